Source: an optimization exercise on an open RTL-to-GDS flow (aim: small area). Production flows keep margins and buffers that such runs may drop. At most, simulation tests tie the RTL to the original design; equivalence was not proved. The runs stand in the order in which they began. Some may have run side by side, so a run need not build on the results above it, and the first need not be the original design. The series may have gaps, and a smaller design here may also do less where the tests do not look. The RTL of runs 3 to 8, 10, 11, 13, 16, 18, 20 and 22 to 24 was laid out without a check of its function. No activity file was given, so power comes from the tool's default toggle rates.

`flow/run.sh`:
```
#!/bin/bash
# synth_recipe.tcl (not shown) runs the flow's synth.tcl, then flattens the netlist and writes it again
# the make line also repeats each setting of config.mk as NAME=value (left out here)
make -C /OpenROAD-flow-scripts/flow DESIGN_CONFIG=/design/flow/config.mk WORK_HOME=/design/flow/orfs CLKGATE_MAP_FILE= SYNTH_SCRIPT=/design/flow/synth_recipe.tcl finish
```
`flow/config.mk`:
```
export PLATFORM = sky130hd
export DESIGN_NAME = fp_mult
export DESIGN_NICKNAME = fp_mult
export VERILOG_FILES = /design/flow/design.v
export SDC_FILE = /design/flow/constraint.sdc
export NUM_CORES = 4
export LEC_CHECK = 0
export CAP_MARGIN = 20
export CORE_MARGIN = 2
export CORE_UTILIZATION = 40
export SLEW_MARGIN = 20
```
`flow/constraint.sdc`:
```
create_clock -name core_clock -period 8.0 [get_ports {clk}]
set_input_delay 1.6000 -clock core_clock [delete_from_list [all_inputs] [get_ports {clk}]]
set_output_delay 1.6000 -clock core_clock [all_outputs]
set_load 0.01 [all_outputs]
```
`flow/design.v`:
```
`timescale 1ns / 1ps
module preprocess #(parameter E_WIDTH=8, M_WIDTH=23) (clk, reset, a, b, res_sign, a_with_hid, b_with_hid, a_exp, b_exp);
    input [E_WIDTH+M_WIDTH:0] a;
    input [E_WIDTH+M_WIDTH:0] b;
    input clk;
    input reset;
    output reg res_sign;
    output reg [M_WIDTH:0] a_with_hid;
    output reg [M_WIDTH:0] b_with_hid;
    output reg [E_WIDTH-1:0] a_exp;
    output reg [E_WIDTH-1:0] b_exp;
    wire [M_WIDTH-1 : 0]a_m = a[M_WIDTH-1 : 0];
    wire [M_WIDTH-1 : 0]b_m = b[M_WIDTH-1 : 0];
    wire [E_WIDTH-1 : 0]a_e = a[E_WIDTH+M_WIDTH-1 : M_WIDTH];
    wire [E_WIDTH-1 : 0]b_e = b[E_WIDTH+M_WIDTH-1 : M_WIDTH];
    wire a_s = a[E_WIDTH+M_WIDTH];
    wire b_s = b[E_WIDTH+M_WIDTH];
    wire a_expo_is_00 = ~|a_e;
    wire b_expo_is_00 = ~|b_e;
    wire a_expo_is_ff = &a_e;
    wire b_expo_is_ff = &b_e;
    wire a_frac_is_00 = ~|a_e;
    wire b_frac_is_00 = ~|b_e;
    wire a_is_inf = a_expo_is_ff & a_frac_is_00;
    wire b_is_inf = b_expo_is_ff & b_frac_is_00;
    wire a_is_nan = a_expo_is_ff & ~a_frac_is_00;
    wire b_is_nan = b_expo_is_ff & ~b_frac_is_00;
    wire a_is_0 = a_expo_is_00 & a_frac_is_00;
    wire b_is_0 = b_expo_is_00 & b_frac_is_00;
    wire out_is_0 = a_is_0 | b_is_0;
  	wire [2:0] spc_case;
  assign spc_case[0] = a_is_nan | b_is_nan | (a_is_0 & b_is_inf) | (b_is_0 & a_is_inf);
  assign spc_case[1] = a_is_inf | b_is_inf;
  assign spc_case[2] = ~spc_case[1] & ~spc_case[0];
    always @(posedge clk) begin
      if(reset == 0) begin
        res_sign <= 0;
        a_with_hid <= 0;
        b_with_hid <= 0;
        res_sign <= 0;
        a_exp <= 0;
        b_exp <= 0;
      end
      else begin
    	a_with_hid <= {~a_expo_is_00,a_m};  
    	b_with_hid <= {~b_expo_is_00,b_m};
        res_sign <= a_s ^ b_s;
        a_exp <= a_e;
        b_exp <= b_e;
      end
    end
endmodule
`timescale 1ns / 1ps
module mult1 #(parameter E_WIDTH=8, M_WIDTH=23) (clk, reset, a_with_hid, b_with_hid, a_exp, b_exp, a_with_hid_prev, b_with_hid_prev, temp_48resman, norm_e);
    input clk;
    input reset;
    input [M_WIDTH:0] a_with_hid;
    input [M_WIDTH:0] b_with_hid;
  	input [E_WIDTH-1:0] a_exp;
    input [E_WIDTH-1:0] b_exp;
  	output reg [M_WIDTH:0] a_with_hid_prev;
    output reg [M_WIDTH:0] b_with_hid_prev;
  	output reg [E_WIDTH:0] norm_e;
    output reg [2*M_WIDTH+1:0] temp_48resman;
    always @(posedge clk) begin
      if(reset == 0) begin
        temp_48resman <= 0;
        norm_e <= 0;
        a_with_hid_prev <= 0;
        b_with_hid_prev <= 0;
      end
      else begin
    	temp_48resman <= ({6'b000000, a_with_hid[23:0]}*{11'b00000000000, b_with_hid[23:17]});
        norm_e <= a_exp+b_exp;
        a_with_hid_prev <= a_with_hid;
        b_with_hid_prev <= b_with_hid;
      end
    end
endmodule
`timescale 1ns / 1ps
module mult2 #(parameter E_WIDTH=8, M_WIDTH=23) (clk, reset, a_with_hid, b_with_hid, norm_e_prev, temp_48resman, norm_m, norm_e, grs);
    input clk;
    input reset;
    input [M_WIDTH:0] a_with_hid;
    input [M_WIDTH:0] b_with_hid;
    input [E_WIDTH:0] norm_e_prev;
    input [2*(M_WIDTH+1)-1:0] temp_48resman;
    output reg [M_WIDTH-1:0] norm_m;
    output reg [E_WIDTH:0] norm_e;
    output reg grs;
    wire [2*(E_WIDTH+M_WIDTH+1)-1:0]temp_m;
    assign temp_m = (temp_48resman<<17) + ({6'b000000, a_with_hid}*{1'b0, b_with_hid[16:0]});
    always @(posedge clk) begin
      if(reset == 0) begin
        grs <= 0;
        norm_m <= 0;
        norm_e <= 0;
      end
      else begin
  		grs <= (temp_m[M_WIDTH] & temp_m[M_WIDTH+1]) | (|temp_m[M_WIDTH-1:0]);
    	norm_m <= (temp_m[2*(M_WIDTH+1)-1]? temp_m[2*M_WIDTH:M_WIDTH+1] : temp_m[2*(M_WIDTH+1)-1:M_WIDTH]);
    	norm_e <= norm_e_prev + temp_m[2*(M_WIDTH+1)-1];
      end
    end
endmodule
`timescale 1ns / 1ps
module norm_round #(parameter E_WIDTH=8, M_WIDTH=23) (clk, reset, res_sign, norm_e, norm_m, grs, res);
    input clk;
    input reset;
    input res_sign;
    input [E_WIDTH:0] norm_e;
    input [M_WIDTH-1:0] norm_m;
    input grs;
    output reg [E_WIDTH+M_WIDTH:0] res;
    wire [E_WIDTH:0] e;
    wire [M_WIDTH:0] m;
    wire [M_WIDTH:0] mm;
    wire [M_WIDTH:0] round_man;
    assign mm = norm_m + 1;
    assign round_man = grs ? mm : norm_m;
    assign m = round_man[M_WIDTH] ? {1'b0, round_man[M_WIDTH:1]} : round_man[M_WIDTH:0];
    assign e = round_man[M_WIDTH] ? norm_e - 126 : norm_e - 127;
  	always @(posedge clk) begin
      if(reset == 0) begin
      	res <= 0;
      end
      else begin
  		res <= {res_sign, e[E_WIDTH-1:0], m[M_WIDTH-1:0]};
      end
    end
endmodule
`timescale 1ns / 1ps
module fp_mult #(parameter E_WIDTH=8, M_WIDTH=23) (clk, reset, a, b, res);
    input clk;
    input reset;
    input [E_WIDTH+M_WIDTH:0] a;
    input [E_WIDTH+M_WIDTH:0] b;
    output [E_WIDTH+M_WIDTH:0] res;
  	wire res_sign;
    wire [M_WIDTH:0] a_with_hid;
    wire [M_WIDTH:0] b_with_hid;
    wire [M_WIDTH:0] a_with_hid_prev;
    wire [M_WIDTH:0] b_with_hid_prev;
    wire [E_WIDTH-1:0] a_exp;
    wire [E_WIDTH-1:0] b_exp;
    wire [2*(M_WIDTH+1)-1:0] temp_48resman;
    wire [M_WIDTH-1:0] norm_m;
    wire [E_WIDTH:0] norm_e;
  	wire [E_WIDTH:0] norm_e_prev;
    wire grs;
  	wire [E_WIDTH+M_WIDTH:0] ress;    
  reg [2:1] res_sign_prev;
  preprocess #(E_WIDTH, M_WIDTH) prep(
    				clk, 
    				reset, 
    				a,
    				b,
    				res_sign, 
    				a_with_hid[M_WIDTH:0], 		
    				b_with_hid[M_WIDTH:0], 
    				a_exp[E_WIDTH-1:0], 
    				b_exp[E_WIDTH-1:0]
  				);
  mult1 #(E_WIDTH, M_WIDTH) m1 (
    				clk, 
    				reset,
    				a_with_hid,
    				b_with_hid,
    				a_exp[E_WIDTH-1:0], 
    				b_exp[E_WIDTH-1:0], 
    				a_with_hid_prev,
    				b_with_hid_prev,
    				temp_48resman[2*(M_WIDTH+1)-1:0],
    				norm_e_prev
  		   );
  mult2 #(E_WIDTH, M_WIDTH) m2 (
    				clk, 
    				reset, 
    				a_with_hid_prev, 
    				b_with_hid_prev, 
    				norm_e_prev,
    				temp_48resman, 
    				norm_m[M_WIDTH-1:0], 
    				norm_e[E_WIDTH:0], 
    				grs
  		   );
  norm_round #(E_WIDTH, M_WIDTH) nr(
    				clk, 
    				reset, 
    				res_sign_prev[2], 
    				norm_e, 
    				norm_m, 
    				grs, 
    				ress[E_WIDTH+M_WIDTH:0]
  			   );
    assign res = ress;
  always @ (posedge clk) begin
      res_sign_prev[2] <= res_sign_prev[1];
      res_sign_prev[1] <= res_sign;
    end
endmodule
```
==> results.txt, run 1 <==
- Type of the tightest min-delay check: reg -> reg
- Core area: ~65,000 sq um
- Post-synth EDFFs: 0
- Post-Place Cell Area: about 28,000 sq um
- Multi-input gate area: around 19,000 sq um
- Most Frequent Cell on Critical Path: fa_1
- Asr flop ratio synth: 0%
- Sequential area share after synthesis: between 10% and 20%
- Rows: between 90 and 100
- Worst vdd ir: between 0.00015 and 0.0002 V
- Final WS setup: roughly 0.5 ns
- # fillers: 6,302
- Crit path capture type: flop
- Final Skew: 0.0216 ns
- Kind of critical path: reg -> reg
- Delay-heaviest family, CP: adder cells
- Maximum fanout along the worst path: 23
- CTS H-tree depth: 1
- # hold bufs at CTS: 0
- Slowest cell on the critical path: dfxtp_1
- Initial antenna violation count: 0
- Final HPWL from detailed placement: 51,800 um
- First-pass DRT Iterations: 7
- Synthesized instance count: 2,921
- IO Pins: 98
- Setup Buffers After CTS: 0
- DR iter-0 viols: a little under 900
- Post-route cell area: around 29,000 sq um
- Synth cell types: 74
- DRC Markers: 0
- Final GP Congestion: between 0.9 and 1
- Place WS: 0.350 ns
- Post-Syn Area: around 26,000 sq um
- Clk sinks: around 210
- Synth warnings: 5
- Final hold slack: between 0.3 and 0.4 ns
- Worst slew margin: between 20% and 30%
- Grt ovf: 0
- Synth Register Bits: between 200 and 250
- Die Wd: around 260 um
- DIE HEIGHT: around 260 um
- Period Utilization, post-route: ~94%
- Largest net degree at the start of global routing: 99
- Clock-pin slew of the registers on the worst-case setup and hold paths: 0.06 ns
- Hold depth: 0
- Final hold viol count: 0
- Max Cap Violations: 0
- Synth top area cells: fa_1 (35%), dfxtp_1 (16%), ha_1 (9.3%)
- Final worst path period need: approximately 7.5 ns
- R2R setup slack: 0.51 ns
- Peak Freq: roughly 130 MHz
- Critical Path RT: between 8 and 9 ns
- Vias in the first global route: approximately 22,000
- Antenna-violating nets left: 0
- Min-delay src: prep.res_sign
- GRT Util Overall: roughly a fifth
- Arr. time, crit path: between 7 and 8 ns
- WP buf/inv: 3
- Maximum clock path buffer count: 3
- CTS tree: yes
- Synth top area share: 35.5%
- CTS Buf Count: 23
- Root buf cell: clkbuf_16
- Leak pwr: between 10 and 15 nW
- CP Depth: 23
- Initial Util: 40.5%
- Total number of vias: 19,200
- Critical Path, Cell by Cell: nand2_1, fa_1, inv_1, fa_1, fa_1, fa_1, fa_1, inv_1, fa_1, inv_1, ha_1, a21oi_1, o21ai_0, a311oi_2, nand2_1, a211oi_2, mux2_4, nand3_4, ha_1, and3_1, nand3_1, xor2_1, nor2_1
- Total Wirelength: roughly 63,000 um
- Area added between synthesis and finish: 10.1%
- Total power: about 3.5 mW
- Setup TNS: 0 ns
- Status: complete, no violations
- Fraction of layout instances using a drive strength above 1: roughly 3.2%
- Skew-Pair Late Insertion Delay: 0.54 ns
- Vias per inst: 5.01
- Average cell area after synthesis: a little under 9 sq um
- Critical R2R Launch: m1.b_with_hid_prev[11]
- Crit path launch type: flop
- Fin nets: 3,681
- Slew Viols, Final: 0
- Slowest cell delay on critical path: 1.03 ns
- Final setup vio count: 0
- Worst setup startpoint: m1.b_with_hid_prev[11]
- Register area: 4230 sq um
- Global-route wire length before repair: about 110,000 um
- Reg2Reg Depth: 23
- Post-CTS Resized: 0
- Dominant cell type by area after synthesis: fa_1
- Ant. Diodes: 0
- Wire per inst: ~16 um
- RSZ-0062 raised after global routing: no
- Port bufs: 97
- Main synth FF type: dfxtp_1
- Worst-Margin Slew: 1.08 ns
- Full die area: ~67,000 sq um
- PwrDens: 120 nW/um^2
Yosys cell counts, types with 3 or more instances:
| cell | instances |
|---|---|
| o21a_1 | 7 |
| nor4_1 | 11 |
| a31oi_1 | 7 |
| mux2i_1 | 16 |
| nand3b_1 | 3 |
| a21boi_0 | 3 |
| o211a_1 | 3 |
| o21ai_0 | 37 |
| or2_2 | 3 |
| o211ai_1 | 8 |
| ha_1 | 194 |
| or3_1 | 5 |
| o2111ai_1 | 3 |
| and2_1 | 325 |
| nand4_1 | 18 |
| o21ai_1 | 6 |
| o41ai_1 | 3 |
| o21bai_1 | 13 |
| xor2_1 | 44 |
| clkbuf_1 | 104 |
| nor3_1 | 19 |
| o22ai_1 | 7 |
| o31ai_1 | 4 |
| xnor2_1 | 54 |
| and3_1 | 12 |
| nor2_1 | 100 |
| a21o_1 | 33 |
| nor2b_1 | 13 |
| fa_1 | 463 |
| nand2b_1 | 9 |
| a21oi_1 | 93 |
| dfxtp_1 | 211 |
| a221o_1 | 3 |
| nand3_1 | 25 |
| and4_1 | 3 |
| or4_1 | 3 |
| a211oi_1 | 11 |
| nand2_1 | 426 |
| buf_2 | 5 |
| inv_1 | 570 |
layout make-up:
class	instances	area share [%]
Multi-Input combinational cell	2022	67.1
Sequential cell	211	14.7
Inverter	571	7.45
Timing Repair Buffer	129	4.20
Tap cell	855	3.72
Clock buffer	30	2.20
Clock inverter	12	0.678
kinds of logic after synthesis:
family                     count (synthesis)  synth area share, %
muxes                                     19                0.756
AOI/OAI and AO/OA                        262                 6.42
buffers and inverters                    688                 10.0
xor gates and xnor gates                  98                 3.28
DFF                                      211                 16.2
adders and majority gates                657                 44.8
and+or+nand+nor                          986                 18.6
metal layers:
layer | vias to the layer above | GRT usage [%] | wire length, um
li1 | 8914 | - | -
met1 | 9690 | 24.2 | 26400
met2 | 466 | 36.2 | 32000
met3 | 124 | 2.29 | 3040
met4 | 0 | 6.32 | 1800
met5 | - | 0 | 0
report_power, final:
group	leakage, nW	switching, mW	internal [mW]
Sequential	1.74	0.129	1.14
Combinational	11.9	0.587	0.438
Clock	0.398	0.456	0.698
cells in the final DEF (no fill, tap or decap), types with 36 or more instances in the layout:
cell type        count
a21oi_1             93
and2_1             325
clkdlybuf4s50_1     96
dfxtp_1            208
fa_1               463
ha_1               194
inv_1              570
nand2_1            426
nor2_1             100
o21ai_0             36
xnor2_1             54
xor2_1              44
flip-flops by register name, summed over array words and instances, names as in the netlist, 17 cells and up:
name	cells
nr.res	32
m1.temp_48resman	31
m1.a_with_hid_prev	24
prep.a_with_hid	24
prep.b_with_hid	24
m2.norm_m	23
m1.b_with_hid_prev	17
worst paths after layout:
kind	endpoint
worst max-delay path	m2.norm_e[7]
worst min-delay path	res_sign_prev[1]
worst max register to register	m2.norm_e[7]
worst min register to register	res_sign_prev[1]
metrics by stage:
step                instances  utilization (%)
finish                   3830             44.5
global route             3830             44.5
CTS                      3830             44.5
detailed placement       3788             43.3
global placement         3788             43.3
floorplan                2921                -
==> run 2, diff against run 1 <==
==> flow/design.v (replaced) <==
module fpm_pre (a, b, xe, ma, mb);
  input [31:0] a;
  input [31:0] b;
  output [7:0] xe;
  output [23:0] ma;
  output [23:0] mb;
  assign xe = a[30:23] + b[30:23] + 8'd129;
  assign ma = {|a[30:23], a[22:0]};
  assign mb = {|b[30:23], b[22:0]};
endmodule
module fpm_mul (ma, mb, ph, g);
  input [23:0] ma;
  input [23:0] mb;
  output [24:0] ph;   
  output g;           
  wire one0 = mb[0] ^ 1'b0;
  wire two0 = (mb[1] & ~mb[0] & ~1'b0) | (~mb[1] & mb[0] & 1'b0);
  wire neg0 = mb[1] & ~(mb[0] & 1'b0);
  wire [24:0] pp0;
  assign pp0[0] = (one0 & (ma[0] ^ neg0)) | (two0 & (1'b0 ^ neg0));
  assign pp0[1] = (one0 & (ma[1] ^ neg0)) | (two0 & (ma[0] ^ neg0));
  assign pp0[2] = (one0 & (ma[2] ^ neg0)) | (two0 & (ma[1] ^ neg0));
  assign pp0[3] = (one0 & (ma[3] ^ neg0)) | (two0 & (ma[2] ^ neg0));
  assign pp0[4] = (one0 & (ma[4] ^ neg0)) | (two0 & (ma[3] ^ neg0));
  assign pp0[5] = (one0 & (ma[5] ^ neg0)) | (two0 & (ma[4] ^ neg0));
  assign pp0[6] = (one0 & (ma[6] ^ neg0)) | (two0 & (ma[5] ^ neg0));
  assign pp0[7] = (one0 & (ma[7] ^ neg0)) | (two0 & (ma[6] ^ neg0));
  assign pp0[8] = (one0 & (ma[8] ^ neg0)) | (two0 & (ma[7] ^ neg0));
  assign pp0[9] = (one0 & (ma[9] ^ neg0)) | (two0 & (ma[8] ^ neg0));
  assign pp0[10] = (one0 & (ma[10] ^ neg0)) | (two0 & (ma[9] ^ neg0));
  assign pp0[11] = (one0 & (ma[11] ^ neg0)) | (two0 & (ma[10] ^ neg0));
  assign pp0[12] = (one0 & (ma[12] ^ neg0)) | (two0 & (ma[11] ^ neg0));
  assign pp0[13] = (one0 & (ma[13] ^ neg0)) | (two0 & (ma[12] ^ neg0));
  assign pp0[14] = (one0 & (ma[14] ^ neg0)) | (two0 & (ma[13] ^ neg0));
  assign pp0[15] = (one0 & (ma[15] ^ neg0)) | (two0 & (ma[14] ^ neg0));
  assign pp0[16] = (one0 & (ma[16] ^ neg0)) | (two0 & (ma[15] ^ neg0));
  assign pp0[17] = (one0 & (ma[17] ^ neg0)) | (two0 & (ma[16] ^ neg0));
  assign pp0[18] = (one0 & (ma[18] ^ neg0)) | (two0 & (ma[17] ^ neg0));
  assign pp0[19] = (one0 & (ma[19] ^ neg0)) | (two0 & (ma[18] ^ neg0));
  assign pp0[20] = (one0 & (ma[20] ^ neg0)) | (two0 & (ma[19] ^ neg0));
  assign pp0[21] = (one0 & (ma[21] ^ neg0)) | (two0 & (ma[20] ^ neg0));
  assign pp0[22] = (one0 & (ma[22] ^ neg0)) | (two0 & (ma[21] ^ neg0));
  assign pp0[23] = (one0 & (ma[23] ^ neg0)) | (two0 & (ma[22] ^ neg0));
  assign pp0[24] = (one0 & (1'b0 ^ neg0)) | (two0 & (ma[23] ^ neg0));
  wire n0 = ~neg0;
  wire one1 = mb[2] ^ mb[1];
  wire two1 = (mb[3] & ~mb[2] & ~mb[1]) | (~mb[3] & mb[2] & mb[1]);
  wire neg1 = mb[3] & ~(mb[2] & mb[1]);
  wire [24:0] pp1;
  assign pp1[0] = (one1 & (ma[0] ^ neg1)) | (two1 & (1'b0 ^ neg1));
  assign pp1[1] = (one1 & (ma[1] ^ neg1)) | (two1 & (ma[0] ^ neg1));
  assign pp1[2] = (one1 & (ma[2] ^ neg1)) | (two1 & (ma[1] ^ neg1));
  assign pp1[3] = (one1 & (ma[3] ^ neg1)) | (two1 & (ma[2] ^ neg1));
  assign pp1[4] = (one1 & (ma[4] ^ neg1)) | (two1 & (ma[3] ^ neg1));
  assign pp1[5] = (one1 & (ma[5] ^ neg1)) | (two1 & (ma[4] ^ neg1));
  assign pp1[6] = (one1 & (ma[6] ^ neg1)) | (two1 & (ma[5] ^ neg1));
  assign pp1[7] = (one1 & (ma[7] ^ neg1)) | (two1 & (ma[6] ^ neg1));
  assign pp1[8] = (one1 & (ma[8] ^ neg1)) | (two1 & (ma[7] ^ neg1));
  assign pp1[9] = (one1 & (ma[9] ^ neg1)) | (two1 & (ma[8] ^ neg1));
  assign pp1[10] = (one1 & (ma[10] ^ neg1)) | (two1 & (ma[9] ^ neg1));
  assign pp1[11] = (one1 & (ma[11] ^ neg1)) | (two1 & (ma[10] ^ neg1));
  assign pp1[12] = (one1 & (ma[12] ^ neg1)) | (two1 & (ma[11] ^ neg1));
  assign pp1[13] = (one1 & (ma[13] ^ neg1)) | (two1 & (ma[12] ^ neg1));
  assign pp1[14] = (one1 & (ma[14] ^ neg1)) | (two1 & (ma[13] ^ neg1));
  assign pp1[15] = (one1 & (ma[15] ^ neg1)) | (two1 & (ma[14] ^ neg1));
  assign pp1[16] = (one1 & (ma[16] ^ neg1)) | (two1 & (ma[15] ^ neg1));
  assign pp1[17] = (one1 & (ma[17] ^ neg1)) | (two1 & (ma[16] ^ neg1));
  assign pp1[18] = (one1 & (ma[18] ^ neg1)) | (two1 & (ma[17] ^ neg1));
  assign pp1[19] = (one1 & (ma[19] ^ neg1)) | (two1 & (ma[18] ^ neg1));
  assign pp1[20] = (one1 & (ma[20] ^ neg1)) | (two1 & (ma[19] ^ neg1));
  assign pp1[21] = (one1 & (ma[21] ^ neg1)) | (two1 & (ma[20] ^ neg1));
  assign pp1[22] = (one1 & (ma[22] ^ neg1)) | (two1 & (ma[21] ^ neg1));
  assign pp1[23] = (one1 & (ma[23] ^ neg1)) | (two1 & (ma[22] ^ neg1));
  assign pp1[24] = (one1 & (1'b0 ^ neg1)) | (two1 & (ma[23] ^ neg1));
  wire n1 = ~neg1;
  wire one2 = mb[4] ^ mb[3];
  wire two2 = (mb[5] & ~mb[4] & ~mb[3]) | (~mb[5] & mb[4] & mb[3]);
  wire neg2 = mb[5] & ~(mb[4] & mb[3]);
  wire [24:0] pp2;
  assign pp2[0] = (one2 & (ma[0] ^ neg2)) | (two2 & (1'b0 ^ neg2));
  assign pp2[1] = (one2 & (ma[1] ^ neg2)) | (two2 & (ma[0] ^ neg2));
  assign pp2[2] = (one2 & (ma[2] ^ neg2)) | (two2 & (ma[1] ^ neg2));
  assign pp2[3] = (one2 & (ma[3] ^ neg2)) | (two2 & (ma[2] ^ neg2));
  assign pp2[4] = (one2 & (ma[4] ^ neg2)) | (two2 & (ma[3] ^ neg2));
  assign pp2[5] = (one2 & (ma[5] ^ neg2)) | (two2 & (ma[4] ^ neg2));
  assign pp2[6] = (one2 & (ma[6] ^ neg2)) | (two2 & (ma[5] ^ neg2));
  assign pp2[7] = (one2 & (ma[7] ^ neg2)) | (two2 & (ma[6] ^ neg2));
  assign pp2[8] = (one2 & (ma[8] ^ neg2)) | (two2 & (ma[7] ^ neg2));
  assign pp2[9] = (one2 & (ma[9] ^ neg2)) | (two2 & (ma[8] ^ neg2));
  assign pp2[10] = (one2 & (ma[10] ^ neg2)) | (two2 & (ma[9] ^ neg2));
  assign pp2[11] = (one2 & (ma[11] ^ neg2)) | (two2 & (ma[10] ^ neg2));
  assign pp2[12] = (one2 & (ma[12] ^ neg2)) | (two2 & (ma[11] ^ neg2));
  assign pp2[13] = (one2 & (ma[13] ^ neg2)) | (two2 & (ma[12] ^ neg2));
  assign pp2[14] = (one2 & (ma[14] ^ neg2)) | (two2 & (ma[13] ^ neg2));
  assign pp2[15] = (one2 & (ma[15] ^ neg2)) | (two2 & (ma[14] ^ neg2));
  assign pp2[16] = (one2 & (ma[16] ^ neg2)) | (two2 & (ma[15] ^ neg2));
  assign pp2[17] = (one2 & (ma[17] ^ neg2)) | (two2 & (ma[16] ^ neg2));
  assign pp2[18] = (one2 & (ma[18] ^ neg2)) | (two2 & (ma[17] ^ neg2));
  assign pp2[19] = (one2 & (ma[19] ^ neg2)) | (two2 & (ma[18] ^ neg2));
  assign pp2[20] = (one2 & (ma[20] ^ neg2)) | (two2 & (ma[19] ^ neg2));
  assign pp2[21] = (one2 & (ma[21] ^ neg2)) | (two2 & (ma[20] ^ neg2));
  assign pp2[22] = (one2 & (ma[22] ^ neg2)) | (two2 & (ma[21] ^ neg2));
  assign pp2[23] = (one2 & (ma[23] ^ neg2)) | (two2 & (ma[22] ^ neg2));
  assign pp2[24] = (one2 & (1'b0 ^ neg2)) | (two2 & (ma[23] ^ neg2));
  wire n2 = ~neg2;
  wire one3 = mb[6] ^ mb[5];
  wire two3 = (mb[7] & ~mb[6] & ~mb[5]) | (~mb[7] & mb[6] & mb[5]);
  wire neg3 = mb[7] & ~(mb[6] & mb[5]);
  wire [24:0] pp3;
  assign pp3[0] = (one3 & (ma[0] ^ neg3)) | (two3 & (1'b0 ^ neg3));
  assign pp3[1] = (one3 & (ma[1] ^ neg3)) | (two3 & (ma[0] ^ neg3));
  assign pp3[2] = (one3 & (ma[2] ^ neg3)) | (two3 & (ma[1] ^ neg3));
  assign pp3[3] = (one3 & (ma[3] ^ neg3)) | (two3 & (ma[2] ^ neg3));
  assign pp3[4] = (one3 & (ma[4] ^ neg3)) | (two3 & (ma[3] ^ neg3));
  assign pp3[5] = (one3 & (ma[5] ^ neg3)) | (two3 & (ma[4] ^ neg3));
  assign pp3[6] = (one3 & (ma[6] ^ neg3)) | (two3 & (ma[5] ^ neg3));
  assign pp3[7] = (one3 & (ma[7] ^ neg3)) | (two3 & (ma[6] ^ neg3));
  assign pp3[8] = (one3 & (ma[8] ^ neg3)) | (two3 & (ma[7] ^ neg3));
  assign pp3[9] = (one3 & (ma[9] ^ neg3)) | (two3 & (ma[8] ^ neg3));
  assign pp3[10] = (one3 & (ma[10] ^ neg3)) | (two3 & (ma[9] ^ neg3));
  assign pp3[11] = (one3 & (ma[11] ^ neg3)) | (two3 & (ma[10] ^ neg3));
  assign pp3[12] = (one3 & (ma[12] ^ neg3)) | (two3 & (ma[11] ^ neg3));
  assign pp3[13] = (one3 & (ma[13] ^ neg3)) | (two3 & (ma[12] ^ neg3));
  assign pp3[14] = (one3 & (ma[14] ^ neg3)) | (two3 & (ma[13] ^ neg3));
  assign pp3[15] = (one3 & (ma[15] ^ neg3)) | (two3 & (ma[14] ^ neg3));
  assign pp3[16] = (one3 & (ma[16] ^ neg3)) | (two3 & (ma[15] ^ neg3));
  assign pp3[17] = (one3 & (ma[17] ^ neg3)) | (two3 & (ma[16] ^ neg3));
  assign pp3[18] = (one3 & (ma[18] ^ neg3)) | (two3 & (ma[17] ^ neg3));
  assign pp3[19] = (one3 & (ma[19] ^ neg3)) | (two3 & (ma[18] ^ neg3));
  assign pp3[20] = (one3 & (ma[20] ^ neg3)) | (two3 & (ma[19] ^ neg3));
  assign pp3[21] = (one3 & (ma[21] ^ neg3)) | (two3 & (ma[20] ^ neg3));
  assign pp3[22] = (one3 & (ma[22] ^ neg3)) | (two3 & (ma[21] ^ neg3));
  assign pp3[23] = (one3 & (ma[23] ^ neg3)) | (two3 & (ma[22] ^ neg3));
  assign pp3[24] = (one3 & (1'b0 ^ neg3)) | (two3 & (ma[23] ^ neg3));
  wire n3 = ~neg3;
  wire one4 = mb[8] ^ mb[7];
  wire two4 = (mb[9] & ~mb[8] & ~mb[7]) | (~mb[9] & mb[8] & mb[7]);
  wire neg4 = mb[9] & ~(mb[8] & mb[7]);
  wire [24:0] pp4;
  assign pp4[0] = (one4 & (ma[0] ^ neg4)) | (two4 & (1'b0 ^ neg4));
  assign pp4[1] = (one4 & (ma[1] ^ neg4)) | (two4 & (ma[0] ^ neg4));
  assign pp4[2] = (one4 & (ma[2] ^ neg4)) | (two4 & (ma[1] ^ neg4));
  assign pp4[3] = (one4 & (ma[3] ^ neg4)) | (two4 & (ma[2] ^ neg4));
  assign pp4[4] = (one4 & (ma[4] ^ neg4)) | (two4 & (ma[3] ^ neg4));
  assign pp4[5] = (one4 & (ma[5] ^ neg4)) | (two4 & (ma[4] ^ neg4));
  assign pp4[6] = (one4 & (ma[6] ^ neg4)) | (two4 & (ma[5] ^ neg4));
  assign pp4[7] = (one4 & (ma[7] ^ neg4)) | (two4 & (ma[6] ^ neg4));
  assign pp4[8] = (one4 & (ma[8] ^ neg4)) | (two4 & (ma[7] ^ neg4));
  assign pp4[9] = (one4 & (ma[9] ^ neg4)) | (two4 & (ma[8] ^ neg4));
  assign pp4[10] = (one4 & (ma[10] ^ neg4)) | (two4 & (ma[9] ^ neg4));
  assign pp4[11] = (one4 & (ma[11] ^ neg4)) | (two4 & (ma[10] ^ neg4));
  assign pp4[12] = (one4 & (ma[12] ^ neg4)) | (two4 & (ma[11] ^ neg4));
  assign pp4[13] = (one4 & (ma[13] ^ neg4)) | (two4 & (ma[12] ^ neg4));
  assign pp4[14] = (one4 & (ma[14] ^ neg4)) | (two4 & (ma[13] ^ neg4));
  assign pp4[15] = (one4 & (ma[15] ^ neg4)) | (two4 & (ma[14] ^ neg4));
  assign pp4[16] = (one4 & (ma[16] ^ neg4)) | (two4 & (ma[15] ^ neg4));
  assign pp4[17] = (one4 & (ma[17] ^ neg4)) | (two4 & (ma[16] ^ neg4));
  assign pp4[18] = (one4 & (ma[18] ^ neg4)) | (two4 & (ma[17] ^ neg4));
  assign pp4[19] = (one4 & (ma[19] ^ neg4)) | (two4 & (ma[18] ^ neg4));
  assign pp4[20] = (one4 & (ma[20] ^ neg4)) | (two4 & (ma[19] ^ neg4));
  assign pp4[21] = (one4 & (ma[21] ^ neg4)) | (two4 & (ma[20] ^ neg4));
  assign pp4[22] = (one4 & (ma[22] ^ neg4)) | (two4 & (ma[21] ^ neg4));
  assign pp4[23] = (one4 & (ma[23] ^ neg4)) | (two4 & (ma[22] ^ neg4));
  assign pp4[24] = (one4 & (1'b0 ^ neg4)) | (two4 & (ma[23] ^ neg4));
  wire n4 = ~neg4;
  wire one5 = mb[10] ^ mb[9];
  wire two5 = (mb[11] & ~mb[10] & ~mb[9]) | (~mb[11] & mb[10] & mb[9]);
  wire neg5 = mb[11] & ~(mb[10] & mb[9]);
  wire [24:0] pp5;
  assign pp5[0] = (one5 & (ma[0] ^ neg5)) | (two5 & (1'b0 ^ neg5));
  assign pp5[1] = (one5 & (ma[1] ^ neg5)) | (two5 & (ma[0] ^ neg5));
  assign pp5[2] = (one5 & (ma[2] ^ neg5)) | (two5 & (ma[1] ^ neg5));
  assign pp5[3] = (one5 & (ma[3] ^ neg5)) | (two5 & (ma[2] ^ neg5));
  assign pp5[4] = (one5 & (ma[4] ^ neg5)) | (two5 & (ma[3] ^ neg5));
  assign pp5[5] = (one5 & (ma[5] ^ neg5)) | (two5 & (ma[4] ^ neg5));
  assign pp5[6] = (one5 & (ma[6] ^ neg5)) | (two5 & (ma[5] ^ neg5));
  assign pp5[7] = (one5 & (ma[7] ^ neg5)) | (two5 & (ma[6] ^ neg5));
  assign pp5[8] = (one5 & (ma[8] ^ neg5)) | (two5 & (ma[7] ^ neg5));
  assign pp5[9] = (one5 & (ma[9] ^ neg5)) | (two5 & (ma[8] ^ neg5));
  assign pp5[10] = (one5 & (ma[10] ^ neg5)) | (two5 & (ma[9] ^ neg5));
  assign pp5[11] = (one5 & (ma[11] ^ neg5)) | (two5 & (ma[10] ^ neg5));
  assign pp5[12] = (one5 & (ma[12] ^ neg5)) | (two5 & (ma[11] ^ neg5));
  assign pp5[13] = (one5 & (ma[13] ^ neg5)) | (two5 & (ma[12] ^ neg5));
  assign pp5[14] = (one5 & (ma[14] ^ neg5)) | (two5 & (ma[13] ^ neg5));
  assign pp5[15] = (one5 & (ma[15] ^ neg5)) | (two5 & (ma[14] ^ neg5));
  assign pp5[16] = (one5 & (ma[16] ^ neg5)) | (two5 & (ma[15] ^ neg5));
  assign pp5[17] = (one5 & (ma[17] ^ neg5)) | (two5 & (ma[16] ^ neg5));
  assign pp5[18] = (one5 & (ma[18] ^ neg5)) | (two5 & (ma[17] ^ neg5));
  assign pp5[19] = (one5 & (ma[19] ^ neg5)) | (two5 & (ma[18] ^ neg5));
  assign pp5[20] = (one5 & (ma[20] ^ neg5)) | (two5 & (ma[19] ^ neg5));
  assign pp5[21] = (one5 & (ma[21] ^ neg5)) | (two5 & (ma[20] ^ neg5));
  assign pp5[22] = (one5 & (ma[22] ^ neg5)) | (two5 & (ma[21] ^ neg5));
  assign pp5[23] = (one5 & (ma[23] ^ neg5)) | (two5 & (ma[22] ^ neg5));
  assign pp5[24] = (one5 & (1'b0 ^ neg5)) | (two5 & (ma[23] ^ neg5));
  wire n5 = ~neg5;
  wire one6 = mb[12] ^ mb[11];
  wire two6 = (mb[13] & ~mb[12] & ~mb[11]) | (~mb[13] & mb[12] & mb[11]);
  wire neg6 = mb[13] & ~(mb[12] & mb[11]);
  wire [24:0] pp6;
  assign pp6[0] = (one6 & (ma[0] ^ neg6)) | (two6 & (1'b0 ^ neg6));
  assign pp6[1] = (one6 & (ma[1] ^ neg6)) | (two6 & (ma[0] ^ neg6));
  assign pp6[2] = (one6 & (ma[2] ^ neg6)) | (two6 & (ma[1] ^ neg6));
  assign pp6[3] = (one6 & (ma[3] ^ neg6)) | (two6 & (ma[2] ^ neg6));
  assign pp6[4] = (one6 & (ma[4] ^ neg6)) | (two6 & (ma[3] ^ neg6));
  assign pp6[5] = (one6 & (ma[5] ^ neg6)) | (two6 & (ma[4] ^ neg6));
  assign pp6[6] = (one6 & (ma[6] ^ neg6)) | (two6 & (ma[5] ^ neg6));
  assign pp6[7] = (one6 & (ma[7] ^ neg6)) | (two6 & (ma[6] ^ neg6));
  assign pp6[8] = (one6 & (ma[8] ^ neg6)) | (two6 & (ma[7] ^ neg6));
  assign pp6[9] = (one6 & (ma[9] ^ neg6)) | (two6 & (ma[8] ^ neg6));
  assign pp6[10] = (one6 & (ma[10] ^ neg6)) | (two6 & (ma[9] ^ neg6));
  assign pp6[11] = (one6 & (ma[11] ^ neg6)) | (two6 & (ma[10] ^ neg6));
  assign pp6[12] = (one6 & (ma[12] ^ neg6)) | (two6 & (ma[11] ^ neg6));
  assign pp6[13] = (one6 & (ma[13] ^ neg6)) | (two6 & (ma[12] ^ neg6));
  assign pp6[14] = (one6 & (ma[14] ^ neg6)) | (two6 & (ma[13] ^ neg6));
  assign pp6[15] = (one6 & (ma[15] ^ neg6)) | (two6 & (ma[14] ^ neg6));
  assign pp6[16] = (one6 & (ma[16] ^ neg6)) | (two6 & (ma[15] ^ neg6));
  assign pp6[17] = (one6 & (ma[17] ^ neg6)) | (two6 & (ma[16] ^ neg6));
  assign pp6[18] = (one6 & (ma[18] ^ neg6)) | (two6 & (ma[17] ^ neg6));
  assign pp6[19] = (one6 & (ma[19] ^ neg6)) | (two6 & (ma[18] ^ neg6));
  assign pp6[20] = (one6 & (ma[20] ^ neg6)) | (two6 & (ma[19] ^ neg6));
  assign pp6[21] = (one6 & (ma[21] ^ neg6)) | (two6 & (ma[20] ^ neg6));
  assign pp6[22] = (one6 & (ma[22] ^ neg6)) | (two6 & (ma[21] ^ neg6));
  assign pp6[23] = (one6 & (ma[23] ^ neg6)) | (two6 & (ma[22] ^ neg6));
  assign pp6[24] = (one6 & (1'b0 ^ neg6)) | (two6 & (ma[23] ^ neg6));
  wire n6 = ~neg6;
  wire one7 = mb[14] ^ mb[13];
  wire two7 = (mb[15] & ~mb[14] & ~mb[13]) | (~mb[15] & mb[14] & mb[13]);
  wire neg7 = mb[15] & ~(mb[14] & mb[13]);
  wire [24:0] pp7;
  assign pp7[0] = (one7 & (ma[0] ^ neg7)) | (two7 & (1'b0 ^ neg7));
  assign pp7[1] = (one7 & (ma[1] ^ neg7)) | (two7 & (ma[0] ^ neg7));
  assign pp7[2] = (one7 & (ma[2] ^ neg7)) | (two7 & (ma[1] ^ neg7));
  assign pp7[3] = (one7 & (ma[3] ^ neg7)) | (two7 & (ma[2] ^ neg7));
  assign pp7[4] = (one7 & (ma[4] ^ neg7)) | (two7 & (ma[3] ^ neg7));
  assign pp7[5] = (one7 & (ma[5] ^ neg7)) | (two7 & (ma[4] ^ neg7));
  assign pp7[6] = (one7 & (ma[6] ^ neg7)) | (two7 & (ma[5] ^ neg7));
  assign pp7[7] = (one7 & (ma[7] ^ neg7)) | (two7 & (ma[6] ^ neg7));
  assign pp7[8] = (one7 & (ma[8] ^ neg7)) | (two7 & (ma[7] ^ neg7));
  assign pp7[9] = (one7 & (ma[9] ^ neg7)) | (two7 & (ma[8] ^ neg7));
  assign pp7[10] = (one7 & (ma[10] ^ neg7)) | (two7 & (ma[9] ^ neg7));
  assign pp7[11] = (one7 & (ma[11] ^ neg7)) | (two7 & (ma[10] ^ neg7));
  assign pp7[12] = (one7 & (ma[12] ^ neg7)) | (two7 & (ma[11] ^ neg7));
  assign pp7[13] = (one7 & (ma[13] ^ neg7)) | (two7 & (ma[12] ^ neg7));
  assign pp7[14] = (one7 & (ma[14] ^ neg7)) | (two7 & (ma[13] ^ neg7));
  assign pp7[15] = (one7 & (ma[15] ^ neg7)) | (two7 & (ma[14] ^ neg7));
  assign pp7[16] = (one7 & (ma[16] ^ neg7)) | (two7 & (ma[15] ^ neg7));
  assign pp7[17] = (one7 & (ma[17] ^ neg7)) | (two7 & (ma[16] ^ neg7));
  assign pp7[18] = (one7 & (ma[18] ^ neg7)) | (two7 & (ma[17] ^ neg7));
  assign pp7[19] = (one7 & (ma[19] ^ neg7)) | (two7 & (ma[18] ^ neg7));
  assign pp7[20] = (one7 & (ma[20] ^ neg7)) | (two7 & (ma[19] ^ neg7));
  assign pp7[21] = (one7 & (ma[21] ^ neg7)) | (two7 & (ma[20] ^ neg7));
  assign pp7[22] = (one7 & (ma[22] ^ neg7)) | (two7 & (ma[21] ^ neg7));
  assign pp7[23] = (one7 & (ma[23] ^ neg7)) | (two7 & (ma[22] ^ neg7));
  assign pp7[24] = (one7 & (1'b0 ^ neg7)) | (two7 & (ma[23] ^ neg7));
  wire n7 = ~neg7;
  wire one8 = mb[16] ^ mb[15];
  wire two8 = (mb[17] & ~mb[16] & ~mb[15]) | (~mb[17] & mb[16] & mb[15]);
  wire neg8 = mb[17] & ~(mb[16] & mb[15]);
  wire [24:0] pp8;
  assign pp8[0] = (one8 & (ma[0] ^ neg8)) | (two8 & (1'b0 ^ neg8));
  assign pp8[1] = (one8 & (ma[1] ^ neg8)) | (two8 & (ma[0] ^ neg8));
  assign pp8[2] = (one8 & (ma[2] ^ neg8)) | (two8 & (ma[1] ^ neg8));
  assign pp8[3] = (one8 & (ma[3] ^ neg8)) | (two8 & (ma[2] ^ neg8));
  assign pp8[4] = (one8 & (ma[4] ^ neg8)) | (two8 & (ma[3] ^ neg8));
  assign pp8[5] = (one8 & (ma[5] ^ neg8)) | (two8 & (ma[4] ^ neg8));
  assign pp8[6] = (one8 & (ma[6] ^ neg8)) | (two8 & (ma[5] ^ neg8));
  assign pp8[7] = (one8 & (ma[7] ^ neg8)) | (two8 & (ma[6] ^ neg8));
  assign pp8[8] = (one8 & (ma[8] ^ neg8)) | (two8 & (ma[7] ^ neg8));
  assign pp8[9] = (one8 & (ma[9] ^ neg8)) | (two8 & (ma[8] ^ neg8));
  assign pp8[10] = (one8 & (ma[10] ^ neg8)) | (two8 & (ma[9] ^ neg8));
  assign pp8[11] = (one8 & (ma[11] ^ neg8)) | (two8 & (ma[10] ^ neg8));
  assign pp8[12] = (one8 & (ma[12] ^ neg8)) | (two8 & (ma[11] ^ neg8));
  assign pp8[13] = (one8 & (ma[13] ^ neg8)) | (two8 & (ma[12] ^ neg8));
  assign pp8[14] = (one8 & (ma[14] ^ neg8)) | (two8 & (ma[13] ^ neg8));
  assign pp8[15] = (one8 & (ma[15] ^ neg8)) | (two8 & (ma[14] ^ neg8));
  assign pp8[16] = (one8 & (ma[16] ^ neg8)) | (two8 & (ma[15] ^ neg8));
  assign pp8[17] = (one8 & (ma[17] ^ neg8)) | (two8 & (ma[16] ^ neg8));
  assign pp8[18] = (one8 & (ma[18] ^ neg8)) | (two8 & (ma[17] ^ neg8));
  assign pp8[19] = (one8 & (ma[19] ^ neg8)) | (two8 & (ma[18] ^ neg8));
  assign pp8[20] = (one8 & (ma[20] ^ neg8)) | (two8 & (ma[19] ^ neg8));
  assign pp8[21] = (one8 & (ma[21] ^ neg8)) | (two8 & (ma[20] ^ neg8));
  assign pp8[22] = (one8 & (ma[22] ^ neg8)) | (two8 & (ma[21] ^ neg8));
  assign pp8[23] = (one8 & (ma[23] ^ neg8)) | (two8 & (ma[22] ^ neg8));
  assign pp8[24] = (one8 & (1'b0 ^ neg8)) | (two8 & (ma[23] ^ neg8));
  wire n8 = ~neg8;
  wire one9 = mb[18] ^ mb[17];
  wire two9 = (mb[19] & ~mb[18] & ~mb[17]) | (~mb[19] & mb[18] & mb[17]);
  wire neg9 = mb[19] & ~(mb[18] & mb[17]);
  wire [24:0] pp9;
  assign pp9[0] = (one9 & (ma[0] ^ neg9)) | (two9 & (1'b0 ^ neg9));
  assign pp9[1] = (one9 & (ma[1] ^ neg9)) | (two9 & (ma[0] ^ neg9));
  assign pp9[2] = (one9 & (ma[2] ^ neg9)) | (two9 & (ma[1] ^ neg9));
  assign pp9[3] = (one9 & (ma[3] ^ neg9)) | (two9 & (ma[2] ^ neg9));
  assign pp9[4] = (one9 & (ma[4] ^ neg9)) | (two9 & (ma[3] ^ neg9));
  assign pp9[5] = (one9 & (ma[5] ^ neg9)) | (two9 & (ma[4] ^ neg9));
  assign pp9[6] = (one9 & (ma[6] ^ neg9)) | (two9 & (ma[5] ^ neg9));
  assign pp9[7] = (one9 & (ma[7] ^ neg9)) | (two9 & (ma[6] ^ neg9));
  assign pp9[8] = (one9 & (ma[8] ^ neg9)) | (two9 & (ma[7] ^ neg9));
  assign pp9[9] = (one9 & (ma[9] ^ neg9)) | (two9 & (ma[8] ^ neg9));
  assign pp9[10] = (one9 & (ma[10] ^ neg9)) | (two9 & (ma[9] ^ neg9));
  assign pp9[11] = (one9 & (ma[11] ^ neg9)) | (two9 & (ma[10] ^ neg9));
  assign pp9[12] = (one9 & (ma[12] ^ neg9)) | (two9 & (ma[11] ^ neg9));
  assign pp9[13] = (one9 & (ma[13] ^ neg9)) | (two9 & (ma[12] ^ neg9));
  assign pp9[14] = (one9 & (ma[14] ^ neg9)) | (two9 & (ma[13] ^ neg9));
  assign pp9[15] = (one9 & (ma[15] ^ neg9)) | (two9 & (ma[14] ^ neg9));
  assign pp9[16] = (one9 & (ma[16] ^ neg9)) | (two9 & (ma[15] ^ neg9));
  assign pp9[17] = (one9 & (ma[17] ^ neg9)) | (two9 & (ma[16] ^ neg9));
  assign pp9[18] = (one9 & (ma[18] ^ neg9)) | (two9 & (ma[17] ^ neg9));
  assign pp9[19] = (one9 & (ma[19] ^ neg9)) | (two9 & (ma[18] ^ neg9));
  assign pp9[20] = (one9 & (ma[20] ^ neg9)) | (two9 & (ma[19] ^ neg9));
  assign pp9[21] = (one9 & (ma[21] ^ neg9)) | (two9 & (ma[20] ^ neg9));
  assign pp9[22] = (one9 & (ma[22] ^ neg9)) | (two9 & (ma[21] ^ neg9));
  assign pp9[23] = (one9 & (ma[23] ^ neg9)) | (two9 & (ma[22] ^ neg9));
  assign pp9[24] = (one9 & (1'b0 ^ neg9)) | (two9 & (ma[23] ^ neg9));
  wire n9 = ~neg9;
  wire one10 = mb[20] ^ mb[19];
  wire two10 = (mb[21] & ~mb[20] & ~mb[19]) | (~mb[21] & mb[20] & mb[19]);
  wire neg10 = mb[21] & ~(mb[20] & mb[19]);
  wire [24:0] pp10;
  assign pp10[0] = (one10 & (ma[0] ^ neg10)) | (two10 & (1'b0 ^ neg10));
  assign pp10[1] = (one10 & (ma[1] ^ neg10)) | (two10 & (ma[0] ^ neg10));
  assign pp10[2] = (one10 & (ma[2] ^ neg10)) | (two10 & (ma[1] ^ neg10));
  assign pp10[3] = (one10 & (ma[3] ^ neg10)) | (two10 & (ma[2] ^ neg10));
  assign pp10[4] = (one10 & (ma[4] ^ neg10)) | (two10 & (ma[3] ^ neg10));
  assign pp10[5] = (one10 & (ma[5] ^ neg10)) | (two10 & (ma[4] ^ neg10));
  assign pp10[6] = (one10 & (ma[6] ^ neg10)) | (two10 & (ma[5] ^ neg10));
  assign pp10[7] = (one10 & (ma[7] ^ neg10)) | (two10 & (ma[6] ^ neg10));
  assign pp10[8] = (one10 & (ma[8] ^ neg10)) | (two10 & (ma[7] ^ neg10));
  assign pp10[9] = (one10 & (ma[9] ^ neg10)) | (two10 & (ma[8] ^ neg10));
  assign pp10[10] = (one10 & (ma[10] ^ neg10)) | (two10 & (ma[9] ^ neg10));
  assign pp10[11] = (one10 & (ma[11] ^ neg10)) | (two10 & (ma[10] ^ neg10));
  assign pp10[12] = (one10 & (ma[12] ^ neg10)) | (two10 & (ma[11] ^ neg10));
  assign pp10[13] = (one10 & (ma[13] ^ neg10)) | (two10 & (ma[12] ^ neg10));
  assign pp10[14] = (one10 & (ma[14] ^ neg10)) | (two10 & (ma[13] ^ neg10));
  assign pp10[15] = (one10 & (ma[15] ^ neg10)) | (two10 & (ma[14] ^ neg10));
  assign pp10[16] = (one10 & (ma[16] ^ neg10)) | (two10 & (ma[15] ^ neg10));
  assign pp10[17] = (one10 & (ma[17] ^ neg10)) | (two10 & (ma[16] ^ neg10));
  assign pp10[18] = (one10 & (ma[18] ^ neg10)) | (two10 & (ma[17] ^ neg10));
  assign pp10[19] = (one10 & (ma[19] ^ neg10)) | (two10 & (ma[18] ^ neg10));
  assign pp10[20] = (one10 & (ma[20] ^ neg10)) | (two10 & (ma[19] ^ neg10));
  assign pp10[21] = (one10 & (ma[21] ^ neg10)) | (two10 & (ma[20] ^ neg10));
  assign pp10[22] = (one10 & (ma[22] ^ neg10)) | (two10 & (ma[21] ^ neg10));
  assign pp10[23] = (one10 & (ma[23] ^ neg10)) | (two10 & (ma[22] ^ neg10));
  assign pp10[24] = (one10 & (1'b0 ^ neg10)) | (two10 & (ma[23] ^ neg10));
  wire n10 = ~neg10;
  wire one11 = mb[22] ^ mb[21];
  wire two11 = (mb[23] & ~mb[22] & ~mb[21]) | (~mb[23] & mb[22] & mb[21]);
  wire neg11 = mb[23] & ~(mb[22] & mb[21]);
  wire [24:0] pp11;
  assign pp11[0] = (one11 & (ma[0] ^ neg11)) | (two11 & (1'b0 ^ neg11));
  assign pp11[1] = (one11 & (ma[1] ^ neg11)) | (two11 & (ma[0] ^ neg11));
  assign pp11[2] = (one11 & (ma[2] ^ neg11)) | (two11 & (ma[1] ^ neg11));
  assign pp11[3] = (one11 & (ma[3] ^ neg11)) | (two11 & (ma[2] ^ neg11));
  assign pp11[4] = (one11 & (ma[4] ^ neg11)) | (two11 & (ma[3] ^ neg11));
  assign pp11[5] = (one11 & (ma[5] ^ neg11)) | (two11 & (ma[4] ^ neg11));
  assign pp11[6] = (one11 & (ma[6] ^ neg11)) | (two11 & (ma[5] ^ neg11));
  assign pp11[7] = (one11 & (ma[7] ^ neg11)) | (two11 & (ma[6] ^ neg11));
  assign pp11[8] = (one11 & (ma[8] ^ neg11)) | (two11 & (ma[7] ^ neg11));
  assign pp11[9] = (one11 & (ma[9] ^ neg11)) | (two11 & (ma[8] ^ neg11));
  assign pp11[10] = (one11 & (ma[10] ^ neg11)) | (two11 & (ma[9] ^ neg11));
  assign pp11[11] = (one11 & (ma[11] ^ neg11)) | (two11 & (ma[10] ^ neg11));
  assign pp11[12] = (one11 & (ma[12] ^ neg11)) | (two11 & (ma[11] ^ neg11));
  assign pp11[13] = (one11 & (ma[13] ^ neg11)) | (two11 & (ma[12] ^ neg11));
  assign pp11[14] = (one11 & (ma[14] ^ neg11)) | (two11 & (ma[13] ^ neg11));
  assign pp11[15] = (one11 & (ma[15] ^ neg11)) | (two11 & (ma[14] ^ neg11));
  assign pp11[16] = (one11 & (ma[16] ^ neg11)) | (two11 & (ma[15] ^ neg11));
  assign pp11[17] = (one11 & (ma[17] ^ neg11)) | (two11 & (ma[16] ^ neg11));
  assign pp11[18] = (one11 & (ma[18] ^ neg11)) | (two11 & (ma[17] ^ neg11));
  assign pp11[19] = (one11 & (ma[19] ^ neg11)) | (two11 & (ma[18] ^ neg11));
  assign pp11[20] = (one11 & (ma[20] ^ neg11)) | (two11 & (ma[19] ^ neg11));
  assign pp11[21] = (one11 & (ma[21] ^ neg11)) | (two11 & (ma[20] ^ neg11));
  assign pp11[22] = (one11 & (ma[22] ^ neg11)) | (two11 & (ma[21] ^ neg11));
  assign pp11[23] = (one11 & (ma[23] ^ neg11)) | (two11 & (ma[22] ^ neg11));
  assign pp11[24] = (one11 & (1'b0 ^ neg11)) | (two11 & (ma[23] ^ neg11));
  wire n11 = ~neg11;
  wire n12 = ma[0] & mb[23];
  wire n13 = ma[1] & mb[23];
  wire n14 = ma[2] & mb[23];
  wire n15 = ma[3] & mb[23];
  wire n16 = ma[4] & mb[23];
  wire n17 = ma[5] & mb[23];
  wire n18 = ma[6] & mb[23];
  wire n19 = ma[7] & mb[23];
  wire n20 = ma[8] & mb[23];
  wire n21 = ma[9] & mb[23];
  wire n22 = ma[10] & mb[23];
  wire n23 = ma[11] & mb[23];
  wire n24 = ma[12] & mb[23];
  wire n25 = ma[13] & mb[23];
  wire n26 = ma[14] & mb[23];
  wire n27 = ma[15] & mb[23];
  wire n28 = ma[16] & mb[23];
  wire n29 = ma[17] & mb[23];
  wire n30 = ma[18] & mb[23];
  wire n31 = ma[19] & mb[23];
  wire n32 = ma[20] & mb[23];
  wire n33 = ma[21] & mb[23];
  wire n34 = ma[22] & mb[23];
  wire n35 = ma[23] & mb[23];
  wire hs1, hc1;
  fpm_ha ha1 (.a(neg0), .b(pp0[0]), .s(hs1), .co(hc1));
  wire hs2, hc2;
  fpm_ha ha2 (.a(pp0[1]), .b(hc1), .s(hs2), .co(hc2));
  wire fs1, fc1;
  fpm_fa fa1 (.a(neg1), .b(pp0[2]), .c(pp1[0]), .s(fs1), .co(fc1));
  wire hs3, hc3;
  fpm_ha ha3 (.a(fs1), .b(hc2), .s(hs3), .co(hc3));
  wire fs2, fc2;
  fpm_fa fa2 (.a(pp0[3]), .b(pp1[1]), .c(fc1), .s(fs2), .co(fc2));
  wire hs4, hc4;
  fpm_ha ha4 (.a(hc3), .b(fs2), .s(hs4), .co(hc4));
  wire fs3, fc3;
  fpm_fa fa3 (.a(neg2), .b(pp0[4]), .c(pp1[2]), .s(fs3), .co(fc3));
  wire fs4, fc4;
  fpm_fa fa4 (.a(pp2[0]), .b(fs3), .c(fc2), .s(fs4), .co(fc4));
  wire hs5, hc5;
  fpm_ha ha5 (.a(hc4), .b(fs4), .s(hs5), .co(hc5));
  wire fs5, fc5;
  fpm_fa fa5 (.a(pp0[5]), .b(pp1[3]), .c(pp2[1]), .s(fs5), .co(fc5));
  wire fs6, fc6;
  fpm_fa fa6 (.a(fc3), .b(fs5), .c(fc4), .s(fs6), .co(fc6));
  wire hs6, hc6;
  fpm_ha ha6 (.a(hc5), .b(fs6), .s(hs6), .co(hc6));
  wire fs7, fc7;
  fpm_fa fa7 (.a(neg3), .b(pp0[6]), .c(pp1[4]), .s(fs7), .co(fc7));
  wire fs8, fc8;
  fpm_fa fa8 (.a(pp2[2]), .b(pp3[0]), .c(fc5), .s(fs8), .co(fc8));
  wire fs9, fc9;
  fpm_fa fa9 (.a(fs7), .b(fs8), .c(fc6), .s(fs9), .co(fc9));
  wire hs7, hc7;
  fpm_ha ha7 (.a(hc6), .b(fs9), .s(hs7), .co(hc7));
  wire fs10, fc10;
  fpm_fa fa10 (.a(pp0[7]), .b(pp1[5]), .c(pp2[3]), .s(fs10), .co(fc10));
  wire fs11, fc11;
  fpm_fa fa11 (.a(pp3[1]), .b(fc7), .c(fs10), .s(fs11), .co(fc11));
  wire fs12, fc12;
  fpm_fa fa12 (.a(fc8), .b(fs11), .c(fc9), .s(fs12), .co(fc12));
  wire hs8, hc8;
  fpm_ha ha8 (.a(hc7), .b(fs12), .s(hs8), .co(hc8));
  wire fs13, fc13;
  fpm_fa fa13 (.a(neg4), .b(pp0[8]), .c(pp1[6]), .s(fs13), .co(fc13));
  wire fs14, fc14;
  fpm_fa fa14 (.a(pp2[4]), .b(pp3[2]), .c(pp4[0]), .s(fs14), .co(fc14));
  wire fs15, fc15;
  fpm_fa fa15 (.a(fc10), .b(fs13), .c(fs14), .s(fs15), .co(fc15));
  wire fs16, fc16;
  fpm_fa fa16 (.a(fc11), .b(fs15), .c(fc12), .s(fs16), .co(fc16));
  wire fs17, fc17;
  fpm_fa fa17 (.a(pp0[9]), .b(pp1[7]), .c(pp2[5]), .s(fs17), .co(fc17));
  wire fs18, fc18;
  fpm_fa fa18 (.a(pp3[3]), .b(pp4[1]), .c(fc13), .s(fs18), .co(fc18));
  wire fs19, fc19;
  fpm_fa fa19 (.a(fc14), .b(fs17), .c(fc15), .s(fs19), .co(fc19));
  wire hs9, hc9;
  fpm_ha ha9 (.a(fs18), .b(fs19), .s(hs9), .co(hc9));
  wire fs20, fc20;
  fpm_fa fa20 (.a(neg5), .b(pp0[10]), .c(pp1[8]), .s(fs20), .co(fc20));
  wire fs21, fc21;
  fpm_fa fa21 (.a(pp2[6]), .b(pp3[4]), .c(pp4[2]), .s(fs21), .co(fc21));
  wire fs22, fc22;
  fpm_fa fa22 (.a(pp5[0]), .b(fc17), .c(fs20), .s(fs22), .co(fc22));
  wire fs23, fc23;
  fpm_fa fa23 (.a(fs21), .b(fc18), .c(fs22), .s(fs23), .co(fc23));
  wire hs10, hc10;
  fpm_ha ha10 (.a(fc19), .b(fs23), .s(hs10), .co(hc10));
  wire fs24, fc24;
  fpm_fa fa24 (.a(pp0[11]), .b(pp1[9]), .c(pp2[7]), .s(fs24), .co(fc24));
  wire fs25, fc25;
  fpm_fa fa25 (.a(pp3[5]), .b(pp4[3]), .c(pp5[1]), .s(fs25), .co(fc25));
  wire fs26, fc26;
  fpm_fa fa26 (.a(fc20), .b(fc21), .c(fs24), .s(fs26), .co(fc26));
  wire fs27, fc27;
  fpm_fa fa27 (.a(fs25), .b(fc22), .c(fs26), .s(fs27), .co(fc27));
  wire hs11, hc11;
  fpm_ha ha11 (.a(fc23), .b(fs27), .s(hs11), .co(hc11));
  wire fs28, fc28;
  fpm_fa fa28 (.a(neg6), .b(pp0[12]), .c(pp1[10]), .s(fs28), .co(fc28));
  wire fs29, fc29;
  fpm_fa fa29 (.a(pp2[8]), .b(pp3[6]), .c(pp4[4]), .s(fs29), .co(fc29));
  wire fs30, fc30;
  fpm_fa fa30 (.a(pp5[2]), .b(pp6[0]), .c(fc24), .s(fs30), .co(fc30));
  wire fs31, fc31;
  fpm_fa fa31 (.a(fc25), .b(fs28), .c(fs29), .s(fs31), .co(fc31));
  wire fs32, fc32;
  fpm_fa fa32 (.a(fc26), .b(fs30), .c(fs31), .s(fs32), .co(fc32));
  wire hs12, hc12;
  fpm_ha ha12 (.a(fc27), .b(fs32), .s(hs12), .co(hc12));
  wire fs33, fc33;
  fpm_fa fa33 (.a(pp0[13]), .b(pp1[11]), .c(pp2[9]), .s(fs33), .co(fc33));
  wire fs34, fc34;
  fpm_fa fa34 (.a(pp3[7]), .b(pp4[5]), .c(pp5[3]), .s(fs34), .co(fc34));
  wire fs35, fc35;
  fpm_fa fa35 (.a(pp6[1]), .b(fc28), .c(fc29), .s(fs35), .co(fc35));
  wire fs36, fc36;
  fpm_fa fa36 (.a(fs33), .b(fs34), .c(fc30), .s(fs36), .co(fc36));
  wire fs37, fc37;
  fpm_fa fa37 (.a(fc31), .b(fs35), .c(fs36), .s(fs37), .co(fc37));
  wire hs13, hc13;
  fpm_ha ha13 (.a(fc32), .b(fs37), .s(hs13), .co(hc13));
  wire fs38, fc38;
  fpm_fa fa38 (.a(neg7), .b(pp0[14]), .c(pp1[12]), .s(fs38), .co(fc38));
  wire fs39, fc39;
  fpm_fa fa39 (.a(pp2[10]), .b(pp3[8]), .c(pp4[6]), .s(fs39), .co(fc39));
  wire fs40, fc40;
  fpm_fa fa40 (.a(pp5[4]), .b(pp6[2]), .c(pp7[0]), .s(fs40), .co(fc40));
  wire fs41, fc41;
  fpm_fa fa41 (.a(fc33), .b(fc34), .c(fs38), .s(fs41), .co(fc41));
  wire fs42, fc42;
  fpm_fa fa42 (.a(fs39), .b(fs40), .c(fc35), .s(fs42), .co(fc42));
  wire fs43, fc43;
  fpm_fa fa43 (.a(fs41), .b(fc36), .c(fs42), .s(fs43), .co(fc43));
  wire hs14, hc14;
  fpm_ha ha14 (.a(fc37), .b(fs43), .s(hs14), .co(hc14));
  wire fs44, fc44;
  fpm_fa fa44 (.a(pp0[15]), .b(pp1[13]), .c(pp2[11]), .s(fs44), .co(fc44));
  wire fs45, fc45;
  fpm_fa fa45 (.a(pp3[9]), .b(pp4[7]), .c(pp5[5]), .s(fs45), .co(fc45));
  wire fs46, fc46;
  fpm_fa fa46 (.a(pp6[3]), .b(pp7[1]), .c(fc38), .s(fs46), .co(fc46));
  wire fs47, fc47;
  fpm_fa fa47 (.a(fc39), .b(fc40), .c(fs44), .s(fs47), .co(fc47));
  wire fs48, fc48;
  fpm_fa fa48 (.a(fs45), .b(fc41), .c(fs46), .s(fs48), .co(fc48));
  wire fs49, fc49;
  fpm_fa fa49 (.a(fs47), .b(fc42), .c(fs48), .s(fs49), .co(fc49));
  wire hs15, hc15;
  fpm_ha ha15 (.a(fc43), .b(fs49), .s(hs15), .co(hc15));
  wire fs50, fc50;
  fpm_fa fa50 (.a(neg8), .b(pp0[16]), .c(pp1[14]), .s(fs50), .co(fc50));
  wire fs51, fc51;
  fpm_fa fa51 (.a(pp2[12]), .b(pp3[10]), .c(pp4[8]), .s(fs51), .co(fc51));
  wire fs52, fc52;
  fpm_fa fa52 (.a(pp5[6]), .b(pp6[4]), .c(pp7[2]), .s(fs52), .co(fc52));
  wire fs53, fc53;
  fpm_fa fa53 (.a(pp8[0]), .b(fc44), .c(fc45), .s(fs53), .co(fc53));
  wire fs54, fc54;
  fpm_fa fa54 (.a(fs50), .b(fs51), .c(fs52), .s(fs54), .co(fc54));
  wire fs55, fc55;
  fpm_fa fa55 (.a(fc46), .b(fc47), .c(fs53), .s(fs55), .co(fc55));
  wire fs56, fc56;
  fpm_fa fa56 (.a(fs54), .b(fc48), .c(fs55), .s(fs56), .co(fc56));
  wire hs16, hc16;
  fpm_ha ha16 (.a(fc49), .b(fs56), .s(hs16), .co(hc16));
  wire fs57, fc57;
  fpm_fa fa57 (.a(pp0[17]), .b(pp1[15]), .c(pp2[13]), .s(fs57), .co(fc57));
  wire fs58, fc58;
  fpm_fa fa58 (.a(pp3[11]), .b(pp4[9]), .c(pp5[7]), .s(fs58), .co(fc58));
  wire fs59, fc59;
  fpm_fa fa59 (.a(pp6[5]), .b(pp7[3]), .c(pp8[1]), .s(fs59), .co(fc59));
  wire fs60, fc60;
  fpm_fa fa60 (.a(fc50), .b(fc51), .c(fc52), .s(fs60), .co(fc60));
  wire fs61, fc61;
  fpm_fa fa61 (.a(fs57), .b(fs58), .c(fs59), .s(fs61), .co(fc61));
  wire fs62, fc62;
  fpm_fa fa62 (.a(fc53), .b(fc54), .c(fs60), .s(fs62), .co(fc62));
  wire fs63, fc63;
  fpm_fa fa63 (.a(fs61), .b(fc55), .c(fs62), .s(fs63), .co(fc63));
  wire hs17, hc17;
  fpm_ha ha17 (.a(fc56), .b(fs63), .s(hs17), .co(hc17));
  wire fs64, fc64;
  fpm_fa fa64 (.a(neg9), .b(pp0[18]), .c(pp1[16]), .s(fs64), .co(fc64));
  wire fs65, fc65;
  fpm_fa fa65 (.a(pp2[14]), .b(pp3[12]), .c(pp4[10]), .s(fs65), .co(fc65));
  wire fs66, fc66;
  fpm_fa fa66 (.a(pp5[8]), .b(pp6[6]), .c(pp7[4]), .s(fs66), .co(fc66));
  wire fs67, fc67;
  fpm_fa fa67 (.a(pp8[2]), .b(pp9[0]), .c(fc57), .s(fs67), .co(fc67));
  wire fs68, fc68;
  fpm_fa fa68 (.a(fc58), .b(fc59), .c(fs64), .s(fs68), .co(fc68));
  wire fs69, fc69;
  fpm_fa fa69 (.a(fs65), .b(fs66), .c(fc60), .s(fs69), .co(fc69));
  wire fs70, fc70;
  fpm_fa fa70 (.a(fc61), .b(fs67), .c(fs68), .s(fs70), .co(fc70));
  wire fs71, fc71;
  fpm_fa fa71 (.a(fc62), .b(fs69), .c(fs70), .s(fs71), .co(fc71));
  wire hs18, hc18;
  fpm_ha ha18 (.a(fc63), .b(fs71), .s(hs18), .co(hc18));
  wire fs72, fc72;
  fpm_fa fa72 (.a(pp0[19]), .b(pp1[17]), .c(pp2[15]), .s(fs72), .co(fc72));
  wire fs73, fc73;
  fpm_fa fa73 (.a(pp3[13]), .b(pp4[11]), .c(pp5[9]), .s(fs73), .co(fc73));
  wire fs74, fc74;
  fpm_fa fa74 (.a(pp6[7]), .b(pp7[5]), .c(pp8[3]), .s(fs74), .co(fc74));
  wire fs75, fc75;
  fpm_fa fa75 (.a(pp9[1]), .b(fc64), .c(fc65), .s(fs75), .co(fc75));
  wire fs76, fc76;
  fpm_fa fa76 (.a(fc66), .b(fs72), .c(fs73), .s(fs76), .co(fc76));
  wire fs77, fc77;
  fpm_fa fa77 (.a(fs74), .b(fc67), .c(fc68), .s(fs77), .co(fc77));
  wire fs78, fc78;
  fpm_fa fa78 (.a(fs75), .b(fs76), .c(fc69), .s(fs78), .co(fc78));
  wire fs79, fc79;
  fpm_fa fa79 (.a(fc70), .b(fs77), .c(fs78), .s(fs79), .co(fc79));
  wire hs19, hc19;
  fpm_ha ha19 (.a(fc71), .b(fs79), .s(hs19), .co(hc19));
  wire fs80, fc80;
  fpm_fa fa80 (.a(neg10), .b(pp0[20]), .c(pp10[0]), .s(fs80), .co(fc80));
  wire fs81, fc81;
  fpm_fa fa81 (.a(pp1[18]), .b(pp2[16]), .c(pp3[14]), .s(fs81), .co(fc81));
  wire fs82, fc82;
  fpm_fa fa82 (.a(pp4[12]), .b(pp5[10]), .c(pp6[8]), .s(fs82), .co(fc82));
  wire fs83, fc83;
  fpm_fa fa83 (.a(pp7[6]), .b(pp8[4]), .c(pp9[2]), .s(fs83), .co(fc83));
  wire fs84, fc84;
  fpm_fa fa84 (.a(fc72), .b(fc73), .c(fc74), .s(fs84), .co(fc84));
  wire fs85, fc85;
  fpm_fa fa85 (.a(fs80), .b(fs81), .c(fs82), .s(fs85), .co(fc85));
  wire fs86, fc86;
  fpm_fa fa86 (.a(fs83), .b(fc75), .c(fc76), .s(fs86), .co(fc86));
  wire fs87, fc87;
  fpm_fa fa87 (.a(fs84), .b(fs85), .c(fc77), .s(fs87), .co(fc87));
  wire fs88, fc88;
  fpm_fa fa88 (.a(fs86), .b(fc78), .c(fs87), .s(fs88), .co(fc88));
  wire hs20, hc20;
  fpm_ha ha20 (.a(fc79), .b(fs88), .s(hs20), .co(hc20));
  wire fs89, fc89;
  fpm_fa fa89 (.a(pp0[21]), .b(pp10[1]), .c(pp1[19]), .s(fs89), .co(fc89));
  wire fs90, fc90;
  fpm_fa fa90 (.a(pp2[17]), .b(pp3[15]), .c(pp4[13]), .s(fs90), .co(fc90));
  wire fs91, fc91;
  fpm_fa fa91 (.a(pp5[11]), .b(pp6[9]), .c(pp7[7]), .s(fs91), .co(fc91));
  wire fs92, fc92;
  fpm_fa fa92 (.a(pp8[5]), .b(pp9[3]), .c(fc80), .s(fs92), .co(fc92));
  wire fs93, fc93;
  fpm_fa fa93 (.a(fc81), .b(fc82), .c(fc83), .s(fs93), .co(fc93));
  wire fs94, fc94;
  fpm_fa fa94 (.a(fs89), .b(fs90), .c(fs91), .s(fs94), .co(fc94));
  wire fs95, fc95;
  fpm_fa fa95 (.a(fc84), .b(fc85), .c(fs92), .s(fs95), .co(fc95));
  wire fs96, fc96;
  fpm_fa fa96 (.a(fs93), .b(fs94), .c(fc86), .s(fs96), .co(fc96));
  wire fs97, fc97;
  fpm_fa fa97 (.a(fs95), .b(fc87), .c(fs96), .s(fs97), .co(fc97));
  wire hs21, hc21;
  fpm_ha ha21 (.a(fc88), .b(fs97), .s(hs21), .co(hc21));
  wire fs98, fc98;
  fpm_fa fa98 (.a(neg11), .b(pp0[22]), .c(pp10[2]), .s(fs98), .co(fc98));
  wire fs99, fc99;
  fpm_fa fa99 (.a(pp11[0]), .b(pp1[20]), .c(pp2[18]), .s(fs99), .co(fc99));
  wire fs100, fc100;
  fpm_fa fa100 (.a(pp3[16]), .b(pp4[14]), .c(pp5[12]), .s(fs100), .co(fc100));
  wire fs101, fc101;
  fpm_fa fa101 (.a(pp6[10]), .b(pp7[8]), .c(pp8[6]), .s(fs101), .co(fc101));
  wire fs102, fc102;
  fpm_fa fa102 (.a(pp9[4]), .b(fc89), .c(fc90), .s(fs102), .co(fc102));
  wire fs103, fc103;
  fpm_fa fa103 (.a(fc91), .b(fs100), .c(fs101), .s(fs103), .co(fc103));
  wire fs104, fc104;
  fpm_fa fa104 (.a(fs98), .b(fs99), .c(fc92), .s(fs104), .co(fc104));
  wire fs105, fc105;
  fpm_fa fa105 (.a(fc93), .b(fc94), .c(fs102), .s(fs105), .co(fc105));
  wire fs106, fc106;
  fpm_fa fa106 (.a(fs103), .b(fc95), .c(fs104), .s(fs106), .co(fc106));
  wire fs107, fc107;
  fpm_fa fa107 (.a(fs105), .b(fc96), .c(fs106), .s(fs107), .co(fc107));
  wire hs22, hc22;
  fpm_ha ha22 (.a(fc97), .b(fs107), .s(hs22), .co(hc22));
  wire fs108, fc108;
  fpm_fa fa108 (.a(pp0[23]), .b(pp10[3]), .c(pp11[1]), .s(fs108), .co(fc108));
  wire fs109, fc109;
  fpm_fa fa109 (.a(pp1[21]), .b(pp2[19]), .c(pp3[17]), .s(fs109), .co(fc109));
  wire fs110, fc110;
  fpm_fa fa110 (.a(pp4[15]), .b(pp5[13]), .c(pp6[11]), .s(fs110), .co(fc110));
  wire fs111, fc111;
  fpm_fa fa111 (.a(pp7[9]), .b(pp8[7]), .c(pp9[5]), .s(fs111), .co(fc111));
  wire fs112, fc112;
  fpm_fa fa112 (.a(fc100), .b(fc101), .c(fc98), .s(fs112), .co(fc112));
  wire fs113, fc113;
  fpm_fa fa113 (.a(fc99), .b(fs108), .c(fs109), .s(fs113), .co(fc113));
  wire fs114, fc114;
  fpm_fa fa114 (.a(fs110), .b(fs111), .c(fc102), .s(fs114), .co(fc114));
  wire fs115, fc115;
  fpm_fa fa115 (.a(fc103), .b(fs112), .c(fs113), .s(fs115), .co(fc115));
  wire fs116, fc116;
  fpm_fa fa116 (.a(fc104), .b(fc105), .c(fs114), .s(fs116), .co(fc116));
  wire fs117, fc117;
  fpm_fa fa117 (.a(fs115), .b(fc106), .c(fs116), .s(fs117), .co(fc117));
  wire hs23, hc23;
  fpm_ha ha23 (.a(fc107), .b(fs117), .s(hs23), .co(hc23));
  wire fs118, fc118;
  fpm_fa fa118 (.a(n12), .b(pp0[24]), .c(pp10[4]), .s(fs118), .co(fc118));
  wire fs119, fc119;
  fpm_fa fa119 (.a(pp11[2]), .b(pp1[22]), .c(pp2[20]), .s(fs119), .co(fc119));
  wire fs120, fc120;
  fpm_fa fa120 (.a(pp3[18]), .b(pp4[16]), .c(pp5[14]), .s(fs120), .co(fc120));
  wire fs121, fc121;
  fpm_fa fa121 (.a(pp6[12]), .b(pp7[10]), .c(pp8[8]), .s(fs121), .co(fc121));
  wire fs122, fc122;
  fpm_fa fa122 (.a(pp9[6]), .b(fc108), .c(fc109), .s(fs122), .co(fc122));
  wire fs123, fc123;
  fpm_fa fa123 (.a(fc110), .b(fc111), .c(fs118), .s(fs123), .co(fc123));
  wire fs124, fc124;
  fpm_fa fa124 (.a(fs119), .b(fs120), .c(fs121), .s(fs124), .co(fc124));
  wire fs125, fc125;
  fpm_fa fa125 (.a(fc112), .b(fc113), .c(fs122), .s(fs125), .co(fc125));
  wire fs126, fc126;
  fpm_fa fa126 (.a(fs123), .b(fs124), .c(fc114), .s(fs126), .co(fc126));
  wire fs127, fc127;
  fpm_fa fa127 (.a(fc115), .b(fs125), .c(fc116), .s(fs127), .co(fc127));
  wire fs128, fc128;
  fpm_fa fa128 (.a(fs126), .b(fc117), .c(fs127), .s(fs128), .co(fc128));
  wire fs129, fc129;
  fpm_fa fa129 (.a(1'b1), .b(n13), .c(n0), .s(fs129), .co(fc129));
  wire fs130, fc130;
  fpm_fa fa130 (.a(pp10[5]), .b(pp11[3]), .c(pp1[23]), .s(fs130), .co(fc130));
  wire fs131, fc131;
  fpm_fa fa131 (.a(pp2[21]), .b(pp3[19]), .c(pp4[17]), .s(fs131), .co(fc131));
  wire fs132, fc132;
  fpm_fa fa132 (.a(pp5[15]), .b(pp6[13]), .c(pp7[11]), .s(fs132), .co(fc132));
  wire fs133, fc133;
  fpm_fa fa133 (.a(pp8[9]), .b(pp9[7]), .c(fs129), .s(fs133), .co(fc133));
  wire fs134, fc134;
  fpm_fa fa134 (.a(fc118), .b(fc119), .c(fc120), .s(fs134), .co(fc134));
  wire fs135, fc135;
  fpm_fa fa135 (.a(fc121), .b(fs130), .c(fs131), .s(fs135), .co(fc135));
  wire fs136, fc136;
  fpm_fa fa136 (.a(fs132), .b(fc122), .c(fs133), .s(fs136), .co(fc136));
  wire fs137, fc137;
  fpm_fa fa137 (.a(fc123), .b(fc124), .c(fs134), .s(fs137), .co(fc137));
  wire fs138, fc138;
  fpm_fa fa138 (.a(fs135), .b(fc125), .c(fs136), .s(fs138), .co(fc138));
  wire fs139, fc139;
  fpm_fa fa139 (.a(fs137), .b(fc126), .c(fs138), .s(fs139), .co(fc139));
  wire hs24, hc24;
  fpm_ha ha24 (.a(fc127), .b(fs139), .s(hs24), .co(hc24));
  wire fs140, fc140;
  fpm_fa fa140 (.a(1'b1), .b(n14), .c(pp10[6]), .s(fs140), .co(fc140));
  wire fs141, fc141;
  fpm_fa fa141 (.a(pp11[4]), .b(pp1[24]), .c(pp2[22]), .s(fs141), .co(fc141));
  wire fs142, fc142;
  fpm_fa fa142 (.a(pp3[20]), .b(pp4[18]), .c(pp5[16]), .s(fs142), .co(fc142));
  wire fs143, fc143;
  fpm_fa fa143 (.a(pp6[14]), .b(pp7[12]), .c(pp8[10]), .s(fs143), .co(fc143));
  wire fs144, fc144;
  fpm_fa fa144 (.a(pp9[8]), .b(fc129), .c(fc130), .s(fs144), .co(fc144));
  wire fs145, fc145;
  fpm_fa fa145 (.a(fc131), .b(fc132), .c(fs140), .s(fs145), .co(fc145));
  wire fs146, fc146;
  fpm_fa fa146 (.a(fs141), .b(fs142), .c(fs143), .s(fs146), .co(fc146));
  wire fs147, fc147;
  fpm_fa fa147 (.a(fc133), .b(fc134), .c(fc135), .s(fs147), .co(fc147));
  wire fs148, fc148;
  fpm_fa fa148 (.a(fs144), .b(fs145), .c(fs146), .s(fs148), .co(fc148));
  wire fs149, fc149;
  fpm_fa fa149 (.a(fc136), .b(fc137), .c(fs147), .s(fs149), .co(fc149));
  wire fs150, fc150;
  fpm_fa fa150 (.a(fs148), .b(fc138), .c(fs149), .s(fs150), .co(fc150));
  wire hs25, hc25;
  fpm_ha ha25 (.a(fc139), .b(fs150), .s(hs25), .co(hc25));
  wire fs151, fc151;
  fpm_fa fa151 (.a(n15), .b(n1), .c(pp10[7]), .s(fs151), .co(fc151));
  wire fs152, fc152;
  fpm_fa fa152 (.a(pp11[5]), .b(pp2[23]), .c(pp3[21]), .s(fs152), .co(fc152));
  wire fs153, fc153;
  fpm_fa fa153 (.a(pp4[19]), .b(pp5[17]), .c(pp6[15]), .s(fs153), .co(fc153));
  wire fs154, fc154;
  fpm_fa fa154 (.a(pp7[13]), .b(pp8[11]), .c(pp9[9]), .s(fs154), .co(fc154));
  wire fs155, fc155;
  fpm_fa fa155 (.a(fc140), .b(fc141), .c(fc142), .s(fs155), .co(fc155));
  wire fs156, fc156;
  fpm_fa fa156 (.a(fc143), .b(fs151), .c(fs152), .s(fs156), .co(fc156));
  wire fs157, fc157;
  fpm_fa fa157 (.a(fs153), .b(fs154), .c(fc144), .s(fs157), .co(fc157));
  wire fs158, fc158;
  fpm_fa fa158 (.a(fc145), .b(fc146), .c(fs155), .s(fs158), .co(fc158));
  wire fs159, fc159;
  fpm_fa fa159 (.a(fs156), .b(fc147), .c(fs157), .s(fs159), .co(fc159));
  wire fs160, fc160;
  fpm_fa fa160 (.a(fc148), .b(fs158), .c(fc149), .s(fs160), .co(fc160));
  wire fs161, fc161;
  fpm_fa fa161 (.a(fs159), .b(fc150), .c(fs160), .s(fs161), .co(fc161));
  wire fs162, fc162;
  fpm_fa fa162 (.a(1'b1), .b(n16), .c(pp10[8]), .s(fs162), .co(fc162));
  wire fs163, fc163;
  fpm_fa fa163 (.a(pp11[6]), .b(pp2[24]), .c(pp3[22]), .s(fs163), .co(fc163));
  wire fs164, fc164;
  fpm_fa fa164 (.a(pp4[20]), .b(pp5[18]), .c(pp6[16]), .s(fs164), .co(fc164));
  wire fs165, fc165;
  fpm_fa fa165 (.a(pp7[14]), .b(pp8[12]), .c(pp9[10]), .s(fs165), .co(fc165));
  wire fs166, fc166;
  fpm_fa fa166 (.a(fc151), .b(fc152), .c(fc153), .s(fs166), .co(fc166));
  wire fs167, fc167;
  fpm_fa fa167 (.a(fc154), .b(fs162), .c(fs163), .s(fs167), .co(fc167));
  wire fs168, fc168;
  fpm_fa fa168 (.a(fs164), .b(fs165), .c(fc155), .s(fs168), .co(fc168));
  wire fs169, fc169;
  fpm_fa fa169 (.a(fc156), .b(fs166), .c(fs167), .s(fs169), .co(fc169));
  wire fs170, fc170;
  fpm_fa fa170 (.a(fc157), .b(fc158), .c(fs168), .s(fs170), .co(fc170));
  wire fs171, fc171;
  fpm_fa fa171 (.a(fs169), .b(fc159), .c(fs170), .s(fs171), .co(fc171));
  wire hs26, hc26;
  fpm_ha ha26 (.a(fc160), .b(fs171), .s(hs26), .co(hc26));
  wire fs172, fc172;
  fpm_fa fa172 (.a(n17), .b(n2), .c(pp10[9]), .s(fs172), .co(fc172));
  wire fs173, fc173;
  fpm_fa fa173 (.a(pp11[7]), .b(pp3[23]), .c(pp4[21]), .s(fs173), .co(fc173));
  wire fs174, fc174;
  fpm_fa fa174 (.a(pp5[19]), .b(pp6[17]), .c(pp7[15]), .s(fs174), .co(fc174));
  wire fs175, fc175;
  fpm_fa fa175 (.a(pp8[13]), .b(pp9[11]), .c(fc162), .s(fs175), .co(fc175));
  wire fs176, fc176;
  fpm_fa fa176 (.a(fc163), .b(fc164), .c(fc165), .s(fs176), .co(fc176));
  wire fs177, fc177;
  fpm_fa fa177 (.a(fs172), .b(fs173), .c(fs174), .s(fs177), .co(fc177));
  wire fs178, fc178;
  fpm_fa fa178 (.a(fc166), .b(fc167), .c(fs175), .s(fs178), .co(fc178));
  wire fs179, fc179;
  fpm_fa fa179 (.a(fs176), .b(fs177), .c(fc168), .s(fs179), .co(fc179));
  wire fs180, fc180;
  fpm_fa fa180 (.a(fc169), .b(fs178), .c(fc170), .s(fs180), .co(fc180));
  wire fs181, fc181;
  fpm_fa fa181 (.a(fs179), .b(fc171), .c(fs180), .s(fs181), .co(fc181));
  wire fs182, fc182;
  fpm_fa fa182 (.a(1'b1), .b(n18), .c(pp10[10]), .s(fs182), .co(fc182));
  wire fs183, fc183;
  fpm_fa fa183 (.a(pp11[8]), .b(pp3[24]), .c(pp4[22]), .s(fs183), .co(fc183));
  wire fs184, fc184;
  fpm_fa fa184 (.a(pp5[20]), .b(pp6[18]), .c(pp7[16]), .s(fs184), .co(fc184));
  wire fs185, fc185;
  fpm_fa fa185 (.a(pp8[14]), .b(pp9[12]), .c(fc172), .s(fs185), .co(fc185));
  wire fs186, fc186;
  fpm_fa fa186 (.a(fc173), .b(fc174), .c(fs182), .s(fs186), .co(fc186));
  wire fs187, fc187;
  fpm_fa fa187 (.a(fs183), .b(fs184), .c(fc175), .s(fs187), .co(fc187));
  wire fs188, fc188;
  fpm_fa fa188 (.a(fc176), .b(fc177), .c(fs185), .s(fs188), .co(fc188));
  wire fs189, fc189;
  fpm_fa fa189 (.a(fs186), .b(fc178), .c(fs187), .s(fs189), .co(fc189));
  wire fs190, fc190;
  fpm_fa fa190 (.a(fs188), .b(fc179), .c(fs189), .s(fs190), .co(fc190));
  wire hs27, hc27;
  fpm_ha ha27 (.a(fc180), .b(fs190), .s(hs27), .co(hc27));
  wire fs191, fc191;
  fpm_fa fa191 (.a(n19), .b(n3), .c(pp10[11]), .s(fs191), .co(fc191));
  wire fs192, fc192;
  fpm_fa fa192 (.a(pp11[9]), .b(pp4[23]), .c(pp5[21]), .s(fs192), .co(fc192));
  wire fs193, fc193;
  fpm_fa fa193 (.a(pp6[19]), .b(pp7[17]), .c(pp8[15]), .s(fs193), .co(fc193));
  wire fs194, fc194;
  fpm_fa fa194 (.a(pp9[13]), .b(fc182), .c(fc183), .s(fs194), .co(fc194));
  wire fs195, fc195;
  fpm_fa fa195 (.a(fc184), .b(fs191), .c(fs192), .s(fs195), .co(fc195));
  wire fs196, fc196;
  fpm_fa fa196 (.a(fs193), .b(fc185), .c(fc186), .s(fs196), .co(fc196));
  wire fs197, fc197;
  fpm_fa fa197 (.a(fs194), .b(fs195), .c(fc187), .s(fs197), .co(fc197));
  wire fs198, fc198;
  fpm_fa fa198 (.a(fc188), .b(fs196), .c(fc189), .s(fs198), .co(fc198));
  wire fs199, fc199;
  fpm_fa fa199 (.a(fs197), .b(fc190), .c(fs198), .s(fs199), .co(fc199));
  wire fs200, fc200;
  fpm_fa fa200 (.a(1'b1), .b(n20), .c(pp10[12]), .s(fs200), .co(fc200));
  wire fs201, fc201;
  fpm_fa fa201 (.a(pp11[10]), .b(pp4[24]), .c(pp5[22]), .s(fs201), .co(fc201));
  wire fs202, fc202;
  fpm_fa fa202 (.a(pp6[20]), .b(pp7[18]), .c(pp8[16]), .s(fs202), .co(fc202));
  wire fs203, fc203;
  fpm_fa fa203 (.a(pp9[14]), .b(fc191), .c(fc192), .s(fs203), .co(fc203));
  wire fs204, fc204;
  fpm_fa fa204 (.a(fc193), .b(fs200), .c(fs201), .s(fs204), .co(fc204));
  wire fs205, fc205;
  fpm_fa fa205 (.a(fs202), .b(fc194), .c(fc195), .s(fs205), .co(fc205));
  wire fs206, fc206;
  fpm_fa fa206 (.a(fs203), .b(fs204), .c(fc196), .s(fs206), .co(fc206));
  wire fs207, fc207;
  fpm_fa fa207 (.a(fs205), .b(fc197), .c(fs206), .s(fs207), .co(fc207));
  wire hs28, hc28;
  fpm_ha ha28 (.a(fc198), .b(fs207), .s(hs28), .co(hc28));
  wire fs208, fc208;
  fpm_fa fa208 (.a(n21), .b(n4), .c(pp10[13]), .s(fs208), .co(fc208));
  wire fs209, fc209;
  fpm_fa fa209 (.a(pp11[11]), .b(pp5[23]), .c(pp6[21]), .s(fs209), .co(fc209));
  wire fs210, fc210;
  fpm_fa fa210 (.a(pp7[19]), .b(pp8[17]), .c(pp9[15]), .s(fs210), .co(fc210));
  wire fs211, fc211;
  fpm_fa fa211 (.a(fc200), .b(fc201), .c(fc202), .s(fs211), .co(fc211));
  wire fs212, fc212;
  fpm_fa fa212 (.a(fs208), .b(fs209), .c(fs210), .s(fs212), .co(fc212));
  wire fs213, fc213;
  fpm_fa fa213 (.a(fc203), .b(fc204), .c(fs211), .s(fs213), .co(fc213));
  wire fs214, fc214;
  fpm_fa fa214 (.a(fs212), .b(fc205), .c(fs213), .s(fs214), .co(fc214));
  wire fs215, fc215;
  fpm_fa fa215 (.a(fc206), .b(fs214), .c(fc207), .s(fs215), .co(fc215));
  wire fs216, fc216;
  fpm_fa fa216 (.a(1'b1), .b(n22), .c(pp10[14]), .s(fs216), .co(fc216));
  wire fs217, fc217;
  fpm_fa fa217 (.a(pp11[12]), .b(pp5[24]), .c(pp6[22]), .s(fs217), .co(fc217));
  wire fs218, fc218;
  fpm_fa fa218 (.a(pp7[20]), .b(pp8[18]), .c(pp9[16]), .s(fs218), .co(fc218));
  wire fs219, fc219;
  fpm_fa fa219 (.a(fc208), .b(fc209), .c(fc210), .s(fs219), .co(fc219));
  wire fs220, fc220;
  fpm_fa fa220 (.a(fs216), .b(fs217), .c(fs218), .s(fs220), .co(fc220));
  wire fs221, fc221;
  fpm_fa fa221 (.a(fc211), .b(fc212), .c(fs219), .s(fs221), .co(fc221));
  wire fs222, fc222;
  fpm_fa fa222 (.a(fs220), .b(fc213), .c(fs221), .s(fs222), .co(fc222));
  wire hs29, hc29;
  fpm_ha ha29 (.a(fc214), .b(fs222), .s(hs29), .co(hc29));
  wire fs223, fc223;
  fpm_fa fa223 (.a(n23), .b(n5), .c(pp10[15]), .s(fs223), .co(fc223));
  wire fs224, fc224;
  fpm_fa fa224 (.a(pp11[13]), .b(pp6[23]), .c(pp7[21]), .s(fs224), .co(fc224));
  wire fs225, fc225;
  fpm_fa fa225 (.a(pp8[19]), .b(pp9[17]), .c(fc216), .s(fs225), .co(fc225));
  wire fs226, fc226;
  fpm_fa fa226 (.a(fc217), .b(fc218), .c(fs223), .s(fs226), .co(fc226));
  wire fs227, fc227;
  fpm_fa fa227 (.a(fs224), .b(fc219), .c(fc220), .s(fs227), .co(fc227));
  wire fs228, fc228;
  fpm_fa fa228 (.a(fs225), .b(fs226), .c(fc221), .s(fs228), .co(fc228));
  wire fs229, fc229;
  fpm_fa fa229 (.a(fs227), .b(fc222), .c(fs228), .s(fs229), .co(fc229));
  wire fs230, fc230;
  fpm_fa fa230 (.a(1'b1), .b(n24), .c(pp10[16]), .s(fs230), .co(fc230));
  wire fs231, fc231;
  fpm_fa fa231 (.a(pp11[14]), .b(pp6[24]), .c(pp7[22]), .s(fs231), .co(fc231));
  wire fs232, fc232;
  fpm_fa fa232 (.a(pp8[20]), .b(pp9[18]), .c(fc223), .s(fs232), .co(fc232));
  wire fs233, fc233;
  fpm_fa fa233 (.a(fc224), .b(fs230), .c(fs231), .s(fs233), .co(fc233));
  wire fs234, fc234;
  fpm_fa fa234 (.a(fc225), .b(fc226), .c(fs232), .s(fs234), .co(fc234));
  wire fs235, fc235;
  fpm_fa fa235 (.a(fs233), .b(fc227), .c(fs234), .s(fs235), .co(fc235));
  wire hs30, hc30;
  fpm_ha ha30 (.a(fc228), .b(fs235), .s(hs30), .co(hc30));
  wire fs236, fc236;
  fpm_fa fa236 (.a(n25), .b(n6), .c(pp10[17]), .s(fs236), .co(fc236));
  wire fs237, fc237;
  fpm_fa fa237 (.a(pp11[15]), .b(pp7[23]), .c(pp8[21]), .s(fs237), .co(fc237));
  wire fs238, fc238;
  fpm_fa fa238 (.a(pp9[19]), .b(fc230), .c(fc231), .s(fs238), .co(fc238));
  wire fs239, fc239;
  fpm_fa fa239 (.a(fs236), .b(fs237), .c(fc232), .s(fs239), .co(fc239));
  wire fs240, fc240;
  fpm_fa fa240 (.a(fc233), .b(fs238), .c(fc234), .s(fs240), .co(fc240));
  wire fs241, fc241;
  fpm_fa fa241 (.a(fs239), .b(fc235), .c(fs240), .s(fs241), .co(fc241));
  wire fs242, fc242;
  fpm_fa fa242 (.a(1'b1), .b(n26), .c(pp10[18]), .s(fs242), .co(fc242));
  wire fs243, fc243;
  fpm_fa fa243 (.a(pp11[16]), .b(pp7[24]), .c(pp8[22]), .s(fs243), .co(fc243));
  wire fs244, fc244;
  fpm_fa fa244 (.a(pp9[20]), .b(fc236), .c(fc237), .s(fs244), .co(fc244));
  wire fs245, fc245;
  fpm_fa fa245 (.a(fs242), .b(fs243), .c(fc238), .s(fs245), .co(fc245));
  wire fs246, fc246;
  fpm_fa fa246 (.a(fs244), .b(fc239), .c(fs245), .s(fs246), .co(fc246));
  wire hs31, hc31;
  fpm_ha ha31 (.a(fc240), .b(fs246), .s(hs31), .co(hc31));
  wire fs247, fc247;
  fpm_fa fa247 (.a(n27), .b(n7), .c(pp10[19]), .s(fs247), .co(fc247));
  wire fs248, fc248;
  fpm_fa fa248 (.a(pp11[17]), .b(pp8[23]), .c(pp9[21]), .s(fs248), .co(fc248));
  wire fs249, fc249;
  fpm_fa fa249 (.a(fc242), .b(fc243), .c(fs247), .s(fs249), .co(fc249));
  wire fs250, fc250;
  fpm_fa fa250 (.a(fs248), .b(fc244), .c(fs249), .s(fs250), .co(fc250));
  wire fs251, fc251;
  fpm_fa fa251 (.a(fc245), .b(fs250), .c(fc246), .s(fs251), .co(fc251));
  wire fs252, fc252;
  fpm_fa fa252 (.a(1'b1), .b(n28), .c(pp10[20]), .s(fs252), .co(fc252));
  wire fs253, fc253;
  fpm_fa fa253 (.a(pp11[18]), .b(pp8[24]), .c(pp9[22]), .s(fs253), .co(fc253));
  wire fs254, fc254;
  fpm_fa fa254 (.a(fc247), .b(fc248), .c(fs252), .s(fs254), .co(fc254));
  wire fs255, fc255;
  fpm_fa fa255 (.a(fs253), .b(fc249), .c(fs254), .s(fs255), .co(fc255));
  wire hs32, hc32;
  fpm_ha ha32 (.a(fc250), .b(fs255), .s(hs32), .co(hc32));
  wire fs256, fc256;
  fpm_fa fa256 (.a(n29), .b(n8), .c(pp10[21]), .s(fs256), .co(fc256));
  wire fs257, fc257;
  fpm_fa fa257 (.a(pp11[19]), .b(pp9[23]), .c(fc252), .s(fs257), .co(fc257));
  wire fs258, fc258;
  fpm_fa fa258 (.a(fc253), .b(fs256), .c(fc254), .s(fs258), .co(fc258));
  wire fs259, fc259;
  fpm_fa fa259 (.a(fs257), .b(fc255), .c(fs258), .s(fs259), .co(fc259));
  wire fs260, fc260;
  fpm_fa fa260 (.a(1'b1), .b(n30), .c(pp10[22]), .s(fs260), .co(fc260));
  wire fs261, fc261;
  fpm_fa fa261 (.a(pp11[20]), .b(pp9[24]), .c(fc256), .s(fs261), .co(fc261));
  wire fs262, fc262;
  fpm_fa fa262 (.a(fs260), .b(fc257), .c(fs261), .s(fs262), .co(fc262));
  wire hs33, hc33;
  fpm_ha ha33 (.a(fc258), .b(fs262), .s(hs33), .co(hc33));
  wire fs263, fc263;
  fpm_fa fa263 (.a(n31), .b(n9), .c(pp10[23]), .s(fs263), .co(fc263));
  wire fs264, fc264;
  fpm_fa fa264 (.a(pp11[21]), .b(fc260), .c(fs263), .s(fs264), .co(fc264));
  wire fs265, fc265;
  fpm_fa fa265 (.a(fc261), .b(fs264), .c(fc262), .s(fs265), .co(fc265));
  wire fs266, fc266;
  fpm_fa fa266 (.a(1'b1), .b(n32), .c(pp10[24]), .s(fs266), .co(fc266));
  wire fs267, fc267;
  fpm_fa fa267 (.a(pp11[22]), .b(fc263), .c(fs266), .s(fs267), .co(fc267));
  wire hs34, hc34;
  fpm_ha ha34 (.a(fc264), .b(fs267), .s(hs34), .co(hc34));
  wire fs268, fc268;
  fpm_fa fa268 (.a(n33), .b(n10), .c(pp11[23]), .s(fs268), .co(fc268));
  wire fs269, fc269;
  fpm_fa fa269 (.a(fc266), .b(fs268), .c(fc267), .s(fs269), .co(fc269));
  wire fs270, fc270;
  fpm_fa fa270 (.a(1'b1), .b(n34), .c(pp11[24]), .s(fs270), .co(fc270));
  wire hs35, hc35;
  fpm_ha ha35 (.a(fc268), .b(fs270), .s(hs35), .co(hc35));
  wire fs271, fc271;
  fpm_fa fa271 (.a(n35), .b(n11), .c(fc270), .s(fs271), .co(fc271));
  wire [47:0] p;
  assign p[0] = hs1;
  assign p[1] = hs2;
  assign p[2] = hs3;
  assign p[3] = hs4;
  assign p[4] = hs5;
  assign p[5] = hs6;
  assign p[6] = hs7;
  assign p[7] = hs8;
  wire [39:0] fx = {hc35, fc269, hc34, fc265, hc33, fc259, hc32, fc251, hc31, fc241, hc30, fc229, hc29, fc215, hc28, fc199, hc27, fc181, hc26, fc161, hc25, hc24, fc128, hc23, hc22, hc21, hc20, hc19, hc18, hc17, hc16, hc15, hc14, hc13, hc12, hc11, hc10, hc9, fc16, hc8};
  wire [39:0] fy = {fs271, hs35, fs269, hs34, fs265, hs33, fs259, hs32, fs251, hs31, fs241, hs30, fs229, hs29, fs215, hs28, fs199, hs27, fs181, hs26, fs161, hs25, hs24, fs128, hs23, hs22, hs21, hs20, hs19, hs18, hs17, hs16, hs15, hs14, hs13, hs12, hs11, hs10, hs9, fs16};
  wire [39:0] fg = fx & fy;
  wire [39:0] fh = fx ^ fy;
  wire bg1 = fg[1] | (fh[1] & fg[0]);
  wire bp1 = fh[1] & fh[0];
  wire bg2 = fg[3] | (fh[3] & fg[2]);
  wire bp2 = fh[3] & fh[2];
  wire bg3 = fg[5] | (fh[5] & fg[4]);
  wire bp3 = fh[5] & fh[4];
  wire bg4 = fg[7] | (fh[7] & fg[6]);
  wire bp4 = fh[7] & fh[6];
  wire bg5 = fg[9] | (fh[9] & fg[8]);
  wire bp5 = fh[9] & fh[8];
  wire bg6 = fg[11] | (fh[11] & fg[10]);
  wire bp6 = fh[11] & fh[10];
  wire bg7 = fg[13] | (fh[13] & fg[12]);
  wire bp7 = fh[13] & fh[12];
  wire bg8 = fg[15] | (fh[15] & fg[14]);
  wire bp8 = fh[15] & fh[14];
  wire bg9 = fg[17] | (fh[17] & fg[16]);
  wire bp9 = fh[17] & fh[16];
  wire bg10 = fg[19] | (fh[19] & fg[18]);
  wire bp10 = fh[19] & fh[18];
  wire bg11 = fg[21] | (fh[21] & fg[20]);
  wire bp11 = fh[21] & fh[20];
  wire bg12 = fg[23] | (fh[23] & fg[22]);
  wire bp12 = fh[23] & fh[22];
  wire bg13 = fg[25] | (fh[25] & fg[24]);
  wire bp13 = fh[25] & fh[24];
  wire bg14 = fg[27] | (fh[27] & fg[26]);
  wire bp14 = fh[27] & fh[26];
  wire bg15 = fg[29] | (fh[29] & fg[28]);
  wire bp15 = fh[29] & fh[28];
  wire bg16 = fg[31] | (fh[31] & fg[30]);
  wire bp16 = fh[31] & fh[30];
  wire bg17 = fg[33] | (fh[33] & fg[32]);
  wire bp17 = fh[33] & fh[32];
  wire bg18 = fg[35] | (fh[35] & fg[34]);
  wire bp18 = fh[35] & fh[34];
  wire bg19 = fg[37] | (fh[37] & fg[36]);
  wire bp19 = fh[37] & fh[36];
  wire bg20 = fg[39] | (fh[39] & fg[38]);
  wire bp20 = fh[39] & fh[38];
  wire bg21 = bg2 | (bp2 & bg1);
  wire bp21 = bp2 & bp1;
  wire bg22 = bg4 | (bp4 & bg3);
  wire bp22 = bp4 & bp3;
  wire bg23 = bg6 | (bp6 & bg5);
  wire bp23 = bp6 & bp5;
  wire bg24 = bg8 | (bp8 & bg7);
  wire bp24 = bp8 & bp7;
  wire bg25 = bg10 | (bp10 & bg9);
  wire bp25 = bp10 & bp9;
  wire bg26 = bg12 | (bp12 & bg11);
  wire bp26 = bp12 & bp11;
  wire bg27 = bg14 | (bp14 & bg13);
  wire bp27 = bp14 & bp13;
  wire bg28 = bg16 | (bp16 & bg15);
  wire bp28 = bp16 & bp15;
  wire bg29 = bg18 | (bp18 & bg17);
  wire bp29 = bp18 & bp17;
  wire bg30 = bg20 | (bp20 & bg19);
  wire bp30 = bp20 & bp19;
  wire bg31 = bg22 | (bp22 & bg21);
  wire bp31 = bp22 & bp21;
  wire bg32 = bg24 | (bp24 & bg23);
  wire bp32 = bp24 & bp23;
  wire bg33 = bg26 | (bp26 & bg25);
  wire bp33 = bp26 & bp25;
  wire bg34 = bg28 | (bp28 & bg27);
  wire bp34 = bp28 & bp27;
  wire bg35 = bg30 | (bp30 & bg29);
  wire bp35 = bp30 & bp29;
  wire bg36 = bg32 | (bp32 & bg31);
  wire bp36 = bp32 & bp31;
  wire bg37 = bg34 | (bp34 & bg33);
  wire bp37 = bp34 & bp33;
  wire bg38 = bg37 | (bp37 & bg36);
  wire bp38 = bp37 & bp36;
  wire bg39 = bg33 | (bp33 & bg36);
  wire bp39 = bp33 & bp36;
  wire bg40 = bg35 | (bp35 & bg38);
  wire bp40 = bp35 & bp38;
  wire bg41 = bg23 | (bp23 & bg31);
  wire bp41 = bp23 & bp31;
  wire bg42 = bg25 | (bp25 & bg36);
  wire bp42 = bp25 & bp36;
  wire bg43 = bg27 | (bp27 & bg39);
  wire bp43 = bp27 & bp39;
  wire bg44 = bg29 | (bp29 & bg38);
  wire bp44 = bp29 & bp38;
  wire bg45 = bg3 | (bp3 & bg21);
  wire bp45 = bp3 & bp21;
  wire bg46 = bg5 | (bp5 & bg31);
  wire bp46 = bp5 & bp31;
  wire bg47 = bg7 | (bp7 & bg41);
  wire bp47 = bp7 & bp41;
  wire bg48 = bg9 | (bp9 & bg36);
  wire bp48 = bp9 & bp36;
  wire bg49 = bg11 | (bp11 & bg42);
  wire bp49 = bp11 & bp42;
  wire bg50 = bg13 | (bp13 & bg39);
  wire bp50 = bp13 & bp39;
  wire bg51 = bg15 | (bp15 & bg43);
  wire bp51 = bp15 & bp43;
  wire bg52 = bg17 | (bp17 & bg38);
  wire bp52 = bp17 & bp38;
  wire bg53 = bg19 | (bp19 & bg44);
  wire bp53 = bp19 & bp44;
  wire bg54 = fg[2] | (fh[2] & bg1);
  wire bp54 = fh[2] & bp1;
  wire bg55 = fg[4] | (fh[4] & bg21);
  wire bp55 = fh[4] & bp21;
  wire bg56 = fg[6] | (fh[6] & bg45);
  wire bp56 = fh[6] & bp45;
  wire bg57 = fg[8] | (fh[8] & bg31);
  wire bp57 = fh[8] & bp31;
  wire bg58 = fg[10] | (fh[10] & bg46);
  wire bp58 = fh[10] & bp46;
  wire bg59 = fg[12] | (fh[12] & bg41);
  wire bp59 = fh[12] & bp41;
  wire bg60 = fg[14] | (fh[14] & bg47);
  wire bp60 = fh[14] & bp47;
  wire bg61 = fg[16] | (fh[16] & bg36);
  wire bp61 = fh[16] & bp36;
  wire bg62 = fg[18] | (fh[18] & bg48);
  wire bp62 = fh[18] & bp48;
  wire bg63 = fg[20] | (fh[20] & bg42);
  wire bp63 = fh[20] & bp42;
  wire bg64 = fg[22] | (fh[22] & bg49);
  wire bp64 = fh[22] & bp49;
  wire bg65 = fg[24] | (fh[24] & bg39);
  wire bp65 = fh[24] & bp39;
  wire bg66 = fg[26] | (fh[26] & bg50);
  wire bp66 = fh[26] & bp50;
  wire bg67 = fg[28] | (fh[28] & bg43);
  wire bp67 = fh[28] & bp43;
  wire bg68 = fg[30] | (fh[30] & bg51);
  wire bp68 = fh[30] & bp51;
  wire bg69 = fg[32] | (fh[32] & bg38);
  wire bp69 = fh[32] & bp38;
  wire bg70 = fg[34] | (fh[34] & bg52);
  wire bp70 = fh[34] & bp52;
  wire bg71 = fg[36] | (fh[36] & bg44);
  wire bp71 = fh[36] & bp44;
  wire bg72 = fg[38] | (fh[38] & bg53);
  wire bp72 = fh[38] & bp53;
  assign p[8] = fh[0] ^ 1'b0;
  assign p[9] = fh[1] ^ fg[0];
  assign p[10] = fh[2] ^ bg1;
  assign p[11] = fh[3] ^ bg54;
  assign p[12] = fh[4] ^ bg21;
  assign p[13] = fh[5] ^ bg55;
  assign p[14] = fh[6] ^ bg45;
  assign p[15] = fh[7] ^ bg56;
  assign p[16] = fh[8] ^ bg31;
  assign p[17] = fh[9] ^ bg57;
  assign p[18] = fh[10] ^ bg46;
  assign p[19] = fh[11] ^ bg58;
  assign p[20] = fh[12] ^ bg41;
  assign p[21] = fh[13] ^ bg59;
  assign p[22] = fh[14] ^ bg47;
  assign p[23] = fh[15] ^ bg60;
  assign p[24] = fh[16] ^ bg36;
  assign p[25] = fh[17] ^ bg61;
  assign p[26] = fh[18] ^ bg48;
  assign p[27] = fh[19] ^ bg62;
  assign p[28] = fh[20] ^ bg42;
  assign p[29] = fh[21] ^ bg63;
  assign p[30] = fh[22] ^ bg49;
  assign p[31] = fh[23] ^ bg64;
  assign p[32] = fh[24] ^ bg39;
  assign p[33] = fh[25] ^ bg65;
  assign p[34] = fh[26] ^ bg50;
  assign p[35] = fh[27] ^ bg66;
  assign p[36] = fh[28] ^ bg43;
  assign p[37] = fh[29] ^ bg67;
  assign p[38] = fh[30] ^ bg51;
  assign p[39] = fh[31] ^ bg68;
  assign p[40] = fh[32] ^ bg38;
  assign p[41] = fh[33] ^ bg69;
  assign p[42] = fh[34] ^ bg52;
  assign p[43] = fh[35] ^ bg70;
  assign p[44] = fh[36] ^ bg44;
  assign p[45] = fh[37] ^ bg71;
  assign p[46] = fh[38] ^ bg53;
  assign p[47] = fh[39] ^ bg72;
  assign ph = p[47:23];
  assign g = (p[23] & p[24]) | (|p[22:0]);
endmodule
module fpm_fa (a, b, c, s, co);
  input a, b, c;
  output s, co;
  assign s = a ^ b ^ c;
  assign co = (a & b) | (a & c) | (b & c);
endmodule
module fpm_ha (a, b, s, co);
  input a, b;
  output s, co;
  assign s = a ^ b;
  assign co = a & b;
endmodule
module fpm_round (xe, ph, g, r);
  input [7:0] xe;
  input [24:0] ph;
  input g;
  output [30:0] r;
  wire t = ph[24];
  wire [22:0] n = t ? ph[23:1] : ph[22:0];
  wire [23:0] rr = {1'b0, n} + g;
  wire [7:0] e = xe + t + rr[23];
  assign r = {e, rr[23] ? rr[23:1] : rr[22:0]};
endmodule
module fp_mult (clk, reset, a, b, res);
  input clk;
  input reset;
  input [31:0] a;
  input [31:0] b;
  output reg [31:0] res;
  wire [7:0] xe0;
  wire [23:0] ma0, mb0;
  fpm_pre pre (.a(a), .b(b), .xe(xe0), .ma(ma0), .mb(mb0));
  reg s1;
  reg [7:0] xe1;
  reg [23:0] ma1, mb1;
  always @(posedge clk) begin
    s1 <= a[31] ^ b[31];
    xe1 <= xe0;
    ma1 <= ma0;
    mb1 <= mb0;
  end
  wire [24:0] ph1;
  wire g1;
  fpm_mul mul (.ma(ma1), .mb(mb1), .ph(ph1), .g(g1));
  reg s2;
  reg [7:0] xe2;
  reg [24:0] ph2;
  reg g2;
  always @(posedge clk) begin
    s2 <= s1;
    xe2 <= xe1;
    ph2 <= ph1;
    g2 <= g1;
  end
  wire [30:0] r2;
  fpm_round rnd (.xe(xe2), .ph(ph2), .g(g2), .r(r2));
  reg [31:0] r3;
  always @(posedge clk) r3 <= {s2, r2};
  always @(posedge clk) res <= reset ? r3 : 32'd0;
endmodule
--- a/flow/config.mk
+++ b/flow/config.mk
@@ -9,3 +9,5 @@
 export CORE_MARGIN = 2
 export CORE_UTILIZATION = 40
 export SLEW_MARGIN = 20
+export SYNTH_HIERARCHICAL = 1
+export SYNTH_MINIMUM_KEEP_SIZE = 0
==> results.txt, run 2 <==
- Synth cell count leaders: fa_1 (292), xnor2_1 (286), o22ai_1 (264)
- Final setup vio count: 0
- Post-Syn Area: 18,700 sq um
- Synth cell types: 67
- Slowest cell delay on critical path: about 0.6 ns
- Clk sinks: roughly 160
- Slowest cell on the critical path: inv_2
- Total Wirelength: 53,100 um
- Antenna-violating nets left: 0
- CP Depth: 21
- Delay-heaviest family, CP: adder cells
- Commonest non-fill, non-tap cell in the layout: fa_1
- Final Skew: roughly 0.019 ns
- Largest net degree at the start of global routing: 43
- DRC Markers: 0
- Worst-Margin Slew: 1.07 ns
- Period Utilization, post-route: between 90% and 100%
- Post-synth EDFFs: 0
- CTS Buf Count: 17
- Rows: just under 80
- Crit path launch type: flop
- Synth top area cells: fa_1 (31%), dfxtp_1 (17%), xnor2_1 (13%)
- Max Cap Violations: 0
- Sequential area share after synthesis: around 17%
- Crit path capture type: flop
- Critical R2R Launch: mb1[15]
- Initial antenna violation count: 0
- Root buf cell: clkbuf_16
- Synth Register Bits: between 150 and 200
- CTS H-tree depth: 4
- DR iter-0 viols: around 1,300
- Maximum clock path buffer count: 2
- Largest regs: r3 (32), res (32), ph2 (25)
- Peak Freq: ~130 MHz
- Ant. Diodes: 0
- Setup TNS: 0 ns
- Cell with the most instances after synthesis: fa_1
- # fillers: between 4,000 and 5,000
- Total number of vias: roughly 14,000
- Slew Viols, Final: 0
- Die Wd: between 200 and 250 um
- Average cell area after synthesis: 10.2 sq um
- Global-route wire length before repair: 81,900 um
- Core area: 46,400 sq um
- Synth top area share: 31.2%
- Maximum fanout along the worst path: 26
- Fin nets: approximately 2,300
- Hold depth: 0
- Final HPWL from detailed placement: 44,000 um
- Initial Util: slightly above 40%
- Post-CTS Resized: 0
- Status: complete, no violations
- Synth warnings: 7
- Main synth FF type: dfxtp_1
- CTS tree: yes
- Port bufs: 97
- Synthesized instance count: about 1,800
- Vias in the first global route: approximately 14,000
- RSZ-0062 raised after global routing: no
- Final hold slack: approximately 0.33 ns
- Full die area: between 40,000 and 50,000 sq um
- Vias per inst: roughly 5.7
- Wire per inst: 21.6 um
- First-pass DRT Iterations: 7
- Critical Path RT: 8.34 ns
- Worst slew margin: 28.6%
- Worst setup startpoint: mb1[15]
- Most frequent cells in the layout: fa_1 (292), xnor2_1 (286), o22ai_1 (264)
- Dominant cell type by area after synthesis: fa_1
- Arr. time, crit path: between 7 and 8 ns
- Reg2Reg Depth: 21
- Skew-Pair Late Insertion Delay: 0.47 ns
- Kind of critical path: reg -> reg
- Critical Path, Cell by Cell: ha_1, nand2b_1, inv_2, xnor2_1, o22ai_1, fa_1, fa_1, fa_1, fa_1, fa_1, fa_1, ha_1, a21oi_2, o21ai_1, a221o_1, a31o_1, a31o_2, a221o_1, a211o_1, fa_1, xor2_1
- Clock-pin slew of the registers on the worst-case setup and hold paths: approximately 0.070 ns
- Fraction of layout instances using a drive strength above 1: under 10%
- DIE HEIGHT: between 200 and 250 um
- Area added between synthesis and finish: 10.6%
- IO Pins: between 90 and 100
- Min-delay src: xe1[2]
- Type of the tightest min-delay check: reg -> reg
- Grt ovf: 0
- # hold bufs at CTS: 0
- WP buf/inv: 1
- Final GP Congestion: 0.969
- Final hold viol count: 0
- GRT Util Overall: between 20% and 30%
- Most Frequent Cell on Critical Path: fa_1
- Final worst path period need: between 7 and 8 ns
- Asr flop ratio synth: 0%
- Setup Buffers After CTS: 0
run 2: cell families after synthesis:
kind of cell | after synthesis | share of synthesized area [%]
muxes | 39 | 2.15
buffers and inverters | 247 | 6.14
and+or+nand+nor | 256 | 7.81
AOI/OAI and AO/OA | 423 | 14.6
adders and majority gates | 392 | 37.9
DFF | 156 | 16.7
xor gates and xnor gates | 315 | 14.7
other | 1 | 0.0200
run 2: area by class of cell:
type,instances,area [sq um],area share [%]
Clock buffer,17,425,2.05
Clock inverter,15,188,0.906
Inverter,57,214,1.03
Multi-Input combinational cell,1437,14500,70.1
Sequential cell,156,3120,15.1
Tap cell,607,759,3.67
Timing Repair Buffer,165,1480,7.15
run 2: per-stage QoR:
stage	std cells	utilization (%)	worst slack [ns]	area, sq um
finish	2454	44.7	0.529	20700
floorplan	1840	-	0.716	18800
global route	2454	44.7	0.206	20700
detailed placement	2422	43.4	0.522	20100
global placement	2422	43.4	0.625	20100
CTS	2454	44.7	0.499	20700
run 2: Yosys stat by module, one instance, submodules excluded:
module     area, sq um  copies in the design
fpm_fa            20.0                   271
fpm_round         1340                     1
fpm_ha            12.5                    35
fpm_pre            744                     1
fpm_mul           7390                     1
fp_mult           3390                     1
run 2: final timing paths:
| check | endpoint | slack (ns) |
|---|---|---|
| setup / recovery | ph2[22] | 0.53 |
| hold / removal | xe2[2] | 0.33 |
| setup reg to reg | ph2[22] | 0.53 |
| hold reg to reg | xe2[2] | 0.33 |
run 2: worst reg2reg max path: stages, from the launching register on:
cell	delay, ns
dfxtp_1	0.37
ha_1	0.21
nand2b_1	0.31
inv_2	0.60
xnor2_1	0.23
o22ai_1	0.14
fa_1	0.42
fa_1	0.46
fa_1	0.53
fa_1	0.43
fa_1	0.41
fa_1	0.48
ha_1	0.37
a21oi_2	0.20
o21ai_1	0.09
a221o_1	0.34
a31o_1	0.24
a31o_2	0.28
a221o_1	0.39
a211o_1	0.30
fa_1	0.38
xor2_1	0.17
run 2: per-layer routing:
metal  global-route usage (%)  wire length (um)
met2                     34.2             23200
met4                     8.37              1880
met3                     4.65              4430
met1                     31.5             23600
met5                        0                 0
Power of run 2 is not shown: default switching activity piles up to over one toggle a cycle in this logic, so the estimate is an artifact.
==> run 3, diff against run 2 <==
--- a/flow/design.v
+++ b/flow/design.v
@@ -4,9 +4,21 @@
   output [7:0] xe;
   output [23:0] ma;
   output [23:0] mb;
-  assign xe = a[30:23] + b[30:23] + 8'd129;
-  assign ma = {|a[30:23], a[22:0]};
-  assign mb = {|b[30:23], b[22:0]};
+  wire [7:0] ea = a[30:23];
+  wire [7:0] eb = b[30:23];
+  wire [7:0] c;
+  wire [7:0] s;
+  fpm_fa e0 (.a(ea[0]), .b(eb[0]), .c(1'b1), .s(s[0]), .co(c[1]));
+  genvar i;
+  generate
+    for (i = 1; i < 7; i = i + 1) begin : g_e
+      fpm_fa ei (.a(ea[i]), .b(eb[i]), .c(c[i]), .s(s[i]), .co(c[i + 1]));
+    end
+  endgenerate
+  assign s[7] = ~(ea[7] ^ eb[7] ^ c[7]);
+  assign xe = s;
+  assign ma = {|ea, a[22:0]};
+  assign mb = {|eb, b[22:0]};
 endmodule
 module fpm_mul (ma, mb, ph, g);
   input [23:0] ma;
@@ -1228,9 +1240,26 @@
   output [30:0] r;
   wire t = ph[24];
   wire [22:0] n = t ? ph[23:1] : ph[22:0];
-  wire [23:0] rr = {1'b0, n} + g;
-  wire [7:0] e = xe + t + rr[23];
-  assign r = {e, rr[23] ? rr[23:1] : rr[22:0]};
+  wire [23:0] c;
+  wire [22:0] rr;
+  assign c[0] = g;
+  genvar i;
+  generate
+    for (i = 0; i < 23; i = i + 1) begin : g_r
+      fpm_ha ri (.a(n[i]), .b(c[i]), .s(rr[i]), .co(c[i + 1]));
+    end
+  endgenerate
+  wire ovf = c[23];
+  wire [7:0] e;
+  wire [8:0] ec;
+  fpm_fa e0 (.a(xe[0]), .b(t), .c(ovf), .s(e[0]), .co(ec[1]));
+  generate
+    for (i = 1; i < 7; i = i + 1) begin : g_e
+      fpm_ha ei (.a(xe[i]), .b(ec[i]), .s(e[i]), .co(ec[i + 1]));
+    end
+  endgenerate
+  assign e[7] = xe[7] ^ ec[7];
+  assign r = {e, rr[22] | ovf, rr[21:0]};
 endmodule
 module fp_mult (clk, reset, a, b, res);
   input clk;
@@ -1265,7 +1294,7 @@
   end
   wire [30:0] r2;
   fpm_round rnd (.xe(xe2), .ph(ph2), .g(g2), .r(r2));
-  reg [31:0] r3;
-  always @(posedge clk) r3 <= {s2, r2};
-  always @(posedge clk) res <= reset ? r3 : 32'd0;
+  reg [31:0] r3n;
+  always @(posedge clk) r3n <= ~{s2, r2};
+  always @(posedge clk) res <= ~(r3n | {32{~reset}});
 endmodule
--- a/flow/config.mk
+++ b/flow/config.mk
@@ -8,6 +8,7 @@
 export CAP_MARGIN = 20
 export CORE_MARGIN = 2
 export CORE_UTILIZATION = 40
+export CTS_BUF_LIST = sky130_fd_sc_hd__clkbuf_4 sky130_fd_sc_hd__clkbuf_8
 export SLEW_MARGIN = 20
 export SYNTH_HIERARCHICAL = 1
 export SYNTH_MINIMUM_KEEP_SIZE = 0
==> results.txt, run 3 <==
- Kind of critical path: reg -> reg
- Worst-Margin Slew: 0.840 ns
- Global-route wire length before repair: between 70,000 and 80,000 um
- Status: complete, no violations
- Final WS setup: 0.484 ns
- Most frequent cells in the layout: fa_1 (299), xnor2_1 (272), o22ai_1 (264)
- Critical Path RT: around 8.4 ns
- Hold Path End: xe2[0]
- Antenna-violating nets left: 0
- Area added between synthesis and finish: 10.1%
- Clock-pin slew of the registers on the worst-case setup and hold paths: 0.10 ns
- CTS H-tree depth: 4
- Synth cell types: 50
- Cell with the most instances after synthesis: fa_1
- Clk sinks: approximately 160
- Synth cell count leaders: fa_1 (299), xnor2_1 (272), o22ai_1 (264)
- Total Wirelength: approximately 51,000 um
- Ant. Diodes: 0
- Synth top area share: between 30 and 40%
- Critical R2R Launch: mb1[7]
- Period Utilization, post-route: 93.9%
- Final HPWL from detailed placement: between 40,000 and 50,000 um
- Commonest non-fill, non-tap cell in the layout: fa_1
- Arr. time, crit path: a little under 8 ns
- Main synth FF type: dfxtp_1
- Synth top area cells: fa_1 (33%), dfxtp_1 (17%), xnor2_1 (13%)
- Synth Register Bits: 156
- Rows: 78
- Wire per inst: ~22 um
- Largest net degree at the start of global routing: 33
- DIE HEIGHT: around 220 um
- Initial Util: around two fifths
- Post-CTS Resized: 0
- # fillers: 4,332
- Sequential area share after synthesis: between 10% and 20%
- First-pass DRT Iterations: 7
- Vias in the first global route: approximately 14,000
- Skew-Pair Late Insertion Delay: 0.54 ns
- Total number of vias: approximately 13,000
- Largest regs: r3n (32), res (32), ph2 (25)
- Root buf cell: clkbuf_8
- Inst Count DP: around 2,300
- DRC Markers: 0
- Reg2Reg Depth: 22
- Final setup vio count: 0
- Post-Syn Area: roughly 18,000 sq um
- Post-synth EDFFs: 0
- Crit path capture type: flop
- Min-delay src: xe1[0]
- Fin nets: between 2,000 and 2,500
- Worst slew margin: roughly 44%
- Final worst path period need: 7.52 ns
- R2R Path End: ph2[22]
- Maximum fanout along the worst path: 26
- Final Skew: roughly 0.026 ns
- Average cell area after synthesis: roughly 11 sq um
- Maximum clock path buffer count: 2
- Place WS: ~0.49 ns
- # hold bufs at CTS: 0
- Dominant cell type by area after synthesis: fa_1
- Full die area: 47,100 sq um
- Util after Layout: between 40 and 50%
- Core area: roughly 45,000 sq um
- Die Wd: between 200 and 250 um
- Asr flop ratio synth: 0%
- Fin cells: 2,336
- Fraction of layout instances using a drive strength above 1: 9.56%
- Slew Viols, Final: 0
- IO Pins: 98
- CTS tree: yes
- Crit path launch type: flop
- Final GP Congestion: about 0.98
- Synth warnings: 7
- Grt ovf: 0
- Peak Freq: roughly 130 MHz
- Initial antenna violation count: 1
- Setup TNS: 0 ns
- DR iter-0 viols: 1,042
- Final hold viol count: 0
- R2R setup slack: roughly 0.48 ns
- Type of the tightest min-delay check: reg -> reg
- Hold depth: 0
- Max Cap Violations: 0
- CTS Buf Count: 17
- Vias per inst: 5.52
- Port bufs: just under 100
- RSZ-0062 raised after global routing: no
- Setup Buffers After CTS: 0
- GRT Util Overall: 22.6%
- Synthesized instance count: between 1,500 and 2,000
-- run 3: changes by cell type after synthesis, sizes merged, moves of 12 or more --
cell / change
and2: -34
nand2: -31
and2b: +30
inv: +20
mux2: +16
buf: +15
a21oi: -14
nand4: -14
nor2: -14
xnor2: -14
ha: +12
nand3: -12
xor2: -12
-- run 3: cell families (layout without fill, tap and decap cells) --
family	after synthesis	count (layout)	share of synthesized area [%]
adder cells (fa/ha/maj)	411	411	40.7
XOR/XNOR	289	289	14.0
multiplexers	46	46	2.70
AND/OR/NAND/NOR	158	158	5.15
other	2	13	0.0414
buffers and inverters	275	291	7.20
AO/OA/AOI/OAI	372	372	13.0
flip-flops	156	156	17.2
-- run 3: worst max-delay path by stage --
stage / to / cells after the start / start / slack [ns]
2_1_floorplan: ph2[22] / 24 / mb1[1] / 0.72
3_3_place_gp: ph2[22] / 22 / mb1[7] / 0.51
3_5_place_dp: ph2[22] / 22 / mb1[7] / 0.49
4_1_cts: ph2[24] / 24 / mb1[1] / 0.47
5_1_grt: ph2[24] / 24 / mb1[1] / 0.12
6_report: ph2[22] / 22 / mb1[7] / 0.48
-- run 3: worst max-delay path, stage by stage (launching register included) --
cell and delay, ns:
dfxtp_1 0.50, ha_1 0.19, nand2b_1 0.43, inv_2 0.09
buf_12 0.20, xnor2_1 0.26, o22ai_1 0.15, fa_1 0.54
fa_1 0.45, fa_1 0.50, fa_1 0.50, fa_1 0.41
fa_1 0.48, ha_1 0.36, a21oi_1 0.17, o21ai_0 0.14
a221o_1 0.28, a31o_1 0.25, a31o_2 0.30, a221o_1 0.39
a211o_1 0.28, fa_1 0.37, xor2_1 0.16
-- run 3: final cells by class --
class | count | area (sq um) | share of cell area [%]
clock buffers | 18 | 248 | 1.24
clock inverters | 14 | 150 | 0.752
inverters | 76 | 285 | 1.43
multi-input cells | 1289 | 13800 | 69.0
flip-flops and latches | 156 | 3120 | 15.6
well taps | 600 | 751 | 3.76
repair buffers | 183 | 1620 | 8.14
-- run 3: metal layers --
layer	vias to the layer above	part of all wire [%]	track usage, %	wire, um
met5	-	0	0	0
met4	0	2.3	7.15	1200
met3	71	9.5	5.94	4880
met2	553	46	35.4	23400
met1	6456	43	30.7	21900
li1	5826	-	-	-
-- run 3: per-module statistics from Yosys, one instance, submodules excluded --
module     cells  times used
fpm_pre       55           1
fpm_fa         1         279
fp_mult      224           1
fpm_ha         1          64
fpm_mul     1038           1
fpm_round     49           1
-- run 3: metrics by stage --
step	cell area, sq um	hold slack (ns)
6_report	20000	0.334
5_1_grt	20000	0.340
4_1_cts	20000	0.335
3_5_place_dp	19600	0.312
3_3_place_gp	19600	0.312
2_1_floorplan	18200	0.310
Power of run 3 is not shown: the default activity estimate is doubtful for this run.
==> run 4, diff against run 3 <==
--- a/flow/config.mk
+++ b/flow/config.mk
@@ -8,7 +8,6 @@
 export CAP_MARGIN = 20
 export CORE_MARGIN = 2
 export CORE_UTILIZATION = 40
-export CTS_BUF_LIST = sky130_fd_sc_hd__clkbuf_4 sky130_fd_sc_hd__clkbuf_8
 export SLEW_MARGIN = 20
 export SYNTH_HIERARCHICAL = 1
 export SYNTH_MINIMUM_KEEP_SIZE = 0
==> results.txt, run 4 <==
- Status: complete, no violations
- Crit path capture type: flop
- Antenna-violating nets left: 0
- Post-CTS Resized: 0
- RSZ-0062 raised after global routing: no
- Period Utilization, post-route: around 94%
- Grt ovf: 0
- Max Cap Violations: 0
- Largest net degree at the start of global routing: 33
- CTS tree: yes
- Final Skew: between 0.015 and 0.02 ns
- Clk sinks: between 150 and 200
- Full die area: around 47,000 sq um
- Initial Util: around two fifths
- Clock-pin slew of the registers on the worst-case setup and hold paths: 0.07 ns
- R2R Path End: ph2[22]
- First-pass DRT Iterations: 5
- Synthesized instance count: roughly 1,700
- Worst Setup EP: ph2[22]
- Global-route wire length before repair: between 70,000 and 80,000 um
- Setup Buffers After CTS: 0
- WP buf/inv: 2
- Synth cell count leaders: fa_1 (299), xnor2_1 (272), o22ai_1 (264)
- Port bufs: a little under 100
- Crit path launch type: flop
- Vias per inst: between 5 and 6
- Synth top area share: between 30 and 40%
- Cell with the most instances after synthesis: fa_1
- Slew Viols, Final: 0
- Final worst path period need: 7.50 ns
- Worst slew margin: a little over two fifths
- Dominant cell type by area after synthesis: fa_1
- Wire per inst: 22.0 um
- # fillers: 4,313
- Maximum fanout along the worst path: 26
- Root buf cell: clkbuf_16
- Final hold viol count: 0
- Delay-heaviest family, CP: adder cells
- Initial antenna violation count: 1
- # hold bufs at CTS: 0
- Critical R2R Launch: mb1[7]
- GRT Util Overall: 22.7%
- Die Wd: 217 um
- Final GP Congestion: 0.983
- Final HPWL from detailed placement: roughly 43,000 um
- Setup TNS: 0 ns
- Rows: 78
- CTS H-tree depth: 4
- Slowest cell on the critical path: fa_1
- Arr. time, crit path: slightly below 8 ns
- DIE HEIGHT: roughly 220 um
- Final setup vio count: 0
- IO Pins: 98
- Critical Path RT: roughly 8.4 ns
- Ant. Diodes: 0
- DRC Markers: 0
- Skew-Pair Late Insertion Delay: around 0.48 ns
- Critical Path, Cell by Cell: ha_1, nand2b_1, inv_2, buf_12, xnor2_1, o22ai_1, fa_1, fa_1, fa_1, fa_1, fa_1, fa_1, ha_1, a21oi_2, o21ai_1, a221o_1, a31o_1, a31o_2, a221o_1, a211o_1, fa_1, xor2_1
- Reg2Reg Depth: 22
- Largest regs: r3n (32), res (32), ph2 (25)
- Average cell area after synthesis: 10.6 sq um
- Post-synth EDFFs: 0
- Synth Register Bits: approximately 160
- Area added between synthesis and finish: 11.1%
- Fraction of layout instances using a drive strength above 1: about a tenth
- Most Frequent Cell on Critical Path: fa_1
- Slowest cell delay on critical path: 0.53 ns
- R2R setup slack: 0.50 ns
- Fin nets: 2,200
- Kind of critical path: reg -> reg
- Main synth FF type: dfxtp_1
- Hold depth: 0
- Vias in the first global route: around 14,000
- Worst setup startpoint: mb1[7]
- Total number of vias: ~13,000
- DR iter-0 viols: 961
- Most frequent cells in the layout: fa_1 (299), xnor2_1 (272), o22ai_1 (264)
- CP Depth: 22
- Sequential area share after synthesis: between 10% and 20%
- Synth top area cells: fa_1 (33%), dfxtp_1 (17%), xnor2_1 (13%)
- Post-Syn Area: roughly 18,000 sq um
- Total Wirelength: 51,300 um
- Core area: between 40,000 and 50,000 sq um
- Asr flop ratio synth: 0%
- CTS Buf Count: 17
- Min-delay src: xe1[1]
- Maximum clock path buffer count: 2
- Peak Freq: approximately 130 MHz
- Type of the tightest min-delay check: reg -> reg
- Worst-Margin Slew: around 0.86 ns
- Commonest non-fill, non-tap cell in the layout: fa_1
- Synth warnings: 7
- Synth cell types: 50
## run 4: worst min-delay path by stage
stage | end | slack (ns)
floorplan | s2 | 0.31
global placement | xe2[3] | 0.31
detailed placement | s2 | 0.31
CTS | s2 | 0.33
global route | xe2[7] | 0.33
finish | xe2[1] | 0.33
## run 4: cell families after synthesis
| group | share of synthesized area, % |
|---|---|
| other | 0.0414 |
| flip-flops | 17.2 |
| multiplexers | 2.70 |
| AND/OR/NAND/NOR | 5.15 |
| buffers and inverters | 7.20 |
| AO/OA/AOI/OAI | 13.0 |
| XOR/XNOR | 14.0 |
| adder cells (fa/ha/maj) | 40.7 |
## run 4: layout make-up
type / instances / area (sq um) / area share, %
flip-flops and latches: 156 / 3120 / 15.5
multi-input cells: 1289 / 13800 / 68.4
clock inverters: 14 / 150 / 0.745
well taps: 600 / 751 / 3.73
repair buffers: 183 / 1620 / 8.06
inverters: 76 / 285 / 1.42
clock buffers: 18 / 439 / 2.18
## run 4: per-stage QoR
stage | std cells | utilization (%) | cell area, sq um | setup slack (ns) | hold slack (ns)
6_report | 2336 | 44.7 | 20200 | 0.505 | 0.328
5_1_grt | 2336 | 44.7 | 20200 | 0.108 | 0.333
4_1_cts | 2336 | 44.7 | 20200 | 0.466 | 0.328
3_5_place_dp | 2304 | 43.4 | 19600 | 0.494 | 0.312
3_3_place_gp | 2304 | 43.4 | 19600 | 0.512 | 0.312
2_1_floorplan | 1720 | - | 18200 | 0.716 | 0.310
## run 4: metal layers
metal | vias up | routed length, um | part of all wire, % | track usage (%)
met4 | 0 | 1500 | 2.9 | 8.06
met3 | 82 | 5560 | 11 | 8.05
met1 | 6443 | 21100 | 41 | 29.4
met5 | - | 0 | 0 | 0
li1 | 5834 | - | - | -
met2 | 544 | 23100 | 45 | 34.9
## run 4: per-module statistics from Yosys, one instance, submodules excluded
| module | area [sq um] | flops+latches | times used |
|---|---|---|---|
| fpm_mul | 7390 | 0 | 1 |
| fp_mult | 3500 | 156 | 1 |
| fpm_round | 462 | 0 | 1 |
| fpm_pre | 399 | 0 | 1 |
| fpm_fa | 20.0 | 0 | 279 |
| fpm_ha | 12.5 | 0 | 64 |
Power of run 4 is not shown: the default activity estimate is doubtful for this run.
==> run 5, diff against run 4 <==
--- a/flow/design.v
+++ b/flow/design.v
@@ -1294,7 +1294,7 @@
   end
   wire [30:0] r2;
   fpm_round rnd (.xe(xe2), .ph(ph2), .g(g2), .r(r2));
-  reg [31:0] r3n;
-  always @(posedge clk) r3n <= ~{s2, r2};
-  always @(posedge clk) res <= ~(r3n | {32{~reset}});
+  reg [31:0] r3;
+  always @(posedge clk) r3 <= {s2, r2};
+  always @(posedge clk) res <= reset ? r3 : 32'd0;
 endmodule
==> flow/config.mk (replaced) <==
export PLATFORM = sky130hd
export DESIGN_NAME = fp_mult
export DESIGN_NICKNAME = fp_mult
export VERILOG_FILES = /design/flow/design.v
export SDC_FILE = /design/flow/constraint.sdc
export NUM_CORES = 4
export LEC_CHECK = 0
export CAP_MARGIN = 0
export CORE_MARGIN = 2
export CORE_UTILIZATION = 60
export CTS_BUF_LIST = sky130_fd_sc_hd__clkbuf_8
export SLEW_MARGIN = 0
export SYNTH_HIERARCHICAL = 1
export SYNTH_MINIMUM_KEEP_SIZE = 0
==> results.txt, run 5 <==
- Status: complete, no violations
- # fillers: about 2,400
- Kind of critical path: reg -> reg
- Final setup vio count: 0
- Root buf cell: clkbuf_8
- CTS tree: yes
- Initial Util: about three fifths
- Clk sinks: 156
- Total Wirelength: ~49,000 um
- # hold bufs at CTS: 0
- Critical Path, Cell by Cell: ha_1, nand2b_1, inv_2, xnor2_1, o22ai_1, fa_1, fa_1, fa_1, fa_1, fa_1, ha_1, ha_1, a21oi_1, o21ai_0, a221o_1, a31o_1, a31o_2, a221o_1, a211o_1, fa_1, xor2_1
- Type of the tightest min-delay check: reg -> reg
- Crit path capture type: flop
- Vias in the first global route: 13,100
- R2R setup slack: roughly 0.50 ns
- Critical R2R Launch: mb1[13]
- Critical Path RT: 8.37 ns
- Dominant cell type by area after synthesis: fa_1
- Total number of vias: 12,800
- Port bufs: 97
- Clock-pin slew of the registers on the worst-case setup and hold paths: about 0.080 ns
- Antenna-violating nets left: 0
- Maximum clock path buffer count: 2
- Slowest cell delay on critical path: roughly 0.54 ns
- Synthesized instance count: roughly 1,700
- Final GP Congestion: ~1.1
- WP buf/inv: 1
- Setup TNS: 0 ns
- RSZ-0062 raised after global routing: no
- Synth top area cells: fa_1 (33%), dfxtp_1 (17%), xnor2_1 (13%)
- Setup Buffers After CTS: 0
- Skew-Pair Late Insertion Delay: 0.49 ns
- Post-Place Cell Area: between 15,000 and 20,000 sq um
- Largest net degree at the start of global routing: 33
- Wire per inst: 23.5 um
- Final HPWL from detailed placement: between 40,000 and 50,000 um
- Crit path launch type: flop
- Ant. Diodes: 0
- Reg2Reg Depth: 21
- Main synth FF type: dfxtp_1
- Worst slew margin: 44.8%
- R2R Path End: ph2[22]
- Place WS: between 0.5 and 0.6 ns
- Final WS setup: 0.498 ns
- IO Pins: just under 100
- Largest regs: r3 (32), res (32), ph2 (25)
- DIE HEIGHT: 177 um
- Final Skew: between 0.015 and 0.02 ns
- Slew Viols, Final: 0
- Grt ovf: 0
- Period Utilization, post-route: between 90% and 100%
- Post-synth EDFFs: 0
- Synth cell count leaders: fa_1 (299), xnor2_1 (274), o22ai_1 (264)
- Commonest non-fill, non-tap cell in the layout: fa_1
- Post-route cell area: around 20,000 sq um
- Final worst path period need: between 7 and 8 ns
- Slowest cell on the critical path: fa_1
- CTS H-tree depth: 4
- Post-Syn Area: about 18,000 sq um
- Fin nets: roughly 2,200
- DRC Markers: 0
- Global-route wire length before repair: 75,300 um
- Rows: 63
- Die Wd: approximately 180 um
- Worst-Margin Slew: 0.827 ns
- Post-CTS Resized: 0
- Arr. time, crit path: 7.88 ns
- Area added between synthesis and finish: 8.71%
- Full die area: 31,400 sq um
- Average cell area after synthesis: around 11 sq um
- Worst Setup EP: ph2[22]
- Initial antenna violation count: 1
- Synth warnings: 7
- Worst setup startpoint: mb1[13]
- Most Frequent Cell on Critical Path: fa_1
- GRT Util Overall: roughly a third
- Cell with the most instances after synthesis: fa_1
- Asr flop ratio synth: 0%
- Most frequent cells in the layout: fa_1 (299), xnor2_1 (274), o22ai_1 (264)
- CTS Buf Count: 17
- Peak Freq: around 130 MHz
- Sequential area share after synthesis: between 10% and 20%
- Core area: between 20,000 and 30,000 sq um
- Max Cap Violations: 0
- Fraction of layout instances using a drive strength above 1: between 10% and 20%
- Synth cell types: 50
- DR iter-0 viols: 1,185
- CP Depth: 21
- Final hold viol count: 0
- Maximum fanout along the worst path: 19
- Delay-heaviest family, CP: adder cells
- Vias per inst: around 6
- Synth Register Bits: 156
- First-pass DRT Iterations: 5
- Synth top area share: approximately a third
==> run 5: cell types whose count changed after synthesis, sizes merged <==
cell | before | now
buf | 121 | 117
and2b | 30 | 0
clkbuf | 78 | 82
inv | 76 | 44
and2 | 25 | 57
nor2b | 13 | 11
xor2 | 17 | 15
xnor2 | 272 | 274
==> run 5: through the flow <==
step	hold WS [ns]	util [%]	cells
after floorplan	0.310	-	1688
after global placement	0.310	64.5	2055
after detailed placement	0.313	64.5	2055
after CTS	0.327	66.1	2087
after global routing	0.328	66.1	2087
final	0.326	66.1	2087
==> run 5: modules after synthesis (local to each module, per instance) <==
module | cells inside | times used
fp_mult | 192 | 1
fpm_fa | 1 | 279
fpm_mul | 1038 | 1
fpm_pre | 55 | 1
fpm_ha | 1 | 64
fpm_round | 49 | 1
==> run 5: worst register-to-register path: stages, from the launching register on <==
cell and delay (ns):
dfxtp_1 0.44, ha_1 0.17, nand2b_1 0.37, inv_2 0.35, xnor2_1 0.38, o22ai_1 0.17, fa_1 0.49, fa_1 0.42
fa_1 0.49, fa_1 0.54, fa_1 0.42, ha_1 0.31, ha_1 0.33, a21oi_1 0.14, o21ai_0 0.22, a221o_1 0.35
a31o_1 0.25, a31o_2 0.29, a221o_1 0.41, a211o_1 0.30, fa_1 0.38, xor2_1 0.17
==> run 5: worst min-delay path by stage <==
| stage | to | startpoint | cells after the start | slack (ns) |
|---|---|---|---|---|
| after floorplan | r3[31] | s2 | 0 | 0.31 |
| after global placement | r3[31] | s2 | 0 | 0.31 |
| after detailed placement | xe2[4] | xe1[4] | 0 | 0.31 |
| after CTS | s2 | s1 | 0 | 0.33 |
| after global routing | xe2[2] | xe1[2] | 0 | 0.33 |
| final | s2 | s1 | 0 | 0.33 |
==> run 5: kinds of logic (layout without fill, tap and decap cells) <==
logic type	Yosys count	count (layout)	share of synthesized area [%]
mux	46	46	2.71
other cells	2	13	0.0417
flops	156	156	17.3
simple gates	158	158	5.20
fa+ha+maj	411	411	41.0
compound gates	372	372	13.1
buf+inv	243	252	6.58
xor+xnor	289	289	14.0
==> run 5: layout make-up <==
type | count | area, sq um | share of cell area, %
clock buffers | 18 | 248 | 1.26
clock inverters | 14 | 216 | 1.10
inverters | 44 | 165 | 0.843
multi-input cells | 1289 | 13800 | 70.4
flip-flops and latches | 156 | 3120 | 15.9
well taps | 390 | 488 | 2.49
repair buffers | 176 | 1560 | 7.98
==> run 5: layer usage <==
metal / global-route usage [%] / part of all wire (%) / vias to the layer above
met1: 46.6 / 43 / 6288
met3: 7.54 / 9.6 / 95
met5: 0 / 0 / -
li1: - / - / 5756
met4: 9.46 / 2.5 / 0
met2: 49.0 / 44 / 637
Power of run 5 is not shown: default switching activity piles up to over one toggle a cycle in this logic, so the estimate is an artifact.
==> run 6, diff against run 5 <==
==> flow/flow/run.sh (new file) <==
#!/bin/bash
# Layout flow: the standard ORFS flow (standard synthesis unchanged),
# with the port buffers that global placement inserts made plain buf_1
# cells instead of the tool's default choice. Every input and output port
# still gets its own buffer.
set -euo pipefail
export BUFFER_PORTS_ARGS="-buffer_cell sky130_fd_sc_hd__buf_1"
bash standard.sh > standard_flow.log 2>&1
==> flow/standard.sh (new file) <==
#!/bin/bash
# synth_recipe.tcl (not shown) runs the flow's synth.tcl, then flattens the netlist and writes it again
# the make line also repeats each setting of config.mk as NAME=value (left out here)
make -C /OpenROAD-flow-scripts/flow DESIGN_CONFIG=/design/flow/config.mk WORK_HOME=/design/flow/orfs CLKGATE_MAP_FILE= SYNTH_SCRIPT=/design/flow/synth_recipe.tcl "${@:-finish}"
removed: flow/run.sh
==> results.txt, run 6 <==
- Max Cap Violations: 0
- Setup Buffers After CTS: 0
- IO Pins: between 90 and 100
- Crit path launch type: flop
- Total number of vias: roughly 13,000
- First-pass DRT Iterations: 5
- Main synth FF type: dfxtp_1
- # hold bufs at CTS: 0
- CTS tree: yes
- Skew-Pair Late Insertion Delay: roughly 0.48 ns
- Root buf cell: clkbuf_8
- Total Wirelength: 50,800 um
- Reg2Reg Depth: 23
- Slowest cell delay on critical path: ~0.52 ns
- Initial Util: 60.8%
- Grt ovf: 0
- Cell with the most instances after synthesis: fa_1
- Core area: 29,600 sq um
- Area added between synthesis and finish: 5.11%
- Antenna-violating nets left: 0
- DIE HEIGHT: 177 um
- Worst-Margin Slew: around 1.0 ns
- Kind of critical path: reg -> reg
- Critical Path, Cell by Cell: ha_1, nand2b_1, inv_2, xnor2_1, o22ai_1, fa_1, fa_1, fa_1, fa_1, fa_1, fa_1, fa_1, ha_1, fa_1, a211oi_2, o211ai_1, a41o_1, a31o_1, a31o_2, a221o_1, a211o_1, fa_1, xor2_1
- Final Skew: around 0.015 ns
- Initial antenna violation count: 0
- RSZ-0062 raised after global routing: no
- Wire per inst: 24.3 um
- Rows: 63
- Multi-input gate area: approximately 14,000 sq um
- Die Wd: between 150 and 200 um
- Post-synth EDFFs: 0
- DR iter-0 viols: roughly 1,300
- Peak Freq: 130 MHz
- Clk sinks: between 150 and 200
- Worst slew margin: 32.2%
- Synth cell count leaders: fa_1 (299), xnor2_1 (274), o22ai_1 (264)
- Setup TNS: 0 ns
- Inst Count DP: 2,057
- Global-route wire length before repair: 77,700 um
- Slew Viols, Final: 0
- Post-CTS Resized: 0
- Most Frequent Cell on Critical Path: fa_1
- Sequential area share after synthesis: between 15 and 20%
- Hold depth: 0
- Synth warnings: 7
- Largest regs: r3 (32), res (32), ph2 (25)
- Type of the tightest min-delay check: reg -> reg
- Vias in the first global route: around 13,000
- Synth Register Bits: about 160
- Slowest cell on the critical path: fa_1
- Critical Path RT: 8.38 ns
- Most frequent cells in the layout: fa_1 (299), xnor2_1 (274), o22ai_1 (264)
- Final hold slack: approximately 0.33 ns
- Fin nets: approximately 2,200
- Status: complete, no violations
- Final setup vio count: 0
- CTS H-tree depth: 4
- Synthesized instance count: about 1,700
- Period Utilization, post-route: 95.8%
- Arr. time, crit path: about 8.1 ns
- Maximum fanout along the worst path: 13
- Fraction of layout instances using a drive strength above 1: 11.4%
- Commonest non-fill, non-tap cell in the layout: fa_1
- Full die area: 31,400 sq um
- Post-route cell area: ~19,000 sq um
- Final hold viol count: 0
- Synth top area share: between 30 and 40%
- Final worst path period need: 7.67 ns
- Vias per inst: a little over 6
- Dominant cell type by area after synthesis: fa_1
- Post-Place Cell Area: ~19,000 sq um
- # fillers: around 2,500
- DRC Markers: 0
- Fin cells: between 2,000 and 2,500
- Synth top area cells: fa_1 (33%), dfxtp_1 (17%), xnor2_1 (13%)
- Final GP Congestion: between 1 and 1.5
- Register area: around 3100 sq um
- CTS Buf Count: 17
- Post-Syn Area: ~18,000 sq um
- Average cell area after synthesis: about 11 sq um
- Asr flop ratio synth: 0%
- GRT Util Overall: roughly a third
- Maximum clock path buffer count: 2
- Final HPWL from detailed placement: ~42,000 um
- Clock-pin slew of the registers on the worst-case setup and hold paths: roughly 0.09 ns
- Crit path capture type: flop
- Port bufs: a little under 100
- Ant. Diodes: 0
- Largest net degree at the start of global routing: 33
- Synth cell types: 50
-- run 6: worst paths after layout --
check                             from       to  slack [ns]
worst max-delay path            mb1[1]  ph2[22]        0.33
worst min-delay path            xe1[5]   xe2[5]        0.33
worst min register to register  xe1[5]   xe2[5]        0.33
worst max register to register  mb1[1]  ph2[22]        0.33
-- run 6: critical path: cells and delay by family, from the launching register on --
family	cells	cell delay, ns
xor gates and xnor gates	2	0.35
buffers and inverters	1	0.30
AOI/OAI and AO/OA	8	2.22
and+or+nand+nor	1	0.23
adders and majority gates	11	4.13
DFF	1	0.32
-- run 6: through the flow --
step                      setup slack (ns)  utilization, %
after floorplan                      0.716               -
after global placement               0.477            62.6
after detailed placement             0.455            62.6
after CTS                            0.424            63.9
after global routing                0.0254            63.9
final                                0.333            63.9
-- run 6: layer usage --
layer / wire length, um / GRT usage [%] / up-vias
li1: - / - / 5762
met1: 21600 / 47.4 / 6326
met2: 22300 / 50.6 / 680
met3: 5490 / 9.23 / 110
met4: 1460 / 10.2 / 0
met5: 0 / 0 / -
-- run 6: final cells by class --
type / instances / share of cell area (%)
clock buffers: 18 / 1.31
flip-flops and latches: 156 / 16.5
inverters: 44 / 0.872
repair buffers: 178 / 5.20
multi-input cells: 1289 / 72.8
well taps: 390 / 2.58
clock inverters: 14 / 0.733
-- run 6: cell families (layout without fill, tap and decap cells) --
group	after synthesis	after routing	share of synthesized area, %
adder cells (fa/ha/maj)	411	411	41.0
AO/OA/AOI/OAI	372	372	13.1
XOR/XNOR	289	289	14.0
buffers and inverters	243	254	6.58
AND/OR/NAND/NOR	158	158	5.20
flip-flops	156	156	17.3
multiplexers	46	46	2.71
other	2	13	0.0417
-- run 6: modules after synthesis, one instance, submodules excluded --
module / cells / flops+latches / area [sq um] / times used
fp_mult: 192 / 156 / 3390 / 1
fpm_fa: 1 / 0 / 20.0 / 279
fpm_ha: 1 / 0 / 12.5 / 64
fpm_mul: 1038 / 0 / 7390 / 1
fpm_pre: 55 / 0 / 399 / 1
fpm_round: 49 / 0 / 462 / 1
Power of run 6 is left out for the same reason.
## Run 7: large edit since run 6, in outline
flow/design.v: 1300 -> 1300 lines; modules unchanged: 5
  fpm_mul: edited, 1201 -> 1201 lines, shown in part
==> module fpm_mul, changes in run 7, first 35 of 866 lines <==
@@ -451,554 +451,554 @@
   fpm_fa fa22 (.a(pp5[0]), .b(fc17), .c(fs20), .s(fs22), .co(fc22));
   wire fs23, fc23;
   fpm_fa fa23 (.a(fs21), .b(fc18), .c(fs22), .s(fs23), .co(fc23));
-  wire hs10, hc10;
-  fpm_ha ha10 (.a(fc19), .b(fs23), .s(hs10), .co(hc10));
   wire fs24, fc24;
-  fpm_fa fa24 (.a(pp0[11]), .b(pp1[9]), .c(pp2[7]), .s(fs24), .co(fc24));
+  fpm_fa fa24 (.a(fc19), .b(fs23), .c(hc9), .s(fs24), .co(fc24));
   wire fs25, fc25;
-  fpm_fa fa25 (.a(pp3[5]), .b(pp4[3]), .c(pp5[1]), .s(fs25), .co(fc25));
+  fpm_fa fa25 (.a(pp0[11]), .b(pp1[9]), .c(pp2[7]), .s(fs25), .co(fc25));
   wire fs26, fc26;
-  fpm_fa fa26 (.a(fc20), .b(fc21), .c(fs24), .s(fs26), .co(fc26));
+  fpm_fa fa26 (.a(pp3[5]), .b(pp4[3]), .c(pp5[1]), .s(fs26), .co(fc26));
   wire fs27, fc27;
-  fpm_fa fa27 (.a(fs25), .b(fc22), .c(fs26), .s(fs27), .co(fc27));
-  wire hs11, hc11;
-  fpm_ha ha11 (.a(fc23), .b(fs27), .s(hs11), .co(hc11));
+  fpm_fa fa27 (.a(fc20), .b(fc21), .c(fs25), .s(fs27), .co(fc27));
   wire fs28, fc28;
-  fpm_fa fa28 (.a(neg6), .b(pp0[12]), .c(pp1[10]), .s(fs28), .co(fc28));
+  fpm_fa fa28 (.a(fs26), .b(fc22), .c(fs27), .s(fs28), .co(fc28));
   wire fs29, fc29;
-  fpm_fa fa29 (.a(pp2[8]), .b(pp3[6]), .c(pp4[4]), .s(fs29), .co(fc29));
+  fpm_fa fa29 (.a(fc23), .b(fs28), .c(fc24), .s(fs29), .co(fc29));
   wire fs30, fc30;
-  fpm_fa fa30 (.a(pp5[2]), .b(pp6[0]), .c(fc24), .s(fs30), .co(fc30));
+  fpm_fa fa30 (.a(neg6), .b(pp0[12]), .c(pp1[10]), .s(fs30), .co(fc30));
   wire fs31, fc31;
-  fpm_fa fa31 (.a(fc25), .b(fs28), .c(fs29), .s(fs31), .co(fc31));
+  fpm_fa fa31 (.a(pp2[8]), .b(pp3[6]), .c(pp4[4]), .s(fs31), .co(fc31));
   wire fs32, fc32;
-  fpm_fa fa32 (.a(fc26), .b(fs30), .c(fs31), .s(fs32), .co(fc32));
-  wire hs12, hc12;
--- a/flow/config.mk
+++ b/flow/config.mk
@@ -9,6 +9,7 @@
 export CORE_MARGIN = 2
 export CORE_UTILIZATION = 60
 export CTS_BUF_LIST = sky130_fd_sc_hd__clkbuf_8
+export GPL_TIMING_DRIVEN = 0
 export SLEW_MARGIN = 0
 export SYNTH_HIERARCHICAL = 1
 export SYNTH_MINIMUM_KEEP_SIZE = 0
==> results.txt, run 7 <==
- Status: complete, no violations
- Vias per inst: between 6 and 7
- Final worst path period need: slightly below 8 ns
- Peak Freq: about 130 MHz
- Fin cells: between 2,000 and 2,500
- First-pass DRT Iterations: 5
- Rows: 63
- CTS Buf Count: 17
- Full die area: 31,500 sq um
- R2R setup slack: 0.18 ns
- Die Wd: 177 um
- IO Pins: 98
- Initial antenna violation count: 0
- Grt ovf: 0
- DIE HEIGHT: roughly 180 um
- Synth Register Bits: 156
- WL met2: 22,700 um
- Asr flop ratio synth: 0%
- Register area: 3120 sq um
- Dominant cell type by area after synthesis: fa_1
- GRT Util Overall: a little over a third
- Final GP Congestion: about 1.0
- Fraction of layout instances using a drive strength above 1: ~15%
- Worst-Margin Slew: about 1.3 ns
- Largest net degree at the start of global routing: 17
- Final hold viol count: 0
- Critical Path RT: ~8.3 ns
- Type of the tightest min-delay check: reg -> reg
- Main synth FF type: dfxtp_1
- DRC Markers: 0
- Inst Count DP: between 2,000 and 2,500
- Cell with the most instances after synthesis: fa_1
- Fin nets: around 2,200
- Maximum clock path buffer count: 2
- Global-route wire length before repair: 80,000 um
- Post-synth EDFFs: 0
- Wire per inst: between 20 and 25 um
- Arr. time, crit path: between 8 and 9 ns
- Sequential area share after synthesis: between 15 and 20%
- Crit path capture type: flop
- Synth warnings: 7
- Area added between synthesis and finish: 6.06%
- Total Wirelength: ~52,000 um
- Ant. Diodes: 0
- Synthesized instance count: between 1,500 and 2,000
- Slew Viols, Final: 0
- Multi-input gate area: 13,700 sq um
- Port bufs: 51
- Synth top area share: around a third
- # hold bufs at CTS: 0
- Post-Syn Area: about 18,000 sq um
- CTS H-tree depth: 4
- Maximum fanout along the worst path: 10
- Synth top area cells: fa_1 (33%), dfxtp_1 (17%), xnor2_1 (13%)
- Final setup vio count: 0
- Skew-Pair Late Insertion Delay: approximately 0.5 ns
- Core area: roughly 30,000 sq um
- Worst slew margin: 13.8%
- Largest regs: r3 (32), res (32), ph2 (25)
- Most frequent cells in the layout: fa_1 (300), xnor2_1 (272), o22ai_1 (264)
- DR WL met3: between 6000 and 7000 um
- Kind of critical path: reg -> reg
- Clk sinks: 156
- Root buf cell: clkbuf_8
- Max Cap Violations: 0
- Commonest non-fill, non-tap cell in the layout: fa_1
- Final HPWL from detailed placement: ~43,000 um
- Synth cell count leaders: fa_1 (301), xnor2_1 (272), o22ai_1 (264)
- Antenna-violating nets left: 0
- Post-route cell area: roughly 19,000 sq um
- Post-Place Cell Area: ~19,000 sq um
- Crit path launch type: flop
- Initial Util: 60.9%
- Period Utilization, post-route: 97.7%
- Clock-pin slew of the registers on the worst-case setup and hold paths: around 0.09 ns
- Util after Layout: 64.6%
- Average cell area after synthesis: ~11 sq um
- CTS tree: yes
- Highest Signal Layer: met4
- Setup TNS: 0 ns
- Vias in the first global route: approximately 13,000
- # fillers: between 2,000 and 3,000
- M1 WL: approximately 22,000 um
- Total number of vias: 13,200
- Final Skew: between 0.02 and 0.025 ns
- DR iter-0 viols: approximately 1,500
- Synth cell types: 57
run 7: changes by cell type after synthesis, moves of 3 or more:
cell / delta
buf_2: +56
clkbuf_1: -33
buf_4: +20
o21a_1: +3
and3_1: -4
and4_1: +4
ha_1: -13
a31oi_1: +4
o21ai_0: -6
a21oi_1: -6
a21o_1: -7
buf_1: -45
inv_1: -13
nand2_1: -3
run 7: layer usage:
metal	global-route usage (%)	vias to the layer above
met3	9.92	110
met1	49.2	6551
li1	-	5813
met5	0	-
met2	51.7	739
met4	12.6	0
run 7: per-module statistics from Yosys (local to each module, per instance):
module	flops+latches	times used
fpm_fa	0	291
fpm_mul	0	1
fpm_round	0	1
fpm_pre	0	1
fp_mult	156	1
fpm_ha	0	52
run 7: layout make-up:
cell class | instances | area share (%)
multi-input cells | 1271 | 71.5
flip-flops and latches | 156 | 16.3
plain buffers | 195 | 6.11
well taps | 390 | 2.55
clock buffers | 17 | 1.22
repair buffers | 52 | 1.04
inverters | 31 | 0.673
clock inverters | 14 | 0.575
run 7: logic make-up after synthesis:
family,after synthesis,share of synthesized area [%]
AOI/OAI and AO/OA,363,13.0
other,2,0.0416
xor gates and xnor gates,289,14.0
muxes,46,2.71
and+or+nand+nor,160,5.46
adders and majority gates,400,40.2
DFF,156,17.3
buffers and inverters,230,7.19
run 7: through the flow:
stage	hold slack, ns	setup WS [ns]
2_1_floorplan	0.310	1.29
3_3_place_gp	0.310	-0.0847
3_5_place_dp	0.313	-0.155
4_1_cts	0.334	0.00643
5_1_grt	0.331	-0.0562
6_report	0.333	0.181
run 7: path summary, 6_finish.rpt:
path | start | to | cells past startpoint
max | ma1[4] | g2 | 22
min | xe1[4] | xe2[4] | 0
max reg2reg | ma1[4] | g2 | 22
min reg2reg | xe1[4] | xe2[4] | 0
run 7: critical path, cell delays in order (launching register included):
cell	delay, ns
dfxtp_1	0.32
clkbuf_1	0.47
buf_2	0.50
mux2i_1	0.14
a22o_1	0.22
fa_1	0.48
fa_1	0.42
fa_1	0.40
fa_1	0.39
fa_1	0.40
fa_1	0.44
ha_1	0.20
fa_1	0.44
a41o_1	0.29
a41oi_4	0.32
o21bai_1	0.14
a21oi_1	0.24
o21ai_0	0.17
fa_2	0.53
nor4b_2	0.29
nand4_1	0.28
a21oi_1	0.20
nand4_1	0.28
run 7: what timing repair did:
item | CTS | global route
hold endpoints to repair | 0 | 0
pin swaps | 1 | 1
gates resized for setup | 4 | 9
buffers inserted | 1 | 0
endpoints found under the setup margin | 1 | 1
Power of run 7 is left out for the same reason.
==> run 8, diff against run 7 <==
--- a/flow/config.mk
+++ b/flow/config.mk
@@ -8,7 +8,7 @@
 export CAP_MARGIN = 0
 export CORE_MARGIN = 2
 export CORE_UTILIZATION = 60
-export CTS_BUF_LIST = sky130_fd_sc_hd__clkbuf_8
+export CTS_BUF_LIST = sky130_fd_sc_hd__clkbuf_4 sky130_fd_sc_hd__clkbuf_8 sky130_fd_sc_hd__clkbuf_16
 export GPL_TIMING_DRIVEN = 0
 export SLEW_MARGIN = 0
 export SYNTH_HIERARCHICAL = 1
==> results.txt, run 8 <==
- Final HPWL from detailed placement: between 40,000 and 50,000 um
- Skew-Pair Late Insertion Delay: about 0.45 ns
- Final Skew: between 0.02 and 0.025 ns
- Critical Path RT: slightly above 8 ns
- Period Utilization, post-route: slightly below 100%
- Slew Viols, Final: 0
- Initial Util: approximately three fifths
- Die Wd: approximately 180 um
- Max Cap Violations: 0
- Maximum clock path buffer count: 2
- Final GP Congestion: around 1.0
- CTS H-tree depth: 4
- Port bufs: between 50 and 60
- CTS tree: yes
- Kind of critical path: reg -> reg
- Reg2Reg Depth: 23
- Status: complete, no violations
- Clock-pin slew of the registers on the worst-case setup and hold paths: around 0.06 ns
- Multi-input gate area: roughly 14,000 sq um
- Synth Register Bits: roughly 160
- Most Frequent Cell on Critical Path: fa_1
- Commonest non-fill, non-tap cell in the layout: fa_1
- Post-Syn Area: 18,100 sq um
- Worst slew margin: 9.48%
- Synth warnings: 7
- Peak Freq: ~130 MHz
- R2R Path End: g2
- Arr. time, crit path: approximately 8.1 ns
- Final hold viol count: 0
- CP Depth: 23
- DRC Markers: 0
- Worst-Margin Slew: 1.36 ns
- Final worst path period need: between 7 and 8 ns
- IO Pins: 98
- Type of the tightest min-delay check: reg -> reg
- Rows: 63
- Area added between synthesis and finish: 7.07%
- Ant. Diodes: 0
- R2R setup slack: ~0.15 ns
- Fraction of layout instances using a drive strength above 1: approximately 15%
- Maximum fanout along the worst path: 10
- Fin nets: 2,191
- Core area: roughly 30,000 sq um
- Critical R2R Launch: ma1[1]
- Total Wirelength: roughly 53,000 um
- GRT Util Overall: a little over a third
- Root buf cell: clkbuf_16
- Initial antenna violation count: 0
- Delay-heaviest family, CP: adder cells
- WP buf/inv: 2
- Synth cell types: 57
- Crit path launch type: flop
- Vias in the first global route: approximately 13,000
- Vias per inst: 6.26
- # fillers: 2,479
- Slowest cell delay on critical path: around 0.53 ns
- Dominant cell type by area after synthesis: fa_1
- Main synth FF type: dfxtp_1
- Total number of vias: ~13,000
- Post-Place Cell Area: between 15,000 and 20,000 sq um
- Final setup vio count: 0
- DIE HEIGHT: between 150 and 200 um
- Cell with the most instances after synthesis: fa_1
- Largest net degree at the start of global routing: 17
- Full die area: 31,500 sq um
- Largest regs: r3 (32), res (32), ph2 (25)
- Synthesized instance count: between 1,500 and 2,000
- Post-synth EDFFs: 0
- Wire per inst: between 20 and 25 um
- Worst setup startpoint: ma1[1]
- CTS Buf Count: 17
- Sequential area share after synthesis: roughly 17%
- Register area: approximately 3100 sq um
- Global-route wire length before repair: 80,400 um
- Antenna-violating nets left: 0
- Asr flop ratio synth: 0%
- Average cell area after synthesis: between 10 and 15 sq um
- Synth top area cells: fa_1 (33%), dfxtp_1 (17%), xnor2_1 (13%)
- DR iter-0 viols: 1,593
- Util after Layout: 65.2%
- Clk sinks: about 160
- Grt ovf: 0
- Setup TNS: 0 ns
- Synth top area share: between 30% and 40%
- Worst Setup EP: g2
- # hold bufs at CTS: 0
- Synth cell count leaders: fa_1 (301), xnor2_1 (272), o22ai_1 (264)
- Crit path capture type: flop
- Post-route cell area: 19,300 sq um
- Critical Path, Cell by Cell: clkbuf_1, buf_4, mux2i_1, a22o_1, fa_1, fa_1, fa_1, fa_1, fa_1, fa_1, fa_1, ha_1, fa_1, a41o_1, a41oi_4, o21bai_1, a21oi_1, o21ai_0, fa_2, nor4b_2, nand4_1, a21oi_1, nand4_1
- Slowest cell on the critical path: fa_2
- Most frequent cells in the layout: fa_1 (300), xnor2_1 (272), o22ai_1 (264)
- First-pass DRT Iterations: 5
[run 8: metal layers]
metal | global-route usage, % | vias up | wire (um)
li1 | - | 5813 | -
met1 | 48.9 | 6641 | 22000
met2 | 52.4 | 762 | 22900
met3 | 10.9 | 106 | 6280
met4 | 12.4 | 0 | 1730
met5 | 0 | - | 0
[run 8: worst min path at each step]
stage          endpoint  depth (start not counted)  startpoint
2_1_floorplan    r3[31]                          0          s2
5_1_grt          r3[31]                          0          s2
3_3_place_gp         s2                          0          s1
3_5_place_dp     r3[31]                          0          s2
4_1_cts          r3[31]                          0          s2
6_report         r3[31]                          0          s2
[run 8: cell type report]
cell class | instances | area share, %
plain buffers | 196 | 6.06
clock buffers | 17 | 2.20
clock inverters | 14 | 0.570
inverters | 31 | 0.641
multi-input cells | 1271 | 70.8
flip-flops and latches | 156 | 16.2
well taps | 390 | 2.52
repair buffers | 52 | 1.03
[run 8: logic make-up (layout without fill, tap and decap cells)]
family / after synthesis / in the layout / synth area share, %
fa+ha+maj: 400 / 400 / 40.2
mux: 46 / 46 / 2.71
simple gates: 160 / 160 / 5.46
flops: 156 / 156 / 17.3
xor+xnor: 289 / 289 / 14.0
compound gates: 363 / 363 / 13.0
buf+inv: 230 / 310 / 7.19
other cells: 2 / 13 / 0.0416
[run 8: repair_timing]
item                                    4_1_cts  5_1_grt
setup buffers                                 1        0
cloned                                        0        0
endpoints found under the setup margin        1        1
pin swaps                                     1        1
gates resized for setup                       5        4
hold endpoints to repair                      0        0
[run 8: through the flow]
step                      instances  worst slack (ns)  hold slack (ns)
after floorplan                1657              1.29            0.310
after global placement         2098           -0.0847            0.310
after detailed placement       2098            -0.155            0.313
after CTS                      2130            0.0139            0.329
after global routing           2127           -0.0451            0.328
final                          2127             0.149            0.327
[run 8: per-module statistics from Yosys, one instance, submodules excluded]
module,cells,copies in the design,area [sq um]
fp_mult,192,1,3390
fpm_pre,55,1,399
fpm_ha,1,52,12.5
fpm_round,49,1,462
fpm_mul,1007,1,7330
fpm_fa,1,291,20.0
Power of run 8 is left out for the same reason.
==> run 9: too many edits to list; what changed since run 8 <==
flow/design.v: 1300 -> 1341 lines; modules unchanged: 5
  fpm_mul: edited, 1201 -> 1237 lines, shown in part
  fpm_bsel: new, 5 lines
==> module fpm_mul as of run 9, first 27 of 1237 lines <==
module fpm_mul (ma, mb, ph, g);
  input [23:0] ma;
  input [23:0] mb;
  output [24:0] ph;   
  output g;           
  wire one0 = mb[0] ^ 1'b0;
  wire two0 = (mb[1] & ~mb[0] & ~1'b0) | (~mb[1] & mb[0] & 1'b0);
  wire neg0 = mb[1] & ~(mb[0] & 1'b0);
  wire [24:0] pp0;
  wire [25:0] y0 = ~({1'b0, ma, 1'b0} ^ {26{neg0}});
  wire one_n0 = ~one0;
  wire two_n0 = ~two0;
  fpm_bsel bs0_0 (.y0(y0[1]), .y1(y0[0]), .one_n(one_n0), .two_n(two_n0), .pp(pp0[0]));
  fpm_bsel bs0_1 (.y0(y0[2]), .y1(y0[1]), .one_n(one_n0), .two_n(two_n0), .pp(pp0[1]));
  fpm_bsel bs0_2 (.y0(y0[3]), .y1(y0[2]), .one_n(one_n0), .two_n(two_n0), .pp(pp0[2]));
  fpm_bsel bs0_3 (.y0(y0[4]), .y1(y0[3]), .one_n(one_n0), .two_n(two_n0), .pp(pp0[3]));
  fpm_bsel bs0_4 (.y0(y0[5]), .y1(y0[4]), .one_n(one_n0), .two_n(two_n0), .pp(pp0[4]));
  fpm_bsel bs0_5 (.y0(y0[6]), .y1(y0[5]), .one_n(one_n0), .two_n(two_n0), .pp(pp0[5]));
  fpm_bsel bs0_6 (.y0(y0[7]), .y1(y0[6]), .one_n(one_n0), .two_n(two_n0), .pp(pp0[6]));
  fpm_bsel bs0_7 (.y0(y0[8]), .y1(y0[7]), .one_n(one_n0), .two_n(two_n0), .pp(pp0[7]));
  fpm_bsel bs0_8 (.y0(y0[9]), .y1(y0[8]), .one_n(one_n0), .two_n(two_n0), .pp(pp0[8]));
  fpm_bsel bs0_9 (.y0(y0[10]), .y1(y0[9]), .one_n(one_n0), .two_n(two_n0), .pp(pp0[9]));
  fpm_bsel bs0_10 (.y0(y0[11]), .y1(y0[10]), .one_n(one_n0), .two_n(two_n0), .pp(pp0[10]));
  fpm_bsel bs0_11 (.y0(y0[12]), .y1(y0[11]), .one_n(one_n0), .two_n(two_n0), .pp(pp0[11]));
  fpm_bsel bs0_12 (.y0(y0[13]), .y1(y0[12]), .one_n(one_n0), .two_n(two_n0), .pp(pp0[12]));
  fpm_bsel bs0_13 (.y0(y0[14]), .y1(y0[13]), .one_n(one_n0), .two_n(two_n0), .pp(pp0[13]));
  fpm_bsel bs0_14 (.y0(y0[15]), .y1(y0[14]), .one_n(one_n0), .two_n(two_n0), .pp(pp0[14]));
==> module fpm_bsel as of run 9 <==
module fpm_bsel (y0, y1, one_n, two_n, pp);
  input y0, y1, one_n, two_n;
  output pp;
  assign pp = ~((one_n | y0) & (two_n | y1));
endmodule
--- a/flow/config.mk
+++ b/flow/config.mk
@@ -9,7 +9,7 @@
 export CORE_MARGIN = 2
 export CORE_UTILIZATION = 60
 export CTS_BUF_LIST = sky130_fd_sc_hd__clkbuf_4 sky130_fd_sc_hd__clkbuf_8 sky130_fd_sc_hd__clkbuf_16
-export GPL_TIMING_DRIVEN = 0
+export CTS_CLUSTER_SIZE = 30
 export SLEW_MARGIN = 0
 export SYNTH_HIERARCHICAL = 1
 export SYNTH_MINIMUM_KEEP_SIZE = 0
==> results.txt, run 9 <==
- Slowest cell on the critical path: nor2b_2
- Largest net degree at the start of global routing: 33
- Max Cap Violations: 0
- Final HPWL from detailed placement: approximately 38,000 um
- Grt ovf: 0
- CTS H-tree depth: 4
- Critical Path RT: 8.31 ns
- Clock-pin slew of the registers on the worst-case setup and hold paths: about 0.080 ns
- Final GP Congestion: 0.952
- Total number of vias: about 13,000
- CTS Buf Count: 17
- Period Utilization, post-route: roughly 90%
- # hold bufs at CTS: 0
- Asr flop ratio synth: 0%
- Synth cell count leaders: fa_1 (301), o22ai_1 (300), xnor2_1 (293)
- R2R Path End: g2
- Post-CTS Resized: 0
- Maximum clock path buffer count: 2
- Critical R2R Launch: mb1[1]
- Synth top area cells: fa_1 (35%), dfxtp_1 (18%), xnor2_1 (15%)
- Total Wirelength: 49,300 um
- Delay-heaviest family, CP: adder cells
- Status: complete, no violations
- Reg2Reg Depth: 23
- Crit path launch type: flop
- Type of the tightest min-delay check: reg -> reg
- Die Wd: ~170 um
- Worst slew margin: between 15 and 20%
- Largest regs: r3 (32), res (32), ph2 (25)
- CTS tree: yes
- Setup Buffers After CTS: 0
- Synth Register Bits: between 150 and 200
- Slew Viols, Final: 0
- Sequential area share after synthesis: between 15 and 20%
- RSZ-0062 raised after global routing: no
- Synthesized instance count: ~1,500
- Peak Freq: about 140 MHz
- Full die area: a little over 30,000 sq um
- Synth warnings: 7
- Final setup vio count: 0
- Dominant cell type by area after synthesis: fa_1
- Core area: roughly 29,000 sq um
- Worst-Margin Slew: between 1 and 1.5 ns
- First-pass DRT Iterations: 5
- Initial antenna violation count: 0
- Maximum fanout along the worst path: 11
- DIE HEIGHT: between 150 and 200 um
- Most frequent cells in the layout: fa_1 (301), o22ai_1 (300), xnor2_1 (293)
- Rows: 62
- Initial Util: between 60% and 70%
- Global-route wire length before repair: between 70,000 and 80,000 um
- Average cell area after synthesis: approximately 11 sq um
- Vias per inst: about 6.4
- Hold Path End: xe2[2]
- Final Skew: ~0.022 ns
- Kind of critical path: reg -> reg
- Hold depth: 0
- Most Frequent Cell on Critical Path: fa_1
- R2R setup slack: 0.81 ns
- Area added between synthesis and finish: 6.22%
- Wire per inst: 24.9 um
- Synth top area share: between 30% and 40%
- WP buf/inv: 0
- Root buf cell: clkbuf_16
- Post-synth EDFFs: 0
- Vias in the first global route: around 13,000
- Cell with the most instances after synthesis: fa_1
- DR iter-0 viols: roughly 1,300
- Main synth FF type: dfxtp_1
- Crit path capture type: flop
- Fraction of layout instances using a drive strength above 1: 10.1%
- Final worst path period need: between 7 and 8 ns
- Register area: about 3100 sq um
- Critical Path, Cell by Cell: ha_1, nor2b_2, xnor2_1, o22ai_1, fa_1, fa_1, fa_1, fa_1, fa_1, fa_1, fa_1, ha_1, fa_1, a41oi_2, o21bai_1, a31o_2, a31oi_1, o21ai_0, fa_1, nor4b_1, nand4_1, a21oi_1, nand4_1
- DRC Markers: 0
- Skew-Pair Late Insertion Delay: between 0.4 and 0.5 ns
- Final hold slack: about 0.32 ns
- GRT Util Overall: roughly 33%
- Final hold viol count: 0
- Fin nets: between 2,000 and 2,500
- Ant. Diodes: 0
- Setup TNS: 0 ns
- IO Pins: 98
- # fillers: approximately 2,300
- Clk sinks: around 160
- Min-delay src: xe1[2]
- Synth cell types: 46
- Post-Syn Area: around 17,000 sq um
- Antenna-violating nets left: 0
- Slowest cell delay on critical path: 0.53 ns
- Multi-input gate area: between 10,000 and 15,000 sq um
- Arr. time, crit path: about 7.5 ns
- Port bufs: a little under 100
- Commonest non-fill, non-tap cell in the layout: fa_1
## run 9: layout make-up
| type | instances | area share (%) |
|---|---|---|
| clock buffer | 17 | 2.30 |
| clock inverter | 15 | 1.06 |
| inverter | 30 | 0.609 |
| multi-input combinational | 1236 | 72.8 |
| sequential | 156 | 16.9 |
| tap | 384 | 2.60 |
| timing repair buffer | 140 | 3.71 |
## run 9: metrics by stage
| stage | setup slack, ns | cell area [sq um] | utilization [%] | instances |
|---|---|---|---|---|
| finish | 0.806 | 18500 | 64.6 | 1978 |
| global route | 0.333 | 18500 | 64.6 | 1978 |
| CTS | 0.817 | 18500 | 64.6 | 1978 |
| detailed placement | 0.840 | 17900 | 62.4 | 1946 |
| global placement | 1.03 | 17900 | 62.4 | 1946 |
| floorplan | 0.687 | 17500 | - | 1557 |
## run 9: kinds of logic (layout without fill, tap and decap cells)
kind of cell,Yosys count,count (layout),synth area share (%)
mux,23,23,1.49
buf+inv,165,202,5.37
other cells,2,13,0.0431
xor+xnor,312,312,15.7
fa+ha+maj,400,400,41.7
flops,156,156,17.9
compound gates,355,355,12.9
simple gates,133,133,4.85
## run 9: routing by layer
metal | wire length (um) | vias to the layer above | global-route usage, %
li1 | - | 5467 | -
met1 | 21600 | 6276 | 50.0
met2 | 20200 | 795 | 47.0
met3 | 6300 | 80 | 10.4
met4 | 1120 | 0 | 8.72
met5 | 0 | - | 0
## run 9: worst max-delay path by stage
| stage | slack, ns | cells after the start | start | endpoint |
|---|---|---|---|---|
| after detailed placement | 0.84 | 23 | mb1[1] | g2 |
| after floorplan | 0.69 | 23 | mb1[1] | g2 |
| after CTS | 0.82 | 23 | mb1[1] | g2 |
| final | 0.81 | 23 | mb1[1] | g2 |
| after global routing | 0.33 | 23 | mb1[1] | g2 |
| after global placement | 1.03 | 23 | mb1[1] | g2 |
## run 9: per-module statistics from Yosys (local to each module, per instance)
module / flops+latches / cells inside / area (sq um) / times used
fpm_ha: 0 / 1 / 12.5 / 52
fpm_round: 0 / 49 / 462 / 1
fpm_pre: 0 / 55 / 399 / 1
fpm_bsel: 0 / 1 / 6.26 / 300
fpm_mul: 0 / 607 / 4810 / 1
fpm_fa: 0 / 1 / 20.0 / 291
fp_mult: 156 / 192 / 3390 / 1
Power of run 9 is left out for the same reason.
==> run 10, diff against run 9 <==
--- a/flow/design.v
+++ b/flow/design.v
@@ -445,6 +445,16 @@
   wire n33 = ma[21] & mb[23];
   wire n34 = ma[22] & mb[23];
   wire n35 = ma[23] & mb[23];
+  wire n36 = ~n16;
+  wire n37 = ~n18;
+  wire n38 = ~n20;
+  wire n39 = ~n22;
+  wire n40 = ~n24;
+  wire n41 = ~n26;
+  wire n42 = ~n28;
+  wire n43 = ~n30;
+  wire n44 = ~n32;
+  wire n45 = ~n34;
   wire hs1, hc1;
   fpm_ha ha1 (.a(neg0), .b(pp0[0]), .s(hs1), .co(hc1));
   wire hs2, hc2;
@@ -748,31 +758,29 @@
   wire fs134, fc134;
   fpm_fa fa134 (.a(fs132), .b(fc123), .c(fs133), .s(fs134), .co(fc134));
   wire fs135, fc135;
-  fpm_fa fa135 (.a(1'b1), .b(n13), .c(n0), .s(fs135), .co(fc135));
+  fpm_fa fa135 (.a(n13), .b(neg0), .c(pp10[5]), .s(fs135), .co(fc135));
   wire fs136, fc136;
-  fpm_fa fa136 (.a(pp10[5]), .b(pp11[3]), .c(pp1[23]), .s(fs136), .co(fc136));
+  fpm_fa fa136 (.a(pp11[3]), .b(pp1[23]), .c(pp2[21]), .s(fs136), .co(fc136));
   wire fs137, fc137;
-  fpm_fa fa137 (.a(pp2[21]), .b(pp3[19]), .c(pp4[17]), .s(fs137), .co(fc137));
+  fpm_fa fa137 (.a(pp3[19]), .b(pp4[17]), .c(pp5[15]), .s(fs137), .co(fc137));
   wire fs138, fc138;
-  fpm_fa fa138 (.a(pp5[15]), .b(pp6[13]), .c(pp7[11]), .s(fs138), .co(fc138));
+  fpm_fa fa138 (.a(pp6[13]), .b(pp7[11]), .c(pp8[9]), .s(fs138), .co(fc138));
   wire fs139, fc139;
-  fpm_fa fa139 (.a(pp8[9]), .b(pp9[7]), .c(fs135), .s(fs139), .co(fc139));
+  fpm_fa fa139 (.a(pp9[7]), .b(fc124), .c(fc125), .s(fs139), .co(fc139));
   wire fs140, fc140;
-  fpm_fa fa140 (.a(fc124), .b(fc125), .c(fc126), .s(fs140), .co(fc140));
+  fpm_fa fa140 (.a(fc126), .b(fc127), .c(fs135), .s(fs140), .co(fc140));
   wire fs141, fc141;
-  fpm_fa fa141 (.a(fc127), .b(fs136), .c(fs137), .s(fs141), .co(fc141));
+  fpm_fa fa141 (.a(fs136), .b(fs137), .c(fs138), .s(fs141), .co(fc141));
   wire fs142, fc142;
-  fpm_fa fa142 (.a(fs138), .b(fc128), .c(fs139), .s(fs142), .co(fc142));
+  fpm_fa fa142 (.a(fc128), .b(fc129), .c(fc130), .s(fs142), .co(fc142));
   wire fs143, fc143;
-  fpm_fa fa143 (.a(fc129), .b(fc130), .c(fs140), .s(fs143), .co(fc143));
+  fpm_fa fa143 (.a(fs139), .b(fs140), .c(fs141), .s(fs143), .co(fc143));
   wire fs144, fc144;
-  fpm_fa fa144 (.a(fs141), .b(fc131), .c(fs142), .s(fs144), .co(fc144));
+  fpm_fa fa144 (.a(fc131), .b(fs142), .c(fc132), .s(fs144), .co(fc144));
   wire fs145, fc145;
-  fpm_fa fa145 (.a(fs143), .b(fc132), .c(fs144), .s(fs145), .co(fc145));
-  wire hs18, hc18;
-  fpm_ha ha18 (.a(fc133), .b(fs145), .s(hs18), .co(hc18));
+  fpm_fa fa145 (.a(fs143), .b(fc133), .c(fs144), .s(fs145), .co(fc145));
   wire fs146, fc146;
-  fpm_fa fa146 (.a(1'b1), .b(n14), .c(pp10[6]), .s(fs146), .co(fc146));
+  fpm_fa fa146 (.a(n14), .b(neg0), .c(pp10[6]), .s(fs146), .co(fc146));
   wire fs147, fc147;
   fpm_fa fa147 (.a(pp11[4]), .b(pp1[24]), .c(pp2[22]), .s(fs147), .co(fc147));
   wire fs148, fc148;
@@ -793,270 +801,248 @@
   fpm_fa fa155 (.a(fc142), .b(fc143), .c(fs153), .s(fs155), .co(fc155));
   wire fs156, fc156;
   fpm_fa fa156 (.a(fs154), .b(fc144), .c(fs155), .s(fs156), .co(fc156));
-  wire hs19, hc19;
-  fpm_ha ha19 (.a(fc145), .b(fs156), .s(hs19), .co(hc19));
   wire fs157, fc157;
-  fpm_fa fa157 (.a(n15), .b(n1), .c(pp10[7]), .s(fs157), .co(fc157));
+  fpm_fa fa157 (.a(n15), .b(n0), .c(n1), .s(fs157), .co(fc157));
   wire fs158, fc158;
-  fpm_fa fa158 (.a(pp11[5]), .b(pp2[23]), .c(pp3[21]), .s(fs158), .co(fc158));
+  fpm_fa fa158 (.a(pp10[7]), .b(pp11[5]), .c(pp2[23]), .s(fs158), .co(fc158));
   wire fs159, fc159;
-  fpm_fa fa159 (.a(pp4[19]), .b(pp5[17]), .c(pp6[15]), .s(fs159), .co(fc159));
+  fpm_fa fa159 (.a(pp3[21]), .b(pp4[19]), .c(pp5[17]), .s(fs159), .co(fc159));
   wire fs160, fc160;
-  fpm_fa fa160 (.a(pp7[13]), .b(pp8[11]), .c(pp9[9]), .s(fs160), .co(fc160));
+  fpm_fa fa160 (.a(pp6[15]), .b(pp7[13]), .c(pp8[11]), .s(fs160), .co(fc160));
   wire fs161, fc161;
-  fpm_fa fa161 (.a(fc146), .b(fc147), .c(fc148), .s(fs161), .co(fc161));
+  fpm_fa fa161 (.a(pp9[9]), .b(fs157), .c(fc146), .s(fs161), .co(fc161));
   wire fs162, fc162;
-  fpm_fa fa162 (.a(fc149), .b(fs157), .c(fs158), .s(fs162), .co(fc162));
+  fpm_fa fa162 (.a(fc147), .b(fc148), .c(fc149), .s(fs162), .co(fc162));
   wire fs163, fc163;
-  fpm_fa fa163 (.a(fs159), .b(fs160), .c(fc150), .s(fs163), .co(fc163));
+  fpm_fa fa163 (.a(fs158), .b(fs159), .c(fs160), .s(fs163), .co(fc163));
   wire fs164, fc164;
-  fpm_fa fa164 (.a(fc151), .b(fc152), .c(fs161), .s(fs164), .co(fc164));
+  fpm_fa fa164 (.a(fc150), .b(fc151), .c(fc152), .s(fs164), .co(fc164));
   wire fs165, fc165;
-  fpm_fa fa165 (.a(fs162), .b(fc153), .c(fs163), .s(fs165), .co(fc165));
+  fpm_fa fa165 (.a(fs161), .b(fs162), .c(fs163), .s(fs165), .co(fc165));
   wire fs166, fc166;
-  fpm_fa fa166 (.a(fc154), .b(fs164), .c(fc155), .s(fs166), .co(fc166));
+  fpm_fa fa166 (.a(fc153), .b(fc154), .c(fs164), .s(fs166), .co(fc166));
   wire fs167, fc167;
-  fpm_fa fa167 (.a(fs165), .b(fc156), .c(fs166), .s(fs167), .co(fc167));
+  fpm_fa fa167 (.a(fs165), .b(fc155), .c(fs166), .s(fs167), .co(fc167));
   wire fs168, fc168;
-  fpm_fa fa168 (.a(1'b1), .b(n16), .c(pp10[8]), .s(fs168), .co(fc168));
+  fpm_fa fa168 (.a(n36), .b(pp10[8]), .c(pp11[6]), .s(fs168), .co(fc168));
   wire fs169, fc169;
-  fpm_fa fa169 (.a(pp11[6]), .b(pp2[24]), .c(pp3[22]), .s(fs169), .co(fc169));
+  fpm_fa fa169 (.a(pp2[24]), .b(pp3[22]), .c(pp4[20]), .s(fs169), .co(fc169));
   wire fs170, fc170;
-  fpm_fa fa170 (.a(pp4[20]), .b(pp5[18]), .c(pp6[16]), .s(fs170), .co(fc170));
+  fpm_fa fa170 (.a(pp5[18]), .b(pp6[16]), .c(pp7[14]), .s(fs170), .co(fc170));
   wire fs171, fc171;
-  fpm_fa fa171 (.a(pp7[14]), .b(pp8[12]), .c(pp9[10]), .s(fs171), .co(fc171));
+  fpm_fa fa171 (.a(pp8[12]), .b(pp9[10]), .c(fc157), .s(fs171), .co(fc171));
   wire fs172, fc172;
-  fpm_fa fa172 (.a(fc157), .b(fc158), .c(fc159), .s(fs172), .co(fc172));
+  fpm_fa fa172 (.a(fc158), .b(fc159), .c(fc160), .s(fs172), .co(fc172));
   wire fs173, fc173;
-  fpm_fa fa173 (.a(fc160), .b(fs168), .c(fs169), .s(fs173), .co(fc173));
+  fpm_fa fa173 (.a(fs168), .b(fs169), .c(fs170), .s(fs173), .co(fc173));
   wire fs174, fc174;
-  fpm_fa fa174 (.a(fs170), .b(fs171), .c(fc161), .s(fs174), .co(fc174));
+  fpm_fa fa174 (.a(fs171), .b(fc161), .c(fc162), .s(fs174), .co(fc174));
   wire fs175, fc175;
-  fpm_fa fa175 (.a(fc162), .b(fs172), .c(fs173), .s(fs175), .co(fc175));
+  fpm_fa fa175 (.a(fc163), .b(fs172), .c(fs173), .s(fs175), .co(fc175));
   wire fs176, fc176;
-  fpm_fa fa176 (.a(fc163), .b(fc164), .c(fs174), .s(fs176), .co(fc176));
+  fpm_fa fa176 (.a(fc164), .b(fs174), .c(fc165), .s(fs176), .co(fc176));
   wire fs177, fc177;
-  fpm_fa fa177 (.a(fs175), .b(fc165), .c(fs176), .s(fs177), .co(fc177));
-  wire hs20, hc20;
-  fpm_ha ha20 (.a(fc166), .b(fs177), .s(hs20), .co(hc20));
+  fpm_fa fa177 (.a(fs175), .b(fc166), .c(fs176), .s(fs177), .co(fc177));
   wire fs178, fc178;
-  fpm_fa fa178 (.a(n17), .b(n2), .c(pp10[9]), .s(fs178), .co(fc178));
+  fpm_fa fa178 (.a(n16), .b(n17), .c(n2), .s(fs178), .co(fc178));
   wire fs179, fc179;
-  fpm_fa fa179 (.a(pp11[7]), .b(pp3[23]), .c(pp4[21]), .s(fs179), .co(fc179));
+  fpm_fa fa179 (.a(pp10[9]), .b(pp11[7]), .c(pp3[23]), .s(fs179), .co(fc179));
   wire fs180, fc180;
-  fpm_fa fa180 (.a(pp5[19]), .b(pp6[17]), .c(pp7[15]), .s(fs180), .co(fc180));
+  fpm_fa fa180 (.a(pp4[21]), .b(pp5[19]), .c(pp6[17]), .s(fs180), .co(fc180));
   wire fs181, fc181;
-  fpm_fa fa181 (.a(pp8[13]), .b(pp9[11]), .c(fc168), .s(fs181), .co(fc181));
+  fpm_fa fa181 (.a(pp7[15]), .b(pp8[13]), .c(pp9[11]), .s(fs181), .co(fc181));
   wire fs182, fc182;
-  fpm_fa fa182 (.a(fc169), .b(fc170), .c(fc171), .s(fs182), .co(fc182));
+  fpm_fa fa182 (.a(fs178), .b(fc168), .c(fc169), .s(fs182), .co(fc182));
   wire fs183, fc183;
-  fpm_fa fa183 (.a(fs178), .b(fs179), .c(fs180), .s(fs183), .co(fc183));
+  fpm_fa fa183 (.a(fc170), .b(fc171), .c(fs179), .s(fs183), .co(fc183));
   wire fs184, fc184;
-  fpm_fa fa184 (.a(fc172), .b(fc173), .c(fs181), .s(fs184), .co(fc184));
+  fpm_fa fa184 (.a(fs180), .b(fs181), .c(fc172), .s(fs184), .co(fc184));
   wire fs185, fc185;
-  fpm_fa fa185 (.a(fs182), .b(fs183), .c(fc174), .s(fs185), .co(fc185));
+  fpm_fa fa185 (.a(fc173), .b(fs182), .c(fs183), .s(fs185), .co(fc185));
   wire fs186, fc186;
-  fpm_fa fa186 (.a(fc175), .b(fs184), .c(fc176), .s(fs186), .co(fc186));
+  fpm_fa fa186 (.a(fc174), .b(fs184), .c(fc175), .s(fs186), .co(fc186));
   wire fs187, fc187;
-  fpm_fa fa187 (.a(fs185), .b(fc177), .c(fs186), .s(fs187), .co(fc187));
+  fpm_fa fa187 (.a(fs185), .b(fc176), .c(fs186), .s(fs187), .co(fc187));
   wire fs188, fc188;
-  fpm_fa fa188 (.a(1'b1), .b(n18), .c(pp10[10]), .s(fs188), .co(fc188));
+  fpm_fa fa188 (.a(n37), .b(pp10[10]), .c(pp11[8]), .s(fs188), .co(fc188));
   wire fs189, fc189;
-  fpm_fa fa189 (.a(pp11[8]), .b(pp3[24]), .c(pp4[22]), .s(fs189), .co(fc189));
+  fpm_fa fa189 (.a(pp3[24]), .b(pp4[22]), .c(pp5[20]), .s(fs189), .co(fc189));
   wire fs190, fc190;
-  fpm_fa fa190 (.a(pp5[20]), .b(pp6[18]), .c(pp7[16]), .s(fs190), .co(fc190));
+  fpm_fa fa190 (.a(pp6[18]), .b(pp7[16]), .c(pp8[14]), .s(fs190), .co(fc190));
   wire fs191, fc191;
-  fpm_fa fa191 (.a(pp8[14]), .b(pp9[12]), .c(fc178), .s(fs191), .co(fc191));
+  fpm_fa fa191 (.a(pp9[12]), .b(fc178), .c(fc179), .s(fs191), .co(fc191));
   wire fs192, fc192;
-  fpm_fa fa192 (.a(fc179), .b(fc180), .c(fs188), .s(fs192), .co(fc192));
+  fpm_fa fa192 (.a(fc180), .b(fc181), .c(fs188), .s(fs192), .co(fc192));
   wire fs193, fc193;
-  fpm_fa fa193 (.a(fs189), .b(fs190), .c(fc181), .s(fs193), .co(fc193));
+  fpm_fa fa193 (.a(fs189), .b(fs190), .c(fc182), .s(fs193), .co(fc193));
   wire fs194, fc194;
-  fpm_fa fa194 (.a(fc182), .b(fc183), .c(fs191), .s(fs194), .co(fc194));
+  fpm_fa fa194 (.a(fc183), .b(fs191), .c(fs192), .s(fs194), .co(fc194));
   wire fs195, fc195;
-  fpm_fa fa195 (.a(fs192), .b(fc184), .c(fs193), .s(fs195), .co(fc195));
+  fpm_fa fa195 (.a(fc184), .b(fs193), .c(fc185), .s(fs195), .co(fc195));
   wire fs196, fc196;
-  fpm_fa fa196 (.a(fs194), .b(fc185), .c(fs195), .s(fs196), .co(fc196));
-  wire hs21, hc21;
-  fpm_ha ha21 (.a(fc186), .b(fs196), .s(hs21), .co(hc21));
+  fpm_fa fa196 (.a(fs194), .b(fc186), .c(fs195), .s(fs196), .co(fc196));
   wire fs197, fc197;
-  fpm_fa fa197 (.a(n19), .b(n3), .c(pp10[11]), .s(fs197), .co(fc197));
+  fpm_fa fa197 (.a(n18), .b(n19), .c(n3), .s(fs197), .co(fc197));
   wire fs198, fc198;
-  fpm_fa fa198 (.a(pp11[9]), .b(pp4[23]), .c(pp5[21]), .s(fs198), .co(fc198));
+  fpm_fa fa198 (.a(pp10[11]), .b(pp11[9]), .c(pp4[23]), .s(fs198), .co(fc198));
   wire fs199, fc199;
-  fpm_fa fa199 (.a(pp6[19]), .b(pp7[17]), .c(pp8[15]), .s(fs199), .co(fc199));
+  fpm_fa fa199 (.a(pp5[21]), .b(pp6[19]), .c(pp7[17]), .s(fs199), .co(fc199));
   wire fs200, fc200;
-  fpm_fa fa200 (.a(pp9[13]), .b(fc188), .c(fc189), .s(fs200), .co(fc200));
+  fpm_fa fa200 (.a(pp8[15]), .b(pp9[13]), .c(fs197), .s(fs200), .co(fc200));
   wire fs201, fc201;
-  fpm_fa fa201 (.a(fc190), .b(fs197), .c(fs198), .s(fs201), .co(fc201));
+  fpm_fa fa201 (.a(fc188), .b(fc189), .c(fc190), .s(fs201), .co(fc201));
   wire fs202, fc202;
-  fpm_fa fa202 (.a(fs199), .b(fc191), .c(fc192), .s(fs202), .co(fc202));
+  fpm_fa fa202 (.a(fs198), .b(fs199), .c(fc191), .s(fs202), .co(fc202));
   wire fs203, fc203;
-  fpm_fa fa203 (.a(fs200), .b(fs201), .c(fc193), .s(fs203), .co(fc203));
+  fpm_fa fa203 (.a(fs200), .b(fc192), .c(fs201), .s(fs203), .co(fc203));
   wire fs204, fc204;
-  fpm_fa fa204 (.a(fc194), .b(fs202), .c(fc195), .s(fs204), .co(fc204));
+  fpm_fa fa204 (.a(fc193), .b(fs202), .c(fc194), .s(fs204), .co(fc204));
   wire fs205, fc205;
-  fpm_fa fa205 (.a(fs203), .b(fc196), .c(fs204), .s(fs205), .co(fc205));
+  fpm_fa fa205 (.a(fs203), .b(fc195), .c(fs204), .s(fs205), .co(fc205));
   wire fs206, fc206;
-  fpm_fa fa206 (.a(1'b1), .b(n20), .c(pp10[12]), .s(fs206), .co(fc206));
+  fpm_fa fa206 (.a(n38), .b(pp10[12]), .c(pp11[10]), .s(fs206), .co(fc206));
   wire fs207, fc207;
-  fpm_fa fa207 (.a(pp11[10]), .b(pp4[24]), .c(pp5[22]), .s(fs207), .co(fc207));
+  fpm_fa fa207 (.a(pp4[24]), .b(pp5[22]), .c(pp6[20]), .s(fs207), .co(fc207));
   wire fs208, fc208;
-  fpm_fa fa208 (.a(pp6[20]), .b(pp7[18]), .c(pp8[16]), .s(fs208), .co(fc208));
+  fpm_fa fa208 (.a(pp7[18]), .b(pp8[16]), .c(pp9[14]), .s(fs208), .co(fc208));
   wire fs209, fc209;
-  fpm_fa fa209 (.a(pp9[14]), .b(fc197), .c(fc198), .s(fs209), .co(fc209));
+  fpm_fa fa209 (.a(fc197), .b(fc198), .c(fc199), .s(fs209), .co(fc209));
   wire fs210, fc210;
-  fpm_fa fa210 (.a(fc199), .b(fs206), .c(fs207), .s(fs210), .co(fc210));
+  fpm_fa fa210 (.a(fs206), .b(fs207), .c(fs208), .s(fs210), .co(fc210));
   wire fs211, fc211;
-  fpm_fa fa211 (.a(fs208), .b(fc200), .c(fc201), .s(fs211), .co(fc211));
+  fpm_fa fa211 (.a(fc200), .b(fc201), .c(fs209), .s(fs211), .co(fc211));
   wire fs212, fc212;
-  fpm_fa fa212 (.a(fs209), .b(fs210), .c(fc202), .s(fs212), .co(fc212));
+  fpm_fa fa212 (.a(fs210), .b(fc202), .c(fc203), .s(fs212), .co(fc212));
   wire fs213, fc213;
-  fpm_fa fa213 (.a(fs211), .b(fc203), .c(fs212), .s(fs213), .co(fc213));
-  wire hs22, hc22;
-  fpm_ha ha22 (.a(fc204), .b(fs213), .s(hs22), .co(hc22));
+  fpm_fa fa213 (.a(fs211), .b(fc204), .c(fs212), .s(fs213), .co(fc213));
   wire fs214, fc214;
-  fpm_fa fa214 (.a(n21), .b(n4), .c(pp10[13]), .s(fs214), .co(fc214));
+  fpm_fa fa214 (.a(n20), .b(n21), .c(n4), .s(fs214), .co(fc214));
   wire fs215, fc215;
-  fpm_fa fa215 (.a(pp11[11]), .b(pp5[23]), .c(pp6[21]), .s(fs215), .co(fc215));
+  fpm_fa fa215 (.a(pp10[13]), .b(pp11[11]), .c(pp5[23]), .s(fs215), .co(fc215));
   wire fs216, fc216;
-  fpm_fa fa216 (.a(pp7[19]), .b(pp8[17]), .c(pp9[15]), .s(fs216), .co(fc216));
+  fpm_fa fa216 (.a(pp6[21]), .b(pp7[19]), .c(pp8[17]), .s(fs216), .co(fc216));
   wire fs217, fc217;
-  fpm_fa fa217 (.a(fc206), .b(fc207), .c(fc208), .s(fs217), .co(fc217));
+  fpm_fa fa217 (.a(pp9[15]), .b(fs214), .c(fc206), .s(fs217), .co(fc217));
   wire fs218, fc218;
-  fpm_fa fa218 (.a(fs214), .b(fs215), .c(fs216), .s(fs218), .co(fc218));
+  fpm_fa fa218 (.a(fc207), .b(fc208), .c(fs215), .s(fs218), .co(fc218));
   wire fs219, fc219;
-  fpm_fa fa219 (.a(fc209), .b(fc210), .c(fs217), .s(fs219), .co(fc219));
+  fpm_fa fa219 (.a(fs216), .b(fc209), .c(fc210), .s(fs219), .co(fc219));
   wire fs220, fc220;
-  fpm_fa fa220 (.a(fs218), .b(fc211), .c(fs219), .s(fs220), .co(fc220));
+  fpm_fa fa220 (.a(fs217), .b(fs218), .c(fc211), .s(fs220), .co(fc220));
   wire fs221, fc221;
-  fpm_fa fa221 (.a(fc212), .b(fs220), .c(fc213), .s(fs221), .co(fc221));
+  fpm_fa fa221 (.a(fs219), .b(fc212), .c(fs220), .s(fs221), .co(fc221));
   wire fs222, fc222;
-  fpm_fa fa222 (.a(1'b1), .b(n22), .c(pp10[14]), .s(fs222), .co(fc222));
+  fpm_fa fa222 (.a(n39), .b(pp10[14]), .c(pp11[12]), .s(fs222), .co(fc222));
   wire fs223, fc223;
-  fpm_fa fa223 (.a(pp11[12]), .b(pp5[24]), .c(pp6[22]), .s(fs223), .co(fc223));
+  fpm_fa fa223 (.a(pp5[24]), .b(pp6[22]), .c(pp7[20]), .s(fs223), .co(fc223));
   wire fs224, fc224;
-  fpm_fa fa224 (.a(pp7[20]), .b(pp8[18]), .c(pp9[16]), .s(fs224), .co(fc224));
+  fpm_fa fa224 (.a(pp8[18]), .b(pp9[16]), .c(fc214), .s(fs224), .co(fc224));
   wire fs225, fc225;
-  fpm_fa fa225 (.a(fc214), .b(fc215), .c(fc216), .s(fs225), .co(fc225));
+  fpm_fa fa225 (.a(fc215), .b(fc216), .c(fs222), .s(fs225), .co(fc225));
   wire fs226, fc226;
-  fpm_fa fa226 (.a(fs222), .b(fs223), .c(fs224), .s(fs226), .co(fc226));
+  fpm_fa fa226 (.a(fs223), .b(fs224), .c(fc217), .s(fs226), .co(fc226));
   wire fs227, fc227;
-  fpm_fa fa227 (.a(fc217), .b(fc218), .c(fs225), .s(fs227), .co(fc227));
+  fpm_fa fa227 (.a(fc218), .b(fs225), .c(fc219), .s(fs227), .co(fc227));
   wire fs228, fc228;
-  fpm_fa fa228 (.a(fs226), .b(fc219), .c(fs227), .s(fs228), .co(fc228));
-  wire hs23, hc23;
-  fpm_ha ha23 (.a(fc220), .b(fs228), .s(hs23), .co(hc23));
+  fpm_fa fa228 (.a(fs226), .b(fc220), .c(fs227), .s(fs228), .co(fc228));
   wire fs229, fc229;
-  fpm_fa fa229 (.a(n23), .b(n5), .c(pp10[15]), .s(fs229), .co(fc229));
+  fpm_fa fa229 (.a(n22), .b(n23), .c(n5), .s(fs229), .co(fc229));
   wire fs230, fc230;
-  fpm_fa fa230 (.a(pp11[13]), .b(pp6[23]), .c(pp7[21]), .s(fs230), .co(fc230));
+  fpm_fa fa230 (.a(pp10[15]), .b(pp11[13]), .c(pp6[23]), .s(fs230), .co(fc230));
   wire fs231, fc231;
-  fpm_fa fa231 (.a(pp8[19]), .b(pp9[17]), .c(fc222), .s(fs231), .co(fc231));
+  fpm_fa fa231 (.a(pp7[21]), .b(pp8[19]), .c(pp9[17]), .s(fs231), .co(fc231));
   wire fs232, fc232;
-  fpm_fa fa232 (.a(fc223), .b(fc224), .c(fs229), .s(fs232), .co(fc232));
+  fpm_fa fa232 (.a(fs229), .b(fc222), .c(fc223), .s(fs232), .co(fc232));
   wire fs233, fc233;
-  fpm_fa fa233 (.a(fs230), .b(fc225), .c(fc226), .s(fs233), .co(fc233));
+  fpm_fa fa233 (.a(fc224), .b(fs230), .c(fs231), .s(fs233), .co(fc233));
   wire fs234, fc234;
-  fpm_fa fa234 (.a(fs231), .b(fs232), .c(fc227), .s(fs234), .co(fc234));
+  fpm_fa fa234 (.a(fc225), .b(fs232), .c(fs233), .s(fs234), .co(fc234));
   wire fs235, fc235;
-  fpm_fa fa235 (.a(fs233), .b(fc228), .c(fs234), .s(fs235), .co(fc235));
+  fpm_fa fa235 (.a(fc226), .b(fs234), .c(fc227), .s(fs235), .co(fc235));
   wire fs236, fc236;
-  fpm_fa fa236 (.a(1'b1), .b(n24), .c(pp10[16]), .s(fs236), .co(fc236));
+  fpm_fa fa236 (.a(n40), .b(pp10[16]), .c(pp11[14]), .s(fs236), .co(fc236));
   wire fs237, fc237;
-  fpm_fa fa237 (.a(pp11[14]), .b(pp6[24]), .c(pp7[22]), .s(fs237), .co(fc237));
+  fpm_fa fa237 (.a(pp6[24]), .b(pp7[22]), .c(pp8[20]), .s(fs237), .co(fc237));
   wire fs238, fc238;
-  fpm_fa fa238 (.a(pp8[20]), .b(pp9[18]), .c(fc229), .s(fs238), .co(fc238));
+  fpm_fa fa238 (.a(pp9[18]), .b(fc229), .c(fc230), .s(fs238), .co(fc238));
   wire fs239, fc239;
-  fpm_fa fa239 (.a(fc230), .b(fs236), .c(fs237), .s(fs239), .co(fc239));
+  fpm_fa fa239 (.a(fc231), .b(fs236), .c(fs237), .s(fs239), .co(fc239));
   wire fs240, fc240;
-  fpm_fa fa240 (.a(fc231), .b(fc232), .c(fs238), .s(fs240), .co(fc240));
+  fpm_fa fa240 (.a(fc232), .b(fc233), .c(fs238), .s(fs240), .co(fc240));
   wire fs241, fc241;
-  fpm_fa fa241 (.a(fs239), .b(fc233), .c(fs240), .s(fs241), .co(fc241));
+  fpm_fa fa241 (.a(fs239), .b(fc234), .c(fs240), .s(fs241), .co(fc241));
   wire fs242, fc242;
-  fpm_fa fa242 (.a(fc234), .b(fs241), .c(fc235), .s(fs242), .co(fc242));
+  fpm_fa fa242 (.a(n24), .b(n25), .c(n6), .s(fs242), .co(fc242));
   wire fs243, fc243;
-  fpm_fa fa243 (.a(n25), .b(n6), .c(pp10[17]), .s(fs243), .co(fc243));
+  fpm_fa fa243 (.a(pp10[17]), .b(pp11[15]), .c(pp7[23]), .s(fs243), .co(fc243));
   wire fs244, fc244;
-  fpm_fa fa244 (.a(pp11[15]), .b(pp7[23]), .c(pp8[21]), .s(fs244), .co(fc244));
+  fpm_fa fa244 (.a(pp8[21]), .b(pp9[19]), .c(fs242), .s(fs244), .co(fc244));
   wire fs245, fc245;
-  fpm_fa fa245 (.a(pp9[19]), .b(fc236), .c(fc237), .s(fs245), .co(fc245));
+  fpm_fa fa245 (.a(fc236), .b(fc237), .c(fs243), .s(fs245), .co(fc245));
   wire fs246, fc246;
-  fpm_fa fa246 (.a(fs243), .b(fs244), .c(fc238), .s(fs246), .co(fc246));
+  fpm_fa fa246 (.a(fc238), .b(fs244), .c(fc239), .s(fs246), .co(fc246));
   wire fs247, fc247;
-  fpm_fa fa247 (.a(fc239), .b(fs245), .c(fc240), .s(fs247), .co(fc247));
+  fpm_fa fa247 (.a(fs245), .b(fc240), .c(fs246), .s(fs247), .co(fc247));
   wire fs248, fc248;
-  fpm_fa fa248 (.a(fs246), .b(fc241), .c(fs247), .s(fs248), .co(fc248));
+  fpm_fa fa248 (.a(n41), .b(pp10[18]), .c(pp11[16]), .s(fs248), .co(fc248));
   wire fs249, fc249;
-  fpm_fa fa249 (.a(1'b1), .b(n26), .c(pp10[18]), .s(fs249), .co(fc249));
+  fpm_fa fa249 (.a(pp7[24]), .b(pp8[22]), .c(pp9[20]), .s(fs249), .co(fc249));
   wire fs250, fc250;
-  fpm_fa fa250 (.a(pp11[16]), .b(pp7[24]), .c(pp8[22]), .s(fs250), .co(fc250));
+  fpm_fa fa250 (.a(fc242), .b(fc243), .c(fs248), .s(fs250), .co(fc250));
   wire fs251, fc251;
-  fpm_fa fa251 (.a(pp9[20]), .b(fc243), .c(fc244), .s(fs251), .co(fc251));
+  fpm_fa fa251 (.a(fs249), .b(fc244), .c(fc245), .s(fs251), .co(fc251));
   wire fs252, fc252;
-  fpm_fa fa252 (.a(fs249), .b(fs250), .c(fc245), .s(fs252), .co(fc252));
+  fpm_fa fa252 (.a(fs250), .b(fc246), .c(fs251), .s(fs252), .co(fc252));
   wire fs253, fc253;
-  fpm_fa fa253 (.a(fs251), .b(fc246), .c(fs252), .s(fs253), .co(fc253));
+  fpm_fa fa253 (.a(n26), .b(n27), .c(n7), .s(fs253), .co(fc253));
   wire fs254, fc254;
-  fpm_fa fa254 (.a(fc247), .b(fs253), .c(fc248), .s(fs254), .co(fc254));
+  fpm_fa fa254 (.a(pp10[19]), .b(pp11[17]), .c(pp8[23]), .s(fs254), .co(fc254));
   wire fs255, fc255;
-  fpm_fa fa255 (.a(n27), .b(n7), .c(pp10[19]), .s(fs255), .co(fc255));
+  fpm_fa fa255 (.a(pp9[21]), .b(fs253), .c(fc248), .s(fs255), .co(fc255));
   wire fs256, fc256;
-  fpm_fa fa256 (.a(pp11[17]), .b(pp8[23]), .c(pp9[21]), .s(fs256), .co(fc256));
+  fpm_fa fa256 (.a(fc249), .b(fs254), .c(fc250), .s(fs256), .co(fc256));
   wire fs257, fc257;
-  fpm_fa fa257 (.a(fc249), .b(fc250), .c(fs255), .s(fs257), .co(fc257));
+  fpm_fa fa257 (.a(fs255), .b(fc251), .c(fs256), .s(fs257), .co(fc257));
   wire fs258, fc258;
-  fpm_fa fa258 (.a(fs256), .b(fc251), .c(fs257), .s(fs258), .co(fc258));
+  fpm_fa fa258 (.a(n42), .b(pp10[20]), .c(pp11[18]), .s(fs258), .co(fc258));
   wire fs259, fc259;
-  fpm_fa fa259 (.a(fc252), .b(fs258), .c(fc253), .s(fs259), .co(fc259));
+  fpm_fa fa259 (.a(pp8[24]), .b(pp9[22]), .c(fc253), .s(fs259), .co(fc259));
   wire fs260, fc260;
-  fpm_fa fa260 (.a(1'b1), .b(n28), .c(pp10[20]), .s(fs260), .co(fc260));
+  fpm_fa fa260 (.a(fc254), .b(fs258), .c(fs259), .s(fs260), .co(fc260));
   wire fs261, fc261;
-  fpm_fa fa261 (.a(pp11[18]), .b(pp8[24]), .c(pp9[22]), .s(fs261), .co(fc261));
+  fpm_fa fa261 (.a(fc255), .b(fs260), .c(fc256), .s(fs261), .co(fc261));
   wire fs262, fc262;
-  fpm_fa fa262 (.a(fc255), .b(fc256), .c(fs260), .s(fs262), .co(fc262));
+  fpm_fa fa262 (.a(n28), .b(n29), .c(n8), .s(fs262), .co(fc262));
   wire fs263, fc263;
-  fpm_fa fa263 (.a(fs261), .b(fc257), .c(fs262), .s(fs263), .co(fc263));
+  fpm_fa fa263 (.a(pp10[21]), .b(pp11[19]), .c(pp9[23]), .s(fs263), .co(fc263));
   wire fs264, fc264;
-  fpm_fa fa264 (.a(fc258), .b(fs263), .c(fc259), .s(fs264), .co(fc264));
+  fpm_fa fa264 (.a(fs262), .b(fc258), .c(fc259), .s(fs264), .co(fc264));
   wire fs265, fc265;
-  fpm_fa fa265 (.a(n29), .b(n8), .c(pp10[21]), .s(fs265), .co(fc265));
+  fpm_fa fa265 (.a(fs263), .b(fc260), .c(fs264), .s(fs265), .co(fc265));
   wire fs266, fc266;
-  fpm_fa fa266 (.a(pp11[19]), .b(pp9[23]), .c(fc260), .s(fs266), .co(fc266));
+  fpm_fa fa266 (.a(n43), .b(pp10[22]), .c(pp11[20]), .s(fs266), .co(fc266));
   wire fs267, fc267;
-  fpm_fa fa267 (.a(fc261), .b(fs265), .c(fc262), .s(fs267), .co(fc267));
+  fpm_fa fa267 (.a(pp9[24]), .b(fc262), .c(fc263), .s(fs267), .co(fc267));
   wire fs268, fc268;
-  fpm_fa fa268 (.a(fs266), .b(fc263), .c(fs267), .s(fs268), .co(fc268));
+  fpm_fa fa268 (.a(fs266), .b(fc264), .c(fs267), .s(fs268), .co(fc268));
   wire fs269, fc269;
-  fpm_fa fa269 (.a(1'b1), .b(n30), .c(pp10[22]), .s(fs269), .co(fc269));
+  fpm_fa fa269 (.a(n30), .b(n31), .c(n9), .s(fs269), .co(fc269));
   wire fs270, fc270;
-  fpm_fa fa270 (.a(pp11[20]), .b(pp9[24]), .c(fc265), .s(fs270), .co(fc270));
+  fpm_fa fa270 (.a(pp10[23]), .b(pp11[21]), .c(fs269), .s(fs270), .co(fc270));
   wire fs271, fc271;
-  fpm_fa fa271 (.a(fs269), .b(fc266), .c(fs270), .s(fs271), .co(fc271));
+  fpm_fa fa271 (.a(fc266), .b(fc267), .c(fs270), .s(fs271), .co(fc271));
   wire fs272, fc272;
-  fpm_fa fa272 (.a(fc267), .b(fs271), .c(fc268), .s(fs272), .co(fc272));
+  fpm_fa fa272 (.a(n44), .b(pp10[24]), .c(pp11[22]), .s(fs272), .co(fc272));
   wire fs273, fc273;
-  fpm_fa fa273 (.a(n31), .b(n9), .c(pp10[23]), .s(fs273), .co(fc273));
+  fpm_fa fa273 (.a(fc269), .b(fs272), .c(fc270), .s(fs273), .co(fc273));
   wire fs274, fc274;
-  fpm_fa fa274 (.a(pp11[21]), .b(fc269), .c(fs273), .s(fs274), .co(fc274));
+  fpm_fa fa274 (.a(n32), .b(n33), .c(n10), .s(fs274), .co(fc274));
   wire fs275, fc275;
-  fpm_fa fa275 (.a(fc270), .b(fs274), .c(fc271), .s(fs275), .co(fc275));
+  fpm_fa fa275 (.a(pp11[23]), .b(fs274), .c(fc272), .s(fs275), .co(fc275));
   wire fs276, fc276;
-  fpm_fa fa276 (.a(1'b1), .b(n32), .c(pp10[24]), .s(fs276), .co(fc276));
+  fpm_fa fa276 (.a(n45), .b(pp11[24]), .c(fc274), .s(fs276), .co(fc276));
   wire fs277, fc277;
-  fpm_fa fa277 (.a(pp11[22]), .b(fc273), .c(fs276), .s(fs277), .co(fc277));
-  wire fs278, fc278;
-  fpm_fa fa278 (.a(fc274), .b(fs277), .c(fc275), .s(fs278), .co(fc278));
-  wire fs279, fc279;
-  fpm_fa fa279 (.a(n33), .b(n10), .c(pp11[23]), .s(fs279), .co(fc279));
-  wire fs280, fc280;
-  fpm_fa fa280 (.a(fc276), .b(fs279), .c(fc277), .s(fs280), .co(fc280));
-  wire fs281, fc281;
-  fpm_fa fa281 (.a(1'b1), .b(n34), .c(pp11[24]), .s(fs281), .co(fc281));
-  wire fs282, fc282;
-  fpm_fa fa282 (.a(fc279), .b(fs281), .c(fc280), .s(fs282), .co(fc282));
-  wire fs283, fc283;
-  fpm_fa fa283 (.a(n35), .b(n11), .c(fc281), .s(fs283), .co(fc283));
+  fpm_fa fa277 (.a(n34), .b(n35), .c(n11), .s(fs277), .co(fc277));
   wire [47:0] p;
   assign p[0] = hs1;
   assign p[1] = hs2;
@@ -1066,8 +1052,8 @@
   assign p[5] = hs6;
   assign p[6] = hs7;
   assign p[7] = hs8;
-  wire [39:0] fx = {fc282, fs282, fc278, fs278, fc272, fs272, fc264, fs264, fc254, fs254, fc242, fs242, hc23, fc221, hc22, fc205, hc21, fc187, hc20, fc167, hc19, hc18, fc134, hc17, hc16, hc15, hc14, hc13, fc77, fs77, fc61, fs61, fc47, fs47, fs40, fc29, fs29, fs24, fc16, hc8};
-  wire [39:0] fy = {fs283, 1'b0, fs280, 1'b0, fs275, 1'b0, fs268, 1'b0, fs259, 1'b0, fs248, 1'b0, fs235, hs23, fs221, hs22, fs205, hs21, fs187, hs20, fs167, hs19, hs18, fs134, hs17, hs16, hs15, hs14, hs13, 1'b0, hs12, 1'b0, hs11, 1'b0, 1'b0, hs10, 1'b0, 1'b0, hs9, fs16};
+  wire [39:0] fx = {fc276, fc275, fc273, fc271, fc268, fc265, fc261, fc257, fc252, fc247, fc241, fc235, fc228, fc221, fc213, fc205, fc196, fc187, fc177, fc167, fc156, fc145, fc134, hc17, hc16, hc15, hc14, hc13, fc77, fs77, fc61, fs61, fc47, fs47, fs40, fc29, fs29, fs24, fc16, hc8};
+  wire [39:0] fy = {fs277, fs276, fs275, fs273, fs271, fs268, fs265, fs261, fs257, fs252, fs247, fs241, fs235, fs228, fs221, fs213, fs205, fs196, fs187, fs177, fs167, fs156, fs145, fs134, hs17, hs16, hs15, hs14, hs13, 1'b0, hs12, 1'b0, hs11, 1'b0, 1'b0, hs10, 1'b0, 1'b0, hs9, fs16};
   wire [39:0] fg = fx & fy;
   wire [39:0] fh = fx ^ fy;
   wire bg1 = fg[1] | (fh[1] & fg[0]);
==> flow/flow/run.sh (replaced) <==
#!/bin/bash
# Layout flow: the standard ORFS flow (standard synthesis unchanged) with
#  - plain buf_1 cells as the port buffers global placement inserts (every
#    input and output port still gets its own buffer);
#  - clock tree built from clkbuf_8 (clkbuf_16 at the root), without the
#    dummy loads CTS otherwise adds for balancing.
set -euo pipefail
export BUFFER_PORTS_ARGS="-buffer_cell sky130_fd_sc_hd__buf_1"
export CTS_ARGS="-sink_clustering_enable -repair_clock_nets -buf_list sky130_fd_sc_hd__clkbuf_8 -root_buf sky130_fd_sc_hd__clkbuf_16 -dont_use_dummy_load"
bash standard.sh > standard_flow.log 2>&1
--- a/flow/config.mk
+++ b/flow/config.mk
@@ -8,8 +8,7 @@
 export CAP_MARGIN = 0
 export CORE_MARGIN = 2
 export CORE_UTILIZATION = 60
-export CTS_BUF_LIST = sky130_fd_sc_hd__clkbuf_4 sky130_fd_sc_hd__clkbuf_8 sky130_fd_sc_hd__clkbuf_16
-export CTS_CLUSTER_SIZE = 30
+export CTS_BUF_LIST = sky130_fd_sc_hd__clkbuf_8
 export SLEW_MARGIN = 0
 export SYNTH_HIERARCHICAL = 1
 export SYNTH_MINIMUM_KEEP_SIZE = 0
==> results.txt, run 10 <==
- Synth cell count leaders: fa_1 (301), o22ai_1 (300), xnor2_1 (296)
- Slew Viols, Final: 0
- Die Wd: between 150 and 200 um
- Arr. time, crit path: ~8 ns
- Full die area: around 30,000 sq um
- Commonest non-fill, non-tap cell in the layout: fa_1
- Final GP Congestion: approximately 1.1
- Crit path capture type: flop
- Maximum clock path buffer count: 2
- Max Cap Violations: 0
- Grt ovf: 0
- Asr flop ratio synth: 0%
- Initial Util: 60.6%
- Dominant cell type by area after synthesis: fa_1
- Worst slew margin: 29.4%
- Fin nets: 2,064
- Area added between synthesis and finish: 5.63%
- Final Skew: roughly 0.047 ns
- Final setup vio count: 0
- DR iter-0 viols: about 1,600
- DIE HEIGHT: approximately 170 um
- Peak Freq: 131 MHz
- Synth cell types: 45
- CTS H-tree depth: 4
- Wire per inst: between 20 and 25 um
- # fillers: 2,438
- Critical Path RT: between 8 and 9 ns
- Grt met2 use: between 40% and 50%
- RSZ-0062 raised after global routing: no
- Rows: 62
- Maximum fanout along the worst path: 24
- CTS tree: yes
- Worst-Margin Slew: 1.06 ns
- Final HPWL from detailed placement: about 41,000 um
- Reg2Reg Depth: 24
- Hold depth: 0
- Met1 Use GR: between 40% and 50%
- Clock-pin slew of the registers on the worst-case setup and hold paths: about 0.070 ns
- Port bufs: 97
- Vias in the first global route: 13,000
- Skew-Pair Late Insertion Delay: between 0.4 and 0.5 ns
- Synth top area cells: fa_1 (35%), dfxtp_1 (18%), xnor2_1 (15%)
- Post-Syn Area: between 15,000 and 20,000 sq um
- Min-delay src: xe1[5]
- CTS Buf Count: 17
- Setup TNS: 0 ns
- R2R setup slack: ~0.35 ns
- Worst setup startpoint: mb1[1]
- Largest net degree at the start of global routing: 33
- Global-route wire length before repair: between 70,000 and 80,000 um
- Final hold viol count: 0
- Vias per inst: 6.37
- Post-synth EDFFs: 0
- Root buf cell: clkbuf_16
- Setup Buffers After CTS: 0
- First-pass DRT Iterations: 5
- Crit path launch type: flop
- Most frequent cells in the layout: fa_1 (301), o22ai_1 (300), xnor2_1 (296)
- Main synth FF type: dfxtp_1
- Critical R2R Launch: mb1[1]
- IO Pins: 98
- GRT Util Overall: approximately a third
- Total Wirelength: about 50,000 um
- Type of the tightest min-delay check: reg -> reg
- Largest regs: r3 (32), res (32), ph2 (25)
- Fraction of layout instances using a drive strength above 1: 11.4%
- Initial antenna violation count: 0
- GRT busiest layer: met2
- Antenna-violating nets left: 0
- Period Utilization, post-route: between 90% and 100%
- Synth warnings: 7
- Cell with the most instances after synthesis: fa_1
- Kind of critical path: reg -> reg
- Synthesized instance count: about 1,600
- Synth top area share: between 30% and 40%
- DRC Markers: 0
- Clk sinks: 156
- Core area: roughly 29,000 sq um
- Total number of vias: roughly 13,000
- Sequential area share after synthesis: a little under a fifth
- Synth Register Bits: roughly 160
- Final worst path period need: about 7.7 ns
- Average cell area after synthesis: about 11 sq um
- Met3 Usage GRT: between 10% and 20%
- Status: complete, no violations
==> run 10: cell count changes after synthesis, moves of 4 or more <==
cell and change:
a21o_1 +6, clkbuf_1 +29, buf_2 -34, o21bai_1 -4, a21oi_1 -4, buf_1 +15
inv_1 +14, nand2_1 +6, and2_1 -9, ha_1 -7
==> run 10: routing by layer <==
layer | vias to the layer above | share of wire [%] | wire, um
met2 | 766 | 42 | 21000
met4 | 0 | 2.9 | 1450
li1 | 5468 | - | -
met5 | - | 0 | 0
met3 | 107 | 13 | 6490
met1 | 6326 | 42 | 20700
==> run 10: repair_timing <==
item / in CTS / in global routing
hold buffers: 0 / 0
resized for setup: 0 / 1
endpoints found under the setup margin: 0 / 1
==> run 10: stage by stage <==
stage / instances / instance area, sq um / hold slack [ns] / setup WS, ns / util (%)
after floorplan: 1554 / 17300 / 0.310 / 0.222 / -
after global placement: 1970 / 18000 / 0.310 / 0.450 / 63.1
after detailed placement: 1970 / 18000 / 0.312 / 0.348 / 63.1
after CTS: 1987 / 18300 / 0.329 / 0.304 / 64.0
after global routing: 1987 / 18300 / 0.340 / 0.0126 / 64.0
final: 1988 / 18300 / 0.329 / 0.347 / 64.0
==> run 10: logic make-up (layout without fill, tap and decap cells) <==
group / after synthesis / after routing / synth area share [%]
XOR/XNOR: 312 / 312 / 15.8
flip-flops: 156 / 156 / 18.1
buffers and inverters: 189 / 238 / 5.69
adder cells (fa/ha/maj): 393 / 393 / 41.5
other: 1 / 2 / 0.0217
AO/OA/AOI/OAI: 348 / 348 / 12.7
AND/OR/NAND/NOR: 132 / 132 / 4.68
multiplexers: 23 / 23 / 1.50
==> run 10: per-module statistics from Yosys, one instance, submodules excluded <==
module     copies in the design  cells inside  area, sq um
fpm_bsel                    300             1         6.26
fpm_fa                      285             1         20.0
fpm_mul                       1           627         4880
fp_mult                       1           192         3390
fpm_pre                       1            55          399
fpm_round                     1            49          462
fpm_ha                       46             1         12.5
==> run 10: worst paths after layout <==
kind,endpoint
setup / recovery,ph2[24]
hold / removal,xe2[5]
setup reg to reg,ph2[24]
hold reg to reg,xe2[5]
==> run 10: area by class of cell <==
class                   instances  area (sq um)  share of cell area [%]
diodes                          1          2.50                  0.0137
clock buffers                  17           245                    1.34
inverters                      44           165                   0.904
multi-input cells            1209         13300                    72.6
flip-flops and latches        156          3120                    17.1
well taps                     384           480                    2.63
repair buffers                177           993                    5.44
==> run 10: critical path, cell delays in order, from the launching register on <==
cell	delay, ns
dfxtp_2	0.47
ha_1	0.28
nor2b_2	0.18
buf_6	0.32
xnor2_1	0.13
o22ai_1	0.25
fa_1	0.48
fa_1	0.43
fa_1	0.41
fa_1	0.40
fa_1	0.39
fa_1	0.45
ha_1	0.21
fa_1	0.41
a41o_1	0.21
a41o_2	0.30
a211oi_1	0.20
buf_4	0.17
o31a_1	0.25
o21ai_2	0.11
a21oi_2	0.27
o41a_1	0.26
o41ai_2	0.10
fa_1	0.38
xnor2_1	0.43
Power of run 10 is not shown: the default activity estimate is doubtful for this run.
==> run 11, diff against run 10 <==
--- a/flow/config.mk
+++ b/flow/config.mk
@@ -7,7 +7,7 @@
 export LEC_CHECK = 0
 export CAP_MARGIN = 0
 export CORE_MARGIN = 2
-export CORE_UTILIZATION = 60
+export CORE_UTILIZATION = 70
 export CTS_BUF_LIST = sky130_fd_sc_hd__clkbuf_8
 export SLEW_MARGIN = 0
 export SYNTH_HIERARCHICAL = 1
==> results.txt, run 11 <==
- Type of the tightest min-delay check: reg -> reg
- RSZ-0062 raised after global routing: no
- Global-route wire length before repair: between 70,000 and 80,000 um
- Area added between synthesis and finish: 4.89%
- Final hold viol count: 0
- Synth top area share: about a third
- Vias in the first global route: 13,300
- Rows: 57
- Cell with the most instances after synthesis: fa_1
- First-pass DRT Iterations: 6
- Synth warnings: 7
- Asr flop ratio synth: 0%
- Wire per inst: about 25 um
- Max Cap Violations: 0
- Final Skew: 0.0388 ns
- DR iter-0 viols: approximately 1,400
- Die Wd: between 150 and 200 um
- Period Utilization, post-route: between 90 and 100%
- CTS H-tree depth: 4
- Worst slew margin: between 20 and 30%
- DIE HEIGHT: between 150 and 200 um
- R2R Path End: ph2[16]
- Initial Util: between 70% and 80%
- Fin nets: around 2,000
- Grt ovf: 0
- Fraction of layout instances using a drive strength above 1: 11.1%
- Clk sinks: around 160
- Fin cells: ~1,900
- # fillers: between 1,500 and 2,000
- Initial antenna violation count: 0
- Port bufs: slightly below 100
- Synth cell count leaders: fa_1 (301), o22ai_1 (300), xnor2_1 (296)
- Commonest non-fill, non-tap cell in the layout: fa_1
- Ant. Diodes: 0
- # hold bufs at CTS: 0
- Util after Layout: approximately three quarters
- Clock-pin slew of the registers on the worst-case setup and hold paths: around 0.10 ns
- Reg2Reg Depth: 23
- Sequential area share after synthesis: a little under a fifth
- R2R setup slack: about 0.50 ns
- Hold depth: 0
- Largest net degree at the start of global routing: 33
- Hold Path End: xe2[5]
- Full die area: between 20,000 and 30,000 sq um
- DRC Markers: 0
- IO Pins: roughly 100
- Most frequent cells in the layout: fa_1 (301), o22ai_1 (300), xnor2_1 (296)
- Final worst path period need: approximately 7.5 ns
- Main synth FF type: dfxtp_1
- Final hold slack: between 0.3 and 0.4 ns
- Synth top area cells: fa_1 (35%), dfxtp_1 (18%), xnor2_1 (15%)
- Skew-Pair Late Insertion Delay: about 0.39 ns
- Total number of vias: 12,900
- Final GP Congestion: ~1.0
- Total Wirelength: 47,900 um
- Vias per inst: 6.72
- Core area: 24,300 sq um
- GRT Util Overall: a little under two fifths
- Final setup vio count: 0
- Synthesized instance count: approximately 1,600
- Root buf cell: clkbuf_16
- Min-delay src: xe1[5]
- Setup Buffers After CTS: 0
- Inst Count DP: around 1,900
- Kind of critical path: reg -> reg
- Critical R2R Launch: mb1[3]
- Setup TNS: 0 ns
- Final HPWL from detailed placement: roughly 38,000 um
- Post-Syn Area: roughly 17,000 sq um
- Status: complete, no violations
- Post-CTS Resized: 0
- Antenna-violating nets left: 0
- Synth cell types: 45
- Arr. time, crit path: between 7 and 8 ns
- Maximum clock path buffer count: 2
- Critical Path RT: between 8 and 9 ns
- Crit path capture type: flop
- Crit path launch type: flop
- Largest regs: r3 (32), res (32), ph2 (25)
- Slew Viols, Final: 0
- Post-synth EDFFs: 0
- CTS tree: yes
- CTS Buf Count: 17
- Synth Register Bits: between 150 and 200
- Worst-Margin Slew: roughly 1.1 ns
- Dominant cell type by area after synthesis: fa_1
- Average cell area after synthesis: between 10 and 15 sq um
- Peak Freq: between 100 and 150 MHz
- Maximum fanout along the worst path: 9
[run 11: worst max path at each step]
stage,from,to,cells after the start,slack [ns]
2_1_floorplan,mb1[1],g2,25,0.22
3_3_place_gp,mb1[3],ph2[16],23,0.70
3_5_place_dp,mb1[3],ph2[16],23,0.59
4_1_cts,mb1[3],ph2[16],23,0.57
5_1_grt,mb1[3],g2,24,0.11
6_report,mb1[3],ph2[16],23,0.50
[run 11: per-stage QoR]
step / setup WS (ns) / area (sq um)
after floorplan: 0.222 / 17300
after global placement: 0.702 / 17900
after detailed placement: 0.592 / 17900
after CTS: 0.567 / 18100
after global routing: 0.111 / 18100
final: 0.497 / 18100
[run 11: critical path, cell delays in order (launching register included)]
cell	delay (ns)
dfxtp_1	0.54
nor2b_2	0.53
xnor2_1	0.21
o22ai_1	0.15
fa_1	0.41
fa_1	0.39
fa_1	0.40
fa_1	0.40
fa_1	0.40
fa_1	0.39
fa_1	0.45
ha_1	0.20
fa_1	0.41
a41o_1	0.22
a41o_2	0.30
a211oi_1	0.23
buf_4	0.18
o31a_1	0.24
o21ai_2	0.10
a21oi_2	0.28
nor2_1	0.12
or2_2	0.32
fa_1	0.37
xor2_1	0.14
[run 11: logic make-up (layout without fill, tap and decap cells)]
group	count (synthesis)	count (layout)	share of synthesized area, %
adders and majority gates	393	393	41.5
AOI/OAI and AO/OA	348	348	12.7
xor gates and xnor gates	312	312	15.8
buffers and inverters	189	234	5.69
DFF	156	156	18.1
and+or+nand+nor	132	132	4.68
muxes	23	23	1.50
other	1	1	0.0217
[run 11: routing by layer]
layer	GRT usage, %	up-vias	wire [um]
met5	2.46	-	85
met4	13.1	2	1820
met3	14.5	153	7190
met2	55.5	958	20600
met1	52.5	6343	18300
li1	-	5458	-
[run 11: area by class of cell]
type,count,area (sq um),share of cell area (%)
well taps,324,405,2.24
multi-input cells,1209,13200,73.1
clock buffers,17,245,1.35
repair buffers,173,947,5.22
inverters,44,165,0.911
flip-flops and latches,156,3120,17.2
[run 11: modules after synthesis (local to each module, per instance)]
module	flip-flops and latches	copies in the design	cells
fpm_pre	0	1	55
fpm_bsel	0	300	1
fpm_mul	0	1	627
fpm_round	0	1	49
fp_mult	156	1	192
fpm_ha	0	46	1
fpm_fa	0	285	1
Power of run 11 is not shown: default switching activity piles up to over one toggle a cycle in this logic, so the estimate is an artifact.
==> run 12, diff against run 11 <==
==> flow/design.v: back to that of run 9 <==
--- a/flow/config.mk
+++ b/flow/config.mk
@@ -7,7 +7,7 @@
 export LEC_CHECK = 0
 export CAP_MARGIN = 0
 export CORE_MARGIN = 2
-export CORE_UTILIZATION = 70
+export CORE_UTILIZATION = 60
 export CTS_BUF_LIST = sky130_fd_sc_hd__clkbuf_8
 export SLEW_MARGIN = 0
 export SYNTH_HIERARCHICAL = 1
==> results.txt, run 12 <==
- Crit path launch type: flop
- Vias per inst: ~6.4
- CTS Buf Count: 17
- Setup TNS: 0 ns
- Asr flop ratio synth: 0%
- Area added between synthesis and finish: 4.07%
- CTS tree: yes
- Crit path capture type: flop
- Wire per inst: 24.8 um
- Total Wirelength: roughly 49,000 um
- Grt ovf: 0
- Skew-Pair Late Insertion Delay: between 0.4 and 0.5 ns
- IO Pins: 98
- Kind of critical path: reg -> reg
- Slew Viols, Final: 0
- Grt met2 use: a little under half
- Max Cap Violations: 0
- Final setup vio count: 0
- Worst setup startpoint: mb1[1]
- First-pass DRT Iterations: 7
- CTS H-tree depth: 4
- Post-Syn Area: ~17,000 sq um
- Cell with the most instances after synthesis: fa_1
- Synthesized instance count: approximately 1,500
- Met3 Usage GRT: approximately a tenth
- Register area: 3120 sq um
- Synth top area cells: fa_1 (35%), dfxtp_1 (18%), xnor2_1 (15%)
- Maximum fanout along the worst path: 11
- DR iter-0 viols: between 1,000 and 1,500
- Initial antenna violation count: 0
- Type of the tightest min-delay check: reg -> reg
- Post-CTS Resized: 0
- Clk sinks: ~160
- Port bufs: 97
- Final hold viol count: 0
- Synth warnings: 7
- GRT busiest layer: met1
- Average cell area after synthesis: 11.3 sq um
- Arr. time, crit path: roughly 7.5 ns
- Fin nets: around 2,000
- Maximum clock path buffer count: 2
- DRC Markers: 0
- Post-synth EDFFs: 0
- Largest regs: r3 (32), res (32), ph2 (25)
- Critical Path RT: between 8 and 9 ns
- Die Wd: about 170 um
- Root buf cell: clkbuf_16
- Total number of vias: roughly 13,000
- Setup Buffers After CTS: 0
- Commonest non-fill, non-tap cell in the layout: fa_1
- Critical R2R Launch: mb1[1]
- Main synth FF type: dfxtp_1
- Worst-Margin Slew: roughly 1.2 ns
- # fillers: around 2,400
- Synth cell count leaders: fa_1 (301), o22ai_1 (300), xnor2_1 (293)
- Global-route wire length before repair: between 70,000 and 80,000 um
- Largest net degree at the start of global routing: 33
- # hold bufs at CTS: 0
- Clock-pin slew of the registers on the worst-case setup and hold paths: roughly 0.09 ns
- RSZ-0062 raised after global routing: no
- Final worst path period need: 7.23 ns
- Final Skew: 0.0432 ns
- Final HPWL from detailed placement: about 38,000 um
- Status: complete, no violations
- Period Utilization, post-route: 90.3%
- Worst slew margin: between 10% and 20%
- Util after Layout: 63.3%
- Synth Register Bits: 156
- Core area: between 20,000 and 30,000 sq um
- Multi-input gate area: around 13,000 sq um
- Peak Freq: approximately 140 MHz
- Most frequent cells in the layout: fa_1 (301), o22ai_1 (300), xnor2_1 (293)
- Dominant cell type by area after synthesis: fa_1
- Final GP Congestion: 0.952
- Vias in the first global route: roughly 13,000
- Min-delay src: xe1[2]
- Antenna-violating nets left: 0
- Met1 Use GR: around half
- Full die area: slightly above 30,000 sq um
- Inst Count DP: around 2,000
- Fraction of layout instances using a drive strength above 1: under 10%
- Initial Util: between 60% and 70%
- Fin cells: 1,964
- GRT Util Overall: between 30% and 40%
- Rows: between 60 and 70
- Synth top area share: between 30% and 40%
- Synth cell types: between 40 and 50
- DIE HEIGHT: 174 um
- Sequential area share after synthesis: between 10% and 20%
-- run 12: layer usage --
layer	part of all wire, %	up-vias
met5	0	-
met4	2.3	0
met3	13	74
met2	41	764
met1	44	6244
li1	-	5449
-- run 12: final timing paths --
| check | endpoint | slack [ns] | cells after the start |
|---|---|---|---|
| worst max-delay path | g2 | 0.77 | 23 |
| worst min-delay path | xe2[2] | 0.30 | 0 |
| worst max register to register | g2 | 0.77 | 23 |
| worst min register to register | xe2[2] | 0.30 | 0 |
-- run 12: cell type report --
class / instances / area share [%]
multi-input cells: 1236 / 74.3
clock buffers: 17 / 1.35
inverters: 30 / 0.621
diodes: 1 / 0.0138
flip-flops and latches: 156 / 17.2
well taps: 384 / 2.65
repair buffers: 140 / 3.79
-- run 12: per-stage QoR --
step / cell area, sq um / hold slack (ns) / worst slack [ns]
CTS: 18100 / 0.306 / 0.817
global placement: 17900 / 0.312 / 1.03
finish: 18100 / 0.304 / 0.773
global route: 18100 / 0.301 / 0.339
detailed placement: 17900 / 0.313 / 0.840
floorplan: 17500 / 0.310 / 0.687
-- run 12: logic make-up after synthesis --
family / count (synthesis) / synth area share (%)
adder cells (fa/ha/maj): 400 / 41.7
AO/OA/AOI/OAI: 355 / 12.9
XOR/XNOR: 312 / 15.7
buffers and inverters: 165 / 5.37
flip-flops: 156 / 17.9
AND/OR/NAND/NOR: 133 / 4.85
multiplexers: 23 / 1.49
other: 2 / 0.0431
-- run 12: modules after synthesis (local to each module, per instance) --
module,flip-flops and latches,times used,cell area (sq um),cells
fp_mult,156,1,3390,192
fpm_bsel,0,300,6.26,1
fpm_fa,0,291,20.0,1
fpm_ha,0,52,12.5,1
fpm_mul,0,1,4810,607
fpm_pre,0,1,399,55
fpm_round,0,1,462,49
-- run 12: worst max-delay path, stage by stage (launching register included) --
cell	delay, ns
dfxtp_1	0.32
ha_1	0.20
nor2b_2	0.54
xnor2_1	0.22
o22ai_1	0.14
fa_1	0.42
fa_1	0.40
fa_1	0.40
fa_1	0.40
fa_1	0.39
fa_1	0.39
fa_1	0.44
ha_1	0.21
fa_1	0.44
a41oi_2	0.19
o21bai_1	0.14
a31o_2	0.28
a31oi_1	0.26
o21ai_0	0.17
fa_1	0.45
nor4b_1	0.32
nand4_1	0.14
a21oi_1	0.15
nand4_1	0.10
Power of run 12 is left out for the same reason.
==> run 13, diff against run 12 <==
--- a/flow/design.v
+++ b/flow/design.v
@@ -445,6 +445,16 @@
   wire n33 = ma[21] & mb[23];
   wire n34 = ma[22] & mb[23];
   wire n35 = ma[23] & mb[23];
+  wire n36 = ~n16;
+  wire n37 = ~n18;
+  wire n38 = ~n20;
+  wire n39 = ~n22;
+  wire n40 = ~n24;
+  wire n41 = ~n26;
+  wire n42 = ~n28;
+  wire n43 = ~n30;
+  wire n44 = ~n32;
+  wire n45 = ~n34;
   wire hs1, hc1;
   fpm_ha ha1 (.a(neg0), .b(pp0[0]), .s(hs1), .co(hc1));
   wire hs2, hc2;
@@ -452,7 +462,7 @@
   wire fs1, fc1;
   fpm_fa fa1 (.a(neg1), .b(pp0[2]), .c(pp1[0]), .s(fs1), .co(fc1));
   wire hs3, hc3;
-  fpm_ha ha3 (.a(fs1), .b(hc2), .s(hs3), .co(hc3));
+  fpm_ha ha3 (.a(hc2), .b(fs1), .s(hs3), .co(hc3));
   wire fs2, fc2;
   fpm_fa fa2 (.a(pp0[3]), .b(pp1[1]), .c(fc1), .s(fs2), .co(fc2));
   wire hs4, hc4;
@@ -531,20 +541,20 @@
   fpm_fa fa33 (.a(fc26), .b(fs30), .c(fs31), .s(fs33), .co(fc33));
   wire fs34, fc34;
   fpm_fa fa34 (.a(fc27), .b(fs32), .c(fs33), .s(fs34), .co(fc34));
-  wire hs10, hc10;
-  fpm_ha ha10 (.a(fc28), .b(fs34), .s(hs10), .co(hc10));
   wire fs35, fc35;
-  fpm_fa fa35 (.a(pp0[13]), .b(pp1[11]), .c(pp2[9]), .s(fs35), .co(fc35));
+  fpm_fa fa35 (.a(fc28), .b(fs34), .c(fc29), .s(fs35), .co(fc35));
   wire fs36, fc36;
-  fpm_fa fa36 (.a(pp3[7]), .b(pp4[5]), .c(pp5[3]), .s(fs36), .co(fc36));
+  fpm_fa fa36 (.a(pp0[13]), .b(pp1[11]), .c(pp2[9]), .s(fs36), .co(fc36));
   wire fs37, fc37;
-  fpm_fa fa37 (.a(pp6[1]), .b(fc30), .c(fc31), .s(fs37), .co(fc37));
+  fpm_fa fa37 (.a(pp3[7]), .b(pp4[5]), .c(pp5[3]), .s(fs37), .co(fc37));
   wire fs38, fc38;
-  fpm_fa fa38 (.a(fs35), .b(fs36), .c(fc32), .s(fs38), .co(fc38));
+  fpm_fa fa38 (.a(pp6[1]), .b(fc30), .c(fc31), .s(fs38), .co(fc38));
   wire fs39, fc39;
-  fpm_fa fa39 (.a(fc33), .b(fs37), .c(fs38), .s(fs39), .co(fc39));
+  fpm_fa fa39 (.a(fs36), .b(fs37), .c(fc32), .s(fs39), .co(fc39));
   wire fs40, fc40;
-  fpm_fa fa40 (.a(fc34), .b(fs39), .c(hc10), .s(fs40), .co(fc40));
+  fpm_fa fa40 (.a(fc33), .b(fs38), .c(fs39), .s(fs40), .co(fc40));
+  wire hs10, hc10;
+  fpm_ha ha10 (.a(fc34), .b(fs40), .s(hs10), .co(hc10));
   wire fs41, fc41;
   fpm_fa fa41 (.a(neg7), .b(pp0[14]), .c(pp1[12]), .s(fs41), .co(fc41));
   wire fs42, fc42;
@@ -552,13 +562,13 @@
   wire fs43, fc43;
   fpm_fa fa43 (.a(pp5[4]), .b(pp6[2]), .c(pp7[0]), .s(fs43), .co(fc43));
   wire fs44, fc44;
-  fpm_fa fa44 (.a(fc35), .b(fc36), .c(fs41), .s(fs44), .co(fc44));
+  fpm_fa fa44 (.a(fc36), .b(fc37), .c(fs41), .s(fs44), .co(fc44));
   wire fs45, fc45;
-  fpm_fa fa45 (.a(fs42), .b(fs43), .c(fc37), .s(fs45), .co(fc45));
+  fpm_fa fa45 (.a(fs42), .b(fs43), .c(fc38), .s(fs45), .co(fc45));
   wire fs46, fc46;
-  fpm_fa fa46 (.a(fs44), .b(fc38), .c(fs45), .s(fs46), .co(fc46));
+  fpm_fa fa46 (.a(fs44), .b(fc39), .c(fs45), .s(fs46), .co(fc46));
   wire fs47, fc47;
-  fpm_fa fa47 (.a(fc39), .b(fs46), .c(fc40), .s(fs47), .co(fc47));
+  fpm_fa fa47 (.a(fc40), .b(fs46), .c(hc10), .s(fs47), .co(fc47));
   wire fs48, fc48;
   fpm_fa fa48 (.a(pp0[15]), .b(pp1[13]), .c(pp2[11]), .s(fs48), .co(fc48));
   wire fs49, fc49;
@@ -571,24 +581,24 @@
   fpm_fa fa52 (.a(fs49), .b(fc44), .c(fs50), .s(fs52), .co(fc52));
   wire fs53, fc53;
   fpm_fa fa53 (.a(fs51), .b(fc45), .c(fs52), .s(fs53), .co(fc53));
-  wire hs11, hc11;
-  fpm_ha ha11 (.a(fc46), .b(fs53), .s(hs11), .co(hc11));
   wire fs54, fc54;
-  fpm_fa fa54 (.a(neg8), .b(pp0[16]), .c(pp1[14]), .s(fs54), .co(fc54));
+  fpm_fa fa54 (.a(fc46), .b(fs53), .c(fc47), .s(fs54), .co(fc54));
   wire fs55, fc55;
-  fpm_fa fa55 (.a(pp2[12]), .b(pp3[10]), .c(pp4[8]), .s(fs55), .co(fc55));
+  fpm_fa fa55 (.a(neg8), .b(pp0[16]), .c(pp1[14]), .s(fs55), .co(fc55));
   wire fs56, fc56;
-  fpm_fa fa56 (.a(pp5[6]), .b(pp6[4]), .c(pp7[2]), .s(fs56), .co(fc56));
+  fpm_fa fa56 (.a(pp2[12]), .b(pp3[10]), .c(pp4[8]), .s(fs56), .co(fc56));
   wire fs57, fc57;
-  fpm_fa fa57 (.a(pp8[0]), .b(fc48), .c(fc49), .s(fs57), .co(fc57));
+  fpm_fa fa57 (.a(pp5[6]), .b(pp6[4]), .c(pp7[2]), .s(fs57), .co(fc57));
   wire fs58, fc58;
-  fpm_fa fa58 (.a(fs54), .b(fs55), .c(fs56), .s(fs58), .co(fc58));
+  fpm_fa fa58 (.a(pp8[0]), .b(fc48), .c(fc49), .s(fs58), .co(fc58));
   wire fs59, fc59;
-  fpm_fa fa59 (.a(fc50), .b(fc51), .c(fs57), .s(fs59), .co(fc59));
+  fpm_fa fa59 (.a(fs55), .b(fs56), .c(fs57), .s(fs59), .co(fc59));
   wire fs60, fc60;
-  fpm_fa fa60 (.a(fs58), .b(fc52), .c(fs59), .s(fs60), .co(fc60));
+  fpm_fa fa60 (.a(fc50), .b(fc51), .c(fs58), .s(fs60), .co(fc60));
   wire fs61, fc61;
-  fpm_fa fa61 (.a(fc53), .b(fs60), .c(hc11), .s(fs61), .co(fc61));
+  fpm_fa fa61 (.a(fs59), .b(fc52), .c(fs60), .s(fs61), .co(fc61));
+  wire hs11, hc11;
+  fpm_ha ha11 (.a(fc53), .b(fs61), .s(hs11), .co(hc11));
   wire fs62, fc62;
   fpm_fa fa62 (.a(pp0[17]), .b(pp1[15]), .c(pp2[13]), .s(fs62), .co(fc62));
   wire fs63, fc63;
@@ -596,33 +606,33 @@
   wire fs64, fc64;
   fpm_fa fa64 (.a(pp6[5]), .b(pp7[3]), .c(pp8[1]), .s(fs64), .co(fc64));
   wire fs65, fc65;
-  fpm_fa fa65 (.a(fc54), .b(fc55), .c(fc56), .s(fs65), .co(fc65));
+  fpm_fa fa65 (.a(fc55), .b(fc56), .c(fc57), .s(fs65), .co(fc65));
   wire fs66, fc66;
   fpm_fa fa66 (.a(fs62), .b(fs63), .c(fs64), .s(fs66), .co(fc66));
   wire fs67, fc67;
-  fpm_fa fa67 (.a(fc57), .b(fc58), .c(fs65), .s(fs67), .co(fc67));
+  fpm_fa fa67 (.a(fc58), .b(fc59), .c(fs65), .s(fs67), .co(fc67));
   wire fs68, fc68;
-  fpm_fa fa68 (.a(fs66), .b(fc59), .c(fs67), .s(fs68), .co(fc68));
-  wire hs12, hc12;
-  fpm_ha ha12 (.a(fc60), .b(fs68), .s(hs12), .co(hc12));
+  fpm_fa fa68 (.a(fs66), .b(fc60), .c(fs67), .s(fs68), .co(fc68));
   wire fs69, fc69;
-  fpm_fa fa69 (.a(neg9), .b(pp0[18]), .c(pp1[16]), .s(fs69), .co(fc69));
+  fpm_fa fa69 (.a(fc61), .b(fs68), .c(hc11), .s(fs69), .co(fc69));
   wire fs70, fc70;
-  fpm_fa fa70 (.a(pp2[14]), .b(pp3[12]), .c(pp4[10]), .s(fs70), .co(fc70));
+  fpm_fa fa70 (.a(neg9), .b(pp0[18]), .c(pp1[16]), .s(fs70), .co(fc70));
   wire fs71, fc71;
-  fpm_fa fa71 (.a(pp5[8]), .b(pp6[6]), .c(pp7[4]), .s(fs71), .co(fc71));
+  fpm_fa fa71 (.a(pp2[14]), .b(pp3[12]), .c(pp4[10]), .s(fs71), .co(fc71));
   wire fs72, fc72;
-  fpm_fa fa72 (.a(pp8[2]), .b(pp9[0]), .c(fc62), .s(fs72), .co(fc72));
+  fpm_fa fa72 (.a(pp5[8]), .b(pp6[6]), .c(pp7[4]), .s(fs72), .co(fc72));
   wire fs73, fc73;
-  fpm_fa fa73 (.a(fc63), .b(fc64), .c(fs69), .s(fs73), .co(fc73));
+  fpm_fa fa73 (.a(pp8[2]), .b(pp9[0]), .c(fc62), .s(fs73), .co(fc73));
   wire fs74, fc74;
-  fpm_fa fa74 (.a(fs70), .b(fs71), .c(fc65), .s(fs74), .co(fc74));
+  fpm_fa fa74 (.a(fc63), .b(fc64), .c(fs70), .s(fs74), .co(fc74));
   wire fs75, fc75;
-  fpm_fa fa75 (.a(fc66), .b(fs72), .c(fs73), .s(fs75), .co(fc75));
+  fpm_fa fa75 (.a(fs71), .b(fs72), .c(fc65), .s(fs75), .co(fc75));
   wire fs76, fc76;
-  fpm_fa fa76 (.a(fc67), .b(fs74), .c(fs75), .s(fs76), .co(fc76));
+  fpm_fa fa76 (.a(fc66), .b(fs73), .c(fs74), .s(fs76), .co(fc76));
   wire fs77, fc77;
-  fpm_fa fa77 (.a(fc68), .b(fs76), .c(hc12), .s(fs77), .co(fc77));
+  fpm_fa fa77 (.a(fc67), .b(fs75), .c(fs76), .s(fs77), .co(fc77));
+  wire hs12, hc12;
+  fpm_ha ha12 (.a(fc68), .b(fs77), .s(hs12), .co(hc12));
   wire fs78, fc78;
   fpm_fa fa78 (.a(pp0[19]), .b(pp1[17]), .c(pp2[15]), .s(fs78), .co(fc78));
   wire fs79, fc79;
@@ -630,433 +640,409 @@
   wire fs80, fc80;
   fpm_fa fa80 (.a(pp6[7]), .b(pp7[5]), .c(pp8[3]), .s(fs80), .co(fc80));
   wire fs81, fc81;
-  fpm_fa fa81 (.a(pp9[1]), .b(fc69), .c(fc70), .s(fs81), .co(fc81));
+  fpm_fa fa81 (.a(pp9[1]), .b(fc70), .c(fc71), .s(fs81), .co(fc81));
   wire fs82, fc82;
-  fpm_fa fa82 (.a(fc71), .b(fs78), .c(fs79), .s(fs82), .co(fc82));
+  fpm_fa fa82 (.a(fc72), .b(fs78), .c(fs79), .s(fs82), .co(fc82));
   wire fs83, fc83;
-  fpm_fa fa83 (.a(fs80), .b(fc72), .c(fc73), .s(fs83), .co(fc83));
+  fpm_fa fa83 (.a(fs80), .b(fc73), .c(fc74), .s(fs83), .co(fc83));
   wire fs84, fc84;
-  fpm_fa fa84 (.a(fs81), .b(fs82), .c(fc74), .s(fs84), .co(fc84));
+  fpm_fa fa84 (.a(fs81), .b(fs82), .c(fc75), .s(fs84), .co(fc84));
   wire fs85, fc85;
-  fpm_fa fa85 (.a(fc75), .b(fs83), .c(fs84), .s(fs85), .co(fc85));
-  wire hs13, hc13;
-  fpm_ha ha13 (.a(fc76), .b(fs85), .s(hs13), .co(hc13));
+  fpm_fa fa85 (.a(fs83), .b(fc76), .c(fs84), .s(fs85), .co(fc85));
   wire fs86, fc86;
-  fpm_fa fa86 (.a(neg10), .b(pp0[20]), .c(pp10[0]), .s(fs86), .co(fc86));
+  fpm_fa fa86 (.a(fc77), .b(hc12), .c(fs85), .s(fs86), .co(fc86));
   wire fs87, fc87;
-  fpm_fa fa87 (.a(pp1[18]), .b(pp2[16]), .c(pp3[14]), .s(fs87), .co(fc87));
+  fpm_fa fa87 (.a(neg10), .b(pp0[20]), .c(pp10[0]), .s(fs87), .co(fc87));
   wire fs88, fc88;
-  fpm_fa fa88 (.a(pp4[12]), .b(pp5[10]), .c(pp6[8]), .s(fs88), .co(fc88));
+  fpm_fa fa88 (.a(pp1[18]), .b(pp2[16]), .c(pp3[14]), .s(fs88), .co(fc88));
   wire fs89, fc89;
-  fpm_fa fa89 (.a(pp7[6]), .b(pp8[4]), .c(pp9[2]), .s(fs89), .co(fc89));
+  fpm_fa fa89 (.a(pp4[12]), .b(pp5[10]), .c(pp6[8]), .s(fs89), .co(fc89));
   wire fs90, fc90;
-  fpm_fa fa90 (.a(fc78), .b(fc79), .c(fc80), .s(fs90), .co(fc90));
+  fpm_fa fa90 (.a(pp7[6]), .b(pp8[4]), .c(pp9[2]), .s(fs90), .co(fc90));
   wire fs91, fc91;
-  fpm_fa fa91 (.a(fs86), .b(fs87), .c(fs88), .s(fs91), .co(fc91));
+  fpm_fa fa91 (.a(fc78), .b(fc79), .c(fc80), .s(fs91), .co(fc91));
   wire fs92, fc92;
-  fpm_fa fa92 (.a(fs89), .b(fc81), .c(fc82), .s(fs92), .co(fc92));
+  fpm_fa fa92 (.a(fs87), .b(fs88), .c(fs89), .s(fs92), .co(fc92));
   wire fs93, fc93;
-  fpm_fa fa93 (.a(fs90), .b(fs91), .c(fc83), .s(fs93), .co(fc93));
+  fpm_fa fa93 (.a(fs90), .b(fc81), .c(fc82), .s(fs93), .co(fc93));
   wire fs94, fc94;
-  fpm_fa fa94 (.a(fs92), .b(fc84), .c(fs93), .s(fs94), .co(fc94));
-  wire hs14, hc14;
-  fpm_ha ha14 (.a(fc85), .b(fs94), .s(hs14), .co(hc14));
+  fpm_fa fa94 (.a(fs91), .b(fs92), .c(fc83), .s(fs94), .co(fc94));
   wire fs95, fc95;
-  fpm_fa fa95 (.a(pp0[21]), .b(pp10[1]), .c(pp1[19]), .s(fs95), .co(fc95));
+  fpm_fa fa95 (.a(fs93), .b(fc84), .c(fs94), .s(fs95), .co(fc95));
+  wire hs13, hc13;
+  fpm_ha ha13 (.a(fc85), .b(fs95), .s(hs13), .co(hc13));
   wire fs96, fc96;
-  fpm_fa fa96 (.a(pp2[17]), .b(pp3[15]), .c(pp4[13]), .s(fs96), .co(fc96));
+  fpm_fa fa96 (.a(pp0[21]), .b(pp10[1]), .c(pp1[19]), .s(fs96), .co(fc96));
   wire fs97, fc97;
-  fpm_fa fa97 (.a(pp5[11]), .b(pp6[9]), .c(pp7[7]), .s(fs97), .co(fc97));
+  fpm_fa fa97 (.a(pp2[17]), .b(pp3[15]), .c(pp4[13]), .s(fs97), .co(fc97));
   wire fs98, fc98;
-  fpm_fa fa98 (.a(pp8[5]), .b(pp9[3]), .c(fc86), .s(fs98), .co(fc98));
+  fpm_fa fa98 (.a(pp5[11]), .b(pp6[9]), .c(pp7[7]), .s(fs98), .co(fc98));
   wire fs99, fc99;
-  fpm_fa fa99 (.a(fc87), .b(fc88), .c(fc89), .s(fs99), .co(fc99));
+  fpm_fa fa99 (.a(pp8[5]), .b(pp9[3]), .c(fc87), .s(fs99), .co(fc99));
   wire fs100, fc100;
-  fpm_fa fa100 (.a(fs95), .b(fs96), .c(fs97), .s(fs100), .co(fc100));
+  fpm_fa fa100 (.a(fc88), .b(fc89), .c(fc90), .s(fs100), .co(fc100));
   wire fs101, fc101;
-  fpm_fa fa101 (.a(fc90), .b(fc91), .c(fs98), .s(fs101), .co(fc101));
+  fpm_fa fa101 (.a(fs96), .b(fs97), .c(fs98), .s(fs101), .co(fc101));
   wire fs102, fc102;
-  fpm_fa fa102 (.a(fs99), .b(fs100), .c(fc92), .s(fs102), .co(fc102));
+  fpm_fa fa102 (.a(fc91), .b(fc92), .c(fs100), .s(fs102), .co(fc102));
   wire fs103, fc103;
-  fpm_fa fa103 (.a(fs101), .b(fc93), .c(fs102), .s(fs103), .co(fc103));
-  wire hs15, hc15;
-  fpm_ha ha15 (.a(fc94), .b(fs103), .s(hs15), .co(hc15));
+  fpm_fa fa103 (.a(fs99), .b(fs101), .c(fc93), .s(fs103), .co(fc103));
   wire fs104, fc104;
-  fpm_fa fa104 (.a(neg11), .b(pp0[22]), .c(pp10[2]), .s(fs104), .co(fc104));
+  fpm_fa fa104 (.a(fs102), .b(fc94), .c(fs103), .s(fs104), .co(fc104));
+  wire hs14, hc14;
+  fpm_ha ha14 (.a(fc95), .b(fs104), .s(hs14), .co(hc14));
   wire fs105, fc105;
-  fpm_fa fa105 (.a(pp11[0]), .b(pp1[20]), .c(pp2[18]), .s(fs105), .co(fc105));
+  fpm_fa fa105 (.a(neg11), .b(pp0[22]), .c(pp10[2]), .s(fs105), .co(fc105));
   wire fs106, fc106;
-  fpm_fa fa106 (.a(pp3[16]), .b(pp4[14]), .c(pp5[12]), .s(fs106), .co(fc106));
+  fpm_fa fa106 (.a(pp11[0]), .b(pp1[20]), .c(pp2[18]), .s(fs106), .co(fc106));
   wire fs107, fc107;
-  fpm_fa fa107 (.a(pp6[10]), .b(pp7[8]), .c(pp8[6]), .s(fs107), .co(fc107));
+  fpm_fa fa107 (.a(pp3[16]), .b(pp4[14]), .c(pp5[12]), .s(fs107), .co(fc107));
   wire fs108, fc108;
-  fpm_fa fa108 (.a(pp9[4]), .b(fc95), .c(fc96), .s(fs108), .co(fc108));
+  fpm_fa fa108 (.a(pp6[10]), .b(pp7[8]), .c(pp8[6]), .s(fs108), .co(fc108));
   wire fs109, fc109;
-  fpm_fa fa109 (.a(fc97), .b(fs104), .c(fs105), .s(fs109), .co(fc109));
+  fpm_fa fa109 (.a(pp9[4]), .b(fc96), .c(fc97), .s(fs109), .co(fc109));
   wire fs110, fc110;
-  fpm_fa fa110 (.a(fs106), .b(fs107), .c(fc98), .s(fs110), .co(fc110));
+  fpm_fa fa110 (.a(fc98), .b(fs105), .c(fs106), .s(fs110), .co(fc110));
   wire fs111, fc111;
-  fpm_fa fa111 (.a(fc99), .b(fc100), .c(fs108), .s(fs111), .co(fc111));
+  fpm_fa fa111 (.a(fs107), .b(fs108), .c(fc100), .s(fs111), .co(fc111));
   wire fs112, fc112;
-  fpm_fa fa112 (.a(fs109), .b(fc101), .c(fs110), .s(fs112), .co(fc112));
+  fpm_fa fa112 (.a(fc99), .b(fc101), .c(fs109), .s(fs112), .co(fc112));
   wire fs113, fc113;
-  fpm_fa fa113 (.a(fs111), .b(fc102), .c(fs112), .s(fs113), .co(fc113));
-  wire hs16, hc16;
-  fpm_ha ha16 (.a(fc103), .b(fs113), .s(hs16), .co(hc16));
+  fpm_fa fa113 (.a(fs110), .b(fc102), .c(fs111), .s(fs113), .co(fc113));
   wire fs114, fc114;
-  fpm_fa fa114 (.a(pp0[23]), .b(pp10[3]), .c(pp11[1]), .s(fs114), .co(fc114));
+  fpm_fa fa114 (.a(fs112), .b(fc103), .c(fs113), .s(fs114), .co(fc114));
+  wire hs15, hc15;
+  fpm_ha ha15 (.a(fc104), .b(fs114), .s(hs15), .co(hc15));
   wire fs115, fc115;
-  fpm_fa fa115 (.a(pp1[21]), .b(pp2[19]), .c(pp3[17]), .s(fs115), .co(fc115));
+  fpm_fa fa115 (.a(pp0[23]), .b(pp10[3]), .c(pp11[1]), .s(fs115), .co(fc115));
   wire fs116, fc116;
-  fpm_fa fa116 (.a(pp4[15]), .b(pp5[13]), .c(pp6[11]), .s(fs116), .co(fc116));
+  fpm_fa fa116 (.a(pp1[21]), .b(pp2[19]), .c(pp3[17]), .s(fs116), .co(fc116));
   wire fs117, fc117;
-  fpm_fa fa117 (.a(pp7[9]), .b(pp8[7]), .c(pp9[5]), .s(fs117), .co(fc117));
+  fpm_fa fa117 (.a(pp4[15]), .b(pp5[13]), .c(pp6[11]), .s(fs117), .co(fc117));
   wire fs118, fc118;
-  fpm_fa fa118 (.a(fc104), .b(fc105), .c(fc106), .s(fs118), .co(fc118));
+  fpm_fa fa118 (.a(pp7[9]), .b(pp8[7]), .c(pp9[5]), .s(fs118), .co(fc118));
   wire fs119, fc119;
-  fpm_fa fa119 (.a(fc107), .b(fs114), .c(fs115), .s(fs119), .co(fc119));
+  fpm_fa fa119 (.a(fc105), .b(fc106), .c(fc107), .s(fs119), .co(fc119));
   wire fs120, fc120;
-  fpm_fa fa120 (.a(fs116), .b(fs117), .c(fc108), .s(fs120), .co(fc120));
+  fpm_fa fa120 (.a(fc108), .b(fs115), .c(fs116), .s(fs120), .co(fc120));
   wire fs121, fc121;
-  fpm_fa fa121 (.a(fc109), .b(fs118), .c(fs119), .s(fs121), .co(fc121));
+  fpm_fa fa121 (.a(fs117), .b(fs118), .c(fc109), .s(fs121), .co(fc121));
   wire fs122, fc122;
-  fpm_fa fa122 (.a(fc110), .b(fc111), .c(fs120), .s(fs122), .co(fc122));
+  fpm_fa fa122 (.a(fc110), .b(fs119), .c(fs120), .s(fs122), .co(fc122));
   wire fs123, fc123;
-  fpm_fa fa123 (.a(fs121), .b(fc112), .c(fs122), .s(fs123), .co(fc123));
-  wire hs17, hc17;
-  fpm_ha ha17 (.a(fc113), .b(fs123), .s(hs17), .co(hc17));
+  fpm_fa fa123 (.a(fc111), .b(fc112), .c(fs121), .s(fs123), .co(fc123));
   wire fs124, fc124;
-  fpm_fa fa124 (.a(n12), .b(pp0[24]), .c(pp10[4]), .s(fs124), .co(fc124));
+  fpm_fa fa124 (.a(fs122), .b(fc113), .c(fs123), .s(fs124), .co(fc124));
+  wire hs16, hc16;
+  fpm_ha ha16 (.a(fc114), .b(fs124), .s(hs16), .co(hc16));
   wire fs125, fc125;
-  fpm_fa fa125 (.a(pp11[2]), .b(pp1[22]), .c(pp2[20]), .s(fs125), .co(fc125));
+  fpm_fa fa125 (.a(n12), .b(pp0[24]), .c(pp10[4]), .s(fs125), .co(fc125));
   wire fs126, fc126;
-  fpm_fa fa126 (.a(pp3[18]), .b(pp4[16]), .c(pp5[14]), .s(fs126), .co(fc126));
+  fpm_fa fa126 (.a(pp11[2]), .b(pp1[22]), .c(pp2[20]), .s(fs126), .co(fc126));
   wire fs127, fc127;
-  fpm_fa fa127 (.a(pp6[12]), .b(pp7[10]), .c(pp8[8]), .s(fs127), .co(fc127));
+  fpm_fa fa127 (.a(pp3[18]), .b(pp4[16]), .c(pp5[14]), .s(fs127), .co(fc127));
   wire fs128, fc128;
-  fpm_fa fa128 (.a(pp9[6]), .b(fc114), .c(fc115), .s(fs128), .co(fc128));
+  fpm_fa fa128 (.a(pp6[12]), .b(pp7[10]), .c(pp8[8]), .s(fs128), .co(fc128));
   wire fs129, fc129;
-  fpm_fa fa129 (.a(fc116), .b(fc117), .c(fs124), .s(fs129), .co(fc129));
+  fpm_fa fa129 (.a(pp9[6]), .b(fc115), .c(fc116), .s(fs129), .co(fc129));
   wire fs130, fc130;
-  fpm_fa fa130 (.a(fs125), .b(fs126), .c(fs127), .s(fs130), .co(fc130));
+  fpm_fa fa130 (.a(fc117), .b(fc118), .c(fs125), .s(fs130), .co(fc130));
   wire fs131, fc131;
-  fpm_fa fa131 (.a(fc118), .b(fc119), .c(fs128), .s(fs131), .co(fc131));
+  fpm_fa fa131 (.a(fs126), .b(fs127), .c(fs128), .s(fs131), .co(fc131));
   wire fs132, fc132;
-  fpm_fa fa132 (.a(fs129), .b(fs130), .c(fc120), .s(fs132), .co(fc132));
+  fpm_fa fa132 (.a(fc119), .b(fc120), .c(fs129), .s(fs132), .co(fc132));
   wire fs133, fc133;
-  fpm_fa fa133 (.a(fc121), .b(fs131), .c(fc122), .s(fs133), .co(fc133));
+  fpm_fa fa133 (.a(fs130), .b(fs131), .c(fc121), .s(fs133), .co(fc133));
   wire fs134, fc134;
-  fpm_fa fa134 (.a(fs132), .b(fc123), .c(fs133), .s(fs134), .co(fc134));
+  fpm_fa fa134 (.a(fs132), .b(fc122), .c(fc123), .s(fs134), .co(fc134));
   wire fs135, fc135;
-  fpm_fa fa135 (.a(1'b1), .b(n13), .c(n0), .s(fs135), .co(fc135));
+  fpm_fa fa135 (.a(fs133), .b(fc124), .c(fs134), .s(fs135), .co(fc135));
   wire fs136, fc136;
-  fpm_fa fa136 (.a(pp10[5]), .b(pp11[3]), .c(pp1[23]), .s(fs136), .co(fc136));
+  fpm_fa fa136 (.a(n13), .b(neg0), .c(pp10[5]), .s(fs136), .co(fc136));
   wire fs137, fc137;
-  fpm_fa fa137 (.a(pp2[21]), .b(pp3[19]), .c(pp4[17]), .s(fs137), .co(fc137));
+  fpm_fa fa137 (.a(pp11[3]), .b(pp1[23]), .c(pp2[21]), .s(fs137), .co(fc137));
   wire fs138, fc138;
-  fpm_fa fa138 (.a(pp5[15]), .b(pp6[13]), .c(pp7[11]), .s(fs138), .co(fc138));
+  fpm_fa fa138 (.a(pp3[19]), .b(pp4[17]), .c(pp5[15]), .s(fs138), .co(fc138));
   wire fs139, fc139;
-  fpm_fa fa139 (.a(pp8[9]), .b(pp9[7]), .c(fs135), .s(fs139), .co(fc139));
+  fpm_fa fa139 (.a(pp6[13]), .b(pp7[11]), .c(pp8[9]), .s(fs139), .co(fc139));
   wire fs140, fc140;
-  fpm_fa fa140 (.a(fc124), .b(fc125), .c(fc126), .s(fs140), .co(fc140));
+  fpm_fa fa140 (.a(pp9[7]), .b(fc125), .c(fc126), .s(fs140), .co(fc140));
   wire fs141, fc141;
-  fpm_fa fa141 (.a(fc127), .b(fs136), .c(fs137), .s(fs141), .co(fc141));
+  fpm_fa fa141 (.a(fc127), .b(fc128), .c(fs136), .s(fs141), .co(fc141));
   wire fs142, fc142;
-  fpm_fa fa142 (.a(fs138), .b(fc128), .c(fs139), .s(fs142), .co(fc142));
+  fpm_fa fa142 (.a(fs137), .b(fs138), .c(fs139), .s(fs142), .co(fc142));
   wire fs143, fc143;
-  fpm_fa fa143 (.a(fc129), .b(fc130), .c(fs140), .s(fs143), .co(fc143));
+  fpm_fa fa143 (.a(fc129), .b(fc130), .c(fc131), .s(fs143), .co(fc143));
   wire fs144, fc144;
-  fpm_fa fa144 (.a(fs141), .b(fc131), .c(fs142), .s(fs144), .co(fc144));
+  fpm_fa fa144 (.a(fs140), .b(fs141), .c(fs142), .s(fs144), .co(fc144));
   wire fs145, fc145;
-  fpm_fa fa145 (.a(fs143), .b(fc132), .c(fs144), .s(fs145), .co(fc145));
-  wire hs18, hc18;
-  fpm_ha ha18 (.a(fc133), .b(fs145), .s(hs18), .co(hc18));
+  fpm_fa fa145 (.a(fc132), .b(fs143), .c(fs144), .s(fs145), .co(fc145));
   wire fs146, fc146;
-  fpm_fa fa146 (.a(1'b1), .b(n14), .c(pp10[6]), .s(fs146), .co(fc146));
+  fpm_fa fa146 (.a(fc133), .b(fs145), .c(fc134), .s(fs146), .co(fc146));
   wire fs147, fc147;
-  fpm_fa fa147 (.a(pp11[4]), .b(pp1[24]), .c(pp2[22]), .s(fs147), .co(fc147));
+  fpm_fa fa147 (.a(n14), .b(neg0), .c(pp10[6]), .s(fs147), .co(fc147));
   wire fs148, fc148;
-  fpm_fa fa148 (.a(pp3[20]), .b(pp4[18]), .c(pp5[16]), .s(fs148), .co(fc148));
+  fpm_fa fa148 (.a(pp11[4]), .b(pp1[24]), .c(pp2[22]), .s(fs148), .co(fc148));
   wire fs149, fc149;
-  fpm_fa fa149 (.a(pp6[14]), .b(pp7[12]), .c(pp8[10]), .s(fs149), .co(fc149));
+  fpm_fa fa149 (.a(pp3[20]), .b(pp4[18]), .c(pp5[16]), .s(fs149), .co(fc149));
   wire fs150, fc150;
-  fpm_fa fa150 (.a(pp9[8]), .b(fc135), .c(fc136), .s(fs150), .co(fc150));
+  fpm_fa fa150 (.a(pp6[14]), .b(pp7[12]), .c(pp8[10]), .s(fs150), .co(fc150));
   wire fs151, fc151;
-  fpm_fa fa151 (.a(fc137), .b(fc138), .c(fs146), .s(fs151), .co(fc151));
+  fpm_fa fa151 (.a(pp9[8]), .b(fc136), .c(fc137), .s(fs151), .co(fc151));
   wire fs152, fc152;
-  fpm_fa fa152 (.a(fs147), .b(fs148), .c(fs149), .s(fs152), .co(fc152));
+  fpm_fa fa152 (.a(fc138), .b(fc139), .c(fs147), .s(fs152), .co(fc152));
   wire fs153, fc153;
-  fpm_fa fa153 (.a(fc139), .b(fc140), .c(fc141), .s(fs153), .co(fc153));
+  fpm_fa fa153 (.a(fs148), .b(fs149), .c(fs150), .s(fs153), .co(fc153));
   wire fs154, fc154;
-  fpm_fa fa154 (.a(fs150), .b(fs151), .c(fs152), .s(fs154), .co(fc154));
+  fpm_fa fa154 (.a(fc140), .b(fc141), .c(fc142), .s(fs154), .co(fc154));
   wire fs155, fc155;
-  fpm_fa fa155 (.a(fc142), .b(fc143), .c(fs153), .s(fs155), .co(fc155));
+  fpm_fa fa155 (.a(fs151), .b(fs152), .c(fs153), .s(fs155), .co(fc155));
   wire fs156, fc156;
-  fpm_fa fa156 (.a(fs154), .b(fc144), .c(fs155), .s(fs156), .co(fc156));
-  wire hs19, hc19;
-  fpm_ha ha19 (.a(fc145), .b(fs156), .s(hs19), .co(hc19));
+  fpm_fa fa156 (.a(fc143), .b(fs154), .c(fc144), .s(fs156), .co(fc156));
   wire fs157, fc157;
-  fpm_fa fa157 (.a(n15), .b(n1), .c(pp10[7]), .s(fs157), .co(fc157));
+  fpm_fa fa157 (.a(fs155), .b(fc145), .c(fs156), .s(fs157), .co(fc157));
   wire fs158, fc158;
-  fpm_fa fa158 (.a(pp11[5]), .b(pp2[23]), .c(pp3[21]), .s(fs158), .co(fc158));
+  fpm_fa fa158 (.a(n15), .b(n0), .c(n1), .s(fs158), .co(fc158));
   wire fs159, fc159;
-  fpm_fa fa159 (.a(pp4[19]), .b(pp5[17]), .c(pp6[15]), .s(fs159), .co(fc159));
+  fpm_fa fa159 (.a(pp10[7]), .b(pp11[5]), .c(pp2[23]), .s(fs159), .co(fc159));
   wire fs160, fc160;
-  fpm_fa fa160 (.a(pp7[13]), .b(pp8[11]), .c(pp9[9]), .s(fs160), .co(fc160));
+  fpm_fa fa160 (.a(pp3[21]), .b(pp4[19]), .c(pp5[17]), .s(fs160), .co(fc160));
   wire fs161, fc161;
-  fpm_fa fa161 (.a(fc146), .b(fc147), .c(fc148), .s(fs161), .co(fc161));
+  fpm_fa fa161 (.a(pp6[15]), .b(pp7[13]), .c(pp8[11]), .s(fs161), .co(fc161));
   wire fs162, fc162;
-  fpm_fa fa162 (.a(fc149), .b(fs157), .c(fs158), .s(fs162), .co(fc162));
+  fpm_fa fa162 (.a(pp9[9]), .b(fs158), .c(fc147), .s(fs162), .co(fc162));
   wire fs163, fc163;
-  fpm_fa fa163 (.a(fs159), .b(fs160), .c(fc150), .s(fs163), .co(fc163));
+  fpm_fa fa163 (.a(fc148), .b(fc149), .c(fc150), .s(fs163), .co(fc163));
   wire fs164, fc164;
-  fpm_fa fa164 (.a(fc151), .b(fc152), .c(fs161), .s(fs164), .co(fc164));
+  fpm_fa fa164 (.a(fs159), .b(fs160), .c(fs161), .s(fs164), .co(fc164));
   wire fs165, fc165;
-  fpm_fa fa165 (.a(fs162), .b(fc153), .c(fs163), .s(fs165), .co(fc165));
+  fpm_fa fa165 (.a(fc151), .b(fc152), .c(fc153), .s(fs165), .co(fc165));
   wire fs166, fc166;
-  fpm_fa fa166 (.a(fc154), .b(fs164), .c(fc155), .s(fs166), .co(fc166));
+  fpm_fa fa166 (.a(fs162), .b(fs163), .c(fs164), .s(fs166), .co(fc166));
   wire fs167, fc167;
-  fpm_fa fa167 (.a(fs165), .b(fc156), .c(fs166), .s(fs167), .co(fc167));
+  fpm_fa fa167 (.a(fc154), .b(fs165), .c(fc155), .s(fs167), .co(fc167));
   wire fs168, fc168;
-  fpm_fa fa168 (.a(1'b1), .b(n16), .c(pp10[8]), .s(fs168), .co(fc168));
+  fpm_fa fa168 (.a(fs166), .b(fc156), .c(fs167), .s(fs168), .co(fc168));
   wire fs169, fc169;
-  fpm_fa fa169 (.a(pp11[6]), .b(pp2[24]), .c(pp3[22]), .s(fs169), .co(fc169));
+  fpm_fa fa169 (.a(n36), .b(pp10[8]), .c(pp11[6]), .s(fs169), .co(fc169));
   wire fs170, fc170;
-  fpm_fa fa170 (.a(pp4[20]), .b(pp5[18]), .c(pp6[16]), .s(fs170), .co(fc170));
+  fpm_fa fa170 (.a(pp2[24]), .b(pp3[22]), .c(pp4[20]), .s(fs170), .co(fc170));
   wire fs171, fc171;
-  fpm_fa fa171 (.a(pp7[14]), .b(pp8[12]), .c(pp9[10]), .s(fs171), .co(fc171));
+  fpm_fa fa171 (.a(pp5[18]), .b(pp6[16]), .c(pp7[14]), .s(fs171), .co(fc171));
   wire fs172, fc172;
-  fpm_fa fa172 (.a(fc157), .b(fc158), .c(fc159), .s(fs172), .co(fc172));
+  fpm_fa fa172 (.a(pp8[12]), .b(pp9[10]), .c(fc158), .s(fs172), .co(fc172));
   wire fs173, fc173;
-  fpm_fa fa173 (.a(fc160), .b(fs168), .c(fs169), .s(fs173), .co(fc173));
+  fpm_fa fa173 (.a(fc159), .b(fc160), .c(fc161), .s(fs173), .co(fc173));
   wire fs174, fc174;
-  fpm_fa fa174 (.a(fs170), .b(fs171), .c(fc161), .s(fs174), .co(fc174));
+  fpm_fa fa174 (.a(fs169), .b(fs170), .c(fs171), .s(fs174), .co(fc174));
   wire fs175, fc175;
-  fpm_fa fa175 (.a(fc162), .b(fs172), .c(fs173), .s(fs175), .co(fc175));
+  fpm_fa fa175 (.a(fs172), .b(fc162), .c(fc163), .s(fs175), .co(fc175));
   wire fs176, fc176;
-  fpm_fa fa176 (.a(fc163), .b(fc164), .c(fs174), .s(fs176), .co(fc176));
+  fpm_fa fa176 (.a(fc164), .b(fs173), .c(fs174), .s(fs176), .co(fc176));
   wire fs177, fc177;
-  fpm_fa fa177 (.a(fs175), .b(fc165), .c(fs176), .s(fs177), .co(fc177));
-  wire hs20, hc20;
-  fpm_ha ha20 (.a(fc166), .b(fs177), .s(hs20), .co(hc20));
+  fpm_fa fa177 (.a(fc165), .b(fs175), .c(fc166), .s(fs177), .co(fc177));
   wire fs178, fc178;
-  fpm_fa fa178 (.a(n17), .b(n2), .c(pp10[9]), .s(fs178), .co(fc178));
+  fpm_fa fa178 (.a(fs176), .b(fc167), .c(fs177), .s(fs178), .co(fc178));
   wire fs179, fc179;
-  fpm_fa fa179 (.a(pp11[7]), .b(pp3[23]), .c(pp4[21]), .s(fs179), .co(fc179));
+  fpm_fa fa179 (.a(n16), .b(n17), .c(n2), .s(fs179), .co(fc179));
   wire fs180, fc180;
-  fpm_fa fa180 (.a(pp5[19]), .b(pp6[17]), .c(pp7[15]), .s(fs180), .co(fc180));
+  fpm_fa fa180 (.a(pp10[9]), .b(pp11[7]), .c(pp3[23]), .s(fs180), .co(fc180));
   wire fs181, fc181;
-  fpm_fa fa181 (.a(pp8[13]), .b(pp9[11]), .c(fc168), .s(fs181), .co(fc181));
+  fpm_fa fa181 (.a(pp4[21]), .b(pp5[19]), .c(pp6[17]), .s(fs181), .co(fc181));
   wire fs182, fc182;
-  fpm_fa fa182 (.a(fc169), .b(fc170), .c(fc171), .s(fs182), .co(fc182));
+  fpm_fa fa182 (.a(pp7[15]), .b(pp8[13]), .c(pp9[11]), .s(fs182), .co(fc182));
   wire fs183, fc183;
-  fpm_fa fa183 (.a(fs178), .b(fs179), .c(fs180), .s(fs183), .co(fc183));
+  fpm_fa fa183 (.a(fs179), .b(fc169), .c(fc170), .s(fs183), .co(fc183));
   wire fs184, fc184;
-  fpm_fa fa184 (.a(fc172), .b(fc173), .c(fs181), .s(fs184), .co(fc184));
+  fpm_fa fa184 (.a(fc171), .b(fs180), .c(fs181), .s(fs184), .co(fc184));
   wire fs185, fc185;
-  fpm_fa fa185 (.a(fs182), .b(fs183), .c(fc174), .s(fs185), .co(fc185));
+  fpm_fa fa185 (.a(fs182), .b(fc172), .c(fc173), .s(fs185), .co(fc185));
   wire fs186, fc186;
-  fpm_fa fa186 (.a(fc175), .b(fs184), .c(fc176), .s(fs186), .co(fc186));
+  fpm_fa fa186 (.a(fc174), .b(fs183), .c(fs184), .s(fs186), .co(fc186));
   wire fs187, fc187;
-  fpm_fa fa187 (.a(fs185), .b(fc177), .c(fs186), .s(fs187), .co(fc187));
+  fpm_fa fa187 (.a(fc175), .b(fs185), .c(fc176), .s(fs187), .co(fc187));
   wire fs188, fc188;
-  fpm_fa fa188 (.a(1'b1), .b(n18), .c(pp10[10]), .s(fs188), .co(fc188));
+  fpm_fa fa188 (.a(fs186), .b(fc177), .c(fs187), .s(fs188), .co(fc188));
   wire fs189, fc189;
-  fpm_fa fa189 (.a(pp11[8]), .b(pp3[24]), .c(pp4[22]), .s(fs189), .co(fc189));
+  fpm_fa fa189 (.a(n37), .b(pp10[10]), .c(pp11[8]), .s(fs189), .co(fc189));
   wire fs190, fc190;
-  fpm_fa fa190 (.a(pp5[20]), .b(pp6[18]), .c(pp7[16]), .s(fs190), .co(fc190));
+  fpm_fa fa190 (.a(pp3[24]), .b(pp4[22]), .c(pp5[20]), .s(fs190), .co(fc190));
   wire fs191, fc191;
-  fpm_fa fa191 (.a(pp8[14]), .b(pp9[12]), .c(fc178), .s(fs191), .co(fc191));
+  fpm_fa fa191 (.a(pp6[18]), .b(pp7[16]), .c(pp8[14]), .s(fs191), .co(fc191));
   wire fs192, fc192;
-  fpm_fa fa192 (.a(fc179), .b(fc180), .c(fs188), .s(fs192), .co(fc192));
+  fpm_fa fa192 (.a(pp9[12]), .b(fc179), .c(fc180), .s(fs192), .co(fc192));
   wire fs193, fc193;
-  fpm_fa fa193 (.a(fs189), .b(fs190), .c(fc181), .s(fs193), .co(fc193));
+  fpm_fa fa193 (.a(fc181), .b(fc182), .c(fs189), .s(fs193), .co(fc193));
   wire fs194, fc194;
-  fpm_fa fa194 (.a(fc182), .b(fc183), .c(fs191), .s(fs194), .co(fc194));
+  fpm_fa fa194 (.a(fs190), .b(fs191), .c(fc183), .s(fs194), .co(fc194));
   wire fs195, fc195;
-  fpm_fa fa195 (.a(fs192), .b(fc184), .c(fs193), .s(fs195), .co(fc195));
+  fpm_fa fa195 (.a(fc184), .b(fs192), .c(fs193), .s(fs195), .co(fc195));
   wire fs196, fc196;
-  fpm_fa fa196 (.a(fs194), .b(fc185), .c(fs195), .s(fs196), .co(fc196));
-  wire hs21, hc21;
-  fpm_ha ha21 (.a(fc186), .b(fs196), .s(hs21), .co(hc21));
+  fpm_fa fa196 (.a(fc185), .b(fs194), .c(fc186), .s(fs196), .co(fc196));
   wire fs197, fc197;
-  fpm_fa fa197 (.a(n19), .b(n3), .c(pp10[11]), .s(fs197), .co(fc197));
+  fpm_fa fa197 (.a(fs195), .b(fc187), .c(fs196), .s(fs197), .co(fc197));
   wire fs198, fc198;
-  fpm_fa fa198 (.a(pp11[9]), .b(pp4[23]), .c(pp5[21]), .s(fs198), .co(fc198));
+  fpm_fa fa198 (.a(n18), .b(n19), .c(n3), .s(fs198), .co(fc198));
   wire fs199, fc199;
-  fpm_fa fa199 (.a(pp6[19]), .b(pp7[17]), .c(pp8[15]), .s(fs199), .co(fc199));
+  fpm_fa fa199 (.a(pp10[11]), .b(pp11[9]), .c(pp4[23]), .s(fs199), .co(fc199));
   wire fs200, fc200;
-  fpm_fa fa200 (.a(pp9[13]), .b(fc188), .c(fc189), .s(fs200), .co(fc200));
+  fpm_fa fa200 (.a(pp5[21]), .b(pp6[19]), .c(pp7[17]), .s(fs200), .co(fc200));
   wire fs201, fc201;
-  fpm_fa fa201 (.a(fc190), .b(fs197), .c(fs198), .s(fs201), .co(fc201));
+  fpm_fa fa201 (.a(pp8[15]), .b(pp9[13]), .c(fs198), .s(fs201), .co(fc201));
   wire fs202, fc202;
-  fpm_fa fa202 (.a(fs199), .b(fc191), .c(fc192), .s(fs202), .co(fc202));
+  fpm_fa fa202 (.a(fc189), .b(fc190), .c(fc191), .s(fs202), .co(fc202));
   wire fs203, fc203;
-  fpm_fa fa203 (.a(fs200), .b(fs201), .c(fc193), .s(fs203), .co(fc203));
+  fpm_fa fa203 (.a(fs199), .b(fs200), .c(fs201), .s(fs203), .co(fc203));
   wire fs204, fc204;
-  fpm_fa fa204 (.a(fc194), .b(fs202), .c(fc195), .s(fs204), .co(fc204));
+  fpm_fa fa204 (.a(fc192), .b(fc193), .c(fs202), .s(fs204), .co(fc204));
   wire fs205, fc205;
-  fpm_fa fa205 (.a(fs203), .b(fc196), .c(fs204), .s(fs205), .co(fc205));
+  fpm_fa fa205 (.a(fs203), .b(fc194), .c(fs204), .s(fs205), .co(fc205));
   wire fs206, fc206;
-  fpm_fa fa206 (.a(1'b1), .b(n20), .c(pp10[12]), .s(fs206), .co(fc206));
+  fpm_fa fa206 (.a(fc195), .b(fc196), .c(fs205), .s(fs206), .co(fc206));
   wire fs207, fc207;
-  fpm_fa fa207 (.a(pp11[10]), .b(pp4[24]), .c(pp5[22]), .s(fs207), .co(fc207));
+  fpm_fa fa207 (.a(n38), .b(pp10[12]), .c(pp11[10]), .s(fs207), .co(fc207));
   wire fs208, fc208;
-  fpm_fa fa208 (.a(pp6[20]), .b(pp7[18]), .c(pp8[16]), .s(fs208), .co(fc208));
+  fpm_fa fa208 (.a(pp4[24]), .b(pp5[22]), .c(pp6[20]), .s(fs208), .co(fc208));
   wire fs209, fc209;
-  fpm_fa fa209 (.a(pp9[14]), .b(fc197), .c(fc198), .s(fs209), .co(fc209));
+  fpm_fa fa209 (.a(pp7[18]), .b(pp8[16]), .c(pp9[14]), .s(fs209), .co(fc209));
   wire fs210, fc210;
-  fpm_fa fa210 (.a(fc199), .b(fs206), .c(fs207), .s(fs210), .co(fc210));
+  fpm_fa fa210 (.a(fc198), .b(fc199), .c(fc200), .s(fs210), .co(fc210));
   wire fs211, fc211;
-  fpm_fa fa211 (.a(fs208), .b(fc200), .c(fc201), .s(fs211), .co(fc211));
+  fpm_fa fa211 (.a(fs207), .b(fs208), .c(fs209), .s(fs211), .co(fc211));
   wire fs212, fc212;
-  fpm_fa fa212 (.a(fs209), .b(fs210), .c(fc202), .s(fs212), .co(fc212));
+  fpm_fa fa212 (.a(fc201), .b(fc202), .c(fs210), .s(fs212), .co(fc212));
   wire fs213, fc213;
-  fpm_fa fa213 (.a(fs211), .b(fc203), .c(fs212), .s(fs213), .co(fc213));
-  wire hs22, hc22;
-  fpm_ha ha22 (.a(fc204), .b(fs213), .s(hs22), .co(hc22));
+  fpm_fa fa213 (.a(fs211), .b(fc203), .c(fc204), .s(fs213), .co(fc213));
   wire fs214, fc214;
-  fpm_fa fa214 (.a(n21), .b(n4), .c(pp10[13]), .s(fs214), .co(fc214));
+  fpm_fa fa214 (.a(fs212), .b(fc205), .c(fs213), .s(fs214), .co(fc214));
   wire fs215, fc215;
-  fpm_fa fa215 (.a(pp11[11]), .b(pp5[23]), .c(pp6[21]), .s(fs215), .co(fc215));
+  fpm_fa fa215 (.a(n20), .b(n21), .c(n4), .s(fs215), .co(fc215));
   wire fs216, fc216;
-  fpm_fa fa216 (.a(pp7[19]), .b(pp8[17]), .c(pp9[15]), .s(fs216), .co(fc216));
+  fpm_fa fa216 (.a(pp10[13]), .b(pp11[11]), .c(pp5[23]), .s(fs216), .co(fc216));
   wire fs217, fc217;
-  fpm_fa fa217 (.a(fc206), .b(fc207), .c(fc208), .s(fs217), .co(fc217));
+  fpm_fa fa217 (.a(pp6[21]), .b(pp7[19]), .c(pp8[17]), .s(fs217), .co(fc217));
   wire fs218, fc218;
-  fpm_fa fa218 (.a(fs214), .b(fs215), .c(fs216), .s(fs218), .co(fc218));
+  fpm_fa fa218 (.a(pp9[15]), .b(fs215), .c(fc207), .s(fs218), .co(fc218));
   wire fs219, fc219;
-  fpm_fa fa219 (.a(fc209), .b(fc210), .c(fs217), .s(fs219), .co(fc219));
+  fpm_fa fa219 (.a(fc208), .b(fc209), .c(fs216), .s(fs219), .co(fc219));
   wire fs220, fc220;
-  fpm_fa fa220 (.a(fs218), .b(fc211), .c(fs219), .s(fs220), .co(fc220));
+  fpm_fa fa220 (.a(fs217), .b(fc210), .c(fc211), .s(fs220), .co(fc220));
   wire fs221, fc221;
-  fpm_fa fa221 (.a(fc212), .b(fs220), .c(fc213), .s(fs221), .co(fc221));
+  fpm_fa fa221 (.a(fs218), .b(fs219), .c(fc212), .s(fs221), .co(fc221));
   wire fs222, fc222;
-  fpm_fa fa222 (.a(1'b1), .b(n22), .c(pp10[14]), .s(fs222), .co(fc222));
+  fpm_fa fa222 (.a(fs220), .b(fc213), .c(fs221), .s(fs222), .co(fc222));
   wire fs223, fc223;
-  fpm_fa fa223 (.a(pp11[12]), .b(pp5[24]), .c(pp6[22]), .s(fs223), .co(fc223));
+  fpm_fa fa223 (.a(n39), .b(pp10[14]), .c(pp11[12]), .s(fs223), .co(fc223));
   wire fs224, fc224;
-  fpm_fa fa224 (.a(pp7[20]), .b(pp8[18]), .c(pp9[16]), .s(fs224), .co(fc224));
+  fpm_fa fa224 (.a(pp5[24]), .b(pp6[22]), .c(pp7[20]), .s(fs224), .co(fc224));
   wire fs225, fc225;
-  fpm_fa fa225 (.a(fc214), .b(fc215), .c(fc216), .s(fs225), .co(fc225));
+  fpm_fa fa225 (.a(pp8[18]), .b(pp9[16]), .c(fc215), .s(fs225), .co(fc225));
   wire fs226, fc226;
-  fpm_fa fa226 (.a(fs222), .b(fs223), .c(fs224), .s(fs226), .co(fc226));
+  fpm_fa fa226 (.a(fc216), .b(fc217), .c(fs223), .s(fs226), .co(fc226));
   wire fs227, fc227;
-  fpm_fa fa227 (.a(fc217), .b(fc218), .c(fs225), .s(fs227), .co(fc227));
+  fpm_fa fa227 (.a(fs224), .b(fs225), .c(fc218), .s(fs227), .co(fc227));
   wire fs228, fc228;
-  fpm_fa fa228 (.a(fs226), .b(fc219), .c(fs227), .s(fs228), .co(fc228));
-  wire hs23, hc23;
-  fpm_ha ha23 (.a(fc220), .b(fs228), .s(hs23), .co(hc23));
+  fpm_fa fa228 (.a(fc219), .b(fs226), .c(fc220), .s(fs228), .co(fc228));
   wire fs229, fc229;
-  fpm_fa fa229 (.a(n23), .b(n5), .c(pp10[15]), .s(fs229), .co(fc229));
+  fpm_fa fa229 (.a(fs227), .b(fc221), .c(fs228), .s(fs229), .co(fc229));
   wire fs230, fc230;
-  fpm_fa fa230 (.a(pp11[13]), .b(pp6[23]), .c(pp7[21]), .s(fs230), .co(fc230));
+  fpm_fa fa230 (.a(n22), .b(n23), .c(n5), .s(fs230), .co(fc230));
   wire fs231, fc231;
-  fpm_fa fa231 (.a(pp8[19]), .b(pp9[17]), .c(fc222), .s(fs231), .co(fc231));
+  fpm_fa fa231 (.a(pp10[15]), .b(pp11[13]), .c(pp6[23]), .s(fs231), .co(fc231));
   wire fs232, fc232;
-  fpm_fa fa232 (.a(fc223), .b(fc224), .c(fs229), .s(fs232), .co(fc232));
+  fpm_fa fa232 (.a(pp7[21]), .b(pp8[19]), .c(pp9[17]), .s(fs232), .co(fc232));
   wire fs233, fc233;
-  fpm_fa fa233 (.a(fs230), .b(fc225), .c(fc226), .s(fs233), .co(fc233));
+  fpm_fa fa233 (.a(fs230), .b(fc223), .c(fc224), .s(fs233), .co(fc233));
   wire fs234, fc234;
-  fpm_fa fa234 (.a(fs231), .b(fs232), .c(fc227), .s(fs234), .co(fc234));
+  fpm_fa fa234 (.a(fs231), .b(fs232), .c(fc225), .s(fs234), .co(fc234));
   wire fs235, fc235;
-  fpm_fa fa235 (.a(fs233), .b(fc228), .c(fs234), .s(fs235), .co(fc235));
+  fpm_fa fa235 (.a(fc226), .b(fs233), .c(fs234), .s(fs235), .co(fc235));
   wire fs236, fc236;
-  fpm_fa fa236 (.a(1'b1), .b(n24), .c(pp10[16]), .s(fs236), .co(fc236));
+  fpm_fa fa236 (.a(fc227), .b(fs235), .c(fc228), .s(fs236), .co(fc236));
   wire fs237, fc237;
-  fpm_fa fa237 (.a(pp11[14]), .b(pp6[24]), .c(pp7[22]), .s(fs237), .co(fc237));
+  fpm_fa fa237 (.a(n40), .b(pp10[16]), .c(pp11[14]), .s(fs237), .co(fc237));
   wire fs238, fc238;
-  fpm_fa fa238 (.a(pp8[20]), .b(pp9[18]), .c(fc229), .s(fs238), .co(fc238));
+  fpm_fa fa238 (.a(pp6[24]), .b(pp7[22]), .c(pp8[20]), .s(fs238), .co(fc238));
   wire fs239, fc239;
-  fpm_fa fa239 (.a(fc230), .b(fs236), .c(fs237), .s(fs239), .co(fc239));
+  fpm_fa fa239 (.a(pp9[18]), .b(fc230), .c(fc231), .s(fs239), .co(fc239));
   wire fs240, fc240;
-  fpm_fa fa240 (.a(fc231), .b(fc232), .c(fs238), .s(fs240), .co(fc240));
+  fpm_fa fa240 (.a(fc232), .b(fs237), .c(fs238), .s(fs240), .co(fc240));
   wire fs241, fc241;
-  fpm_fa fa241 (.a(fs239), .b(fc233), .c(fs240), .s(fs241), .co(fc241));
+  fpm_fa fa241 (.a(fc233), .b(fs239), .c(fc234), .s(fs241), .co(fc241));
   wire fs242, fc242;
-  fpm_fa fa242 (.a(fc234), .b(fs241), .c(fc235), .s(fs242), .co(fc242));
+  fpm_fa fa242 (.a(fs240), .b(fc235), .c(fs241), .s(fs242), .co(fc242));
   wire fs243, fc243;
-  fpm_fa fa243 (.a(n25), .b(n6), .c(pp10[17]), .s(fs243), .co(fc243));
+  fpm_fa fa243 (.a(n24), .b(n25), .c(n6), .s(fs243), .co(fc243));
   wire fs244, fc244;
-  fpm_fa fa244 (.a(pp11[15]), .b(pp7[23]), .c(pp8[21]), .s(fs244), .co(fc244));
+  fpm_fa fa244 (.a(pp10[17]), .b(pp11[15]), .c(pp7[23]), .s(fs244), .co(fc244));
   wire fs245, fc245;
-  fpm_fa fa245 (.a(pp9[19]), .b(fc236), .c(fc237), .s(fs245), .co(fc245));
+  fpm_fa fa245 (.a(pp8[21]), .b(pp9[19]), .c(fs243), .s(fs245), .co(fc245));
   wire fs246, fc246;
-  fpm_fa fa246 (.a(fs243), .b(fs244), .c(fc238), .s(fs246), .co(fc246));
+  fpm_fa fa246 (.a(fc237), .b(fc238), .c(fs244), .s(fs246), .co(fc246));
   wire fs247, fc247;
-  fpm_fa fa247 (.a(fc239), .b(fs245), .c(fc240), .s(fs247), .co(fc247));
+  fpm_fa fa247 (.a(fs245), .b(fc239), .c(fc240), .s(fs247), .co(fc247));
   wire fs248, fc248;
   fpm_fa fa248 (.a(fs246), .b(fc241), .c(fs247), .s(fs248), .co(fc248));
   wire fs249, fc249;
-  fpm_fa fa249 (.a(1'b1), .b(n26), .c(pp10[18]), .s(fs249), .co(fc249));
+  fpm_fa fa249 (.a(n41), .b(pp10[18]), .c(pp11[16]), .s(fs249), .co(fc249));
   wire fs250, fc250;
-  fpm_fa fa250 (.a(pp11[16]), .b(pp7[24]), .c(pp8[22]), .s(fs250), .co(fc250));
+  fpm_fa fa250 (.a(pp7[24]), .b(pp8[22]), .c(pp9[20]), .s(fs250), .co(fc250));
   wire fs251, fc251;
-  fpm_fa fa251 (.a(pp9[20]), .b(fc243), .c(fc244), .s(fs251), .co(fc251));
+  fpm_fa fa251 (.a(fc243), .b(fc244), .c(fs249), .s(fs251), .co(fc251));
   wire fs252, fc252;
-  fpm_fa fa252 (.a(fs249), .b(fs250), .c(fc245), .s(fs252), .co(fc252));
+  fpm_fa fa252 (.a(fs250), .b(fc245), .c(fc246), .s(fs252), .co(fc252));
   wire fs253, fc253;
-  fpm_fa fa253 (.a(fs251), .b(fc246), .c(fs252), .s(fs253), .co(fc253));
+  fpm_fa fa253 (.a(fs251), .b(fc247), .c(fs252), .s(fs253), .co(fc253));
   wire fs254, fc254;
-  fpm_fa fa254 (.a(fc247), .b(fs253), .c(fc248), .s(fs254), .co(fc254));
+  fpm_fa fa254 (.a(n26), .b(n27), .c(n7), .s(fs254), .co(fc254));
   wire fs255, fc255;
-  fpm_fa fa255 (.a(n27), .b(n7), .c(pp10[19]), .s(fs255), .co(fc255));
+  fpm_fa fa255 (.a(pp10[19]), .b(pp11[17]), .c(pp8[23]), .s(fs255), .co(fc255));
   wire fs256, fc256;
-  fpm_fa fa256 (.a(pp11[17]), .b(pp8[23]), .c(pp9[21]), .s(fs256), .co(fc256));
+  fpm_fa fa256 (.a(pp9[21]), .b(fs254), .c(fc249), .s(fs256), .co(fc256));
   wire fs257, fc257;
-  fpm_fa fa257 (.a(fc249), .b(fc250), .c(fs255), .s(fs257), .co(fc257));
+  fpm_fa fa257 (.a(fc250), .b(fs255), .c(fc251), .s(fs257), .co(fc257));
   wire fs258, fc258;
-  fpm_fa fa258 (.a(fs256), .b(fc251), .c(fs257), .s(fs258), .co(fc258));
+  fpm_fa fa258 (.a(fs256), .b(fc252), .c(fs257), .s(fs258), .co(fc258));
   wire fs259, fc259;
-  fpm_fa fa259 (.a(fc252), .b(fs258), .c(fc253), .s(fs259), .co(fc259));
+  fpm_fa fa259 (.a(n42), .b(pp10[20]), .c(pp11[18]), .s(fs259), .co(fc259));
   wire fs260, fc260;
-  fpm_fa fa260 (.a(1'b1), .b(n28), .c(pp10[20]), .s(fs260), .co(fc260));
+  fpm_fa fa260 (.a(pp8[24]), .b(pp9[22]), .c(fc254), .s(fs260), .co(fc260));
   wire fs261, fc261;
-  fpm_fa fa261 (.a(pp11[18]), .b(pp8[24]), .c(pp9[22]), .s(fs261), .co(fc261));
+  fpm_fa fa261 (.a(fc255), .b(fs259), .c(fs260), .s(fs261), .co(fc261));
   wire fs262, fc262;
-  fpm_fa fa262 (.a(fc255), .b(fc256), .c(fs260), .s(fs262), .co(fc262));
+  fpm_fa fa262 (.a(fc256), .b(fs261), .c(fc257), .s(fs262), .co(fc262));
   wire fs263, fc263;
-  fpm_fa fa263 (.a(fs261), .b(fc257), .c(fs262), .s(fs263), .co(fc263));
+  fpm_fa fa263 (.a(n28), .b(n29), .c(n8), .s(fs263), .co(fc263));
   wire fs264, fc264;
-  fpm_fa fa264 (.a(fc258), .b(fs263), .c(fc259), .s(fs264), .co(fc264));
+  fpm_fa fa264 (.a(pp10[21]), .b(pp11[19]), .c(pp9[23]), .s(fs264), .co(fc264));
   wire fs265, fc265;
-  fpm_fa fa265 (.a(n29), .b(n8), .c(pp10[21]), .s(fs265), .co(fc265));
+  fpm_fa fa265 (.a(fs263), .b(fc259), .c(fs264), .s(fs265), .co(fc265));
   wire fs266, fc266;
-  fpm_fa fa266 (.a(pp11[19]), .b(pp9[23]), .c(fc260), .s(fs266), .co(fc266));
+  fpm_fa fa266 (.a(fc260), .b(fs265), .c(fc261), .s(fs266), .co(fc266));
   wire fs267, fc267;
-  fpm_fa fa267 (.a(fc261), .b(fs265), .c(fc262), .s(fs267), .co(fc267));
+  fpm_fa fa267 (.a(n43), .b(pp10[22]), .c(pp11[20]), .s(fs267), .co(fc267));
   wire fs268, fc268;
-  fpm_fa fa268 (.a(fs266), .b(fc263), .c(fs267), .s(fs268), .co(fc268));
+  fpm_fa fa268 (.a(pp9[24]), .b(fc263), .c(fc264), .s(fs268), .co(fc268));
   wire fs269, fc269;
-  fpm_fa fa269 (.a(1'b1), .b(n30), .c(pp10[22]), .s(fs269), .co(fc269));
+  fpm_fa fa269 (.a(fs267), .b(fc265), .c(fs268), .s(fs269), .co(fc269));
   wire fs270, fc270;
-  fpm_fa fa270 (.a(pp11[20]), .b(pp9[24]), .c(fc265), .s(fs270), .co(fc270));
+  fpm_fa fa270 (.a(n30), .b(n31), .c(n9), .s(fs270), .co(fc270));
   wire fs271, fc271;
-  fpm_fa fa271 (.a(fs269), .b(fc266), .c(fs270), .s(fs271), .co(fc271));
+  fpm_fa fa271 (.a(pp10[23]), .b(pp11[21]), .c(fs270), .s(fs271), .co(fc271));
   wire fs272, fc272;
   fpm_fa fa272 (.a(fc267), .b(fs271), .c(fc268), .s(fs272), .co(fc272));
   wire fs273, fc273;
-  fpm_fa fa273 (.a(n31), .b(n9), .c(pp10[23]), .s(fs273), .co(fc273));
+  fpm_fa fa273 (.a(n44), .b(pp10[24]), .c(pp11[22]), .s(fs273), .co(fc273));
   wire fs274, fc274;
-  fpm_fa fa274 (.a(pp11[21]), .b(fc269), .c(fs273), .s(fs274), .co(fc274));
+  fpm_fa fa274 (.a(fc270), .b(fs273), .c(fc271), .s(fs274), .co(fc274));
   wire fs275, fc275;
-  fpm_fa fa275 (.a(fc270), .b(fs274), .c(fc271), .s(fs275), .co(fc275));
+  fpm_fa fa275 (.a(n32), .b(n33), .c(n10), .s(fs275), .co(fc275));
   wire fs276, fc276;
-  fpm_fa fa276 (.a(1'b1), .b(n32), .c(pp10[24]), .s(fs276), .co(fc276));
+  fpm_fa fa276 (.a(pp11[23]), .b(fs275), .c(fc273), .s(fs276), .co(fc276));
   wire fs277, fc277;
-  fpm_fa fa277 (.a(pp11[22]), .b(fc273), .c(fs276), .s(fs277), .co(fc277));
+  fpm_fa fa277 (.a(n45), .b(pp11[24]), .c(fc275), .s(fs277), .co(fc277));
   wire fs278, fc278;
-  fpm_fa fa278 (.a(fc274), .b(fs277), .c(fc275), .s(fs278), .co(fc278));
-  wire fs279, fc279;
-  fpm_fa fa279 (.a(n33), .b(n10), .c(pp11[23]), .s(fs279), .co(fc279));
-  wire fs280, fc280;
-  fpm_fa fa280 (.a(fc276), .b(fs279), .c(fc277), .s(fs280), .co(fc280));
-  wire fs281, fc281;
-  fpm_fa fa281 (.a(1'b1), .b(n34), .c(pp11[24]), .s(fs281), .co(fc281));
-  wire fs282, fc282;
-  fpm_fa fa282 (.a(fc279), .b(fs281), .c(fc280), .s(fs282), .co(fc282));
-  wire fs283, fc283;
-  fpm_fa fa283 (.a(n35), .b(n11), .c(fc281), .s(fs283), .co(fc283));
+  fpm_fa fa278 (.a(n34), .b(n35), .c(n11), .s(fs278), .co(fc278));
   wire [47:0] p;
   assign p[0] = hs1;
   assign p[1] = hs2;
@@ -1066,8 +1052,8 @@
   assign p[5] = hs6;
   assign p[6] = hs7;
   assign p[7] = hs8;
-  wire [39:0] fx = {fc282, fs282, fc278, fs278, fc272, fs272, fc264, fs264, fc254, fs254, fc242, fs242, hc23, fc221, hc22, fc205, hc21, fc187, hc20, fc167, hc19, hc18, fc134, hc17, hc16, hc15, hc14, hc13, fc77, fs77, fc61, fs61, fc47, fs47, fs40, fc29, fs29, fs24, fc16, hc8};
-  wire [39:0] fy = {fs283, 1'b0, fs280, 1'b0, fs275, 1'b0, fs268, 1'b0, fs259, 1'b0, fs248, 1'b0, fs235, hs23, fs221, hs22, fs205, hs21, fs187, hs20, fs167, hs19, hs18, fs134, hs17, hs16, hs15, hs14, hs13, 1'b0, hs12, 1'b0, hs11, 1'b0, 1'b0, hs10, 1'b0, 1'b0, hs9, fs16};
+  wire [39:0] fx = {fc277, fc276, fc274, fc272, fc269, fc266, fc262, fc258, fc253, fc248, fc242, fc236, fc229, fc222, fc214, fc206, fc197, fc188, fc178, fc168, fc157, fc146, fc135, hc16, hc15, hc14, hc13, fc86, fs86, fc69, fs69, fc54, fs54, fs47, fc35, fs35, fs29, fs24, fc16, hc8};
+  wire [39:0] fy = {fs278, fs277, fs276, fs274, fs272, fs269, fs266, fs262, fs258, fs253, fs248, fs242, fs236, fs229, fs222, fs214, fs206, fs197, fs188, fs178, fs168, fs157, fs146, fs135, hs16, hs15, hs14, hs13, 1'b0, hs12, 1'b0, hs11, 1'b0, 1'b0, hs10, 1'b0, 1'b0, 1'b0, hs9, fs16};
   wire [39:0] fg = fx & fy;
   wire [39:0] fh = fx ^ fy;
   wire bg1 = fg[1] | (fh[1] & fg[0]);
==> results.txt, run 13 <==
- Status: complete, no violations
- Final setup vio count: 0
- Worst slew margin: between 10% and 20%
- Dominant cell type by area after synthesis: fa_1
- Crit path capture type: flop
- Slowest cell on the critical path: nor4_1
- Critical Path RT: 8.25 ns
- Post-route cell area: around 18,000 sq um
- Post-synth EDFFs: 0
- Largest regs: r3 (32), res (32), ph2 (25)
- CTS tree: yes
- Fin nets: roughly 2,100
- Synth top area share: between 30% and 40%
- Synth Register Bits: ~160
- Crit path launch type: flop
- # fillers: 2,359
- Die Wd: 174 um
- Fraction of layout instances using a drive strength above 1: between 10 and 15%
- Rows: 62
- Skew-Pair Late Insertion Delay: around 0.4 ns
- Final hold viol count: 0
- Antenna-violating nets left: 0
- Delay-heaviest family, CP: adder cells
- Post-Place Cell Area: around 18,000 sq um
- Final worst path period need: around 7.7 ns
- Initial Util: about three fifths
- Most frequent cells in the layout: fa_1 (303), o22ai_1 (300), xnor2_1 (296)
- Period Utilization, post-route: 95.7%
- Total number of vias: around 13,000
- Synth top area cells: fa_1 (35%), dfxtp_1 (18%), xnor2_1 (15%)
- Area added between synthesis and finish: 5.02%
- Setup Buffers After CTS: 0
- Asr flop ratio synth: 0%
- Synth cell count leaders: fa_1 (303), o22ai_1 (300), xnor2_1 (296)
- Slew Viols, Final: 0
- Type of the tightest min-delay check: reg -> reg
- Commonest non-fill, non-tap cell in the layout: fa_1
- Root buf cell: clkbuf_16
- Register area: approximately 3100 sq um
- Critical Path, Cell by Cell: buf_4, nand2_1, o22ai_1, fa_1, fa_1, fa_1, fa_1, fa_1, fa_1, fa_1, ha_1, fa_1, and3_4, a31oi_4, nor2_1, o211a_1, o2111ai_1, nand2_1, fa_1, nor2_1, nand4_1, nor4_1, nand3_1
- Worst-Margin Slew: about 1.2 ns
- DRC Markers: 0
- Peak Freq: ~130 MHz
- Final HPWL from detailed placement: around 40,000 um
- Final Skew: between 0.03 and 0.04 ns
- Global-route wire length before repair: approximately 75,000 um
- Synth warnings: 7
- Port bufs: slightly below 100
- Post-Syn Area: ~17,000 sq um
- CTS Buf Count: 17
- IO Pins: just under 100
- Synthesized instance count: ~1,600
- Average cell area after synthesis: approximately 11 sq um
- Most Frequent Cell on Critical Path: fa_1
- DIE HEIGHT: 174 um
- Largest net degree at the start of global routing: 33
- RSZ-0062 raised after global routing: no
- Maximum fanout along the worst path: 31
- Grt ovf: 0
- Full die area: between 30,000 and 40,000 sq um
- Multi-input gate area: between 10,000 and 15,000 sq um
- Slowest cell delay on critical path: between 0.7 and 0.8 ns
- CTS H-tree depth: 4
- Post-CTS Resized: 0
- Setup TNS: 0 ns
- # hold bufs at CTS: 0
- Max Cap Violations: 0
- Clk sinks: approximately 160
- GRT Util Overall: between 30% and 40%
- Cell with the most instances after synthesis: fa_1
- Initial antenna violation count: 0
- Vias per inst: roughly 6.3
- Final GP Congestion: 1.02
- Core area: around 29,000 sq um
- Main synth FF type: dfxtp_1
- Ant. Diodes: 0
- WP buf/inv: 1
- First-pass DRT Iterations: 5
- Sequential area share after synthesis: ~18%
- Wire per inst: around 24 um
- Synth cell types: 53
- Arr. time, crit path: 7.90 ns
- Vias in the first global route: about 13,000
- Total Wirelength: ~48,000 um
- DR iter-0 viols: 1,354
- Kind of critical path: reg -> reg
- Clock-pin slew of the registers on the worst-case setup and hold paths: roughly 0.08 ns
- Maximum clock path buffer count: 2
==> run 13: cell types whose count changed after synthesis, moves of 4 or more <==
| cell | change |
|---|---|
| nor2_1 | +4 |
| ha_1 | -10 |
| a31oi_1 | -4 |
| inv_1 | +19 |
| buf_1 | +16 |
| nand2_1 | +6 |
| and2_1 | -10 |
| buf_2 | -25 |
| clkbuf_1 | +19 |
==> run 13: logic make-up after synthesis <==
| group | after synthesis | share of synthesized area (%) |
|---|---|---|
| flip-flops | 156 | 17.9 |
| XOR/XNOR | 312 | 15.7 |
| multiplexers | 23 | 1.49 |
| other | 1 | 0.0215 |
| AO/OA/AOI/OAI | 352 | 12.8 |
| buffers and inverters | 194 | 5.82 |
| adder cells (fa/ha/maj) | 392 | 41.2 |
| AND/OR/NAND/NOR | 143 | 5.03 |
==> run 13: worst paths after layout <==
kind / from / end / slack, ns / depth (start not counted)
max: mb1[1] / g2 / 0.35 / 23
min: s1 / s2 / 0.31 / 0
max reg2reg: mb1[1] / g2 / 0.35 / 23
min reg2reg: s1 / s2 / 0.31 / 0
==> run 13: through the flow <==
stage | utilization, % | hold WS (ns) | setup WS, ns | std cells
floorplan | - | 0.310 | 0.730 | 1573
global placement | 63.1 | 0.310 | 0.727 | 1981
detailed placement | 63.1 | 0.314 | 0.578 | 1981
CTS | 63.9 | 0.308 | 0.576 | 1998
global route | 63.9 | 0.313 | 0.0621 | 1998
finish | 63.9 | 0.307 | 0.345 | 1998
==> run 13: worst register-to-register path: cells and delay by family (launching register included) <==
kind,cells,cell delay (ns)
AOI/OAI and AO/OA,4,0.84
adders and majority gates,10,3.95
buffers and inverters,1,0.27
and+or+nand+nor,8,2.15
DFF,1,0.32
==> run 13: per-module statistics from Yosys, one instance, submodules excluded <==
module | area [sq um] | cells
fp_mult | 3390 | 192
fpm_ha | 12.5 | 1
fpm_fa | 20.0 | 1
fpm_pre | 399 | 55
fpm_mul | 5010 | 646
fpm_bsel | 6.26 | 1
fpm_round | 462 | 49
==> run 13: layout make-up <==
| cell class | instances | share of cell area, % |
|---|---|---|
| multi-input combinational | 1223 | 73.0 |
| clock buffer | 17 | 1.34 |
| timing repair buffer | 169 | 4.94 |
| sequential | 156 | 17.1 |
| tap | 384 | 2.63 |
| inverter | 49 | 1.01 |
==> run 13: layer usage <==
metal | vias to the layer above | share of wire [%] | GRT usage (%)
met2 | 781 | 43 | 47.8
met3 | 95 | 12 | 10.2
met4 | 0 | 3.1 | 11.7
met5 | - | 0 | 0
met1 | 6248 | 42 | 46.9
li1 | 5504 | - | -
Power of run 13 is left out for the same reason.
==> run 14, diff against run 13 <==
==> flow/design.v: back to that of run 9 <==
--- a/flow/config.mk
+++ b/flow/config.mk
@@ -7,7 +7,7 @@
 export LEC_CHECK = 0
 export CAP_MARGIN = 0
 export CORE_MARGIN = 2
-export CORE_UTILIZATION = 60
+export CORE_UTILIZATION = 70
 export CTS_BUF_LIST = sky130_fd_sc_hd__clkbuf_8
 export SLEW_MARGIN = 0
 export SYNTH_HIERARCHICAL = 1
==> results.txt, run 14 <==
- Worst-Margin Slew: 1.25 ns
- Cell with the most instances after synthesis: fa_1
- Clk sinks: 156
- Grt ovf: 0
- Type of the tightest min-delay check: reg -> reg
- First-pass DRT Iterations: 8
- RSZ-0062 raised after global routing: no
- GRT Util Overall: between 30% and 40%
- Final Skew: around 0.052 ns
- Main synth FF type: dfxtp_1
- Maximum clock path buffer count: 2
- Post-Place Cell Area: about 18,000 sq um
- Setup TNS: 0 ns
- Antenna-violating nets left: 0
- # hold bufs at CTS: 0
- CTS Buf Count: 17
- Synthesized instance count: between 1,500 and 2,000
- Fraction of layout instances using a drive strength above 1: under 10%
- Grt met2 use: roughly 57%
- Root buf cell: clkbuf_16
- Final HPWL from detailed placement: 36,100 um
- Peak Freq: roughly 130 MHz
- Synth top area cells: fa_1 (35%), dfxtp_1 (18%), xnor2_1 (15%)
- Met1 Use GR: 52.5%
- Wire per inst: around 25 um
- Asr flop ratio synth: 0%
- Synth cell types: 46
- Max Cap Violations: 0
- Post-Syn Area: roughly 17,000 sq um
- Critical Path RT: roughly 8.2 ns
- DR iter-0 viols: about 1,600
- Largest net degree at the start of global routing: 33
- Total number of vias: about 13,000
- Initial antenna violation count: 1
- IO Pins: 98
- Met3 Usage GRT: a little over an eighth
- Skew-Pair Late Insertion Delay: roughly 0.4 ns
- Global-route wire length before repair: between 70,000 and 80,000 um
- Most frequent cells in the layout: fa_1 (301), o22ai_1 (300), xnor2_1 (293)
- Clock-pin slew of the registers on the worst-case setup and hold paths: around 0.11 ns
- Crit path launch type: flop
- Post-route cell area: approximately 18,000 sq um
- Period Utilization, post-route: around 93%
- Maximum fanout along the worst path: 29
- Worst slew margin: 16.7%
- Most Frequent Cell on Critical Path: fa_1
- Commonest non-fill, non-tap cell in the layout: fa_1
- Final hold viol count: 0
- CTS H-tree depth: 4
- Status: complete, no violations
- Fin nets: roughly 2,100
- Average cell area after synthesis: 11.3 sq um
- Ant. Diodes: 0
- Kind of critical path: reg -> reg
- Final GP Congestion: 0.962
- GRT busiest layer: met2
- Util after Layout: 74.1%
- Critical Path, Cell by Cell: buf_4, nor3b_1, a21oi_1, o22ai_1, fa_1, fa_1, fa_1, fa_1, fa_1, fa_1, fa_1, ha_1, fa_1, a41oi_2, o21bai_1, a31o_2, a31oi_1, o21ai_0, fa_1, nor4b_1, nand4_1, a21oi_1, nand4_1
- Synth warnings: 7
- CTS tree: yes
- Vias per inst: a little under 7
- Vias in the first global route: roughly 14,000
- Area added between synthesis and finish: 3.74%
- Crit path capture type: flop
- Slowest cell on the critical path: fa_1
- Sequential area share after synthesis: approximately 18%
- Final worst path period need: roughly 7.4 ns
- Synth top area share: ~35%
- Dominant cell type by area after synthesis: fa_1
- DRC Markers: 0
- Post-CTS Resized: 0
- Port bufs: 97
- DIE HEIGHT: between 150 and 200 um
- Largest regs: r3 (32), res (32), ph2 (25)
- Final setup vio count: 0
- Slowest cell delay on critical path: roughly 0.46 ns
- Slew Viols, Final: 0
- Synth Register Bits: approximately 160
- Die Wd: roughly 160 um
- Total Wirelength: 48,000 um
- Synth cell count leaders: fa_1 (301), o22ai_1 (300), xnor2_1 (293)
- Full die area: around 26,000 sq um
- Setup Buffers After CTS: 0
- Post-synth EDFFs: 0
- Core area: between 20,000 and 25,000 sq um
- Initial Util: around 70%
- Arr. time, crit path: about 7.7 ns
- Rows: 57
run 14: per-stage QoR:
stage / std cells / hold slack [ns] / setup WS [ns]
floorplan: 1557 / 0.310 / 0.687
CTS: 1907 / 0.308 / 0.706
global route: 1907 / 0.314 / 0.362
global placement: 1890 / 0.310 / 0.903
finish: 1907 / 0.312 / 0.578
detailed placement: 1890 / 0.312 / 0.752
run 14: final timing paths:
check	endpoint	cells past startpoint	slack [ns]	from
setup / recovery	g2	23	0.58	mb1[1]
hold / removal	s2	0	0.31	s1
setup reg to reg	g2	23	0.58	mb1[1]
hold reg to reg	s2	0	0.31	s1
run 14: layout make-up:
class                   instances  area [sq um]
repair buffers                144           717
inverters                      30           113
multi-input cells            1236         13500
well taps                     324           405
flip-flops and latches        156          3120
clock buffers                  17           245
fillers                      1819          6330
run 14: critical path: cells and delay by family (launching register included):
family          cells  cell delay, ns
buf+inv             1            0.38
flops               1            0.34
simple gates        4            0.69
fa+ha+maj          10            3.93
compound gates      8            1.93
run 14: logic make-up after synthesis:
logic type,Yosys count,share of synthesized area (%)
flops,156,17.9
xor+xnor,312,15.7
compound gates,355,12.9
other cells,2,0.0431
mux,23,1.49
simple gates,133,4.85
fa+ha+maj,400,41.7
buf+inv,165,5.37
run 14: per-module statistics from Yosys, one instance, submodules excluded:
module     cell area [sq um]  copies in the design  flops+latches
fpm_pre                  399                     1              0
fpm_mul                 4810                     1              0
fpm_bsel                6.26                   300              0
fpm_fa                  20.0                   291              0
fp_mult                 3390                     1            156
fpm_round                462                     1              0
fpm_ha                  12.5                    52              0
run 14: metal layers:
| layer | part of all wire [%] | wire length [um] |
|---|---|---|
| met1 | 39 | 18700 |
| met2 | 43 | 20600 |
| met3 | 15 | 6970 |
| met4 | 3.6 | 1740 |
| met5 | 0.029 | 14 |
Power of run 14 is left out for the same reason.
==> run 15, diff against run 14 <==
--- a/flow/config.mk
+++ b/flow/config.mk
@@ -5,9 +5,10 @@
 export SDC_FILE = /design/flow/constraint.sdc
 export NUM_CORES = 4
 export LEC_CHECK = 0
+export ABC_AREA = 1
 export CAP_MARGIN = 0
 export CORE_MARGIN = 2
-export CORE_UTILIZATION = 70
+export CORE_UTILIZATION = 60
 export CTS_BUF_LIST = sky130_fd_sc_hd__clkbuf_8
 export SLEW_MARGIN = 0
 export SYNTH_HIERARCHICAL = 1
==> results.txt, run 15 <==
- Most Frequent Cell on Critical Path: fa_1
- Largest net degree at the start of global routing: 33
- R2R setup slack: 1.13 ns
- WP buf/inv: 1
- Maximum fanout along the worst path: 26
- Status: complete, no violations
- IO Pins: 98
- CTS H-tree depth: 4
- Fin nets: between 4,000 and 5,000
- Initial Util: between 60% and 70%
- CTS Buf Count: 17
- Critical R2R Launch: mb1[2]
- Synth cell types: 34
- Setup TNS: 0 ns
- GRT Util Overall: 33.6%
- Maximum clock path buffer count: 2
- Post-Syn Area: between 20,000 and 25,000 sq um
- Multiplexer share of the synthesized area: 0%
- Multi-input gate area: 14,800 sq um
- Ant. Diodes: 0
- Final HPWL from detailed placement: between 50,000 and 60,000 um
- Core area: 38,900 sq um
- Dominant cell type by area after synthesis: fa_1
- Max Cap Violations: 0
- Synth cell count leaders: inv_1 (1,327), nand2_1 (1,081), fa_1 (301)
- R2R Path End: g2
- Commonest non-fill, non-tap cell in the layout: inv_1
- Grt ovf: 0
- Worst setup startpoint: mb1[2]
- Global-route wire length before repair: around 100,000 um
- Clk sinks: roughly 160
- Die Wd: around 200 um
- Main synth FF type: dfxtp_1
- DIE HEIGHT: 203 um
- Critical Path RT: 8.31 ns
- Type of the tightest min-delay check: reg -> reg
- Rows: between 70 and 80
- Largest regs: r3 (32), res (32), ph2 (25)
- Register area: about 3100 sq um
- Slew Viols, Final: 0
- Final Skew: between 0.04 and 0.05 ns
- Kind of critical path: reg -> reg
- Wire per inst: between 15 and 20 um
- Final setup vio count: 0
- Final hold viol count: 0
- DR iter-0 viols: roughly 1,300
- Hold depth: 0
- CP Depth: 26
- Reg2Reg Depth: 26
- Slowest cell delay on critical path: 0.80 ns
- Xor/xnor share of the synthesized area: between 10% and 20%
- Total Wirelength: about 65,000 um
- Sequential area share after synthesis: between 10% and 20%
- Post-synth EDFFs: 0
- Root buf cell: clkbuf_16
- Period Utilization, post-route: 85.8%
- # hold bufs at CTS: 0
- Full die area: between 40,000 and 50,000 sq um
- Antenna-violating nets left: 0
- Port bufs: 97
- Synthesized instance count: approximately 3,500
- Crit path launch type: flop
- Largest family of logic cells by synthesized area: adder cells
- Delay-heaviest family, CP: adder cells
- First-pass DRT Iterations: 5
- Setup Buffers After CTS: 0
- Synth Area in Adders: 30.5%
- Synth warnings: 7
- Crit path capture type: flop
- Arr. time, crit path: slightly above 7 ns
- Worst slew margin: 17.0%
- Cell with the most instances after synthesis: inv_1
- Synth top area share: about a quarter
- Average cell area after synthesis: roughly 6.7 sq um
- RSZ-0062 raised after global routing: no
- Asr flop ratio synth: 0%
- # fillers: 3,755
- Total number of vias: 18,400
- Area added between synthesis and finish: 3.59%
- Clock-pin slew of the registers on the worst-case setup and hold paths: 0.08 ns
- Post-CTS Resized: 0
- Vias per inst: ~4.5
- Skew-Pair Late Insertion Delay: approximately 0.45 ns
- Final hold slack: 0.327 ns
- Peak Freq: about 150 MHz
- CTS tree: yes
- Worst-Margin Slew: 1.24 ns
- Fraction of layout instances using a drive strength above 1: 3.60%
- Simple-Gate Fraction of Synth Area: between 10% and 20%
- Synth top area cells: fa_1 (25%), inv_1 (21%), nand2_1 (17%)
- Vias in the first global route: 18,300
- Synth Area in Compound Gates: less than 1%
- Final worst path period need: 6.87 ns
- Initial antenna violation count: 0
- Synth Register Bits: approximately 160
- Slowest cell on the critical path: nor2_4
- Most frequent cells in the layout: inv_1 (1,327), nand2_1 (1,081), fa_1 (301)
- DRC Markers: 0
- Worst Setup EP: g2
- Final GP Congestion: around 0.93
run 15: cell types whose count changed in the layout (fill, tap and decap cells not counted), moves of 10 or more:
cell and change:
nor2_1 +24, buf_4 +15, nor2_4 +12, nor2b_1 -11, nand2_2 +11, and2_2 -33
nor3b_1 -10, and2_1 -24, nor2b_2 -11, inv_1 +1297, mux2_2 -23, nand2_1 +1067
o22ai_1 -299
run 15: layout make-up:
type	instances	area share, %
Multi-Input combinational cell	1919	60.1
Inverter	1330	20.2
Sequential cell	156	12.7
Timing Repair Buffer	160	3.44
Tap cell	518	2.63
Clock buffer	17	0.994
run 15: metrics by stage:
step                      cell area (sq um)  setup WS (ns)  util (%)  instances
after global routing                  24700          0.775      63.4       4100
after CTS                             24700           1.13      63.4       4100
final                                 24700           1.13      63.4       4100
after global placement                24400           1.27      62.8       4083
after detailed placement              24400           1.08      62.8       4083
after floorplan                       23900           1.06         -       3556
run 15: worst min-delay path by stage:
stage           start  endpoint  slack [ns]
2_1_floorplan      s2    r3[31]        0.31
3_3_place_gp   xe1[6]    xe2[6]        0.31
3_5_place_dp   xe1[6]    xe2[6]        0.31
4_1_cts        xe1[7]    xe2[7]        0.32
5_1_grt        xe1[7]    xe2[7]        0.33
6_report       xe1[7]    xe2[7]        0.33
run 15: cells by family after synthesis:
group,count (synthesis)
AND/OR/NAND/NOR,1163
XOR/XNOR,304
adder cells (fa/ha/maj),400
other,2
flip-flops,156
AO/OA/AOI/OAI,39
buffers and inverters,1481
run 15: worst register-to-register path: cells and delay by family, from the launching register on:
kind                     cells  cell delay (ns)
AO/OA/AOI/OAI                2             0.37
XOR/XNOR                     1             0.23
adder cells (fa/ha/maj)     11             4.03
buffers and inverters        1             0.06
flip-flops                   1             0.34
AND/OR/NAND/NOR             11             1.69
run 15: layer usage:
layer	up-vias	GRT usage, %	part of all wire, %
met3	91	8.55	8.7
met5	-	0	0
met1	8352	45.8	45
li1	9418	-	-
met4	0	10.8	2.9
met2	538	52.4	43
run 15: modules after synthesis (local to each module, per instance):
module / cells inside / times used / flip-flops and latches / cell area, sq um
fp_mult: 228 / 1 / 156 / 3420
fpm_mul: 706 / 1 / 0 / 5130
fpm_pre: 66 / 1 / 0 / 429
fpm_bsel: 7 / 300 / 0 / 26.3
fpm_ha: 1 / 52 / 0 / 12.5
fpm_round: 102 / 1 / 0 / 490
fpm_fa: 1 / 291 / 0 / 20.0
Power of run 15 is not shown: the default activity estimate is doubtful for this run.
==> run 16: too many edits to list; what changed since run 15 <==
flow/design.v: 1341 -> 1341 lines; modules unchanged: 6
  fpm_mul: edited, 1237 -> 1237 lines, shown in part
==> module fpm_mul, changes in run 16, first 40 of 809 lines <==
@@ -430,7 +430,7 @@
   wire fs1, fc1;
   fpm_fa fa1 (.a(neg1), .b(pp0[2]), .c(pp1[0]), .s(fs1), .co(fc1));
   wire hs3, hc3;
-  fpm_ha ha3 (.a(fs1), .b(hc2), .s(hs3), .co(hc3));
+  fpm_ha ha3 (.a(hc2), .b(fs1), .s(hs3), .co(hc3));
   wire fs2, fc2;
   fpm_fa fa2 (.a(pp0[3]), .b(pp1[1]), .c(fc1), .s(fs2), .co(fc2));
   wire hs4, hc4;
@@ -509,20 +509,20 @@
   fpm_fa fa33 (.a(fc26), .b(fs30), .c(fs31), .s(fs33), .co(fc33));
   wire fs34, fc34;
   fpm_fa fa34 (.a(fc27), .b(fs32), .c(fs33), .s(fs34), .co(fc34));
-  wire hs10, hc10;
-  fpm_ha ha10 (.a(fc28), .b(fs34), .s(hs10), .co(hc10));
   wire fs35, fc35;
-  fpm_fa fa35 (.a(pp0[13]), .b(pp1[11]), .c(pp2[9]), .s(fs35), .co(fc35));
+  fpm_fa fa35 (.a(fc28), .b(fs34), .c(fc29), .s(fs35), .co(fc35));
   wire fs36, fc36;
-  fpm_fa fa36 (.a(pp3[7]), .b(pp4[5]), .c(pp5[3]), .s(fs36), .co(fc36));
+  fpm_fa fa36 (.a(pp0[13]), .b(pp1[11]), .c(pp2[9]), .s(fs36), .co(fc36));
   wire fs37, fc37;
-  fpm_fa fa37 (.a(pp6[1]), .b(fc30), .c(fc31), .s(fs37), .co(fc37));
+  fpm_fa fa37 (.a(pp3[7]), .b(pp4[5]), .c(pp5[3]), .s(fs37), .co(fc37));
   wire fs38, fc38;
-  fpm_fa fa38 (.a(fs35), .b(fs36), .c(fc32), .s(fs38), .co(fc38));
+  fpm_fa fa38 (.a(pp6[1]), .b(fc30), .c(fc31), .s(fs38), .co(fc38));
   wire fs39, fc39;
-  fpm_fa fa39 (.a(fc33), .b(fs37), .c(fs38), .s(fs39), .co(fc39));
+  fpm_fa fa39 (.a(fs36), .b(fs37), .c(fc32), .s(fs39), .co(fc39));
   wire fs40, fc40;
-  fpm_fa fa40 (.a(fc34), .b(fs39), .c(hc10), .s(fs40), .co(fc40));
+  fpm_fa fa40 (.a(fc33), .b(fs38), .c(fs39), .s(fs40), .co(fc40));
+  wire hs10, hc10;
+  fpm_ha ha10 (.a(fc34), .b(fs40), .s(hs10), .co(hc10));
   wire fs41, fc41;
   fpm_fa fa41 (.a(neg7), .b(pp0[14]), .c(pp1[12]), .s(fs41), .co(fc41));
   wire fs42, fc42;
@@ -530,13 +530,13 @@
   wire fs43, fc43;
--- a/flow/config.mk
+++ b/flow/config.mk
@@ -5,7 +5,6 @@
 export SDC_FILE = /design/flow/constraint.sdc
 export NUM_CORES = 4
 export LEC_CHECK = 0
-export ABC_AREA = 1
 export CAP_MARGIN = 0
 export CORE_MARGIN = 2
 export CORE_UTILIZATION = 60
==> results.txt, run 16 <==
- Status: complete, no violations
- DIE HEIGHT: 174 um
- Final HPWL from detailed placement: between 30,000 and 40,000 um
- Clk sinks: 156
- R2R Path End: g2
- WP buf/inv: 2
- Slew Viols, Final: 0
- Synth top area share: a little over a third
- Grt ovf: 0
- Crit path launch type: flop
- Core area: 28,600 sq um
- Final setup vio count: 0
- IO Pins: 98
- Post-Syn Area: ~17,000 sq um
- Initial Util: 60.8%
- Synth warnings: 7
- Reg2Reg Depth: 25
- CTS Buf Count: 17
- Inst Count DP: about 2,000
- DR iter-0 viols: about 1,400
- Asr flop ratio synth: 0%
- Global-route wire length before repair: 77,600 um
- Synth Register Bits: between 150 and 200
- Critical Path RT: 8.28 ns
- Synthesized instance count: 1,545
- Sequential area share after synthesis: approximately 18%
- # hold bufs at CTS: 0
- Rows: between 60 and 70
- Area added between synthesis and finish: 5.30%
- Commonest non-fill, non-tap cell in the layout: fa_1
- Wire per inst: between 20 and 30 um
- Fraction of layout instances using a drive strength above 1: roughly 11%
- Kind of critical path: reg -> reg
- Final WS setup: a little over 0.6 ns
- Synth top area cells: fa_1 (35%), dfxtp_1 (18%), xnor2_1 (15%)
- Average cell area after synthesis: between 10 and 15 sq um
- Vias per inst: ~6.4
- Critical R2R Launch: mb1[1]
- Worst slew margin: approximately 30%
- Fin nets: approximately 2,100
- Final hold slack: approximately 0.3 ns
- RSZ-0062 raised after global routing: no
- Initial antenna violation count: 1
- Setup TNS: 0 ns
- Slowest cell on the critical path: fa_1
- Port bufs: 97
- Max Cap Violations: 0
- Maximum clock path buffer count: 2
- Most Frequent Cell on Critical Path: fa_1
- Die Wd: approximately 170 um
- Full die area: 30,400 sq um
- Worst-Margin Slew: between 1 and 1.5 ns
- Type of the tightest min-delay check: reg -> reg
- Final Skew: around 0.045 ns
- # fillers: ~2,300
- Hold depth: 0
- Delay-heaviest family, CP: adder cells
- Peak Freq: between 100 and 150 MHz
- Root buf cell: clkbuf_16
- R2R setup slack: between 0.6 and 0.7 ns
- Hold Path End: xe2[4]
- Final worst path period need: ~7.4 ns
- Largest net degree at the start of global routing: 33
- Ant. Diodes: 0
- Setup Buffers After CTS: 0
- DRC Markers: 0
- CTS H-tree depth: 4
- Total number of vias: 12,800
- Maximum fanout along the worst path: 29
- Dominant cell type by area after synthesis: fa_1
- Arr. time, crit path: approximately 7.7 ns
- Post-CTS Resized: 0
- Min-delay src: xe1[4]
- Antenna-violating nets left: 0
- Place WS: about 0.7 ns
- First-pass DRT Iterations: 5
- Synth cell types: 48
- Main synth FF type: dfxtp_1
- Post-synth EDFFs: 0
- Vias in the first global route: roughly 13,000
- Skew-Pair Late Insertion Delay: approximately 0.40 ns
- Fin cells: between 1,500 and 2,000
- Synth cell count leaders: fa_1 (303), o22ai_1 (300), xnor2_1 (295)
- Total Wirelength: 50,200 um
- Final hold viol count: 0
- Cell with the most instances after synthesis: fa_1
- Most frequent cells in the layout: fa_1 (303), o22ai_1 (300), xnor2_1 (295)
- GRT Util Overall: ~34%
- CTS tree: yes
- Crit path capture type: flop
- Slowest cell delay on critical path: 0.44 ns
- Final GP Congestion: 1.03
- Clock-pin slew of the registers on the worst-case setup and hold paths: around 0.10 ns
- Largest regs: r3 (32), res (32), ph2 (25)
- Period Utilization, post-route: between 90% and 100%
[run 16: cell types whose count changed after synthesis, sizes merged, moves of 7 or more]
cell | previous run | this run
o21ai | 23 | 5
a31oi | 0 | 7
a21oi | 6 | 20
nor2b | 0 | 24
and2 | 0 | 56
inv | 1330 | 31
o22ai | 1 | 300
nor3b | 0 | 10
nand2 | 1096 | 16
mux2 | 0 | 23
buf | 127 | 116
nor2 | 48 | 5
[run 16: cell type report]
cell class                 count  area, sq um  share of cell area (%)
timing repair buffer         166          895                    4.88
inverter                      31          116                   0.635
clock buffer                  17          245                    1.34
tap                          384          480                    2.62
sequential                   156         3120                    17.0
multi-input combinational   1234        13500                    73.5
[run 16: modules after synthesis (local to each module, per instance)]
module | times used | area (sq um) | flops+latches | cells
fpm_mul | 1 | 4790 | 0 | 606
fp_mult | 1 | 3390 | 156 | 192
fpm_round | 1 | 462 | 0 | 49
fpm_pre | 1 | 399 | 0 | 55
fpm_fa | 292 | 20.0 | 0 | 1
fpm_ha | 51 | 12.5 | 0 | 1
fpm_bsel | 300 | 6.26 | 0 | 1
[run 16: worst max path at each step]
stage / startpoint / depth (start not counted) / end
finish: mb1[1] / 25 / g2
CTS: mb1[1] / 25 / g2
floorplan: mb1[1] / 24 / g2
global route: mb1[1] / 25 / g2
detailed placement: mb1[1] / 25 / g2
global placement: mb1[1] / 25 / g2
[run 16: metal layers]
layer	GRT usage (%)	part of all wire, %	up-vias
met5	0	0.018	-
met4	12.8	4.1	2
met3	8.27	11	144
met2	50.9	44	820
met1	48.5	41	6322
li1	-	-	5481
[run 16: per-stage QoR]
stage	utilization [%]	area, sq um
floorplan	-	17400
global placement	63.1	18100
detailed placement	63.1	18100
CTS	64.0	18300
global route	64.0	18300
finish	64.0	18300
[run 16: kinds of logic (layout without fill, tap and decap cells)]
family | after synthesis | in the layout | synth area share (%)
and+or+nand+nor | 140 | 140 | 5.08
other | 2 | 13 | 0.0432
muxes | 23 | 23 | 1.49
DFF | 156 | 156 | 17.9
buffers and inverters | 166 | 214 | 5.31
xor gates and xnor gates | 312 | 312 | 15.7
AOI/OAI and AO/OA | 347 | 347 | 12.6
adders and majority gates | 399 | 399 | 41.8
Power of run 16 is not shown: default switching activity piles up to over one toggle a cycle in this logic, so the estimate is an artifact.
==> run 17, diff against run 16 <==
==> flow/design.v: back to that of run 9 <==
==> flow/flow/run.sh (replaced) <==
#!/bin/bash
# Layout flow: the standard ORFS flow (standard synthesis unchanged) with
#  - the buffers synthesis inserted removed at floorplan (global placement
#    is not timing-driven here, so it would not remove them);
#  - plain buf_1 cells as the port buffers global placement inserts (every
#    input and output port still gets its own buffer);
#  - clock tree built from clkbuf_8 (clkbuf_16 at the root), without the
#    dummy loads CTS otherwise adds for balancing.
set -euo pipefail
export REMOVE_ABC_BUFFERS=1
export BUFFER_PORTS_ARGS="-buffer_cell sky130_fd_sc_hd__buf_1"
export CTS_ARGS="-sink_clustering_enable -repair_clock_nets -buf_list sky130_fd_sc_hd__clkbuf_8 -root_buf sky130_fd_sc_hd__clkbuf_16 -dont_use_dummy_load"
bash standard.sh > standard_flow.log 2>&1
--- a/flow/config.mk
+++ b/flow/config.mk
@@ -9,6 +9,7 @@
 export CORE_MARGIN = 2
 export CORE_UTILIZATION = 60
 export CTS_BUF_LIST = sky130_fd_sc_hd__clkbuf_8
+export GPL_TIMING_DRIVEN = 0
 export SLEW_MARGIN = 0
 export SYNTH_HIERARCHICAL = 1
 export SYNTH_MINIMUM_KEEP_SIZE = 0
==> results.txt, run 17 <==
- Worst-Margin Slew: 1.24 ns
- Final Skew: 0.0324 ns
- Post-synth EDFFs: 0
- Inst Count DP: 1,923
- Main synth FF type: dfxtp_1
- Cell with the most instances after synthesis: fa_1
- Status: complete, no violations
- Vias in the first global route: 12,900
- Synth cell count leaders: fa_1 (301), o22ai_1 (300), xnor2_1 (293)
- Most frequent cells in the layout: fa_1 (301), o22ai_1 (300), xnor2_1 (293)
- Arr. time, crit path: 7.88 ns
- Final HPWL from detailed placement: around 37,000 um
- Average cell area after synthesis: around 11 sq um
- Worst slew margin: between 15 and 20%
- # fillers: around 2,300
- Synth warnings: 7
- Synth Register Bits: approximately 160
- Final GP Congestion: between 0.9 and 1
- Maximum fanout along the worst path: 30
- CTS tree: yes
- Critical Path, Cell by Cell: nor3b_1, a21oi_2, o22ai_1, fa_1, fa_1, fa_1, fa_1, fa_1, fa_1, fa_1, ha_1, fa_1, a41oi_2, o21bai_1, a31o_2, a31oi_2, o21ai_0, fa_1, nor4b_1, nand4_1, a21oi_1, nand4_1
- Type of the tightest min-delay check: reg -> reg
- Register area: about 3100 sq um
- CP Depth: 22
- Clk sinks: 156
- Fraction of layout instances using a drive strength above 1: 8.88%
- Clock-pin slew of the registers on the worst-case setup and hold paths: about 0.080 ns
- Final setup vio count: 0
- GRT Util Overall: between 30% and 40%
- Synth top area share: 34.6%
- Slowest cell on the critical path: dfxtp_4
- Crit path capture type: flop
- Rows: 62
- Asr flop ratio synth: 0%
- Final hold slack: 0.332 ns
- Largest regs: r3 (32), res (32), ph2 (25)
- DR iter-0 viols: roughly 1,800
- CTS H-tree depth: 4
- Period Utilization, post-route: a little over nine tenths
- Largest net degree at the start of global routing: 33
- Initial antenna violation count: 0
- # hold bufs at CTS: 0
- Slew Viols, Final: 0
- Crit path launch type: flop
- DIE HEIGHT: approximately 170 um
- Delay-heaviest family, CP: adder cells
- Total Wirelength: between 40,000 and 50,000 um
- Root buf cell: clkbuf_16
- Fin nets: about 2,000
- Final worst path period need: between 7 and 8 ns
- First-pass DRT Iterations: 6
- Core area: approximately 29,000 sq um
- Sequential area share after synthesis: between 10% and 20%
- Die Wd: roughly 170 um
- Skew-Pair Late Insertion Delay: around 0.40 ns
- Maximum clock path buffer count: 2
- Grt ovf: 0
- Area added between synthesis and finish: 5.20%
- Slowest cell delay on critical path: between 0.7 and 0.8 ns
- Full die area: 30,400 sq um
- Critical Path RT: a little over 8 ns
- DRC Markers: 0
- Commonest non-fill, non-tap cell in the layout: fa_1
- RSZ-0062 raised after global routing: no
- Peak Freq: between 100 and 150 MHz
- Global-route wire length before repair: between 70,000 and 80,000 um
- Hold depth: 0
- Reg2Reg Depth: 22
- Ant. Diodes: 0
- Kind of critical path: reg -> reg
- Initial Util: approximately three fifths
- Max Cap Violations: 0
- Port bufs: 97
- Synth cell types: 46
- Synth top area cells: fa_1 (35%), dfxtp_1 (18%), xnor2_1 (15%)
- Antenna-violating nets left: 0
- WP buf/inv: 0
- Total number of vias: approximately 13,000
- Fin cells: between 1,500 and 2,000
- Synthesized instance count: between 1,500 and 2,000
- IO Pins: 98
- Post-Syn Area: approximately 17,000 sq um
- Multi-input gate area: 13,500 sq um
- Most Frequent Cell on Critical Path: fa_1
- Wire per inst: 25.4 um
- Dominant cell type by area after synthesis: fa_1
- Vias per inst: around 6.5
- CTS Buf Count: 17
- Final hold viol count: 0
run 17: changes by cell type after synthesis, moves of 3 or more:
cell      before  now
buf_1         24   19
buf_2         22   34
o21ai_0        2    7
o21a_1         0    3
clkbuf_1      16    9
a21oi_1       18   22
ha_1          96   99
run 17: cell type report:
| class | count | area share [%] |
|---|---|---|
| tap | 384 | 2.62 |
| sequential | 156 | 17.1 |
| timing repair buffer | 126 | 4.36 |
| multi-input combinational | 1236 | 73.9 |
| inverter | 30 | 0.656 |
| clock buffer | 17 | 1.34 |
run 17: Yosys stat by module, one instance, submodules excluded:
module / cells / flip-flops and latches
fpm_round: 49 / 0
fpm_pre: 55 / 0
fpm_fa: 1 / 0
fpm_mul: 607 / 0
fpm_bsel: 1 / 0
fpm_ha: 1 / 0
fp_mult: 192 / 156
run 17: final timing paths:
check | startpoint | to | slack (ns)
hold reg to reg | xe1[6] | xe2[6] | 0.33
setup / recovery | mb1[1] | g2 | 0.34
hold / removal | xe1[6] | xe2[6] | 0.33
setup reg to reg | mb1[1] | g2 | 0.34
run 17: cells by family after synthesis:
kind of cell	count (synthesis)	share of synthesized area, %
AOI/OAI and AO/OA	355	12.9
xor gates and xnor gates	312	15.7
adders and majority gates	400	41.7
buffers and inverters	165	5.37
DFF	156	17.9
muxes	23	1.49
other	2	0.0431
and+or+nand+nor	133	4.85
run 17: repair_timing:
| action | in CTS | in global routing |
|---|---|---|
| buffers inserted | 0 | 9 |
| pin swaps | 0 | 0 |
| resized for setup | 2 | 6 |
| endpoints found under the setup margin | 1 | 3 |
run 17: metrics by stage:
| step | worst slack (ns) | cell area (sq um) | utilization, % | TNS (ns) |
|---|---|---|---|---|
| after floorplan | -0.476 | 16600 | - | -0.632 |
| after global placement | -2.23 | 17500 | 61.1 | -41.65 |
| after detailed placement | -0.272 | 18000 | 62.8 | -0.272 |
| after CTS | 0.0124 | 18200 | 63.7 | 0 |
| after global routing | 0.0156 | 18300 | 64.0 | 0 |
| final | 0.335 | 18300 | 64.0 | 0 |
run 17: worst reg2reg max path: stages, from the launching register on:
cell and delay (ns):
dfxtp_4 0.74, nor3b_1 0.15, a21oi_2 0.58, o22ai_1 0.19
fa_1 0.42, fa_1 0.38, fa_1 0.39, fa_1 0.39
fa_1 0.39, fa_1 0.39, fa_1 0.46, ha_1 0.23
fa_1 0.44, a41oi_2 0.18, o21bai_1 0.19, a31o_2 0.31
a31oi_2 0.29, o21ai_0 0.17, fa_1 0.47, nor4b_1 0.29
nand4_1 0.15, a21oi_1 0.18, nand4_1 0.14
run 17: per-layer routing:
metal  track usage (%)  wire, um
met5                 0         0
met4              9.73      1240
met1              49.9     21200
met3              9.56      6350
met2              47.3     20700
Power of run 17 is left out for the same reason.
==> run 18, diff against run 17 <==
--- a/flow/design.v
+++ b/flow/design.v
@@ -1274,6 +1274,12 @@
   output pp;
   assign pp = ~((one_n | y0) & (two_n | y1));
 endmodule
+module fpm_clr (d, keep, q);
+  input [31:0] d;
+  input keep;
+  output [31:0] q;
+  assign q = d & {32{keep}};
+endmodule
 module fpm_round (xe, ph, g, r);
   input [7:0] xe;
   input [24:0] ph;
@@ -1337,5 +1343,7 @@
   fpm_round rnd (.xe(xe2), .ph(ph2), .g(g2), .r(r2));
   reg [31:0] r3;
   always @(posedge clk) r3 <= {s2, r2};
-  always @(posedge clk) res <= reset ? r3 : 32'd0;
+  wire [31:0] r3g;
+  fpm_clr clr (.d(r3), .keep(reset), .q(r3g));
+  always @(posedge clk) res <= r3g;
 endmodule
==> flow/flow/run.sh (replaced) <==
#!/bin/bash
# Layout flow: the standard ORFS flow (standard synthesis unchanged) with
#  - plain buf_1 cells as the port buffers global placement inserts (every
#    input and output port still gets its own buffer);
#  - clock tree built from clkbuf_8 (clkbuf_16 at the root), without the
#    dummy loads CTS otherwise adds for balancing.
set -euo pipefail
export BUFFER_PORTS_ARGS="-buffer_cell sky130_fd_sc_hd__buf_1"
export CTS_ARGS="-sink_clustering_enable -repair_clock_nets -buf_list sky130_fd_sc_hd__clkbuf_8 -root_buf sky130_fd_sc_hd__clkbuf_16 -dont_use_dummy_load"
bash standard.sh > standard_flow.log 2>&1
--- a/flow/config.mk
+++ b/flow/config.mk
@@ -9,7 +9,6 @@
 export CORE_MARGIN = 2
 export CORE_UTILIZATION = 60
 export CTS_BUF_LIST = sky130_fd_sc_hd__clkbuf_8
-export GPL_TIMING_DRIVEN = 0
 export SLEW_MARGIN = 0
 export SYNTH_HIERARCHICAL = 1
 export SYNTH_MINIMUM_KEEP_SIZE = 0
==> results.txt, run 18 <==
- # hold bufs at CTS: 0
- Ant. Diodes: 0
- Wire per inst: roughly 25 um
- Slowest cell on the critical path: fa_1
- DIE HEIGHT: roughly 170 um
- DRC Markers: 0
- Clk sinks: 156
- Post-CTS Resized: 0
- Peak Freq: between 100 and 150 MHz
- Worst-Margin Slew: about 1.2 ns
- Final HPWL from detailed placement: 39,800 um
- Total number of vias: 12,900
- Synth Area in Compound Gates: between 10% and 20%
- Global-route wire length before repair: ~78,000 um
- Final worst path period need: roughly 7.4 ns
- Xor/xnor share of the synthesized area: between 15 and 20%
- Slowest cell delay on critical path: 0.45 ns
- First-pass DRT Iterations: 6
- CTS tree: yes
- Crit path launch type: flop
- # fillers: about 2,400
- Final setup vio count: 0
- Maximum fanout along the worst path: 29
- Area added between synthesis and finish: 5.32%
- WP buf/inv: 1
- Synth cell count leaders: fa_1 (301), o22ai_1 (300), xnor2_1 (295)
- DR iter-0 viols: ~1,500
- Final Skew: between 0.03 and 0.04 ns
- Post-synth EDFFs: 0
- Kind of critical path: reg -> reg
- Main synth FF type: dfxtp_1
- Largest net degree at the start of global routing: 33
- Rows: 62
- Port bufs: between 90 and 100
- Initial antenna violation count: 1
- Final hold viol count: 0
- IO Pins: slightly below 100
- Synth Area in Adders: between 40% and 50%
- Critical Path RT: around 8.3 ns
- Root buf cell: clkbuf_16
- CTS Buf Count: 17
- Setup TNS: 0 ns
- Synth warnings: 7
- Grt ovf: 0
- RSZ-0062 raised after global routing: no
- Clock-pin slew of the registers on the worst-case setup and hold paths: roughly 0.1 ns
- Synth top area share: a little over a third
- Cell with the most instances after synthesis: fa_1
- Skew-Pair Late Insertion Delay: 0.40 ns
- Initial Util: 60.7%
- Commonest non-fill, non-tap cell in the layout: fa_1
- Max Cap Violations: 0
- Final GP Congestion: 1.04
- Synth cell types: 46
- Arr. time, crit path: about 7.7 ns
- Setup Buffers After CTS: 0
- Period Utilization, post-route: about 90%
- CTS H-tree depth: 4
- Util after Layout: ~64%
- Slew Viols, Final: 0
- Delay-heaviest family, CP: adder cells
- Most frequent cells in the layout: fa_1 (301), o22ai_1 (300), xnor2_1 (295)
- Crit path capture type: flop
- Worst slew margin: approximately 18%
- Largest family of logic cells by synthesized area: adder cells
- Vias in the first global route: roughly 13,000
- Fin nets: 2,073
- Maximum clock path buffer count: 2
- Full die area: around 30,000 sq um
- GRT Util Overall: approximately a third
- Vias per inst: roughly 6.5
- Largest regs: r3 (32), res (32), ph2 (25)
- Synth top area cells: fa_1 (35%), dfxtp_1 (18%), xnor2_1 (15%)
- Antenna-violating nets left: 0
- Simple-Gate Fraction of Synth Area: under 10%
- Die Wd: about 170 um
- Critical Path, Cell by Cell: buf_4, nor3b_1, a21oi_2, o22ai_1, fa_1, fa_1, fa_1, fa_1, fa_1, fa_1, fa_1, ha_1, fa_1, a41o_1, a41o_1, a31o_2, a31oi_1, o21ai_0, fa_1, nor4b_1, nand4_1, a21oi_1, nand4_1
- Synthesized instance count: ~1,500
- Core area: around 29,000 sq um
- Sequential area share after synthesis: roughly 18%
- Type of the tightest min-delay check: reg -> reg
- Post-Syn Area: 17,400 sq um
- Dominant cell type by area after synthesis: fa_1
- Asr flop ratio synth: 0%
- Average cell area after synthesis: around 11 sq um
- Fraction of layout instances using a drive strength above 1: 10.7%
- Synth Register Bits: about 160
- Most Frequent Cell on Critical Path: fa_1
- Multiplexer share of the synthesized area: under 10%
- Status: complete, no violations
- Total Wirelength: 50,200 um
run 18: worst register-to-register path, stage by stage, from the launching register on:
cell,delay (ns)
dfxtp_1,0.35
buf_4,0.40
nor3b_1,0.13
a21oi_2,0.42
o22ai_1,0.18
fa_1,0.42
fa_1,0.43
fa_1,0.42
fa_1,0.40
fa_1,0.40
fa_1,0.39
fa_1,0.44
ha_1,0.20
fa_1,0.41
a41o_1,0.21
a41o_1,0.28
a31o_2,0.27
a31oi_1,0.25
o21ai_0,0.18
fa_1,0.46
nor4b_1,0.28
nand4_1,0.13
a21oi_1,0.14
nand4_1,0.10
run 18: per-stage QoR:
step | hold slack (ns) | std cells | cell area, sq um | setup slack (ns)
after floorplan | 0.310 | 1555 | 17400 | 0.538
after global placement | 0.310 | 1972 | 18000 | 0.785
after detailed placement | 0.312 | 1972 | 18000 | 0.685
after CTS | 0.325 | 1989 | 18300 | 0.650
after global routing | 0.329 | 1989 | 18300 | 0.272
final | 0.321 | 1989 | 18300 | 0.588
run 18: path summary, 6_finish.rpt:
kind | from | to | slack [ns] | depth (start not counted)
setup / recovery | mb1[1] | g2 | 0.59 | 23
hold / removal | xe1[7] | xe2[7] | 0.32 | 0
setup reg to reg | mb1[1] | g2 | 0.59 | 23
hold reg to reg | xe1[7] | xe2[7] | 0.32 | 0
run 18: final cells by class:
type | count | area [sq um] | area share (%)
multi-input combinational | 1234 | 13400 | 73.4
sequential | 156 | 3120 | 17.1
timing repair buffer | 168 | 897 | 4.91
tap | 384 | 480 | 2.63
clock buffer | 17 | 245 | 1.34
inverter | 30 | 113 | 0.616
run 18: modules after synthesis (local to each module, per instance), a selection:
module	area [sq um]	flops+latches	cells	times used
fpm_clr	255	0	35	1
fp_mult	3130	156	157	1
fpm_round	462	0	49	1
fpm_pre	399	0	55	1
fpm_mul	4760	0	605	1
fpm_fa	20.0	0	1	291
run 18: logic make-up (layout without fill, tap and decap cells):
| logic type | count (synthesis) | count (layout) |
|---|---|---|
| buf+inv | 165 | 215 |
| simple gates | 135 | 135 |
| xor+xnor | 312 | 312 |
| other cells | 2 | 13 |
| flops | 156 | 156 |
| fa+ha+maj | 400 | 400 |
| compound gates | 351 | 351 |
| mux | 23 | 23 |
run 18: layer usage:
| layer | part of all wire, % | global-route usage (%) | wire length (um) |
|---|---|---|---|
| met1 | 42 | 49.4 | 21100 |
| met2 | 42 | 49.9 | 21300 |
| met3 | 12 | 9.45 | 5940 |
| met4 | 3.5 | 11.6 | 1760 |
| met5 | 0 | 0 | 0 |
Power of run 18 is left out for the same reason.
==> run 19, diff against run 18 <==
--- a/flow/design.v
+++ b/flow/design.v
@@ -1274,12 +1274,6 @@
   output pp;
   assign pp = ~((one_n | y0) & (two_n | y1));
 endmodule
-module fpm_clr (d, keep, q);
-  input [31:0] d;
-  input keep;
-  output [31:0] q;
-  assign q = d & {32{keep}};
-endmodule
 module fpm_round (xe, ph, g, r);
   input [7:0] xe;
   input [24:0] ph;
@@ -1343,7 +1337,5 @@
   fpm_round rnd (.xe(xe2), .ph(ph2), .g(g2), .r(r2));
   reg [31:0] r3;
   always @(posedge clk) r3 <= {s2, r2};
-  wire [31:0] r3g;
-  fpm_clr clr (.d(r3), .keep(reset), .q(r3g));
-  always @(posedge clk) res <= r3g;
+  always @(posedge clk) res <= reset ? r3 : 32'd0;
 endmodule
--- a/flow/config.mk
+++ b/flow/config.mk
@@ -9,6 +9,7 @@
 export CORE_MARGIN = 2
 export CORE_UTILIZATION = 60
 export CTS_BUF_LIST = sky130_fd_sc_hd__clkbuf_8
+export PLACE_DENSITY = 0.8
 export SLEW_MARGIN = 0
 export SYNTH_HIERARCHICAL = 1
 export SYNTH_MINIMUM_KEEP_SIZE = 0
==> results.txt, run 19 <==
- Status: complete, no violations
- Place WS: 0.787 ns
- Post-synth EDFFs: 0
- Main synth FF type: dfxtp_1
- First-pass DRT Iterations: 7
- Antenna-violating nets left: 0
- Post-Syn Area: 17,400 sq um
- Synth cell types: 46
- Worst slew margin: 12.3%
- Synth Area in Compound Gates: approximately 13%
- R2R setup slack: just over 0.7 ns
- Synth top area share: between 30 and 40%
- Type of the tightest min-delay check: reg -> reg
- Largest family of logic cells by synthesized area: adder cells
- Clock-pin slew of the registers on the worst-case setup and hold paths: around 0.090 ns
- Reg2Reg Depth: 24
- Core area: around 29,000 sq um
- Multiplexer share of the synthesized area: approximately 1.5%
- Min-delay src: xe1[1]
- CTS Buf Count: 17
- Simple-Gate Fraction of Synth Area: roughly 4.8%
- Area added between synthesis and finish: 4.04%
- Synth warnings: 7
- Period Utilization, post-route: 90.9%
- Global-route wire length before repair: between 70,000 and 80,000 um
- Worst-Margin Slew: approximately 1.3 ns
- Synth top area cells: fa_1 (35%), dfxtp_1 (18%), xnor2_1 (15%)
- Crit path capture type: flop
- Largest net degree at the start of global routing: 33
- CTS H-tree depth: 4
- Final hold viol count: 0
- Root buf cell: clkbuf_16
- Commonest non-fill, non-tap cell in the layout: fa_1
- Setup TNS: 0 ns
- Asr flop ratio synth: 0%
- Fraction of layout instances using a drive strength above 1: 9.05%
- Final GP Congestion: approximately 0.97
- Worst setup startpoint: mb1[1]
- IO Pins: 98
- Critical R2R Launch: mb1[1]
- DR iter-0 viols: around 1,500
- Dominant cell type by area after synthesis: fa_1
- Most Frequent Cell on Critical Path: fa_1
- Final WS setup: roughly 0.73 ns
- GRT Util Overall: approximately a third
- Vias per inst: 6.48
- Maximum clock path buffer count: 2
- Total Wirelength: ~47,000 um
- Fin nets: 2,048
- Sequential area share after synthesis: 17.9%
- Hold Path End: xe2[1]
- Vias in the first global route: 13,400
- Critical Path RT: a little over 8 ns
- Grt ovf: 0
- R2R Path End: g2
- Final worst path period need: roughly 7.3 ns
- Slowest cell on the critical path: fa_1
- Max Cap Violations: 0
- Synth Register Bits: between 150 and 200
- Synthesized instance count: about 1,500
- Final setup vio count: 0
- # hold bufs at CTS: 0
- Total number of vias: 12,700
- Average cell area after synthesis: roughly 11 sq um
- Full die area: ~30,000 sq um
- CTS tree: yes
- Xor/xnor share of the synthesized area: between 15 and 20%
- Final HPWL from detailed placement: ~36,000 um
- Maximum fanout along the worst path: 29
- Wire per inst: 23.7 um
- Slew Viols, Final: 0
- Port bufs: 97
- Rows: 62
- Post-CTS Resized: 0
- Critical Path, Cell by Cell: buf_4, nor3b_1, a21oi_1, buf_4, o22ai_1, fa_1, fa_1, fa_1, fa_1, fa_1, fa_1, fa_1, ha_1, fa_1, a41oi_2, o21bai_1, a31o_2, a31oi_1, o21ai_0, fa_1, nor4b_1, nand4_1, a21oi_1, nand4_1
- Slowest cell delay on critical path: 0.45 ns
- Ant. Diodes: 0
- Initial antenna violation count: 0
- Cell with the most instances after synthesis: fa_1
- Die Wd: around 170 um
- Crit path launch type: flop
- Hold depth: 0
- RSZ-0062 raised after global routing: no
- Peak Freq: 137 MHz
- Initial Util: around 61%
- Synth cell count leaders: fa_1 (301), o22ai_1 (300), xnor2_1 (293)
- DRC Markers: 0
- Skew-Pair Late Insertion Delay: ~0.40 ns
- Most frequent cells in the layout: fa_1 (301), o22ai_1 (300), xnor2_1 (293)
- Clk sinks: around 160
- Final Skew: 0.0323 ns
- Arr. time, crit path: 7.52 ns
- DIE HEIGHT: around 170 um
- Synth Area in Adders: 41.7%
- Setup Buffers After CTS: 0
- Kind of critical path: reg -> reg
- Largest regs: r3 (32), res (32), ph2 (25)
-- run 19: cell types whose count changed after synthesis, moves of 2 or more --
cell,previous run,this run
nor4_1,9,7
nand3_1,1,3
xor2_1,17,19
a41o_1,4,0
buf_2,23,34
o21a_1,1,3
a21o_1,4,2
xnor2_1,295,293
a21oi_1,18,22
clkbuf_1,20,9
-- run 19: how the worst max path moves through the flow --
stage                     to  slack (ns)
after floorplan           g2        0.69
after detailed placement  g2        0.79
after CTS                 g2        0.75
final                     g2        0.73
after global routing      g2        0.31
after global placement    g2        0.96
-- run 19: layout make-up --
cell class | instances | area [sq um]
Sequential cell | 156 | 3120
Tap cell | 384 | 480
Timing Repair Buffer | 141 | 707
Clock buffer | 17 | 245
Inverter | 30 | 113
Fill cell | 2296 | 10500
Multi-Input combinational cell | 1236 | 13500
-- run 19: kinds of logic after synthesis --
family,Yosys count
simple gates,133
xor+xnor,312
compound gates,355
flops,156
other cells,2
fa+ha+maj,400
buf+inv,165
mux,23
-- run 19: layer usage --
layer | global-route usage (%) | vias to the layer above | routed length (um)
met1 | 41.8 | 6231 | 17800
li1 | - | 5431 | -
met5 | 0 | - | 0
met3 | 10.1 | 162 | 6080
met4 | 14.4 | 0 | 2300
met2 | 48.0 | 894 | 20500
-- run 19: metrics by stage --
| stage | util [%] | hold slack (ns) | std cells | instance area (sq um) |
|---|---|---|---|---|
| after global placement | 62.4 | 0.313 | 1947 | 17900 |
| final | 63.3 | 0.318 | 1964 | 18100 |
| after detailed placement | 62.4 | 0.313 | 1947 | 17900 |
| after CTS | 63.3 | 0.320 | 1964 | 18100 |
| after global routing | 63.3 | 0.317 | 1964 | 18100 |
| after floorplan | - | 0.310 | 1557 | 17500 |
-- run 19: Yosys stat by module, one instance, submodules excluded --
module | cells | flops+latches | copies in the design | cell area (sq um)
fpm_bsel | 1 | 0 | 300 | 6.26
fpm_pre | 55 | 0 | 1 | 399
fpm_round | 49 | 0 | 1 | 462
fpm_ha | 1 | 0 | 52 | 12.5
fpm_fa | 1 | 0 | 291 | 20.0
fp_mult | 192 | 156 | 1 | 3390
fpm_mul | 607 | 0 | 1 | 4810
-- run 19: worst max-delay path, delay by kind of cell, from the launching register on --
kind | cells | cell delay (ns)
adder cells (fa/ha/maj) | 10 | 3.87
flip-flops | 1 | 0.33
AO/OA/AOI/OAI | 8 | 1.57
buffers and inverters | 2 | 0.67
AND/OR/NAND/NOR | 4 | 0.69
Power of run 19 is left out for the same reason.
==> run 20: too many edits to list; what changed since run 19 <==
flow/design.v: 1341 -> 1593 lines; modules unchanged: 6
  fpm_mul: edited, 1237 -> 1484 lines, shown in part
  fpm_sel3: new, 5 lines
==> module fpm_mul as of run 20, first 61 of 1484 lines <==
module fpm_mul (ma, mb, ph, g);
  input [23:0] ma;
  input [23:0] mb;
  output [24:0] ph;   
  output g;           
  wire tg0 = ma[0] & 1'b0;
  wire th0 = ma[0] ^ 1'b0;
  wire tg1 = ma[1] & ma[0];
  wire th1 = ma[1] ^ ma[0];
  wire tg2 = ma[2] & ma[1];
  wire th2 = ma[2] ^ ma[1];
  wire tg3 = ma[3] & ma[2];
  wire th3 = ma[3] ^ ma[2];
  wire tg4 = ma[4] & ma[3];
  wire th4 = ma[4] ^ ma[3];
  wire tg5 = ma[5] & ma[4];
  wire th5 = ma[5] ^ ma[4];
  wire tg6 = ma[6] & ma[5];
  wire th6 = ma[6] ^ ma[5];
  wire tg7 = ma[7] & ma[6];
  wire th7 = ma[7] ^ ma[6];
  wire tg8 = ma[8] & ma[7];
  wire th8 = ma[8] ^ ma[7];
  wire tg9 = ma[9] & ma[8];
  wire th9 = ma[9] ^ ma[8];
  wire tg10 = ma[10] & ma[9];
  wire th10 = ma[10] ^ ma[9];
  wire tg11 = ma[11] & ma[10];
  wire th11 = ma[11] ^ ma[10];
  wire tg12 = ma[12] & ma[11];
  wire th12 = ma[12] ^ ma[11];
  wire tg13 = ma[13] & ma[12];
  wire th13 = ma[13] ^ ma[12];
  wire tg14 = ma[14] & ma[13];
  wire th14 = ma[14] ^ ma[13];
  wire tg15 = ma[15] & ma[14];
  wire th15 = ma[15] ^ ma[14];
  wire tg16 = ma[16] & ma[15];
  wire th16 = ma[16] ^ ma[15];
  wire tg17 = ma[17] & ma[16];
  wire th17 = ma[17] ^ ma[16];
  wire tg18 = ma[18] & ma[17];
  wire th18 = ma[18] ^ ma[17];
  wire tg19 = ma[19] & ma[18];
  wire th19 = ma[19] ^ ma[18];
  wire tg20 = ma[20] & ma[19];
  wire th20 = ma[20] ^ ma[19];
  wire tg21 = ma[21] & ma[20];
  wire th21 = ma[21] ^ ma[20];
  wire tg22 = ma[22] & ma[21];
  wire th22 = ma[22] ^ ma[21];
  wire tg23 = ma[23] & ma[22];
  wire th23 = ma[23] ^ ma[22];
  wire tg24 = 1'b0 & ma[23];
  wire th24 = 1'b0 ^ ma[23];
  wire tbg1 = tg1 | (th1 & tg0);
  wire tbp1 = th1 & th0;
  wire tbg2 = tg3 | (th3 & tg2);
  wire tbp2 = th3 & th2;
  wire tbg3 = tg5 | (th5 & tg4);
  wire tbp3 = th5 & th4;
==> module fpm_sel3 as of run 20 <==
module fpm_sel3 (s1, x1, s2, x2, s3, x3, ppn);
  input s1, x1, s2, x2, s3, x3;
  output ppn;
  assign ppn = ~((s1 & x1) | (s2 & x2) | (s3 & x3));
endmodule
--- a/flow/config.mk
+++ b/flow/config.mk
@@ -6,10 +6,11 @@
 export NUM_CORES = 4
 export LEC_CHECK = 0
 export CAP_MARGIN = 0
+export CELL_PAD_IN_SITES_DETAIL_PLACEMENT = 1
+export CELL_PAD_IN_SITES_GLOBAL_PLACEMENT = 2
 export CORE_MARGIN = 2
-export CORE_UTILIZATION = 60
+export CORE_UTILIZATION = 50
 export CTS_BUF_LIST = sky130_fd_sc_hd__clkbuf_8
-export PLACE_DENSITY = 0.8
 export SLEW_MARGIN = 0
 export SYNTH_HIERARCHICAL = 1
 export SYNTH_MINIMUM_KEEP_SIZE = 0
==> results.txt, run 20 <==
- Status: complete, no violations
- Inst Count DP: 1,823
- Vias in the first global route: between 10,000 and 15,000
- Initial antenna violation count: 0
- CTS tree: yes
- Clock-pin slew of the registers on the worst-case setup and hold paths: around 0.1 ns
- Synth warnings: 7
- Clk sinks: 156
- Worst-Margin Slew: just over 1 ns
- Final worst path period need: slightly below 8 ns
- Rows: between 60 and 70
- Synth top area share: between 30% and 40%
- Fraction of layout instances using a drive strength above 1: roughly 18%
- Average cell area after synthesis: around 12 sq um
- Full die area: 33,100 sq um
- Initial Util: about half
- Die Wd: 182 um
- Port bufs: 97
- Critical Path RT: 8.28 ns
- Synth Register Bits: roughly 160
- First-pass DRT Iterations: 20
- Fin nets: roughly 1,900
- Setup TNS: 0 ns
- DRC Markers: 0
- Final hold viol count: 0
- Crit path launch type: flop
- Hold depth: 0
- Commonest non-fill, non-tap cell in the layout: a222oi_1
- Core area: about 31,000 sq um
- Largest regs: r3 (32), res (32), ph2 (25)
- Total number of vias: 13,700
- Multi-input gate area: approximately 12,000 sq um
- Worst slew margin: about 31%
- CTS H-tree depth: 4
- Final setup vio count: 0
- Maximum fanout along the worst path: 10
- Wire per inst: 31.8 um
- Final Skew: about 0.032 ns
- Final hold slack: about 0.33 ns
- Synth cell types: a little under 60
- GRT Util Overall: 36.0%
- IO Pins: 98
- Util after Layout: between 50% and 60%
- Kind of critical path: reg -> reg
- Period Utilization, post-route: between 90% and 100%
- Grt ovf: 0
- Most frequent cells in the layout: a222oi_1 (276), fa_1 (261), dfxtp_1 (156)
- Peak Freq: 129 MHz
- Max Cap Violations: 0
- R2R setup slack: approximately 0.24 ns
- Sequential area share after synthesis: between 10% and 20%
- DIE HEIGHT: between 150 and 200 um
- Ant. Diodes: 0
- Synth top area cells: fa_1 (35%), dfxtp_1 (20%), a222oi_1 (17%)
- Post-synth EDFFs: 0
- Maximum clock path buffer count: 2
- Arr. time, crit path: 8.05 ns
- Vias per inst: around 7.4
- Largest net degree at the start of global routing: 38
- # hold bufs at CTS: 0
- Skew-Pair Late Insertion Delay: 0.41 ns
- CTS Buf Count: 17
- Area added between synthesis and finish: 10.6%
- Fin cells: between 1,500 and 2,000
- # fillers: roughly 3,300
- Final GP Congestion: around 1.0
- Register area: roughly 3100 sq um
- Slew Viols, Final: 0
- Main synth FF type: dfxtp_1
- Total Wirelength: just under 60,000 um
- Post-Syn Area: between 15,000 and 20,000 sq um
- Final HPWL from detailed placement: 42,700 um
- Dominant cell type by area after synthesis: fa_1
- Asr flop ratio synth: 0%
- Crit path capture type: flop
- Type of the tightest min-delay check: reg -> reg
- Synthesized instance count: ~1,300
- Antenna-violating nets left: 0
- Root buf cell: clkbuf_16
- Global-route wire length before repair: 88,800 um
- Synth cell count leaders: a222oi_1 (276), fa_1 (276), dfxtp_1 (156)
- Reg2Reg Depth: 27
- DR iter-0 viols: 2,927
==> run 20: repair_timing <==
action                                  in CTS  in global routing
endpoints found under the setup margin       8                 19
resized for setup                            2                 48
buffers inserted                             1                  6
pin swaps                                    2                 29
==> run 20: worst max-delay path, cell delays in order, from the launching register on <==
cell and delay, ns:
dfxtp_1 0.34, ha_1 0.31, a21o_1 0.17, a21oi_2 0.15
o21a_2 0.20, o21ai_2 0.11, buf_4 0.16, o21a_1 0.21
o21a_1 0.20, o21a_1 0.19, nor2_1 0.28, buf_4 0.28
a222oi_1 0.14, fa_1 0.53, fa_1 0.53, fa_1 0.45
fa_1 0.41, fa_1 0.46, fa_1 0.39, ha_1 0.36
a31o_2 0.28, a21oi_4 0.20, o21ai_1 0.14, a21oi_1 0.17
o221ai_1 0.18, or3_4 0.37, a31oi_2 0.21, xor2_1 0.23
==> run 20: worst paths after layout <==
check,from,end
worst max-delay path,ma1[3],ph2[8]
worst min-delay path,s1,s2
worst max register to register,ma1[3],ph2[8]
worst min register to register,s1,s2
==> run 20: metal layers <==
layer / up-vias / wire length (um) / global-route usage, %
met5: - / 0 / 0
met4: 0 / 4090 / 22.7
met3: 230 / 6960 / 7.06
met2: 1096 / 27200 / 58.1
met1: 6904 / 20400 / 44.6
li1: 5488 / - / -
==> run 20: cell type report <==
type | count | area share (%)
multi-input combinational | 1015 | 69.7
sequential | 156 | 17.8
timing repair buffer | 215 | 7.25
tap | 402 | 2.87
clock buffer | 17 | 1.40
inverter | 42 | 0.900
==> run 20: cells by family after synthesis <==
logic type               Yosys count  share of synthesized area [%]
AO/OA/AOI/OAI                    360                           21.4
XOR/XNOR                          45                           2.58
adder cells (fa/ha/maj)          364                           41.9
buffers and inverters            123                           4.67
flip-flops                       156                           19.7
multiplexers                      35                           2.49
other                              1                         0.0237
AND/OR/NAND/NOR                  210                           7.24
==> run 20: Yosys stat by module, one instance, submodules excluded <==
module	flops+latches	cells inside
fp_mult	156	192
fpm_fa	0	1
fpm_ha	0	1
fpm_mul	0	415
fpm_pre	0	55
fpm_round	0	49
fpm_sel3	0	1
==> run 20: per-stage QoR <==
stage / cell area [sq um] / worst slack (ns)
2_1_floorplan: 15800 / 0.316
3_3_place_gp: 17000 / 0.125
3_5_place_dp: 17000 / -0.132
4_1_cts: 17200 / 0.00732
5_1_grt: 17500 / -0.0121
6_report: 17500 / 0.239
Power of run 20 is left out for the same reason.
## Run 21: large edit since run 20, in outline
flow/design.v: 1593 -> 1523 lines; modules unchanged: 6
  fpm_x3: new, 163 lines, not shown
  fpm_mul: edited, 1484 -> 1247 lines, shown in part
  fp_mult: edited, 37 -> 41 lines
==> module fpm_mul, changes in run 21, first 60 of 1045 lines <==
@@ -1,191 +1,10 @@
-module fpm_mul (ma, mb, ph, g);
+module fpm_mul (ma, a3h, mb, ph, g);
+  input [25:1] a3h;
   input [23:0] ma;
   input [23:0] mb;
   output [24:0] ph;   
   output g;           
-  wire tg0 = ma[0] & 1'b0;
-  wire th0 = ma[0] ^ 1'b0;
-  wire tg1 = ma[1] & ma[0];
-  wire th1 = ma[1] ^ ma[0];
-  wire tg2 = ma[2] & ma[1];
-  wire th2 = ma[2] ^ ma[1];
-  wire tg3 = ma[3] & ma[2];
-  wire th3 = ma[3] ^ ma[2];
-  wire tg4 = ma[4] & ma[3];
-  wire th4 = ma[4] ^ ma[3];
-  wire tg5 = ma[5] & ma[4];
-  wire th5 = ma[5] ^ ma[4];
-  wire tg6 = ma[6] & ma[5];
-  wire th6 = ma[6] ^ ma[5];
-  wire tg7 = ma[7] & ma[6];
-  wire th7 = ma[7] ^ ma[6];
-  wire tg8 = ma[8] & ma[7];
-  wire th8 = ma[8] ^ ma[7];
-  wire tg9 = ma[9] & ma[8];
-  wire th9 = ma[9] ^ ma[8];
-  wire tg10 = ma[10] & ma[9];
-  wire th10 = ma[10] ^ ma[9];
-  wire tg11 = ma[11] & ma[10];
-  wire th11 = ma[11] ^ ma[10];
-  wire tg12 = ma[12] & ma[11];
-  wire th12 = ma[12] ^ ma[11];
-  wire tg13 = ma[13] & ma[12];
-  wire th13 = ma[13] ^ ma[12];
-  wire tg14 = ma[14] & ma[13];
-  wire th14 = ma[14] ^ ma[13];
-  wire tg15 = ma[15] & ma[14];
-  wire th15 = ma[15] ^ ma[14];
-  wire tg16 = ma[16] & ma[15];
-  wire th16 = ma[16] ^ ma[15];
-  wire tg17 = ma[17] & ma[16];
-  wire th17 = ma[17] ^ ma[16];
-  wire tg18 = ma[18] & ma[17];
-  wire th18 = ma[18] ^ ma[17];
-  wire tg19 = ma[19] & ma[18];
-  wire th19 = ma[19] ^ ma[18];
-  wire tg20 = ma[20] & ma[19];
-  wire th20 = ma[20] ^ ma[19];
-  wire tg21 = ma[21] & ma[20];
-  wire th21 = ma[21] ^ ma[20];
-  wire tg22 = ma[22] & ma[21];
-  wire th22 = ma[22] ^ ma[21];
-  wire tg23 = ma[23] & ma[22];
-  wire th23 = ma[23] ^ ma[22];
-  wire tg24 = 1'b0 & ma[23];
-  wire th24 = 1'b0 ^ ma[23];
-  wire tbg1 = tg1 | (th1 & tg0);
-  wire tbp1 = th1 & th0;
==> module fp_mult, changes in run 21 <==
@@ -7,10 +7,14 @@
   wire [7:0] xe0;
   wire [23:0] ma0, mb0;
   fpm_pre pre (.a(a), .b(b), .xe(xe0), .ma(ma0), .mb(mb0));
+  wire [25:1] a3h0;
+  fpm_x3 x3 (.ma(ma0), .a3h(a3h0));
   reg s1;
   reg [7:0] xe1;
   reg [23:0] ma1, mb1;
+  reg [25:1] a3h1;
   always @(posedge clk) begin
+    a3h1 <= a3h0;
     s1 <= a[31] ^ b[31];
     xe1 <= xe0;
     ma1 <= ma0;
@@ -18,7 +22,7 @@
   end
   wire [24:0] ph1;
   wire g1;
-  fpm_mul mul (.ma(ma1), .mb(mb1), .ph(ph1), .g(g1));
+  fpm_mul mul (.ma(ma1), .a3h(a3h1), .mb(mb1), .ph(ph1), .g(g1));
   reg s2;
   reg [7:0] xe2;
   reg [24:0] ph2;
==> results.txt, run 21 <==
- IO Pins: roughly 100
- Final setup vio count: 0
- # hold bufs at CTS: 0
- Min-delay src: xe1[0]
- Grt ovf: 0
- Synth Area in Adders: between 40% and 50%
- Slew Viols, Final: 0
- Worst slew margin: around 22%
- Antenna-violating nets left: 0
- Root buf cell: clkbuf_16
- Arr. time, crit path: roughly 7.3 ns
- Setup TNS: 0 ns
- Area added between synthesis and finish: 5.69%
- Final hold viol count: 0
- Maximum clock path buffer count: 2
- Hold depth: 0
- Total Wirelength: 56,900 um
- Final HPWL from detailed placement: 41,000 um
- Synthesized instance count: between 1,000 and 1,500
- DR iter-0 viols: ~3,100
- Cell with the most instances after synthesis: fa_1
- Synth top area share: 35.4%
- Final worst path period need: about 7 ns
- Critical Path RT: 8.32 ns
- Met3 Usage GRT: between 10% and 20%
- Synth cell types: 52
- CTS tree: yes
- Wire per inst: about 31 um
- Max Cap Violations: 0
- Slowest cell on the critical path: fa_1
- Synth Register Bits: 181
- Xor/xnor share of the synthesized area: 1.85%
- Sequential area share after synthesis: between 20% and 30%
- Initial Util: 50.8%
- Synth cell count leaders: fa_1 (292), a222oi_1 (276), dfxtp_1 (181)
- Worst-Margin Slew: between 1 and 1.5 ns
- First-pass DRT Iterations: 15
- Largest family of logic cells by synthesized area: adder cells
- Peak Freq: around 140 MHz
- Critical R2R Launch: ph2[24]
- Die Wd: approximately 190 um
- Met1 Use GR: 43.3%
- Multiplexer share of the synthesized area: under 10%
- Rows: 66
- Post-Syn Area: around 17,000 sq um
- Synth Area in Compound Gates: between 10% and 20%
- Fraction of layout instances using a drive strength above 1: 12.0%
- Post-CTS Resized: 0
- Skew-Pair Late Insertion Delay: roughly 0.43 ns
- CTS H-tree depth: 4
- CTS Buf Count: 17
- Core area: ~33,000 sq um
- Total number of vias: between 10,000 and 15,000
- Vias in the first global route: about 14,000
- Vias per inst: ~7.2
- Slowest cell delay on critical path: a little under 0.4 ns
- Worst setup startpoint: ph2[24]
- Reg2Reg Depth: 32
- Setup Buffers After CTS: 0
- Clk sinks: between 150 and 200
- Average cell area after synthesis: about 13 sq um
- Simple-Gate Fraction of Synth Area: 5.61%
- Grt met2 use: 52.6%
- Asr flop ratio synth: 0%
- Final Skew: about 0.038 ns
- Largest regs: r3 (32), res (32)
- Global-route wire length before repair: 86,200 um
- Main synth FF type: dfxtp_1
- GRT Util Overall: between 30% and 40%
- Most frequent cells in the layout: fa_1 (292), a222oi_1 (276), dfxtp_1 (181)
- Post-synth EDFFs: 0
- Kind of critical path: reg -> reg
- DRC Markers: 0
- Final GP Congestion: around 0.97
- Crit path capture type: flop
- Full die area: around 35,000 sq um
- Commonest non-fill, non-tap cell in the layout: fa_1
- Fin nets: 1,853
- RSZ-0062 raised after global routing: no
- Status: complete, no violations
- Period Utilization, post-route: ~90%
- Synth top area cells: fa_1 (35%), dfxtp_1 (22%), a222oi_1 (17%)
- Crit path launch type: flop
- Clock-pin slew of the registers on the worst-case setup and hold paths: about 0.10 ns
- Dominant cell type by area after synthesis: fa_1
- Port bufs: 97
- Synth warnings: 7
- Type of the tightest min-delay check: reg -> reg
- GRT busiest layer: met2
- Most Frequent Cell on Critical Path: ha_1
- Largest net degree at the start of global routing: 33
- Maximum fanout along the worst path: 23
- Initial antenna violation count: 1
- DIE HEIGHT: ~190 um
[run 21: cell types whose count changed in the layout (fill, tap and decap cells not counted), sizes merged, moves of 5 or more]
cell	before	now
dfxtp	156	181
a21boi	12	0
nand2	62	55
a21oi	20	14
nand3	23	3
fa	276	292
xor2	23	13
inv	42	79
buf	215	167
or2	7	2
nor2	13	7
[run 21: worst max-delay path, delay by kind of cell, from the launching register on]
family                   cells  cell delay, ns
XOR/XNOR                     1            0.16
adder cells (fa/ha/maj)     29            5.72
buffers and inverters        1            0.30
flip-flops                   1            0.36
multiplexers                 1            0.38
[run 21: routing by layer]
| metal | wire length, um | share of wire [%] |
|---|---|---|
| met1 | 21200 | 37 |
| met2 | 25400 | 45 |
| met3 | 7620 | 13 |
| met4 | 2610 | 4.6 |
| met5 | 16 | 0.028 |
[run 21: cell type report]
class | count | area (sq um)
tap | 442 | 553
multi-input combinational | 959 | 11900
timing repair buffer | 167 | 890
inverter | 79 | 297
antenna | 1 | 2.50
fill | 3427 | 15100
clock buffer | 17 | 245
sequential | 181 | 3620
[run 21: cell families (layout without fill, tap and decap cells)]
logic type / count (synthesis) / after routing
other: 1 / 2
AOI/OAI and AO/OA: 340 / 340
and+or+nand+nor: 166 / 166
xor gates and xnor gates: 35 / 35
DFF: 181 / 181
buffers and inverters: 181 / 263
muxes: 35 / 35
adders and majority gates: 382 / 382
[run 21: per-stage QoR]
| step | cell area (sq um) | hold WS, ns | instances | utilization [%] | setup WS (ns) |
|---|---|---|---|---|---|
| global placement | 17200 | 0.310 | 1828 | 52.9 | 1.15 |
| global route | 17500 | 0.325 | 1845 | 53.7 | 0.609 |
| floorplan | 16500 | 0.310 | 1321 | - | 1.55 |
| detailed placement | 17200 | 0.313 | 1828 | 52.9 | 0.970 |
| CTS | 17500 | 0.322 | 1845 | 53.7 | 0.911 |
| finish | 17500 | 0.321 | 1846 | 53.7 | 0.979 |
[run 21: worst paths after layout]
path              endpoint  slack, ns
setup reg to reg    r3[30]       0.98
hold reg to reg     xe2[0]       0.32
hold / removal      xe2[0]       0.32
setup / recovery    r3[30]       0.98
[run 21: Yosys stat by module (local to each module, per instance), a selection]
module | cells inside | cell area (sq um)
fpm_fa | 1 | 20.0
fpm_sel3 | 1 | 10.0
fp_mult | 217 | 3890
fpm_round | 49 | 462
fpm_ha | 1 | 12.5
fpm_x3 | 141 | 1190
Power of run 21 is left out for the same reason.
==> run 22, diff against run 21 <==
--- a/flow/design.v
+++ b/flow/design.v
@@ -1427,7 +1427,7 @@
   assign p[45] = qs37;
   assign p[46] = qs38;
   assign p[47] = qs39;
-  assign ph = ~p[47:23];
+  assign ph = p[47:23];
   assign g = (~p[23] & ~p[24]) | ~(&p[22:0]);
 endmodule
 module fpm_fa (a, b, c, s, co);
@@ -1452,13 +1452,13 @@
   output ppn;
   assign ppn = ~((s1 & x1) | (s2 & x2) | (s3 & x3));
 endmodule
-module fpm_round (xe, ph, g, r);
+module fpm_round (xe, phn, g, r);
   input [7:0] xe;
-  input [24:0] ph;
+  input [24:0] phn;
   input g;
   output [30:0] r;
-  wire t = ph[24];
-  wire [22:0] n = t ? ph[23:1] : ph[22:0];
+  wire t = ~phn[24];
+  wire [22:0] n = ~(t ? phn[23:1] : phn[22:0]);
   wire [23:0] c;
   wire [22:0] rr;
   assign c[0] = g;
@@ -1516,7 +1516,7 @@
     g2 <= g1;
   end
   wire [30:0] r2;
-  fpm_round rnd (.xe(xe2), .ph(ph2), .g(g2), .r(r2));
+  fpm_round rnd (.xe(xe2), .phn(ph2), .g(g2), .r(r2));
   reg [31:0] r3;
   always @(posedge clk) r3 <= {s2, r2};
   always @(posedge clk) res <= reset ? r3 : 32'd0;
==> results.txt, run 22 <==
- Setup Buffers After CTS: 0
- Fraction of layout instances using a drive strength above 1: 10.9%
- Synth cell count leaders: fa_1 (292), a222oi_1 (276), dfxtp_1 (181)
- Worst setup startpoint: mb1[0]
- Final hold viol count: 0
- Grt met2 use: between 50% and 60%
- Largest regs: r3 (32), res (32)
- Kind of critical path: reg -> reg
- Max Cap Violations: 0
- Critical Path, Cell by Cell: and2_1, a222oi_1, fa_1, fa_1, fa_1, fa_1, fa_1, fa_1, ha_1, nand2_1, o21ai_0, a21oi_1, nor2b_1, o21ai_0, fa_1, nor4_1, nand4_1, nor4_1, buf_4, o211ai_1
- Asr flop ratio synth: 0%
- IO Pins: between 90 and 100
- Global-route wire length before repair: between 80,000 and 90,000 um
- CTS tree: yes
- CP Depth: 20
- Main synth FF type: dfxtp_1
- Initial Util: approximately half
- CTS H-tree depth: 4
- Simple-Gate Fraction of Synth Area: ~5.6%
- Worst slew margin: between 30 and 40%
- Post-Syn Area: about 17,000 sq um
- Status: complete, no violations
- Core area: about 33,000 sq um
- Post-synth EDFFs: 0
- RSZ-0062 raised after global routing: no
- Synth top area share: a little over a third
- Worst-Margin Slew: 1.05 ns
- CTS Buf Count: 17
- Area added between synthesis and finish: 4.96%
- Min-delay src: s2
- Arr. time, crit path: between 7 and 8 ns
- Most Frequent Cell on Critical Path: fa_1
- Setup TNS: 0 ns
- Final GP Congestion: between 0.9 and 1
- Hold depth: 0
- Vias in the first global route: around 15,000
- Clock-pin slew of the registers on the worst-case setup and hold paths: roughly 0.070 ns
- Total Wirelength: 58,100 um
- Full die area: 34,800 sq um
- Cell with the most instances after synthesis: fa_1
- Vias per inst: 7.26
- Synth warnings: 7
- Average cell area after synthesis: 12.4 sq um
- Sequential area share after synthesis: between 20% and 30%
- Largest family of logic cells by synthesized area: adder cells
- Slowest cell delay on critical path: 0.83 ns
- First-pass DRT Iterations: 14
- GRT Util Overall: about 34%
- Root buf cell: clkbuf_16
- Inst Count DP: roughly 1,800
- Initial antenna violation count: 0
- Final HPWL from detailed placement: approximately 43,000 um
- Rows: 66
- Ant. Diodes: 0
- Slowest cell on the critical path: and2_1
- Xor/xnor share of the synthesized area: roughly 1.8%
- Largest net degree at the start of global routing: 33
- Final setup vio count: 0
- Skew-Pair Late Insertion Delay: 0.41 ns
- Die Wd: 186 um
- Dominant cell type by area after synthesis: fa_1
- Synth Area in Compound Gates: between 10% and 20%
- Crit path launch type: flop
- WP buf/inv: 1
- Delay-heaviest family, CP: adder cells
- Total number of vias: between 10,000 and 15,000
- Critical Path RT: approximately 8 ns
- Grt ovf: 0
- Met1 Use GR: between 40% and 50%
- Reg2Reg Depth: 20
- Synth Area in Adders: roughly two fifths
- Final Skew: 0.0437 ns
- Synth top area cells: fa_1 (35%), dfxtp_1 (22%), a222oi_1 (17%)
- Port bufs: 97
- Period Utilization, post-route: 87.9%
- Met3 Usage GRT: about 12%
- Antenna-violating nets left: 0
- Peak Freq: approximately 140 MHz
- Most frequent cells in the layout: fa_1 (292), a222oi_1 (276), dfxtp_1 (181)
- Clk sinks: 181
- Final worst path period need: around 7.0 ns
- Post-CTS Resized: 0
- Commonest non-fill, non-tap cell in the layout: fa_1
- Crit path capture type: flop
- Critical R2R Launch: mb1[0]
- DRC Markers: 0
- Fin cells: between 1,500 and 2,000
- DIE HEIGHT: ~190 um
- Synth cell types: just over 50
- GRT busiest layer: met2
- Maximum fanout along the worst path: 24
- Multiplexer share of the synthesized area: 2.19%
- Wire per inst: about 31 um
- Util after Layout: between 50% and 60%
- Type of the tightest min-delay check: reg -> reg
- # hold bufs at CTS: 0
- Maximum clock path buffer count: 2
- Synthesized instance count: around 1,300
- Fin nets: 1,862
- Synth Register Bits: roughly 180
- Slew Viols, Final: 0
- DR iter-0 viols: approximately 3,400
-- run 22: cell types whose count changed in the layout (fill, tap and decap cells not counted), moves of 5 or more --
| cell | change |
|---|---|
| inv_1 | -12 |
| buf_4 | +14 |
| mux2i_1 | +23 |
| o21a_1 | -5 |
| mux2_2 | -23 |
| xor2_1 | +8 |
| a21oi_1 | +6 |
| xnor2_1 | -8 |
-- run 22: cell type report --
class	count	area, sq um
clock buffers	17	245
multi-input cells	966	11800
repair buffers	181	995
well taps	442	553
inverters	67	251
flip-flops and latches	181	3620
fillers	3435	15200
-- run 22: cells by family (layout without fill, tap and decap cells) --
| group | after synthesis | count (layout) |
|---|---|---|
| and+or+nand+nor | 169 | 169 |
| buffers and inverters | 195 | 265 |
| DFF | 181 | 181 |
| adders and majority gates | 382 | 382 |
| AOI/OAI and AO/OA | 344 | 344 |
| muxes | 35 | 35 |
| xor gates and xnor gates | 35 | 35 |
| other | 1 | 1 |
-- run 22: per-layer routing --
metal / wire (um) / share of wire, % / vias to the layer above
li1: - / - / 5357
met1: 22100 / 38 / 6780
met2: 25300 / 43 / 1156
met3: 8670 / 15 / 162
met4: 2090 / 3.6 / 0
met5: 0 / 0 / -
-- run 22: worst register-to-register path, delay by kind of cell, from the launching register on --
family,cells,cell delay [ns]
AO/OA/AOI/OAI,5,1.01
flip-flops,1,0.39
buffers and inverters,1,0.21
AND/OR/NAND/NOR,6,1.68
adder cells (fa/ha/maj),8,3.56
-- run 22: modules after synthesis (local to each module, per instance) --
module	cell area, sq um	flops+latches
fp_mult	3890	181
fpm_fa	20.0	0
fpm_ha	12.5	0
fpm_mul	2040	0
fpm_pre	399	0
fpm_round	465	0
fpm_sel3	10.0	0
fpm_x3	1200	0
-- run 22: worst paths after layout --
check,end,slack (ns)
max,g2,0.97
min,r3[31],0.33
max reg2reg,g2,0.97
min reg2reg,r3[31],0.33
-- run 22: per-stage QoR --
stage	setup WS [ns]	area, sq um	hold slack (ns)
6_report	0.970	17500	0.328
5_1_grt	0.622	17500	0.340
4_1_cts	1.05	17500	0.329
3_5_place_dp	1.09	17200	0.313
3_3_place_gp	1.22	17200	0.310
2_1_floorplan	1.67	16600	0.310
Power of run 22 is not shown: the default activity estimate is doubtful for this run.
--- run 23: outline of the changes from run 22 ---
flow/design.v: 1523 -> 1511 lines; modules unchanged: 7
  fpm_mul: edited, 1247 -> 1227 lines, shown in part
  fpm_clr: new, 6 lines
  fp_mult: edited, 41 -> 43 lines
==> module fpm_mul, changes in run 23, first 36 of 1137 lines <==
@@ -434,6 +434,8 @@
   fpm_fa fa18 (.a(fc12), .b(fs16), .c(fs17), .s(fs18), .co(fc18));
   wire fs19, fc19;
   fpm_fa fa19 (.a(fc13), .b(fs18), .c(fc14), .s(fs19), .co(fc19));
+  wire hs5, hc5;
+  fpm_ha ha5 (.a(fs19), .b(fc15), .s(hs5), .co(hc5));
   wire fs20, fc20;
   fpm_fa fa20 (.a(ppn1[8]), .b(ppn2[6]), .c(ppn3[4]), .s(fs20), .co(fc20));
   wire fs21, fc21;
@@ -443,491 +445,497 @@
   wire fs23, fc23;
   fpm_fa fa23 (.a(fs21), .b(fc18), .c(fs22), .s(fs23), .co(fc23));
   wire fs24, fc24;
-  fpm_fa fa24 (.a(ppn0[10]), .b(ppn0[11]), .c(ppn1[9]), .s(fs24), .co(fc24));
+  fpm_fa fa24 (.a(fs23), .b(fc19), .c(hc5), .s(fs24), .co(fc24));
   wire fs25, fc25;
-  fpm_fa fa25 (.a(ppn2[7]), .b(ppn3[5]), .c(ppn4[3]), .s(fs25), .co(fc25));
+  fpm_fa fa25 (.a(ppn0[10]), .b(ppn0[11]), .c(ppn1[9]), .s(fs25), .co(fc25));
   wire fs26, fc26;
-  fpm_fa fa26 (.a(ppn5[1]), .b(fc20), .c(fc21), .s(fs26), .co(fc26));
+  fpm_fa fa26 (.a(ppn2[7]), .b(ppn3[5]), .c(ppn4[3]), .s(fs26), .co(fc26));
   wire fs27, fc27;
-  fpm_fa fa27 (.a(fs24), .b(fs25), .c(fc22), .s(fs27), .co(fc27));
+  fpm_fa fa27 (.a(ppn5[1]), .b(fc20), .c(fc21), .s(fs27), .co(fc27));
   wire fs28, fc28;
-  fpm_fa fa28 (.a(fs26), .b(fs27), .c(fc23), .s(fs28), .co(fc28));
+  fpm_fa fa28 (.a(fs25), .b(fs26), .c(fc22), .s(fs28), .co(fc28));
   wire fs29, fc29;
-  fpm_fa fa29 (.a(ppn1[10]), .b(ppn2[8]), .c(ppn3[6]), .s(fs29), .co(fc29));
+  fpm_fa fa29 (.a(fs27), .b(fs28), .c(fc23), .s(fs29), .co(fc29));
+  wire hs6, hc6;
+  fpm_ha ha6 (.a(fs29), .b(fc24), .s(hs6), .co(hc6));
   wire fs30, fc30;
-  fpm_fa fa30 (.a(ppn4[4]), .b(ppn5[2]), .c(ppn6[0]), .s(fs30), .co(fc30));
+  fpm_fa fa30 (.a(ppn1[10]), .b(ppn2[8]), .c(ppn3[6]), .s(fs30), .co(fc30));
   wire fs31, fc31;
==> module fpm_clr as of run 23 <==
module fpm_clr (d, keep, q);
  input [31:0] d;
  input keep;
  output [31:0] q;
  assign q = d & {32{keep}};
endmodule
==> module fp_mult, changes in run 23 <==
@@ -37,5 +37,7 @@
   fpm_round rnd (.xe(xe2), .phn(ph2), .g(g2), .r(r2));
   reg [31:0] r3;
   always @(posedge clk) r3 <= {s2, r2};
-  always @(posedge clk) res <= reset ? r3 : 32'd0;
+  wire [31:0] r3g;
+  fpm_clr clr (.d(r3), .keep(reset), .q(r3g));
+  always @(posedge clk) res <= r3g;
 endmodule
==> results.txt, run 23 <==
- Crit path launch type: flop
- Core area: approximately 33,000 sq um
- Worst-Margin Slew: between 1 and 1.5 ns
- Largest regs: r3 (32), res (32)
- Most frequent cells in the layout: fa_1 (292), a222oi_1 (276), dfxtp_1 (181)
- Port bufs: 97
- Slowest cell on the critical path: and2_1
- Max Cap Violations: 0
- Clock-pin slew of the registers on the worst-case setup and hold paths: approximately 0.11 ns
- Final worst path period need: roughly 7.4 ns
- Setup TNS: 0 ns
- Clk sinks: around 180
- Period Utilization, post-route: between 90% and 100%
- Final hold viol count: 0
- Full die area: roughly 35,000 sq um
- Total number of vias: around 13,000
- Delay-heaviest family, CP: adder cells
- Fin nets: around 1,900
- Vias per inst: around 7
- Critical Path RT: around 8.3 ns
- Final setup vio count: 0
- Commonest non-fill, non-tap cell in the layout: fa_1
- CTS tree: yes
- Synth top area share: between 30% and 40%
- CTS H-tree depth: 4
- Final Skew: 0.0528 ns
- # hold bufs at CTS: 0
- Worst slew margin: about 25%
- IO Pins: 98
- Multi-input gate area: 11,900 sq um
- # fillers: between 3,000 and 4,000
- Grt ovf: 0
- Setup Buffers After CTS: 0
- Maximum fanout along the worst path: 24
- WP buf/inv: 1
- Synth top area cells: fa_1 (35%), dfxtp_1 (22%), a222oi_1 (17%)
- Synth warnings: 7
- Peak Freq: 136 MHz
- Final HPWL from detailed placement: between 40,000 and 50,000 um
- Cell with the most instances after synthesis: fa_1
- Die Wd: about 190 um
- Final GP Congestion: 0.941
- Vias in the first global route: around 14,000
- Sequential area share after synthesis: 21.7%
- Slowest cell delay on critical path: around 0.73 ns
- RSZ-0062 raised after global routing: no
- Arr. time, crit path: about 7.6 ns
- Antenna-violating nets left: 0
- Place WS: 0.801 ns
- Synthesized instance count: approximately 1,300
- Main synth FF type: dfxtp_1
- Skew-Pair Late Insertion Delay: ~0.4 ns
- Crit path capture type: flop
- Root buf cell: clkbuf_16
- Reg2Reg Depth: 25
- GRT Util Overall: between 30% and 40%
- Average cell area after synthesis: around 13 sq um
- Hold depth: 0
- Rows: 66
- Ant. Diodes: 0
- Maximum clock path buffer count: 2
- Asr flop ratio synth: 0%
- Total Wirelength: 58,600 um
- Synth cell types: 57
- Fraction of layout instances using a drive strength above 1: around 12%
- Post-CTS Resized: 0
- Area added between synthesis and finish: 5.25%
- Slew Viols, Final: 0
- Largest net degree at the start of global routing: 33
- Status: complete, no violations
- Final WS setup: 0.639 ns
- Initial Util: between 50% and 60%
- CP Depth: 25
- Global-route wire length before repair: around 88,000 um
- Dominant cell type by area after synthesis: fa_1
- DRC Markers: 0
- Post-Syn Area: approximately 17,000 sq um
- Kind of critical path: reg -> reg
- First-pass DRT Iterations: 19
- DR iter-0 viols: 3,350
- Post-synth EDFFs: 0
- Type of the tightest min-delay check: reg -> reg
- Synth Register Bits: between 150 and 200
- CTS Buf Count: 17
- Most Frequent Cell on Critical Path: fa_1
- Wire per inst: between 30 and 40 um
- DIE HEIGHT: roughly 190 um
- Initial antenna violation count: 0
- Synth cell count leaders: fa_1 (292), a222oi_1 (276), dfxtp_1 (181)
- Register area: 3620 sq um
[run 23: cell types whose count changed after synthesis, sizes merged, moves of 4 or more]
| cell | previous run | this run |
|---|---|---|
| a211oi | 1 | 6 |
| inv | 67 | 60 |
| nand4 | 10 | 6 |
| o21a | 2 | 7 |
| o21ai | 14 | 8 |
[run 23: cells by family after synthesis]
group,after synthesis,synth area share [%]
adder cells (fa/ha/maj),383,41.9
AO/OA/AOI/OAI,340,19.7
buffers and inverters,188,7.14
flip-flops,181,21.7
AND/OR/NAND/NOR,166,5.64
multiplexers,35,2.19
XOR/XNOR,33,1.73
other,1,0.0225
[run 23: worst paths after layout]
kind	start	end	slack [ns]
worst min-delay path	xe1[2]	xe2[2]	0.32
worst max-delay path	mb1[0]	g2	0.64
worst max register to register	mb1[0]	g2	0.64
worst min register to register	xe1[2]	xe2[2]	0.32
[run 23: layout make-up]
type	instances	area share (%)
flip-flops and latches	181	20.6
repair buffers	187	5.92
clock buffers	17	1.40
well taps	442	3.15
inverters	60	1.28
multi-input cells	958	67.6
[run 23: per-module statistics from Yosys (local to each module, per instance)]
module / cells inside / flops+latches / area [sq um] / times used
fp_mult: 182 / 181 / 3630 / 1
fpm_clr: 35 / 0 / 255 / 1
fpm_fa: 1 / 0 / 20.0 / 273
fpm_ha: 1 / 0 / 12.5 / 38
fpm_mul: 276 / 0 / 2020 / 1
fpm_pre: 55 / 0 / 399 / 1
fpm_round: 51 / 0 / 465 / 1
fpm_sel3: 1 / 0 / 10.0 / 276
fpm_x3: 141 / 0 / 1210 / 1
[run 23: per-layer routing]
| metal | GRT usage, % | up-vias | share of wire [%] |
|---|---|---|---|
| li1 | - | 5322 | - |
| met1 | 46.4 | 6701 | 39 |
| met2 | 49.8 | 1140 | 43 |
| met3 | 9.97 | 144 | 14 |
| met4 | 13.1 | 0 | 3.7 |
| met5 | 0 | - | 0 |
[run 23: through the flow]
step                      hold WS, ns  util (%)  cells  area, sq um
after global routing            0.320      53.7   1845        17600
final                           0.316      53.7   1845        17600
after detailed placement        0.313      53.0   1828        17300
after CTS                       0.314      53.7   1845        17600
after floorplan                 0.310         -   1327        16700
after global placement          0.310      53.0   1828        17300
Power of run 23 is not shown: the default activity estimate is doubtful for this run.
==> run 24, diff against run 23 <==
--- a/flow/design.v
+++ b/flow/design.v
@@ -857,270 +857,270 @@
   fpm_fa fa134 (.a(fs131), .b(fc122), .c(fs132), .s(fs134), .co(fc134));
   wire fs135, fc135;
   fpm_fa fa135 (.a(fs133), .b(fc123), .c(fs134), .s(fs135), .co(fc135));
-  wire hs8, hc8;
-  fpm_ha ha8 (.a(fc124), .b(fs135), .s(hs8), .co(hc8));
   wire fs136, fc136;
-  fpm_fa fa136 (.a(ppn0[25]), .b(ppn10[5]), .c(ppn11[3]), .s(fs136), .co(fc136));
+  fpm_fa fa136 (.a(fc124), .b(fs135), .c(fc125), .s(fs136), .co(fc136));
   wire fs137, fc137;
-  fpm_fa fa137 (.a(ppn1[23]), .b(ppn2[21]), .c(ppn3[19]), .s(fs137), .co(fc137));
+  fpm_fa fa137 (.a(ppn0[25]), .b(ppn10[5]), .c(ppn11[3]), .s(fs137), .co(fc137));
   wire fs138, fc138;
-  fpm_fa fa138 (.a(ppn4[17]), .b(ppn5[15]), .c(ppn6[13]), .s(fs138), .co(fc138));
+  fpm_fa fa138 (.a(ppn1[23]), .b(ppn2[21]), .c(ppn3[19]), .s(fs138), .co(fc138));
   wire fs139, fc139;
-  fpm_fa fa139 (.a(ppn7[11]), .b(ppn8[9]), .c(ppn9[7]), .s(fs139), .co(fc139));
+  fpm_fa fa139 (.a(ppn4[17]), .b(ppn5[15]), .c(ppn6[13]), .s(fs139), .co(fc139));
   wire fs140, fc140;
-  fpm_fa fa140 (.a(fc126), .b(fc127), .c(fc128), .s(fs140), .co(fc140));
+  fpm_fa fa140 (.a(ppn7[11]), .b(ppn8[9]), .c(ppn9[7]), .s(fs140), .co(fc140));
   wire fs141, fc141;
-  fpm_fa fa141 (.a(fc129), .b(fs136), .c(fs137), .s(fs141), .co(fc141));
+  fpm_fa fa141 (.a(fc126), .b(fc127), .c(fc128), .s(fs141), .co(fc141));
   wire fs142, fc142;
-  fpm_fa fa142 (.a(fs138), .b(fs139), .c(fc130), .s(fs142), .co(fc142));
+  fpm_fa fa142 (.a(fc129), .b(fs137), .c(fs138), .s(fs142), .co(fc142));
   wire fs143, fc143;
-  fpm_fa fa143 (.a(fc131), .b(fs140), .c(fs141), .s(fs143), .co(fc143));
+  fpm_fa fa143 (.a(fs139), .b(fs140), .c(fc130), .s(fs143), .co(fc143));
   wire fs144, fc144;
-  fpm_fa fa144 (.a(fc132), .b(fc133), .c(fs142), .s(fs144), .co(fc144));
+  fpm_fa fa144 (.a(fc131), .b(fs141), .c(fs142), .s(fs144), .co(fc144));
   wire fs145, fc145;
-  fpm_fa fa145 (.a(fs143), .b(fc134), .c(fs144), .s(fs145), .co(fc145));
-  wire hs9, hc9;
-  fpm_ha ha9 (.a(fc135), .b(fs145), .s(hs9), .co(hc9));
+  fpm_fa fa145 (.a(fc132), .b(fc133), .c(fs143), .s(fs145), .co(fc145));
   wire fs146, fc146;
-  fpm_fa fa146 (.a(ppn11[4]), .b(ppn1[24]), .c(ppn2[22]), .s(fs146), .co(fc146));
+  fpm_fa fa146 (.a(fs144), .b(fc134), .c(fs145), .s(fs146), .co(fc146));
+  wire hs8, hc8;
+  fpm_ha ha8 (.a(fc135), .b(fs146), .s(hs8), .co(hc8));
   wire fs147, fc147;
-  fpm_fa fa147 (.a(ppn3[20]), .b(ppn4[18]), .c(ppn5[16]), .s(fs147), .co(fc147));
+  fpm_fa fa147 (.a(ppn11[4]), .b(ppn1[24]), .c(ppn2[22]), .s(fs147), .co(fc147));
   wire fs148, fc148;
-  fpm_fa fa148 (.a(ppn6[14]), .b(ppn7[12]), .c(ppn8[10]), .s(fs148), .co(fc148));
+  fpm_fa fa148 (.a(ppn3[20]), .b(ppn4[18]), .c(ppn5[16]), .s(fs148), .co(fc148));
   wire fs149, fc149;
-  fpm_fa fa149 (.a(ppn9[8]), .b(n11), .c(fc136), .s(fs149), .co(fc149));
+  fpm_fa fa149 (.a(ppn6[14]), .b(ppn7[12]), .c(ppn8[10]), .s(fs149), .co(fc149));
   wire fs150, fc150;
-  fpm_fa fa150 (.a(fc137), .b(fc138), .c(fc139), .s(fs150), .co(fc150));
+  fpm_fa fa150 (.a(ppn9[8]), .b(n11), .c(fc137), .s(fs150), .co(fc150));
   wire fs151, fc151;
-  fpm_fa fa151 (.a(fs146), .b(fs147), .c(fs148), .s(fs151), .co(fc151));
+  fpm_fa fa151 (.a(fc138), .b(fc139), .c(fc140), .s(fs151), .co(fc151));
   wire fs152, fc152;
-  fpm_fa fa152 (.a(fc140), .b(fc141), .c(fs149), .s(fs152), .co(fc152));
+  fpm_fa fa152 (.a(fs147), .b(fs148), .c(fs149), .s(fs152), .co(fc152));
   wire fs153, fc153;
-  fpm_fa fa153 (.a(fs150), .b(fs151), .c(fc142), .s(fs153), .co(fc153));
+  fpm_fa fa153 (.a(fc141), .b(fc142), .c(fs150), .s(fs153), .co(fc153));
   wire fs154, fc154;
-  fpm_fa fa154 (.a(fs152), .b(fc143), .c(fc144), .s(fs154), .co(fc154));
+  fpm_fa fa154 (.a(fs151), .b(fs152), .c(fc143), .s(fs154), .co(fc154));
   wire fs155, fc155;
-  fpm_fa fa155 (.a(fs153), .b(fc145), .c(fs154), .s(fs155), .co(fc155));
+  fpm_fa fa155 (.a(fs153), .b(fc144), .c(fc145), .s(fs155), .co(fc155));
   wire fs156, fc156;
-  fpm_fa fa156 (.a(ppn10[7]), .b(ppn11[5]), .c(ppn1[25]), .s(fs156), .co(fc156));
+  fpm_fa fa156 (.a(fs154), .b(fc146), .c(fs155), .s(fs156), .co(fc156));
   wire fs157, fc157;
-  fpm_fa fa157 (.a(ppn2[23]), .b(ppn3[21]), .c(ppn4[19]), .s(fs157), .co(fc157));
+  fpm_fa fa157 (.a(ppn10[7]), .b(ppn11[5]), .c(ppn1[25]), .s(fs157), .co(fc157));
   wire fs158, fc158;
-  fpm_fa fa158 (.a(ppn5[17]), .b(ppn6[15]), .c(ppn7[13]), .s(fs158), .co(fc158));
+  fpm_fa fa158 (.a(ppn2[23]), .b(ppn3[21]), .c(ppn4[19]), .s(fs158), .co(fc158));
   wire fs159, fc159;
-  fpm_fa fa159 (.a(ppn8[11]), .b(ppn9[9]), .c(n12), .s(fs159), .co(fc159));
+  fpm_fa fa159 (.a(ppn5[17]), .b(ppn6[15]), .c(ppn7[13]), .s(fs159), .co(fc159));
   wire fs160, fc160;
-  fpm_fa fa160 (.a(fc146), .b(fc147), .c(fc148), .s(fs160), .co(fc160));
+  fpm_fa fa160 (.a(ppn8[11]), .b(ppn9[9]), .c(n12), .s(fs160), .co(fc160));
   wire fs161, fc161;
-  fpm_fa fa161 (.a(fs156), .b(fs157), .c(fs158), .s(fs161), .co(fc161));
+  fpm_fa fa161 (.a(fc147), .b(fc148), .c(fc149), .s(fs161), .co(fc161));
   wire fs162, fc162;
-  fpm_fa fa162 (.a(fs159), .b(fc149), .c(fc150), .s(fs162), .co(fc162));
+  fpm_fa fa162 (.a(fs157), .b(fs158), .c(fs159), .s(fs162), .co(fc162));
   wire fs163, fc163;
-  fpm_fa fa163 (.a(fc151), .b(fs160), .c(fs161), .s(fs163), .co(fc163));
+  fpm_fa fa163 (.a(fs160), .b(fc150), .c(fc151), .s(fs163), .co(fc163));
   wire fs164, fc164;
-  fpm_fa fa164 (.a(fc152), .b(fs162), .c(fc153), .s(fs164), .co(fc164));
+  fpm_fa fa164 (.a(fc152), .b(fs161), .c(fs162), .s(fs164), .co(fc164));
   wire fs165, fc165;
-  fpm_fa fa165 (.a(fs163), .b(fc154), .c(fs164), .s(fs165), .co(fc165));
+  fpm_fa fa165 (.a(fc153), .b(fs163), .c(fc154), .s(fs165), .co(fc165));
   wire fs166, fc166;
-  fpm_fa fa166 (.a(ppn10[6]), .b(ppn10[8]), .c(ppn11[6]), .s(fs166), .co(fc166));
+  fpm_fa fa166 (.a(fs164), .b(fc155), .c(fs165), .s(fs166), .co(fc166));
   wire fs167, fc167;
-  fpm_fa fa167 (.a(ppn2[24]), .b(ppn3[22]), .c(ppn4[20]), .s(fs167), .co(fc167));
+  fpm_fa fa167 (.a(ppn10[6]), .b(ppn10[8]), .c(ppn11[6]), .s(fs167), .co(fc167));
   wire fs168, fc168;
-  fpm_fa fa168 (.a(ppn5[18]), .b(ppn6[16]), .c(ppn7[14]), .s(fs168), .co(fc168));
+  fpm_fa fa168 (.a(ppn2[24]), .b(ppn3[22]), .c(ppn4[20]), .s(fs168), .co(fc168));
   wire fs169, fc169;
-  fpm_fa fa169 (.a(ppn8[12]), .b(ppn9[10]), .c(fc156), .s(fs169), .co(fc169));
+  fpm_fa fa169 (.a(ppn5[18]), .b(ppn6[16]), .c(ppn7[14]), .s(fs169), .co(fc169));
   wire fs170, fc170;
-  fpm_fa fa170 (.a(fc157), .b(fc158), .c(fc159), .s(fs170), .co(fc170));
+  fpm_fa fa170 (.a(ppn8[12]), .b(ppn9[10]), .c(fc157), .s(fs170), .co(fc170));
   wire fs171, fc171;
-  fpm_fa fa171 (.a(fs166), .b(fs167), .c(fs168), .s(fs171), .co(fc171));
+  fpm_fa fa171 (.a(fc158), .b(fc159), .c(fc160), .s(fs171), .co(fc171));
   wire fs172, fc172;
-  fpm_fa fa172 (.a(fc160), .b(fc161), .c(fs169), .s(fs172), .co(fc172));
+  fpm_fa fa172 (.a(fs167), .b(fs168), .c(fs169), .s(fs172), .co(fc172));
   wire fs173, fc173;
-  fpm_fa fa173 (.a(fs170), .b(fs171), .c(fc162), .s(fs173), .co(fc173));
+  fpm_fa fa173 (.a(fc161), .b(fc162), .c(fs170), .s(fs173), .co(fc173));
   wire fs174, fc174;
-  fpm_fa fa174 (.a(fs172), .b(fc163), .c(fs173), .s(fs174), .co(fc174));
+  fpm_fa fa174 (.a(fs171), .b(fs172), .c(fc163), .s(fs174), .co(fc174));
   wire fs175, fc175;
-  fpm_fa fa175 (.a(fc164), .b(fs174), .c(fc165), .s(fs175), .co(fc175));
+  fpm_fa fa175 (.a(fs173), .b(fc164), .c(fs174), .s(fs175), .co(fc175));
   wire fs176, fc176;
-  fpm_fa fa176 (.a(ppn11[7]), .b(ppn2[25]), .c(ppn3[23]), .s(fs176), .co(fc176));
+  fpm_fa fa176 (.a(fc165), .b(fs175), .c(fc166), .s(fs176), .co(fc176));
   wire fs177, fc177;
-  fpm_fa fa177 (.a(ppn4[21]), .b(ppn5[19]), .c(ppn6[17]), .s(fs177), .co(fc177));
+  fpm_fa fa177 (.a(ppn11[7]), .b(ppn2[25]), .c(ppn3[23]), .s(fs177), .co(fc177));
   wire fs178, fc178;
-  fpm_fa fa178 (.a(ppn7[15]), .b(ppn8[13]), .c(ppn9[11]), .s(fs178), .co(fc178));
+  fpm_fa fa178 (.a(ppn4[21]), .b(ppn5[19]), .c(ppn6[17]), .s(fs178), .co(fc178));
   wire fs179, fc179;
-  fpm_fa fa179 (.a(n13), .b(fc166), .c(fc167), .s(fs179), .co(fc179));
+  fpm_fa fa179 (.a(ppn7[15]), .b(ppn8[13]), .c(ppn9[11]), .s(fs179), .co(fc179));
   wire fs180, fc180;
-  fpm_fa fa180 (.a(fc168), .b(fs176), .c(fs177), .s(fs180), .co(fc180));
+  fpm_fa fa180 (.a(n13), .b(fc167), .c(fc168), .s(fs180), .co(fc180));
   wire fs181, fc181;
-  fpm_fa fa181 (.a(fs178), .b(fc169), .c(fc170), .s(fs181), .co(fc181));
+  fpm_fa fa181 (.a(fc169), .b(fs177), .c(fs178), .s(fs181), .co(fc181));
   wire fs182, fc182;
-  fpm_fa fa182 (.a(fc171), .b(fs179), .c(fs180), .s(fs182), .co(fc182));
+  fpm_fa fa182 (.a(fs179), .b(fc170), .c(fc171), .s(fs182), .co(fc182));
   wire fs183, fc183;
-  fpm_fa fa183 (.a(fc172), .b(fs181), .c(fc173), .s(fs183), .co(fc183));
+  fpm_fa fa183 (.a(fc172), .b(fs180), .c(fs181), .s(fs183), .co(fc183));
   wire fs184, fc184;
-  fpm_fa fa184 (.a(fs182), .b(fc174), .c(fs183), .s(fs184), .co(fc184));
+  fpm_fa fa184 (.a(fc173), .b(fs182), .c(fc174), .s(fs184), .co(fc184));
   wire fs185, fc185;
-  fpm_fa fa185 (.a(ppn10[10]), .b(ppn10[9]), .c(ppn11[8]), .s(fs185), .co(fc185));
+  fpm_fa fa185 (.a(fs183), .b(fc175), .c(fs184), .s(fs185), .co(fc185));
   wire fs186, fc186;
-  fpm_fa fa186 (.a(ppn3[24]), .b(ppn4[22]), .c(ppn5[20]), .s(fs186), .co(fc186));
+  fpm_fa fa186 (.a(ppn10[10]), .b(ppn10[9]), .c(ppn11[8]), .s(fs186), .co(fc186));
   wire fs187, fc187;
-  fpm_fa fa187 (.a(ppn6[18]), .b(ppn7[16]), .c(ppn8[14]), .s(fs187), .co(fc187));
+  fpm_fa fa187 (.a(ppn3[24]), .b(ppn4[22]), .c(ppn5[20]), .s(fs187), .co(fc187));
   wire fs188, fc188;
-  fpm_fa fa188 (.a(ppn9[12]), .b(fc176), .c(fc177), .s(fs188), .co(fc188));
+  fpm_fa fa188 (.a(ppn6[18]), .b(ppn7[16]), .c(ppn8[14]), .s(fs188), .co(fc188));
   wire fs189, fc189;
-  fpm_fa fa189 (.a(fc178), .b(fs185), .c(fs186), .s(fs189), .co(fc189));
+  fpm_fa fa189 (.a(ppn9[12]), .b(fc177), .c(fc178), .s(fs189), .co(fc189));
   wire fs190, fc190;
-  fpm_fa fa190 (.a(fs187), .b(fc179), .c(fc180), .s(fs190), .co(fc190));
+  fpm_fa fa190 (.a(fc179), .b(fs186), .c(fs187), .s(fs190), .co(fc190));
   wire fs191, fc191;
-  fpm_fa fa191 (.a(fs188), .b(fs189), .c(fc181), .s(fs191), .co(fc191));
+  fpm_fa fa191 (.a(fs188), .b(fc180), .c(fc181), .s(fs191), .co(fc191));
   wire fs192, fc192;
-  fpm_fa fa192 (.a(fs190), .b(fc182), .c(fs191), .s(fs192), .co(fc192));
+  fpm_fa fa192 (.a(fs189), .b(fs190), .c(fc182), .s(fs192), .co(fc192));
   wire fs193, fc193;
-  fpm_fa fa193 (.a(fc183), .b(fs192), .c(fc184), .s(fs193), .co(fc193));
+  fpm_fa fa193 (.a(fs191), .b(fc183), .c(fs192), .s(fs193), .co(fc193));
   wire fs194, fc194;
-  fpm_fa fa194 (.a(ppn11[9]), .b(ppn3[25]), .c(ppn4[23]), .s(fs194), .co(fc194));
+  fpm_fa fa194 (.a(fc184), .b(fs193), .c(fc185), .s(fs194), .co(fc194));
   wire fs195, fc195;
-  fpm_fa fa195 (.a(ppn5[21]), .b(ppn6[19]), .c(ppn7[17]), .s(fs195), .co(fc195));
+  fpm_fa fa195 (.a(ppn11[9]), .b(ppn3[25]), .c(ppn4[23]), .s(fs195), .co(fc195));
   wire fs196, fc196;
-  fpm_fa fa196 (.a(ppn8[15]), .b(ppn9[13]), .c(n14), .s(fs196), .co(fc196));
+  fpm_fa fa196 (.a(ppn5[21]), .b(ppn6[19]), .c(ppn7[17]), .s(fs196), .co(fc196));
   wire fs197, fc197;
-  fpm_fa fa197 (.a(fc185), .b(fc186), .c(fc187), .s(fs197), .co(fc197));
+  fpm_fa fa197 (.a(ppn8[15]), .b(ppn9[13]), .c(n14), .s(fs197), .co(fc197));
   wire fs198, fc198;
-  fpm_fa fa198 (.a(fs194), .b(fs195), .c(fs196), .s(fs198), .co(fc198));
+  fpm_fa fa198 (.a(fc186), .b(fc187), .c(fc188), .s(fs198), .co(fc198));
   wire fs199, fc199;
-  fpm_fa fa199 (.a(fc188), .b(fc189), .c(fs197), .s(fs199), .co(fc199));
+  fpm_fa fa199 (.a(fs195), .b(fs196), .c(fs197), .s(fs199), .co(fc199));
   wire fs200, fc200;
-  fpm_fa fa200 (.a(fs198), .b(fc190), .c(fs199), .s(fs200), .co(fc200));
+  fpm_fa fa200 (.a(fc189), .b(fc190), .c(fs198), .s(fs200), .co(fc200));
   wire fs201, fc201;
-  fpm_fa fa201 (.a(fc191), .b(fs200), .c(fc192), .s(fs201), .co(fc201));
+  fpm_fa fa201 (.a(fs199), .b(fc191), .c(fs200), .s(fs201), .co(fc201));
   wire fs202, fc202;
-  fpm_fa fa202 (.a(ppn10[11]), .b(ppn10[12]), .c(ppn11[10]), .s(fs202), .co(fc202));
+  fpm_fa fa202 (.a(fc192), .b(fs201), .c(fc193), .s(fs202), .co(fc202));
   wire fs203, fc203;
-  fpm_fa fa203 (.a(ppn4[24]), .b(ppn5[22]), .c(ppn6[20]), .s(fs203), .co(fc203));
+  fpm_fa fa203 (.a(ppn10[11]), .b(ppn10[12]), .c(ppn11[10]), .s(fs203), .co(fc203));
   wire fs204, fc204;
-  fpm_fa fa204 (.a(ppn7[18]), .b(ppn8[16]), .c(ppn9[14]), .s(fs204), .co(fc204));
+  fpm_fa fa204 (.a(ppn4[24]), .b(ppn5[22]), .c(ppn6[20]), .s(fs204), .co(fc204));
   wire fs205, fc205;
-  fpm_fa fa205 (.a(fc194), .b(fc195), .c(fc196), .s(fs205), .co(fc205));
+  fpm_fa fa205 (.a(ppn7[18]), .b(ppn8[16]), .c(ppn9[14]), .s(fs205), .co(fc205));
   wire fs206, fc206;
-  fpm_fa fa206 (.a(fs202), .b(fs203), .c(fs204), .s(fs206), .co(fc206));
+  fpm_fa fa206 (.a(fc195), .b(fc196), .c(fc197), .s(fs206), .co(fc206));
   wire fs207, fc207;
-  fpm_fa fa207 (.a(fc197), .b(fc198), .c(fs205), .s(fs207), .co(fc207));
+  fpm_fa fa207 (.a(fs203), .b(fs204), .c(fs205), .s(fs207), .co(fc207));
   wire fs208, fc208;
-  fpm_fa fa208 (.a(fs206), .b(fc199), .c(fs207), .s(fs208), .co(fc208));
+  fpm_fa fa208 (.a(fc198), .b(fc199), .c(fs206), .s(fs208), .co(fc208));
   wire fs209, fc209;
-  fpm_fa fa209 (.a(fc200), .b(fs208), .c(fc201), .s(fs209), .co(fc209));
+  fpm_fa fa209 (.a(fs207), .b(fc200), .c(fs208), .s(fs209), .co(fc209));
   wire fs210, fc210;
-  fpm_fa fa210 (.a(ppn11[11]), .b(ppn4[25]), .c(ppn5[23]), .s(fs210), .co(fc210));
+  fpm_fa fa210 (.a(fc201), .b(fs209), .c(fc202), .s(fs210), .co(fc210));
   wire fs211, fc211;
-  fpm_fa fa211 (.a(ppn6[21]), .b(ppn7[19]), .c(ppn8[17]), .s(fs211), .co(fc211));
+  fpm_fa fa211 (.a(ppn11[11]), .b(ppn4[25]), .c(ppn5[23]), .s(fs211), .co(fc211));
   wire fs212, fc212;
-  fpm_fa fa212 (.a(ppn9[15]), .b(n15), .c(fc202), .s(fs212), .co(fc212));
+  fpm_fa fa212 (.a(ppn6[21]), .b(ppn7[19]), .c(ppn8[17]), .s(fs212), .co(fc212));
   wire fs213, fc213;
-  fpm_fa fa213 (.a(fc203), .b(fc204), .c(fs210), .s(fs213), .co(fc213));
+  fpm_fa fa213 (.a(ppn9[15]), .b(n15), .c(fc203), .s(fs213), .co(fc213));
   wire fs214, fc214;
-  fpm_fa fa214 (.a(fs211), .b(fc205), .c(fc206), .s(fs214), .co(fc214));
+  fpm_fa fa214 (.a(fc204), .b(fc205), .c(fs211), .s(fs214), .co(fc214));
   wire fs215, fc215;
-  fpm_fa fa215 (.a(fs212), .b(fs213), .c(fc207), .s(fs215), .co(fc215));
+  fpm_fa fa215 (.a(fs212), .b(fc206), .c(fc207), .s(fs215), .co(fc215));
   wire fs216, fc216;
-  fpm_fa fa216 (.a(fs214), .b(fc208), .c(fs215), .s(fs216), .co(fc216));
+  fpm_fa fa216 (.a(fs213), .b(fs214), .c(fc208), .s(fs216), .co(fc216));
   wire fs217, fc217;
-  fpm_fa fa217 (.a(ppn10[13]), .b(ppn10[14]), .c(ppn11[12]), .s(fs217), .co(fc217));
+  fpm_fa fa217 (.a(fs215), .b(fc209), .c(fs216), .s(fs217), .co(fc217));
   wire fs218, fc218;
-  fpm_fa fa218 (.a(ppn5[24]), .b(ppn6[22]), .c(ppn7[20]), .s(fs218), .co(fc218));
+  fpm_fa fa218 (.a(ppn10[13]), .b(ppn10[14]), .c(ppn11[12]), .s(fs218), .co(fc218));
   wire fs219, fc219;
-  fpm_fa fa219 (.a(ppn8[18]), .b(ppn9[16]), .c(fc210), .s(fs219), .co(fc219));
+  fpm_fa fa219 (.a(ppn5[24]), .b(ppn6[22]), .c(ppn7[20]), .s(fs219), .co(fc219));
   wire fs220, fc220;
-  fpm_fa fa220 (.a(fc211), .b(fs217), .c(fs218), .s(fs220), .co(fc220));
+  fpm_fa fa220 (.a(ppn8[18]), .b(ppn9[16]), .c(fc211), .s(fs220), .co(fc220));
   wire fs221, fc221;
-  fpm_fa fa221 (.a(fc212), .b(fc213), .c(fs219), .s(fs221), .co(fc221));
+  fpm_fa fa221 (.a(fc212), .b(fs218), .c(fs219), .s(fs221), .co(fc221));
   wire fs222, fc222;
-  fpm_fa fa222 (.a(fs220), .b(fc214), .c(fs221), .s(fs222), .co(fc222));
+  fpm_fa fa222 (.a(fc213), .b(fc214), .c(fs220), .s(fs222), .co(fc222));
   wire fs223, fc223;
-  fpm_fa fa223 (.a(fc215), .b(fs222), .c(fc216), .s(fs223), .co(fc223));
+  fpm_fa fa223 (.a(fs221), .b(fc215), .c(fs222), .s(fs223), .co(fc223));
   wire fs224, fc224;
-  fpm_fa fa224 (.a(ppn11[13]), .b(ppn5[25]), .c(ppn6[23]), .s(fs224), .co(fc224));
+  fpm_fa fa224 (.a(fc216), .b(fs223), .c(fc217), .s(fs224), .co(fc224));
   wire fs225, fc225;
-  fpm_fa fa225 (.a(ppn7[21]), .b(ppn8[19]), .c(ppn9[17]), .s(fs225), .co(fc225));
+  fpm_fa fa225 (.a(ppn11[13]), .b(ppn5[25]), .c(ppn6[23]), .s(fs225), .co(fc225));
   wire fs226, fc226;
-  fpm_fa fa226 (.a(n16), .b(fc217), .c(fc218), .s(fs226), .co(fc226));
+  fpm_fa fa226 (.a(ppn7[21]), .b(ppn8[19]), .c(ppn9[17]), .s(fs226), .co(fc226));
   wire fs227, fc227;
-  fpm_fa fa227 (.a(fs224), .b(fs225), .c(fc219), .s(fs227), .co(fc227));
+  fpm_fa fa227 (.a(n16), .b(fc218), .c(fc219), .s(fs227), .co(fc227));
   wire fs228, fc228;
-  fpm_fa fa228 (.a(fc220), .b(fs226), .c(fc221), .s(fs228), .co(fc228));
+  fpm_fa fa228 (.a(fs225), .b(fs226), .c(fc220), .s(fs228), .co(fc228));
   wire fs229, fc229;
-  fpm_fa fa229 (.a(fs227), .b(fc222), .c(fs228), .s(fs229), .co(fc229));
+  fpm_fa fa229 (.a(fc221), .b(fs227), .c(fc222), .s(fs229), .co(fc229));
   wire fs230, fc230;
-  fpm_fa fa230 (.a(ppn10[15]), .b(ppn10[16]), .c(ppn11[14]), .s(fs230), .co(fc230));
+  fpm_fa fa230 (.a(fs228), .b(fc223), .c(fs229), .s(fs230), .co(fc230));
   wire fs231, fc231;
-  fpm_fa fa231 (.a(ppn6[24]), .b(ppn7[22]), .c(ppn8[20]), .s(fs231), .co(fc231));
+  fpm_fa fa231 (.a(ppn10[15]), .b(ppn10[16]), .c(ppn11[14]), .s(fs231), .co(fc231));
   wire fs232, fc232;
-  fpm_fa fa232 (.a(ppn9[18]), .b(fc224), .c(fc225), .s(fs232), .co(fc232));
+  fpm_fa fa232 (.a(ppn6[24]), .b(ppn7[22]), .c(ppn8[20]), .s(fs232), .co(fc232));
   wire fs233, fc233;
-  fpm_fa fa233 (.a(fs230), .b(fs231), .c(fc226), .s(fs233), .co(fc233));
+  fpm_fa fa233 (.a(ppn9[18]), .b(fc225), .c(fc226), .s(fs233), .co(fc233));
   wire fs234, fc234;
-  fpm_fa fa234 (.a(fs232), .b(fc227), .c(fs233), .s(fs234), .co(fc234));
+  fpm_fa fa234 (.a(fs231), .b(fs232), .c(fc227), .s(fs234), .co(fc234));
   wire fs235, fc235;
-  fpm_fa fa235 (.a(fc228), .b(fs234), .c(fc229), .s(fs235), .co(fc235));
+  fpm_fa fa235 (.a(fs233), .b(fc228), .c(fs234), .s(fs235), .co(fc235));
   wire fs236, fc236;
-  fpm_fa fa236 (.a(ppn11[15]), .b(ppn6[25]), .c(ppn7[23]), .s(fs236), .co(fc236));
+  fpm_fa fa236 (.a(fc229), .b(fs235), .c(fc230), .s(fs236), .co(fc236));
   wire fs237, fc237;
-  fpm_fa fa237 (.a(ppn8[21]), .b(ppn9[19]), .c(n17), .s(fs237), .co(fc237));
+  fpm_fa fa237 (.a(ppn11[15]), .b(ppn6[25]), .c(ppn7[23]), .s(fs237), .co(fc237));
   wire fs238, fc238;
-  fpm_fa fa238 (.a(fc230), .b(fc231), .c(fs236), .s(fs238), .co(fc238));
+  fpm_fa fa238 (.a(ppn8[21]), .b(ppn9[19]), .c(n17), .s(fs238), .co(fc238));
   wire fs239, fc239;
-  fpm_fa fa239 (.a(fs237), .b(fc232), .c(fs238), .s(fs239), .co(fc239));
+  fpm_fa fa239 (.a(fc231), .b(fc232), .c(fs237), .s(fs239), .co(fc239));
   wire fs240, fc240;
-  fpm_fa fa240 (.a(fc233), .b(fs239), .c(fc234), .s(fs240), .co(fc240));
+  fpm_fa fa240 (.a(fs238), .b(fc233), .c(fs239), .s(fs240), .co(fc240));
   wire fs241, fc241;
-  fpm_fa fa241 (.a(ppn10[17]), .b(ppn10[18]), .c(ppn11[16]), .s(fs241), .co(fc241));
+  fpm_fa fa241 (.a(fc234), .b(fs240), .c(fc235), .s(fs241), .co(fc241));
   wire fs242, fc242;
-  fpm_fa fa242 (.a(ppn7[24]), .b(ppn8[22]), .c(ppn9[20]), .s(fs242), .co(fc242));
+  fpm_fa fa242 (.a(ppn10[17]), .b(ppn10[18]), .c(ppn11[16]), .s(fs242), .co(fc242));
   wire fs243, fc243;
-  fpm_fa fa243 (.a(fc236), .b(fc237), .c(fs241), .s(fs243), .co(fc243));
+  fpm_fa fa243 (.a(ppn7[24]), .b(ppn8[22]), .c(ppn9[20]), .s(fs243), .co(fc243));
   wire fs244, fc244;
-  fpm_fa fa244 (.a(fs242), .b(fc238), .c(fs243), .s(fs244), .co(fc244));
+  fpm_fa fa244 (.a(fc237), .b(fc238), .c(fs242), .s(fs244), .co(fc244));
   wire fs245, fc245;
-  fpm_fa fa245 (.a(fc239), .b(fs244), .c(fc240), .s(fs245), .co(fc245));
+  fpm_fa fa245 (.a(fs243), .b(fc239), .c(fs244), .s(fs245), .co(fc245));
   wire fs246, fc246;
-  fpm_fa fa246 (.a(ppn11[17]), .b(ppn7[25]), .c(ppn8[23]), .s(fs246), .co(fc246));
+  fpm_fa fa246 (.a(fc240), .b(fs245), .c(fc241), .s(fs246), .co(fc246));
   wire fs247, fc247;
-  fpm_fa fa247 (.a(ppn9[21]), .b(n18), .c(fc241), .s(fs247), .co(fc247));
+  fpm_fa fa247 (.a(ppn11[17]), .b(ppn7[25]), .c(ppn8[23]), .s(fs247), .co(fc247));
   wire fs248, fc248;
-  fpm_fa fa248 (.a(fc242), .b(fs246), .c(fc243), .s(fs248), .co(fc248));
+  fpm_fa fa248 (.a(ppn9[21]), .b(n18), .c(fc242), .s(fs248), .co(fc248));
   wire fs249, fc249;
-  fpm_fa fa249 (.a(fs247), .b(fs248), .c(fc244), .s(fs249), .co(fc249));
+  fpm_fa fa249 (.a(fc243), .b(fs247), .c(fc244), .s(fs249), .co(fc249));
   wire fs250, fc250;
-  fpm_fa fa250 (.a(ppn10[19]), .b(ppn10[20]), .c(ppn11[18]), .s(fs250), .co(fc250));
+  fpm_fa fa250 (.a(fs248), .b(fs249), .c(fc245), .s(fs250), .co(fc250));
   wire fs251, fc251;
-  fpm_fa fa251 (.a(ppn8[24]), .b(ppn9[22]), .c(fc246), .s(fs251), .co(fc251));
+  fpm_fa fa251 (.a(ppn10[19]), .b(ppn10[20]), .c(ppn11[18]), .s(fs251), .co(fc251));
   wire fs252, fc252;
-  fpm_fa fa252 (.a(fs250), .b(fc247), .c(fs251), .s(fs252), .co(fc252));
+  fpm_fa fa252 (.a(ppn8[24]), .b(ppn9[22]), .c(fc247), .s(fs252), .co(fc252));
   wire fs253, fc253;
-  fpm_fa fa253 (.a(fc248), .b(fs252), .c(fc249), .s(fs253), .co(fc253));
+  fpm_fa fa253 (.a(fs251), .b(fc248), .c(fs252), .s(fs253), .co(fc253));
   wire fs254, fc254;
-  fpm_fa fa254 (.a(ppn11[19]), .b(ppn8[25]), .c(ppn9[23]), .s(fs254), .co(fc254));
+  fpm_fa fa254 (.a(fc249), .b(fs253), .c(fc250), .s(fs254), .co(fc254));
   wire fs255, fc255;
-  fpm_fa fa255 (.a(n19), .b(fc250), .c(fs254), .s(fs255), .co(fc255));
+  fpm_fa fa255 (.a(ppn11[19]), .b(ppn8[25]), .c(ppn9[23]), .s(fs255), .co(fc255));
   wire fs256, fc256;
-  fpm_fa fa256 (.a(fc251), .b(fs255), .c(fc252), .s(fs256), .co(fc256));
+  fpm_fa fa256 (.a(n19), .b(fc251), .c(fs255), .s(fs256), .co(fc256));
   wire fs257, fc257;
-  fpm_fa fa257 (.a(ppn10[21]), .b(ppn10[22]), .c(ppn11[20]), .s(fs257), .co(fc257));
+  fpm_fa fa257 (.a(fc252), .b(fs256), .c(fc253), .s(fs257), .co(fc257));
   wire fs258, fc258;
-  fpm_fa fa258 (.a(ppn9[24]), .b(fc254), .c(fs257), .s(fs258), .co(fc258));
+  fpm_fa fa258 (.a(ppn10[21]), .b(ppn10[22]), .c(ppn11[20]), .s(fs258), .co(fc258));
   wire fs259, fc259;
-  fpm_fa fa259 (.a(fc255), .b(fs258), .c(fc256), .s(fs259), .co(fc259));
+  fpm_fa fa259 (.a(ppn9[24]), .b(fc255), .c(fs258), .s(fs259), .co(fc259));
   wire fs260, fc260;
-  fpm_fa fa260 (.a(ppn11[21]), .b(ppn9[25]), .c(n20), .s(fs260), .co(fc260));
+  fpm_fa fa260 (.a(fc256), .b(fs259), .c(fc257), .s(fs260), .co(fc260));
   wire fs261, fc261;
-  fpm_fa fa261 (.a(fc257), .b(fs260), .c(fc258), .s(fs261), .co(fc261));
+  fpm_fa fa261 (.a(ppn11[21]), .b(ppn9[25]), .c(n20), .s(fs261), .co(fc261));
   wire fs262, fc262;
-  fpm_fa fa262 (.a(ppn10[23]), .b(ppn10[24]), .c(ppn11[22]), .s(fs262), .co(fc262));
+  fpm_fa fa262 (.a(fc258), .b(fs261), .c(fc259), .s(fs262), .co(fc262));
   wire fs263, fc263;
-  fpm_fa fa263 (.a(fc260), .b(fs262), .c(fc261), .s(fs263), .co(fc263));
+  fpm_fa fa263 (.a(ppn10[23]), .b(ppn10[24]), .c(ppn11[22]), .s(fs263), .co(fc263));
   wire fs264, fc264;
-  fpm_fa fa264 (.a(ppn11[23]), .b(n21), .c(fc262), .s(fs264), .co(fc264));
+  fpm_fa fa264 (.a(fc261), .b(fs263), .c(fc262), .s(fs264), .co(fc264));
   wire fs265, fc265;
-  fpm_fa fa265 (.a(ppn10[25]), .b(ppn11[24]), .c(fc264), .s(fs265), .co(fc265));
+  fpm_fa fa265 (.a(ppn11[23]), .b(n21), .c(fc263), .s(fs265), .co(fc265));
+  wire fs266, fc266;
+  fpm_fa fa266 (.a(ppn10[25]), .b(ppn11[24]), .c(fc265), .s(fs266), .co(fc266));
   wire [47:0] p;
   assign p[0] = ppn0[0];
   assign p[1] = ppn0[1];
@@ -1134,8 +1134,8 @@
   assign p[9] = hs5;
   assign p[10] = fs24;
   assign p[11] = hs6;
-  wire [35:0] fx = {n22, fs265, fc263, fs263, fc259, fs259, fc253, fs253, fc245, fs245, fc235, fs235, fc223, fs223, fc209, fs209, fc193, fs193, fc175, fs175, fc155, hc9, hc8, fc125, fs125, fc104, fs104, fc85, fs85, fc68, fs68, fc53, fs53, fc40, hc7, hc6};
-  wire [35:0] fy = {fc265, 1'b0, fs264, 1'b0, fs261, 1'b0, fs256, 1'b0, fs249, 1'b0, fs240, 1'b0, fs229, 1'b0, fs216, 1'b0, fs201, 1'b0, fs184, 1'b0, fs165, fs155, hs9, hs8, 1'b0, fs114, 1'b0, fs94, 1'b0, fs76, 1'b0, fs60, 1'b0, fs46, fs40, hs7};
+  wire [35:0] fx = {n22, fs266, fc264, fs264, fc260, fs260, fc254, fs254, fc246, fs246, fc236, fs236, fc224, fs224, fc210, fs210, fc194, fs194, fc176, fs176, fc156, hc8, fc136, fs136, fs125, fc104, fs104, fc85, fs85, fc68, fs68, fc53, fs53, fc40, hc7, hc6};
+  wire [35:0] fy = {fc266, 1'b0, fs265, 1'b0, fs262, 1'b0, fs257, 1'b0, fs250, 1'b0, fs241, 1'b0, fs230, 1'b0, fs217, 1'b0, fs202, 1'b0, fs185, 1'b0, fs166, fs156, hs8, 1'b0, 1'b0, fs114, 1'b0, fs94, 1'b0, fs76, 1'b0, fs60, 1'b0, fs46, fs40, hs7};
   wire qg0 = fx[0] & fy[0];
   wire qh0 = fx[0] ^ fy[0];
   wire qg1 = fx[1] & fy[1];
==> results.txt, run 24 <==
- Maximum clock path buffer count: 2
- IO Pins: roughly 100
- Largest regs: r3 (32), res (32)
- Setup TNS: 0 ns
- Synth cell types: 52
- Worst-Margin Slew: 1.01 ns
- Largest family of logic cells by synthesized area: adder cells
- Synth warnings: 7
- CTS tree: yes
- Fraction of layout instances using a drive strength above 1: around an eighth
- Clk sinks: around 180
- Full die area: 34,900 sq um
- Multiplexer share of the synthesized area: 2.19%
- Crit path launch type: flop
- Maximum fanout along the worst path: 12
- Simple-Gate Fraction of Synth Area: about 5.8%
- Synth Area in Compound Gates: a little under 20%
- Grt ovf: 0
- Arr. time, crit path: 7.47 ns
- Initial Util: around 50%
- Synth Register Bits: roughly 180
- Hold depth: 0
- Final GP Congestion: ~0.96
- Post-synth EDFFs: 0
- Root buf cell: clkbuf_16
- Synth top area cells: fa_1 (35%), dfxtp_1 (22%), a222oi_1 (17%)
- Critical Path, Cell by Cell: nor2b_1, buf_4, a222oi_1, fa_1, fa_1, ha_1, fa_1, ha_1, fa_1, ha_1, fa_1, ha_1, ha_1, inv_1, fa_1, nor2b_1, o21ai_0, nor2_1, o21ai_0, fa_1, or4_1, nor4_1, o2111ai_1
- R2R setup slack: 0.77 ns
- Final setup vio count: 0
- Core area: between 30,000 and 40,000 sq um
- Wire per inst: roughly 31 um
- Post-Syn Area: between 15,000 and 20,000 sq um
- Register area: between 3000 and 4000 sq um
- Max Cap Violations: 0
- Worst slew margin: ~33%
- Type of the tightest min-delay check: reg -> reg
- Global-route wire length before repair: roughly 90,000 um
- Cell with the most instances after synthesis: fa_1
- Hold Path End: xe2[7]
- Slowest cell delay on critical path: about 0.71 ns
- Critical Path RT: ~8.2 ns
- Vias per inst: 7.21
- R2R Path End: g2
- Initial antenna violation count: 1
- Crit path capture type: flop
- Most Frequent Cell on Critical Path: fa_1
- Peak Freq: 138 MHz
- Slowest cell on the critical path: nor2b_1
- Area added between synthesis and finish: 5.74%
- Final hold viol count: 0
- DRC Markers: 0
- Vias in the first global route: between 10,000 and 15,000
- Average cell area after synthesis: ~13 sq um
- DR iter-0 viols: 3,235
- Final worst path period need: ~7.2 ns
- Ant. Diodes: 0
- CTS Buf Count: 17
- Rows: 66
- Total number of vias: between 10,000 and 15,000
- Die Wd: roughly 190 um
- RSZ-0062 raised after global routing: no
- Kind of critical path: reg -> reg
- Reg2Reg Depth: 23
- Period Utilization, post-route: around nine tenths
- Place WS: 0.844 ns
- Status: complete, no violations
- Setup Buffers After CTS: 0
- DIE HEIGHT: roughly 190 um
- Synth Area in Adders: a little over two fifths
- Multi-input gate area: 11,900 sq um
- Largest net degree at the start of global routing: 33
- Total Wirelength: about 60,000 um
- # hold bufs at CTS: 0
- Asr flop ratio synth: 0%
- Synth cell count leaders: fa_1 (292), a222oi_1 (276), dfxtp_1 (181)
- Final HPWL from detailed placement: around 44,000 um
- Port bufs: between 90 and 100
- Post-CTS Resized: 0
- Most frequent cells in the layout: fa_1 (292), a222oi_1 (276), dfxtp_1 (181)
- Main synth FF type: dfxtp_1
- Clock-pin slew of the registers on the worst-case setup and hold paths: 0.11 ns
- Final Skew: 0.0484 ns
- WP buf/inv: 2
- Delay-heaviest family, CP: adder cells
- First-pass DRT Iterations: 13
- Dominant cell type by area after synthesis: fa_1
- CTS H-tree depth: 4
- Commonest non-fill, non-tap cell in the layout: fa_1
- Synthesized instance count: roughly 1,300
- Slew Viols, Final: 0
- Fin nets: 1,869
- Antenna-violating nets left: 0
- Skew-Pair Late Insertion Delay: between 0.4 and 0.5 ns
- # fillers: about 3,400
- GRT Util Overall: around a third
- Synth top area share: 35.0%
- Sequential area share after synthesis: 21.7%
- Final WS setup: 0.766 ns
- Xor/xnor share of the synthesized area: between 1.5 and 2%
- Critical R2R Launch: mb1[0]
- Min-delay src: xe1[7]
## run 24: cell count changes after synthesis, sizes merged, moves of 4 or more
cell,delta
a211oi,+5
a21oi,+6
a31oi,-5
xnor2,-4
o21ai,+4
nand2,-4
xor2,+4
## run 24: kinds of logic after synthesis
logic type / count (synthesis)
flops: 181
fa+ha+maj: 382
other cells: 1
xor+xnor: 33
compound gates: 344
buf+inv: 188
mux: 35
simple gates: 169
## run 24: metal layers
layer / GRT usage (%) / part of all wire, % / vias to the layer above
met5: 0 / 0.015 / -
met4: 16.9 / 5.2 / 2
met3: 10.1 / 14 / 217
met2: 51.3 / 43 / 1147
met1: 44.5 / 37 / 6695
li1: - / - / 5366
## run 24: area by class of cell
| type | instances | area share (%) |
|---|---|---|
| inverter | 60 | 1.28 |
| clock buffer | 17 | 1.39 |
| sequential | 181 | 20.5 |
| timing repair buffer | 197 | 6.38 |
| multi-input combinational | 964 | 67.3 |
| tap | 442 | 3.13 |
## run 24: worst max-delay path by stage
stage / start / to / slack (ns) / cells past startpoint
2_1_floorplan: mb1[0] / g2 / 1.27 / 23
3_3_place_gp: ph2[24] / r3[30] / 0.93 / 32
3_5_place_dp: ph2[24] / r3[30] / 0.84 / 32
4_1_cts: ph2[24] / r3[30] / 0.80 / 32
5_1_grt: mb1[0] / g2 / 0.33 / 23
6_report: mb1[0] / g2 / 0.77 / 23
## run 24: through the flow
stage,cells,area (sq um),utilization [%],hold slack [ns]
floorplan,1333,16700,-,0.310
global placement,1844,17400,53.2,0.310
detailed placement,1844,17400,53.2,0.313
CTS,1861,17700,54.0,0.331
global route,1861,17700,54.0,0.334
finish,1861,17700,54.0,0.329
## run 24: per-module statistics from Yosys (local to each module, per instance), excerpt
module / flip-flops and latches / cells / cell area, sq um / times used
fpm_pre: 0 / 55 / 399 / 1
fpm_x3: 0 / 141 / 1210 / 1
fpm_sel3: 0 / 1 / 10.0 / 276
fpm_fa: 0 / 1 / 20.0 / 274
fpm_clr: 0 / 35 / 255 / 1
fpm_ha: 0 / 1 / 12.5 / 37
Power of run 24 is not shown: the default activity estimate is doubtful for this run.

[what the ideal ports hide]
Ports are ideal in the flow. The routed layouts listed here were re-timed in OpenROAD. Step 1: set_driving_cell puts a clkbuf_16 on clk and a buf_2 on each other input, an assumption about the parent block. Step 2 also shifts input and output timing later by t, the mid clock arrival at the registers, as if the neighbouring blocks saw the same clock. Slacks: no drivers / after step 1 / after step 2; pairs: no drivers / after step 1.
| run | shift t [ns] | setup WS [ns] | worst register clock-pin slew, ns | worst data-port slew with drivers (ns) | pins driven straight from the clock port |
|---|---|---|---|---|---|
| run 1 | 0.587 | 0.512 / 0.512 / 0.512 | 0.07 / 0.07 | 0.04 | 1 |
| run 2 | 0.506 | 0.529 / 0.529 / 0.529 | 0.08 / 0.08 | 0.05 | 1 |
| run 3 | 0.582 | 0.484 / 0.484 / 0.484 | 0.12 / 0.12 | 0.04 | 1 |
| run 4 | 0.521 | 0.505 / 0.505 / 0.505 | 0.08 / 0.08 | 0.04 | 1 |
| run 5 | 0.531 | 0.498 / 0.498 / 0.498 | 0.09 / 0.09 | 0.04 | 1 |
| run 6 | 0.528 | 0.333 / 0.333 / 0.333 | 0.09 / 0.09 | 0.04 | 1 |
| run 7 | 0.527 | 0.181 / 0.181 / 0.181 | 0.09 / 0.09 | 0.04 | 1 |
| run 8 | 0.492 | 0.149 / 0.149 / 0.149 | 0.07 / 0.07 | 0.04 | 1 |
| run 9 | 0.498 | 0.806 / 0.806 / 0.806 | 0.09 / 0.09 | 0.05 | 1 |
| run 10 | 0.444 | 0.347 / 0.347 / 0.347 | 0.10 / 0.10 | 0.05 | 1 |
| run 11 | 0.415 | 0.497 / 0.497 / 0.497 | 0.10 / 0.10 | 0.05 | 1 |
| run 12 | 0.438 | 0.773 / 0.773 / 0.773 | 0.11 / 0.11 | 0.05 | 1 |
| run 13 | 0.435 | 0.345 / 0.345 / 0.345 | 0.09 / 0.09 | 0.04 | 1 |
| run 14 | 0.422 | 0.578 / 0.578 / 0.578 | 0.11 / 0.11 | 0.03 | 1 |
| run 15 | 0.486 | 1.133 / 1.133 / 1.133 | 0.10 / 0.10 | 0.06 | 1 |
| run 16 | 0.430 | 0.610 / 0.610 / 0.610 | 0.10 / 0.10 | 0.06 | 1 |
| run 17 | 0.439 | 0.335 / 0.335 / 0.335 | 0.10 / 0.10 | 0.03 | 1 |
| run 18 | 0.441 | 0.588 / 0.588 / 0.588 | 0.10 / 0.10 | 0.09 | 1 |
| run 19 | 0.426 | 0.727 / 0.727 / 0.727 | 0.09 / 0.09 | 0.04 | 1 |
| run 20 | 0.445 | 0.239 / 0.239 / 0.239 | 0.10 / 0.10 | 0.06 | 1 |
| run 21 | 0.466 | 0.979 / 0.979 / 0.979 | 0.11 / 0.11 | 0.04 | 1 |
| run 22 | 0.448 | 0.970 / 0.970 / 0.970 | 0.10 / 0.10 | 0.04 | 1 |
| run 23 | 0.440 | 0.639 / 0.639 / 0.639 | 0.11 / 0.11 | 0.05 | 1 |
| run 24 | 0.446 | 0.766 / 0.766 / 0.766 | 0.11 / 0.11 | 0.04 | 1 |
After both steps every run listed still meets setup and hold.
